This design comes from an exercise in tuning for a short achievable clock period and few clock cycles on the open sky130 flow, not from production work.
RTL that was checked went through simulation tests only; none was proved equivalent to the original.
Runs are listed by start time; runs that overlapped did not see each other's results, and the first one shown may already differ from the original design.
The series may have gaps, and a smaller design here may also do less where the tests do not look.
Function not checked in runs 2 to 5, 10 to 19, 21, 22, 25 to 30 and 32 to 35: the RTL went through the layout flow alone.
Power figures rest on the tool's default switching activity, not on a simulated workload.

### design/flow/constraint.sdc
create_clock -name core_clock -period 13.0 [get_ports {clk}]
set_input_delay 2.6000 -clock core_clock [delete_from_list [all_inputs] [get_ports {clk}]]
set_output_delay 2.6000 -clock core_clock [all_outputs]
set_load 0.01 [all_outputs]
### design/flow/config.mk
export PLATFORM = sky130hd
export DESIGN_NAME = cpu_pipeline
export DESIGN_NICKNAME = cpu_pipeline
export VERILOG_FILES = /design/flow/design.v
export SDC_FILE = /design/flow/constraint.sdc
export NUM_CORES = 8
export LEC_CHECK = 0
export CAP_MARGIN = 20
export CORE_MARGIN = 2
export CORE_UTILIZATION = 40
export PLACE_DENSITY = 0.6
export SETUP_SLACK_MARGIN = 0.3
export SLEW_MARGIN = 20
### design/flow/design.v
module ALU(A,B,ALUfun,S,sign);
    input [31:0] A,B;
    input [5:0]  ALUfun;
    input        sign;
    output [31:0] S;
    wire  [31:0] addout,compareout,logicout,shifterout;
    wire         Z,V,N;
    adder addmodule(.A(A),.B(B),.S(addout),.addorsub(ALUfun[0]),. Z(Z),.V(V),.N(N),.sign(sign));
    cmp comparemodule(.V(V),.Z(Z),.N(N),.ALUfun(ALUfun[2:0]),.S(compareout));
    logicer logicmodule(.A(A),.B(B),.ALUfun(ALUfun[3:0]),.Z(logicout));
    shifter shiftmodule(.A(A),.B(B),.Z(shifterout),.ALUfun(ALUfun[1:0]));
    mux_4 m(.A(addout),.B(logicout),.C(shifterout),.D(compareout),.s(ALUfun[5:4]),.Z(S));
endmodule
module mux_4(A,B,C,D,s,Z);
	input      [31:0] A,B,C,D;
	input      [1:0]  s;
	output reg [31:0] Z;
	always@(*)
	case(s)
		2'b00:Z = A;
		2'b01:Z = B;
		2'b10:Z = C;
		default:Z = D;
	endcase
endmodule
module adder(A,B,S,addorsub,Z,V,N,sign);
	input      [31:0] A,B;
	input             sign,addorsub;
	output reg        Z,V,N;
	output reg [31:0] S;
	reg               C;	 
	always @(*)
	begin
	case(addorsub)
		1'b0:
		begin
			{C, S} = {1'b0, A} + {1'b0, B};
			Z = (S == 0);
			V = (A[31] == B[31]) && (S[31] != A[31]);
			N = sign ? (S[31] ^ V) : 1'b0;
		end
		default:
		begin
			{C, S} = {1'b0, A} + {1'b0, ~B} + 33'd1;
			Z = (S == 0);
			V = (A[31] != B[31]) && (S[31] != A[31]);
			N = sign ? (S[31] ^ V) : ~C;	 
		end
	endcase
	end
endmodule
module cmp(Z,V,N,ALUfun,S);
	input             Z,V,N;
	input      [2:0]  ALUfun;
	output reg [31:0] S;
	always @(*)
	case(ALUfun)
		3'b001:
			if(Z == 0)
				S = 1;
			else
				S = 0;
		3'b000:
			if(Z == 0)
				S = 0;
			else
				S = 1;
		3'b010:
			if(N == 1)
				S = 1;
			else
				S = 0;
		3'b011:
			if(Z == 1)
				S = 1;
			else
				S = 0;
		3'b101:
		   if(N == 1)  
		      S = 1;
		   else
		      S = 0;
		3'b111:
		   if(N == 1)  
		      S = 0;
		   else
		      S = 1;
		default:
		      S = 0;
	endcase
endmodule
module logicer(A,B,ALUfun,Z);
	input [31:0]A,B;
	input [3:0]	ALUfun;
	output reg [31:0] Z;
	always@(*)
	case(ALUfun)
		4'b1000:
			Z = A&B;
		4'b1110:
			Z = A|B;
		4'b0110:
			Z = A^B;
		4'b0001:
			Z = ~(A|B);
		4'b1010:
			Z = A;
		default:
			Z = 0;
	endcase
endmodule
module shifter(A,B,Z,ALUfun);
	input      [31:0] A,B;
	input      [1:0]  ALUfun;
	output reg [31:0] Z;
	always@(*)
	begin
	case(ALUfun)
		2'b00:
			Z <= (B << A[4:0]);
		2'b01:
			Z <= (B >> A[4:0]);
		2'b11:
			Z <= ({{32{B[31]}}, B} >> A[4:0]);
		default:
			Z <= 0;
	endcase
	end
endmodule
module ALUControl(ALUOp, Funct, ALUCtl, Sign);
	input      [4:0] ALUOp;
	input      [5:0] Funct;
	output reg [5:0] ALUCtl;
	output Sign;
	parameter aluAND = 6'b011_000;
	parameter aluOR  = 6'b011_110;
	parameter aluADD = 6'b000_000;
	parameter aluSUB = 6'b000_001;
	parameter aluNOR = 6'b010_001;
	parameter aluXOR = 6'b010_110;
	parameter aluSLL = 6'b100_000;
	parameter aluSRL = 6'b100_001;
	parameter aluSRA = 6'b100_011;
	parameter aluA   = 6'b011_010; 
	parameter aluEQ  = 6'b110_011;
	parameter aluNEQ = 6'b110_001;
	parameter aluLT  = 6'b110_101;
	parameter aluLEZ = 6'b111_101;
	parameter aluGEZ = 6'b111_001;
	parameter aluGTZ = 6'b111_111;
	assign Sign = (ALUOp[3:0] == 3'b0010)? ~Funct[0]: ~ALUOp[4];
	reg [5:0] aluFunct;
	always @(*)
		case (Funct)
			6'b00_0000: aluFunct <= aluSLL;
			6'b00_0010: aluFunct <= aluSRL;
			6'b00_0011: aluFunct <= aluSRA;
			6'b10_0000: aluFunct <= aluADD;
			6'b10_0001: aluFunct <= aluADD;
			6'b10_0010: aluFunct <= aluSUB;
			6'b10_0011: aluFunct <= aluSUB;
			6'b10_0100: aluFunct <= aluAND;
			6'b10_0101: aluFunct <= aluOR;
			6'b10_0110: aluFunct <= aluXOR;
			6'b10_0111: aluFunct <= aluNOR;
			6'b10_1010: aluFunct <= aluLT;	 
			6'b10_1011: aluFunct <= aluLT;	 
			default: aluFunct <= aluADD;
		endcase
	always @(*)
		case (ALUOp[3:0])
			4'b0000: ALUCtl <= aluADD;
			4'b0001: ALUCtl <= aluEQ; 
			4'b0100: ALUCtl <= aluAND;
			4'b0101: ALUCtl <= aluLT;
			4'b0010: ALUCtl <= aluFunct;
			4'b0011: ALUCtl <= aluNEQ; 
			4'b0110: ALUCtl <= aluLEZ; 
			4'b0111: ALUCtl <= aluGTZ; 
			4'b1000: ALUCtl <= aluGEZ; 
			default: ALUCtl <= aluADD;
		endcase
endmodule
module Control(Instruction,
	            PCSrc, Branch, RegWrite, RegDst, 
	            MemRead, MemWrite, MemtoReg, 
	            ALUSrc1, ALUSrc2, ExtOp, LuOp, ALUOp);
   input      [31:0] Instruction;
	output reg [2:0]  PCSrc;
	output reg        Branch;
	output reg        RegWrite;
	output reg [1:0]  RegDst;
	output reg        MemRead;
	output reg        MemWrite;
	output reg [1:0]  MemtoReg;
	output reg        ALUSrc1;
	output reg        ALUSrc2;
	output reg        ExtOp;
	output reg        LuOp;
	output     [4:0]  ALUOp;
	always @(*)
	begin
       case (Instruction[31:26]) 
	        6'h23: PCSrc <= 3'b000;
		     6'h2b: PCSrc <= 3'b000;
		     6'h0f: PCSrc <= 3'b000;
		     6'h08: PCSrc <= 3'b000;
		     6'h09: PCSrc <= 3'b000;
		     6'h0c: PCSrc <= 3'b000;
		     6'h0a: PCSrc <= 3'b000;
		     6'h0b: PCSrc <= 3'b000;
		     6'h04: PCSrc <= 3'b011; 
		     6'h02: PCSrc <= 3'b001; 
		     6'h03: PCSrc <= 3'b001; 
		     6'h06: PCSrc <= 3'b011; 
		     6'h07: PCSrc <= 3'b011; 
		     6'h01: begin
			             if(Instruction[20:16] == 00001) 
							     PCSrc <= 3'b011; 
							 else 
							     PCSrc <= 3'b000;
						end
			  6'h05: PCSrc <= 3'b011; 
		     6'h0: case (Instruction[5:0]) 
		               6'h20: PCSrc <= 3'b000;
					      6'h21: PCSrc <= 3'b000;
					      6'h22: PCSrc <= 3'b000;
					      6'h23: PCSrc <= 3'b000;
					      6'h24: PCSrc <= 3'b000;
					      6'h25: PCSrc <= 3'b000;
					      6'h26: PCSrc <= 3'b000;
					      6'h27: PCSrc <= 3'b000;
					      6'h00: PCSrc <= 3'b000;
					      6'h02: PCSrc <= 3'b000;
					      6'h03: PCSrc <= 3'b000;
					      6'h2a: PCSrc <= 3'b000;
					      6'h2b: PCSrc <= 3'b000;
					      6'h08: PCSrc <= 3'b010; 
					      6'h09: PCSrc <= 3'b010; 
					      default: begin 
							             PCSrc <= 3'b000;
										end
				     endcase 
		     default: begin 
			               PCSrc <= 3'b000;
						  end
	    endcase
		case (Instruction[31:26])
			6'b000_100: Branch <= 1;   
			6'b000_101: Branch <= 1;   
			6'b000_110: Branch <= 1;   
			6'b000_111: Branch <= 1;   
			6'b000_001: Branch <= 1;   
			default: Branch <= 0;
		endcase
		case (Instruction[31:26])
			6'b101_011: RegWrite <= 0;   
			6'b000_100: RegWrite <= 0;   
			6'b000_101: RegWrite <= 0;   
			6'b000_110: RegWrite <= 0;   
			6'b000_111: RegWrite <= 0;   
			6'b000_001: RegWrite <= 0;   
			6'b000_010: RegWrite <= 0;   
			6'b000_000: begin 
			                 if (Instruction[5:0]==6'b001_000) RegWrite <= 0;   
			                 else RegWrite <= 1;
							end
			default: RegWrite <= 1;
		endcase
		case (Instruction[31:26])
			6'b100_011: RegDst <= 0;   
			6'b001_111: RegDst <= 0;   
			6'b001_000: RegDst <= 0;   
			6'b001_001: RegDst <= 0;   
			6'b001_100: RegDst <= 0;   
			6'b001_010: RegDst <= 0;   
			6'b001_011: RegDst <= 0;   
			6'b000_011: RegDst <= 2;   
			default: RegDst <= 1;
		endcase
		case (Instruction[31:26])
			6'b100_011: MemRead <= 1;   
			default: MemRead <= 0;
		endcase
		case (Instruction[31:26])
			6'b101_011: MemWrite <= 1;   
			default: MemWrite <= 0;
		endcase
		case (Instruction[31:26])
			6'b100_011: MemtoReg <= 1;   
			6'b000_011: MemtoReg <= 2;   
			6'b000_000: begin 
			                 if (Instruction[5:0]==6'b001_001) MemtoReg <= 2;   
			                 else MemtoReg <= 0;
							end
			default: MemtoReg <= 0;
		endcase
		case (Instruction[31:26])
			6'b000_000: begin
			                 if (Instruction[5:0]==6'b000_000) ALUSrc1 <= 1;   
								  else if (Instruction[5:0]==6'b000_010) ALUSrc1 <= 1;   
								  else if (Instruction[5:0]==6'b000_011) ALUSrc1 <= 1;   
								  else ALUSrc1 <= 0;
							end
			default: ALUSrc1 <= 0;
		endcase
		case (Instruction[31:26])
			6'b100_011: ALUSrc2 <= 1;   
			6'b101_011: ALUSrc2 <= 1;   
			6'b001_111: ALUSrc2 <= 1;   
			6'b001_000: ALUSrc2 <= 1;   
			6'b001_001: ALUSrc2 <= 1;   
			6'b001_100: ALUSrc2 <= 1;   
			6'b001_010: ALUSrc2 <= 1;   
			6'b001_011: ALUSrc2 <= 1;   
			default: ALUSrc2 <= 0;
		endcase
		case (Instruction[31:26])
			6'b001_100: ExtOp <= 0;   
			default: ExtOp <= 1;
		endcase
		case (Instruction[31:26])
			6'b001_111: LuOp <= 1;   
			default: LuOp <= 0;
		endcase		
	end
	assign ALUOp[3:0] = 
		(Instruction[31:26] == 6'h00)? 4'b0010: 
		(Instruction[31:26] == 6'h04)? 4'b0001:    
		(Instruction[31:26] == 6'h05)? 4'b0011:    
		(Instruction[31:26] == 6'h06)? 4'b0110:    
		(Instruction[31:26] == 6'h07)? 4'b0111:    
		(Instruction[31:26] == 6'h01)? 4'b1000:    
		(Instruction[31:26] == 6'h0c)? 4'b0100:    
		(Instruction[31:26] == 6'h0a || Instruction[31:26] == 6'h0b)? 4'b0101:    
		4'b0000;
	assign ALUOp[4] = Instruction[26];
endmodule
module RegisterFile(reset, clk, RegWrite,
                    Read_register1, Read_register2, 
						  Write_register1,
						  Write_data1,
						  Read_data1, Read_data2);
	input             reset, clk;
	input             RegWrite;
	input      [4:0]  Read_register1, Read_register2, Write_register1;
	input      [31:0] Write_data1;
	output     [31:0] Read_data1, Read_data2;
	reg    [31:0] RF_data[31:1];
	assign Read_data1 = (Read_register1 == 5'b00000)? 32'h00000000: RF_data[Read_register1];
	assign Read_data2 = (Read_register2 == 5'b00000)? 32'h00000000: RF_data[Read_register2];
	integer i;
	always @(negedge reset or negedge clk)
		if (~reset)
			 for (i = 1; i < 32; i = i + 1)
				  RF_data[i] <= 32'h00000000;
		else begin
		    if (RegWrite && (Write_register1 != 5'b00000))
			     RF_data[Write_register1] <= Write_data1;
		end
endmodule
module IF (
    input clk,       
    input rst_n,     
    input PC_IF_ID_Write,           
    input [31:0] branch_target,
    input [31:0] jump_target,   
    input [31:0] jr_target,     
    input [2:0] select_PC_next,  
    input [31:0] instruction,    
    output [31:0] PC_out,        
    output reg [63:0] IF_ID      
);
reg [31:0] PC;
wire [31:0] PC_plus4;
wire flush_IF_ID;                
assign PC_plus4 = {PC[31], PC[30:0] + 31'd4};    
assign PC_out = PC;
assign flush_IF_ID = (|select_PC_next) & PC_IF_ID_Write;
always @(posedge clk or negedge rst_n) begin
    if(~rst_n) begin
        PC <= 32'h8000_0000;
        IF_ID <= 0;
    end else begin
        if(PC_IF_ID_Write) begin    
            case (select_PC_next)
                3'b000  : PC <= PC_plus4;
                3'b100  : PC <= branch_target;   
                3'b010  : PC <= jump_target;     
                3'b001  : PC <= jr_target;       
                default : PC <= 32'hffff_ffff;   
            endcase
            if(flush_IF_ID) IF_ID <= {PC_plus4, 32'd0};
            else IF_ID <= {PC_plus4, instruction};
        end
    end
end
endmodule
module ID (
    input clk,     
    input rst_n,   
    input [31:0] instruction,    
    input [31:0] PC_plus4,       
    input WB_RegWrite,           
    input [4:0] WB_WriteRegister,    
    input [31:0] WB_RegWriteData,    
    input [4:0] EX_WriteRegister,    
    input [31:0] EX_ALUResult,       
    input [4:0] MEM_WriteRegister,   
    input [31:0] MEM_ALUResult,      
    input MEM_RegWrite,              
    input MEM_MemRead,               
    output Z,    
    output J,    
    output JR,   
    output PC_IF_ID_Write,   
    output [31:0] branch_target, 
    output [31:0] jump_target, 
    output [31:0] jr_target,
    output reg [190:0] ID_EX
);
wire [1:0] ID_MemtoReg;    
wire ID_RegWrite; 
wire ID_MemRead; 
wire ID_MemWrite;
wire [5:0] ID_ALUCtl;
wire ID_ALUSign;         
wire ID_ALUSrc1;
wire ID_ALUSrc2;
wire [1:0] ID_RegDst;    
wire [2:0] PCSrc;
wire Branch;
wire ExtOp;          
wire LuOp;
wire [4:0] ALUOp;
wire [4:0] ID_Rd;
wire [4:0] ID_Rs; 
wire [4:0] ID_Rt; 
wire [31:0] ID_RsData;
wire [31:0] ID_RtData;
assign ID_Rd = instruction[15:11];
assign ID_Rs = instruction[25:21];
assign ID_Rt = instruction[20:16];
Control C1(
    .Instruction(instruction), 
    .PCSrc      (PCSrc),
    .Branch     (Branch),
    .RegWrite   (ID_RegWrite),
    .RegDst     (ID_RegDst),
    .MemRead    (ID_MemRead),
    .MemWrite   (ID_MemWrite),
    .MemtoReg   (ID_MemtoReg),
    .ALUSrc1    (ID_ALUSrc1),
    .ALUSrc2    (ID_ALUSrc2),
    .ExtOp      (ExtOp),
    .LuOp       (LuOp),
    .ALUOp      (ALUOp)
);
ALUControl AC1(
    .ALUOp (ALUOp),
    .Funct (instruction[5:0]),
    .ALUCtl(ID_ALUCtl),
    .Sign  (ID_ALUSign)
);
RegisterFile R1(
    .reset          (rst_n),
    .clk            (clk),
    .RegWrite       (WB_RegWrite),
    .Read_register1 (ID_Rs),
    .Read_register2 (ID_Rt),
    .Write_register1(WB_WriteRegister),
    .Write_data1    (WB_RegWriteData),
    .Read_data1     (ID_RsData),
    .Read_data2     (ID_RtData)
);
wire [1:0] forwardRs, forwardRt;
wire [31:0] RsData, RtData;
assign RsData = (forwardRs == 2'b00) ? ID_RsData :
                (forwardRs == 2'b01) ? EX_ALUResult :
                (forwardRs == 2'b10) ? MEM_ALUResult :
                32'hffff_ffff;   
assign RtData = (forwardRt == 2'b00) ? ID_RtData :
                (forwardRt == 2'b01) ? EX_ALUResult :
                (forwardRt == 2'b10) ? MEM_ALUResult :
                32'hffff_ffff;   
ZeroTest Z1(
    .ALUOp (ALUOp),
    .RsData(RsData),
    .RtData(RtData),
    .Z     (Z)
);
wire [31:0] imm32;
wire [31:0] LuOut;   
wire [31:0] shamt32;
assign imm32 = ExtOp ? {{16{instruction[15]}}, instruction[15:0]} :
                       {16'b0, instruction[15:0]};
assign LuOut = LuOp ? {instruction[15:0], 16'b0} : imm32;
assign shamt32 = {27'b0, instruction[10:6]};                       
assign branch_target = PC_plus4 + {imm32[29:0], 2'b00};
assign J = (PCSrc == 3'b001);
assign jump_target = {PC_plus4[31:28], instruction[25:0], 2'b00};
assign JR = (PCSrc == 3'b010);
assign jr_target = RsData;
wire bubble;     
HazardDetector H1(
    .EX_MemRead      (ID_EX[155]),
    .EX_WriteRegister(EX_WriteRegister),
    .MEM_MemRead     (MEM_MemRead),
    .MEM_WriteRegister(MEM_WriteRegister),
    .ID_UseRegs      (Branch | JR),
    .ID_Rs           (ID_Rs),
    .ID_Rt           (ID_Rt),
    .PC_IF_ID_Write  (PC_IF_ID_Write),
    .bubble          (bubble)
);
IDForward IDF1(
    .bubble           (bubble),
    .ALUOp            (ALUOp),
    .ID_Rs            (ID_Rs),
    .ID_Rt            (ID_Rt),
    .EX_RegWrite      (ID_EX[156]),
    .MEM_RegWrite     (MEM_RegWrite),
    .EX_WriteRegister (EX_WriteRegister),
    .MEM_WriteRegister(MEM_WriteRegister),
    .forwardRs        (forwardRs),
    .forwardRt        (forwardRt)
);
always @(posedge clk or negedge rst_n) begin
    if(~rst_n) begin
        ID_EX <= 0;
    end else begin
        ID_EX[31:0] <= ID_RtData;
        ID_EX[63:32] <= ID_RsData;
        ID_EX[68:64] <= ID_Rt;
        ID_EX[73:69] <= ID_Rs;
        ID_EX[78:74] <= ID_Rd;
        ID_EX[110:79] <= LuOut;
        ID_EX[142:111] <= shamt32;
        if(~bubble) begin
            ID_EX[153:143] <= {ID_ALUCtl, ID_ALUSign, ID_ALUSrc1, ID_ALUSrc2, ID_RegDst};    
            ID_EX[155:154] <= {ID_MemRead, ID_MemWrite};     
            ID_EX[158:156] <= {ID_MemtoReg, ID_RegWrite};    
        end else begin
            ID_EX[158:143] <= 0;
        end
        ID_EX[190:159] <= PC_plus4;      
    end
end
endmodule
module ZeroTest (
    input [4:0] ALUOp,
    input [31:0] RsData,
    input [31:0] RtData,
    output reg Z     
);
wire eq;     
wire zero;   
assign eq = (RsData == RtData);
assign zero = (RsData == 32'd0);
always @(*) begin
    case (ALUOp[3:0])
        4'b0001 : Z <= eq;   
        4'b0011 : Z <= ~eq;  
        4'b0110 : Z <= RsData[31] | zero;     
        4'b0111 : Z <= ~RsData[31] & ~zero;   
        4'b1000 : Z <= ~RsData[31] | zero;    
        default : Z <= 0;
    endcase
end
endmodule
module HazardDetector (
    input EX_MemRead,    
    input [4:0] EX_WriteRegister, 
    input MEM_MemRead,   
    input [4:0] MEM_WriteRegister,
    input ID_UseRegs,    
    input [4:0] ID_Rs,
    input [4:0] ID_Rt,
    output PC_IF_ID_Write,
    output bubble    
);
assign bubble = (EX_MemRead == 1
                && (EX_WriteRegister == ID_Rs
                || EX_WriteRegister == ID_Rt))
             || (ID_UseRegs && MEM_MemRead
                && MEM_WriteRegister != 0
                && (MEM_WriteRegister == ID_Rs
                || MEM_WriteRegister == ID_Rt));
assign PC_IF_ID_Write = ~bubble;
endmodule
module IDForward (
    input bubble,    
    input [4:0] ALUOp,
    input [4:0] ID_Rs,
    input [4:0] ID_Rt,
    input EX_RegWrite,
    input MEM_RegWrite,
    input [4:0] EX_WriteRegister,
    input [4:0] MEM_WriteRegister,
    output reg [1:0] forwardRs,      
    output reg [1:0] forwardRt       
);
always @(*) begin
    forwardRs <= 2'b00;
    if (~bubble) begin
        if (EX_RegWrite && EX_WriteRegister != 0 && EX_WriteRegister == ID_Rs) begin
            forwardRs <= 2'b01;
        end else if (MEM_RegWrite && MEM_WriteRegister != 0 && MEM_WriteRegister == ID_Rs) begin
            forwardRs <= 2'b10;
        end else begin
            forwardRs <= 2'b00;
        end
    end
end
always @(*) begin
    forwardRt <= 2'b00;
    if (~bubble && (ALUOp[3:0] == 4'b0001 || ALUOp[3:0] == 4'b0011)) begin   
        if (EX_RegWrite && EX_WriteRegister != 0 && EX_WriteRegister == ID_Rt) begin
            forwardRt <= 2'b01;
        end else if (MEM_RegWrite && MEM_WriteRegister != 0 && MEM_WriteRegister == ID_Rt) begin
            forwardRt <= 2'b10;
        end else begin
            forwardRt <= 2'b00;
        end
    end
end
endmodule
module EX (
    input clk,     
    input rst_n,   
    input [5:0] EX_ALUCtl,   
    input EX_ALUSign,        
    input EX_ALUSrc1,        
    input EX_ALUSrc2,        
    input [1:0] EX_RegDst,   
    input [31:0] EX_Shamt32,     
    input [31:0] EX_LuOut,       
    input [4:0] EX_Rd,       
    input [4:0] EX_Rs,       
    input [4:0] EX_Rt,       
    input [31:0] EX_RsData,  
    input [31:0] EX_RtData,  
    input MEM_RegWrite,
    input [4:0] MEM_WriteRegister,
    input [31:0] MEM_RegWriteData,
    input WB_RegWrite,
    input [4:0] WB_WriteRegister, 
    input [31:0] WB_RegWriteData,
    input EX_MemWrite,           
    input EX_MemRead,            
    input EX_RegWrite,           
    input [1:0] EX_MemtoReg,     
    input [31:0] PC_plus4,       
    output [4:0] EX_WriteRegister,
    output [31:0] EX_ALUResult,      
    output reg [105:0] EX_MEM
);
wire [1:0] forward1, forward2;
Forward F1(
    .MEM_RegWrite     (MEM_RegWrite),
    .MEM_WriteRegister(MEM_WriteRegister),
    .WB_RegWrite      (WB_RegWrite),
    .WB_WriteRegister (WB_WriteRegister),
    .EX_Rs            (EX_Rs),
    .EX_Rt            (EX_Rt),
    .forward1         (forward1),
    .forward2         (forward2)
);
wire [31:0] A, B;    
assign A = (forward1 == 2'b00) ? EX_RsData : 
           (forward1 == 2'b01) ? MEM_RegWriteData :
           (forward1 == 2'b10) ? WB_RegWriteData : 0;
assign B = (forward2 == 2'b00) ? EX_RtData :
           (forward2 == 2'b01) ? MEM_RegWriteData :
           (forward2 == 2'b10) ? WB_RegWriteData : 0;
wire [31:0] operand1, operand2;      
assign operand1 = (EX_ALUSrc1) ? EX_Shamt32 : A;     
assign operand2 = (EX_ALUSrc2) ? EX_LuOut : B;
wire [31:0] EX_MemWriteData;
assign EX_MemWriteData = B;
wire [31:0] ALU_S;
ALU A1(
    .A     (operand1),
    .B     (operand2),
    .sign  (EX_ALUSign),
    .ALUfun(EX_ALUCtl),
    .S     (ALU_S)
);
assign EX_ALUResult = (EX_MemtoReg == 2'b10) ? PC_plus4 : ALU_S;
assign EX_WriteRegister = (EX_RegDst == 2'b00) ? EX_Rt :
                          (EX_RegDst == 2'b01) ? EX_Rd :
                          (EX_RegDst == 2'b10) ? 5'd31 :     
                          5'd26;     
always @(posedge clk or negedge rst_n) begin
    if(~rst_n) begin
        EX_MEM <= 0;
    end else begin
        EX_MEM[31:0] <= EX_MemWriteData;
        EX_MEM[63:32] <= EX_ALUResult;
        EX_MEM[68:64] <= EX_WriteRegister;
        EX_MEM[70:69] <= {EX_MemWrite, EX_MemRead};      
        EX_MEM[73:71] <= {EX_MemtoReg, EX_RegWrite};     
        EX_MEM[105:74] <= PC_plus4;  
    end
end
endmodule
module Forward (
    input MEM_RegWrite,
    input [4:0] MEM_WriteRegister,
    input WB_RegWrite,
    input [4:0] WB_WriteRegister,
    input [4:0] EX_Rs,
    input [4:0] EX_Rt,
    output reg [1:0] forward1,   
    output reg [1:0] forward2    
);
always @(*) begin
    if (MEM_RegWrite && MEM_WriteRegister != 0 && MEM_WriteRegister == EX_Rs) begin
        forward1 <= 2'b01;   
    end else if (WB_RegWrite && WB_WriteRegister != 0 && WB_WriteRegister == EX_Rs) begin
        forward1 <= 2'b10;   
    end else begin
        forward1 <= 2'b00;
    end
end
always @(*) begin
    if (MEM_RegWrite && MEM_WriteRegister != 0 && MEM_WriteRegister == EX_Rt) begin
        forward2 <= 2'b01;   
    end else if (WB_RegWrite && WB_WriteRegister != 0 && WB_WriteRegister == EX_Rt) begin
        forward2 <= 2'b10;   
    end else begin
        forward2 <= 2'b00;
    end
end
endmodule
module MEM (
    input clk,     
    input rst_n,   
    input MEM_MemWrite,          
    input MEM_MemRead,           
    input [31:0] MEM_ALUResult,  
    input [31:0] MEM_WriteData,  
    input [31:0] PC_plus4,       
    input [1:0] MEM_MemtoReg,    
    input MEM_RegWrite,          
    input [4:0] MEM_WriteRegister,   
    input [31:0] MEM_ReadData,   
    output reg [103:0] MEM_WB
);
always @(posedge clk or negedge rst_n) begin
    if(~rst_n) begin
        MEM_WB <= 0;
    end else begin
        MEM_WB[31:0] <= MEM_ALUResult;
        MEM_WB[63:32] <= MEM_ReadData;
        MEM_WB[68:64] <= MEM_WriteRegister;
        MEM_WB[71:69] <= {MEM_MemtoReg, MEM_RegWrite};
        MEM_WB[103:72] <= PC_plus4;
    end
end
endmodule
module cpu_pipeline (
    input clk,           
    input rst_n,         
    output [31:0] imem_addr,     
    input  [31:0] imem_rdata,    
    output [31:0] dmem_addr,     
    output [31:0] dmem_wdata,    
    output        dmem_we,       
    input  [31:0] dmem_rdata     
);
wire [63:0] IF_ID;
wire [190:0] ID_EX;
wire [105:0] EX_MEM;
wire [103:0] MEM_WB;
wire PC_IF_ID_Write;
wire [31:0] branch_target;
wire [31:0] jump_target;
wire [31:0] jr_target;
wire Z, J, JR;   
IF IF1(
    .clk           (clk),
    .rst_n         (rst_n),
    .PC_IF_ID_Write(PC_IF_ID_Write),
    .branch_target (branch_target),
    .jump_target   (jump_target),
    .jr_target     (jr_target),
    .select_PC_next({Z, J, JR}),
    .instruction   (imem_rdata),
    .PC_out        (imem_addr),
    .IF_ID         (IF_ID)
);
wire [4:0] EX_WriteRegister;
wire [31:0] EX_ALUResult;
wire [1:0] WB_MemtoReg;
wire [31:0] WB_RegWriteData;
assign WB_MemtoReg = MEM_WB[71:70];
assign WB_RegWriteData = (WB_MemtoReg == 2'b00) ? MEM_WB[31:0] :     
                         (WB_MemtoReg == 2'b01) ? MEM_WB[63:32] :    
                         (WB_MemtoReg == 2'b10) ? MEM_WB[103:72] :   
                         32'hffffffff;   
ID ID1(
    .clk              (clk),
    .rst_n            (rst_n),
    .instruction      (IF_ID[31:0]),
    .PC_plus4         (IF_ID[63:32]),
    .WB_WriteRegister (MEM_WB[68:64]),
    .WB_RegWrite      (MEM_WB[69]),
    .WB_RegWriteData  (WB_RegWriteData),
    .EX_WriteRegister (EX_WriteRegister),
    .EX_ALUResult     (EX_ALUResult),
    .MEM_RegWrite     (EX_MEM[71]),
    .MEM_MemRead      (EX_MEM[69]),
    .MEM_WriteRegister(EX_MEM[68:64]),
    .MEM_ALUResult    (EX_MEM[63:32]),
    .Z                (Z),
    .J                (J),
    .JR               (JR),
    .PC_IF_ID_Write   (PC_IF_ID_Write),
    .branch_target    (branch_target),
    .jump_target      (jump_target),
    .jr_target        (jr_target),
    .ID_EX            (ID_EX)
);
EX EX1(
    .clk              (clk),
    .rst_n            (rst_n),
    .PC_plus4         (ID_EX[190:159]),
    .EX_MemtoReg      (ID_EX[158:157]),
    .EX_RegWrite      (ID_EX[156]),
    .EX_MemRead       (ID_EX[155]),
    .EX_MemWrite      (ID_EX[154]),
    .EX_ALUCtl        (ID_EX[153:148]),
    .EX_ALUSign       (ID_EX[147]),
    .EX_ALUSrc1       (ID_EX[146]),
    .EX_ALUSrc2       (ID_EX[145]),
    .EX_RegDst        (ID_EX[144:143]),
    .EX_Shamt32       (ID_EX[142:111]),
    .EX_LuOut         (ID_EX[110:79]),
    .EX_Rd            (ID_EX[78:74]),
    .EX_Rs            (ID_EX[73:69]),
    .EX_Rt            (ID_EX[68:64]),
    .EX_RsData        (ID_EX[63:32]),
    .EX_RtData        (ID_EX[31:0]),
    .MEM_RegWrite     (EX_MEM[71]),
    .MEM_WriteRegister(EX_MEM[68:64]),
    .MEM_RegWriteData (EX_MEM[63:32]),
    .WB_RegWrite      (MEM_WB[69]),
    .WB_WriteRegister (MEM_WB[68:64]),
    .WB_RegWriteData  (WB_RegWriteData),
    .EX_WriteRegister (EX_WriteRegister),
    .EX_ALUResult     (EX_ALUResult),
    .EX_MEM           (EX_MEM)
);
MEM MEM1(
    .clk              (clk),
    .rst_n            (rst_n),
    .PC_plus4         (EX_MEM[105:74]),
    .MEM_MemtoReg     (EX_MEM[73:72]),
    .MEM_RegWrite     (EX_MEM[71]),
    .MEM_MemWrite     (EX_MEM[70]),
    .MEM_MemRead      (EX_MEM[69]),
    .MEM_WriteRegister(EX_MEM[68:64]),
    .MEM_ALUResult    (EX_MEM[63:32]),
    .MEM_WriteData    (EX_MEM[31:0]),
    .MEM_ReadData     (dmem_rdata),
    .MEM_WB           (MEM_WB)
);
assign dmem_addr  = EX_MEM[63:32];
assign dmem_wdata = EX_MEM[31:0];
assign dmem_we    = EX_MEM[70];
endmodule
### design/flow/run.sh
#!/bin/bash
# synth_recipe.tcl (not shown) runs the flow's synth.tcl, then flattens the netlist and writes it again
# the make line also repeats each setting of config.mk as NAME=value (left out here)
make -C /OpenROAD-flow-scripts/flow DESIGN_CONFIG=/design/flow/config.mk WORK_HOME=/design/flow/orfs CLKGATE_MAP_FILE= SYNTH_SCRIPT=/design/flow/synth_recipe.tcl finish
==> flow_summary.json, run 1 <==
{
  "track_usage_pct": 46.14,
  "root_buffer": "clkbuf_16",
  "start_util_pct": 40.34,
  "gr-total-overflow": 0,
  "die_x_microns": 456.2,
  "crit_required_ns": 13.75,
  "nets": 9606,
  "r2r-start": "ID1.R1.RF_data[18][16]$_DFFE_NN0P_",
  "r2r_cells": 19,
  "holdCritStartpoint": "EX1.EX_MEM[78]$_DFF_PN0_",
  "yosysSeqAreaShare_pct": 44.67,
  "fillCellCount": 19543,
  "grt_max_degree": 149,
  "worst_pin_slew_ns": 1.354,
  "antenna_found_initial": 34,
  "gp_congestion": 1.111,
  "async_reset_ff_share_pct": 100.0,
  "routed_wl_microns": 495300,
  "drt_pass1_iterations": 17,
  "synth_edf_count": 0,
  "cap_violations": 0,
  "grt_pass1_wl_microns": 675300,
  "critPathMaxStageDelay_ns": 1.00,
  "synth_area_sq_mm": 0.08179,
  "clkSinkCount": 1460,
  "crit_chain": "a22oi_1, nand4_1, nor2_1, a21oi_1, o22a_1, o21ai_0, nor4_1, o2111ai_1, or4b_1, nor4_1, nand4_1, nor3_2, buf_4, mux2i_4, buf_12, nor2_2, nand2_1, buf_4, o21ai_0",
  "syn_avg_cell_area_sq_um": 8.727,
  "cts_buffer_depth": 3,
  "crit_path_max_fanout": 12,
  "startpoint_type": "register",
  "cts_buffers": 162,
  "die_area_sq_mm": 0.2081,
  "worstSetupEndpointType": "register",
  "setup_viol": 0,
  "drt_iter0_markers": 16116,
  "ant_nets": 0,
  "crit_slowest_cell": "a21oi_1",
  "die_h_microns": 456.2,
  "synth_cells": 9372,
  "ys_warn_count": 16,
  "vias": 87046,
  "rsz0062_at_grt": "no",
  "tritoncts": "built",
  "tns_ns": 0,
  "path_clk_slew_ns": 0.07,
  "grt_pass1_vias": 81407,
  "layout_common_cells": "1629 x nand2_1, 1255 x o21ai_0, 992 x dfrtn_1",
  "syn_to_final_growth_pct": 15.41,
  "slew_headroom_pct": 9.333,
  "place_hpwl_microns": 332500,
  "clk_latency_ns": 0.88,
  "synthesis.nets": 9575,
  "htree_levels": 4,
  "coreArea_sq_mm": 0.2027,
  "cp.arrival_ns": 13.00,
  "hold_class": "reg2reg",
  "worst_clock_skew_ns": 0.1296,
  "holdPathStages": 0,
  "drive_gt1_share_pct": 12.50,
  "final_common_cell": "nand2_1",
  "hold_violations": 0,
  "via_per_inst": 7.110,
  "critPathKind": "reg2reg",
  "ys_types": 106,
  "wire_per_inst_microns": 40.46,
  "postCtsHoldBufs": 0,
  "slew_viol_final": 0,
  "status": "complete, no violations",
  "r2r_slack_ns": 0.75,
  "synth-main-ff-cell": "dfrtn_1",
  "io_buffers": 162,
  "pin_count": 163,
  "hold_end": "MEM1.MEM_WB[76]$_DFF_PN0_",
  "r2r-end": "IF1.IF_ID[24]$_DFFE_PN0P_",
  "ys_ff_latch": 1460,
  "drcViolationCount": 0,
  "num_rows": 165
}
-- flip-flops by register name, indices dropped and copies added (netlist names) --
register / flops
MEM1.MEM_WB: 104
EX1.EX_MEM: 105
ID1.R1.RF_data: 992
ID1.ID_EX: 163
IF1.PC: 32
IF1.IF_ID: 64
-- kinds of logic (layout without fill, tap and decap cells) --
group | after synthesis | after routing | synth area share (%)
compound gates | 3382 | 3382 | 26.61
mux | 193 | 193 | 3.258
flops | 1460 | 1460 | 44.67
simple gates | 3035 | 3035 | 16.70
other cells | 0 | 33 | 0
xor+xnor | 137 | 137 | 1.467
fa+ha+maj | 137 | 137 | 2.132
buf+inv | 1028 | 1194 | 5.166
-- layout make-up --
class	count	area, sq um	area share, %
multi-input combinational	6884	41950	44.44
clock inverter	67	873.3	0.9252
tap	2672	3343	3.542
clock buffer	232	4671	4.948
inverter	146	548.0	0.5805
sequential	1460	36540	38.71
timing repair buffer	749	6387	6.766
antenna	33	82.58	0.08748
-- worst max-delay path, delay by kind of cell (launching register included) --
kind / cells / cell delay (ns)
compound gates: 6 / 1.98
mux: 1 / 0.09
simple gates: 9 / 2.54
flops: 1 / 0.45
buf+inv: 3 / 0.62
-- stage by stage --
stage	utilization, %	instance area [sq um]	std cells	setup WS [ns]	hold WS [ns]
after floorplan	-	81790	9372	2.020	0.3312
after global placement	43.71	88610	11901	0.8520	0.3322
after detailed placement	43.72	88640	11903	0.7604	0.3347
after CTS	46.46	94190	12202	0.7084	0.3437
after global routing	46.52	94320	12211	0.3283	0.3497
final	46.56	94400	12243	0.7489	0.3394
-- how the worst max path moves through the flow --
| stage | from | end |
|---|---|---|
| 6_report | ID1.R1.RF_data[18][16]$_DFFE_NN0P_ | IF1.IF_ID[24]$_DFFE_PN0P_ |
| 5_1_grt | EX1.EX_MEM[66]$_DFF_PN0_ | IF1.IF_ID[24]$_DFFE_PN0P_ |
| 4_1_cts | MEM1.MEM_WB[67]$_DFF_PN0_ | IF1.IF_ID[24]$_DFFE_PN0P_ |
| 3_5_place_dp | ID1.R1.RF_data[19][4]$_DFFE_NN0P_ | IF1.IF_ID[24]$_DFFE_PN0P_ |
| 3_3_place_gp | ID1.R1.RF_data[7][9]$_DFFE_NN0P_ | IF1.IF_ID[17]$_DFFE_PN0P_ |
| 2_1_floorplan | EX1.EX_MEM[65]$_DFF_PN0_ | IF1.PC[30]$_DFFE_PN0P_ |
-- layer usage --
| layer | share of wire (%) | wire length, microns | up-vias | GRT usage [%] |
|---|---|---|---|---|
| li1 | - | - | 34456 | - |
| met1 | 38 | 187600 | 42625 | 60.27 |
| met2 | 38 | 189100 | 7733 | 61.12 |
| met3 | 16 | 79380 | 2198 | 21.50 |
| met4 | 7.9 | 38980 | 34 | 28.11 |
| met5 | 0.066 | 326 | - | 0.8037 |
-- synthesized netlist by cell type, drive strengths merged, types with 59 or more instances --
library cell / count / area share, %
and2: 77 / 0.59
nor3: 165 / 1.0
o21ai: 1272 / 7.8
ha: 133 / 2.0
buf: 172 / 1.2
a21oi: 405 / 2.5
mux2i: 90 / 1.1
inv: 142 / 0.65
clkbuf: 710 / 3.3
a22oi: 822 / 7.5
a211oi: 67 / 0.61
or3: 65 / 0.50
nand2: 1653 / 7.6
xnor2: 85 / 0.91
dfrtp: 467 / 14
nor4: 94 / 0.72
nand3: 227 / 1.4
nand4: 152 / 1.2
a21o: 59 / 0.54
nor2: 368 / 1.7
dfrtn: 992 / 30
a31oi: 111 / 0.89
o22ai: 89 / 0.68
-- repair_timing --
| item | 4_1_cts | 5_1_grt |
|---|---|---|
| gates resized for setup | 0 | 3 |
| buffers inserted | 0 | 2 |
| setup endpoints to repair | 0 | 63 |
| hold endpoints to repair | 0 | 0 |
Testbench counts, summed over its fixed seeds: cycles 286,050.
Power of run 1 is not shown: the default activity estimate is doubtful for this run.
==> run 2: changes to the inputs <==
==> design/flow/design.v (replaced) <==
module ALU (
    input  [31:0] A,
    input  [31:0] B,
    input  [4:0]  sh,
    input  op_add, op_sub, op_slt, op_sltu,
    input  op_and, op_or, op_xor, op_nor, op_passb,
    input  op_sll, op_srl, op_sra,
    output [31:0] S
);
wire [31:0] sum  = A + B;
wire [32:0] diff = {1'b0, A} - {1'b0, B};
wire lt_s = (A[31] ^ B[31]) ? A[31] : diff[31];
wire lt_u = diff[32];
wire [31:0] shl = B << sh;
wire [31:0] shr = B >> sh;
wire [31:0] sra = $signed(B) >>> sh;
assign S = ({32{op_add}}   & sum)
         | ({32{op_sub}}   & diff[31:0])
         | ({31'd0, op_slt  & lt_s})
         | ({31'd0, op_sltu & lt_u})
         | ({32{op_and}}   & (A & B))
         | ({32{op_or}}    & (A | B))
         | ({32{op_xor}}   & (A ^ B))
         | ({32{op_nor}}   & ~(A | B))
         | ({32{op_passb}} & B)
         | ({32{op_sll}}   & shl)
         | ({32{op_srl}}   & shr)
         | ({32{op_sra}}   & sra);
endmodule
module ALUControl (
    input  [31:0] ir,
    output op_add, op_sub, op_slt, op_sltu,
    output op_and, op_or, op_xor, op_nor, op_passb,
    output op_sll, op_srl, op_sra
);
wire [5:0] op = ir[31:26];
wire [5:0] fn = ir[5:0];
wire is_r = (op == 6'h00);
assign op_add   = (is_r & (fn == 6'h20 | fn == 6'h21)) | op == 6'h08 | op == 6'h09 |
                  op == 6'h23 | op == 6'h2b;
assign op_sub   = is_r & (fn == 6'h22 | fn == 6'h23);
assign op_slt   = (is_r & fn == 6'h2a) | op == 6'h0a;
assign op_sltu  = (is_r & fn == 6'h2b) | op == 6'h0b;
assign op_and   = (is_r & fn == 6'h24) | op == 6'h0c;
assign op_or    = is_r & fn == 6'h25;
assign op_xor   = is_r & fn == 6'h26;
assign op_nor   = is_r & fn == 6'h27;
assign op_passb = op == 6'h0f | op == 6'h03 | (is_r & fn == 6'h09);
assign op_sll   = is_r & fn == 6'h00;
assign op_srl   = is_r & fn == 6'h02;
assign op_sra   = is_r & fn == 6'h03;
endmodule
module Control (
    input  [31:0] ir,
    output        uses_rs,       
    output        uses_rt,       
    output        b_rt,          
    output        b_sext,        
    output        b_zext,        
    output        b_lui,         
    output        b_pc4,         
    output        writes,        
    output [4:0]  dst,           
    output        is_lw,
    output        is_sw,
    output        is_beq,
    output        is_bne,
    output        is_blez,
    output        is_bgtz,
    output        is_bgez,
    output        is_br,         
    output        is_j,          
    output        is_jr,         
    output        is_jalr,       
    output        is_call,       
    output        is_ctl         
);
wire [5:0] op = ir[31:26];
wire [5:0] fn = ir[5:0];
wire [4:0] rt = ir[20:16];
wire [4:0] rd = ir[15:11];
wire is_r    = (op == 6'h00);
wire r_alu   = is_r & (fn == 6'h20 | fn == 6'h21 | fn == 6'h22 | fn == 6'h23 |
                       fn == 6'h24 | fn == 6'h25 | fn == 6'h26 | fn == 6'h27 |
                       fn == 6'h2a | fn == 6'h2b);
wire r_sh    = is_r & (fn == 6'h00 | fn == 6'h02 | fn == 6'h03);
assign is_jr   = is_r & (fn == 6'h08);
assign is_jalr = is_r & (fn == 6'h09);
wire i_sext  = (op == 6'h08) | (op == 6'h09) | (op == 6'h0a) | (op == 6'h0b);
wire i_andi  = (op == 6'h0c);
wire i_lui   = (op == 6'h0f);
assign is_lw   = (op == 6'h23);
assign is_sw   = (op == 6'h2b);
assign is_beq  = (op == 6'h04);
assign is_bne  = (op == 6'h05);
assign is_blez = (op == 6'h06);
assign is_bgtz = (op == 6'h07);
assign is_bgez = (op == 6'h01);
assign is_br   = is_beq | is_bne | is_blez | is_bgtz | is_bgez;
wire   is_jal  = (op == 6'h03);
assign is_j    = (op == 6'h02) | is_jal;
assign is_call = is_jal | is_jalr;
assign is_ctl  = is_br | is_j | is_jr | is_jalr;
assign uses_rs = r_alu | is_jr | is_jalr | i_sext | i_andi | is_lw | is_sw | is_br;
assign uses_rt = r_alu | r_sh | is_sw | is_beq | is_bne;
assign b_rt   = r_alu | r_sh | is_beq | is_bne;
assign b_sext = i_sext | is_lw | is_sw;
assign b_zext = i_andi;
assign b_lui  = i_lui;
assign b_pc4  = is_call;
assign writes = r_alu | r_sh | is_jalr | i_sext | i_andi | i_lui | is_lw | is_jal;
assign dst    = is_jal ? 5'd31 : (is_r ? rd : rt);
endmodule
module RegisterFile (
    input         clk,
    input         rst_n,
    input         we,
    input  [4:0]  wa,
    input  [31:0] wd,
    input  [4:0]  ra1,
    input  [4:0]  ra2,
    output [31:0] rd1,
    output [31:0] rd2
);
reg [31:0] rf [1:31];
assign rd1 = (ra1 == 5'd0) ? 32'd0 : rf[ra1];
assign rd2 = (ra2 == 5'd0) ? 32'd0 : rf[ra2];
integer i;
always @(posedge clk or negedge rst_n) begin
    if (~rst_n) begin
        for (i = 1; i < 32; i = i + 1)
            rf[i] <= 32'd0;
    end else if (we && wa != 5'd0) begin
        rf[wa] <= wd;
    end
end
endmodule
module IF_BTB #(parameter N = 16, parameter TW = 12) (
    input clk,
    input rst_n,
    input  [TW-1:0] f_tag,
    input  [31:0]   ras,
    output          pt,          
    output [31:0]   ptgt,        
    input           upd,
    input           u_taken,
    input  [TW-1:0] u_tag,
    input  [31:0]   u_tgt,
    input           u_ret
);
reg  [N-1:0] v;
reg  [N-1:0] isret;
reg  [TW-1:0] tag [0:N-1];
reg  [31:0]   tgt [0:N-1];
reg  [1:0]    ctr [0:N-1];
reg  [$clog2(N)-1:0] rr;
wire [N-1:0] hit, hitnz, hitret, um;
wire [31:0]  tsel [0:N];
assign tsel[0] = 32'd0;
genvar i;
generate
for (i = 0; i < N; i = i + 1) begin : g
    assign hit[i]    = v[i] & (tag[i] == f_tag);
    assign hitnz[i]  = hit[i] & (|ctr[i]);
    assign hitret[i] = hit[i] & isret[i];
    assign um[i]     = v[i] & (tag[i] == u_tag);
    assign tsel[i+1] = tsel[i] | ({32{hit[i] & ~isret[i]}} & tgt[i]);
    wire alloc = upd & u_taken & ~(|um) & (rr == i);
    always @(posedge clk) begin
        if (alloc) begin
            tag[i]   <= u_tag;
            tgt[i]   <= u_tgt;
            isret[i] <= u_ret;
            ctr[i]   <= 2'd2;
        end else if (upd & um[i]) begin
            if (u_taken) begin
                tgt[i]   <= u_tgt;
                isret[i] <= u_ret;
                if (ctr[i] != 2'd3) ctr[i] <= ctr[i] + 2'd1;
            end else begin
                if (ctr[i] != 2'd0) ctr[i] <= ctr[i] - 2'd1;
            end
        end
    end
end
endgenerate
assign pt   = |hitnz;
assign ptgt = tsel[N] | ({32{|hitret}} & ras);
always @(posedge clk or negedge rst_n) begin
    if (~rst_n) begin
        v  <= {N{1'b0}};
        rr <= 0;
    end else if (upd & u_taken & ~(|um)) begin
        v[rr] <= 1'b1;
        rr    <= rr + 1'b1;
    end
end
endmodule
module IDForward (
    input  [4:0] r,
    input        e_rw,
    input  [4:0] e_dst,
    input        m_rw,
    input  [4:0] m_dst,
    output       sel_em,
    output       sel_mw
);
wire hit_e = e_rw & (e_dst == r);
assign sel_em = hit_e;
assign sel_mw = ~hit_e & m_rw & (m_dst == r);
endmodule
module BranchCond (
    input  [31:0] A,
    input  [31:0] B,
    input  is_beq, is_bne, is_blez, is_bgtz, is_bgez,
    output taken
);
wire eq   = (A == B);
wire zero = (A == 32'd0);
wire neg  = A[31];
assign taken = (is_beq  & eq)
             | (is_bne  & ~eq)
             | (is_blez & (neg | zero))
             | (is_bgtz & ~neg & ~zero)
             | (is_bgez & ~neg);
endmodule
module MEM (
    input         is_lw,
    input  [31:0] alu_res,
    input  [31:0] rdata,
    output [31:0] res
);
assign res = is_lw ? rdata : alu_res;
endmodule
module cpu_pipeline (
    input clk,           
    input rst_n,         
    output [31:0] imem_addr,     
    input  [31:0] imem_rdata,    
    output [31:0] dmem_addr,     
    output [31:0] dmem_wdata,    
    output        dmem_we,       
    input  [31:0] dmem_rdata     
);
reg  [31:0] pc;
reg         d_valid;
reg  [31:0] d_ir, d_pc, d_pc4, d_pnpc;
reg         d_pt;
reg         e_valid;
reg  [31:0] e_a, e_b, e_sd, e_pc4, e_bt, e_pnpc;
reg  [4:0]  e_sh, e_dst;
reg  [11:0] e_tag;
reg         e_rw, e_lw, e_sw;
reg         e_beq, e_bne, e_blez, e_bgtz, e_bgez, e_br, e_j, e_jr, e_jalr;
reg         e_pt, e_tgt_ok;
reg         e_a_em, e_a_mw, e_b_em, e_b_mw, e_s_em, e_s_mw;
reg         e_add, e_sub, e_slt, e_sltu, e_and, e_or, e_xor, e_nor, e_passb;
reg         e_sll, e_srl, e_sra;
reg  [31:0] m_res, m_sd;
reg         m_we, m_rw, m_lw;
reg  [4:0]  m_dst;
reg  [31:0] w_res;
reg         w_rw;
reg  [4:0]  w_dst;
reg  [31:0] ra;
wire [31:0] f_pc4 = {pc[31], pc[30:0] + 31'd4};
wire        f_pt;
wire [31:0] f_ptgt;
wire [31:0] f_npc = f_pt ? f_ptgt : f_pc4;
wire        d_call;
wire [31:0] ras = (d_valid & d_call) ? d_pc4 : ra;
wire        btb_upd, btb_taken, btb_ret;
wire [31:0] btb_tgt;
IF_BTB #(.N(16), .TW(12)) BTB (
    .clk    (clk),
    .rst_n  (rst_n),
    .f_tag  (pc[13:2]),
    .ras    (ras),
    .pt     (f_pt),
    .ptgt   (f_ptgt),
    .upd    (btb_upd),
    .u_taken(btb_taken),
    .u_tag  (e_tag),
    .u_tgt  (btb_tgt),
    .u_ret  (btb_ret)
);
assign imem_addr = pc;
wire [4:0] d_rs = d_ir[25:21];
wire [4:0] d_rt = d_ir[20:16];
wire [15:0] d_imm = d_ir[15:0];
wire d_uses_rs, d_uses_rt, d_b_rt, d_b_sext, d_b_zext, d_b_lui, d_b_pc4, d_writes;
wire [4:0] d_dst;
wire d_lw, d_sw, d_beq, d_bne, d_blez, d_bgtz, d_bgez, d_br, d_j, d_jr, d_jalr, d_ctl;
Control C1 (
    .ir     (d_ir),
    .uses_rs(d_uses_rs),
    .uses_rt(d_uses_rt),
    .b_rt   (d_b_rt),
    .b_sext (d_b_sext),
    .b_zext (d_b_zext),
    .b_lui  (d_b_lui),
    .b_pc4  (d_b_pc4),
    .writes (d_writes),
    .dst    (d_dst),
    .is_lw  (d_lw),
    .is_sw  (d_sw),
    .is_beq (d_beq),
    .is_bne (d_bne),
    .is_blez(d_blez),
    .is_bgtz(d_bgtz),
    .is_bgez(d_bgez),
    .is_br  (d_br),
    .is_j   (d_j),
    .is_jr  (d_jr),
    .is_jalr(d_jalr),
    .is_call(d_call),
    .is_ctl (d_ctl)
);
wire d_add, d_sub, d_slt, d_sltu, d_and, d_or, d_xor, d_nor, d_passb, d_sll, d_srl, d_sra;
ALUControl AC1 (
    .ir      (d_ir),
    .op_add  (d_add),
    .op_sub  (d_sub),
    .op_slt  (d_slt),
    .op_sltu (d_sltu),
    .op_and  (d_and),
    .op_or   (d_or),
    .op_xor  (d_xor),
    .op_nor  (d_nor),
    .op_passb(d_passb),
    .op_sll  (d_sll),
    .op_srl  (d_srl),
    .op_sra  (d_sra)
);
wire [31:0] rf_rs, rf_rt;
RegisterFile RF (
    .clk  (clk),
    .rst_n(rst_n),
    .we   (w_rw),
    .wa   (w_dst),
    .wd   (w_res),
    .ra1  (d_rs),
    .ra2  (d_rt),
    .rd1  (rf_rs),
    .rd2  (rf_rt)
);
wire [31:0] d_rsv = (w_rw && w_dst == d_rs) ? w_res : rf_rs;
wire [31:0] d_rtv = (w_rw && w_dst == d_rt) ? w_res : rf_rt;
wire d_rw = d_writes & (d_dst != 5'd0);
wire stall = d_valid & e_lw & e_rw &
             ((d_uses_rs & (e_dst == d_rs)) | (d_uses_rt & (e_dst == d_rt)));
wire [31:0] d_jt = {d_pc4[31:28], d_ir[25:0], 2'b00};
wire [31:0] d_bt = d_pc4 + {{14{d_imm[15]}}, d_imm, 2'b00};
wire red_j  = d_j & ~(d_pt & (d_pnpc == d_jt));
wire red_b  = d_br & ~d_pt & d_imm[15];           
wire red_jr = d_jr & ~d_pt;                       
wire red_nc = d_pt & ~d_ctl;                      
wire d_red  = d_valid & (red_j | red_b | red_jr | red_nc);
wire [31:0] d_rtgt = red_j  ? d_jt :
                     red_b  ? d_bt :
                     red_jr ? ra   : d_pc4;
wire a_em, a_mw, b_em, b_mw, s_em, s_mw;
IDForward FA (.r(d_rs), .e_rw(e_rw), .e_dst(e_dst), .m_rw(m_rw), .m_dst(m_dst), .sel_em(a_em), .sel_mw(a_mw));
IDForward FB (.r(d_rt), .e_rw(e_rw), .e_dst(e_dst), .m_rw(m_rw), .m_dst(m_dst), .sel_em(b_em), .sel_mw(b_mw));
assign s_em = b_em;
assign s_mw = b_mw;
wire [31:0] d_bval = d_b_rt   ? d_rtv :
                     d_b_sext ? {{16{d_imm[15]}}, d_imm} :
                     d_b_zext ? {16'd0, d_imm} :
                     d_b_lui  ? {d_imm, 16'd0} :
                                d_pc4;
wire [31:0] A  = ({32{e_a_em}} & m_res) | ({32{e_a_mw}} & w_res) | ({32{~e_a_em & ~e_a_mw}} & e_a);
wire [31:0] B  = ({32{e_b_em}} & m_res) | ({32{e_b_mw}} & w_res) | ({32{~e_b_em & ~e_b_mw}} & e_b);
wire [31:0] SD = ({32{e_s_em}} & m_res) | ({32{e_s_mw}} & w_res) | ({32{~e_s_em & ~e_s_mw}} & e_sd);
wire [31:0] e_res;
ALU A1 (
    .A(A), .B(B), .sh(e_sh),
    .op_add(e_add), .op_sub(e_sub), .op_slt(e_slt), .op_sltu(e_sltu),
    .op_and(e_and), .op_or(e_or), .op_xor(e_xor), .op_nor(e_nor), .op_passb(e_passb),
    .op_sll(e_sll), .op_srl(e_srl), .op_sra(e_sra),
    .S(e_res)
);
wire taken;
BranchCond BC (
    .A(A), .B(B),
    .is_beq(e_beq), .is_bne(e_bne), .is_blez(e_blez), .is_bgtz(e_bgtz), .is_bgez(e_bgez),
    .taken(taken)
);
wire e_jrx = e_jr | e_jalr;
wire e_mis = e_valid & ((e_br & (taken ? ~(e_pt & e_tgt_ok) : e_pt)) |
                        (e_jrx & (A != e_pnpc)));
wire [31:0] e_tgt = e_jrx ? A : (taken ? e_bt : e_pc4);
assign btb_upd   = e_valid & (e_br | e_j | e_jrx);
assign btb_taken = ~e_br | taken;
assign btb_tgt   = e_jrx ? A : e_bt;
assign btb_ret   = e_jr;
wire [31:0] m_out;
MEM MEM1 (.is_lw(m_lw), .alu_res(m_res), .rdata(dmem_rdata), .res(m_out));
assign dmem_addr  = m_res;
assign dmem_wdata = m_sd;
assign dmem_we    = m_we;
wire d_go = d_valid & ~stall & ~e_mis;    
always @(posedge clk or negedge rst_n) begin
    if (~rst_n) begin
        pc      <= 32'h8000_0000;
        d_valid <= 1'b0;
    end else if (e_mis) begin
        pc      <= e_tgt;
        d_valid <= 1'b0;
    end else if (stall) begin
        pc      <= pc;
    end else if (d_red) begin
        pc      <= d_rtgt;
        d_valid <= 1'b0;
    end else begin
        pc      <= f_npc;
        d_valid <= 1'b1;
    end
end
always @(posedge clk) begin
    if (~stall) begin
        d_ir   <= imem_rdata;
        d_pc   <= pc;
        d_pc4  <= f_pc4;
        d_pnpc <= f_npc;
        d_pt   <= f_pt;
    end
end
always @(posedge clk or negedge rst_n) begin
    if (~rst_n) begin
        ra <= 32'd0;
    end else if (d_go & d_call) begin
        ra <= d_pc4;
    end
end
always @(posedge clk or negedge rst_n) begin
    if (~rst_n) begin
        e_valid <= 1'b0;
        e_rw <= 1'b0; e_lw <= 1'b0; e_sw <= 1'b0;
        e_br <= 1'b0; e_j <= 1'b0; e_jr <= 1'b0; e_jalr <= 1'b0;
    end else begin
        e_valid <= d_go;
        e_rw    <= d_go & d_rw;
        e_lw    <= d_go & d_lw;
        e_sw    <= d_go & d_sw;
        e_br    <= d_go & d_br;
        e_j     <= d_go & d_j;
        e_jr    <= d_go & d_jr;
        e_jalr  <= d_go & d_jalr;
    end
end
always @(posedge clk) begin
    e_a    <= d_rsv;
    e_b    <= d_bval;
    e_sd   <= d_rtv;
    e_sh   <= d_ir[10:6];
    e_dst  <= d_dst;
    e_pc4  <= d_pc4;
    e_bt   <= d_br ? d_bt : d_jt;
    e_pnpc <= d_red ? d_rtgt : d_pnpc;
    e_pt   <= d_pt | red_j | red_b | red_jr;
    e_tgt_ok <= red_b | (d_pnpc == d_bt);
    e_tag  <= d_pc[13:2];
    e_beq  <= d_beq; e_bne <= d_bne; e_blez <= d_blez; e_bgtz <= d_bgtz; e_bgez <= d_bgez;
    e_a_em <= a_em;
    e_a_mw <= a_mw;
    e_b_em <= b_em & d_b_rt;
    e_b_mw <= b_mw & d_b_rt;
    e_s_em <= s_em;
    e_s_mw <= s_mw;
    e_add <= d_add; e_sub <= d_sub; e_slt <= d_slt; e_sltu <= d_sltu;
    e_and <= d_and; e_or <= d_or; e_xor <= d_xor; e_nor <= d_nor; e_passb <= d_passb;
    e_sll <= d_sll; e_srl <= d_srl; e_sra <= d_sra;
end
always @(posedge clk or negedge rst_n) begin
    if (~rst_n) begin
        m_we <= 1'b0;
        m_rw <= 1'b0;
    end else begin
        m_we <= e_sw;
        m_rw <= e_rw;
    end
end
always @(posedge clk) begin
    m_res <= e_res;
    m_sd  <= SD;
    m_lw  <= e_lw;
    m_dst <= e_dst;
end
always @(posedge clk or negedge rst_n) begin
    if (~rst_n) begin
        w_rw <= 1'b0;
    end else begin
        w_rw <= m_rw;
    end
end
always @(posedge clk) begin
    w_res <= m_out;
    w_dst <= m_dst;
end
endmodule
--- a/design/flow/config.mk
+++ b/design/flow/config.mk
@@ -5,9 +5,10 @@
 export SDC_FILE = /design/flow/constraint.sdc
 export NUM_CORES = 8
 export LEC_CHECK = 0
+export ABC_CLOCK_PERIOD_IN_PS = 3000
 export CAP_MARGIN = 20
 export CORE_MARGIN = 2
 export CORE_UTILIZATION = 40
 export PLACE_DENSITY = 0.6
-export SETUP_SLACK_MARGIN = 0.3
+export SETUP_SLACK_MARGIN = 5
 export SLEW_MARGIN = 20
==> flow_summary.json, run 2 <==
{
  "wire_per_inst_microns": 38.66,
  "regMostFlops": "RF.rf",
  "async_reset_ff_share_pct": 47.41,
  "crit_required_ns": 13.51,
  "synthTopCellsByArea": "dfrtp_1 24%, edfxtp_1 22%, mux2_2 11%",
  "period_needed_ns": 7.875,
  "antenna_found_initial": 41,
  "p_sw_mw": 8.217,
  "tns_ns": 0,
  "clkSinkCount": 2295,
  "p_int_mw": 14.59,
  "startpoint_type": "register",
  "ys_warn_count": 7,
  "max_freq_mhz": 127.0,
  "crit_chain": "buf_4, nor2_2, buf_4, a21oi_1, inv_1, ha_1, or4_1, nor3_1, nand3_1, nor4_1, mux2_2, a21oi_4, and2_2, buf_4, nor3_4, nand2_1, nor2_4, o21a_2, buf_4",
  "hold_class": "reg2reg",
  "clk_latency_ns": 0.99,
  "cts_buffers": 242,
  "drt_iter0_markers": 16003,
  "cp_num_buf_inv": 5,
  "worst_pin_slew_ns": 1.366,
  "setup_viol": 0,
  "start_util_pct": 40.17,
  "ys_ff_latch": 2295,
  "crit_family": "simple AND/OR/NAND/NOR gates",
  "synth_top_cell_by_area": "dfrtp_1",
  "crit_top_cell": "buf_4",
  "via_per_inst": 6.825,
  "htree_levels": 4,
  "postCtsHoldBufs": 0,
  "drt_pass1_iterations": 10,
  "grt_max_degree": 182,
  "synth.most_common_cell": "mux2_2",
  "swShare_pct": 36.02,
  "netlist.area_leader.share_pct": 24.03,
  "synth-main-ff-cell": "dfrtp_1",
  "worst_clock_skew_ns": 0.1321,
  "num_rows": 195,
  "largest_reg_flops": 992,
  "ant_nets": 0,
  "yosysSeqAreaShare_pct": 52.73,
  "fillCellCount": 25672,
  "cp.arrival_ns": 8.39,
  "largestRegisters": "RF.rf: 992 flops, BTB.tgt: 512 flops, BTB.tag: 192 flops",
  "power_density_mw_per_mm2": 177.6,
  "grt_pass1_vias": 90264,
  "power.share.sequential_pct": 40.6,
  "pin_count": 163,
  "cts_buffer_depth": 4,
  "seq_area_sq_mm": 0.05972,
  "vias": 94251,
  "drcViolationCount": 0,
  "cap_violations": 0,
  "final_common_cell": "mux2_2",
  "critPathKind": "reg2reg",
  "synth_edf_count": 829,
  "slew_headroom_pct": 8.254,
  "ir_drop_mv": 0.1338,
  "routed_wl_microns": 533900,
  "hold_violations": 0,
  "syn_avg_cell_area_sq_um": 11.39,
  "status": "complete, no violations",
  "critPathMaxStageDelay_ns": 0.64,
  "die_x_microns": 535.9,
  "gp_congestion": 1.021,
  "die_area_sq_mm": 0.2872,
  "synth_cells": 9936,
  "crit_slowest_cell": "or4_1",
  "io_buffers": 162,
  "synth_area_sq_mm": 0.1132,
  "p_total_mw": 22.81,
  "place_hpwl_microns": 331200,
  "tritoncts": "built",
  "p_clk_share_pct": 31.9,
  "coreArea_sq_mm": 0.2818,
  "nets": 10038,
  "layout_common_cells": "1124 x mux2_2, 1086 x dfrtp_1, 829 x edfxtp_1",
  "root_buffer": "clkbuf_16",
  "die_h_microns": 535.9,
  "slew_viol_final": 0,
  "syn_to_final_growth_pct": 13.47,
  "rsz0062_at_grt": "yes",
  "drive_gt1_share_pct": 20.96,
  "synthesis.nets": 10141,
  "synthTopCellsByCount": "1124 x mux2_2, 1087 x dfrtp_1, 829 x edfxtp_1",
  "ys_types": 90,
  "combPwrFrac_pct": 27.5,
  "grt_pass1_wl_microns": 731600,
  "track_usage_pct": 36.08,
  "power.leakage_nw": 52.37,
  "fin_util_pct": 45.57,
  "crit_path_max_fanout": 37,
  "path_clk_slew_ns": 0.06,
  "fin_crit_sh_pct": 60.58,
  "worstSetupEndpointType": "register",
  "gr-total-overflow": 0,
  "multi_input_area_sq_mm": 0.05092,
  "post_cts_buffers": 0
}
==> run 2: cells by family (layout without fill, tap and decap cells) <==
group           Yosys count  after routing  synth area share, %
fa+ha+maj               140            140                1.572
simple gates           1997           1997                8.364
flops                  2295           2295                52.73
xor+xnor                568            568                4.395
other cells               0             28                    0
buf+inv                 986           1088                3.326
mux                    1330           1330                13.06
compound gates         2620           2620                16.55
==> run 2: power by group through the flow <==
stage | registers, mW | clock network [mW] | logic (mW)
finish | 9.25 | 7.28 | 6.28
global route | 9.30 | 7.58 | 6.50
CTS | 9.20 | 7.31 | 6.05
detailed placement | 9.34 | 0 | 6.01
global placement | 9.31 | 0 | 5.98
floorplan | 8.99 | 0 | 3.49
==> run 2: per-stage QoR <==
stage | setup WS, ns | cells | hold WS [ns] | cell area (sq um)
CTS | 4.817 | 13778 | 0.3408 | 128200
finish | 5.125 | 13809 | 0.3375 | 128400
floorplan | 6.679 | 9936 | 0.3233 | 113200
detailed placement | 4.205 | 13329 | 0.3268 | 119900
global route | 4.907 | 13792 | 0.3439 | 128400
global placement | 4.437 | 13328 | 0.3237 | 119900
==> run 2: final timing paths <==
check                      slack (ns)  cells past startpoint                  endpoint               from
setup reg to reg                 5.13                     19   BTB.tgt[9][7]$_DFFE_PP_     e_a_mw$_DFF_P_
setup / recovery                 5.13                     19   BTB.tgt[9][7]$_DFFE_PP_     e_a_mw$_DFF_P_
max in group asynchronous        8.87                      3        pc[13]$_DFFE_PN0P_              rst_n
hold reg to reg                  0.34                      0          e_tag[6]$_DFF_P_  d_pc[8]$_DFFE_PN_
min in group asynchronous        1.65                      1  RF.rf[17][0]$_DFFE_PN0P_              rst_n
hold / removal                   0.34                      0          e_tag[6]$_DFF_P_  d_pc[8]$_DFFE_PN_
==> run 2: timing repair <==
action,4_1_cts,5_1_grt
endpoints found under the setup margin,177,436
resized for setup,9,7
pin swaps,0,1
==> run 2: area by class of cell <==
type | instances | area share, %
repair buffers | 499 | 3.313
diodes | 28 | 0.05456
multi-input cells | 6655 | 39.64
flip-flops and latches | 2295 | 46.50
well taps | 3743 | 3.647
clock inverters | 115 | 1.100
clock buffers | 334 | 5.324
inverters | 140 | 0.4131
==> run 2: layer usage <==
metal	routed length, microns	vias up	GRT usage, %	part of all wire [%]
li1	-	37473	-	-
met1	206300	47486	48.35	39
met2	216000	7338	50.52	40
met3	71260	1936	11.63	13
met4	40170	18	21.65	7.5
met5	136	-	0.04997	0.025
==> run 3: changes to the inputs <==
--- a/design/flow/design.v
+++ b/design/flow/design.v
@@ -2,30 +2,49 @@
     input  [31:0] A,
     input  [31:0] B,
     input  [4:0]  sh,
-    input  op_add, op_sub, op_slt, op_sltu,
+    input  arith,                
+    input  sub,                  
+    input  op_slt, op_sltu,
     input  op_and, op_or, op_xor, op_nor, op_passb,
     input  op_sll, op_srl, op_sra,
     output [31:0] S
 );
-wire [31:0] sum  = A + B;
-wire [32:0] diff = {1'b0, A} - {1'b0, B};
-wire lt_s = (A[31] ^ B[31]) ? A[31] : diff[31];
-wire lt_u = diff[32];
+wire [31:0] Bx = B ^ {32{sub}};
+wire [31:0] p0 = A ^ Bx;
+wire [31:0] g0 = A & Bx;
+wire [32*6-1:0] G, P;
+assign G[31:0] = {g0[31:1], g0[0] | (p0[0] & sub)};
+assign P[31:0] = p0;
+genvar i, l;
+generate
+for (l = 0; l < 5; l = l + 1) begin : lv
+    for (i = 0; i < 32; i = i + 1) begin : b
+        if (i < (1 << l)) begin : pass
+            assign G[32*(l+1)+i] = G[32*l+i];
+            assign P[32*(l+1)+i] = P[32*l+i];
+        end else begin : op
+            assign G[32*(l+1)+i] = G[32*l+i] | (P[32*l+i] & G[32*l+i-(1<<l)]);
+            assign P[32*(l+1)+i] = P[32*l+i] & P[32*l+i-(1<<l)];
+        end
+    end
+end
+endgenerate
+wire [31:0] c    = G[32*5 +: 32];            
+wire [31:0] sum  = p0 ^ {c[30:0], sub};
+wire        lt_s = (A[31] ^ B[31]) ? A[31] : sum[31];
+wire        lt_u = ~c[31];
 wire [31:0] shl = B << sh;
 wire [31:0] shr = B >> sh;
 wire [31:0] sra = $signed(B) >>> sh;
-assign S = ({32{op_add}}   & sum)
-         | ({32{op_sub}}   & diff[31:0])
-         | ({31'd0, op_slt  & lt_s})
-         | ({31'd0, op_sltu & lt_u})
-         | ({32{op_and}}   & (A & B))
-         | ({32{op_or}}    & (A | B))
-         | ({32{op_xor}}   & (A ^ B))
-         | ({32{op_nor}}   & ~(A | B))
-         | ({32{op_passb}} & B)
-         | ({32{op_sll}}   & shl)
-         | ({32{op_srl}}   & shr)
-         | ({32{op_sra}}   & sra);
+wire [31:0] other = ({32{op_and}}   & (A & B))
+                  | ({32{op_or}}    & (A | B))
+                  | ({32{op_xor}}   & (A ^ B))
+                  | ({32{op_nor}}   & ~(A | B))
+                  | ({32{op_passb}} & B)
+                  | ({32{op_sll}}   & shl)
+                  | ({32{op_srl}}   & shr)
+                  | ({32{op_sra}}   & sra);
+assign S = ({32{arith}} & sum) | other | {31'd0, (op_slt & lt_s) | (op_sltu & lt_u)};
 endmodule
 module ALUControl (
     input  [31:0] ir,
@@ -122,41 +141,51 @@
     output [31:0] rd1,
     output [31:0] rd2
 );
-reg [31:0] rf [1:31];
-assign rd1 = (ra1 == 5'd0) ? 32'd0 : rf[ra1];
-assign rd2 = (ra2 == 5'd0) ? 32'd0 : rf[ra2];
-integer i;
+reg [31:0] rf [0:31];
+reg [31:0] written;
+wire [31:0] q [0:31];
+genvar i;
+generate
+for (i = 0; i < 32; i = i + 1) begin : g
+    assign q[i] = rf[i] & {32{written[i]}};
+end
+endgenerate
+assign rd1 = q[ra1];
+assign rd2 = q[ra2];
 always @(posedge clk or negedge rst_n) begin
     if (~rst_n) begin
-        for (i = 1; i < 32; i = i + 1)
-            rf[i] <= 32'd0;
+        written <= 32'd0;
     end else if (we && wa != 5'd0) begin
-        rf[wa] <= wd;
+        written[wa] <= 1'b1;
     end
 end
+always @(posedge clk) begin
+    if (we && wa != 5'd0)
+        rf[wa] <= wd;
+end
 endmodule
 module IF_BTB #(parameter N = 16, parameter TW = 12) (
     input clk,
     input rst_n,
     input  [TW-1:0] f_tag,
-    input  [31:0]   ras,
     output          pt,          
-    output [31:0]   ptgt,        
+    output          pret,        
+    output [TW-1:0] ptgt,        
     input           upd,
     input           u_taken,
     input  [TW-1:0] u_tag,
-    input  [31:0]   u_tgt,
+    input  [TW-1:0] u_tgt,
     input           u_ret
 );
-reg  [N-1:0] v;
-reg  [N-1:0] isret;
+reg  [N-1:0]  v;
+reg  [N-1:0]  isret;
 reg  [TW-1:0] tag [0:N-1];
-reg  [31:0]   tgt [0:N-1];
+reg  [TW-1:0] tgt [0:N-1];
 reg  [1:0]    ctr [0:N-1];
 reg  [$clog2(N)-1:0] rr;
 wire [N-1:0] hit, hitnz, hitret, um;
-wire [31:0]  tsel [0:N];
-assign tsel[0] = 32'd0;
+wire [TW-1:0] tsel [0:N];
+assign tsel[0] = {TW{1'b0}};
 genvar i;
 generate
 for (i = 0; i < N; i = i + 1) begin : g
@@ -164,7 +193,7 @@
     assign hitnz[i]  = hit[i] & (|ctr[i]);
     assign hitret[i] = hit[i] & isret[i];
     assign um[i]     = v[i] & (tag[i] == u_tag);
-    assign tsel[i+1] = tsel[i] | ({32{hit[i] & ~isret[i]}} & tgt[i]);
+    assign tsel[i+1] = tsel[i] | ({TW{hit[i]}} & tgt[i]);
     wire alloc = upd & u_taken & ~(|um) & (rr == i);
     always @(posedge clk) begin
         if (alloc) begin
@@ -185,7 +214,8 @@
 end
 endgenerate
 assign pt   = |hitnz;
-assign ptgt = tsel[N] | ({32{|hitret}} & ras);
+assign pret = |hitret;
+assign ptgt = tsel[N];
 always @(posedge clk or negedge rst_n) begin
     if (~rst_n) begin
         v  <= {N{1'b0}};
@@ -210,14 +240,29 @@
 assign sel_mw = ~hit_e & m_rw & (m_dst == r);
 endmodule
 module BranchCond (
-    input  [31:0] A,
-    input  [31:0] B,
+    input  [31:0] m,             
+    input  [31:0] w,             
+    input  [31:0] ra,            
+    input  [31:0] rb,            
+    input  [31:0] pnpc,          
+    input  a_m, a_w, a_r,        
+    input  [8:0] ab,             
     input  is_beq, is_bne, is_blez, is_bgtz, is_bgez,
-    output taken
+    output taken,
+    output jr_ne                 
 );
-wire eq   = (A == B);
-wire zero = (A == 32'd0);
-wire neg  = A[31];
+wire eq_mw = (m == w);
+wire eq_mr = (m == rb);
+wire eq_wr = (w == rb);
+wire eq_rm = (ra == m);
+wire eq_rw = (ra == w);
+wire eq_rr = (ra == rb);
+wire eq = ab[0] | (ab[1] & eq_mw) | (ab[2] & eq_mr) |
+          (ab[3] & eq_mw) | ab[4] | (ab[5] & eq_wr) |
+          (ab[6] & eq_rm) | (ab[7] & eq_rw) | (ab[8] & eq_rr);
+wire zero = (a_m & (m == 32'd0)) | (a_w & (w == 32'd0)) | (a_r & (ra == 32'd0));
+wire neg  = (a_m & m[31]) | (a_w & w[31]) | (a_r & ra[31]);
+assign jr_ne = (a_m & (m != pnpc)) | (a_w & (w != pnpc)) | (a_r & (ra != pnpc));
 assign taken = (is_beq  & eq)
              | (is_bne  & ~eq)
              | (is_blez & (neg | zero))
@@ -244,16 +289,17 @@
 );
 reg  [31:0] pc;
 reg         d_valid;
-reg  [31:0] d_ir, d_pc, d_pc4, d_pnpc;
+reg  [31:0] d_ir, d_pc4, d_pnpc;
+reg  [11:0] d_tag;
 reg         d_pt;
-reg         e_valid;
 reg  [31:0] e_a, e_b, e_sd, e_pc4, e_bt, e_pnpc;
 reg  [4:0]  e_sh, e_dst;
 reg  [11:0] e_tag;
-reg         e_rw, e_lw, e_sw;
-reg         e_beq, e_bne, e_blez, e_bgtz, e_bgez, e_br, e_j, e_jr, e_jalr;
-reg         e_pt, e_tgt_ok;
-reg         e_a_em, e_a_mw, e_b_em, e_b_mw, e_s_em, e_s_mw;
+reg         e_rw, e_lw, e_sw, e_br, e_j, e_jr, e_jalr;
+reg         e_beq, e_bne, e_blez, e_bgtz, e_bgez;
+reg         e_pt, e_ptok;
+reg         e_a_m, e_a_w, e_a_r, e_b_m, e_b_w, e_b_r, e_s_m, e_s_w, e_s_r;
+reg  [8:0]  e_ab;
 reg         e_add, e_sub, e_slt, e_sltu, e_and, e_or, e_xor, e_nor, e_passb;
 reg         e_sll, e_srl, e_sra;
 reg  [31:0] m_res, m_sd;
@@ -263,30 +309,31 @@
 reg         w_rw;
 reg  [4:0]  w_dst;
 reg  [31:0] ra;
+reg         u_upd, u_taken, u_ret;
+reg  [11:0] u_tag, u_tgt;
 wire [31:0] f_pc4 = {pc[31], pc[30:0] + 31'd4};
-wire        f_pt;
-wire [31:0] f_ptgt;
-wire [31:0] f_npc = f_pt ? f_ptgt : f_pc4;
-wire        d_call;
-wire [31:0] ras = (d_valid & d_call) ? d_pc4 : ra;
-wire        btb_upd, btb_taken, btb_ret;
-wire [31:0] btb_tgt;
+wire        f_pt, f_pret;
+wire [11:0] f_ptgt;
 IF_BTB #(.N(16), .TW(12)) BTB (
     .clk    (clk),
     .rst_n  (rst_n),
     .f_tag  (pc[13:2]),
-    .ras    (ras),
     .pt     (f_pt),
+    .pret   (f_pret),
     .ptgt   (f_ptgt),
-    .upd    (btb_upd),
-    .u_taken(btb_taken),
-    .u_tag  (e_tag),
-    .u_tgt  (btb_tgt),
-    .u_ret  (btb_ret)
+    .upd    (u_upd),
+    .u_taken(u_taken),
+    .u_tag  (u_tag),
+    .u_tgt  (u_tgt),
+    .u_ret  (u_ret)
 );
+wire        d_call;
+wire [31:0] ras   = (d_valid & d_call) ? d_pc4 : ra;
+wire [31:0] f_npc = ~f_pt  ? f_pc4 :
+                    f_pret ? ras   : {pc[31:14], f_ptgt, 2'b00};
 assign imem_addr = pc;
-wire [4:0] d_rs = d_ir[25:21];
-wire [4:0] d_rt = d_ir[20:16];
+wire [4:0]  d_rs  = d_ir[25:21];
+wire [4:0]  d_rt  = d_ir[20:16];
 wire [15:0] d_imm = d_ir[15:0];
 wire d_uses_rs, d_uses_rt, d_b_rt, d_b_sext, d_b_zext, d_b_lui, d_b_pc4, d_writes;
 wire [4:0] d_dst;
@@ -347,7 +394,7 @@
 wire [31:0] d_rsv = (w_rw && w_dst == d_rs) ? w_res : rf_rs;
 wire [31:0] d_rtv = (w_rw && w_dst == d_rt) ? w_res : rf_rt;
 wire d_rw = d_writes & (d_dst != 5'd0);
-wire stall = d_valid & e_lw & e_rw &
+wire stall = d_valid & e_lw &
              ((d_uses_rs & (e_dst == d_rs)) | (d_uses_rt & (e_dst == d_rt)));
 wire [31:0] d_jt = {d_pc4[31:28], d_ir[25:0], 2'b00};
 wire [31:0] d_bt = d_pc4 + {{14{d_imm[15]}}, d_imm, 2'b00};
@@ -359,68 +406,61 @@
 wire [31:0] d_rtgt = red_j  ? d_jt :
                      red_b  ? d_bt :
                      red_jr ? ra   : d_pc4;
-wire a_em, a_mw, b_em, b_mw, s_em, s_mw;
+wire a_em, a_mw, b_em, b_mw;
 IDForward FA (.r(d_rs), .e_rw(e_rw), .e_dst(e_dst), .m_rw(m_rw), .m_dst(m_dst), .sel_em(a_em), .sel_mw(a_mw));
 IDForward FB (.r(d_rt), .e_rw(e_rw), .e_dst(e_dst), .m_rw(m_rw), .m_dst(m_dst), .sel_em(b_em), .sel_mw(b_mw));
-assign s_em = b_em;
-assign s_mw = b_mw;
+wire a_rg = ~a_em & ~a_mw;
+wire b_rg = ~b_em & ~b_mw;
 wire [31:0] d_bval = d_b_rt   ? d_rtv :
                      d_b_sext ? {{16{d_imm[15]}}, d_imm} :
                      d_b_zext ? {16'd0, d_imm} :
                      d_b_lui  ? {d_imm, 16'd0} :
                                 d_pc4;
-wire [31:0] A  = ({32{e_a_em}} & m_res) | ({32{e_a_mw}} & w_res) | ({32{~e_a_em & ~e_a_mw}} & e_a);
-wire [31:0] B  = ({32{e_b_em}} & m_res) | ({32{e_b_mw}} & w_res) | ({32{~e_b_em & ~e_b_mw}} & e_b);
-wire [31:0] SD = ({32{e_s_em}} & m_res) | ({32{e_s_mw}} & w_res) | ({32{~e_s_em & ~e_s_mw}} & e_sd);
+wire [31:0] A  = ({32{e_a_m}} & m_res) | ({32{e_a_w}} & w_res) | ({32{e_a_r}} & e_a);
+wire [31:0] B  = ({32{e_b_m}} & m_res) | ({32{e_b_w}} & w_res) | ({32{e_b_r}} & e_b);
+wire [31:0] SD = ({32{e_s_m}} & m_res) | ({32{e_s_w}} & w_res) | ({32{e_s_r}} & e_sd);
 wire [31:0] e_res;
 ALU A1 (
     .A(A), .B(B), .sh(e_sh),
-    .op_add(e_add), .op_sub(e_sub), .op_slt(e_slt), .op_sltu(e_sltu),
+    .arith(e_add), .sub(e_sub), .op_slt(e_slt), .op_sltu(e_sltu),
     .op_and(e_and), .op_or(e_or), .op_xor(e_xor), .op_nor(e_nor), .op_passb(e_passb),
     .op_sll(e_sll), .op_srl(e_srl), .op_sra(e_sra),
     .S(e_res)
 );
-wire taken;
+wire taken, jr_ne;
 BranchCond BC (
-    .A(A), .B(B),
+    .m(m_res), .w(w_res), .ra(e_a), .rb(e_b), .pnpc(e_pnpc),
+    .a_m(e_a_m), .a_w(e_a_w), .a_r(e_a_r), .ab(e_ab),
     .is_beq(e_beq), .is_bne(e_bne), .is_blez(e_blez), .is_bgtz(e_bgtz), .is_bgez(e_bgez),
-    .taken(taken)
+    .taken(taken), .jr_ne(jr_ne)
 );
-wire e_jrx = e_jr | e_jalr;
-wire e_mis = e_valid & ((e_br & (taken ? ~(e_pt & e_tgt_ok) : e_pt)) |
-                        (e_jrx & (A != e_pnpc)));
-wire [31:0] e_tgt = e_jrx ? A : (taken ? e_bt : e_pc4);
-assign btb_upd   = e_valid & (e_br | e_j | e_jrx);
-assign btb_taken = ~e_br | taken;
-assign btb_tgt   = e_jrx ? A : e_bt;
-assign btb_ret   = e_jr;
+wire e_jrx   = e_jr | e_jalr;
+wire mis_t   = e_br & taken & ~e_ptok;    
+wire mis_nt  = e_br & ~taken & e_pt;      
+wire mis_jr  = e_jrx & jr_ne;             
+wire e_mis   = mis_t | mis_nt | mis_jr;
 wire [31:0] m_out;
 MEM MEM1 (.is_lw(m_lw), .alu_res(m_res), .rdata(dmem_rdata), .res(m_out));
 assign dmem_addr  = m_res;
 assign dmem_wdata = m_sd;
 assign dmem_we    = m_we;
 wire d_go = d_valid & ~stall & ~e_mis;    
+wire [31:0] pc_fd = stall ? pc : d_red ? d_rtgt : f_npc;
+wire [31:0] pc_next = ({32{mis_jr}} & A) | ({32{mis_t}} & e_bt) | ({32{mis_nt}} & e_pc4) |
+                      ({32{~e_mis}} & pc_fd);
 always @(posedge clk or negedge rst_n) begin
     if (~rst_n) begin
         pc      <= 32'h8000_0000;
         d_valid <= 1'b0;
-    end else if (e_mis) begin
-        pc      <= e_tgt;
-        d_valid <= 1'b0;
-    end else if (stall) begin
-        pc      <= pc;
-    end else if (d_red) begin
-        pc      <= d_rtgt;
-        d_valid <= 1'b0;
     end else begin
-        pc      <= f_npc;
-        d_valid <= 1'b1;
+        pc      <= pc_next;
+        d_valid <= ~e_mis & (stall | ~d_red);
     end
 end
 always @(posedge clk) begin
     if (~stall) begin
         d_ir   <= imem_rdata;
-        d_pc   <= pc;
+        d_tag  <= pc[13:2];
         d_pc4  <= f_pc4;
         d_pnpc <= f_npc;
         d_pt   <= f_pt;
@@ -429,19 +469,17 @@
 always @(posedge clk or negedge rst_n) begin
     if (~rst_n) begin
         ra <= 32'd0;
-    end else if (d_go & d_call) begin
+    end else if (d_valid & d_call) begin
         ra <= d_pc4;
     end
 end
 always @(posedge clk or negedge rst_n) begin
     if (~rst_n) begin
-        e_valid <= 1'b0;
         e_rw <= 1'b0; e_lw <= 1'b0; e_sw <= 1'b0;
         e_br <= 1'b0; e_j <= 1'b0; e_jr <= 1'b0; e_jalr <= 1'b0;
     end else begin
-        e_valid <= d_go;
         e_rw    <= d_go & d_rw;
-        e_lw    <= d_go & d_lw;
+        e_lw    <= d_go & d_lw & d_rw;
         e_sw    <= d_go & d_sw;
         e_br    <= d_go & d_br;
         e_j     <= d_go & d_j;
@@ -458,22 +496,41 @@
     e_pc4  <= d_pc4;
     e_bt   <= d_br ? d_bt : d_jt;
     e_pnpc <= d_red ? d_rtgt : d_pnpc;
-    e_pt   <= d_pt | red_j | red_b | red_jr;
-    e_tgt_ok <= red_b | (d_pnpc == d_bt);
-    e_tag  <= d_pc[13:2];
+    e_pt   <= d_pt | red_b;
+    e_ptok <= red_b | (d_pt & (d_pnpc == d_bt));
+    e_tag  <= d_tag;
     e_beq  <= d_beq; e_bne <= d_bne; e_blez <= d_blez; e_bgtz <= d_bgtz; e_bgez <= d_bgez;
-    e_a_em <= a_em;
-    e_a_mw <= a_mw;
-    e_b_em <= b_em & d_b_rt;
-    e_b_mw <= b_mw & d_b_rt;
-    e_s_em <= s_em;
-    e_s_mw <= s_mw;
-    e_add <= d_add; e_sub <= d_sub; e_slt <= d_slt; e_sltu <= d_sltu;
+    e_a_m  <= a_em;
+    e_a_w  <= a_mw;
+    e_a_r  <= a_rg;
+    e_b_m  <= b_em & d_b_rt;
+    e_b_w  <= b_mw & d_b_rt;
+    e_b_r  <= b_rg | ~d_b_rt;
+    e_s_m  <= b_em;
+    e_s_w  <= b_mw;
+    e_s_r  <= b_rg;
+    e_ab   <= {a_rg & b_rg, a_rg & b_mw, a_rg & b_em,
+               a_mw & b_rg, a_mw & b_mw, a_mw & b_em,
+               a_em & b_rg, a_em & b_mw, a_em & b_em};
+    e_add <= d_add | d_sub; e_sub <= d_sub | d_slt | d_sltu; e_slt <= d_slt; e_sltu <= d_sltu;
     e_and <= d_and; e_or <= d_or; e_xor <= d_xor; e_nor <= d_nor; e_passb <= d_passb;
     e_sll <= d_sll; e_srl <= d_srl; e_sra <= d_sra;
 end
 always @(posedge clk or negedge rst_n) begin
     if (~rst_n) begin
+        u_upd <= 1'b0;
+    end else begin
+        u_upd <= e_br | e_j | e_jrx;
+    end
+end
+always @(posedge clk) begin
+    u_taken <= ~e_br | taken;
+    u_tgt   <= e_jrx ? A[13:2] : e_bt[13:2];
+    u_ret   <= e_jr;
+    u_tag   <= e_tag;
+end
+always @(posedge clk or negedge rst_n) begin
+    if (~rst_n) begin
         m_we <= 1'b0;
         m_rw <= 1'b0;
     end else begin
==> design/flow/flow/run.sh (new file) <==
#!/bin/bash
set -euo pipefail
MARGIN=${MARGIN:-9}
sed -e "s/SETUP_SLACK_MARGIN=[-0-9.]*/SETUP_SLACK_MARGIN=$MARGIN/" standard.sh > standard_margin.sh
grep -q "SETUP_SLACK_MARGIN=$MARGIN" standard_margin.sh
bash standard_margin.sh finish > flow_make.log 2>&1
==> design/flow/standard.sh (new file) <==
#!/bin/bash
# synth_recipe.tcl (not shown) runs the flow's synth.tcl, then flattens the netlist and writes it again
# the make line also repeats each setting of config.mk as NAME=value (left out here)
make -C /OpenROAD-flow-scripts/flow DESIGN_CONFIG=/design/flow/config.mk WORK_HOME=/design/flow/orfs CLKGATE_MAP_FILE= SYNTH_SCRIPT=/design/flow/synth_recipe.tcl "${@:-finish}"
--- a/design/flow/config.mk
+++ b/design/flow/config.mk
@@ -5,7 +5,7 @@
 export SDC_FILE = /design/flow/constraint.sdc
 export NUM_CORES = 8
 export LEC_CHECK = 0
-export ABC_CLOCK_PERIOD_IN_PS = 3000
+export ABC_CLOCK_PERIOD_IN_PS = 3500
 export CAP_MARGIN = 20
 export CORE_MARGIN = 2
 export CORE_UTILIZATION = 40
removed: design/flow/run.sh
==> flow_summary.json, run 3 <==
{
  "drive_gt1_share_pct": 16.26,
  "fillCellCount": 23993,
  "postCtsHoldBufs": 0,
  "top_layer_used": "met5",
  "grt_pass1_vias": 93385,
  "cp_num_buf_inv": 2,
  "fin_crit_sh_pct": 33.57,
  "syn_to_final_growth_pct": 17.78,
  "nets": 10532,
  "place_hpwl_microns": 339700,
  "layout_common_cells": "2100 x nand3_1, 1533 x edfxtp_1, 577 x nand4_1",
  "cts_buffers": 228,
  "grt_pass1_wl_microns": 773000,
  "routed_wl_microns": 577000,
  "crit_chain": "buf_12, buf_6",
  "cap_violations": 0,
  "routed-wl-met3_microns": 96980,
  "drt_iter0_markers": 22311,
  "num_rows": 188,
  "vias": 101761,
  "grt_max_degree": 75,
  "critPathKind": "reg2out",
  "yosysSeqAreaShare_pct": 54.42,
  "synthesis.nets": 10363,
  "cts_buffer_depth": 4,
  "synth.most_common_cell": "nand3_1",
  "async_reset_ff_share_pct": 6.163,
  "hold_violations": 0,
  "drcViolationCount": 0,
  "pin_count": 163,
  "ant_nets": 0,
  "synthTopCellsByCount": "2102 x nand3_1, 1533 x edfxtp_1, 741 x clkbuf_1",
  "ys_types": 95,
  "wire_per_inst_microns": 40.99,
  "via_per_inst": 7.230,
  "largest_reg_flops": 1024,
  "final_common_cell": "nand3_1",
  "r2r-start": "d_ir[21]$_DFFE_PN_",
  "synthTopCellsByArea": "edfxtp_1 44%, nand3_1 9.9%, dfxtp_1 7.9%",
  "drt_pass1_iterations": 13,
  "crit_family": "flip-flops",
  "ir_drop_mv": 0.3716,
  "slew_viol_final": 0,
  "syn_avg_cell_area_sq_um": 10.41,
  "hold_slack_ns": 0.3262,
  "setup_viol": 0,
  "period_needed_ns": 4.364,
  "status": "complete, no violations",
  "slew_headroom_pct": 15.94,
  "power_density_mw_per_mm2": 186.9,
  "hold_class": "reg2reg",
  "power.leakage_nw": 44.82,
  "ys_ff_latch": 2077,
  "htree_levels": 4,
  "worstSetupEndpointType": "primary output",
  "ys_warn_count": 6,
  "crit_path_max_fanout": 3,
  "met2WireLength_microns": 224700,
  "coreArea_sq_mm": 0.2627,
  "die_h_microns": 518.2,
  "die_area_sq_mm": 0.2686,
  "holdCritStartpoint": "e_tag[1]$_DFF_P_",
  "tritoncts": "built",
  "antenna_found_initial": 51,
  "largestRegisters": "RF.rf: 1024 flops, BTB.tag: 192 flops, BTB.tgt: 192 flops",
  "tns_ns": 0,
  "cp.arrival_ns": 1.76,
  "path_clk_slew_ns": 0.07,
  "startpoint_type": "register",
  "regMostFlops": "RF.rf",
  "worst_pin_slew_ns": 1.261,
  "synth_cells": 10159,
  "crit_required_ns": 10.40,
  "critPathMaxStageDelay_ns": 0.53,
  "critPathLaunch": "pc[11]$_DFF_PN0_",
  "worst_clock_skew_ns": 0.06671,
  "start_util_pct": 40.26,
  "synth-main-ff-cell": "edfxtp_1",
  "die_x_microns": 518.2,
  "gp_congestion": 1.018,
  "gr-total-overflow": 0,
  "netlist.area_leader.share_pct": 43.52,
  "synth_top_cell_by_area": "edfxtp_1",
  "synth_area_sq_mm": 0.1058,
  "clkSinkCount": 2077,
  "track_usage_pct": 41.01,
  "clk_latency_ns": 0.96,
  "root_buffer": "clkbuf_16",
  "io_buffers": 162,
  "rsz0062_at_grt": "yes",
  "max_freq_mhz": 229.1,
  "wl_met1_microns": 200100,
  "synth_edf_count": 1533,
  "crit_slowest_cell": "dfrtp_4"
}
==> run 3: kinds of logic after synthesis <==
kind of cell / count (synthesis) / share of synthesized area, %
adder cells (fa/ha/maj): 138 / 1.646
flip-flops: 2077 / 54.42
buffers and inverters: 1051 / 3.861
multiplexers: 212 / 2.173
AO/OA/AOI/OAI: 1437 / 9.400
AND/OR/NAND/NOR: 4365 / 21.17
XOR/XNOR: 879 / 7.325
==> run 3: cell type report <==
class	count	area, sq um	area share [%]
sequential	2077	57850	46.43
timing repair buffer	806	7641	6.133
antenna	33	82.58	0.06628
multi-input combinational	7034	45970	36.89
clock buffer	271	6176	4.957
timing repair inverter	1	8.758	0.007030
tap	3515	4398	3.530
clock inverter	157	1779	1.428
inverter	180	691.9	0.5553
==> run 3: path summary, 6_finish.rpt <==
| kind | cells after the start | slack (ns) | endpoint |
|---|---|---|---|
| max reg2reg | 9 | 8.70 | e_a[16]$_DFF_P_ |
| min in group asynchronous | 1 | 1.79 | ra[23]$_DFF_PN0_ |
| max in group asynchronous | 2 | 9.65 | RF.written[31]$_DFFE_PN0P_ |
| min reg2reg | 0 | 0.33 | u_tag[1]$_DFF_P_ |
| min | 0 | 0.33 | u_tag[1]$_DFF_P_ |
| max | 2 | 8.64 | imem_addr[11] |
==> run 3: routing by layer <==
metal  up-vias  GRT usage, %
li1      38892             -
met1     48970         50.56
met2     10454         55.83
met3      3369         19.40
met4        76         28.26
met5         -         3.912
==> run 3: power by group <==
| group | switching, mW | total, mW | internal (mW) |
|---|---|---|---|
| clock network | 3.00 | 7.02 | 4.02 |
| logic | 4.82 | 7.30 | 2.48 |
| registers | 1.06 | 8.97 | 7.90 |
| total | 8.89 | 23.3 | 14.4 |
==> run 3: what timing repair did <==
| item | CTS | global route |
|---|---|---|
| resized for setup | 813 | 180 |
| setup endpoints to repair | 618 | 851 |
| setup buffers | 188 | 42 |
| pin swaps | 40 | 27 |
| gates cloned | 13 | 2 |
==> run 3: per-stage QoR <==
step | cells | area (sq um) | utilization [%] | worst slack [ns] | power (mW)
6_report | 14074 | 124600 | 47.42 | 8.636 | 23.29
5_1_grt | 14050 | 124500 | 47.40 | 8.621 | 23.65
4_1_cts | 13993 | 123300 | 46.93 | 8.610 | 22.67
3_3_place_gp | 13360 | 112400 | 42.77 | 7.299 | 15.11
3_5_place_dp | 13364 | 112400 | 42.78 | 7.534 | 15.15
2_1_floorplan | 10159 | 105800 | - | 9.009 | 12.29
==> run 4: changes to the inputs <==
==> design/flow/run.sh (new file) <==
#!/bin/bash
# synth_recipe.tcl (not shown) runs the flow's synth.tcl, then flattens the netlist and writes it again
# the make line also repeats each setting of config.mk as NAME=value (left out here)
make -C /OpenROAD-flow-scripts/flow DESIGN_CONFIG=/design/flow/config.mk WORK_HOME=/design/flow/orfs CLKGATE_MAP_FILE= SYNTH_SCRIPT=/design/flow/synth_recipe.tcl finish
removed: design/flow/flow/run.sh
removed: design/flow/standard.sh
==> flow_summary.json, run 4 <==
{
  "status": "complete, no violations",
  "crit_slowest_cell": "dfxtp_1",
  "swShare_pct": 37.79,
  "drcViolationCount": 0,
  "netlist.area_leader.share_pct": 43.52,
  "antenna_found_initial": 56,
  "largestRegisters": "RF.rf: 1024 flops, BTB.tag: 192 flops, BTB.tgt: 192 flops",
  "synth_edf_count": 1533,
  "vias": 101228,
  "die_area_sq_mm": 0.2686,
  "place_hpwl_microns": 330800,
  "crit_required_ns": 10.40,
  "htree_levels": 4,
  "cts_buffer_depth": 4,
  "synth-main-ff-cell": "edfxtp_1",
  "start_util_pct": 40.26,
  "power_density_mw_per_mm2": 183.2,
  "yosysSeqAreaShare_pct": 54.42,
  "seq_area_sq_mm": 0.05766,
  "combPwrFrac_pct": 28.6,
  "period_needed_ns": 5.323,
  "coreArea_sq_mm": 0.2627,
  "synth.most_common_cell": "nand3_1",
  "cap_violations": 0,
  "clkSinkCount": 2077,
  "cp.arrival_ns": 2.72,
  "tns_ns": 0,
  "grt_pass1_vias": 92378,
  "gp_congestion": 1.028,
  "grt_max_degree": 81,
  "fin_crit_sh_pct": 40.95,
  "synthTopCellsByCount": "2102 x nand3_1, 1533 x edfxtp_1, 741 x clkbuf_1",
  "p_int_mw": 13.64,
  "critPathKind": "reg2out",
  "drive_gt1_share_pct": 10.59,
  "drt_iter0_markers": 23785,
  "ir_drop_mv": 0.2592,
  "crit_path_max_fanout": 10,
  "synthesis.nets": 10363,
  "final_common_cell": "nand3_1",
  "ant_nets": 0,
  "power.share.sequential_pct": 41.6,
  "r2r-start": "w_res[0]$_DFF_P_",
  "grt_pass1_wl_microns": 747400,
  "clk_latency_ns": 0.99,
  "cts_resized": 0,
  "multi_input_area_sq_mm": 0.04503,
  "holdCritStartpoint": "e_tag[10]$_DFF_P_",
  "cp_num_buf_inv": 1,
  "wire_per_inst_microns": 40.15,
  "pin_count": 163,
  "regMostFlops": "RF.rf",
  "dp.cells": 13344,
  "via_per_inst": 7.330,
  "p_clk_share_pct": 29.8,
  "path_clk_slew_ns": 0.07,
  "postCtsHoldBufs": 0,
  "critPathMaxStageDelay_ns": 1.11,
  "synth_area_sq_mm": 0.1058,
  "slew_headroom_pct": 12.82,
  "ys_ff_latch": 2077,
  "async_reset_ff_share_pct": 6.163,
  "critPathLaunch": "m_res[9]$_DFF_P_",
  "drt_pass1_iterations": 17,
  "stdcell_count": 13811,
  "die_x_microns": 518.2,
  "worstSetupEndpointType": "primary output",
  "track_usage_pct": 39.40,
  "ys_warn_count": 6,
  "routed_wl_microns": 554500,
  "hold_slack_ns": 0.3259,
  "setup_viol": 0,
  "slew_viol_final": 0,
  "synth_top_cell_by_area": "edfxtp_1",
  "synth_cells": 10159,
  "fillCellCount": 24340,
  "rsz0062_at_grt": "no",
  "worst_clock_skew_ns": 0.1582,
  "root_buffer": "clkbuf_16",
  "p_sw_mw": 8.288,
  "synthTopCellsByArea": "edfxtp_1 44%, nand3_1 9.9%, dfxtp_1 7.9%",
  "worst_pin_slew_ns": 1.308,
  "gr-total-overflow": 0,
  "nets": 10265,
  "power.leakage_nw": 42.34,
  "largest_reg_flops": 1024,
  "die_h_microns": 518.2,
  "post_cts_buffers": 0,
  "io_buffers": 162,
  "fin_util_pct": 45.57,
  "hold_violations": 0,
  "cts_buffers": 226,
  "tritoncts": "built",
  "crit_chain": "clkdlybuf4s50_1",
  "max_freq_mhz": 187.9,
  "layout_common_cells": "2101 x nand3_1, 1533 x edfxtp_1, 577 x nand4_1",
  "p_total_mw": 21.93,
  "crit_family": "flip-flops",
  "num_rows": 188,
  "syn_avg_cell_area_sq_um": 10.41,
  "hold_class": "reg2reg",
  "syn_to_final_growth_pct": 13.18,
  "ys_types": 95,
  "startpoint_type": "register"
}
run 4: cell types whose count changed in the layout (fill, tap and decap cells not counted), sizes merged, moves of 4 or more:
cell           change
bufbuf            -10
clkdlybuf4s50     +97
bufinv            -14
clkbuf            +26
clkinv            -17
inv                -4
buf              -345
clkinvlp          -10
diode             +17
run 4: worst register-to-register path, cell delays in order, from the launching register on:
cell	delay, ns
dfxtp_2	0.63
a222oi_1	1.02
mux2_2	0.35
fa_1	0.21
nand2b_1	0.15
a21boi_0	0.13
nor4b_1	0.48
o21ai_0	0.31
a311oi_1	0.64
o31ai_1	0.15
buf_4	0.19
o21a_1	0.20
nor2_1	0.16
mux2i_1	0.21
nand4_1	0.10
run 4: routing by layer:
metal / vias to the layer above / track usage [%] / share of wire [%] / routed length [microns]
met3: 3550 / 19.56 / 17 / 96570
met2: 10985 / 53.05 / 38 / 211500
met5: - / 5.228 / 0.34 / 1876
met1: 48275 / 48.16 / 34 / 189700
li1: 38356 / - / - / -
met4: 62 / 27.65 / 9.9 / 54790
run 4: metrics by stage:
step                area [sq um]  setup WS (ns)
floorplan                 105800          7.512
global placement          112200          7.413
detailed placement        112200          7.624
CTS                       119600          7.585
global route              119700          7.559
finish                    119700          7.677
run 4: power groups by stage:
stage | Sequential [mW] | Clock (mW) | Combinational, mW
6_report | 9.12 | 6.54 | 6.27
5_1_grt | 9.10 | 6.76 | 6.46
4_1_cts | 8.99 | 6.51 | 5.94
3_5_place_dp | 9.12 | 0 | 5.91
3_3_place_gp | 9.11 | 0 | 5.84
2_1_floorplan | 8.51 | 0 | 3.78
run 4: layout make-up:
| cell class | count | area share (%) |
|---|---|---|
| diodes | 50 | 0.1045 |
| inverters | 180 | 0.5643 |
| repair buffers | 545 | 3.770 |
| clock buffers | 300 | 5.218 |
| flip-flops and latches | 2077 | 48.16 |
| clock inverters | 113 | 0.8914 |
| well taps | 3515 | 3.673 |
| multi-input cells | 7031 | 37.61 |
run 4: worst paths after layout:
| check | to | slack [ns] | depth (start not counted) |
|---|---|---|---|
| max in group asynchronous | RF.written[0]$_DFFE_PN0P_ | 9.65 | 2 |
| min in group asynchronous | pc[21]$_DFF_PN0_ | 1.84 | 1 |
| min reg2reg | u_tag[10]$_DFF_P_ | 0.33 | 0 |
| min | u_tag[10]$_DFF_P_ | 0.33 | 0 |
| max | dmem_addr[9] | 7.68 | 1 |
| max reg2reg | m_res[30]$_DFF_P_ | 7.90 | 14 |
run 4: cell families after synthesis:
| group | Yosys count | share of synthesized area [%] |
|---|---|---|
| and+or+nand+nor | 4365 | 21.17 |
| DFF | 2077 | 54.42 |
| AOI/OAI and AO/OA | 1437 | 9.400 |
| buffers and inverters | 1051 | 3.861 |
| xor gates and xnor gates | 879 | 7.325 |
| muxes | 212 | 2.173 |
| adders and majority gates | 138 | 1.646 |
==> run 5: changes to the inputs <==
--- a/design/flow/design.v
+++ b/design/flow/design.v
@@ -136,65 +136,79 @@
     input         we,
     input  [4:0]  wa,
     input  [31:0] wd,
-    input  [4:0]  ra1,
-    input  [4:0]  ra2,
+    input  [31:0] ra1,           
+    input  [31:0] ra2,           
     output [31:0] rd1,
     output [31:0] rd2
 );
-reg [31:0] rf [0:31];
-reg [31:0] written;
-wire [31:0] q [0:31];
+reg  [31:0] rf [1:31];
+reg  [31:1] written;
+wire [31:0] q1 [0:31];
+wire [31:0] q2 [0:31];
+assign q1[0] = 32'd0;
+assign q2[0] = 32'd0;
 genvar i;
 generate
-for (i = 0; i < 32; i = i + 1) begin : g
-    assign q[i] = rf[i] & {32{written[i]}};
-end
-endgenerate
-assign rd1 = q[ra1];
-assign rd2 = q[ra2];
-always @(posedge clk or negedge rst_n) begin
-    if (~rst_n) begin
-        written <= 32'd0;
-    end else if (we && wa != 5'd0) begin
-        written[wa] <= 1'b1;
+for (i = 1; i < 32; i = i + 1) begin : g
+    assign q1[i] = q1[i-1] | (rf[i] & {32{written[i] & ra1[i]}});
+    assign q2[i] = q2[i-1] | (rf[i] & {32{written[i] & ra2[i]}});
+    always @(posedge clk) begin
+        if (we && wa == i)
+            rf[i] <= wd;
+    end
+    always @(posedge clk or negedge rst_n) begin
+        if (~rst_n)
+            written[i] <= 1'b0;
+        else if (we && wa == i)
+            written[i] <= 1'b1;
     end
 end
-always @(posedge clk) begin
-    if (we && wa != 5'd0)
-        rf[wa] <= wd;
-end
+endgenerate
+assign rd1 = q1[31];
+assign rd2 = q2[31];
 endmodule
 module IF_BTB #(parameter N = 16, parameter TW = 12) (
     input clk,
     input rst_n,
     input  [TW-1:0] f_tag,
+    output [N-1:0]  hit,         
     output          pt,          
+    output          plx,         
     output          pret,        
     output [TW-1:0] ptgt,        
     input           upd,
     input           u_taken,
     input  [TW-1:0] u_tag,
     input  [TW-1:0] u_tgt,
-    input           u_ret
+    input           u_ret,
+    input           l_upd,       
+    input  [N-1:0]  l_hit,       
+    input           l_taken
 );
 reg  [N-1:0]  v;
 reg  [N-1:0]  isret;
-reg  [TW-1:0] tag [0:N-1];
-reg  [TW-1:0] tgt [0:N-1];
-reg  [1:0]    ctr [0:N-1];
+reg  [N-1:0]  tv;                
+reg  [TW-1:0] tag  [0:N-1];
+reg  [TW-1:0] tgt  [0:N-1];
+reg  [1:0]    ctr  [0:N-1];
+reg  [3:0]    cnt  [0:N-1];      
+reg  [3:0]    trip [0:N-1];
 reg  [$clog2(N)-1:0] rr;
-wire [N-1:0] hit, hitnz, hitret, um;
+wire [N-1:0] hitnz, hitlx, hitret, um;
 wire [TW-1:0] tsel [0:N];
 assign tsel[0] = {TW{1'b0}};
+wire alloc_any = upd & u_taken & ~(|um);
 genvar i;
 generate
 for (i = 0; i < N; i = i + 1) begin : g
+    wire lx = tv[i] & (cnt[i] == trip[i]);
     assign hit[i]    = v[i] & (tag[i] == f_tag);
-    assign hitnz[i]  = hit[i] & (|ctr[i]);
+    assign hitnz[i]  = hit[i] & (|ctr[i]) & ~lx;
+    assign hitlx[i]  = hit[i] & (|ctr[i]) & lx;
     assign hitret[i] = hit[i] & isret[i];
     assign um[i]     = v[i] & (tag[i] == u_tag);
     assign tsel[i+1] = tsel[i] | ({TW{hit[i]}} & tgt[i]);
-    wire alloc = upd & u_taken & ~(|um) & (rr == i);
+    wire alloc = alloc_any & (rr == i);
     always @(posedge clk) begin
         if (alloc) begin
             tag[i]   <= u_tag;
@@ -211,16 +225,38 @@
             end
         end
     end
+    always @(posedge clk) begin
+        if (alloc) begin
+            cnt[i] <= 4'd1;
+        end else if (l_upd & l_hit[i]) begin
+            if (l_taken) begin
+                if (cnt[i] != 4'd15) cnt[i] <= cnt[i] + 4'd1;
+            end else begin
+                trip[i] <= cnt[i];
+                cnt[i]  <= 4'd0;
+            end
+        end
+    end
+    always @(posedge clk or negedge rst_n) begin
+        if (~rst_n) begin
+            tv[i] <= 1'b0;
+        end else if (alloc) begin
+            tv[i] <= 1'b0;
+        end else if (l_upd & l_hit[i] & ~l_taken) begin
+            tv[i] <= 1'b1;
+        end
+    end
 end
 endgenerate
 assign pt   = |hitnz;
+assign plx  = |hitlx;
 assign pret = |hitret;
 assign ptgt = tsel[N];
 always @(posedge clk or negedge rst_n) begin
     if (~rst_n) begin
         v  <= {N{1'b0}};
         rr <= 0;
-    end else if (upd & u_taken & ~(|um)) begin
+    end else if (alloc_any) begin
         v[rr] <= 1'b1;
         rr    <= rr + 1'b1;
     end
@@ -291,10 +327,13 @@
 reg         d_valid;
 reg  [31:0] d_ir, d_pc4, d_pnpc;
 reg  [11:0] d_tag;
-reg         d_pt;
+reg  [15:0] d_hit;
+reg  [31:0] d_rs_oh, d_rt_oh;    
+reg         d_pt, d_lx;
 reg  [31:0] e_a, e_b, e_sd, e_pc4, e_bt, e_pnpc;
 reg  [4:0]  e_sh, e_dst;
 reg  [11:0] e_tag;
+reg  [15:0] e_hit;
 reg         e_rw, e_lw, e_sw, e_br, e_j, e_jr, e_jalr;
 reg         e_beq, e_bne, e_blez, e_bgtz, e_bgez;
 reg         e_pt, e_ptok;
@@ -308,30 +347,41 @@
 reg  [31:0] w_res;
 reg         w_rw;
 reg  [4:0]  w_dst;
+reg  [31:0] pcn, ma;
 reg  [31:0] ra;
 reg         u_upd, u_taken, u_ret;
 reg  [11:0] u_tag, u_tgt;
-wire [31:0] f_pc4 = {pc[31], pc[30:0] + 31'd4};
-wire        f_pt, f_pret;
+wire        taken, jr_ne;
+wire [31:0] pcx = {pcn[31], ~pcn[30:0]};
+wire [31:0] f_pc4 = {pcx[31], pcx[30:0] + 31'd4};
+wire        f_pt, f_plx, f_pret;
+wire [15:0] f_hit;
 wire [11:0] f_ptgt;
 IF_BTB #(.N(16), .TW(12)) BTB (
     .clk    (clk),
     .rst_n  (rst_n),
-    .f_tag  (pc[13:2]),
+    .f_tag  (pcx[13:2]),
+    .hit    (f_hit),
     .pt     (f_pt),
+    .plx    (f_plx),
     .pret   (f_pret),
     .ptgt   (f_ptgt),
     .upd    (u_upd),
     .u_taken(u_taken),
     .u_tag  (u_tag),
     .u_tgt  (u_tgt),
-    .u_ret  (u_ret)
+    .u_ret  (u_ret),
+    .l_upd  (e_br),
+    .l_hit  (e_hit),
+    .l_taken(taken)
 );
 wire        d_call;
 wire [31:0] ras   = (d_valid & d_call) ? d_pc4 : ra;
 wire [31:0] f_npc = ~f_pt  ? f_pc4 :
-                    f_pret ? ras   : {pc[31:14], f_ptgt, 2'b00};
-assign imem_addr = pc;
+                    f_pret ? ras   : {pcx[31:14], f_ptgt, 2'b00};
+assign imem_addr = {~pc[31], pc[30:0]};
+wire [31:0] f_rs_oh = 32'd1 << imem_rdata[25:21];
+wire [31:0] f_rt_oh = 32'd1 << imem_rdata[20:16];
 wire [4:0]  d_rs  = d_ir[25:21];
 wire [4:0]  d_rt  = d_ir[20:16];
 wire [15:0] d_imm = d_ir[15:0];
@@ -386,8 +436,8 @@
     .we   (w_rw),
     .wa   (w_dst),
     .wd   (w_res),
-    .ra1  (d_rs),
-    .ra2  (d_rt),
+    .ra1  (d_rs_oh),
+    .ra2  (d_rt_oh),
     .rd1  (rf_rs),
     .rd2  (rf_rt)
 );
@@ -399,7 +449,7 @@
 wire [31:0] d_jt = {d_pc4[31:28], d_ir[25:0], 2'b00};
 wire [31:0] d_bt = d_pc4 + {{14{d_imm[15]}}, d_imm, 2'b00};
 wire red_j  = d_j & ~(d_pt & (d_pnpc == d_jt));
-wire red_b  = d_br & ~d_pt & d_imm[15];           
+wire red_b  = d_br & ~d_pt & ~d_lx & d_imm[15];   
 wire red_jr = d_jr & ~d_pt;                       
 wire red_nc = d_pt & ~d_ctl;                      
 wire d_red  = d_valid & (red_j | red_b | red_jr | red_nc);
@@ -427,7 +477,6 @@
     .op_sll(e_sll), .op_srl(e_srl), .op_sra(e_sra),
     .S(e_res)
 );
-wire taken, jr_ne;
 BranchCond BC (
     .m(m_res), .w(w_res), .ra(e_a), .rb(e_b), .pnpc(e_pnpc),
     .a_m(e_a_m), .a_w(e_a_w), .a_r(e_a_r), .ab(e_ab),
@@ -441,29 +490,35 @@
 wire e_mis   = mis_t | mis_nt | mis_jr;
 wire [31:0] m_out;
 MEM MEM1 (.is_lw(m_lw), .alu_res(m_res), .rdata(dmem_rdata), .res(m_out));
-assign dmem_addr  = m_res;
+assign dmem_addr  = ma;
 assign dmem_wdata = m_sd;
 assign dmem_we    = m_we;
 wire d_go = d_valid & ~stall & ~e_mis;    
-wire [31:0] pc_fd = stall ? pc : d_red ? d_rtgt : f_npc;
+wire [31:0] pc_fd = stall ? pcx : d_red ? d_rtgt : f_npc;
 wire [31:0] pc_next = ({32{mis_jr}} & A) | ({32{mis_t}} & e_bt) | ({32{mis_nt}} & e_pc4) |
                       ({32{~e_mis}} & pc_fd);
 always @(posedge clk or negedge rst_n) begin
     if (~rst_n) begin
-        pc      <= 32'h8000_0000;
+        pc      <= 32'h0000_0000;
+        pcn     <= 32'hffff_ffff;
         d_valid <= 1'b0;
     end else begin
-        pc      <= pc_next;
+        pc      <= {~pc_next[31], pc_next[30:0]};
+        pcn     <= {pc_next[31], ~pc_next[30:0]};
         d_valid <= ~e_mis & (stall | ~d_red);
     end
 end
 always @(posedge clk) begin
     if (~stall) begin
         d_ir   <= imem_rdata;
-        d_tag  <= pc[13:2];
+        d_rs_oh <= f_rs_oh;
+        d_rt_oh <= f_rt_oh;
+        d_tag  <= pcx[13:2];
         d_pc4  <= f_pc4;
         d_pnpc <= f_npc;
         d_pt   <= f_pt;
+        d_lx   <= f_plx;
+        d_hit  <= f_hit;
     end
 end
 always @(posedge clk or negedge rst_n) begin
@@ -499,6 +554,7 @@
     e_pt   <= d_pt | red_b;
     e_ptok <= red_b | (d_pt & (d_pnpc == d_bt));
     e_tag  <= d_tag;
+    e_hit  <= d_hit;
     e_beq  <= d_beq; e_bne <= d_bne; e_blez <= d_blez; e_bgtz <= d_bgtz; e_bgez <= d_bgez;
     e_a_m  <= a_em;
     e_a_w  <= a_mw;
@@ -538,6 +594,13 @@
         m_rw <= e_rw;
     end
 end
+always @(posedge clk or negedge rst_n) begin
+    if (~rst_n) begin
+        ma <= 32'd0;
+    end else begin
+        ma <= e_res;
+    end
+end
 always @(posedge clk) begin
     m_res <= e_res;
     m_sd  <= SD;
==> design/flow/flow/run.sh (new file) <==
#!/bin/bash
set -euo pipefail
MARGIN=${MARGIN:-9}
sed -e "s/SETUP_SLACK_MARGIN=[-0-9.]*/SETUP_SLACK_MARGIN=$MARGIN/" standard.sh > standard_margin.sh
grep -q "SETUP_SLACK_MARGIN=$MARGIN" standard_margin.sh
bash standard_margin.sh finish > flow_make.log 2>&1
==> design/flow/standard.sh (new file) <==
#!/bin/bash
# synth_recipe.tcl (not shown) runs the flow's synth.tcl, then flattens the netlist and writes it again
# the make line also repeats each setting of config.mk as NAME=value (left out here)
make -C /OpenROAD-flow-scripts/flow DESIGN_CONFIG=/design/flow/config.mk WORK_HOME=/design/flow/orfs CLKGATE_MAP_FILE= SYNTH_SCRIPT=/design/flow/synth_recipe.tcl "${@:-finish}"
--- a/design/flow/config.mk
+++ b/design/flow/config.mk
@@ -5,7 +5,6 @@
 export SDC_FILE = /design/flow/constraint.sdc
 export NUM_CORES = 8
 export LEC_CHECK = 0
-export ABC_CLOCK_PERIOD_IN_PS = 3500
 export CAP_MARGIN = 20
 export CORE_MARGIN = 2
 export CORE_UTILIZATION = 40
removed: design/flow/run.sh
==> flow_summary.json, run 5 <==
{
  "die_area_sq_mm": 0.2805,
  "async_reset_ff_share_pct": 8.820,
  "worst_clock_skew_ns": 0.1028,
  "final_common_cell": "edfxtp_1",
  "clk_latency_ns": 0.94,
  "fin_crit_sh_pct": 33.53,
  "die_h_microns": 529.6,
  "power.leakage_nw": 48.02,
  "num_rows": 192,
  "io_buffers": 162,
  "synthesis.nets": 9541,
  "slew_viol_final": 0,
  "swShare_pct": 35.04,
  "fin_area_sq_mm": 0.1319,
  "critPathMaxStageDelay_ns": 0.57,
  "tritoncts": "built",
  "drt_pass1_iterations": 11,
  "drive_gt1_share_pct": 18.98,
  "via_per_inst": 6.933,
  "fillCellCount": 24024,
  "cap_violations": 0,
  "p_clk_share_pct": 31.1,
  "p_total_mw": 24.72,
  "power_density_mw_per_mm2": 187.3,
  "path_clk_slew_ns": 0.06,
  "start_util_pct": 40.28,
  "tns_ns": 0,
  "synth.most_common_cell": "edfxtp_1",
  "p_sw_mw": 8.660,
  "syn_avg_cell_area_sq_um": 11.85,
  "multi_input_area_sq_mm": 0.04507,
  "crit_chain": "xor2_1, nor4_1, nand4_1, nor3_1, or3_1, or4_4, nand2_8, buf_12, buf_12, mux2i_4, buf_12, buf_12, a21o_4, buf_6, a311oi_4, a211o_1",
  "grt_max_degree": 141,
  "synth_edf_count": 1644,
  "pin_count": 163,
  "gr-total-overflow": 0,
  "hold_violations": 0,
  "crit_slowest_cell": "nor4_1",
  "grt_pass1_vias": 87236,
  "synthTopCellsByArea": "edfxtp_1 45%, dfxtp_1 9.0%, xnor2_1 4.5%",
  "routed_wl_microns": 535900,
  "ir_drop_mv": 0.1490,
  "largestRegisters": "RF.rf: 992 flops, BTB.tag: 192 flops, BTB.tgt: 192 flops",
  "track_usage_pct": 36.63,
  "ys_types": 94,
  "htree_levels": 5,
  "root_buffer": "clkbuf_16",
  "startpoint_type": "register",
  "synth_cells": 9326,
  "die_x_microns": 529.6,
  "grt_pass1_wl_microns": 716600,
  "synth-main-ff-cell": "edfxtp_1",
  "fin_util_pct": 48.09,
  "r2r_slack_ns": 8.64,
  "placed_cell_area_sq_mm": 0.1162,
  "setup_viol": 0,
  "cp_num_buf_inv": 5,
  "crit_family": "simple AND/OR/NAND/NOR gates",
  "cp.arrival_ns": 5.17,
  "hold_class": "reg2reg",
  "cts_buffers": 262,
  "largest_reg_flops": 992,
  "combPwrFrac_pct": 28.0,
  "layout_common_cells": "1644 x edfxtp_1, 520 x xnor2_1, 506 x a22oi_1",
  "slew_headroom_pct": 11.60,
  "hold_slack_ns": 0.3232,
  "power.share.sequential_pct": 40.9,
  "synth_area_sq_mm": 0.1105,
  "clkSinkCount": 2347,
  "drcViolationCount": 0,
  "max_freq_mhz": 229.4,
  "yosysSeqAreaShare_pct": 58.38,
  "seq_area_sq_mm": 0.06476,
  "regMostFlops": "RF.rf",
  "postCtsHoldBufs": 0,
  "crit_path_max_fanout": 6,
  "period_needed_ns": 4.359,
  "ys_ff_latch": 2347,
  "worstSetupEndpointType": "register",
  "crit_required_ns": 13.81,
  "ant_nets": 0,
  "place_hpwl_microns": 315800,
  "syn_to_final_growth_pct": 19.39,
  "drt_iter0_markers": 18456,
  "cts_buffer_depth": 4,
  "p_int_mw": 16.06,
  "status": "complete, no violations",
  "synth_top_cell_by_area": "edfxtp_1",
  "netlist.area_leader.share_pct": 44.67,
  "rsz0062_at_grt": "yes",
  "worst_pin_slew_ns": 1.320,
  "antenna_found_initial": 38,
  "wire_per_inst_microns": 39.73,
  "critPathKind": "reg2reg",
  "nets": 9784,
  "synthTopCellsByCount": "1644 x edfxtp_1, 567 x xnor2_1, 546 x clkbuf_1",
  "vias": 93506,
  "coreArea_sq_mm": 0.2743,
  "gp_congestion": 1.013,
  "crit_top_cell": "buf_12",
  "ys_warn_count": 9
}
## run 5: cell count changes after synthesis, sizes merged, moves of 195 or more
cell	change
a221oi	+233
a22o	+196
a22oi	+473
clkbuf	-195
nand3	-1847
nand4	-357
## run 5: worst paths after layout
check                                 start                         end  cells after the start
max                         e_a[11]$_DFF_P_           pcn[31]$_DFF_PN1_                     16
min                        e_tag[9]$_DFF_P_            u_tag[9]$_DFF_P_                      0
max reg2reg                 e_a[11]$_DFF_P_           pcn[31]$_DFF_PN1_                     16
min reg2reg                e_tag[9]$_DFF_P_            u_tag[9]$_DFF_P_                      0
max in group asynchronous             rst_n  RF.written[25]$_DFFE_PN0P_                      3
min in group asynchronous             rst_n            ma[20]$_DFF_PN0_                      1
## run 5: logic make-up (layout without fill, tap and decap cells)
group,after synthesis,count (layout),share of synthesized area [%]
AO/OA/AOI/OAI,2386,2389,16.08
XOR/XNOR,940,940,7.450
adder cells (fa/ha/maj),149,149,1.701
buffers and inverters,969,1421,3.572
flip-flops,2347,2347,58.38
multiplexers,218,218,2.155
other,0,19,0
AND/OR/NAND/NOR,2317,2318,10.67
## run 5: power groups by stage
stage          sequential (mW)  clock (mW)  combinational (mW)
4_1_cts                   10.0        7.69                6.30
5_1_grt                   10.1        7.98                7.17
3_3_place_gp              10.4           0                5.34
6_report                  10.1        7.69                6.91
2_1_floorplan             9.53           0                3.72
3_5_place_dp              10.4           0                5.37
## run 5: metal layers
layer,share of wire [%],vias up,track usage [%]
li1,-,36310,-
met3,15,2356,13.77
met1,36,46119,46.88
met2,40,8695,51.41
met4,8.6,26,24.29
met5,0.051,-,0.06838
## run 5: cell type report
cell class / instances / share of cell area [%]
clock buffer: 337 / 5.504
antenna: 19 / 0.03604
tap: 3686 / 3.495
sequential: 2347 / 49.08
multi-input combinational: 6014 / 34.16
timing repair buffer: 710 / 5.927
inverter: 234 / 0.6837
clock inverter: 140 / 1.110
## run 5: through the flow
| stage | instances | worst slack (ns) |
|---|---|---|
| floorplan | 9326 | 8.821 |
| global placement | 12680 | 7.508 |
| detailed placement | 12680 | 7.386 |
| CTS | 13379 | 8.833 |
| global route | 13473 | 8.696 |
| finish | 13487 | 8.641 |
## run 5: timing repair
action	4_1_cts	5_1_grt
pin swaps	66	102
resized for setup	919	293
setup buffers	188	82
setup endpoints to repair	909	475
cloned	34	5
==> run 6: changes to the inputs <==
--- a/design/flow/design.v
+++ b/design/flow/design.v
@@ -29,13 +29,10 @@
     end
 end
 endgenerate
-wire [31:0] c    = G[32*5 +: 32];            
-wire [31:0] sum  = p0 ^ {c[30:0], sub};
-wire        lt_s = (A[31] ^ B[31]) ? A[31] : sum[31];
-wire        lt_u = ~c[31];
+wire [31:0] c = G[32*5 +: 32];               
 wire [31:0] shl = B << sh;
 wire [31:0] shr = B >> sh;
-wire [31:0] sra = $signed(B) >>> sh;
+wire [31:0] sra = shr | ({32{B[31]}} & ~(32'hffff_ffff >> sh));
 wire [31:0] other = ({32{op_and}}   & (A & B))
                   | ({32{op_or}}    & (A | B))
                   | ({32{op_xor}}   & (A ^ B))
@@ -44,7 +41,13 @@
                   | ({32{op_sll}}   & shl)
                   | ({32{op_srl}}   & shr)
                   | ({32{op_sra}}   & sra);
-assign S = ({32{arith}} & sum) | other | {31'd0, (op_slt & lt_s) | (op_sltu & lt_u)};
+wire [31:1] s0 = ({31{arith}} &  p0[31:1]) | other[31:1];    
+wire [31:1] s1 = ({31{arith}} & ~p0[31:1]) | other[31:1];    
+assign S[31:1] = (s0 & ~c[30:0]) | (s1 & c[30:0]);
+wire base0 = (arith & (p0[0] ^ sub)) | other[0];
+wire t0 = base0 | (op_slt & (p0[31] | A[31]))  | (op_sltu & ~g0[31]);               
+wire t1 = base0 | (op_slt & ~p0[31] & A[31])   | (op_sltu & ~g0[31] & ~p0[31]);    
+assign S[0] = c[30] ? t1 : t0;
 endmodule
 module ALUControl (
     input  [31:0] ir,
@@ -174,38 +177,39 @@
     output [N-1:0]  hit,         
     output          pt,          
     output          plx,         
-    output          pret,        
     output [TW-1:0] ptgt,        
     input           upd,
     input           u_taken,
     input  [TW-1:0] u_tag,
     input  [TW-1:0] u_tgt,
-    input           u_ret,
     input           l_upd,       
     input  [N-1:0]  l_hit,       
     input           l_taken
 );
 reg  [N-1:0]  v;
-reg  [N-1:0]  isret;
 reg  [N-1:0]  tv;                
 reg  [TW-1:0] tag  [0:N-1];
 reg  [TW-1:0] tgt  [0:N-1];
 reg  [1:0]    ctr  [0:N-1];
 reg  [3:0]    cnt  [0:N-1];      
 reg  [3:0]    trip [0:N-1];
-reg  [$clog2(N)-1:0] rr;
-wire [N-1:0] hitnz, hitlx, hitret, um;
+reg  [3:0]    rr;              
+wire [N-1:0] hitnz, hitlx, um;
 wire [TW-1:0] tsel [0:N];
 assign tsel[0] = {TW{1'b0}};
 wire alloc_any = upd & u_taken & ~(|um);
 genvar i;
 generate
 for (i = 0; i < N; i = i + 1) begin : g
-    wire lx = tv[i] & (cnt[i] == trip[i]);
+    wire [3:0] cnt1 = (cnt[i] == 4'd15) ? 4'd15 : cnt[i] + 4'd1;
+    wire lx_now = tv[i] & (cnt[i] == trip[i]);
+    wire lx_t   = tv[i] & (cnt1 == trip[i]);      
+    wire lx_nt  = (cnt[i] == 4'd0);               
+    wire pend   = l_upd & l_hit[i];
+    wire lx     = pend ? (l_taken ? lx_t : lx_nt) : lx_now;
     assign hit[i]    = v[i] & (tag[i] == f_tag);
     assign hitnz[i]  = hit[i] & (|ctr[i]) & ~lx;
     assign hitlx[i]  = hit[i] & (|ctr[i]) & lx;
-    assign hitret[i] = hit[i] & isret[i];
     assign um[i]     = v[i] & (tag[i] == u_tag);
     assign tsel[i+1] = tsel[i] | ({TW{hit[i]}} & tgt[i]);
     wire alloc = alloc_any & (rr == i);
@@ -213,12 +217,10 @@
         if (alloc) begin
             tag[i]   <= u_tag;
             tgt[i]   <= u_tgt;
-            isret[i] <= u_ret;
             ctr[i]   <= 2'd2;
         end else if (upd & um[i]) begin
             if (u_taken) begin
                 tgt[i]   <= u_tgt;
-                isret[i] <= u_ret;
                 if (ctr[i] != 2'd3) ctr[i] <= ctr[i] + 2'd1;
             end else begin
                 if (ctr[i] != 2'd0) ctr[i] <= ctr[i] - 2'd1;
@@ -230,7 +232,7 @@
             cnt[i] <= 4'd1;
         end else if (l_upd & l_hit[i]) begin
             if (l_taken) begin
-                if (cnt[i] != 4'd15) cnt[i] <= cnt[i] + 4'd1;
+                cnt[i] <= cnt1;
             end else begin
                 trip[i] <= cnt[i];
                 cnt[i]  <= 4'd0;
@@ -250,7 +252,6 @@
 endgenerate
 assign pt   = |hitnz;
 assign plx  = |hitlx;
-assign pret = |hitret;
 assign ptgt = tsel[N];
 always @(posedge clk or negedge rst_n) begin
     if (~rst_n) begin
@@ -334,7 +335,8 @@
 reg  [4:0]  e_sh, e_dst;
 reg  [11:0] e_tag;
 reg  [15:0] e_hit;
-reg         e_rw, e_lw, e_sw, e_br, e_j, e_jr, e_jalr;
+reg         e_rw, e_lw, e_sw, e_br, e_jr, e_jalr;
+reg         e_kill;              
 reg         e_beq, e_bne, e_blez, e_bgtz, e_bgez;
 reg         e_pt, e_ptok;
 reg         e_a_m, e_a_w, e_a_r, e_b_m, e_b_w, e_b_r, e_s_m, e_s_w, e_s_r;
@@ -349,12 +351,20 @@
 reg  [4:0]  w_dst;
 reg  [31:0] pcn, ma;
 reg  [31:0] ra;
-reg         u_upd, u_taken, u_ret;
+reg         u_upd, u_taken;
+reg         l_upd, l_taken;
+reg  [15:0] l_hit;
 reg  [11:0] u_tag, u_tgt;
 wire        taken, jr_ne;
+wire        e_rwv   = e_rw   & ~e_kill;
+wire        e_lwv   = e_lw   & ~e_kill;
+wire        e_swv   = e_sw   & ~e_kill;
+wire        e_brv   = e_br   & ~e_kill;
+wire        e_jrxv  = (e_jr | e_jalr) & ~e_kill;
+wire        e_jalrv = e_jalr & ~e_kill;
 wire [31:0] pcx = {pcn[31], ~pcn[30:0]};
 wire [31:0] f_pc4 = {pcx[31], pcx[30:0] + 31'd4};
-wire        f_pt, f_plx, f_pret;
+wire        f_pt, f_plx;
 wire [15:0] f_hit;
 wire [11:0] f_ptgt;
 IF_BTB #(.N(16), .TW(12)) BTB (
@@ -364,21 +374,24 @@
     .hit    (f_hit),
     .pt     (f_pt),
     .plx    (f_plx),
-    .pret   (f_pret),
     .ptgt   (f_ptgt),
     .upd    (u_upd),
     .u_taken(u_taken),
     .u_tag  (u_tag),
     .u_tgt  (u_tgt),
-    .u_ret  (u_ret),
-    .l_upd  (e_br),
-    .l_hit  (e_hit),
-    .l_taken(taken)
+    .l_upd  (l_upd),
+    .l_hit  (l_hit),
+    .l_taken(l_taken)
 );
 wire        d_call;
 wire [31:0] ras   = (d_valid & d_call) ? d_pc4 : ra;
-wire [31:0] f_npc = ~f_pt  ? f_pc4 :
-                    f_pret ? ras   : {pcx[31:14], f_ptgt, 2'b00};
+wire        f_j   = (imem_rdata[31:27] == 5'b00001);
+wire        f_jr  = (imem_rdata[31:26] == 6'h00) & (imem_rdata[5:0] == 6'h08);
+wire [31:0] f_jt  = {f_pc4[31:28], imem_rdata[25:0], 2'b00};
+wire [31:0] f_npc = f_j  ? f_jt :
+                    f_jr ? ras  :
+                    f_pt ? {pcx[31:14], f_ptgt, 2'b00} : f_pc4;
+wire        f_ptk = f_j | f_jr | f_pt;
 assign imem_addr = {~pc[31], pc[30:0]};
 wire [31:0] f_rs_oh = 32'd1 << imem_rdata[25:21];
 wire [31:0] f_rt_oh = 32'd1 << imem_rdata[20:16];
@@ -444,21 +457,16 @@
 wire [31:0] d_rsv = (w_rw && w_dst == d_rs) ? w_res : rf_rs;
 wire [31:0] d_rtv = (w_rw && w_dst == d_rt) ? w_res : rf_rt;
 wire d_rw = d_writes & (d_dst != 5'd0);
-wire stall = d_valid & e_lw &
+wire stall = d_valid & e_lwv &
              ((d_uses_rs & (e_dst == d_rs)) | (d_uses_rt & (e_dst == d_rt)));
-wire [31:0] d_jt = {d_pc4[31:28], d_ir[25:0], 2'b00};
 wire [31:0] d_bt = d_pc4 + {{14{d_imm[15]}}, d_imm, 2'b00};
-wire red_j  = d_j & ~(d_pt & (d_pnpc == d_jt));
 wire red_b  = d_br & ~d_pt & ~d_lx & d_imm[15];   
-wire red_jr = d_jr & ~d_pt;                       
 wire red_nc = d_pt & ~d_ctl;                      
-wire d_red  = d_valid & (red_j | red_b | red_jr | red_nc);
-wire [31:0] d_rtgt = red_j  ? d_jt :
-                     red_b  ? d_bt :
-                     red_jr ? ra   : d_pc4;
+wire d_red  = d_valid & (red_b | red_nc);
+wire [31:0] d_rtgt = red_b ? d_bt : d_pc4;
 wire a_em, a_mw, b_em, b_mw;
-IDForward FA (.r(d_rs), .e_rw(e_rw), .e_dst(e_dst), .m_rw(m_rw), .m_dst(m_dst), .sel_em(a_em), .sel_mw(a_mw));
-IDForward FB (.r(d_rt), .e_rw(e_rw), .e_dst(e_dst), .m_rw(m_rw), .m_dst(m_dst), .sel_em(b_em), .sel_mw(b_mw));
+IDForward FA (.r(d_rs), .e_rw(e_rwv), .e_dst(e_dst), .m_rw(m_rw), .m_dst(m_dst), .sel_em(a_em), .sel_mw(a_mw));
+IDForward FB (.r(d_rt), .e_rw(e_rwv), .e_dst(e_dst), .m_rw(m_rw), .m_dst(m_dst), .sel_em(b_em), .sel_mw(b_mw));
 wire a_rg = ~a_em & ~a_mw;
 wire b_rg = ~b_em & ~b_mw;
 wire [31:0] d_bval = d_b_rt   ? d_rtv :
@@ -483,20 +491,20 @@
     .is_beq(e_beq), .is_bne(e_bne), .is_blez(e_blez), .is_bgtz(e_bgtz), .is_bgez(e_bgez),
     .taken(taken), .jr_ne(jr_ne)
 );
-wire e_jrx   = e_jr | e_jalr;
-wire mis_t   = e_br & taken & ~e_ptok;    
-wire mis_nt  = e_br & ~taken & e_pt;      
-wire mis_jr  = e_jrx & jr_ne;             
-wire e_mis   = mis_t | mis_nt | mis_jr;
+wire mis_br  = e_brv & (taken ? ~e_ptok : e_pt);   
+wire mis_jr  = e_jrxv & jr_ne;                      
+wire e_mis   = mis_br | mis_jr;
 wire [31:0] m_out;
 MEM MEM1 (.is_lw(m_lw), .alu_res(m_res), .rdata(dmem_rdata), .res(m_out));
 assign dmem_addr  = ma;
 assign dmem_wdata = m_sd;
 assign dmem_we    = m_we;
-wire d_go = d_valid & ~stall & ~e_mis;    
+wire d_go = d_valid & ~stall;             
 wire [31:0] pc_fd = stall ? pcx : d_red ? d_rtgt : f_npc;
-wire [31:0] pc_next = ({32{mis_jr}} & A) | ({32{mis_t}} & e_bt) | ({32{mis_nt}} & e_pc4) |
-                      ({32{~e_mis}} & pc_fd);
+wire [31:0] pc_xt   = e_ptok ? pc_fd : e_bt;
+wire [31:0] pc_xn   = e_pt   ? e_pc4 : pc_fd;
+wire [31:0] pc_br   = taken  ? pc_xt : pc_xn;
+wire [31:0] pc_next = e_brv  ? pc_br : (mis_jr ? A : pc_fd);
 always @(posedge clk or negedge rst_n) begin
     if (~rst_n) begin
         pc      <= 32'h0000_0000;
@@ -516,7 +524,7 @@
         d_tag  <= pcx[13:2];
         d_pc4  <= f_pc4;
         d_pnpc <= f_npc;
-        d_pt   <= f_pt;
+        d_pt   <= f_ptk;
         d_lx   <= f_plx;
         d_hit  <= f_hit;
     end
@@ -531,15 +539,16 @@
 always @(posedge clk or negedge rst_n) begin
     if (~rst_n) begin
         e_rw <= 1'b0; e_lw <= 1'b0; e_sw <= 1'b0;
-        e_br <= 1'b0; e_j <= 1'b0; e_jr <= 1'b0; e_jalr <= 1'b0;
+        e_br <= 1'b0; e_jr <= 1'b0; e_jalr <= 1'b0;
+        e_kill <= 1'b0;
     end else begin
         e_rw    <= d_go & d_rw;
         e_lw    <= d_go & d_lw & d_rw;
         e_sw    <= d_go & d_sw;
         e_br    <= d_go & d_br;
-        e_j     <= d_go & d_j;
         e_jr    <= d_go & d_jr;
         e_jalr  <= d_go & d_jalr;
+        e_kill  <= e_mis;
     end
 end
 always @(posedge clk) begin
@@ -549,7 +558,7 @@
     e_sh   <= d_ir[10:6];
     e_dst  <= d_dst;
     e_pc4  <= d_pc4;
-    e_bt   <= d_br ? d_bt : d_jt;
+    e_bt   <= d_bt;
     e_pnpc <= d_red ? d_rtgt : d_pnpc;
     e_pt   <= d_pt | red_b;
     e_ptok <= red_b | (d_pt & (d_pnpc == d_bt));
@@ -575,14 +584,17 @@
 always @(posedge clk or negedge rst_n) begin
     if (~rst_n) begin
         u_upd <= 1'b0;
+        l_upd <= 1'b0;
     end else begin
-        u_upd <= e_br | e_j | e_jrx;
+        u_upd <= e_brv | e_jalrv;
+        l_upd <= e_brv;
     end
 end
 always @(posedge clk) begin
     u_taken <= ~e_br | taken;
-    u_tgt   <= e_jrx ? A[13:2] : e_bt[13:2];
-    u_ret   <= e_jr;
+    l_taken <= taken;
+    l_hit   <= e_hit;
+    u_tgt   <= e_jalr ? A[13:2] : e_bt[13:2];
     u_tag   <= e_tag;
 end
 always @(posedge clk or negedge rst_n) begin
@@ -590,8 +602,8 @@
         m_we <= 1'b0;
         m_rw <= 1'b0;
     end else begin
-        m_we <= e_sw;
-        m_rw <= e_rw;
+        m_we <= e_swv;
+        m_rw <= e_rwv;
     end
 end
 always @(posedge clk or negedge rst_n) begin
@@ -604,7 +616,7 @@
 always @(posedge clk) begin
     m_res <= e_res;
     m_sd  <= SD;
-    m_lw  <= e_lw;
+    m_lw  <= e_lwv;
     m_dst <= e_dst;
 end
 always @(posedge clk or negedge rst_n) begin
==> flow_summary.json, run 6 <==
{
  "synth_area_sq_mm": 0.1127,
  "routed_wl_microns": 536600,
  "worst_clock_skew_ns": 0.09609,
  "root_buffer": "clkbuf_16",
  "coreArea_sq_mm": 0.2799,
  "num_rows": 194,
  "crit_family": "flip-flops",
  "synthesis.nets": 9982,
  "power.leakage_nw": 48.35,
  "setup_slack_ns": 8.834,
  "clk_latency_ns": 0.95,
  "tns_ns": 0,
  "slew_viol_final": 0,
  "holdCritStartpoint": "e_tag[2]$_DFF_P_",
  "clkSinkCount": 2346,
  "largestRegisters": "RF.rf: 992 flops, BTB.tag: 192 flops, BTB.tgt: 192 flops",
  "synth_edf_count": 1628,
  "cp.arrival_ns": 1.57,
  "grt_pass1_vias": 90081,
  "crit_chain": "buf_6",
  "setup_viol": 0,
  "netlist.area_leader.share_pct": 43.39,
  "dp.cells": 13148,
  "track_usage_pct": 35.90,
  "status": "complete, no violations",
  "fillCellCount": 25039,
  "place_hpwl_microns": 332100,
  "startpoint_type": "register",
  "placed_cell_area_sq_mm": 0.1189,
  "syn_to_final_growth_pct": 16.64,
  "crit_slowest_cell": "dfrtp_2",
  "grt_max_degree": 106,
  "seq_area_sq_mm": 0.06459,
  "ys_ff_latch": 2346,
  "synthTopCellsByCount": "1628 x edfxtp_1, 569 x clkbuf_1, 556 x nand2_1",
  "hold_slack_ns": 0.3060,
  "drt_pass1_iterations": 14,
  "io_buffers": 162,
  "cp_num_buf_inv": 1,
  "stdcell_count": 13869,
  "path_clk_slew_ns": 0.06,
  "largest_reg_flops": 992,
  "fin_crit_sh_pct": 32.04,
  "worstSetupEndpointType": "primary output",
  "start_util_pct": 40.25,
  "nets": 10120,
  "ant_nets": 0,
  "ys_warn_count": 9,
  "fin_area_sq_mm": 0.1314,
  "cts_buffer_depth": 4,
  "htree_levels": 5,
  "via_per_inst": 6.888,
  "preCtsSetupSlack_ns": 7.060,
  "critPathKind": "reg2out",
  "die_h_microns": 534.7,
  "ir_drop_mv": 0.1287,
  "synth-main-ff-cell": "edfxtp_1",
  "fin_util_pct": 46.95,
  "pin_count": 163,
  "critPathLaunch": "pc[13]$_DFF_PN0_",
  "power_density_mw_per_mm2": 180.0,
  "vias": 95524,
  "ys_types": 105,
  "p_total_mw": 23.66,
  "drive_gt1_share_pct": 17.33,
  "r2r-start": "e_a[8]$_DFF_P_",
  "regMostFlops": "RF.rf",
  "syn_avg_cell_area_sq_um": 11.55,
  "final_common_cell": "edfxtp_1",
  "critPathMaxStageDelay_ns": 0.50,
  "die_x_microns": 534.7,
  "wire_per_inst_microns": 38.69,
  "crit_path_max_fanout": 1,
  "crit_required_ns": 10.40,
  "worst_pin_slew_ns": 1.267,
  "gr-total-overflow": 0,
  "rsz0062_at_grt": "yes",
  "drt_iter0_markers": 16298,
  "hold_violations": 0,
  "cap_violations": 0,
  "synth_top_cell_by_area": "edfxtp_1",
  "slew_headroom_pct": 15.12,
  "grt_pass1_wl_microns": 724600,
  "antenna_found_initial": 48,
  "hold_class": "reg2reg",
  "async_reset_ff_share_pct": 8.866,
  "yosysSeqAreaShare_pct": 57.11,
  "multi_input_area_sq_mm": 0.04665,
  "synth_cells": 9751,
  "synthTopCellsByArea": "edfxtp_1 43%, dfxtp_1 9.1%, xor2_1 4.1%",
  "synth.most_common_cell": "edfxtp_1",
  "tritoncts": "built",
  "gp_congestion": 1.037,
  "cts_buffers": 268,
  "die_area_sq_mm": 0.2859,
  "max_freq_mhz": 240.1,
  "r2r_slack_ns": 8.85,
  "layout_common_cells": "1628 x edfxtp_1, 527 x xor2_1, 522 x nand2_1",
  "drcViolationCount": 0,
  "period_needed_ns": 4.166
}
## run 6: cell count changes in the layout (fill, tap and decap cells not counted), sizes merged, moves of 30 or more
cell,before,now
xor2,373,532
nand3,256,288
buf,615,562
a21oi,292,357
a31oi,123,153
nand2,498,558
or4,47,8
nand2b,57,87
xnor2,567,408
a211oi,78,39
o21ai,223,284
## run 6: power breakdown
group,total (mW),internal (mW),switching [mW]
sequential,10.0,8.96,1.05
combinational,6.09,2.22,3.87
clock,7.56,4.31,3.25
total,23.7,15.5,8.17
## run 6: worst paths after layout
kind	to	depth (start not counted)
max in group asynchronous	l_upd$_DFF_PN0_	2
worst min-delay path	u_tag[2]$_DFF_P_	0
worst max-delay path	imem_addr[13]	1
min in group asynchronous	ma[27]$_DFF_PN0_	1
worst max register to register	pc[24]$_DFF_PN0_	12
worst min register to register	u_tag[2]$_DFF_P_	0
## run 6: cell families after synthesis
logic type	share of synthesized area (%)
XOR/XNOR	7.368
flip-flops	57.11
adder cells (fa/ha/maj)	1.839
multiplexers	2.291
AND/OR/NAND/NOR	10.97
AO/OA/AOI/OAI	16.75
buffers and inverters	3.667
## run 6: repair_timing
action / in CTS / in global routing
hold buffers: 0 / 0
gates cloned: 5 / 8
buffers inserted: 103 / 79
pin swaps: 56 / 46
resized for setup: 798 / 267
setup endpoints to repair: 640 / 440
## run 6: routing by layer
layer / track usage [%] / vias up / part of all wire [%]
met3: 11.60 / 2895 / 13
li1: - / 37651 / -
met4: 31.22 / 24 / 11
met2: 53.96 / 8554 / 43
met1: 41.22 / 46400 / 33
met5: 0.06662 / - / 0.028
## run 6: cell type report
cell class / count / area share, %
repair buffers: 640 / 4.477
clock buffers: 343 / 5.545
inverters: 249 / 0.7198
well taps: 3724 / 3.546
clock inverters: 141 / 0.9788
diodes: 42 / 0.07998
multi-input cells: 6384 / 35.50
flip-flops and latches: 2346 / 49.15
Testbench counts for the RTL of run 6, summed over its fixed seeds: cycles 254,461.
==> run 7: changes to the inputs <==
--- a/design/flow/config.mk
+++ b/design/flow/config.mk
@@ -5,9 +5,9 @@
 export SDC_FILE = /design/flow/constraint.sdc
 export NUM_CORES = 8
 export LEC_CHECK = 0
-export CAP_MARGIN = 20
+export CAP_MARGIN = 40
 export CORE_MARGIN = 2
 export CORE_UTILIZATION = 40
 export PLACE_DENSITY = 0.6
 export SETUP_SLACK_MARGIN = 5
-export SLEW_MARGIN = 20
+export SLEW_MARGIN = 40
==> flow_summary.json, run 7 <==
{
  "synth_cells": 9751,
  "synth_top_cell_by_area": "edfxtp_1",
  "drt_pass1_iterations": 10,
  "hold_violations": 0,
  "worstSetupEndpointType": "primary output",
  "fin_util_pct": 47.29,
  "grt_max_degree": 106,
  "final_common_cell": "edfxtp_1",
  "die_h_microns": 534.7,
  "ir_drop_mv": 0.1176,
  "nets": 10145,
  "ant_nets": 0,
  "synthesis.nets": 9982,
  "hold_slack_ns": 0.3172,
  "cap_violations": 0,
  "synth_area_sq_mm": 0.1127,
  "async_reset_ff_share_pct": 8.866,
  "io_buffers": 162,
  "period_needed_ns": 4.180,
  "gr-total-overflow": 0,
  "fillCellCount": 24973,
  "hold_class": "reg2reg",
  "worst_pin_slew_ns": 1.042,
  "power.leakage_nw": 48.74,
  "drive_gt1_share_pct": 17.75,
  "synth.most_common_cell": "edfxtp_1",
  "slew_viol_final": 0,
  "htree_levels": 5,
  "track_usage_pct": 36.14,
  "num_rows": 194,
  "grt_pass1_vias": 90556,
  "clkSinkCount": 2346,
  "wire_per_inst_microns": 38.78,
  "cp.arrival_ns": 1.58,
  "tns_ns": 0,
  "multi_input_area_sq_mm": 0.04681,
  "seq_area_sq_mm": 0.06459,
  "via_per_inst": 6.840,
  "cp_num_buf_inv": 1,
  "layout_common_cells": "1628 x edfxtp_1, 528 x xor2_1, 527 x nand2_1",
  "drcViolationCount": 0,
  "worst_clock_skew_ns": 0.09592,
  "max_freq_mhz": 239.2,
  "syn_to_final_growth_pct": 17.47,
  "vias": 94935,
  "crit_required_ns": 10.40,
  "cts_buffer_depth": 4,
  "netlist.area_leader.share_pct": 43.39,
  "drt_iter0_markers": 16822,
  "start_util_pct": 40.25,
  "stdcell_count": 13879,
  "status": "complete, no violations",
  "coreArea_sq_mm": 0.2799,
  "crit_family": "flip-flops",
  "ys_warn_count": 9,
  "pin_count": 163,
  "die_x_microns": 534.7,
  "critPathMaxStageDelay_ns": 0.50,
  "antenna_found_initial": 52,
  "crit_path_max_fanout": 1,
  "grt_pass1_wl_microns": 728600,
  "setup_viol": 0,
  "rsz0062_at_grt": "yes",
  "path_clk_slew_ns": 0.06,
  "startpoint_type": "register",
  "largestRegisters": "RF.rf: 992 flops, BTB.tag: 192 flops, BTB.tgt: 192 flops",
  "fin_crit_sh_pct": 32.15,
  "place_hpwl_microns": 332700,
  "clk_latency_ns": 0.96,
  "synth-main-ff-cell": "edfxtp_1",
  "tritoncts": "built",
  "routed_wl_microns": 538300,
  "crit_chain": "buf_6",
  "gp_congestion": 1.037,
  "synthTopCellsByCount": "1628 x edfxtp_1, 569 x clkbuf_1, 556 x nand2_1",
  "crit_slowest_cell": "dfrtp_2",
  "root_buffer": "clkbuf_16",
  "synth_edf_count": 1628,
  "power_density_mw_per_mm2": 181.0,
  "dp.cells": 13160,
  "syn_avg_cell_area_sq_um": 11.55,
  "die_area_sq_mm": 0.2859,
  "synthTopCellsByArea": "edfxtp_1 43%, dfxtp_1 9.1%, xor2_1 4.1%",
  "slew_headroom_pct": 30.52,
  "cts_buffers": 264,
  "critPathKind": "reg2out",
  "ys_ff_latch": 2346,
  "regMostFlops": "RF.rf",
  "yosysSeqAreaShare_pct": 57.11,
  "largest_reg_flops": 992,
  "ys_types": 105
}
## run 7: logic make-up (layout without fill, tap and decap cells)
logic type | count (synthesis) | after routing | synth area share (%)
buf+inv | 1023 | 1396 | 3.667
simple gates | 2469 | 2471 | 10.97
compound gates | 2563 | 2564 | 16.75
other cells | 0 | 28 | 0
xor+xnor | 943 | 943 | 7.368
flops | 2346 | 2346 | 57.11
fa+ha+maj | 165 | 165 | 1.839
mux | 242 | 242 | 2.291
## run 7: worst paths after layout
check	from	to	slack, ns	cells past startpoint
max	pc[13]$_DFF_PN0_	imem_addr[13]	8.82	1
min	e_hit[8]$_DFF_P_	l_hit[8]$_DFF_P_	0.32	0
max reg2reg	w_res[3]$_DFF_P_	ma[31]$_DFF_PN0_	8.95	17
min reg2reg	e_hit[8]$_DFF_P_	l_hit[8]$_DFF_P_	0.32	0
max in group asynchronous	rst_n	l_upd$_DFF_PN0_	9.97	2
min in group asynchronous	rst_n	ma[19]$_DFF_PN0_	1.63	1
## run 7: cell type report
type	instances	share of cell area, %
diodes	28	0.05294
clock buffers	363	5.636
clock inverters	116	1.125
inverters	249	0.7147
multi-input cells	6385	35.37
flip-flops and latches	2346	48.80
well taps	3724	3.521
repair buffers	668	4.779
## run 7: metal layers
layer	vias to the layer above	GRT usage, %	part of all wire, %
li1	37666	-	-
met5	-	0.2665	0.061
met4	40	31.11	11
met3	2739	11.68	13
met1	46137	41.73	33
met2	8353	54.20	43
## run 7: metrics by stage
stage | power [mW] | area, sq um | setup WS, ns
5_1_grt | 24.51 | 132300 | 8.819
4_1_cts | 23.41 | 130100 | 8.813
6_report | 23.95 | 132300 | 8.820
3_3_place_gp | 15.35 | 118900 | 7.106
2_1_floorplan | 13.00 | 113100 | 7.790
3_5_place_dp | 15.40 | 119300 | 7.092
## run 7: timing repair
action / in CTS / in global routing
resized for setup: 762 / 292
pin swaps: 54 / 68
buffers inserted: 105 / 90
hold endpoints to repair: 0 / 0
setup endpoints to repair: 560 / 383
hold buffers: 0 / 0
gates cloned: 7 / 6
## run 7: power breakdown
group	switching (mW)	internal (mW)
combinational	3.87	2.21
sequential	1.07	8.96
clock	3.26	4.59
total	8.20	15.8
==> run 8: changes to the inputs <==
--- a/design/flow/design.v
+++ b/design/flow/design.v
@@ -49,6 +49,35 @@
 wire t1 = base0 | (op_slt & ~p0[31] & A[31])   | (op_sltu & ~g0[31] & ~p0[31]);    
 assign S[0] = c[30] ? t1 : t0;
 endmodule
+module KSAdd #(parameter W = 30) (
+    input  [W-1:0] a,
+    input  [W-1:0] b,
+    input          cin,
+    output [W-1:0] s
+);
+wire [W-1:0] p0 = a ^ b;
+wire [W-1:0] g0 = a & b;
+localparam L = (W <= 1) ? 1 : (W <= 2) ? 1 : (W <= 4) ? 2 : (W <= 8) ? 3 : (W <= 16) ? 4 : (W <= 32) ? 5 : 6;
+wire [W*(L+1)-1:0] G, P;
+assign G[W-1:0] = {g0[W-1:1], g0[0] | (p0[0] & cin)};
+assign P[W-1:0] = p0;
+genvar i, l;
+generate
+for (l = 0; l < L; l = l + 1) begin : lv
+    for (i = 0; i < W; i = i + 1) begin : b
+        if (i < (1 << l)) begin : pass
+            assign G[W*(l+1)+i] = G[W*l+i];
+            assign P[W*(l+1)+i] = P[W*l+i];
+        end else begin : op
+            assign G[W*(l+1)+i] = G[W*l+i] | (P[W*l+i] & G[W*l+i-(1<<l)]);
+            assign P[W*(l+1)+i] = P[W*l+i] & P[W*l+i-(1<<l)];
+        end
+    end
+end
+endgenerate
+wire [W-1:0] c = G[W*L +: W];                
+assign s = p0 ^ {c[W-2:0], cin};
+endmodule
 module ALUControl (
     input  [31:0] ir,
     output op_add, op_sub, op_slt, op_sltu,
@@ -267,39 +296,28 @@
     input  [4:0] r,
     input        e_rw,
     input  [4:0] e_dst,
-    input        m_rw,
-    input  [4:0] m_dst,
-    output       sel_em,
-    output       sel_mw
-);
-wire hit_e = e_rw & (e_dst == r);
-assign sel_em = hit_e;
-assign sel_mw = ~hit_e & m_rw & (m_dst == r);
+    output       sel_em
+);
+assign sel_em = e_rw & (e_dst == r);
 endmodule
 module BranchCond (
     input  [31:0] m,             
-    input  [31:0] w,             
     input  [31:0] ra,            
     input  [31:0] rb,            
     input  [31:0] pnpc,          
-    input  a_m, a_w, a_r,        
-    input  [8:0] ab,             
+    input  a_m,                  
+    input  b_m,                  
     input  is_beq, is_bne, is_blez, is_bgtz, is_bgez,
     output taken,
     output jr_ne                 
 );
-wire eq_mw = (m == w);
 wire eq_mr = (m == rb);
-wire eq_wr = (w == rb);
 wire eq_rm = (ra == m);
-wire eq_rw = (ra == w);
 wire eq_rr = (ra == rb);
-wire eq = ab[0] | (ab[1] & eq_mw) | (ab[2] & eq_mr) |
-          (ab[3] & eq_mw) | ab[4] | (ab[5] & eq_wr) |
-          (ab[6] & eq_rm) | (ab[7] & eq_rw) | (ab[8] & eq_rr);
-wire zero = (a_m & (m == 32'd0)) | (a_w & (w == 32'd0)) | (a_r & (ra == 32'd0));
-wire neg  = (a_m & m[31]) | (a_w & w[31]) | (a_r & ra[31]);
-assign jr_ne = (a_m & (m != pnpc)) | (a_w & (w != pnpc)) | (a_r & (ra != pnpc));
+wire eq = a_m ? (b_m | eq_mr) : (b_m ? eq_rm : eq_rr);
+wire zero = a_m ? (m == 32'd0) : (ra == 32'd0);
+wire neg  = a_m ? m[31] : ra[31];
+assign jr_ne = a_m ? (m != pnpc) : (ra != pnpc);
 assign taken = (is_beq  & eq)
              | (is_bne  & ~eq)
              | (is_blez & (neg | zero))
@@ -339,8 +357,7 @@
 reg         e_kill;              
 reg         e_beq, e_bne, e_blez, e_bgtz, e_bgez;
 reg         e_pt, e_ptok;
-reg         e_a_m, e_a_w, e_a_r, e_b_m, e_b_w, e_b_r, e_s_m, e_s_w, e_s_r;
-reg  [8:0]  e_ab;
+reg         e_a_m, e_a_r, e_b_m, e_b_r, e_s_m, e_s_r;
 reg         e_add, e_sub, e_slt, e_sltu, e_and, e_or, e_xor, e_nor, e_passb;
 reg         e_sll, e_srl, e_sra;
 reg  [31:0] m_res, m_sd;
@@ -349,7 +366,7 @@
 reg  [31:0] w_res;
 reg         w_rw;
 reg  [4:0]  w_dst;
-reg  [31:0] pcn, ma;
+reg  [31:0] pci, ma;
 reg  [31:0] ra;
 reg         u_upd, u_taken;
 reg         l_upd, l_taken;
@@ -362,7 +379,7 @@
 wire        e_brv   = e_br   & ~e_kill;
 wire        e_jrxv  = (e_jr | e_jalr) & ~e_kill;
 wire        e_jalrv = e_jalr & ~e_kill;
-wire [31:0] pcx = {pcn[31], ~pcn[30:0]};
+wire [31:0] pcx = pci;
 wire [31:0] f_pc4 = {pcx[31], pcx[30:0] + 31'd4};
 wire        f_pt, f_plx;
 wire [15:0] f_hit;
@@ -454,29 +471,39 @@
     .rd1  (rf_rs),
     .rd2  (rf_rt)
 );
-wire [31:0] d_rsv = (w_rw && w_dst == d_rs) ? w_res : rf_rs;
-wire [31:0] d_rtv = (w_rw && w_dst == d_rt) ? w_res : rf_rt;
+wire [31:0] m_out;
+wire d_rs_m = m_rw && m_dst == d_rs;
+wire d_rt_m = m_rw && m_dst == d_rt;
+wire d_rs_w = w_rw && w_dst == d_rs;
+wire d_rt_w = w_rw && w_dst == d_rt;
+wire [31:0] d_rsv = d_rs_m ? m_out : d_rs_w ? w_res : rf_rs;
+wire [31:0] d_rtv = d_rt_m ? m_out : d_rt_w ? w_res : rf_rt;
 wire d_rw = d_writes & (d_dst != 5'd0);
 wire stall = d_valid & e_lwv &
              ((d_uses_rs & (e_dst == d_rs)) | (d_uses_rt & (e_dst == d_rt)));
-wire [31:0] d_bt = d_pc4 + {{14{d_imm[15]}}, d_imm, 2'b00};
+wire [31:2] d_bts;
+KSAdd #(.W(30)) BTA (
+    .a  (d_pc4[31:2]),
+    .b  ({{14{d_imm[15]}}, d_imm}),
+    .cin(1'b0),
+    .s  (d_bts)
+);
+wire [31:0] d_bt = {d_bts, d_pc4[1:0]};
 wire red_b  = d_br & ~d_pt & ~d_lx & d_imm[15];   
 wire red_nc = d_pt & ~d_ctl;                      
 wire d_red  = d_valid & (red_b | red_nc);
 wire [31:0] d_rtgt = red_b ? d_bt : d_pc4;
-wire a_em, a_mw, b_em, b_mw;
-IDForward FA (.r(d_rs), .e_rw(e_rwv), .e_dst(e_dst), .m_rw(m_rw), .m_dst(m_dst), .sel_em(a_em), .sel_mw(a_mw));
-IDForward FB (.r(d_rt), .e_rw(e_rwv), .e_dst(e_dst), .m_rw(m_rw), .m_dst(m_dst), .sel_em(b_em), .sel_mw(b_mw));
-wire a_rg = ~a_em & ~a_mw;
-wire b_rg = ~b_em & ~b_mw;
+wire a_em, b_em;
+IDForward FA (.r(d_rs), .e_rw(e_rwv), .e_dst(e_dst), .sel_em(a_em));
+IDForward FB (.r(d_rt), .e_rw(e_rwv), .e_dst(e_dst), .sel_em(b_em));
 wire [31:0] d_bval = d_b_rt   ? d_rtv :
                      d_b_sext ? {{16{d_imm[15]}}, d_imm} :
                      d_b_zext ? {16'd0, d_imm} :
                      d_b_lui  ? {d_imm, 16'd0} :
                                 d_pc4;
-wire [31:0] A  = ({32{e_a_m}} & m_res) | ({32{e_a_w}} & w_res) | ({32{e_a_r}} & e_a);
-wire [31:0] B  = ({32{e_b_m}} & m_res) | ({32{e_b_w}} & w_res) | ({32{e_b_r}} & e_b);
-wire [31:0] SD = ({32{e_s_m}} & m_res) | ({32{e_s_w}} & w_res) | ({32{e_s_r}} & e_sd);
+wire [31:0] A  = ({32{e_a_m}} & m_res) | ({32{e_a_r}} & e_a);
+wire [31:0] B  = ({32{e_b_m}} & m_res) | ({32{e_b_r}} & e_b);
+wire [31:0] SD = ({32{e_s_m}} & m_res) | ({32{e_s_r}} & e_sd);
 wire [31:0] e_res;
 ALU A1 (
     .A(A), .B(B), .sh(e_sh),
@@ -486,15 +513,14 @@
     .S(e_res)
 );
 BranchCond BC (
-    .m(m_res), .w(w_res), .ra(e_a), .rb(e_b), .pnpc(e_pnpc),
-    .a_m(e_a_m), .a_w(e_a_w), .a_r(e_a_r), .ab(e_ab),
+    .m(m_res), .ra(e_a), .rb(e_b), .pnpc(e_pnpc),
+    .a_m(e_a_m), .b_m(e_b_m),
     .is_beq(e_beq), .is_bne(e_bne), .is_blez(e_blez), .is_bgtz(e_bgtz), .is_bgez(e_bgez),
     .taken(taken), .jr_ne(jr_ne)
 );
 wire mis_br  = e_brv & (taken ? ~e_ptok : e_pt);   
 wire mis_jr  = e_jrxv & jr_ne;                      
 wire e_mis   = mis_br | mis_jr;
-wire [31:0] m_out;
 MEM MEM1 (.is_lw(m_lw), .alu_res(m_res), .rdata(dmem_rdata), .res(m_out));
 assign dmem_addr  = ma;
 assign dmem_wdata = m_sd;
@@ -505,14 +531,16 @@
 wire [31:0] pc_xn   = e_pt   ? e_pc4 : pc_fd;
 wire [31:0] pc_br   = taken  ? pc_xt : pc_xn;
 wire [31:0] pc_next = e_brv  ? pc_br : (mis_jr ? A : pc_fd);
+wire [31:0] pc_next_i = ({32{e_brv &  taken}} & pc_xt) | ({32{e_brv & ~taken}} & pc_xn) |
+                        ({32{~e_brv &  mis_jr}} & A)   | ({32{~e_brv & ~mis_jr}} & pc_fd);
 always @(posedge clk or negedge rst_n) begin
     if (~rst_n) begin
         pc      <= 32'h0000_0000;
-        pcn     <= 32'hffff_ffff;
+        pci     <= 32'h8000_0000;
         d_valid <= 1'b0;
     end else begin
         pc      <= {~pc_next[31], pc_next[30:0]};
-        pcn     <= {pc_next[31], ~pc_next[30:0]};
+        pci     <= pc_next_i;
         d_valid <= ~e_mis & (stall | ~d_red);
     end
 end
@@ -566,17 +594,11 @@
     e_hit  <= d_hit;
     e_beq  <= d_beq; e_bne <= d_bne; e_blez <= d_blez; e_bgtz <= d_bgtz; e_bgez <= d_bgez;
     e_a_m  <= a_em;
-    e_a_w  <= a_mw;
-    e_a_r  <= a_rg;
+    e_a_r  <= ~a_em;
     e_b_m  <= b_em & d_b_rt;
-    e_b_w  <= b_mw & d_b_rt;
-    e_b_r  <= b_rg | ~d_b_rt;
+    e_b_r  <= ~(b_em & d_b_rt);
     e_s_m  <= b_em;
-    e_s_w  <= b_mw;
-    e_s_r  <= b_rg;
-    e_ab   <= {a_rg & b_rg, a_rg & b_mw, a_rg & b_em,
-               a_mw & b_rg, a_mw & b_mw, a_mw & b_em,
-               a_em & b_rg, a_em & b_mw, a_em & b_em};
+    e_s_r  <= ~b_em;
     e_add <= d_add | d_sub; e_sub <= d_sub | d_slt | d_sltu; e_slt <= d_slt; e_sltu <= d_sltu;
     e_and <= d_and; e_or <= d_or; e_xor <= d_xor; e_nor <= d_nor; e_passb <= d_passb;
     e_sll <= d_sll; e_srl <= d_srl; e_sra <= d_sra;
==> flow_summary.json, run 8 <==
{
  "status": "complete, no violations",
  "cp.arrival_ns": 1.59,
  "max_freq_mhz": 238.7,
  "power_density_mw_per_mm2": 179.5,
  "grt_pass1_wl_microns": 666800,
  "io_buffers": 162,
  "postCtsHoldBufs": 0,
  "die_area_sq_mm": 0.2776,
  "grt_max_degree": 69,
  "drt_pass1_iterations": 11,
  "hold_violations": 0,
  "via_per_inst": 6.892,
  "htree_levels": 4,
  "largest_reg_flops": 992,
  "period_needed_ns": 4.189,
  "synth_top_cell_by_area": "edfxtp_1",
  "synth_edf_count": 1628,
  "critPathKind": "reg2out",
  "yosys.area_share.adder_pct": 1.895,
  "path_clk_slew_ns": 0.06,
  "cts_buffers": 239,
  "final_common_cell": "edfxtp_1",
  "async_reset_ff_share_pct": 8.912,
  "worst_clock_skew_ns": 0.1028,
  "synth-main-ff-cell": "edfxtp_1",
  "hold_class": "reg2reg",
  "synth_area_sq_mm": 0.1093,
  "synthTopCellsByArea": "edfxtp_1 45%, dfxtp_1 9.1%, dfrtp_1 4.7%",
  "drive_gt1_share_pct": 14.22,
  "ys_warn_count": 9,
  "setup_viol": 0,
  "worstSetupEndpointType": "primary output",
  "tns_ns": 0,
  "startpoint_type": "register",
  "antenna_found_initial": 43,
  "syn_avg_cell_area_sq_um": 11.94,
  "nets": 9402,
  "cap_violations": 0,
  "drt_iter0_markers": 15711,
  "fillCellCount": 24192,
  "slew_headroom_pct": 28.09,
  "rsz0062_at_grt": "yes",
  "power.leakage_nw": 44.72,
  "synthesis.nets": 9387,
  "coreArea_sq_mm": 0.2712,
  "yosysSeqAreaShare_pct": 58.59,
  "gp_congestion": 0.9739,
  "cp_num_buf_inv": 1,
  "cts_buffer_depth": 4,
  "synth.most_common_cell": "edfxtp_1",
  "clk_latency_ns": 0.95,
  "synth_cells": 9156,
  "stdcell_count": 12966,
  "ys_ff_latch": 2334,
  "synth_compound_area_share_pct": 16.61,
  "critPathMaxStageDelay_ns": 0.52,
  "gr-total-overflow": 0,
  "synthXorXnorAreaFrac_pct": 6.196,
  "synthTopCellsByCount": "1628 x edfxtp_1, 628 x a22oi_1, 574 x xnor2_1",
  "tritoncts": "built",
  "start_util_pct": 40.31,
  "synth_simple_gate_area_share_pct": 10.41,
  "crit_chain": "buf_6",
  "ir_drop_mv": 0.1145,
  "die_h_microns": 526.8,
  "track_usage_pct": 33.86,
  "pin_count": 163,
  "worst_pin_slew_ns": 1.079,
  "muxShareOfSynthArea_pct": 2.831,
  "slew_viol_final": 0,
  "crit_path_max_fanout": 2,
  "crit_slowest_cell": "dfrtp_2",
  "ant_nets": 0,
  "vias": 89365,
  "drcViolationCount": 0,
  "ys_types": 105,
  "largestRegisters": "RF.rf: 992 flops, BTB.tag: 192 flops, BTB.tgt: 192 flops",
  "wire_per_inst_microns": 37.72,
  "crit_family": "flip-flops",
  "dp.cells": 12407,
  "num_rows": 191,
  "routed_wl_microns": 489100,
  "place_hpwl_microns": 297600,
  "netlist.area_leader.share_pct": 44.71,
  "synth_top_family_by_area": "compound AO/OA/AOI/OAI gates",
  "layout_common_cells": "1628 x edfxtp_1, 624 x a22oi_1, 570 x xnor2_1",
  "root_buffer": "clkbuf_16",
  "grt_pass1_vias": 83858,
  "syn_to_final_growth_pct": 14.45,
  "crit_required_ns": 10.40,
  "fin_crit_sh_pct": 32.22,
  "clkSinkCount": 2334,
  "die_x_microns": 526.8,
  "regMostFlops": "RF.rf"
}
## run 8: where the power goes
group / switching, mW / internal [mW] / total (mW)
sequential: 1.07 / 8.93 / 10.0
combinational: 3.29 / 2.06 / 5.35
clock: 3.04 / 4.06 / 7.11
## run 8: layout make-up
class                           count  area [sq um]  share of cell area, %
Antenna cell                       23         57.56                0.04599
Clock buffer                      343          6994                  5.589
Clock inverter                    100         998.5                 0.7978
Inverter                          211         822.0                 0.6569
Multi-Input combinational cell   5896         42830                  34.23
Sequential cell                  2334         64230                  51.33
Tap cell                         3570          4467                  3.569
Timing Repair Buffer              487          4722                  3.773
Timing Repair inverter              2         17.52                0.01400
## run 8: routing by layer
metal	up-vias	routed length (microns)	track usage (%)	part of all wire (%)
met5	-	300	0.4156	0.061
met4	22	39250	21.07	8.0
met3	2179	70160	11.93	14
met2	7781	202800	49.22	41
met1	44033	176600	42.92	36
li1	35350	-	-	-
## run 8: metrics by stage
| stage | instance area (sq um) | hold slack, ns | setup slack (ns) | power [mW] | util (%) |
|---|---|---|---|---|---|
| 2_1_floorplan | 109400 | 0.3096 | 8.811 | 12.92 | - |
| 3_3_place_gp | 114700 | 0.3101 | 7.063 | 14.97 | 42.30 |
| 3_5_place_dp | 115200 | 0.3118 | 7.047 | 15.03 | 42.48 |
| 4_1_cts | 124100 | 0.3282 | 8.809 | 22.16 | 45.75 |
| 5_1_grt | 125100 | 0.3314 | 8.818 | 23.06 | 46.12 |
| 6_report | 125100 | 0.3272 | 8.811 | 22.46 | 46.14 |
## run 8: final timing paths
| path | slack, ns | depth (start not counted) | startpoint | endpoint |
|---|---|---|---|---|
| max reg2reg | 8.92 | 10 | RF.written[25]$_DFFE_PN0P_ | e_b[16]$_DFF_P_ |
| min | 0.33 | 0 | e_tag[4]$_DFF_P_ | u_tag[4]$_DFF_P_ |
| max in group asynchronous | 10.16 | 2 | rst_n | RF.written[9]$_DFFE_PN0P_ |
| max | 8.81 | 1 | ma[21]$_DFF_PN0_ | dmem_addr[21] |
| min reg2reg | 0.33 | 0 | e_tag[4]$_DFF_P_ | u_tag[4]$_DFF_P_ |
| min in group asynchronous | 1.63 | 1 | rst_n | BTB.v[1]$_DFFE_PN0P_ |
## run 8: logic make-up after synthesis
group	Yosys count
buffers and inverters	928
and+or+nand+nor	2229
xor gates and xnor gates	764
muxes	292
AOI/OAI and AO/OA	2444
adders and majority gates	165
DFF	2334
## run 8: timing repair
action / 4_1_cts / 5_1_grt
gates resized for setup: 609 / 133
endpoints found under the setup margin: 767 / 394
cloned: 8 / 3
setup buffers: 33 / 34
pin swaps: 12 / 22
endpoints found under the hold margin: 0 / 0
Testbench counts for the RTL of run 8, summed over its fixed seeds: cycles 254,461.
==> run 9: changes to the inputs <==
==> design/flow/flow/run.sh (replaced) <==
#!/bin/bash
# Layout flow: the standard flow (standard.sh: ORFS with the standard
# synthesis), with two changes to how the layout is made; the constraints
# (constraint.sdc) are unchanged:
#  - timing repair aims at a larger setup slack margin, so that it works
#    towards the period the design can reach rather than the design's 13 ns;
#  - after global placement, flow/outbuf.tcl moves each output port's buffer
#    next to the register that feeds it (detailed placement legalizes it).
# Each tool's log is in orfs/logs/; make's own output is in flow_make.log.
set -euo pipefail
MARGIN=${MARGIN:-9}
sed -e "s|SETUP_SLACK_MARGIN=[-0-9.]*|SETUP_SLACK_MARGIN=$MARGIN POST_GLOBAL_PLACE_TCL=$PWD/flow/outbuf.tcl|" standard.sh > standard_margin.sh
grep -q "SETUP_SLACK_MARGIN=$MARGIN" standard_margin.sh
bash standard_margin.sh finish > flow_make.log 2>&1
==> design/flow/flow/outbuf.tcl (new file) <==
# Move the buffer of each output port, and any inverter or buffer between
# it and the register that feeds it, next to that register, so that the
# buffer, not the register, drives the wire to the pin. Detailed placement
# legalizes the moved cells afterwards.
proc outbuf_driver {inst} {
  foreach it [$inst getITerms] {
    if {[$it isInputSignal] && [$it getNet] != "NULL"} {
      foreach jt [[$it getNet] getITerms] {
        if {[$jt isOutputSignal]} { return [$jt getInst] }
      }
    }
  }
  return ""
}
proc outbuf_is_single {inst} {
  set n 0
  foreach it [$inst getITerms] {
    if {[$it isInputSignal] && [$it getNet] != "NULL"} { incr n }
  }
  set m [[$inst getMaster] getName]
  return [expr {$n == 1 && [regexp {__(inv|buf|clkbuf|clkinv)_} $m]}]
}
set block [ord::get_db_block]
set moved 0
foreach bterm [$block getBTerms] {
  if {[$bterm getIoType] != "OUTPUT"} { continue }
  set net [$bterm getNet]
  if {$net == "NULL"} { continue }
  set buf ""
  foreach it [$net getITerms] {
    if {[$it isOutputSignal]} { set buf [$it getInst] }
  }
  if {$buf == ""} { continue }
  set chain [list $buf]
  set src [outbuf_driver $buf]
  while {$src != "" && [outbuf_is_single $src] && [llength $chain] < 4} {
    lappend chain $src
    set src [outbuf_driver $src]
  }
  if {$src == ""} { continue }
  set loc [$src getLocation]
  foreach c $chain {
    $c setLocation [lindex $loc 0] [lindex $loc 1]
    incr moved
  }
}
puts "outbuf: moved $moved cells next to the registers that drive the outputs"
==> flow_summary.json, run 9 <==
{
  "status": "complete, no violations",
  "preCtsSetupSlack_ns": 7.066,
  "synthTopCellsByCount": "1628 x edfxtp_1, 628 x a22oi_1, 574 x xnor2_1",
  "grt_max_degree": 69,
  "power.share.sequential_pct": 43.7,
  "cts_buffers": 246,
  "syn_avg_cell_area_sq_um": 11.94,
  "top_layer_used": "met5",
  "critPathKind": "reg2reg",
  "routed_wl_microns": 490700,
  "drt_pass1_iterations": 10,
  "power_density_mw_per_mm2": 181.3,
  "ant_nets": 0,
  "drt_iter0_markers": 15626,
  "fin_crit_sh_pct": 31.51,
  "swShare_pct": 33.00,
  "clkSinkCount": 2334,
  "synth-main-ff-cell": "edfxtp_1",
  "regMostFlops": "RF.rf",
  "pin_count": 163,
  "p_clk_share_pct": 32.4,
  "cap_violations": 0,
  "cp.arrival_ns": 4.87,
  "synth_edf_count": 1628,
  "power.leakage_nw": 44.94,
  "ir_drop_mv": 0.1236,
  "layout_common_cells": "1628 x edfxtp_1, 625 x a22oi_1, 570 x xnor2_1",
  "synthesis.nets": 9387,
  "p_int_mw": 15.25,
  "p_sw_mw": 7.507,
  "ys_types": 105,
  "wire_per_inst_microns": 37.83,
  "drcViolationCount": 0,
  "rsz0062_at_grt": "yes",
  "cts_buffer_depth": 4,
  "yosysSeqAreaShare_pct": 58.59,
  "num_rows": 191,
  "max_freq_mhz": 244.1,
  "via_per_inst": 6.907,
  "period_needed_ns": 4.097,
  "start_util_pct": 40.31,
  "crit_required_ns": 13.77,
  "postCtsHoldBufs": 0,
  "final_common_cell": "edfxtp_1",
  "largestRegisters": "RF.rf: 992 flops, BTB.tag: 192 flops, BTB.tgt: 192 flops",
  "hold_violations": 0,
  "clk_latency_ns": 1.00,
  "grt_pass1_vias": 84143,
  "startpoint_type": "register",
  "hold_class": "reg2reg",
  "wl_met1_microns": 176400,
  "slew_viol_final": 0,
  "antenna_found_initial": 44,
  "io_buffers": 162,
  "path_clk_slew_ns": 0.07,
  "die_area_sq_mm": 0.2776,
  "combPwrFrac_pct": 23.9,
  "slew_headroom_pct": 29.06,
  "synth_area_sq_mm": 0.1093,
  "ys_ff_latch": 2334,
  "grt_pass1_wl_microns": 667900,
  "root_buffer": "clkbuf_16",
  "crit_path_max_fanout": 17,
  "place_hpwl_microns": 297800,
  "synth_cells": 9156,
  "gr-total-overflow": 0,
  "synthTopCellsByArea": "edfxtp_1 45%, dfxtp_1 9.1%, dfrtp_1 4.7%",
  "synth_top_cell_by_area": "edfxtp_1",
  "track_usage_pct": 33.92,
  "largest_reg_flops": 992,
  "coreArea_sq_mm": 0.2712,
  "htree_levels": 4,
  "r2r_cells": 10,
  "async_reset_ff_share_pct": 8.912,
  "syn_to_final_growth_pct": 14.80,
  "nets": 9400,
  "worstSetupEndpointType": "register",
  "die_h_microns": 526.8,
  "met2WireLength_microns": 204600,
  "die_x_microns": 526.8,
  "tns_ns": 0,
  "worst_clock_skew_ns": 0.1294,
  "setup_viol": 0,
  "drive_gt1_share_pct": 14.08,
  "routed-wl-met3_microns": 70480,
  "worst_pin_slew_ns": 1.059,
  "holdPathStages": 0,
  "setup_slack_ns": 8.903,
  "synth.most_common_cell": "edfxtp_1",
  "netlist.area_leader.share_pct": 44.71,
  "vias": 89607,
  "tritoncts": "built",
  "ys_warn_count": 9
}
## run 9: cell families (layout without fill, tap and decap cells)
family / Yosys count / in the layout / share of synthesized area, %
AO/OA/AOI/OAI: 2444 / 2444 / 16.61
XOR/XNOR: 764 / 764 / 6.196
adder cells (fa/ha/maj): 165 / 165 / 1.895
buffers and inverters: 928 / 1150 / 3.467
flip-flops: 2334 / 2334 / 58.59
multiplexers: 292 / 292 / 2.831
other: 0 / 24 / 0
AND/OR/NAND/NOR: 2229 / 2230 / 10.41
## run 9: worst paths after layout
kind | start | to | slack [ns]
max reg2reg | RF.written[25]$_DFFE_PN0P_ | e_b[16]$_DFF_P_ | 8.90
min reg2reg | e_tag[4]$_DFF_P_ | u_tag[4]$_DFF_P_ | 0.33
min in group asynchronous | rst_n | BTB.v[1]$_DFFE_PN0P_ | 1.63
max in group asynchronous | rst_n | w_rw$_DFF_PN0_ | 10.23
min | e_tag[4]$_DFF_P_ | u_tag[4]$_DFF_P_ | 0.33
max | RF.written[25]$_DFFE_PN0P_ | e_b[16]$_DFF_P_ | 8.90
## run 9: repair_timing
action | 4_1_cts | 5_1_grt
pin swaps | 12 | 20
gates cloned | 7 | 2
buffers inserted | 33 | 28
resized for setup | 657 | 148
endpoints found under the setup margin | 749 | 428
## run 9: area by class of cell
cell class                 count  area, sq um
timing repair inverter         2        17.52
fill                       24060       145700
clock inverter               131         1359
clock buffer                 327         6970
sequential                  2334        64200
antenna                       24        60.06
multi-input combinational   5895        42830
timing repair buffer         479         4797
inverter                     211        822.0
tap                         3570         4467
## run 9: critical path: stages, from the launching register on
cell and delay [ns]:
dfrtp_1 0.39, and2_2 0.50, buf_4 0.43, a22o_1 0.28
a221oi_1 0.27, nand4_1 0.14, nor3_1 0.29, nand4_1 0.13
o211ai_1 0.51, o21ai_0 0.56, o22a_1 0.35
## run 9: power groups by stage
| stage | Clock, mW | Combinational (mW) | Sequential [mW] |
|---|---|---|---|
| 6_report | 7.37 | 5.44 | 9.94 |
| 3_3_place_gp | 0 | 4.85 | 10.1 |
| 3_5_place_dp | 0 | 4.96 | 10.1 |
| 2_1_floorplan | 0 | 3.42 | 9.49 |
| 4_1_cts | 7.37 | 5.17 | 9.92 |
| 5_1_grt | 7.65 | 5.70 | 10.0 |
## run 9: layer usage
metal	vias to the layer above	track usage (%)
li1	35393	-
met1	44140	42.77
met2	7829	49.34
met3	2221	12.06
met4	24	21.44
met5	-	0.3290
## run 9: metrics by stage
step	hold WS (ns)	power (mW)	util, %	instance area [sq um]	instances
floorplan	0.3096	12.92	-	109400	9156
CTS	0.3237	22.46	45.88	124400	12905
global route	0.3263	23.35	46.26	125500	12958
finish	0.3254	22.75	46.28	125500	12973
global placement	0.3101	14.97	42.30	114700	12389
detailed placement	0.3118	15.04	42.48	115200	12407
==> run 10: changes to the inputs <==
--- a/design/flow/design.v
+++ b/design/flow/design.v
@@ -174,7 +174,6 @@
     output [31:0] rd2
 );
 reg  [31:0] rf [1:31];
-reg  [31:1] written;
 wire [31:0] q1 [0:31];
 wire [31:0] q2 [0:31];
 assign q1[0] = 32'd0;
@@ -182,17 +181,13 @@
 genvar i;
 generate
 for (i = 1; i < 32; i = i + 1) begin : g
-    assign q1[i] = q1[i-1] | (rf[i] & {32{written[i] & ra1[i]}});
-    assign q2[i] = q2[i-1] | (rf[i] & {32{written[i] & ra2[i]}});
-    always @(posedge clk) begin
-        if (we && wa == i)
-            rf[i] <= wd;
-    end
+    assign q1[i] = q1[i-1] | (rf[i] & {32{ra1[i]}});
+    assign q2[i] = q2[i-1] | (rf[i] & {32{ra2[i]}});
     always @(posedge clk or negedge rst_n) begin
         if (~rst_n)
-            written[i] <= 1'b0;
+            rf[i] <= 32'd0;
         else if (we && wa == i)
-            written[i] <= 1'b1;
+            rf[i] <= wd;
     end
 end
 endgenerate
--- a/design/flow/config.mk
+++ b/design/flow/config.mk
@@ -8,6 +8,8 @@
 export CAP_MARGIN = 40
 export CORE_MARGIN = 2
 export CORE_UTILIZATION = 40
+export CTS_CLUSTER_DIAMETER = 100
+export CTS_CLUSTER_SIZE = 20
 export PLACE_DENSITY = 0.6
 export SETUP_SLACK_MARGIN = 5
 export SLEW_MARGIN = 40
==> flow_summary.json, run 10 <==
{
  "status": "complete, no violations",
  "placed_cell_area_sq_mm": 0.1198,
  "met1_usage_pct": 42.85,
  "syn_to_final_growth_pct": 11.75,
  "fin_crit_sh_pct": 31.58,
  "grt_util_met3_pct": 12.83,
  "netlist.area_leader.share_pct": 25.68,
  "r2r_cells": 16,
  "vias": 95578,
  "final_common_cell": "dfrtp_1",
  "p_total_mw": 19.46,
  "setup_viol": 0,
  "coreArea_sq_mm": 0.2828,
  "cp.arrival_ns": 4.85,
  "die_h_microns": 537.5,
  "largestRegisters": "RF.rf: 992 flops, BTB.tag: 192 flops, BTB.tgt: 192 flops",
  "synth_area_sq_mm": 0.1138,
  "critPathKind": "reg2reg",
  "synthesis.nets": 10287,
  "slew_headroom_pct": 30.09,
  "max_freq_mhz": 243.6,
  "seq_area_sq_mm": 0.05848,
  "r2r_slack_ns": 8.89,
  "worstSetupEndpointType": "register",
  "htree_levels": 4,
  "root_buffer": "clkbuf_16",
  "holdCritStartpoint": "e_tag[9]$_DFF_P_",
  "path_clk_slew_ns": 0.09,
  "drcViolationCount": 0,
  "layout_common_cells": "1167 x dfrtp_1, 1044 x mux2_2, 636 x edfxtp_1",
  "ys_ff_latch": 2303,
  "slew_viol_final": 0,
  "fillCellCount": 25769,
  "synthTopCellsByCount": "1168 x dfrtp_1, 1045 x mux2_2, 636 x edfxtp_1",
  "crit_required_ns": 13.75,
  "hold_class": "reg2reg",
  "rsz0062_at_grt": "yes",
  "hold_violations": 0,
  "die_x_microns": 537.5,
  "regMostFlops": "RF.rf",
  "synth_top_cell_by_area": "dfrtp_1",
  "crit_path_max_fanout": 7,
  "grt_pass1_vias": 90450,
  "hold_slack_ns": 0.3262,
  "drt_pass1_iterations": 15,
  "pin_count": 163,
  "async_reset_ff_share_pct": 50.76,
  "io_buffers": 162,
  "grt_max_degree": 164,
  "postCtsHoldBufs": 0,
  "r2r-start": "e_b_m$_DFF_P_",
  "hold_end": "u_tag[9]$_DFF_P_",
  "synth_edf_count": 636,
  "nets": 10222,
  "preCtsSetupSlack_ns": 7.590,
  "cap_violations": 0,
  "multi_input_area_sq_mm": 0.05298,
  "fin_area_sq_mm": 0.1272,
  "die_area_sq_mm": 0.2889,
  "drt_iter0_markers": 15799,
  "tritoncts": "built",
  "worst_clock_skew_ns": 0.08723,
  "clk_latency_ns": 0.89,
  "cts_buffer_depth": 4,
  "largest_reg_flops": 992,
  "track_usage_pct": 34.70,
  "gr-total-overflow": 0,
  "place_hpwl_microns": 321400,
  "power_density_mw_per_mm2": 153.0,
  "start_util_pct": 40.25,
  "grt_pass1_wl_microns": 712500,
  "drive_gt1_share_pct": 21.84,
  "ant_nets": 0,
  "tns_ns": 0,
  "ys_warn_count": 9,
  "cts_buffers": 146,
  "grt_use_met2_pct": 49.49,
  "num_rows": 195,
  "r2r-end": "pci[27]$_DFF_PN0_",
  "setup_slack_ns": 8.895,
  "busiest_layer": "met2",
  "ys_types": 110,
  "synth_cells": 10056,
  "ir_drop_mv": 0.1398,
  "synth.most_common_cell": "dfrtp_1",
  "power.leakage_nw": 52.31,
  "clkSinkCount": 2303,
  "routed_wl_microns": 522700,
  "synthTopCellsByArea": "dfrtp_1 26%, edfxtp_1 17%, mux2_2 10%",
  "antenna_found_initial": 43,
  "synth-main-ff-cell": "dfrtp_1",
  "period_needed_ns": 4.105,
  "syn_avg_cell_area_sq_um": 11.32,
  "wire_per_inst_microns": 37.69,
  "via_per_inst": 6.891,
  "worst_pin_slew_ns": 1.038,
  "holdPathStages": 0,
  "yosysSeqAreaShare_pct": 51.24,
  "startpoint_type": "register"
}
-- run 10: changes by cell type after synthesis, moves of 64 or more --
| cell | change |
|---|---|
| dfrtp_1 | +961 |
| clkbuf_1 | +64 |
| a221oi_1 | +95 |
| a22oi_1 | -184 |
| and2_1 | -79 |
| mux2_2 | +986 |
| edfxtp_1 | -992 |
| a22o_1 | +88 |
-- run 10: routing by layer --
layer  up-vias  share of wire, %
li1      37732                 -
met1     47598                36
met2      7815                41
met3      2380                14
met4        53               9.4
met5         -              0.10
-- run 10: layout make-up --
class                      instances  area share, %
clock buffer                     235          3.201
multi-input combinational       6721          41.64
timing repair buffer             615          4.662
tap                             3743          3.682
clock inverter                    17         0.1672
antenna                           31        0.06098
inverter                         204         0.6098
sequential                      2303          45.97
-- run 10: repair_timing --
action / in CTS / in global routing
cloned: 7 / 14
pin swaps: 32 / 62
setup endpoints to repair: 555 / 377
setup buffers: 61 / 81
endpoints found under the hold margin: 0 / 0
gates resized for setup: 703 / 207
-- run 10: power by group --
part	internal [mW]	switching, mW	total, mW	leakage (nW)
Clock	2.21	2.63	4.84	2.05
Sequential	8.34	1.02	9.36	26.4
Combinational	1.92	3.33	5.25	23.8
Total	12.5	6.99	19.5	52.3
-- run 10: cells by family (layout without fill, tap and decap cells) --
| family | Yosys count | count (layout) | synth area share (%) |
|---|---|---|---|
| compound gates | 2424 | 2425 | 15.75 |
| xor+xnor | 767 | 767 | 5.901 |
| fa+ha+maj | 165 | 165 | 1.820 |
| buf+inv | 1042 | 1071 | 3.735 |
| flops | 2303 | 2303 | 51.24 |
| mux | 1281 | 1281 | 12.50 |
| other cells | 0 | 31 | 0 |
| simple gates | 2074 | 2083 | 9.054 |
-- run 10: worst max-delay path, stage by stage, from the launching register on --
cell and delay [ns]:
dfxtp_4 0.46, clkbuf_16 0.20, buf_12 0.12, buf_6 0.09
mux2i_2 0.21, xor2_1 0.19, nand4_1 0.22, nor4_2 0.24
a32oi_2 0.23, mux2i_1 0.26, nand2_2 0.09, and3b_2 0.28
buf_12 0.14, clkbuf_16 0.16, a222oi_1 0.59, o21ai_1 0.22
a31o_2 0.26
-- run 10: how the worst max path moves through the flow --
stage,slack (ns),end,depth (start not counted),from
floorplan,8.91,BTB.tgt[11][0]$_DFFE_PP_,13,u_tag[3]$_DFF_P_
CTS,8.95,pci[25]$_DFF_PN0_,8,imem_rdata[1]
finish,8.89,pci[27]$_DFF_PN0_,16,e_b_m$_DFF_P_
global placement,7.60,pci[18]$_DFF_PN0_,9,imem_rdata[31]
detailed placement,7.59,pc[18]$_DFF_PN0_,9,imem_rdata[31]
global route,8.81,ma[30]$_DFF_PN0_,18,e_b_m$_DFF_P_
-- run 10: per-stage QoR --
| stage | std cells | utilization [%] |
|---|---|---|
| 4_1_cts | 13732 | 44.27 |
| 5_1_grt | 13840 | 44.96 |
| 3_5_place_dp | 13412 | 42.35 |
| 3_3_place_gp | 13401 | 42.21 |
| 6_report | 13869 | 44.99 |
| 2_1_floorplan | 10056 | - |
==> run 11: changes to the inputs <==
--- a/design/flow/flow/run.sh
+++ b/design/flow/flow/run.sh
@@ -8,7 +8,7 @@
 #    next to the register that feeds it (detailed placement legalizes it).
 # Each tool's log is in orfs/logs/; make's own output is in flow_make.log.
 set -euo pipefail
-MARGIN=${MARGIN:-9}
+MARGIN=${MARGIN:-9.3}
 sed -e "s|SETUP_SLACK_MARGIN=[-0-9.]*|SETUP_SLACK_MARGIN=$MARGIN POST_GLOBAL_PLACE_TCL=$PWD/flow/outbuf.tcl|" standard.sh > standard_margin.sh
 grep -q "SETUP_SLACK_MARGIN=$MARGIN" standard_margin.sh
 bash standard_margin.sh finish > flow_make.log 2>&1
==> flow_summary.json, run 11 <==
{
  "synth-main-ff-cell": "dfrtp_1",
  "track_usage_pct": 35.49,
  "critPathKind": "reg2reg",
  "status": "complete, no violations",
  "routed_wl_microns": 531100,
  "largestRegisters": "RF.rf: 992 flops, BTB.tag: 192 flops, BTB.tgt: 192 flops",
  "path_clk_slew_ns": 0.09,
  "clkSinkCount": 2303,
  "max_freq_mhz": 240.1,
  "netlist.area_leader.share_pct": 25.68,
  "vias": 96139,
  "coreArea_sq_mm": 0.2828,
  "drive_gt1_share_pct": 24.69,
  "postCtsHoldBufs": 0,
  "ys_warn_count": 9,
  "nets": 10356,
  "wire_per_inst_microns": 37.96,
  "synthTopCellsByArea": "dfrtp_1 26%, edfxtp_1 17%, mux2_2 10%",
  "grt_max_degree": 149,
  "cap_violations": 0,
  "via_per_inst": 6.872,
  "yosysSeqAreaShare_pct": 51.24,
  "final_common_cell": "dfrtp_1",
  "grt_pass1_wl_microns": 727100,
  "syn_to_final_growth_pct": 14.45,
  "hold_violations": 0,
  "tritoncts": "built",
  "ir_drop_mv": 0.1434,
  "period_needed_ns": 4.164,
  "cts_buffer_depth": 4,
  "synth_cells": 10056,
  "ys_ff_latch": 2303,
  "power.leakage_nw": 53.46,
  "gr-total-overflow": 0,
  "clk_latency_ns": 0.90,
  "num_rows": 195,
  "antenna_found_initial": 31,
  "slew_headroom_pct": 34.56,
  "drcViolationCount": 0,
  "fin_util_pct": 46.07,
  "place_hpwl_microns": 322600,
  "worst_clock_skew_ns": 0.09568,
  "r2r_slack_ns": 8.84,
  "layout_common_cells": "1165 x dfrtp_1, 1044 x mux2_2, 636 x edfxtp_1",
  "dp.cells": 13421,
  "root_buffer": "clkbuf_16",
  "hold_class": "reg2reg",
  "largest_reg_flops": 992,
  "crit_path_max_fanout": 8,
  "startpoint_type": "register",
  "cts_buffers": 142,
  "ys_types": 110,
  "ant_nets": 0,
  "tns_ns": 0,
  "pin_count": 163,
  "drt_pass1_iterations": 13,
  "crit_required_ns": 13.75,
  "synthesis.nets": 10287,
  "worst_pin_slew_ns": 0.9779,
  "htree_levels": 4,
  "fillCellCount": 25697,
  "syn_avg_cell_area_sq_um": 11.32,
  "worstSetupEndpointType": "register",
  "synth_edf_count": 636,
  "grt_pass1_vias": 92039,
  "async_reset_ff_share_pct": 50.76,
  "regMostFlops": "RF.rf",
  "synth_area_sq_mm": 0.1138,
  "rsz0062_at_grt": "yes",
  "die_h_microns": 537.5,
  "drt_iter0_markers": 15371,
  "synth_top_cell_by_area": "dfrtp_1",
  "die_x_microns": 537.5,
  "synth.most_common_cell": "dfrtp_1",
  "fin_crit_sh_pct": 32.03,
  "power_density_mw_per_mm2": 153.3,
  "die_area_sq_mm": 0.2889,
  "cp.arrival_ns": 4.92,
  "slew_viol_final": 0,
  "synthTopCellsByCount": "1168 x dfrtp_1, 1045 x mux2_2, 636 x edfxtp_1",
  "stdcell_count": 13989,
  "io_buffers": 162,
  "start_util_pct": 40.25,
  "setup_viol": 0
}
run 11: cell types whose count changed in the layout (fill, tap and decap cells not counted), sizes merged, moves of 4 or more:
cell / delta
buf: +136
diode: -11
bufbuf: +10
dlygate4sd2: -7
clkbuf: -4
dlymetal6s2s: -4
inv: -4
run 11: through the flow:
| stage | total power [mW] | hold WS [ns] | setup slack, ns | cell area (sq um) |
|---|---|---|---|---|
| floorplan | 12.10 | 0.3096 | 8.934 | 114200 |
| global placement | 14.19 | 0.3105 | 7.318 | 119600 |
| detailed placement | 14.23 | 0.3120 | 7.347 | 120100 |
| CTS | 19.44 | 0.3077 | 8.906 | 128000 |
| global route | 20.51 | 0.3263 | 8.856 | 130200 |
| finish | 19.97 | 0.2864 | 8.836 | 130300 |
run 11: cells by family after synthesis:
logic type      synth area share [%]
xor+xnor                       5.901
flops                          51.24
buf+inv                        3.735
compound gates                 15.75
simple gates                   9.054
mux                            12.50
fa+ha+maj                      1.820
run 11: final cells by class:
cell class              count  area [sq um]  area share, %
flip-flops and latches   2303         58530          44.93
multi-input cells        6722         54000          41.45
repair buffers            752          7984          6.129
well taps                3743          4683          3.595
clock buffers             229          4028          3.092
inverters                 204         782.0         0.6003
clock inverters            16         217.7         0.1671
diodes                     20         50.05        0.03842
run 11: metal layers:
metal	up-vias	GRT usage [%]	share of wire, %
met3	2164	11.94	13
met2	7526	50.55	41
li1	38012	-	-
met5	-	0.2632	0.071
met1	48410	45.21	37
met4	27	24.63	9.0
run 11: critical path, cell delays in order (launching register included):
cell	delay, ns
dfxtp_1	0.79
mux2i_1	0.19
xor2_1	0.19
nand4_1	0.22
nor4_2	0.33
a32oi_2	0.20
mux2i_1	0.27
nand2_2	0.14
and3b_4	0.23
buf_12	0.13
buf_12	0.13
a222oi_1	0.82
a21boi_2	0.30
o21ai_1	0.10
run 11: power breakdown:
part,total [mW],internal [mW],leakage [nW],switching (mW)
Sequential,9.36,8.34,26.5,1.02
Clock,4.84,2.18,2.03,2.66
Combinational,5.77,2.23,25.0,3.54
run 11: timing repair:
| item | in CTS | in global routing |
|---|---|---|
| gates resized for setup | 925 | 301 |
| gates cloned | 29 | 5 |
| endpoints found under the setup margin | 1248 | 990 |
| setup buffers | 175 | 86 |
| pin swaps | 95 | 130 |
run 11: final timing paths:
check | from | to | cells after the start
setup / recovery | m_res[27]$_DFF_P_ | pc[29]$_DFF_PN0_ | 13
hold / removal | d_hit[5]$_DFFE_PN_ | e_hit[5]$_DFF_P_ | 0
setup reg to reg | m_res[27]$_DFF_P_ | pc[29]$_DFF_PN0_ | 13
hold reg to reg | d_hit[5]$_DFFE_PN_ | e_hit[5]$_DFF_P_ | 0
max in group asynchronous | rst_n | RF.rf[4][23]$_DFFE_PN0P_ | 4
min in group asynchronous | rst_n | ra[4]$_DFF_PN0_ | 1
==> run 12: changes to the inputs <==
--- a/design/flow/flow/run.sh
+++ b/design/flow/flow/run.sh
@@ -8,7 +8,7 @@
 #    next to the register that feeds it (detailed placement legalizes it).
 # Each tool's log is in orfs/logs/; make's own output is in flow_make.log.
 set -euo pipefail
-MARGIN=${MARGIN:-9.3}
+MARGIN=${MARGIN:-9}
 sed -e "s|SETUP_SLACK_MARGIN=[-0-9.]*|SETUP_SLACK_MARGIN=$MARGIN POST_GLOBAL_PLACE_TCL=$PWD/flow/outbuf.tcl|" standard.sh > standard_margin.sh
 grep -q "SETUP_SLACK_MARGIN=$MARGIN" standard_margin.sh
 bash standard_margin.sh finish > flow_make.log 2>&1
--- a/design/flow/config.mk
+++ b/design/flow/config.mk
@@ -7,9 +7,9 @@
 export LEC_CHECK = 0
 export CAP_MARGIN = 40
 export CORE_MARGIN = 2
-export CORE_UTILIZATION = 40
+export CORE_UTILIZATION = 50
 export CTS_CLUSTER_DIAMETER = 100
 export CTS_CLUSTER_SIZE = 20
-export PLACE_DENSITY = 0.6
+export PLACE_DENSITY = 0.68
 export SETUP_SLACK_MARGIN = 5
 export SLEW_MARGIN = 40
==> flow_summary.json, run 12 <==
{
  "synthesis.nets": 10287,
  "largest_reg_flops": 992,
  "synthTopCellsByArea": "dfrtp_1 26%, edfxtp_1 17%, mux2_2 10%",
  "status": "complete, no violations",
  "grt_max_degree": 157,
  "drcViolationCount": 0,
  "startpoint_type": "register",
  "worst_pin_slew_ns": 1.063,
  "nets": 10187,
  "syn_avg_cell_area_sq_um": 11.32,
  "power.leakage_nw": 52.04,
  "die_h_microns": 481.1,
  "yosysSeqAreaShare_pct": 51.24,
  "final_common_cell": "dfrtp_1",
  "ant_nets": 0,
  "netlist.area_leader.share_pct": 25.68,
  "fin_util_pct": 55.38,
  "setup_viol": 0,
  "hold_violations": 0,
  "io_buffers": 162,
  "critPathLaunch": "e_a_r$_DFF_P_",
  "cap_violations": 0,
  "clkSinkCount": 2303,
  "max_freq_mhz": 237.4,
  "syn_to_final_growth_pct": 10.36,
  "r2r-start": "e_a_r$_DFF_P_",
  "crit_path_max_fanout": 32,
  "htree_levels": 4,
  "start_util_pct": 50.18,
  "layout_common_cells": "1167 x dfrtp_1, 1044 x mux2_2, 636 x edfxtp_1",
  "cts_buffers": 136,
  "async_reset_ff_share_pct": 50.76,
  "vias": 96128,
  "path_clk_slew_ns": 0.08,
  "worst_clock_skew_ns": 0.04331,
  "p_int_mw": 12.43,
  "routed_wl_microns": 496300,
  "synth_area_sq_mm": 0.1138,
  "crit_required_ns": 13.70,
  "tns_ns": 0,
  "die_area_sq_mm": 0.2315,
  "synth_edf_count": 636,
  "ir_drop_mv": 0.1393,
  "period_needed_ns": 4.212,
  "fin_crit_sh_pct": 32.40,
  "num_rows": 175,
  "synth_cells": 10056,
  "hold_slack_ns": 0.3201,
  "critPathKind": "reg2reg",
  "pin_count": 163,
  "drt_iter0_markers": 17174,
  "swShare_pct": 35.88,
  "cp.arrival_ns": 4.91,
  "r2r_cells": 15,
  "synthTopCellsByCount": "1168 x dfrtp_1, 1045 x mux2_2, 636 x edfxtp_1",
  "die_x_microns": 481.1,
  "worstSetupEndpointType": "register",
  "ys_types": 110,
  "combPwrFrac_pct": 27.6,
  "synth.most_common_cell": "dfrtp_1",
  "ys_ff_latch": 2303,
  "antenna_found_initial": 36,
  "fillCellCount": 19192,
  "grt_pass1_wl_microns": 685200,
  "hold_class": "reg2reg",
  "grt_pass1_vias": 89725,
  "slew_headroom_pct": 29.15,
  "drive_gt1_share_pct": 21.34,
  "power_density_mw_per_mm2": 154.3,
  "largestRegisters": "RF.rf: 992 flops, BTB.tag: 192 flops, BTB.tgt: 192 flops",
  "rsz0062_at_grt": "yes",
  "p_sw_mw": 6.952,
  "power.share.sequential_pct": 48.2,
  "synth-main-ff-cell": "dfrtp_1",
  "drt_pass1_iterations": 13,
  "track_usage_pct": 41.52,
  "root_buffer": "clkbuf_16",
  "tritoncts": "built",
  "coreArea_sq_mm": 0.2268,
  "ys_warn_count": 9,
  "r2r-end": "ma[30]$_DFF_PN0_",
  "endpoint": "ma[30]$_DFF_PN0_",
  "place_hpwl_microns": 307700,
  "cts_buffer_depth": 3,
  "regMostFlops": "RF.rf",
  "gr-total-overflow": 0,
  "r2r_slack_ns": 8.79,
  "synth_top_cell_by_area": "dfrtp_1",
  "slew_viol_final": 0,
  "p_clk_share_pct": 24.2,
  "via_per_inst": 7.337,
  "wire_per_inst_microns": 37.88,
  "clk_latency_ns": 0.87
}
run 12: cell types whose count changed in the layout (fill, tap and decap cells not counted), sizes merged, moves of 7 or more:
cell          before  now
buf              673  523
bufbuf            12    0
dlymetal6s2s       1   10
diode             20   27
run 12: worst max-delay path, stage by stage (launching register included):
cell	delay [ns]
dfxtp_1	0.33
buf_4	0.37
a22o_1	0.54
ha_1	0.36
and3_1	0.21
o211ai_1	0.17
a21oi_4	0.08
o41ai_4	0.44
o21ai_2	0.10
a32o_2	0.29
nand4_1	0.17
a311oi_4	0.20
buf_4	0.22
nor2_2	0.10
nor2_2	0.05
a221o_1	0.42
run 12: logic make-up (layout without fill, tap and decap cells):
| group | count (synthesis) | count (layout) | share of synthesized area, % |
|---|---|---|---|
| simple gates | 2074 | 2080 | 9.054 |
| buf+inv | 1042 | 1045 | 3.735 |
| compound gates | 2424 | 2425 | 15.75 |
| fa+ha+maj | 165 | 165 | 1.820 |
| flops | 2303 | 2303 | 51.24 |
| xor+xnor | 767 | 767 | 5.901 |
| other cells | 0 | 27 | 0 |
| mux | 1281 | 1281 | 12.50 |
run 12: metrics by stage:
step	power, mW	area (sq um)	instances	worst slack [ns]
global route	19.83	125600	13081	8.718
global placement	14.11	118400	12661	7.112
floorplan	12.08	114000	10056	8.914
CTS	18.88	124100	12997	8.952
detailed placement	14.18	118800	12679	7.672
finish	19.38	125600	13102	8.788
run 12: what timing repair did:
item	4_1_cts	5_1_grt
hold buffers	0	0
pin swaps	41	67
buffers inserted	63	59
gates cloned	7	7
setup endpoints to repair	606	408
resized for setup	687	163
run 12: area by class of cell:
| cell class | count | area, sq um | share of cell area [%] |
|---|---|---|---|
| inverter | 204 | 780.7 | 0.6215 |
| clock inverter | 16 | 203.9 | 0.1623 |
| sequential | 2303 | 58440 | 46.52 |
| tap | 3009 | 3765 | 2.997 |
| multi-input combinational | 6718 | 52780 | 42.01 |
| antenna | 27 | 67.56 | 0.05378 |
| clock buffer | 232 | 3921 | 3.121 |
| timing repair buffer | 593 | 5670 | 4.514 |
run 12: power by group through the flow:
stage,combinational [mW],sequential [mW],clock [mW]
floorplan,3.20,8.88,0
global placement,4.60,9.50,0
detailed placement,4.75,9.42,0
CTS,4.96,9.27,4.65
global route,5.54,9.38,4.91
finish,5.35,9.35,4.68
run 12: worst min path at each step:
stage                       end  slack, ns  depth (start not counted)             start
2_1_floorplan  l_hit[0]$_DFF_P_       0.31                          0  e_hit[0]$_DFF_P_
3_3_place_gp   u_tag[4]$_DFF_P_       0.31                          0  e_tag[4]$_DFF_P_
3_5_place_dp   u_tag[4]$_DFF_P_       0.31                          0  e_tag[4]$_DFF_P_
4_1_cts        l_hit[6]$_DFF_P_       0.33                          0  e_hit[6]$_DFF_P_
5_1_grt        u_tag[4]$_DFF_P_       0.33                          0  e_tag[4]$_DFF_P_
6_report       u_tag[9]$_DFF_P_       0.32                          0  e_tag[9]$_DFF_P_
run 12: per-layer routing:
layer	vias up	wire (microns)	track usage, %
met5	-	482	0.3728
met4	44	49310	31.32
met3	2536	75090	16.71
met2	8592	199000	57.71
met1	47321	172500	51.50
li1	37635	-	-
==> run 13: changes to the inputs <==
--- a/design/flow/design.v
+++ b/design/flow/design.v
@@ -344,6 +344,8 @@
 reg  [15:0] d_hit;
 reg  [31:0] d_rs_oh, d_rt_oh;    
 reg         d_pt, d_lx;
+reg         d_stall;             
+reg         d_redb, d_rednc;     
 reg  [31:0] e_a, e_b, e_sd, e_pc4, e_bt, e_pnpc;
 reg  [4:0]  e_sh, e_dst;
 reg  [11:0] e_tag;
@@ -353,6 +355,7 @@
 reg         e_beq, e_bne, e_blez, e_bgtz, e_bgez;
 reg         e_pt, e_ptok;
 reg         e_a_m, e_a_r, e_b_m, e_b_r, e_s_m, e_s_r;
+reg         e_ac_m, e_bc_m;      
 reg         e_add, e_sub, e_slt, e_sltu, e_and, e_or, e_xor, e_nor, e_passb;
 reg         e_sll, e_srl, e_sra;
 reg  [31:0] m_res, m_sd;
@@ -405,6 +408,17 @@
                     f_pt ? {pcx[31:14], f_ptgt, 2'b00} : f_pc4;
 wire        f_ptk = f_j | f_jr | f_pt;
 assign imem_addr = {~pc[31], pc[30:0]};
+wire f_uses_rs, f_uses_rt, f_br, f_ctl;
+Control C0 (
+    .ir     (imem_rdata),
+    .uses_rs(f_uses_rs),
+    .uses_rt(f_uses_rt),
+    .b_rt   (), .b_sext (), .b_zext (), .b_lui  (), .b_pc4  (), .writes (), .dst    (),
+    .is_lw  (), .is_sw  (), .is_beq (), .is_bne (), .is_blez(), .is_bgtz(), .is_bgez(),
+    .is_br  (f_br),
+    .is_j   (), .is_jr  (), .is_jalr(), .is_call(),
+    .is_ctl (f_ctl)
+);
 wire [31:0] f_rs_oh = 32'd1 << imem_rdata[25:21];
 wire [31:0] f_rt_oh = 32'd1 << imem_rdata[20:16];
 wire [4:0]  d_rs  = d_ir[25:21];
@@ -474,8 +488,7 @@
 wire [31:0] d_rsv = d_rs_m ? m_out : d_rs_w ? w_res : rf_rs;
 wire [31:0] d_rtv = d_rt_m ? m_out : d_rt_w ? w_res : rf_rt;
 wire d_rw = d_writes & (d_dst != 5'd0);
-wire stall = d_valid & e_lwv &
-             ((d_uses_rs & (e_dst == d_rs)) | (d_uses_rt & (e_dst == d_rt)));
+wire stall = d_valid & d_stall;
 wire [31:2] d_bts;
 KSAdd #(.W(30)) BTA (
     .a  (d_pc4[31:2]),
@@ -484,9 +497,9 @@
     .s  (d_bts)
 );
 wire [31:0] d_bt = {d_bts, d_pc4[1:0]};
-wire red_b  = d_br & ~d_pt & ~d_lx & d_imm[15];   
-wire red_nc = d_pt & ~d_ctl;                      
-wire d_red  = d_valid & (red_b | red_nc);
+wire [31:0] d_off = {{14{d_imm[15]}}, d_imm, 2'b00};
+wire red_b  = d_redb;                             
+wire d_red  = d_valid & (d_redb | d_rednc);       
 wire [31:0] d_rtgt = red_b ? d_bt : d_pc4;
 wire a_em, b_em;
 IDForward FA (.r(d_rs), .e_rw(e_rwv), .e_dst(e_dst), .sel_em(a_em));
@@ -509,7 +522,7 @@
 );
 BranchCond BC (
     .m(m_res), .ra(e_a), .rb(e_b), .pnpc(e_pnpc),
-    .a_m(e_a_m), .b_m(e_b_m),
+    .a_m(e_ac_m), .b_m(e_bc_m),
     .is_beq(e_beq), .is_bne(e_bne), .is_blez(e_blez), .is_bgtz(e_bgtz), .is_bgez(e_bgez),
     .taken(taken), .jr_ne(jr_ne)
 );
@@ -539,8 +552,19 @@
         d_valid <= ~e_mis & (stall | ~d_red);
     end
 end
+always @(posedge clk or negedge rst_n) begin
+    if (~rst_n) begin
+        d_stall <= 1'b0;
+    end else begin
+        d_stall <= d_go & d_lw & d_rw &
+                   ((f_uses_rs & (imem_rdata[25:21] == d_dst)) |
+                    (f_uses_rt & (imem_rdata[20:16] == d_dst)));
+    end
+end
 always @(posedge clk) begin
     if (~stall) begin
+        d_redb  <= f_br & ~f_ptk & ~f_plx & imem_rdata[15];
+        d_rednc <= f_ptk & ~f_ctl;
         d_ir   <= imem_rdata;
         d_rs_oh <= f_rs_oh;
         d_rt_oh <= f_rt_oh;
@@ -584,11 +608,14 @@
     e_bt   <= d_bt;
     e_pnpc <= d_red ? d_rtgt : d_pnpc;
     e_pt   <= d_pt | red_b;
-    e_ptok <= red_b | (d_pt & (d_pnpc == d_bt));
+    e_ptok <= red_b | (d_pt & ((d_pc4 ^ d_off ^ d_pnpc) ==
+                               {((d_pc4[30:0] & d_off[30:0]) | ((d_pc4[30:0] | d_off[30:0]) & ~d_pnpc[30:0])), 1'b0}));
     e_tag  <= d_tag;
     e_hit  <= d_hit;
     e_beq  <= d_beq; e_bne <= d_bne; e_blez <= d_blez; e_bgtz <= d_bgtz; e_bgez <= d_bgez;
     e_a_m  <= a_em;
+    e_ac_m <= a_em & (d_br | d_jr | d_jalr);
+    e_bc_m <= b_em & d_br;
     e_a_r  <= ~a_em;
     e_b_m  <= b_em & d_b_rt;
     e_b_r  <= ~(b_em & d_b_rt);
--- a/design/flow/config.mk
+++ b/design/flow/config.mk
@@ -7,9 +7,9 @@
 export LEC_CHECK = 0
 export CAP_MARGIN = 40
 export CORE_MARGIN = 2
-export CORE_UTILIZATION = 50
+export CORE_UTILIZATION = 40
 export CTS_CLUSTER_DIAMETER = 100
 export CTS_CLUSTER_SIZE = 20
-export PLACE_DENSITY = 0.68
+export PLACE_DENSITY = 0.6
 export SETUP_SLACK_MARGIN = 5
 export SLEW_MARGIN = 40
==> flow_summary.json, run 13 <==
{
  "status": "complete, no violations",
  "synth_top_cell_by_area": "dfrtp_1",
  "gr-total-overflow": 0,
  "ys_ff_latch": 2307,
  "power_density_mw_per_mm2": 149.7,
  "coreArea_sq_mm": 0.2903,
  "synth-main-ff-cell": "dfrtp_1",
  "rsz0062_at_grt": "yes",
  "setup_viol": 0,
  "worst_clock_skew_ns": 0.1158,
  "ys_types": 101,
  "vias": 98030,
  "power.leakage_nw": 53.89,
  "synth_cells": 10450,
  "netlist.area_leader.share_pct": 25.10,
  "ys_warn_count": 9,
  "drive_gt1_share_pct": 20.66,
  "grt_pass1_vias": 93475,
  "ant_nets": 0,
  "crit_path_max_fanout": 5,
  "root_buffer": "clkbuf_16",
  "yosysSeqAreaShare_pct": 50.12,
  "clkSinkCount": 2307,
  "slew_viol_final": 0,
  "track_usage_pct": 34.43,
  "hold_violations": 0,
  "critPathKind": "in2reg",
  "clk_latency_ns": 0.90,
  "syn_avg_cell_area_sq_um": 11.15,
  "synthTopCellsByArea": "dfrtp_1 25%, edfxtp_1 16%, mux2_2 9.8%",
  "die_h_microns": 543.8,
  "crit_slowest_cell": "or3_4",
  "wire_per_inst_microns": 36.59,
  "pin_count": 163,
  "tns_ns": 0,
  "preCtsSetupSlack_ns": 6.683,
  "postCtsHoldBufs": 0,
  "cap_violations": 0,
  "die_area_sq_mm": 0.2957,
  "die_x_microns": 543.8,
  "start_util_pct": 40.14,
  "hold_class": "reg2reg",
  "path_clk_slew_ns": 0.08,
  "via_per_inst": 6.805,
  "slew_headroom_pct": 27.83,
  "cts_buffers": 142,
  "largest_reg_flops": 992,
  "cp.arrival_ns": 5.08,
  "setup_slack_ns": 8.690,
  "num_rows": 198,
  "ir_drop_mv": 0.1115,
  "regMostFlops": "RF.rf",
  "combPwrFrac_pct": 27.4,
  "worst_pin_slew_ns": 1.076,
  "worstSetupEndpointType": "register",
  "drt_iter0_markers": 14988,
  "cts_buffer_depth": 4,
  "p_total_mw": 19.43,
  "synthTopCellsByCount": "1169 x dfrtp_1, 1014 x mux2_2, 637 x edfxtp_1",
  "crit_chain": "buf_8, or3_4, or3_4, nor4_4, nor2b_4, buf_12, nor2_4, clkbuf_16, nand2_4, a31o_4, nand2_4, o31a_1, a221o_1",
  "fillCellCount": 26861,
  "synthesis.nets": 10741,
  "drt_pass1_iterations": 19,
  "swShare_pct": 35.94,
  "nets": 10656,
  "place_hpwl_microns": 327000,
  "largestRegisters": "RF.rf: 992 flops, BTB.tag: 192 flops, BTB.tgt: 192 flops",
  "p_int_mw": 12.44,
  "fin_crit_sh_pct": 33.16,
  "tritoncts": "built",
  "p_sw_mw": 6.982,
  "critPathMaxStageDelay_ns": 0.42,
  "grt_max_degree": 155,
  "synth_area_sq_mm": 0.1166,
  "synth.most_common_cell": "dfrtp_1",
  "async_reset_ff_share_pct": 50.72,
  "routed_wl_microns": 527100,
  "final_common_cell": "dfrtp_1",
  "syn_to_final_growth_pct": 11.37,
  "grt_pass1_wl_microns": 728000,
  "io_buffers": 162,
  "period_needed_ns": 4.310,
  "power.share.sequential_pct": 47.5,
  "layout_common_cells": "1167 x dfrtp_1, 1011 x mux2_2, 637 x edfxtp_1",
  "p_clk_share_pct": 25.1,
  "max_freq_mhz": 232.0,
  "synth_edf_count": 637,
  "startpoint_type": "input port",
  "drcViolationCount": 0,
  "htree_levels": 4,
  "hold_slack_ns": 0.3031,
  "crit_required_ns": 13.77,
  "antenna_found_initial": 32
}
==> run 13: cell count changes after synthesis, moves of 35 or more <==
cell / change
inv_1: +87
nand2_1: +71
nor2_1: +43
nand3_1: -42
o211ai_1: +36
xor2_1: -36
xnor2_1: +35
==> run 13: power by group through the flow <==
stage	logic, mW	registers (mW)	clock network, mW
final	5.32	9.22	4.88
after global routing	5.58	9.27	5.14
after CTS	5.04	9.19	4.89
after detailed placement	4.77	9.37	0
after global placement	4.65	9.41	0
after floorplan	3.21	8.82	0
==> run 13: worst paths after layout <==
kind	slack, ns	cells after the start	start	end
min in group asynchronous	1.60	1	rst_n	RF.rf[9][15]$_DFFE_PN0P_
min	0.30	0	e_tag[8]$_DFF_P_	u_tag[8]$_DFF_P_
max in group asynchronous	9.28	5	rst_n	BTB.v[5]$_DFFE_PN0P_
max reg2reg	8.85	7	d_ir[18]$_DFFE_PN_	e_b[0]$_DFF_P_
min reg2reg	0.30	0	e_tag[8]$_DFF_P_	u_tag[8]$_DFF_P_
max	8.69	13	imem_rdata[27]	pc[27]$_DFF_PN0_
==> run 13: layout make-up <==
cell class	count	area (sq um)	area share, %
clock inverter	22	329.1	0.2535
antenna	30	75.07	0.05784
multi-input combinational	7011	55140	42.48
sequential	2307	58550	45.11
timing repair buffer	610	5751	4.430
inverter	293	1116	0.8598
clock buffer	232	3965	3.055
tap	3900	4880	3.759
==> run 13: routing by layer <==
layer  routed length, microns  GRT usage (%)  share of wire [%]
met1                   196700          43.95                 37
met2                   218600          49.84                 41
met3                    70060          11.88                 13
met4                    41350          21.17                7.8
met5                      381         0.5844              0.072
==> run 13: kinds of logic (layout without fill, tap and decap cells) <==
logic type	count (synthesis)	in the layout	synth area share (%)
flops	2307	2307	50.12
simple gates	2237	2241	9.599
xor+xnor	766	766	5.756
compound gates	2537	2537	16.18
mux	1242	1242	11.86
fa+ha+maj	225	225	2.609
other cells	0	30	0
buf+inv	1136	1157	3.872
==> run 13: metrics by stage <==
stage / area (sq um) / instances / util, %
2_1_floorplan: 116700 / 10450 / -
3_3_place_gp: 122500 / 13967 / 42.18
3_5_place_dp: 122900 / 13980 / 42.33
4_1_cts: 128600 / 14320 / 44.31
5_1_grt: 129700 / 14379 / 44.68
6_report: 129800 / 14405 / 44.71
==> run 13: worst max-delay path: cells and delay by family <==
| family | cells | cell delay, ns |
|---|---|---|
| and+or+nand+nor | 7 | 1.36 |
| AOI/OAI and AO/OA | 3 | 0.68 |
| buffers and inverters | 3 | 0.42 |
==> run 13: repair_timing <==
action                     4_1_cts  5_1_grt
pin swaps                       54       55
cloned                           7        3
hold endpoints to repair         0        0
setup buffers                   79       46
gates resized for setup        732      151
setup endpoints to repair      843      596
==> run 14: changes to the inputs <==
--- a/design/flow/config.mk
+++ b/design/flow/config.mk
@@ -7,9 +7,9 @@
 export LEC_CHECK = 0
 export CAP_MARGIN = 40
 export CORE_MARGIN = 2
-export CORE_UTILIZATION = 40
+export CORE_UTILIZATION = 33
 export CTS_CLUSTER_DIAMETER = 100
 export CTS_CLUSTER_SIZE = 20
-export PLACE_DENSITY = 0.6
+export PLACE_DENSITY = 0.55
 export SETUP_SLACK_MARGIN = 5
 export SLEW_MARGIN = 40
==> flow_summary.json, run 14 <==
{
  "path_clk_slew_ns": 0.10,
  "vias": 97551,
  "largest_reg_flops": 992,
  "slew_viol_final": 0,
  "critPathKind": "in2reg",
  "tns_ns": 0,
  "synthTopCellsByCount": "1169 x dfrtp_1, 1014 x mux2_2, 637 x edfxtp_1",
  "ant_nets": 0,
  "largestRegisters": "RF.rf: 992 flops, BTB.tag: 192 flops, BTB.tgt: 192 flops",
  "ys_types": 101,
  "combPwrFrac_pct": 27.2,
  "holdPathStages": 0,
  "clk_latency_ns": 0.95,
  "yosysSeqAreaShare_pct": 50.12,
  "clkSinkCount": 2307,
  "drcViolationCount": 0,
  "die_h_microns": 598.3,
  "final_common_cell": "dfrtp_1",
  "wire_per_inst_microns": 35.49,
  "tritoncts": "built",
  "swShare_pct": 35.86,
  "cap_violations": 0,
  "p_total_mw": 19.41,
  "place_hpwl_microns": 340200,
  "hold_violations": 0,
  "drt_pass1_iterations": 14,
  "worst_clock_skew_ns": 0.1336,
  "period_needed_ns": 4.258,
  "drt_iter0_markers": 15129,
  "synth.most_common_cell": "dfrtp_1",
  "start_util_pct": 33.10,
  "power.leakage_nw": 53.79,
  "crit_required_ns": 13.81,
  "fin_crit_sh_pct": 32.76,
  "p_sw_mw": 6.961,
  "gr-total-overflow": 0,
  "r2r_cells": 12,
  "coreArea_sq_mm": 0.3521,
  "synth_area_sq_mm": 0.1166,
  "power.share.sequential_pct": 47.0,
  "root_buffer": "clkbuf_16",
  "via_per_inst": 6.413,
  "cts_buffers": 144,
  "ir_drop_mv": 0.1542,
  "synth_top_cell_by_area": "dfrtp_1",
  "rsz0062_at_grt": "yes",
  "p_clk_share_pct": 25.8,
  "async_reset_ff_share_pct": 50.72,
  "die_area_sq_mm": 0.3580,
  "ys_warn_count": 9,
  "cts_buffer_depth": 4,
  "grt_max_degree": 164,
  "grt_pass1_wl_microns": 742200,
  "syn_to_final_growth_pct": 12.27,
  "cp.arrival_ns": 5.07,
  "layout_common_cells": "1167 x dfrtp_1, 1010 x mux2_2, 637 x edfxtp_1",
  "drive_gt1_share_pct": 20.51,
  "slew_headroom_pct": 29.76,
  "grt_pass1_vias": 93561,
  "startpoint_type": "input port",
  "synthTopCellsByArea": "dfrtp_1 25%, edfxtp_1 16%, mux2_2 9.8%",
  "synth_cells": 10450,
  "postCtsHoldBufs": 0,
  "routed_wl_microns": 539800,
  "status": "complete, no violations",
  "nets": 10618,
  "synth-main-ff-cell": "dfrtp_1",
  "syn_avg_cell_area_sq_um": 11.15,
  "worstSetupEndpointType": "register",
  "power_density_mw_per_mm2": 148.4,
  "worst_pin_slew_ns": 1.049,
  "hold_class": "reg2reg",
  "pin_count": 163,
  "netlist.area_leader.share_pct": 25.10,
  "ys_ff_latch": 2307,
  "track_usage_pct": 29.01,
  "regMostFlops": "RF.rf",
  "io_buffers": 162,
  "antenna_found_initial": 50,
  "p_int_mw": 12.45,
  "crit_path_max_fanout": 6,
  "setup_slack_ns": 8.742,
  "die_x_microns": 598.3,
  "htree_levels": 4,
  "max_freq_mhz": 234.8,
  "synthesis.nets": 10741,
  "num_rows": 218,
  "preCtsSetupSlack_ns": 6.664,
  "synth_edf_count": 637,
  "setup_viol": 0
}
## run 14: through the flow
| stage | cell area [sq um] | hold WS, ns | cells | utilization, % |
|---|---|---|---|---|
| 2_1_floorplan | 116700 | 0.3096 | 10450 | - |
| 3_3_place_gp | 123400 | 0.3096 | 14777 | 35.04 |
| 3_5_place_dp | 124000 | 0.3120 | 14799 | 35.20 |
| 4_1_cts | 129700 | 0.3151 | 15126 | 36.83 |
| 5_1_grt | 130800 | 0.3270 | 15184 | 37.14 |
| 6_report | 130800 | 0.3217 | 15211 | 37.16 |
## run 14: critical path, cell delays in order
cell and delay (ns):
buf_8 0.09, or3_4 0.38, or3_4 0.41, nor4_4 0.17, nor2b_4 0.23, buf_12 0.13
nor2_4 0.05, buf_12 0.17, nand2_4 0.06, a31o_4 0.11, nand2_4 0.05, o31a_1 0.29
a221o_1 0.32
## run 14: what timing repair did
action	in CTS	in global routing
setup buffers	61	34
resized for setup	781	140
pin swaps	50	67
cloned	5	4
setup endpoints to repair	441	450
hold endpoints to repair	0	0
## run 14: layout make-up
class | count | area (sq um)
diodes | 39 | 97.59
fillers | 34285 | 221300
inverters | 293 | 1126
multi-input cells | 7009 | 55200
clock buffers | 238 | 4098
clock inverters | 23 | 340.3
well taps | 4730 | 5918
flip-flops and latches | 2307 | 58550
repair buffers | 572 | 5527
## run 14: kinds of logic after synthesis
logic type / after synthesis / synth area share [%]
AND/OR/NAND/NOR: 2237 / 9.599
AO/OA/AOI/OAI: 2537 / 16.18
XOR/XNOR: 766 / 5.756
multiplexers: 1242 / 11.86
buffers and inverters: 1136 / 3.872
flip-flops: 2307 / 50.12
adder cells (fa/ha/maj): 225 / 2.609
## run 14: path summary, 6_finish.rpt
| kind | start | end | slack, ns |
|---|---|---|---|
| hold reg to reg | d_hit[4]$_DFFE_PN_ | e_hit[4]$_DFF_P_ | 0.32 |
| max in group asynchronous | rst_n | ra[6]$_DFF_PN0_ | 9.23 |
| setup / recovery | imem_rdata[26] | pci[27]$_DFF_PN0_ | 8.74 |
| hold / removal | d_hit[4]$_DFFE_PN_ | e_hit[4]$_DFF_P_ | 0.32 |
| setup reg to reg | e_bc_m$_DFF_P_ | pc[25]$_DFF_PN0_ | 8.85 |
| min in group asynchronous | rst_n | RF.rf[20][0]$_DFFE_PN0P_ | 1.49 |
## run 14: power groups by stage
stage | Sequential [mW] | Combinational [mW] | Clock [mW]
final | 9.12 | 5.29 | 5.00
after global routing | 9.18 | 5.55 | 5.29
after CTS | 9.09 | 5.08 | 5.04
after detailed placement | 9.22 | 4.93 | 0
after global placement | 9.31 | 4.77 | 0
after floorplan | 8.82 | 3.21 | 0
## run 14: per-layer routing
layer  vias up  track usage [%]  share of wire, %
li1      38950                -                 -
met1     49223            37.18                38
met2      7306            42.26                42
met3      2048            9.336                12
met4        24            17.86               7.5
met5         -           0.1738             0.042
==> run 15: changes to the inputs <==
--- a/design/flow/design.v
+++ b/design/flow/design.v
@@ -403,9 +403,13 @@
 wire        f_j   = (imem_rdata[31:27] == 5'b00001);
 wire        f_jr  = (imem_rdata[31:26] == 6'h00) & (imem_rdata[5:0] == 6'h08);
 wire [31:0] f_jt  = {f_pc4[31:28], imem_rdata[25:0], 2'b00};
-wire [31:0] f_npc = f_j  ? f_jt :
-                    f_jr ? ras  :
-                    f_pt ? {pcx[31:14], f_ptgt, 2'b00} : f_pc4;
+wire        f_sel_j  = f_j;
+wire        f_sel_jr = ~f_j & f_jr;
+wire        f_sel_bt = ~f_j & ~f_jr & f_pt;
+wire        f_sel_p4 = ~f_j & ~f_jr & ~f_pt;
+wire [31:0] f_btgt   = {pcx[31:14], f_ptgt, 2'b00};
+wire [31:0] f_npc = ({32{f_sel_j}}  & f_jt)   | ({32{f_sel_jr}} & ras) |
+                    ({32{f_sel_bt}} & f_btgt) | ({32{f_sel_p4}} & f_pc4);
 wire        f_ptk = f_j | f_jr | f_pt;
 assign imem_addr = {~pc[31], pc[30:0]};
 wire f_uses_rs, f_uses_rt, f_br, f_ctl;
@@ -528,19 +532,26 @@
 );
 wire mis_br  = e_brv & (taken ? ~e_ptok : e_pt);   
 wire mis_jr  = e_jrxv & jr_ne;                      
-wire e_mis   = mis_br | mis_jr;
+wire e_mis   = mis_br | mis_jr;    
 MEM MEM1 (.is_lw(m_lw), .alu_res(m_res), .rdata(dmem_rdata), .res(m_out));
 assign dmem_addr  = ma;
 assign dmem_wdata = m_sd;
 assign dmem_we    = m_we;
 wire d_go = d_valid & ~stall;             
-wire [31:0] pc_fd = stall ? pcx : d_red ? d_rtgt : f_npc;
-wire [31:0] pc_xt   = e_ptok ? pc_fd : e_bt;
-wire [31:0] pc_xn   = e_pt   ? e_pc4 : pc_fd;
-wire [31:0] pc_br   = taken  ? pc_xt : pc_xn;
-wire [31:0] pc_next = e_brv  ? pc_br : (mis_jr ? A : pc_fd);
-wire [31:0] pc_next_i = ({32{e_brv &  taken}} & pc_xt) | ({32{e_brv & ~taken}} & pc_xn) |
-                        ({32{~e_brv &  mis_jr}} & A)   | ({32{~e_brv & ~mis_jr}} & pc_fd);
+wire        e_sel_a  = mis_jr;
+wire        e_sel_bt = e_brv & taken & ~e_ptok;
+wire        e_sel_p4 = e_brv & ~taken & e_pt;
+wire        e_keep   = ~(e_sel_a | e_sel_bt | e_sel_p4);
+wire        d_sel_f  = ~stall & ~d_red;
+wire [31:0] pc_next = ({32{e_sel_a}}  & A) | ({32{e_sel_bt}} & e_bt) | ({32{e_sel_p4}} & e_pc4) |
+                      ({32{e_keep & stall}}             & pcx)    |
+                      ({32{e_keep & ~stall & d_red}}    & d_rtgt) |
+                      ({32{e_keep & d_sel_f & f_sel_j}}  & f_jt)   |
+                      ({32{e_keep & d_sel_f & f_sel_jr}} & ras)    |
+                      ({32{e_keep & d_sel_f & f_sel_bt}} & f_btgt) |
+                      ({32{e_keep & d_sel_f & f_sel_p4}} & f_pc4);
+wire [31:0] pc_next_i = ({32{e_sel_a}}  & A) | ({32{e_sel_bt}} & e_bt) | ({32{e_sel_p4}} & e_pc4) |
+                        ({32{e_keep}} & (d_red ? d_rtgt : f_npc));
 always @(posedge clk or negedge rst_n) begin
     if (~rst_n) begin
         pc      <= 32'h0000_0000;
@@ -548,7 +559,8 @@
         d_valid <= 1'b0;
     end else begin
         pc      <= {~pc_next[31], pc_next[30:0]};
-        pci     <= pc_next_i;
+        if (~stall)
+            pci <= pc_next_i;
         d_valid <= ~e_mis & (stall | ~d_red);
     end
 end
--- a/design/flow/config.mk
+++ b/design/flow/config.mk
@@ -7,9 +7,9 @@
 export LEC_CHECK = 0
 export CAP_MARGIN = 40
 export CORE_MARGIN = 2
-export CORE_UTILIZATION = 33
+export CORE_UTILIZATION = 40
 export CTS_CLUSTER_DIAMETER = 100
 export CTS_CLUSTER_SIZE = 20
-export PLACE_DENSITY = 0.55
+export PLACE_DENSITY = 0.6
 export SETUP_SLACK_MARGIN = 5
 export SLEW_MARGIN = 40
==> flow_summary.json, run 15 <==
{
  "status": "complete, no violations",
  "die_area_sq_mm": 0.2938,
  "drt_pass1_iterations": 11,
  "grt_pass1_wl_microns": 718200,
  "slew_headroom_pct": 29.03,
  "swShare_pct": 35.70,
  "ys_warn_count": 9,
  "synthTopCellsByCount": "1169 x dfrtp_1, 1021 x mux2_2, 637 x edfxtp_1",
  "p_sw_mw": 6.891,
  "drive_gt1_share_pct": 20.36,
  "synth_area_sq_mm": 0.1158,
  "tns_ns": 0,
  "hold_slack_ns": 0.3097,
  "place_hpwl_microns": 324100,
  "regMostFlops": "RF.rf",
  "drt_iter0_markers": 15287,
  "setup_viol": 0,
  "power.share.sequential_pct": 47.6,
  "clkSinkCount": 2307,
  "ys_types": 102,
  "root_buffer": "clkbuf_16",
  "worst_pin_slew_ns": 1.053,
  "power.leakage_nw": 52.97,
  "hold_violations": 0,
  "synth_cells": 10274,
  "synth_top_cell_by_area": "dfrtp_1",
  "period_needed_ns": 4.104,
  "synthesis.nets": 10565,
  "start_util_pct": 40.21,
  "io_buffers": 162,
  "hold_class": "reg2reg",
  "fin_util_pct": 44.54,
  "max_freq_mhz": 243.7,
  "grt_max_degree": 133,
  "wire_per_inst_microns": 36.90,
  "final_common_cell": "dfrtp_1",
  "synth-main-ff-cell": "dfrtp_1",
  "die_h_microns": 542.0,
  "startpoint_type": "register",
  "ys_ff_latch": 2307,
  "netlist.area_leader.share_pct": 25.27,
  "p_clk_share_pct": 24.8,
  "tritoncts": "built",
  "p_int_mw": 12.41,
  "gr-total-overflow": 0,
  "path_clk_slew_ns": 0.09,
  "rsz0062_at_grt": "yes",
  "ant_nets": 0,
  "yosysSeqAreaShare_pct": 50.46,
  "die_x_microns": 542.0,
  "grt_pass1_vias": 92047,
  "fin_crit_sh_pct": 31.57,
  "antenna_found_initial": 40,
  "ir_drop_mv": 0.1194,
  "largest_reg_flops": 992,
  "synthTopCellsByArea": "dfrtp_1 25%, edfxtp_1 17%, mux2_2 9.9%",
  "num_rows": 197,
  "setup_slack_ns": 8.896,
  "pin_count": 163,
  "largestRegisters": "RF.rf: 992 flops, BTB.tag: 192 flops, BTB.tgt: 192 flops",
  "synth.most_common_cell": "dfrtp_1",
  "track_usage_pct": 34.13,
  "via_per_inst": 6.865,
  "synth_edf_count": 637,
  "postCtsHoldBufs": 0,
  "cap_violations": 0,
  "critPathKind": "reg2reg",
  "coreArea_sq_mm": 0.2879,
  "syn_avg_cell_area_sq_um": 11.27,
  "drcViolationCount": 0,
  "nets": 10467,
  "vias": 96765,
  "cp.arrival_ns": 4.65,
  "clk_latency_ns": 0.93,
  "slew_viol_final": 0,
  "crit_required_ns": 13.54,
  "fillCellCount": 26594,
  "power_density_mw_per_mm2": 150.5,
  "worst_clock_skew_ns": 0.1308,
  "cts_buffers": 141,
  "routed_wl_microns": 520100,
  "worstSetupEndpointType": "register",
  "combPwrFrac_pct": 27.6,
  "syn_to_final_growth_pct": 10.76,
  "preCtsSetupSlack_ns": 6.635,
  "crit_path_max_fanout": 37,
  "cts_buffer_depth": 4,
  "layout_common_cells": "1166 x dfrtp_1, 1021 x mux2_2, 637 x edfxtp_1",
  "htree_levels": 4,
  "async_reset_ff_share_pct": 50.72
}
-- run 15: kinds of logic after synthesis --
kind of cell / share of synthesized area (%)
AO/OA/AOI/OAI: 16.50
XOR/XNOR: 5.818
adder cells (fa/ha/maj): 2.626
buffers and inverters: 3.899
flip-flops: 50.46
multiplexers: 11.83
AND/OR/NAND/NOR: 8.866
-- run 15: cell type report --
| cell class | count | area, sq um | share of cell area (%) |
|---|---|---|---|
| well taps | 3781 | 4731 | 3.689 |
| flip-flops and latches | 2307 | 58540 | 45.65 |
| diodes | 33 | 82.58 | 0.06440 |
| repair buffers | 586 | 5455 | 4.254 |
| clock inverters | 19 | 246.5 | 0.1922 |
| multi-input cells | 6852 | 54140 | 42.22 |
| inverters | 288 | 1112 | 0.8675 |
| clock buffers | 229 | 3923 | 3.059 |
-- run 15: repair_timing --
action / in CTS / in global routing
resized for setup: 637 / 154
gates cloned: 7 / 7
hold endpoints to repair: 0 / 0
setup buffers: 58 / 42
pin swaps: 22 / 43
setup endpoints to repair: 838 / 641
-- run 15: worst max-delay path: stages, from the launching register on --
cell,delay (ns)
edfxtp_1,0.47
xor2_1,0.17
nor4_1,0.51
nand3_4,0.68
buf_4,0.57
o211ai_1,0.82
o21ai_0,0.54
-- run 15: layer usage --
layer  vias to the layer above  part of all wire (%)  global-route usage, %
met5                         -                 0.058                 0.2959
met4                        30                   8.5                  23.22
met3                      2084                    13                  11.87
met2                      7470                    41                  48.59
met1                     48714                    37                  43.36
li1                      38467                     -                      -
-- run 15: metrics by stage --
step / area, sq um / cells / total power, mW
after global routing: 128200 / 14064 / 19.89
after floorplan: 115900 / 10274 / 12.18
after CTS: 127000 / 14005 / 19.01
after global placement: 121400 / 13681 / 14.13
final: 128200 / 14095 / 19.30
after detailed placement: 121800 / 13692 / 14.22
-- run 15: final timing paths --
check / from / to / slack [ns] / cells past startpoint
max in group asynchronous: rst_n / RF.rf[17][9]$_DFFE_PN0P_ / 9.24 / 4
min in group asynchronous: rst_n / BTB.tv[12]$_DFFE_PN0P_ / 1.62 / 1
setup / recovery: d_ir[23]$_DFFE_PN_ / e_a[14]$_DFF_P_ / 8.90 / 6
setup reg to reg: d_ir[23]$_DFFE_PN_ / e_a[14]$_DFF_P_ / 8.90 / 6
hold reg to reg: e_hit[14]$_DFF_P_ / l_hit[14]$_DFF_P_ / 0.31 / 0
hold / removal: e_hit[14]$_DFF_P_ / l_hit[14]$_DFF_P_ / 0.31 / 0
-- run 15: power groups by stage --
stage          clock (mW)  sequential [mW]  combinational [mW]
6_report             4.78             9.19                5.33
5_1_grt              5.04             9.24                5.60
4_1_cts              4.79             9.14                5.07
3_5_place_dp            0             9.32                4.90
3_3_place_gp            0             9.35                4.78
2_1_floorplan           0             8.86                3.32
==> run 16: changes to the inputs <==
--- a/design/flow/design.v
+++ b/design/flow/design.v
@@ -344,8 +344,6 @@
 reg  [15:0] d_hit;
 reg  [31:0] d_rs_oh, d_rt_oh;    
 reg         d_pt, d_lx;
-reg         d_stall;             
-reg         d_redb, d_rednc;     
 reg  [31:0] e_a, e_b, e_sd, e_pc4, e_bt, e_pnpc;
 reg  [4:0]  e_sh, e_dst;
 reg  [11:0] e_tag;
@@ -412,17 +410,6 @@
                     ({32{f_sel_bt}} & f_btgt) | ({32{f_sel_p4}} & f_pc4);
 wire        f_ptk = f_j | f_jr | f_pt;
 assign imem_addr = {~pc[31], pc[30:0]};
-wire f_uses_rs, f_uses_rt, f_br, f_ctl;
-Control C0 (
-    .ir     (imem_rdata),
-    .uses_rs(f_uses_rs),
-    .uses_rt(f_uses_rt),
-    .b_rt   (), .b_sext (), .b_zext (), .b_lui  (), .b_pc4  (), .writes (), .dst    (),
-    .is_lw  (), .is_sw  (), .is_beq (), .is_bne (), .is_blez(), .is_bgtz(), .is_bgez(),
-    .is_br  (f_br),
-    .is_j   (), .is_jr  (), .is_jalr(), .is_call(),
-    .is_ctl (f_ctl)
-);
 wire [31:0] f_rs_oh = 32'd1 << imem_rdata[25:21];
 wire [31:0] f_rt_oh = 32'd1 << imem_rdata[20:16];
 wire [4:0]  d_rs  = d_ir[25:21];
@@ -492,7 +479,8 @@
 wire [31:0] d_rsv = d_rs_m ? m_out : d_rs_w ? w_res : rf_rs;
 wire [31:0] d_rtv = d_rt_m ? m_out : d_rt_w ? w_res : rf_rt;
 wire d_rw = d_writes & (d_dst != 5'd0);
-wire stall = d_valid & d_stall;
+wire stall = d_valid & e_lwv &
+             ((d_uses_rs & (e_dst == d_rs)) | (d_uses_rt & (e_dst == d_rt)));
 wire [31:2] d_bts;
 KSAdd #(.W(30)) BTA (
     .a  (d_pc4[31:2]),
@@ -502,8 +490,9 @@
 );
 wire [31:0] d_bt = {d_bts, d_pc4[1:0]};
 wire [31:0] d_off = {{14{d_imm[15]}}, d_imm, 2'b00};
-wire red_b  = d_redb;                             
-wire d_red  = d_valid & (d_redb | d_rednc);       
+wire red_b  = d_br & ~d_pt & ~d_lx & d_imm[15];   
+wire red_nc = d_pt & ~d_ctl;                      
+wire d_red  = d_valid & (red_b | red_nc);
 wire [31:0] d_rtgt = red_b ? d_bt : d_pc4;
 wire a_em, b_em;
 IDForward FA (.r(d_rs), .e_rw(e_rwv), .e_dst(e_dst), .sel_em(a_em));
@@ -564,19 +553,8 @@
         d_valid <= ~e_mis & (stall | ~d_red);
     end
 end
-always @(posedge clk or negedge rst_n) begin
-    if (~rst_n) begin
-        d_stall <= 1'b0;
-    end else begin
-        d_stall <= d_go & d_lw & d_rw &
-                   ((f_uses_rs & (imem_rdata[25:21] == d_dst)) |
-                    (f_uses_rt & (imem_rdata[20:16] == d_dst)));
-    end
-end
 always @(posedge clk) begin
     if (~stall) begin
-        d_redb  <= f_br & ~f_ptk & ~f_plx & imem_rdata[15];
-        d_rednc <= f_ptk & ~f_ctl;
         d_ir   <= imem_rdata;
         d_rs_oh <= f_rs_oh;
         d_rt_oh <= f_rt_oh;
==> flow_summary.json, run 16 <==
{
  "place_hpwl_microns": 332900,
  "die_h_microns": 542.4,
  "drive_gt1_share_pct": 20.65,
  "num_rows": 197,
  "ir_drop_mv": 0.1063,
  "worst_clock_skew_ns": 0.1124,
  "largestRegisters": "RF.rf: 992 flops, BTB.tag: 192 flops, BTB.tgt: 192 flops",
  "synth-main-ff-cell": "dfrtp_1",
  "crit_slowest_cell": "edfxtp_1",
  "synthTopCellsByArea": "dfrtp_1 25%, edfxtp_1 16%, mux2_2 10%",
  "cts_buffers": 141,
  "async_reset_ff_share_pct": 50.72,
  "cts_buffer_depth": 4,
  "synth_cells": 10352,
  "root_buffer": "clkbuf_16",
  "drt_iter0_markers": 15982,
  "holdCritStartpoint": "e_tag[7]$_DFF_P_",
  "drcViolationCount": 0,
  "crit_path_max_fanout": 7,
  "drt_pass1_iterations": 10,
  "clkSinkCount": 2305,
  "fin_crit_sh_pct": 32.44,
  "cp_num_cells": 11,
  "netlist.area_leader.share_pct": 25.21,
  "hold_violations": 0,
  "grt_pass1_vias": 92422,
  "rsz0062_at_grt": "yes",
  "routed_wl_microns": 528300,
  "antenna_found_initial": 29,
  "synth_edf_count": 636,
  "holdPathStages": 0,
  "track_usage_pct": 34.60,
  "status": "complete, no violations",
  "ys_ff_latch": 2305,
  "htree_levels": 4,
  "r2r_cells": 11,
  "power_density_mw_per_mm2": 150.3,
  "hold_class": "reg2reg",
  "cap_violations": 0,
  "ys_warn_count": 9,
  "synthesis.nets": 10643,
  "syn_avg_cell_area_sq_um": 11.20,
  "synth_top_cell_by_area": "dfrtp_1",
  "nets": 10571,
  "ant_nets": 0,
  "wire_per_inst_microns": 37.24,
  "largest_reg_flops": 992,
  "setup_viol": 0,
  "path_clk_slew_ns": 0.09,
  "crit_family": "simple AND/OR/NAND/NOR gates",
  "r2r_slack_ns": 8.78,
  "clk_latency_ns": 0.92,
  "synthTopCellsByCount": "1168 x dfrtp_1, 1027 x mux2_2, 636 x edfxtp_1",
  "startpoint_type": "register",
  "max_freq_mhz": 237.1,
  "grt_pass1_wl_microns": 726900,
  "vias": 96729,
  "pin_count": 163,
  "gr-total-overflow": 0,
  "power.leakage_nw": 53.03,
  "io_buffers": 162,
  "hold_end": "u_tag[7]$_DFF_P_",
  "coreArea_sq_mm": 0.2881,
  "ys_types": 112,
  "grt_max_degree": 152,
  "r2r-end": "pc[27]$_DFF_PN0_",
  "worst_pin_slew_ns": 1.036,
  "critPathKind": "reg2reg",
  "layout_common_cells": "1166 x dfrtp_1, 1023 x mux2_2, 636 x edfxtp_1",
  "tns_ns": 0,
  "slew_headroom_pct": 30.18,
  "synth.most_common_cell": "dfrtp_1",
  "dp.cells": 13763,
  "period_needed_ns": 4.218,
  "yosysSeqAreaShare_pct": 50.33,
  "die_area_sq_mm": 0.2942,
  "cp_num_buf_inv": 1,
  "die_x_microns": 542.4,
  "worstSetupEndpointType": "register",
  "stdcell_count": 14185,
  "regMostFlops": "RF.rf",
  "slew_viol_final": 0,
  "synth_area_sq_mm": 0.1160,
  "via_per_inst": 6.819,
  "cp.arrival_ns": 4.96,
  "start_util_pct": 40.24,
  "final_common_cell": "dfrtp_1",
  "syn_to_final_growth_pct": 11.00,
  "crit_chain": "inv_1, ha_1, nand2_1, or3_1, o2bb2ai_2, a21boi_1, o21ai_0, xnor2_1, o211ai_1, and3_1, or3b_1",
  "crit_required_ns": 13.74,
  "critPathMaxStageDelay_ns": 0.69,
  "r2r-start": "d_ir[13]$_DFFE_PN_",
  "tritoncts": "built"
}
run 16: power breakdown:
group | leakage [nW] | internal, mW | switching (mW) | total (mW)
clock network | 1.99 | 2.12 | 2.70 | 4.82
logic | 24.6 | 1.91 | 3.38 | 5.29
registers | 26.5 | 8.30 | 0.923 | 9.22
total | 53.0 | 12.3 | 7.00 | 19.3
run 16: worst max path at each step:
| stage | start | end |
|---|---|---|
| finish | d_ir[13]$_DFFE_PN_ | pc[27]$_DFF_PN0_ |
| global route | d_ir[13]$_DFFE_PN_ | pc[27]$_DFF_PN0_ |
| CTS | d_ir[14]$_DFFE_PN_ | pc[27]$_DFF_PN0_ |
| detailed placement | imem_rdata[31] | pc[11]$_DFF_PN0_ |
| global placement | imem_rdata[31] | pc[11]$_DFF_PN0_ |
| floorplan | d_ir[26]$_DFFE_PN_ | d_hit[0]$_DFFE_PN_ |
run 16: stage by stage:
step / power [mW] / util [%] / setup slack (ns) / area [sq um] / hold WS [ns]
2_1_floorplan: 12.08 / - / 8.253 / 116400 / 0.3096
3_3_place_gp: 14.17 / 42.23 / 7.387 / 121700 / 0.3101
6_report: 19.34 / 44.67 / 8.782 / 128700 / 0.3048
5_1_grt: 19.91 / 44.66 / 8.797 / 128700 / 0.3086
4_1_cts: 19.04 / 44.15 / 8.824 / 127200 / 0.3101
3_5_place_dp: 14.21 / 42.42 / 7.315 / 122200 / 0.3121
run 16: worst reg2reg max path, cell delays in order (launching register included):
cell       delay [ns]
edfxtp_1         0.69
inv_1            0.29
ha_1             0.52
nand2_1          0.25
or3_1            0.41
o2bb2ai_2        0.42
a21boi_1         0.21
o21ai_0          0.23
xnor2_1          0.17
o211ai_1         0.25
and3_1           0.28
or3b_1           0.36
run 16: routing by layer:
layer	wire [microns]	track usage (%)	vias to the layer above
met5	178	0.2301	-
met4	43090	22.82	22
met3	69880	11.25	2023
met2	215300	49.01	7600
met1	199800	44.95	48473
li1	-	-	38611
run 16: timing repair:
action	CTS	global route
resized for setup	628	120
gates cloned	4	5
hold endpoints to repair	0	0
pin swaps	17	24
endpoints found under the setup margin	507	385
hold buffers	0	0
buffers inserted	57	82
run 16: logic make-up (layout without fill, tap and decap cells):
logic type                 count (synthesis)  count (layout)  synth area share [%]
xor gates and xnor gates                 754             754                 5.695
buffers and inverters                   1119            1156                 3.960
other                                      0              12                     0
adders and majority gates                225             225                 2.622
muxes                                   1251            1252                 11.98
DFF                                     2305            2305                 50.33
AOI/OAI and AO/OA                       2519            2519                 16.10
and+or+nand+nor                         2179            2181                 9.309
run 16: final cells by class:
cell class / count / area (sq um)
fillers: 26626 / 159400
flip-flops and latches: 2305 / 58520
multi-input cells: 6931 / 54290
repair buffers: 621 / 5846
well taps: 3781 / 4731
clock buffers: 234 / 3930
inverters: 280 / 1117
clock inverters: 21 / 246.5
diodes: 12 / 30.03
==> run 17: changes to the inputs <==
==> design/flow/design.v: back to that of run 15 <==
--- a/design/flow/config.mk
+++ b/design/flow/config.mk
@@ -10,6 +10,6 @@
 export CORE_UTILIZATION = 40
 export CTS_CLUSTER_DIAMETER = 100
 export CTS_CLUSTER_SIZE = 20
-export PLACE_DENSITY = 0.6
+export PLACE_DENSITY = 0.7
 export SETUP_SLACK_MARGIN = 5
 export SLEW_MARGIN = 40
==> flow_summary.json, run 17 <==
{
  "wire_per_inst_microns": 35.82,
  "ys_warn_count": 9,
  "gr-total-overflow": 0,
  "tritoncts": "built",
  "power.share.sequential_pct": 47.8,
  "grt_max_degree": 165,
  "postCtsHoldBufs": 0,
  "track_usage_pct": 33.00,
  "async_reset_ff_share_pct": 50.72,
  "netlist.area_leader.share_pct": 25.27,
  "final_common_cell": "dfrtp_1",
  "combPwrFrac_pct": 27.4,
  "io_buffers": 162,
  "r2r-end": "pc[4]$_DFF_PN0_",
  "fin_crit_sh_pct": 31.69,
  "power.leakage_nw": 52.89,
  "crit_chain": "buf_8, nor4_4, nor4b_4, nand3_2, nor3_4, buf_12, nor2_4, buf_12, a31oi_4, nor3_4, buf_12, buf_16, a211o_1",
  "clk_latency_ns": 0.88,
  "die_area_sq_mm": 0.2938,
  "worst_pin_slew_ns": 1.097,
  "cts_buffers": 145,
  "startpoint_type": "input port",
  "slew_headroom_pct": 26.89,
  "nets": 10451,
  "p_total_mw": 19.32,
  "ir_drop_mv": 0.1198,
  "cts_buffer_depth": 4,
  "clkSinkCount": 2307,
  "largest_reg_flops": 992,
  "synthesis.nets": 10565,
  "num_rows": 197,
  "ys_ff_latch": 2307,
  "pin_count": 163,
  "setup_slack_ns": 8.881,
  "swShare_pct": 35.53,
  "fillCellCount": 26242,
  "cp.arrival_ns": 4.85,
  "synth.most_common_cell": "dfrtp_1",
  "worst_clock_skew_ns": 0.1220,
  "via_per_inst": 6.933,
  "holdCritStartpoint": "e_tag[9]$_DFF_P_",
  "ant_nets": 0,
  "r2r_slack_ns": 8.97,
  "syn_to_final_growth_pct": 10.79,
  "critPathMaxStageDelay_ns": 0.30,
  "period_needed_ns": 4.119,
  "tns_ns": 0,
  "start_util_pct": 40.21,
  "setup_viol": 0,
  "coreArea_sq_mm": 0.2879,
  "die_h_microns": 542.0,
  "ys_types": 102,
  "antenna_found_initial": 40,
  "status": "complete, no violations",
  "slew_viol_final": 0,
  "crit_slowest_cell": "nor4b_4",
  "synthTopCellsByArea": "dfrtp_1 25%, edfxtp_1 17%, mux2_2 9.9%",
  "power_density_mw_per_mm2": 150.6,
  "layout_common_cells": "1167 x dfrtp_1, 1021 x mux2_2, 637 x edfxtp_1",
  "hold_class": "reg2reg",
  "yosysSeqAreaShare_pct": 50.46,
  "holdPathStages": 0,
  "synth-main-ff-cell": "dfrtp_1",
  "synth_edf_count": 637,
  "drcViolationCount": 0,
  "r2r-start": "pci[13]$_DFFE_PN0N_",
  "worstSetupEndpointType": "register",
  "preCtsSetupSlack_ns": 6.577,
  "synthTopCellsByCount": "1169 x dfrtp_1, 1021 x mux2_2, 637 x edfxtp_1",
  "p_sw_mw": 6.863,
  "r2r_cells": 12,
  "root_buffer": "clkbuf_16",
  "synth_top_cell_by_area": "dfrtp_1",
  "grt_pass1_wl_microns": 701800,
  "drt_iter0_markers": 16280,
  "crit_top_cell": "buf_12",
  "crit_path_max_fanout": 5,
  "largestRegisters": "RF.rf: 992 flops, BTB.tag: 192 flops, BTB.tgt: 192 flops",
  "path_clk_slew_ns": 0.09,
  "p_clk_share_pct": 24.8,
  "drive_gt1_share_pct": 20.24,
  "placed_cell_area_sq_mm": 0.1217,
  "synth_cells": 10274,
  "rsz0062_at_grt": "yes",
  "grt_pass1_vias": 93677,
  "critPathKind": "in2reg",
  "regMostFlops": "RF.rf",
  "routed_wl_microns": 503900,
  "max_freq_mhz": 242.8,
  "vias": 97534,
  "fin_area_sq_mm": 0.1283,
  "crit_required_ns": 13.73,
  "hold_violations": 0,
  "hold_slack_ns": 0.3186,
  "place_hpwl_microns": 312800,
  "drt_pass1_iterations": 15,
  "htree_levels": 4,
  "hold_end": "u_tag[9]$_DFF_P_",
  "syn_avg_cell_area_sq_um": 11.27,
  "cap_violations": 0,
  "p_int_mw": 12.46,
  "die_x_microns": 542.0,
  "synth_area_sq_mm": 0.1158
}
## run 17: cell types whose count changed in the layout (fill, tap and decap cells not counted), sizes merged, moves of 24 or more
cell    previous run  this run
a211oi            22        47
a221o             22        46
a22oi            481       450
and2              48        23
buf              549       499
nand2            570       477
nand2b            55        80
nand4            303       267
nor2             482       448
o211ai           127       100
xnor2            575       607
## run 17: metrics by stage
stage | utilization, % | std cells
2_1_floorplan | - | 10274
3_3_place_gp | 42.10 | 13654
3_5_place_dp | 42.26 | 13674
4_1_cts | 44.08 | 13975
5_1_grt | 44.53 | 14046
6_report | 44.55 | 14068
## run 17: logic make-up (layout without fill, tap and decap cells)
group / count (synthesis) / in the layout / share of synthesized area, %
DFF: 2307 / 2307 / 50.46
xor gates and xnor gates: 769 / 769 / 5.818
other: 0 / 26 / 0
AOI/OAI and AO/OA: 2566 / 2566 / 16.50
and+or+nand+nor: 2056 / 2059 / 8.866
adders and majority gates: 225 / 225 / 2.626
muxes: 1232 / 1232 / 11.83
buffers and inverters: 1119 / 1103 / 3.899
## run 17: power groups by stage
stage                     combinational (mW)  sequential [mW]  clock [mW]
final                                   5.29             9.23        4.80
after global placement                  4.66             9.41           0
after detailed placement                4.79             9.39           0
after floorplan                         3.32             8.86           0
after CTS                               4.93             9.23        4.78
after global routing                    5.56             9.29        5.05
## run 17: cell type report
cell class / instances / area, sq um / share of cell area, %
timing repair inverter: 1 / 5.005 / 0.003902
sequential: 2307 / 58540 / 45.64
inverter: 288 / 1137 / 0.8867
clock buffer: 231 / 4048 / 3.156
antenna: 26 / 65.06 / 0.05072
timing repair buffer: 566 / 5400 / 4.210
clock inverter: 17 / 190.2 / 0.1483
tap: 3781 / 4731 / 3.688
multi-input combinational: 6851 / 54150 / 42.21
## run 17: worst max-delay path by stage
stage | from | end | depth (start not counted)
CTS | imem_rdata[28] | pc[30]$_DFF_PN0_ | 13
detailed placement | imem_rdata[31] | pc[30]$_DFF_PN0_ | 13
finish | imem_rdata[28] | pc[20]$_DFF_PN0_ | 13
floorplan | imem_rdata[31] | pci[22]$_DFFE_PN0N_ | 9
global placement | imem_rdata[27] | d_redb$_DFFE_PN_ | 8
global route | imem_rdata[28] | pc[20]$_DFF_PN0_ | 13
## run 17: worst max-delay path: cells and delay by family
kind | cells | cell delay (ns)
buffers and inverters | 5 | 0.71
AND/OR/NAND/NOR | 6 | 1.08
AO/OA/AOI/OAI | 2 | 0.47
## run 17: repair_timing
item,in CTS,in global routing
pin swaps,53,34
endpoints found under the setup margin,504,384
gates cloned,8,3
setup buffers,45,58
resized for setup,640,128
## run 17: layer usage
| metal | vias to the layer above | part of all wire (%) | global-route usage, % |
|---|---|---|---|
| li1 | 38406 | - | - |
| met2 | 8276 | 41 | 46.68 |
| met1 | 48278 | 35 | 40.87 |
| met5 | - | 0.054 | 0.3781 |
| met4 | 38 | 9.7 | 24.80 |
| met3 | 2536 | 14 | 12.10 |
==> run 18: changes to the inputs <==
--- a/design/flow/flow/run.sh
+++ b/design/flow/flow/run.sh
@@ -8,7 +8,7 @@
 #    next to the register that feeds it (detailed placement legalizes it).
 # Each tool's log is in orfs/logs/; make's own output is in flow_make.log.
 set -euo pipefail
-MARGIN=${MARGIN:-9}
+MARGIN=${MARGIN:-8.8}
 sed -e "s|SETUP_SLACK_MARGIN=[-0-9.]*|SETUP_SLACK_MARGIN=$MARGIN POST_GLOBAL_PLACE_TCL=$PWD/flow/outbuf.tcl|" standard.sh > standard_margin.sh
 grep -q "SETUP_SLACK_MARGIN=$MARGIN" standard_margin.sh
 bash standard_margin.sh finish > flow_make.log 2>&1
--- a/design/flow/config.mk
+++ b/design/flow/config.mk
@@ -10,6 +10,6 @@
 export CORE_UTILIZATION = 40
 export CTS_CLUSTER_DIAMETER = 100
 export CTS_CLUSTER_SIZE = 20
-export PLACE_DENSITY = 0.7
+export PLACE_DENSITY = 0.6
 export SETUP_SLACK_MARGIN = 5
 export SLEW_MARGIN = 40
==> flow_summary.json, run 18 <==
{
  "fillCellCount": 26553,
  "power.leakage_nw": 52.76,
  "drt_pass1_iterations": 8,
  "cp.arrival_ns": 4.97,
  "startpoint_type": "register",
  "synth_top_cell_by_area": "dfrtp_1",
  "drive_gt1_share_pct": 18.51,
  "via_per_inst": 6.820,
  "nets": 10401,
  "r2r-start": "m_res[24]$_DFF_P_",
  "r2r_cells": 13,
  "grt_max_degree": 119,
  "netlist.area_leader.share_pct": 25.27,
  "ys_warn_count": 9,
  "root_buffer": "clkbuf_16",
  "synth_cells": 10274,
  "io_buffers": 162,
  "setup_viol": 0,
  "worst_clock_skew_ns": 0.1333,
  "wire_per_inst_microns": 36.81,
  "synth_area_sq_mm": 0.1158,
  "critPathKind": "reg2reg",
  "crit_required_ns": 13.76,
  "drcViolationCount": 0,
  "place_hpwl_microns": 325800,
  "grt_pass1_wl_microns": 713300,
  "start_util_pct": 40.21,
  "p_sw_mw": 6.865,
  "ir_drop_mv": 0.1383,
  "pin_count": 163,
  "rsz0062_at_grt": "yes",
  "combPwrFrac_pct": 27.0,
  "tritoncts": "built",
  "coreArea_sq_mm": 0.2879,
  "synth-main-ff-cell": "dfrtp_1",
  "critPathMaxStageDelay_ns": 0.73,
  "antenna_found_initial": 30,
  "largest_reg_flops": 992,
  "async_reset_ff_share_pct": 50.72,
  "fin_crit_sh_pct": 32.38,
  "endpoint": "pc[4]$_DFF_PN0_",
  "die_x_microns": 542.0,
  "routed_wl_microns": 516500,
  "placed_cell_area_sq_mm": 0.1219,
  "die_h_microns": 542.0,
  "slew_viol_final": 0,
  "hold_class": "reg2reg",
  "period_needed_ns": 4.209,
  "largestRegisters": "RF.rf: 992 flops, BTB.tag: 192 flops, BTB.tgt: 192 flops",
  "hold_violations": 0,
  "p_clk_share_pct": 25.1,
  "ys_types": 102,
  "cap_violations": 0,
  "crit_slowest_cell": "dfxtp_1",
  "tns_ns": 0,
  "cts_buffer_depth": 4,
  "synth.most_common_cell": "dfrtp_1",
  "worst_pin_slew_ns": 1.039,
  "layout_common_cells": "1166 x dfrtp_1, 1021 x mux2_2, 637 x edfxtp_1",
  "syn_avg_cell_area_sq_um": 11.27,
  "crit_path_max_fanout": 34,
  "clkSinkCount": 2307,
  "r2r_slack_ns": 8.79,
  "worstSetupEndpointType": "register",
  "die_area_sq_mm": 0.2938,
  "synth_edf_count": 637,
  "grt_pass1_vias": 91574,
  "holdCritStartpoint": "e_tag[2]$_DFF_P_",
  "max_freq_mhz": 237.6,
  "power_density_mw_per_mm2": 150.7,
  "gr-total-overflow": 0,
  "clk_latency_ns": 0.92,
  "critPathLaunch": "m_res[24]$_DFF_P_",
  "ant_nets": 0,
  "r2r-end": "pc[4]$_DFF_PN0_",
  "num_rows": 197,
  "synthesis.nets": 10565,
  "p_int_mw": 12.34,
  "fin_area_sq_mm": 0.1275,
  "final_common_cell": "dfrtp_1",
  "crit_chain": "mux2i_1, xnor2_1, nor4_1, nand4_1, or3_1, a21boi_4, o21a_1, clkbuf_8, nor2_4, inv_2, nor2_4, buf_12, a221o_1",
  "syn_to_final_growth_pct": 10.09,
  "track_usage_pct": 33.91,
  "slew_headroom_pct": 30.70,
  "synthTopCellsByCount": "1169 x dfrtp_1, 1021 x mux2_2, 637 x edfxtp_1",
  "crit_top_cell": "nor2_4",
  "drt_iter0_markers": 14094,
  "ys_ff_latch": 2307,
  "status": "complete, no violations",
  "htree_levels": 4,
  "vias": 95710,
  "yosysSeqAreaShare_pct": 50.46,
  "swShare_pct": 35.74,
  "p_total_mw": 19.21,
  "regMostFlops": "RF.rf",
  "synthTopCellsByArea": "dfrtp_1 25%, edfxtp_1 17%, mux2_2 9.9%",
  "path_clk_slew_ns": 0.09,
  "power.share.sequential_pct": 47.8,
  "cts_buffers": 141
}
[run 18: changes by cell type in the layout (fill, tap and decap cells not counted), moves of 13 or more]
cell	change
buf_2	-53
clkinvlp_4	-13
dlygate4sd2_1	+84
buf_4	-41
buf_6	-26
[run 18: through the flow]
step                hold WS (ns)  util (%)  setup slack [ns]  cells
CTS                       0.3278     43.98             8.784  13974
finish                    0.3255     44.27             8.791  14034
detailed placement        0.3135     42.35             6.345  13695
global placement          0.3108     42.15             6.548  13675
global route              0.3321     44.24             8.753  14003
floorplan                 0.3096         -             8.353  10274
[run 18: worst max-delay path, delay by kind of cell, from the launching register on]
family,cells,cell delay (ns)
xor gates and xnor gates,1,0.16
buffers and inverters,3,0.81
AOI/OAI and AO/OA,3,0.85
and+or+nand+nor,5,1.35
muxes,1,0.19
DFF,1,0.73
[run 18: power groups by stage]
stage	registers [mW]	clock network, mW	logic (mW)
after floorplan	8.86	0	3.32
after global placement	9.33	0	4.85
after detailed placement	9.29	0	4.99
after CTS	9.14	4.84	5.00
after global routing	9.23	5.10	5.48
final	9.19	4.83	5.19
[run 18: kinds of logic (layout without fill, tap and decap cells)]
| group | count (synthesis) | in the layout | synth area share (%) |
|---|---|---|---|
| compound gates | 2566 | 2566 | 16.50 |
| flops | 2307 | 2307 | 50.46 |
| simple gates | 2056 | 2057 | 8.866 |
| mux | 1232 | 1232 | 11.83 |
| buf+inv | 1119 | 1063 | 3.899 |
| xor+xnor | 769 | 769 | 5.818 |
| fa+ha+maj | 225 | 225 | 2.626 |
| other cells | 0 | 34 | 0 |
[run 18: worst min-delay path by stage]
stage                             to  slack, ns  depth (start not counted)
finish              u_tag[2]$_DFF_P_       0.33                          0
global route        u_tag[2]$_DFF_P_       0.33                          0
CTS                 u_tag[2]$_DFF_P_       0.33                          0
detailed placement  u_tag[8]$_DFF_P_       0.31                          0
global placement    u_tag[5]$_DFF_P_       0.31                          0
floorplan           l_hit[0]$_DFF_P_       0.31                          0
[run 18: final cells by class]
cell class              instances  area (sq um)  area share, %
diodes                         34         85.08        0.06676
clock buffers                 234          3976          3.120
clock inverters                18         259.0         0.2032
inverters                     288          1095         0.8590
multi-input cells            6849         53810          42.22
flip-flops and latches       2307         58530          45.92
well taps                    3781          4731          3.712
repair buffers                523          4966          3.896
[run 18: routing by layer]
layer	vias to the layer above	part of all wire, %	global-route usage (%)
met5	-	0.049	0.1480
met4	24	8.2	23.00
met3	1967	13	12.06
met2	7218	41	48.40
met1	48169	37	42.85
li1	38332	-	-
[run 18: what timing repair did]
item,in CTS,in global routing
gates resized for setup,227,117
gates cloned,3,2
setup endpoints to repair,318,203
pin swaps,11,22
setup buffers,24,14
hold buffers,0,0
==> run 19: changes to the inputs <==
--- a/design/flow/design.v
+++ b/design/flow/design.v
@@ -340,6 +340,7 @@
 reg  [31:0] pc;
 reg         d_valid;
 reg  [31:0] d_ir, d_pc4, d_pnpc;
+reg  [31:18] d_hi_p1, d_hi_m1;   
 reg  [11:0] d_tag;
 reg  [15:0] d_hit;
 reg  [31:0] d_rs_oh, d_rt_oh;    
@@ -493,14 +494,17 @@
 wire [31:0] d_rtv = d_rt_m ? m_out : d_rt_w ? w_res : rf_rt;
 wire d_rw = d_writes & (d_dst != 5'd0);
 wire stall = d_valid & d_stall;
-wire [31:2] d_bts;
-KSAdd #(.W(30)) BTA (
-    .a  (d_pc4[31:2]),
-    .b  ({{14{d_imm[15]}}, d_imm}),
+wire [17:2] d_btl;
+wire        d_btc;
+KSAdd #(.W(17)) BTA (
+    .a  ({1'b0, d_pc4[17:2]}),
+    .b  ({1'b0, d_imm}),
     .cin(1'b0),
-    .s  (d_bts)
+    .s  ({d_btc, d_btl})
 );
-wire [31:0] d_bt = {d_bts, d_pc4[1:0]};
+wire [31:18] d_bth = d_imm[15] ? (d_btc ? d_pc4[31:18] : d_hi_m1) :
+                                 (d_btc ? d_hi_p1 : d_pc4[31:18]);
+wire [31:0] d_bt = {d_bth, d_btl, d_pc4[1:0]};
 wire [31:0] d_off = {{14{d_imm[15]}}, d_imm, 2'b00};
 wire red_b  = d_redb;                             
 wire d_red  = d_valid & (d_redb | d_rednc);       
@@ -582,6 +586,8 @@
         d_rt_oh <= f_rt_oh;
         d_tag  <= pcx[13:2];
         d_pc4  <= f_pc4;
+        d_hi_p1 <= f_pc4[31:18] + 14'd1;
+        d_hi_m1 <= f_pc4[31:18] - 14'd1;
         d_pnpc <= f_npc;
         d_pt   <= f_ptk;
         d_lx   <= f_plx;
@@ -618,7 +624,7 @@
     e_dst  <= d_dst;
     e_pc4  <= d_pc4;
     e_bt   <= d_bt;
-    e_pnpc <= d_red ? d_rtgt : d_pnpc;
+    e_pnpc <= d_pnpc;       
     e_pt   <= d_pt | red_b;
     e_ptok <= red_b | (d_pt & ((d_pc4 ^ d_off ^ d_pnpc) ==
                                {((d_pc4[30:0] & d_off[30:0]) | ((d_pc4[30:0] | d_off[30:0]) & ~d_pnpc[30:0])), 1'b0}));
--- a/design/flow/flow/run.sh
+++ b/design/flow/flow/run.sh
@@ -8,7 +8,7 @@
 #    next to the register that feeds it (detailed placement legalizes it).
 # Each tool's log is in orfs/logs/; make's own output is in flow_make.log.
 set -euo pipefail
-MARGIN=${MARGIN:-8.8}
+MARGIN=${MARGIN:-9}
 sed -e "s|SETUP_SLACK_MARGIN=[-0-9.]*|SETUP_SLACK_MARGIN=$MARGIN POST_GLOBAL_PLACE_TCL=$PWD/flow/outbuf.tcl|" standard.sh > standard_margin.sh
 grep -q "SETUP_SLACK_MARGIN=$MARGIN" standard_margin.sh
 bash standard_margin.sh finish > flow_make.log 2>&1
==> flow_summary.json, run 19 <==
{
  "final_common_cell": "dfrtp_1",
  "ys_warn_count": 9,
  "syn_avg_cell_area_sq_um": 11.33,
  "critPathKind": "in2reg",
  "swShare_pct": 34.84,
  "hold_class": "reg2reg",
  "root_buffer": "clkbuf_16",
  "power_density_mw_per_mm2": 147.2,
  "synth_edf_count": 664,
  "path_clk_slew_ns": 0.09,
  "synth_cells": 10279,
  "ys_ff_latch": 2334,
  "cap_violations": 0,
  "synth.most_common_cell": "dfrtp_1",
  "netlist.area_leader.share_pct": 25.12,
  "htree_levels": 4,
  "syn_to_final_growth_pct": 11.73,
  "slew_headroom_pct": 27.41,
  "ir_drop_mv": 0.1017,
  "synthTopCellsByCount": "1169 x dfrtp_1, 1053 x mux2_2, 664 x edfxtp_1",
  "io_buffers": 162,
  "tns_ns": 0,
  "p_total_mw": 19.15,
  "nets": 10471,
  "clk_latency_ns": 0.91,
  "worstSetupEndpointType": "register",
  "via_per_inst": 6.761,
  "gr-total-overflow": 0,
  "combPwrFrac_pct": 26.4,
  "wire_per_inst_microns": 36.49,
  "regMostFlops": "RF.rf",
  "grt_pass1_vias": 92512,
  "routed-wl-met3_microns": 71690,
  "setup_viol": 0,
  "hold_violations": 0,
  "ys_types": 94,
  "async_reset_ff_share_pct": 50.13,
  "synth_area_sq_mm": 0.1164,
  "vias": 96118,
  "drt_pass1_iterations": 10,
  "worst_clock_skew_ns": 0.1087,
  "crit_chain": "buf_12, nor4_4, nor4b_4, nand4_1, buf_4, nor2_4, buf_12, nor2_4, buf_6, nand4_1, mux2i_1, or3_1, a22o_1, a211o_1",
  "grt_max_degree": 157,
  "synthTopCellsByArea": "dfrtp_1 25%, edfxtp_1 17%, mux2_2 10%",
  "crit_slowest_cell": "or3_1",
  "max_freq_mhz": 234.3,
  "grt_pass1_wl_microns": 717500,
  "layout_common_cells": "1164 x dfrtp_1, 1053 x mux2_2, 664 x edfxtp_1",
  "crit_path_max_fanout": 5,
  "p_sw_mw": 6.671,
  "power.share.sequential_pct": 48.3,
  "crit_required_ns": 13.74,
  "p_int_mw": 12.47,
  "die_h_microns": 543.5,
  "preCtsSetupSlack_ns": 6.800,
  "slew_viol_final": 0,
  "place_hpwl_microns": 322200,
  "p_clk_share_pct": 25.2,
  "pin_count": 163,
  "fin_crit_sh_pct": 32.83,
  "die_area_sq_mm": 0.2954,
  "track_usage_pct": 33.97,
  "rsz0062_at_grt": "yes",
  "largestRegisters": "RF.rf: 992 flops, BTB.tag: 192 flops, BTB.tgt: 192 flops",
  "drt_iter0_markers": 14601,
  "tritoncts": "built",
  "placed_cell_area_sq_mm": 0.1226,
  "routed_wl_microns": 518800,
  "top_layer_used": "met5",
  "die_x_microns": 543.5,
  "period_needed_ns": 4.268,
  "largest_reg_flops": 992,
  "yosysSeqAreaShare_pct": 50.86,
  "cp.arrival_ns": 5.01,
  "worst_pin_slew_ns": 1.089,
  "synthesis.nets": 10547,
  "startpoint_type": "input port",
  "coreArea_sq_mm": 0.2903,
  "setup_slack_ns": 8.732,
  "cts_buffers": 147,
  "antenna_found_initial": 37,
  "num_rows": 198,
  "power.leakage_nw": 53.58,
  "drive_gt1_share_pct": 21.55,
  "cts_buffer_depth": 4,
  "critPathMaxStageDelay_ns": 0.34,
  "ant_nets": 0,
  "clkSinkCount": 2334,
  "synth-main-ff-cell": "dfrtp_1",
  "drcViolationCount": 0,
  "wl_met1_microns": 195300,
  "status": "complete, no violations",
  "synth_top_cell_by_area": "dfrtp_1",
  "fin_area_sq_mm": 0.1301,
  "met2WireLength_microns": 210900,
  "start_util_pct": 40.10
}
run 19: critical path: cells and delay by family:
family | cells | cell delay (ns)
mux | 1 | 0.09
buf+inv | 4 | 0.56
compound gates | 2 | 0.41
simple gates | 7 | 1.32
run 19: metal layers:
| layer | up-vias | global-route usage [%] |
|---|---|---|
| met3 | 1998 | 12.47 |
| met5 | - | 0.08117 |
| met2 | 7327 | 47.94 |
| met1 | 48339 | 43.97 |
| met4 | 26 | 20.94 |
| li1 | 38428 | - |
run 19: metrics by stage:
step,hold WS [ns],util [%],std cells
6_report,0.3278,44.81,14217
5_1_grt,0.3351,44.79,14194
4_1_cts,0.3293,44.27,14117
3_5_place_dp,0.3120,42.22,13800
3_3_place_gp,0.3101,42.04,13786
2_1_floorplan,0.3096,-,10279
run 19: logic make-up (layout without fill, tap and decap cells):
logic type / Yosys count / count (layout) / synth area share (%)
AND/OR/NAND/NOR: 2073 / 2074 / 8.936
adder cells (fa/ha/maj): 203 / 203 / 2.373
other: 0 / 27 / 0
buffers and inverters: 1129 / 1139 / 3.904
multiplexers: 1272 / 1272 / 12.13
XOR/XNOR: 771 / 771 / 5.799
flip-flops: 2334 / 2334 / 50.87
AO/OA/AOI/OAI: 2497 / 2497 / 16.00
run 19: layout make-up:
cell class                 count  area, sq um
clock inverter                12        157.7
clock buffer                 224         4031
sequential                  2334        59360
inverter                     287         1126
tap                         3900         4880
fill                       26753       160200
antenna                       27        67.56
timing repair buffer         616         6092
multi-input combinational   6817        54390
run 19: worst paths after layout:
path                                    start                        end  slack (ns)  depth (start not counted)
min reg2reg                  e_tag[1]$_DFF_P_           u_tag[1]$_DFF_P_        0.33                          0
max in group asynchronous               rst_n            l_upd$_DFF_PN0_        9.30                          5
max                            imem_rdata[29]        pci[15]$_DFFE_PN0N_        8.73                         14
min                          e_tag[1]$_DFF_P_           u_tag[1]$_DFF_P_        0.33                          0
min in group asynchronous               rst_n  RF.rf[18][16]$_DFFE_PN0P_        1.60                          1
max reg2reg                pci[4]$_DFFE_PN0N_      d_hi_m1[31]$_DFFE_PN_        8.84                         12
run 19: power groups by stage:
stage               sequential (mW)  combinational (mW)  clock [mW]
detailed placement             9.36                4.55           0
finish                         9.26                5.06        4.83
global route                   9.31                5.33        5.12
global placement               9.40                4.42           0
CTS                            9.21                4.77        4.85
floorplan                      8.91                3.03           0
run 19: what timing repair did:
action                     CTS  global route
resized for setup          726           205
buffers inserted            73            60
setup endpoints to repair  578           422
hold buffers                 0             0
cloned                       8             5
pin swaps                   56            75
==> run 20: changes to the inputs <==
--- a/design/flow/design.v
+++ b/design/flow/design.v
@@ -340,7 +340,6 @@
 reg  [31:0] pc;
 reg         d_valid;
 reg  [31:0] d_ir, d_pc4, d_pnpc;
-reg  [31:18] d_hi_p1, d_hi_m1;   
 reg  [11:0] d_tag;
 reg  [15:0] d_hit;
 reg  [31:0] d_rs_oh, d_rt_oh;    
@@ -402,7 +401,7 @@
 wire        d_call;
 wire [31:0] ras   = (d_valid & d_call) ? d_pc4 : ra;
 wire        f_j   = (imem_rdata[31:27] == 5'b00001);
-wire        f_jr  = (imem_rdata[31:26] == 6'h00) & (imem_rdata[5:0] == 6'h08);
+wire        f_jr  = (imem_rdata[31:26] == 6'h00) & ~imem_rdata[5] & imem_rdata[3] & ~imem_rdata[0];
 wire [31:0] f_jt  = {f_pc4[31:28], imem_rdata[25:0], 2'b00};
 wire        f_sel_j  = f_j;
 wire        f_sel_jr = ~f_j & f_jr;
@@ -502,6 +501,8 @@
     .cin(1'b0),
     .s  ({d_btc, d_btl})
 );
+wire [31:18] d_hi_p1 = d_pc4[31:18] + 14'd1;
+wire [31:18] d_hi_m1 = d_pc4[31:18] - 14'd1;
 wire [31:18] d_bth = d_imm[15] ? (d_btc ? d_pc4[31:18] : d_hi_m1) :
                                  (d_btc ? d_hi_p1 : d_pc4[31:18]);
 wire [31:0] d_bt = {d_bth, d_btl, d_pc4[1:0]};
@@ -586,8 +587,6 @@
         d_rt_oh <= f_rt_oh;
         d_tag  <= pcx[13:2];
         d_pc4  <= f_pc4;
-        d_hi_p1 <= f_pc4[31:18] + 14'd1;
-        d_hi_m1 <= f_pc4[31:18] - 14'd1;
         d_pnpc <= f_npc;
         d_pt   <= f_ptk;
         d_lx   <= f_plx;
==> flow_summary.json, run 20 <==
{
  "hold_violations": 0,
  "tritoncts": "built",
  "power_density_mw_per_mm2": 142.5,
  "crit_slowest_cell": "dfrtp_1",
  "path_clk_slew_ns": 0.10,
  "syn_to_final_growth_pct": 10.10,
  "wire_per_inst_microns": 36.70,
  "coreArea_sq_mm": 0.2881,
  "ant_nets": 0,
  "startpoint_type": "register",
  "place_hpwl_microns": 321100,
  "drt_iter0_markers": 14338,
  "cts_buffers": 139,
  "max_freq_mhz": 247.9,
  "die_h_microns": 542.1,
  "die_area_sq_mm": 0.2939,
  "worst_clock_skew_ns": 0.1015,
  "synth_cells": 10301,
  "grt_pass1_wl_microns": 713000,
  "layout_common_cells": "1167 x dfrtp_1, 1027 x mux2_2, 637 x edfxtp_1",
  "yosysSeqAreaShare_pct": 50.44,
  "synthTopCellsByCount": "1169 x dfrtp_1, 1032 x mux2_2, 637 x edfxtp_1",
  "cap_violations": 0,
  "root_buffer": "clkbuf_16",
  "via_per_inst": 6.838,
  "setup_slack_ns": 8.967,
  "grt_max_degree": 162,
  "final_common_cell": "dfrtp_1",
  "preCtsSetupSlack_ns": 6.630,
  "synth.most_common_cell": "dfrtp_1",
  "wl_met1_microns": 193900,
  "start_util_pct": 40.19,
  "async_reset_ff_share_pct": 50.72,
  "vias": 96005,
  "period_needed_ns": 4.033,
  "drive_gt1_share_pct": 20.15,
  "crit_chain": "buf_6",
  "worstSetupEndpointType": "primary output",
  "routed_wl_microns": 515300,
  "routed-wl-met3_microns": 67510,
  "grt_pass1_vias": 91713,
  "gr-total-overflow": 0,
  "setup_viol": 0,
  "critPathLaunch": "pc[12]$_DFF_PN0_",
  "synth-main-ff-cell": "dfrtp_1",
  "hold_slack_ns": 0.2834,
  "p_total_mw": 18.18,
  "critPathMaxStageDelay_ns": 0.40,
  "regMostFlops": "RF.rf",
  "slew_viol_final": 0,
  "pin_count": 163,
  "status": "complete, no violations",
  "fin_crit_sh_pct": 31.02,
  "cp.arrival_ns": 1.43,
  "met2WireLength_microns": 212700,
  "postCtsHoldBufs": 0,
  "cp_num_buf_inv": 1,
  "tns_ns": 0,
  "die_x_microns": 542.1,
  "holdCritStartpoint": "e_tag[11]$_DFF_P_",
  "ys_ff_latch": 2307,
  "r2r-start": "e_sh[1]$_DFF_P_",
  "syn_avg_cell_area_sq_um": 11.24,
  "power.leakage_nw": 52.37,
  "worst_pin_slew_ns": 1.060,
  "netlist.area_leader.share_pct": 25.26,
  "drt_pass1_iterations": 7,
  "cts_buffer_depth": 4,
  "critPathKind": "reg2out",
  "num_rows": 197,
  "rsz0062_at_grt": "yes",
  "synthTopCellsByArea": "dfrtp_1 25%, edfxtp_1 17%, mux2_2 10%",
  "synth_top_cell_by_area": "dfrtp_1",
  "synth_area_sq_mm": 0.1158,
  "htree_levels": 4,
  "drcViolationCount": 0,
  "slew_headroom_pct": 29.32,
  "fin_area_sq_mm": 0.1275,
  "hold_class": "reg2reg",
  "ir_drop_mv": 0.1123,
  "crit_family": "flip-flops",
  "nets": 10405,
  "clkSinkCount": 2307,
  "antenna_found_initial": 36,
  "crit_path_max_fanout": 1,
  "largest_reg_flops": 992,
  "ys_types": 103,
  "io_buffers": 162,
  "synth_edf_count": 637,
  "track_usage_pct": 33.83,
  "synthesis.nets": 10568,
  "clk_latency_ns": 0.93,
  "crit_required_ns": 10.40,
  "ys_warn_count": 9,
  "top_layer_used": "met5",
  "placed_cell_area_sq_mm": 0.1219,
  "largestRegisters": "RF.rf: 992 flops, BTB.tag: 192 flops, BTB.tgt: 192 flops"
}
==> run 20: cell count changes after synthesis, moves of 26 or more <==
cell | before | now
mux2i_1 | 212 | 241
a22o_1 | 385 | 350
nor2_1 | 420 | 460
and3_1 | 69 | 43
o21ai_0 | 299 | 328
a22oi_1 | 440 | 544
a21oi_1 | 290 | 264
nand2_1 | 505 | 473
nand4_1 | 273 | 315
a221oi_1 | 338 | 273
edfxtp_1 | 664 | 637
nand3_1 | 227 | 266
and2_1 | 53 | 24
==> run 20: what timing repair did <==
action,CTS,global route
gates cloned,3,1
buffers inserted,39,36
resized for setup,585,130
setup endpoints to repair,456,185
pin swaps,16,17
==> run 20: report_power, final <==
group          total, mW  internal [mW]  switching, mW  leakage, nW
Clock               4.68           2.07           2.61         1.92
Combinational       4.46           1.62           2.84         23.9
Sequential          9.04           8.22          0.817         26.5
==> run 20: worst paths after layout <==
| kind | slack (ns) | depth (start not counted) | to |
|---|---|---|---|
| max | 8.97 | 1 | imem_addr[12] |
| min | 0.28 | 0 | u_tag[11]$_DFF_P_ |
| max reg2reg | 8.99 | 7 | ma[25]$_DFF_PN0_ |
| min reg2reg | 0.28 | 0 | u_tag[11]$_DFF_P_ |
| max in group asynchronous | 9.26 | 5 | RF.rf[13][0]$_DFFE_PN0P_ |
| min in group asynchronous | 1.57 | 1 | RF.rf[9][23]$_DFFE_PN0P_ |
==> run 20: area by class of cell <==
type / count / area [sq um]
Antenna cell: 23 / 57.56
Clock buffer: 222 / 3852
Clock inverter: 16 / 172.7
Fill cell: 26668 / 160600
Inverter: 273 / 1047
Multi-Input combinational cell: 6878 / 54250
Sequential cell: 2307 / 58530
Tap cell: 3781 / 4731
Timing Repair Buffer: 539 / 4871
==> run 20: stage by stage <==
stage	cells	util (%)
floorplan	10301	-
global placement	13680	42.16
detailed placement	13691	42.31
CTS	13971	43.89
global route	14019	44.23
finish	14039	44.25
==> run 20: cell families (layout without fill, tap and decap cells) <==
logic type / count (synthesis) / after routing / share of synthesized area, %
other: 0 / 23 / 0
and+or+nand+nor: 2139 / 2143 / 9.346
buffers and inverters: 1120 / 1050 / 3.909
xor gates and xnor gates: 769 / 769 / 5.816
DFF: 2307 / 2307 / 50.44
AOI/OAI and AO/OA: 2479 / 2479 / 15.82
adders and majority gates: 201 / 201 / 2.366
muxes: 1286 / 1286 / 12.31
==> run 20: metal layers <==
| layer | global-route usage (%) | vias to the layer above |
|---|---|---|
| li1 | - | 38326 |
| met1 | 43.58 | 48262 |
| met2 | 48.48 | 7472 |
| met3 | 11.05 | 1923 |
| met4 | 21.98 | 22 |
| met5 | 0.1151 | - |
Testbench counts for the RTL of run 20, summed over its fixed seeds: cycles 254,461.
==> run 21: changes to the inputs <==
--- a/design/flow/design.v
+++ b/design/flow/design.v
@@ -1,7 +1,8 @@
 module ALU (
     input  [31:0] A,
     input  [31:0] B,
-    input  [4:0]  sh,
+    input  [3:0]  shh,           
+    input  [7:0]  shl,           
     input  arith,                
     input  sub,                  
     input  op_slt, op_sltu,
@@ -30,17 +31,33 @@
 end
 endgenerate
 wire [31:0] c = G[32*5 +: 32];               
-wire [31:0] shl = B << sh;
-wire [31:0] shr = B >> sh;
-wire [31:0] sra = shr | ({32{B[31]}} & ~(32'hffff_ffff >> sh));
+wire        fill = op_sra & B[31];
+wire [31:0] fillw = {32{fill}};
+wire [38:0] r1 = ({39{shh[0]}} & {fillw[6:0], B})
+               | ({39{shh[1]}} & {fillw[14:0], B[31:8]})
+               | ({39{shh[2]}} & {fillw[22:0], B[31:16]})
+               | ({39{shh[3]}} & {fillw[30:0], B[31:24]});
+wire [31:0] l1 = ({32{shh[0]}} & B)
+               | ({32{shh[1]}} & {B[23:0], 8'd0})
+               | ({32{shh[2]}} & {B[15:0], 16'd0})
+               | ({32{shh[3]}} & {B[7:0], 24'd0});
+reg  [31:0] shr_r, shl_r;
+integer j;
+always @(*) begin
+    shr_r = 32'd0;
+    shl_r = 32'd0;
+    for (j = 0; j < 8; j = j + 1) begin
+        shr_r = shr_r | ({32{shl[j]}} & r1[j +: 32]);
+        shl_r = shl_r | ({32{shl[j]}} & (l1 << j));
+    end
+end
 wire [31:0] other = ({32{op_and}}   & (A & B))
                   | ({32{op_or}}    & (A | B))
                   | ({32{op_xor}}   & (A ^ B))
                   | ({32{op_nor}}   & ~(A | B))
                   | ({32{op_passb}} & B)
-                  | ({32{op_sll}}   & shl)
-                  | ({32{op_srl}}   & shr)
-                  | ({32{op_sra}}   & sra);
+                  | ({32{op_sll}}   & shl_r)
+                  | ({32{op_srl | op_sra}} & shr_r);
 wire [31:1] s0 = ({31{arith}} &  p0[31:1]) | other[31:1];    
 wire [31:1] s1 = ({31{arith}} & ~p0[31:1]) | other[31:1];    
 assign S[31:1] = (s0 & ~c[30:0]) | (s1 & c[30:0]);
@@ -347,7 +364,9 @@
 reg         d_stall;             
 reg         d_redb, d_rednc;     
 reg  [31:0] e_a, e_b, e_sd, e_pc4, e_bt, e_pnpc;
-reg  [4:0]  e_sh, e_dst;
+reg  [4:0]  e_dst;
+reg  [3:0]  e_shh;               
+reg  [7:0]  e_shl;               
 reg  [11:0] e_tag;
 reg  [15:0] e_hit;
 reg         e_rw, e_lw, e_sw, e_br, e_jr, e_jalr;
@@ -523,7 +542,7 @@
 wire [31:0] SD = ({32{e_s_m}} & m_res) | ({32{e_s_r}} & e_sd);
 wire [31:0] e_res;
 ALU A1 (
-    .A(A), .B(B), .sh(e_sh),
+    .A(A), .B(B), .shh(e_shh), .shl(e_shl),
     .arith(e_add), .sub(e_sub), .op_slt(e_slt), .op_sltu(e_sltu),
     .op_and(e_and), .op_or(e_or), .op_xor(e_xor), .op_nor(e_nor), .op_passb(e_passb),
     .op_sll(e_sll), .op_srl(e_srl), .op_sra(e_sra),
@@ -619,7 +638,8 @@
     e_a    <= d_rsv;
     e_b    <= d_bval;
     e_sd   <= d_rtv;
-    e_sh   <= d_ir[10:6];
+    e_shh  <= 4'd1 << d_ir[10:9];
+    e_shl  <= 8'd1 << d_ir[8:6];
     e_dst  <= d_dst;
     e_pc4  <= d_pc4;
     e_bt   <= d_bt;
==> flow_summary.json, run 21 <==
{
  "synthTopCellsByCount": "1169 x dfrtp_1, 1022 x mux2_2, 667 x clkbuf_1",
  "holdCritStartpoint": "e_hit[9]$_DFF_P_",
  "antenna_found_initial": 41,
  "crit_path_max_fanout": 34,
  "via_per_inst": 6.912,
  "crit_required_ns": 13.81,
  "swShare_pct": 33.10,
  "die_x_microns": 542.3,
  "synth_area_sq_mm": 0.1159,
  "ys_ff_latch": 2314,
  "setup_slack_ns": 8.932,
  "coreArea_sq_mm": 0.2881,
  "synth.most_common_cell": "dfrtp_1",
  "tns_ns": 0,
  "cp_num_buf_inv": 3,
  "grt_max_degree": 102,
  "largestRegisters": "RF.rf: 992 flops, BTB.tag: 192 flops, BTB.tgt: 192 flops",
  "crit_slowest_cell": "dfxtp_1",
  "fin_crit_sh_pct": 31.29,
  "critPathMaxStageDelay_ns": 0.74,
  "grt_pass1_wl_microns": 706600,
  "p_total_mw": 17.63,
  "r2r-start": "m_res[29]$_DFF_P_",
  "startpoint_type": "register",
  "slew_headroom_pct": 30.76,
  "synth_compound_area_share_pct": 16.79,
  "vias": 96764,
  "track_usage_pct": 33.54,
  "fin_area_sq_mm": 0.1278,
  "cap_violations": 0,
  "wire_per_inst_microns": 36.69,
  "p_sw_mw": 5.837,
  "syn_to_final_growth_pct": 10.27,
  "num_rows": 197,
  "synth-main-ff-cell": "dfrtp_1",
  "rsz0062_at_grt": "yes",
  "yosysSeqAreaShare_pct": 50.52,
  "combPwrFrac_pct": 21.8,
  "hold_violations": 0,
  "worstSetupEndpointType": "register",
  "critPathLaunch": "m_res[29]$_DFF_P_",
  "power.leakage_nw": 52.63,
  "hold_class": "reg2reg",
  "power.share.sequential_pct": 50.8,
  "ant_nets": 0,
  "synth_top_family_by_area": "compound AO/OA/AOI/OAI gates",
  "status": "complete, no violations",
  "final_common_cell": "dfrtp_1",
  "routed_wl_microns": 513700,
  "p_clk_share_pct": 27.4,
  "cp.arrival_ns": 4.87,
  "place_hpwl_microns": 312800,
  "clk_latency_ns": 0.90,
  "cts_buffers": 145,
  "die_area_sq_mm": 0.2941,
  "synth_top_cell_by_area": "dfrtp_1",
  "cts_buffer_depth": 4,
  "die_h_microns": 542.3,
  "synthXorXnorAreaFrac_pct": 5.841,
  "muxShareOfSynthArea_pct": 11.44,
  "placed_cell_area_sq_mm": 0.1218,
  "root_buffer": "clkbuf_16",
  "clkSinkCount": 2314,
  "worst_clock_skew_ns": 0.1076,
  "slew_viol_final": 0,
  "netlist.area_leader.share_pct": 25.24,
  "ys_types": 92,
  "max_freq_mhz": 245.8,
  "ir_drop_mv": 0.1168,
  "critPathKind": "reg2reg",
  "power_density_mw_per_mm2": 138.0,
  "synth_simple_gate_area_share_pct": 8.950,
  "p_int_mw": 11.80,
  "path_clk_slew_ns": 0.09,
  "async_reset_ff_share_pct": 50.56,
  "grt_pass1_vias": 91291,
  "crit_family": "simple AND/OR/NAND/NOR gates",
  "htree_levels": 4,
  "crit_top_cell": "buf_4",
  "pin_count": 163,
  "syn_avg_cell_area_sq_um": 11.26,
  "crit_chain": "mux2i_1, xnor2_1, nor4_1, nand2_1, nor3_1, a211oi_4, buf_4, a211oi_2, buf_4, nand2_4, buf_4, o21ai_1, o22a_1",
  "synth_edf_count": 637,
  "synthesis.nets": 10560,
  "synthTopCellsByArea": "dfrtp_1 25%, edfxtp_1 17%, mux2_2 9.9%",
  "regMostFlops": "RF.rf",
  "setup_viol": 0,
  "drt_iter0_markers": 15370,
  "worst_pin_slew_ns": 1.028,
  "io_buffers": 162,
  "ys_warn_count": 10,
  "drcViolationCount": 0,
  "layout_common_cells": "1167 x dfrtp_1, 1022 x mux2_2, 637 x edfxtp_1",
  "yosys.area_share.adder_pct": 2.373,
  "period_needed_ns": 4.068,
  "gr-total-overflow": 0,
  "synth_cells": 10293,
  "preCtsSetupSlack_ns": 6.883,
  "start_util_pct": 40.23,
  "drt_pass1_iterations": 16,
  "drive_gt1_share_pct": 19.82,
  "largest_reg_flops": 992,
  "fin_util_pct": 44.36,
  "tritoncts": "built",
  "nets": 10366
}
run 21: changes by cell type after synthesis, sizes merged, moves of 35 or more:
cell / before / now
o21ai: 333 / 226
a22o: 350 / 433
a221oi: 274 / 343
mux2i: 241 / 172
xor2: 145 / 207
nor2: 460 / 399
xnor2: 624 / 566
clkbuf: 621 / 667
a222oi: 78 / 113
nand2: 473 / 508
run 21: what timing repair did:
action / CTS / global route
setup endpoints to repair: 649 / 274
pin swaps: 28 / 20
hold buffers: 0 / 0
setup buffers: 42 / 33
cloned: 5 / 2
resized for setup: 629 / 120
run 21: cells by family (layout without fill, tap and decap cells):
logic type | after synthesis | after routing
compound gates | 2556 | 2556
xor+xnor | 773 | 773
fa+ha+maj | 202 | 202
buf+inv | 1175 | 1078
flops | 2314 | 2314
mux | 1196 | 1196
other cells | 0 | 22
simple gates | 2077 | 2078
run 21: power by group through the flow:
stage / Sequential [mW] / Clock, mW / Combinational (mW)
floorplan: 8.67 / 0 / 2.48
global placement: 9.08 / 0 / 3.51
detailed placement: 9.05 / 0 / 3.63
CTS: 8.91 / 4.83 / 3.70
global route: 8.99 / 5.11 / 4.05
finish: 8.95 / 4.83 / 3.85
run 21: layer usage:
metal | routed length, microns | global-route usage, %
met1 | 192500 | 43.28
met2 | 210900 | 47.70
met3 | 70600 | 11.84
met4 | 39280 | 20.81
met5 | 360 | 0.4274
run 21: layout make-up:
type                    count  area, sq um
clock buffers             232         4060
inverters                 290         1119
multi-input cells        6805        53910
clock inverters            13        150.1
repair buffers            542         5086
well taps                3781         4731
repair inverters            1        5.005
fillers                 26410       160300
diodes                     22        55.05
flip-flops and latches   2314        58700
run 21: stage by stage:
step / std cells / hold slack (ns)
6_report: 14000 / 0.2983
5_1_grt: 13980 / 0.2968
4_1_cts: 13933 / 0.2888
3_5_place_dp: 13641 / 0.3121
3_3_place_gp: 13618 / 0.3109
2_1_floorplan: 10293 / 0.3096
run 21: final timing paths:
| kind | end | slack, ns | depth (start not counted) |
|---|---|---|---|
| max | pci[14]$_DFFE_PN0N_ | 8.93 | 13 |
| min | l_hit[9]$_DFF_P_ | 0.30 | 0 |
| max reg2reg | pci[14]$_DFFE_PN0N_ | 8.93 | 13 |
| min reg2reg | l_hit[9]$_DFF_P_ | 0.30 | 0 |
| max in group asynchronous | ma[13]$_DFF_PN0_ | 9.21 | 5 |
| min in group asynchronous | pc[12]$_DFF_PN0_ | 1.56 | 1 |
==> run 22: changes to the inputs <==
--- a/design/flow/design.v
+++ b/design/flow/design.v
@@ -1,8 +1,7 @@
 module ALU (
     input  [31:0] A,
     input  [31:0] B,
-    input  [3:0]  shh,           
-    input  [7:0]  shl,           
+    input  [4:0]  sh,
     input  arith,                
     input  sub,                  
     input  op_slt, op_sltu,
@@ -31,33 +30,17 @@
 end
 endgenerate
 wire [31:0] c = G[32*5 +: 32];               
-wire        fill = op_sra & B[31];
-wire [31:0] fillw = {32{fill}};
-wire [38:0] r1 = ({39{shh[0]}} & {fillw[6:0], B})
-               | ({39{shh[1]}} & {fillw[14:0], B[31:8]})
-               | ({39{shh[2]}} & {fillw[22:0], B[31:16]})
-               | ({39{shh[3]}} & {fillw[30:0], B[31:24]});
-wire [31:0] l1 = ({32{shh[0]}} & B)
-               | ({32{shh[1]}} & {B[23:0], 8'd0})
-               | ({32{shh[2]}} & {B[15:0], 16'd0})
-               | ({32{shh[3]}} & {B[7:0], 24'd0});
-reg  [31:0] shr_r, shl_r;
-integer j;
-always @(*) begin
-    shr_r = 32'd0;
-    shl_r = 32'd0;
-    for (j = 0; j < 8; j = j + 1) begin
-        shr_r = shr_r | ({32{shl[j]}} & r1[j +: 32]);
-        shl_r = shl_r | ({32{shl[j]}} & (l1 << j));
-    end
-end
+wire [31:0] shl = B << sh;
+wire [31:0] shr = B >> sh;
+wire [31:0] sra = shr | ({32{B[31]}} & ~(32'hffff_ffff >> sh));
 wire [31:0] other = ({32{op_and}}   & (A & B))
                   | ({32{op_or}}    & (A | B))
                   | ({32{op_xor}}   & (A ^ B))
                   | ({32{op_nor}}   & ~(A | B))
                   | ({32{op_passb}} & B)
-                  | ({32{op_sll}}   & shl_r)
-                  | ({32{op_srl | op_sra}} & shr_r);
+                  | ({32{op_sll}}   & shl)
+                  | ({32{op_srl}}   & shr)
+                  | ({32{op_sra}}   & sra);
 wire [31:1] s0 = ({31{arith}} &  p0[31:1]) | other[31:1];    
 wire [31:1] s1 = ({31{arith}} & ~p0[31:1]) | other[31:1];    
 assign S[31:1] = (s0 & ~c[30:0]) | (s1 & c[30:0]);
@@ -364,9 +347,7 @@
 reg         d_stall;             
 reg         d_redb, d_rednc;     
 reg  [31:0] e_a, e_b, e_sd, e_pc4, e_bt, e_pnpc;
-reg  [4:0]  e_dst;
-reg  [3:0]  e_shh;               
-reg  [7:0]  e_shl;               
+reg  [4:0]  e_sh, e_dst;
 reg  [11:0] e_tag;
 reg  [15:0] e_hit;
 reg         e_rw, e_lw, e_sw, e_br, e_jr, e_jalr;
@@ -378,6 +359,7 @@
 reg         e_add, e_sub, e_slt, e_sltu, e_and, e_or, e_xor, e_nor, e_passb;
 reg         e_sll, e_srl, e_sra;
 reg  [31:0] m_res, m_sd;
+reg  [31:0] m_cmpn;              
 reg         m_we, m_rw, m_lw;
 reg  [4:0]  m_dst;
 reg  [31:0] w_res;
@@ -542,40 +524,32 @@
 wire [31:0] SD = ({32{e_s_m}} & m_res) | ({32{e_s_r}} & e_sd);
 wire [31:0] e_res;
 ALU A1 (
-    .A(A), .B(B), .shh(e_shh), .shl(e_shl),
+    .A(A), .B(B), .sh(e_sh),
     .arith(e_add), .sub(e_sub), .op_slt(e_slt), .op_sltu(e_sltu),
     .op_and(e_and), .op_or(e_or), .op_xor(e_xor), .op_nor(e_nor), .op_passb(e_passb),
     .op_sll(e_sll), .op_srl(e_srl), .op_sra(e_sra),
     .S(e_res)
 );
 BranchCond BC (
-    .m(m_res), .ra(e_a), .rb(e_b), .pnpc(e_pnpc),
+    .m(~m_cmpn), .ra(e_a), .rb(e_b), .pnpc(e_pnpc),
     .a_m(e_ac_m), .b_m(e_bc_m),
     .is_beq(e_beq), .is_bne(e_bne), .is_blez(e_blez), .is_bgtz(e_bgtz), .is_bgez(e_bgez),
     .taken(taken), .jr_ne(jr_ne)
 );
 wire mis_br  = e_brv & (taken ? ~e_ptok : e_pt);   
 wire mis_jr  = e_jrxv & jr_ne;                      
-wire e_mis   = mis_br | mis_jr;    
+wire e_mis   = mis_br | mis_jr;
 MEM MEM1 (.is_lw(m_lw), .alu_res(m_res), .rdata(dmem_rdata), .res(m_out));
 assign dmem_addr  = ma;
 assign dmem_wdata = m_sd;
 assign dmem_we    = m_we;
 wire d_go = d_valid & ~stall;             
-wire        e_sel_a  = mis_jr;
-wire        e_sel_bt = e_brv & taken & ~e_ptok;
-wire        e_sel_p4 = e_brv & ~taken & e_pt;
-wire        e_keep   = ~(e_sel_a | e_sel_bt | e_sel_p4);
-wire        d_sel_f  = ~stall & ~d_red;
-wire [31:0] pc_next = ({32{e_sel_a}}  & A) | ({32{e_sel_bt}} & e_bt) | ({32{e_sel_p4}} & e_pc4) |
-                      ({32{e_keep & stall}}             & pcx)    |
-                      ({32{e_keep & ~stall & d_red}}    & d_rtgt) |
-                      ({32{e_keep & d_sel_f & f_sel_j}}  & f_jt)   |
-                      ({32{e_keep & d_sel_f & f_sel_jr}} & ras)    |
-                      ({32{e_keep & d_sel_f & f_sel_bt}} & f_btgt) |
-                      ({32{e_keep & d_sel_f & f_sel_p4}} & f_pc4);
-wire [31:0] pc_next_i = ({32{e_sel_a}}  & A) | ({32{e_sel_bt}} & e_bt) | ({32{e_sel_p4}} & e_pc4) |
-                        ({32{e_keep}} & (d_red ? d_rtgt : f_npc));
+wire [31:0] e_tgt   = e_jrxv ? A : (taken ? e_bt : e_pc4);
+wire [31:0] pc_rest = ({32{stall}}           & pcx)    |
+                      ({32{~stall & d_red}}  & d_rtgt) |
+                      ({32{~stall & ~d_red}} & f_npc);
+wire [31:0] pc_next = e_mis ? e_tgt : pc_rest;
+wire [31:0] pc_next_i = ({32{e_mis}} & e_tgt) | ({32{~e_mis}} & (d_red ? d_rtgt : f_npc));
 always @(posedge clk or negedge rst_n) begin
     if (~rst_n) begin
         pc      <= 32'h0000_0000;
@@ -638,8 +612,7 @@
     e_a    <= d_rsv;
     e_b    <= d_bval;
     e_sd   <= d_rtv;
-    e_shh  <= 4'd1 << d_ir[10:9];
-    e_shl  <= 8'd1 << d_ir[8:6];
+    e_sh   <= d_ir[10:6];
     e_dst  <= d_dst;
     e_pc4  <= d_pc4;
     e_bt   <= d_bt;
@@ -695,7 +668,8 @@
     end
 end
 always @(posedge clk) begin
-    m_res <= e_res;
+    m_res  <= e_res;
+    m_cmpn <= ~e_res;
     m_sd  <= SD;
     m_lw  <= e_lwv;
     m_dst <= e_dst;
==> flow_summary.json, run 22 <==
{
  "synth_edf_count": 637,
  "drive_gt1_share_pct": 20.50,
  "drt_iter0_markers": 15523,
  "power.leakage_nw": 53.45,
  "synth-main-ff-cell": "dfrtp_1",
  "routed_wl_microns": 527000,
  "syn_to_final_growth_pct": 10.85,
  "synthesis.nets": 10768,
  "p_clk_share_pct": 24.5,
  "worstSetupEndpointType": "register",
  "wire_per_inst_microns": 36.57,
  "start_util_pct": 40.24,
  "clk_latency_ns": 0.91,
  "path_clk_slew_ns": 0.08,
  "p_int_mw": 12.64,
  "period_needed_ns": 4.374,
  "ys_warn_count": 9,
  "gr-total-overflow": 0,
  "preCtsSetupSlack_ns": 6.785,
  "synth_area_sq_mm": 0.1171,
  "die_x_microns": 545.2,
  "clkSinkCount": 2339,
  "fin_area_sq_mm": 0.1298,
  "ys_types": 105,
  "setup_slack_ns": 8.626,
  "largestRegisters": "RF.rf: 992 flops, BTB.tag: 192 flops, BTB.tgt: 192 flops",
  "startpoint_type": "input port",
  "largest_reg_flops": 992,
  "power.share.sequential_pct": 47.4,
  "hold_class": "reg2reg",
  "die_area_sq_mm": 0.2972,
  "root_buffer": "clkbuf_16",
  "synthTopCellsByCount": "1169 x dfrtp_1, 1061 x mux2_2, 637 x edfxtp_1",
  "worst_pin_slew_ns": 1.033,
  "hold_violations": 0,
  "via_per_inst": 6.812,
  "p_total_mw": 19.66,
  "pin_count": 163,
  "combPwrFrac_pct": 28.1,
  "crit_path_max_fanout": 6,
  "regMostFlops": "RF.rf",
  "power_density_mw_per_mm2": 151.4,
  "drcViolationCount": 0,
  "grt_max_degree": 151,
  "tritoncts": "built",
  "synth_top_cell_by_area": "dfrtp_1",
  "nets": 10659,
  "antenna_found_initial": 28,
  "worst_clock_skew_ns": 0.1157,
  "cp.arrival_ns": 5.13,
  "hold_slack_ns": 0.3165,
  "grt_pass1_vias": 93487,
  "synthTopCellsByArea": "dfrtp_1 25%, edfxtp_1 16%, mux2_2 10%",
  "ir_drop_mv": 0.1086,
  "critPathKind": "in2reg",
  "cts_buffer_depth": 4,
  "placed_cell_area_sq_mm": 0.1232,
  "async_reset_ff_share_pct": 50.02,
  "synth.most_common_cell": "dfrtp_1",
  "cts_buffers": 145,
  "grt_pass1_wl_microns": 729300,
  "slew_headroom_pct": 31.13,
  "ant_nets": 0,
  "layout_common_cells": "1167 x dfrtp_1, 1058 x mux2_2, 637 x edfxtp_1",
  "coreArea_sq_mm": 0.2911,
  "tns_ns": 0,
  "setup_viol": 0,
  "track_usage_pct": 34.03,
  "max_freq_mhz": 228.6,
  "rsz0062_at_grt": "yes",
  "drt_pass1_iterations": 9,
  "status": "complete, no violations",
  "num_rows": 198,
  "crit_required_ns": 13.76,
  "final_common_cell": "dfrtp_1",
  "synth_cells": 10501,
  "netlist.area_leader.share_pct": 24.97,
  "swShare_pct": 35.70,
  "fin_crit_sh_pct": 33.64,
  "p_sw_mw": 7.017,
  "die_h_microns": 545.2,
  "io_buffers": 162,
  "place_hpwl_microns": 329400,
  "ys_ff_latch": 2339,
  "slew_viol_final": 0,
  "htree_levels": 4,
  "cap_violations": 0,
  "yosysSeqAreaShare_pct": 50.42,
  "vias": 98163,
  "syn_avg_cell_area_sq_um": 11.15,
  "postCtsHoldBufs": 0
}
## run 22: changes by cell type after synthesis, moves of 41 or more
| cell | change |
|---|---|
| a21oi_1 | +96 |
| a222oi_1 | -46 |
| a22o_1 | -50 |
| a22oi_1 | -126 |
| clkbuf_1 | -67 |
| nand2_1 | +75 |
| nand3_1 | -63 |
| nand4_1 | -41 |
| nor2_1 | +59 |
| o21ai_0 | +115 |
| xnor2_1 | +59 |
| xor2_1 | -87 |
## run 22: area by class of cell
| cell class | count | area [sq um] |
|---|---|---|
| fillers | 26819 | 161200 |
| flip-flops and latches | 2339 | 59160 |
| multi-input cells | 7024 | 54880 |
| repair buffers | 584 | 5568 |
| well taps | 3900 | 4880 |
| clock buffers | 227 | 4021 |
| inverters | 298 | 1146 |
| clock inverters | 9 | 125.1 |
| diodes | 29 | 72.57 |
## run 22: logic make-up (layout without fill, tap and decap cells)
group                      count (synthesis)  in the layout  share of synthesized area (%)
muxes                                   1223           1223                          11.64
DFF                                     2339           2339                          50.42
adders and majority gates                201            201                          2.339
xor gates and xnor gates                 745            745                          5.570
buffers and inverters                   1140           1118                          3.983
other                                      0             29                              0
AOI/OAI and AO/OA                       2615           2615                          16.51
and+or+nand+nor                         2238           2240                          9.538
## run 22: power groups by stage
stage | sequential, mW | clock [mW] | combinational (mW)
after floorplan | 8.96 | 0 | 3.35
final | 9.32 | 4.82 | 5.52
after CTS | 9.27 | 4.83 | 5.22
after detailed placement | 9.42 | 0 | 5.05
after global routing | 9.37 | 5.10 | 5.78
after global placement | 9.47 | 0 | 4.92
## run 22: path summary, 6_finish.rpt
kind                                            end  cells past startpoint  slack (ns)                from
max                             pci[12]$_DFFE_PN0N_                     11        8.63      imem_rdata[30]
min                                u_tag[8]$_DFF_P_                      0        0.32    e_tag[8]$_DFF_P_
max reg2reg                      pci[3]$_DFFE_PN0N_                     12        8.77  pci[3]$_DFFE_PN0N_
min reg2reg                        u_tag[8]$_DFF_P_                      0        0.32    e_tag[8]$_DFF_P_
max in group asynchronous     BTB.tv[4]$_DFFE_PN0P_                      5        9.22               rst_n
min in group asynchronous  RF.rf[20][2]$_DFFE_PN0P_                      1        1.56               rst_n
## run 22: repair_timing
action	CTS	global route
gates resized for setup	692	162
endpoints found under the setup margin	459	673
pin swaps	51	70
hold endpoints to repair	0	0
setup buffers	68	35
cloned	7	3
## run 22: metal layers
metal	GRT usage, %	wire length, microns	vias to the layer above
li1	-	-	39122
met1	44.27	197900	49208
met2	48.45	216400	7872
met3	11.58	71810	1947
met4	20.96	40740	14
met5	0	129	-
## run 22: stage by stage
stage / util [%] / instances
after CTS: 44.19 / 14335
after detailed placement: 42.34 / 14024
after global routing: 44.58 / 14383
final: 44.61 / 14410
after global placement: 42.18 / 14010
after floorplan: - / 10501
## run 22: worst max-delay path: stages
cell     delay (ns)
buf_8          0.10
or3_4          0.39
or4_4          0.53
or4_4          0.50
nand2_8        0.11
buf_8          0.13
buf_12         0.13
buf_6          0.10
o211a_4        0.17
a21oi_2        0.05
a221o_1        0.33
==> run 23: changes to the inputs <==
--- a/design/flow/design.v
+++ b/design/flow/design.v
@@ -1,7 +1,8 @@
 module ALU (
     input  [31:0] A,
     input  [31:0] B,
-    input  [4:0]  sh,
+    input  [3:0]  shh,           
+    input  [7:0]  shl,           
     input  arith,                
     input  sub,                  
     input  op_slt, op_sltu,
@@ -30,17 +31,33 @@
 end
 endgenerate
 wire [31:0] c = G[32*5 +: 32];               
-wire [31:0] shl = B << sh;
-wire [31:0] shr = B >> sh;
-wire [31:0] sra = shr | ({32{B[31]}} & ~(32'hffff_ffff >> sh));
+wire        fill = op_sra & B[31];
+wire [31:0] fillw = {32{fill}};
+wire [38:0] r1 = ({39{shh[0]}} & {fillw[6:0], B})
+               | ({39{shh[1]}} & {fillw[14:0], B[31:8]})
+               | ({39{shh[2]}} & {fillw[22:0], B[31:16]})
+               | ({39{shh[3]}} & {fillw[30:0], B[31:24]});
+wire [31:0] l1 = ({32{shh[0]}} & B)
+               | ({32{shh[1]}} & {B[23:0], 8'd0})
+               | ({32{shh[2]}} & {B[15:0], 16'd0})
+               | ({32{shh[3]}} & {B[7:0], 24'd0});
+reg  [31:0] shr_r, shl_r;
+integer j;
+always @(*) begin
+    shr_r = 32'd0;
+    shl_r = 32'd0;
+    for (j = 0; j < 8; j = j + 1) begin
+        shr_r = shr_r | ({32{shl[j]}} & r1[j +: 32]);
+        shl_r = shl_r | ({32{shl[j]}} & (l1 << j));
+    end
+end
 wire [31:0] other = ({32{op_and}}   & (A & B))
                   | ({32{op_or}}    & (A | B))
                   | ({32{op_xor}}   & (A ^ B))
                   | ({32{op_nor}}   & ~(A | B))
                   | ({32{op_passb}} & B)
-                  | ({32{op_sll}}   & shl)
-                  | ({32{op_srl}}   & shr)
-                  | ({32{op_sra}}   & sra);
+                  | ({32{op_sll}}   & shl_r)
+                  | ({32{op_srl | op_sra}} & shr_r);
 wire [31:1] s0 = ({31{arith}} &  p0[31:1]) | other[31:1];    
 wire [31:1] s1 = ({31{arith}} & ~p0[31:1]) | other[31:1];    
 assign S[31:1] = (s0 & ~c[30:0]) | (s1 & c[30:0]);
@@ -347,7 +364,9 @@
 reg         d_stall;             
 reg         d_redb, d_rednc;     
 reg  [31:0] e_a, e_b, e_sd, e_pc4, e_bt, e_pnpc;
-reg  [4:0]  e_sh, e_dst;
+reg  [4:0]  e_dst;
+reg  [3:0]  e_shh;               
+reg  [7:0]  e_shl;               
 reg  [11:0] e_tag;
 reg  [15:0] e_hit;
 reg         e_rw, e_lw, e_sw, e_br, e_jr, e_jalr;
@@ -524,7 +543,7 @@
 wire [31:0] SD = ({32{e_s_m}} & m_res) | ({32{e_s_r}} & e_sd);
 wire [31:0] e_res;
 ALU A1 (
-    .A(A), .B(B), .sh(e_sh),
+    .A(A), .B(B), .shh(e_shh), .shl(e_shl),
     .arith(e_add), .sub(e_sub), .op_slt(e_slt), .op_sltu(e_sltu),
     .op_and(e_and), .op_or(e_or), .op_xor(e_xor), .op_nor(e_nor), .op_passb(e_passb),
     .op_sll(e_sll), .op_srl(e_srl), .op_sra(e_sra),
@@ -612,7 +631,8 @@
     e_a    <= d_rsv;
     e_b    <= d_bval;
     e_sd   <= d_rtv;
-    e_sh   <= d_ir[10:6];
+    e_shh  <= 4'd1 << d_ir[10:9];
+    e_shl  <= 8'd1 << d_ir[8:6];
     e_dst  <= d_dst;
     e_pc4  <= d_pc4;
     e_bt   <= d_bt;
==> flow_summary.json, run 23 <==
{
  "status": "complete, no violations",
  "slew_headroom_pct": 26.19,
  "critPathMaxStageDelay_ns": 0.40,
  "dp.cells": 14021,
  "ys_warn_count": 10,
  "worst_clock_skew_ns": 0.08569,
  "die_area_sq_mm": 0.2973,
  "startpoint_type": "register",
  "tns_ns": 0,
  "seq_area_sq_mm": 0.05929,
  "grt_pass1_vias": 94231,
  "drcViolationCount": 0,
  "hold_class": "reg2reg",
  "final_common_cell": "dfrtp_1",
  "crit_slowest_cell": "dfrtp_1",
  "pin_count": 163,
  "p_total_mw": 19.42,
  "antenna_found_initial": 31,
  "io_buffers": 162,
  "ant_nets": 0,
  "track_usage_pct": 33.43,
  "drive_gt1_share_pct": 19.26,
  "fin_util_pct": 44.36,
  "start_util_pct": 40.25,
  "rsz0062_at_grt": "yes",
  "regMostFlops": "RF.rf",
  "grt_max_degree": 130,
  "setup_viol": 0,
  "synth_area_sq_mm": 0.1172,
  "ys_types": 97,
  "cts_buffer_depth": 4,
  "path_clk_slew_ns": 0.10,
  "syn_to_final_growth_pct": 10.19,
  "power_density_mw_per_mm2": 150.4,
  "layout_common_cells": "1166 x dfrtp_1, 1022 x mux2_2, 637 x edfxtp_1",
  "crit_family": "flip-flops",
  "synthesis.nets": 10783,
  "coreArea_sq_mm": 0.2911,
  "crit_chain": "inv_2, buf_6",
  "synthTopCellsByArea": "dfrtp_1 25%, edfxtp_1 16%, mux2_2 9.8%",
  "worst_pin_slew_ns": 1.107,
  "via_per_inst": 6.857,
  "period_needed_ns": 4.049,
  "cp.arrival_ns": 1.45,
  "crit_path_max_fanout": 1,
  "die_h_microns": 545.2,
  "postCtsHoldBufs": 0,
  "max_freq_mhz": 247.0,
  "htree_levels": 4,
  "worstSetupEndpointType": "primary output",
  "yosysSeqAreaShare_pct": 50.52,
  "crit_required_ns": 10.40,
  "stdcell_count": 14359,
  "tritoncts": "built",
  "num_rows": 198,
  "hold_violations": 0,
  "ys_ff_latch": 2346,
  "die_x_microns": 545.2,
  "synth_cells": 10516,
  "largest_reg_flops": 992,
  "slew_viol_final": 0,
  "hold_slack_ns": 0.2598,
  "clkSinkCount": 2346,
  "top_layer_used": "met5",
  "routed_wl_microns": 518600,
  "netlist.area_leader.share_pct": 24.97,
  "r2r_slack_ns": 8.98,
  "wire_per_inst_microns": 36.12,
  "critPathKind": "reg2out",
  "vias": 98462,
  "cp_num_buf_inv": 2,
  "place_hpwl_microns": 322500,
  "power.leakage_nw": 53.45,
  "drt_iter0_markers": 16365,
  "largestRegisters": "RF.rf: 992 flops, BTB.tag: 192 flops, BTB.tgt: 192 flops",
  "synthTopCellsByCount": "1169 x dfrtp_1, 1023 x mux2_2, 677 x clkbuf_1",
  "nets": 10613,
  "cts_buffers": 144,
  "drt_pass1_iterations": 13,
  "synth_edf_count": 637,
  "met2WireLength_microns": 210000,
  "synth-main-ff-cell": "dfrtp_1",
  "grt_pass1_wl_microns": 720300,
  "fin_crit_sh_pct": 31.15,
  "ir_drop_mv": 0.1128,
  "fillCellCount": 26794,
  "gr-total-overflow": 0,
  "cap_violations": 0,
  "synth_top_cell_by_area": "dfrtp_1",
  "wl_met1_microns": 192600,
  "synth.most_common_cell": "dfrtp_1",
  "routed-wl-met3_microns": 75150,
  "root_buffer": "clkbuf_16",
  "syn_avg_cell_area_sq_um": 11.14,
  "async_reset_ff_share_pct": 49.87,
  "clk_latency_ns": 0.87,
  "multi_input_area_sq_mm": 0.05435
}
-- run 23: cell count changes in the layout (fill, tap and decap cells not counted), sizes merged, moves of 29 or more --
cell	before	now
a21oi	328	251
a222oi	67	101
a22oi	450	643
a31oi	110	149
and3	88	57
mux2	1061	1023
mux2i	157	115
nand3	229	301
nor2	459	383
nor3	158	187
o21ai	355	294
xnor2	625	590
xor2	120	165
-- run 23: logic make-up after synthesis --
kind of cell    share of synthesized area, %
compound gates                         17.06
mux                                    10.81
simple gates                           9.501
xor+xnor                               5.643
fa+ha+maj                              2.339
flops                                  50.52
buf+inv                                4.119
-- run 23: worst paths after layout --
| check | from | endpoint | cells after the start |
|---|---|---|---|
| worst max-delay path | pc[31]$_DFF_PN0_ | imem_addr[31] | 2 |
| worst min-delay path | d_tag[3]$_DFFE_PN_ | e_tag[3]$_DFF_P_ | 0 |
| worst max register to register | w_dst[2]$_DFF_P_ | e_a[18]$_DFF_P_ | 6 |
| worst min register to register | d_tag[3]$_DFFE_PN_ | e_tag[3]$_DFF_P_ | 0 |
| max in group asynchronous | rst_n | l_upd$_DFF_PN0_ | 4 |
| min in group asynchronous | rst_n | RF.rf[11][15]$_DFFE_PN0P_ | 1 |
-- run 23: metal layers --
metal,GRT usage (%),up-vias
li1,-,39227
met1,43.16,49123
met2,47.18,7988
met3,12.47,2101
met4,20.50,23
met5,0.2724,-
-- run 23: per-stage QoR --
step | cell area, sq um | setup WS, ns
global route | 129000 | 8.938
finish | 129100 | 8.951
floorplan | 117400 | 8.646
CTS | 128200 | 8.937
global placement | 123000 | 7.258
detailed placement | 123500 | 7.192
-- run 23: area by class of cell --
class                           count  area share [%]
Antenna cell                       27         0.05233
Clock buffer                      228           3.148
Clock inverter                      4         0.04942
Inverter                          322          0.9739
Multi-Input combinational cell   6974           42.09
Sequential cell                  2346           45.92
Tap cell                         3900           3.779
Timing Repair Buffer              557           3.973
Timing Repair inverter              1        0.006783
-- run 23: repair_timing --
item,4_1_cts,5_1_grt
gates resized for setup,615,97
buffers inserted,30,32
gates cloned,5,3
pin swaps,17,30
setup endpoints to repair,648,368
-- run 23: power breakdown --
group	total, mW	leakage (nW)	switching [mW]	internal [mW]
Combinational	5.25	24.6	3.37	1.88
Sequential	9.39	26.9	0.947	8.44
Clock	4.78	1.99	2.60	2.18
Total	19.4	53.5	6.91	12.5
Testbench counts for the RTL of run 23, summed over its fixed seeds: cycles 254,461.
==> run 24: changes to the inputs <==
--- a/design/flow/flow/run.sh
+++ b/design/flow/flow/run.sh
@@ -8,7 +8,7 @@
 #    next to the register that feeds it (detailed placement legalizes it).
 # Each tool's log is in orfs/logs/; make's own output is in flow_make.log.
 set -euo pipefail
-MARGIN=${MARGIN:-9}
+MARGIN=${MARGIN:-9.2}
 sed -e "s|SETUP_SLACK_MARGIN=[-0-9.]*|SETUP_SLACK_MARGIN=$MARGIN POST_GLOBAL_PLACE_TCL=$PWD/flow/outbuf.tcl|" standard.sh > standard_margin.sh
 grep -q "SETUP_SLACK_MARGIN=$MARGIN" standard_margin.sh
 bash standard_margin.sh finish > flow_make.log 2>&1
==> flow_summary.json, run 24 <==
{
  "layout_common_cells": "1168 x dfrtp_1, 1021 x mux2_2, 637 x edfxtp_1",
  "htree_levels": 4,
  "crit_required_ns": 13.79,
  "endpoint": "pci[24]$_DFFE_PN0N_",
  "fin_area_sq_mm": 0.1311,
  "rsz0062_at_grt": "yes",
  "p_clk_share_pct": 24.3,
  "power.share.sequential_pct": 48.2,
  "tritoncts": "built",
  "placed_cell_area_sq_mm": 0.1236,
  "power_density_mw_per_mm2": 150.1,
  "wire_per_inst_microns": 36.18,
  "r2r-start": "e_bc_m$_DFF_P_",
  "die_area_sq_mm": 0.2973,
  "slew_viol_final": 0,
  "final_common_cell": "dfrtp_1",
  "critPathMaxStageDelay_ns": 0.40,
  "syn_to_final_growth_pct": 11.87,
  "routed_wl_microns": 522600,
  "syn_avg_cell_area_sq_um": 11.14,
  "holdPathStages": 0,
  "critPathKind": "in2reg",
  "synth-main-ff-cell": "dfrtp_1",
  "synth_top_cell_by_area": "dfrtp_1",
  "ys_types": 97,
  "p_int_mw": 12.58,
  "ys_warn_count": 10,
  "tns_ns": 0,
  "synth_area_sq_mm": 0.1172,
  "critPathLaunch": "imem_rdata[29]",
  "power.leakage_nw": 54.28,
  "swShare_pct": 36.07,
  "ir_drop_mv": 0.1156,
  "postCtsHoldBufs": 0,
  "async_reset_ff_share_pct": 49.87,
  "die_x_microns": 545.2,
  "r2r_slack_ns": 8.99,
  "grt_pass1_wl_microns": 723400,
  "drcViolationCount": 0,
  "crit_slowest_cell": "nor4_4",
  "drt_pass1_iterations": 15,
  "track_usage_pct": 33.58,
  "start_util_pct": 40.25,
  "synth_edf_count": 637,
  "worst_clock_skew_ns": 0.1178,
  "ant_nets": 0,
  "synthesis.nets": 10783,
  "grt_pass1_vias": 94689,
  "stdcell_count": 14445,
  "drt_iter0_markers": 16781,
  "path_clk_slew_ns": 0.09,
  "crit_chain": "buf_12, nor4_4, nand2_2, nor2_4, buf_12, nor2_4, clkbuf_16, buf_4, buf_12, a32o_1, a21oi_2, and2_1, a2bb2oi_1, a221o_1",
  "cp_num_buf_inv": 5,
  "fin_crit_sh_pct": 31.44,
  "synth_cells": 10516,
  "grt_max_degree": 146,
  "io_buffers": 162,
  "crit_path_max_fanout": 6,
  "worstSetupEndpointType": "register",
  "pin_count": 163,
  "coreArea_sq_mm": 0.2911,
  "vias": 99217,
  "place_hpwl_microns": 322300,
  "crit_family": "simple AND/OR/NAND/NOR gates",
  "cts_buffers": 145,
  "root_buffer": "clkbuf_16",
  "r2r-end": "pci[24]$_DFFE_PN0N_",
  "setup_viol": 0,
  "netlist.area_leader.share_pct": 24.97,
  "fillCellCount": 26698,
  "combPwrFrac_pct": 27.5,
  "synth.most_common_cell": "dfrtp_1",
  "yosysSeqAreaShare_pct": 50.52,
  "cts_buffer_depth": 4,
  "synthTopCellsByCount": "1169 x dfrtp_1, 1023 x mux2_2, 677 x clkbuf_1",
  "synthTopCellsByArea": "dfrtp_1 25%, edfxtp_1 16%, mux2_2 9.8%",
  "antenna_found_initial": 42,
  "largestRegisters": "RF.rf: 992 flops, BTB.tag: 192 flops, BTB.tgt: 192 flops",
  "max_freq_mhz": 244.7,
  "nets": 10703,
  "period_needed_ns": 4.087,
  "num_rows": 198,
  "via_per_inst": 6.869,
  "startpoint_type": "input port",
  "largest_reg_flops": 992,
  "clkSinkCount": 2346,
  "slew_headroom_pct": 30.41,
  "hold_class": "reg2reg",
  "worst_pin_slew_ns": 1.044,
  "hold_violations": 0,
  "p_sw_mw": 7.096,
  "status": "complete, no violations",
  "regMostFlops": "RF.rf",
  "ys_ff_latch": 2346,
  "cp_num_cells": 14,
  "clk_latency_ns": 0.90,
  "cap_violations": 0,
  "die_h_microns": 545.2,
  "dp.cells": 14027,
  "gr-total-overflow": 0,
  "crit_top_cell": "buf_12",
  "drive_gt1_share_pct": 21.09,
  "cp.arrival_ns": 4.88,
  "r2r_cells": 15
}
==> run 24: changes by cell type in the layout (fill, tap and decap cells not counted), sizes merged, moves of 2 or more <==
cell,delta
buf,+75
clkbuf,+13
diode,-4
clkdlybuf4s50,-2
dlygate4sd2,-4
inv,+5
clkinv,+2
bufbuf,+3
==> run 24: per-stage QoR <==
stage          total power, mW  hold WS, ns  setup slack [ns]  util, %
2_1_floorplan            12.27       0.3096             8.646        -
3_3_place_gp             14.26       0.3109             7.347    42.28
3_5_place_dp             14.36       0.3118             7.218    42.47
4_1_cts                  19.23       0.2507             8.929    44.39
5_1_grt                  20.20       0.2642             8.793    45.02
6_report                 19.67       0.2405             8.913    45.03
==> run 24: cells by family (layout without fill, tap and decap cells) <==
logic type	Yosys count	in the layout	share of synthesized area, %
buffers and inverters	1198	1203	4.119
muxes	1138	1138	10.81
xor gates and xnor gates	755	755	5.643
DFF	2346	2346	50.52
and+or+nand+nor	2217	2218	9.501
AOI/OAI and AO/OA	2661	2661	17.06
adders and majority gates	201	201	2.339
other	0	23	0
==> run 24: worst min path at each step <==
stage,from,endpoint,slack (ns)
finish,e_tag[3]$_DFF_P_,u_tag[3]$_DFF_P_,0.24
global route,e_tag[3]$_DFF_P_,u_tag[3]$_DFF_P_,0.26
CTS,e_tag[3]$_DFF_P_,u_tag[3]$_DFF_P_,0.25
detailed placement,e_tag[0]$_DFF_P_,u_tag[0]$_DFF_P_,0.31
global placement,e_tag[7]$_DFF_P_,u_tag[7]$_DFF_P_,0.31
floorplan,e_hit[0]$_DFF_P_,l_hit[0]$_DFF_P_,0.31
==> run 24: cell type report <==
class,instances,area (sq um),area share [%]
Antenna cell,23,57.56,0.04391
Clock buffer,224,3978,3.034
Clock inverter,9,113.9,0.08686
Inverter,322,1252,0.9554
Multi-Input combinational cell,6973,54990,41.95
Sequential cell,2346,59340,45.27
Tap cell,3900,4880,3.723
Timing Repair Buffer,646,6456,4.925
Timing Repair inverter,2,17.52,0.01336
==> run 24: repair_timing <==
item / 4_1_cts / 5_1_grt
pin swaps: 37 / 88
cloned: 9 / 5
resized for setup: 748 / 229
buffers inserted: 61 / 82
endpoints found under the setup margin: 829 / 545
==> run 24: routing by layer <==
metal  track usage (%)  vias to the layer above  share of wire (%)
li1                  -                    39442                  -
met1             43.51                    49587                 37
met2             47.43                     8086                 41
met3             12.07                     2076                 14
met4             20.76                       26                7.7
met5            0.4808                        -              0.076
==> run 24: power by group through the flow <==
stage | logic (mW) | clock network, mW | registers [mW]
detailed placement | 4.77 | 0 | 9.60
finish | 5.41 | 4.78 | 9.48
CTS | 5.03 | 4.77 | 9.43
floorplan | 3.29 | 0 | 8.98
global placement | 4.61 | 0 | 9.65
global route | 5.64 | 5.03 | 9.52
==> run 25: changes to the inputs <==
--- a/design/flow/design.v
+++ b/design/flow/design.v
@@ -419,20 +419,17 @@
     .l_taken(l_taken)
 );
 wire        d_call;
-wire [31:0] ras   = (d_valid & d_call) ? d_pc4 : ra;
+reg         d_callr;
+wire [31:0] ras   = (d_valid & d_callr) ? d_pc4 : ra;
 wire        f_j   = (imem_rdata[31:27] == 5'b00001);
 wire        f_jr  = (imem_rdata[31:26] == 6'h00) & ~imem_rdata[5] & imem_rdata[3] & ~imem_rdata[0];
 wire [31:0] f_jt  = {f_pc4[31:28], imem_rdata[25:0], 2'b00};
-wire        f_sel_j  = f_j;
-wire        f_sel_jr = ~f_j & f_jr;
-wire        f_sel_bt = ~f_j & ~f_jr & f_pt;
-wire        f_sel_p4 = ~f_j & ~f_jr & ~f_pt;
 wire [31:0] f_btgt   = {pcx[31:14], f_ptgt, 2'b00};
-wire [31:0] f_npc = ({32{f_sel_j}}  & f_jt)   | ({32{f_sel_jr}} & ras) |
-                    ({32{f_sel_bt}} & f_btgt) | ({32{f_sel_p4}} & f_pc4);
+wire [31:0] f_bpc  = f_pt ? f_btgt : f_pc4;    
+wire [31:0] f_npc  = f_j ? f_jt : (f_jr ? ras : f_bpc);
 wire        f_ptk = f_j | f_jr | f_pt;
 assign imem_addr = {~pc[31], pc[30:0]};
-wire f_uses_rs, f_uses_rt, f_br, f_ctl;
+wire f_uses_rs, f_uses_rt, f_br, f_ctl, f_call;
 Control C0 (
     .ir     (imem_rdata),
     .uses_rs(f_uses_rs),
@@ -440,7 +437,7 @@
     .b_rt   (), .b_sext (), .b_zext (), .b_lui  (), .b_pc4  (), .writes (), .dst    (),
     .is_lw  (), .is_sw  (), .is_beq (), .is_bne (), .is_blez(), .is_bgtz(), .is_bgez(),
     .is_br  (f_br),
-    .is_j   (), .is_jr  (), .is_jalr(), .is_call(),
+    .is_j   (), .is_jr  (), .is_jalr(), .is_call(f_call),
     .is_ctl (f_ctl)
 );
 wire [31:0] f_rs_oh = 32'd1 << imem_rdata[25:21];
@@ -594,6 +591,7 @@
     if (~stall) begin
         d_redb  <= f_br & ~f_ptk & ~f_plx & imem_rdata[15];
         d_rednc <= f_ptk & ~f_ctl;
+        d_callr <= f_call;
         d_ir   <= imem_rdata;
         d_rs_oh <= f_rs_oh;
         d_rt_oh <= f_rt_oh;
--- a/design/flow/flow/run.sh
+++ b/design/flow/flow/run.sh
@@ -8,7 +8,7 @@
 #    next to the register that feeds it (detailed placement legalizes it).
 # Each tool's log is in orfs/logs/; make's own output is in flow_make.log.
 set -euo pipefail
-MARGIN=${MARGIN:-9.2}
+MARGIN=${MARGIN:-9}
 sed -e "s|SETUP_SLACK_MARGIN=[-0-9.]*|SETUP_SLACK_MARGIN=$MARGIN POST_GLOBAL_PLACE_TCL=$PWD/flow/outbuf.tcl|" standard.sh > standard_margin.sh
 grep -q "SETUP_SLACK_MARGIN=$MARGIN" standard_margin.sh
 bash standard_margin.sh finish > flow_make.log 2>&1
==> flow_summary.json, run 25 <==
{
  "synth_top_family_by_area": "compound AO/OA/AOI/OAI gates",
  "num_rows": 199,
  "drcViolationCount": 0,
  "layout_common_cells": "1167 x dfrtp_1, 1031 x mux2_2, 667 x nand2_1",
  "synth_top_cell_by_area": "dfrtp_1",
  "power_density_mw_per_mm2": 149.8,
  "final_common_cell": "dfrtp_1",
  "max_freq_mhz": 238.5,
  "die_h_microns": 546.0,
  "clk_latency_ns": 0.89,
  "wire_per_inst_microns": 36.62,
  "setup_viol": 0,
  "start_util_pct": 40.10,
  "fillCellCount": 27148,
  "cts_buffer_depth": 4,
  "largest_reg_flops": 992,
  "worst_pin_slew_ns": 0.9986,
  "status": "complete, no violations",
  "synth_compound_area_share_pct": 16.74,
  "yosysSeqAreaShare_pct": 50.40,
  "pin_count": 163,
  "critPathMaxStageDelay_ns": 0.66,
  "die_x_microns": 546.0,
  "hold_violations": 0,
  "muxShareOfSynthArea_pct": 11.06,
  "postCtsHoldBufs": 0,
  "vias": 99937,
  "synth_area_sq_mm": 0.1175,
  "drive_gt1_share_pct": 19.45,
  "synthXorXnorAreaFrac_pct": 5.635,
  "ys_ff_latch": 2347,
  "synthTopCellsByCount": "1169 x dfrtp_1, 1031 x mux2_2, 731 x clkbuf_1",
  "synth_cells": 10683,
  "track_usage_pct": 34.16,
  "slew_viol_final": 0,
  "power.leakage_nw": 53.49,
  "largestRegisters": "RF.rf: 992 flops, BTB.tag: 192 flops, BTB.tgt: 192 flops",
  "die_area_sq_mm": 0.2981,
  "tns_ns": 0,
  "ys_warn_count": 10,
  "ys_types": 83,
  "worst_clock_skew_ns": 0.09439,
  "clkSinkCount": 2347,
  "htree_levels": 4,
  "cp.arrival_ns": 4.90,
  "regMostFlops": "RF.rf",
  "drt_iter0_markers": 16703,
  "place_hpwl_microns": 329600,
  "path_clk_slew_ns": 0.09,
  "syn_to_final_growth_pct": 10.77,
  "via_per_inst": 6.866,
  "nets": 10777,
  "yosys.area_share.adder_pct": 2.340,
  "critPathKind": "reg2reg",
  "async_reset_ff_share_pct": 49.85,
  "crit_family": "simple AND/OR/NAND/NOR gates",
  "cp_num_buf_inv": 1,
  "grt_max_degree": 166,
  "crit_chain": "xor2_1, nor4_4, nand3_4, buf_4, o211ai_1, o21ai_0, nor2_1, a31oi_1",
  "hold_class": "reg2reg",
  "coreArea_sq_mm": 0.2931,
  "gr-total-overflow": 0,
  "cap_violations": 0,
  "synth.most_common_cell": "dfrtp_1",
  "fin_crit_sh_pct": 32.25,
  "ir_drop_mv": 0.1366,
  "worstSetupEndpointType": "register",
  "synthesis.nets": 10950,
  "netlist.area_leader.share_pct": 24.89,
  "crit_path_max_fanout": 34,
  "crit_slowest_cell": "o211ai_1",
  "io_buffers": 162,
  "syn_avg_cell_area_sq_um": 11.00,
  "period_needed_ns": 4.193,
  "grt_pass1_vias": 94690,
  "tritoncts": "built",
  "dp.cells": 14183,
  "grt_pass1_wl_microns": 734000,
  "synthTopCellsByArea": "dfrtp_1 25%, edfxtp_1 16%, mux2_2 9.9%",
  "antenna_found_initial": 45,
  "drt_pass1_iterations": 13,
  "routed_wl_microns": 533100,
  "stdcell_count": 14556,
  "rsz0062_at_grt": "yes",
  "synth_edf_count": 638,
  "root_buffer": "clkbuf_16",
  "slew_headroom_pct": 33.42,
  "startpoint_type": "register",
  "ant_nets": 0,
  "crit_required_ns": 13.71,
  "cts_buffers": 144,
  "synth_simple_gate_area_share_pct": 9.846,
  "synth-main-ff-cell": "dfrtp_1"
}
==> run 25: kinds of logic after synthesis <==
family                   after synthesis
AND/OR/NAND/NOR                     2375
buffers and inverters               1202
AO/OA/AOI/OAI                       2631
multiplexers                        1170
adder cells (fa/ha/maj)              202
flip-flops                          2347
XOR/XNOR                             756
==> run 25: area by class of cell <==
class                      instances  area [sq um]  share of cell area [%]
tap                             3919          4903                   3.767
antenna                           29         72.57                 0.05575
clock buffer                     223          3974                   3.053
timing repair inverter             1         5.005                0.003845
multi-input combinational       7136         55000                   42.25
clock inverter                    21         225.2                  0.1730
sequential                      2347         59330                   45.58
inverter                         307          1200                  0.9218
timing repair buffer             573          5458                   4.193
==> run 25: metal layers <==
metal  wire, microns  up-vias  track usage (%)
li1                -    39768                -
met1          200100    50322            44.34
met2          221400     7889            49.21
met3           71520     1929            11.09
met4           39670       29            20.80
met5             430        -           0.5769
==> run 25: path summary, 6_finish.rpt <==
| check | startpoint | endpoint | slack (ns) | cells past startpoint |
|---|---|---|---|---|
| setup / recovery | w_dst[2]$_DFF_P_ | e_b[14]$_DFF_P_ | 8.81 | 8 |
| hold / removal | e_tag[10]$_DFF_P_ | u_tag[10]$_DFF_P_ | 0.31 | 0 |
| setup reg to reg | w_dst[2]$_DFF_P_ | e_b[14]$_DFF_P_ | 8.81 | 8 |
| hold reg to reg | e_tag[10]$_DFF_P_ | u_tag[10]$_DFF_P_ | 0.31 | 0 |
| max in group asynchronous | rst_n | BTB.rr[2]$_DFFE_PN0P_ | 9.21 | 6 |
| min in group asynchronous | rst_n | RF.rf[12][5]$_DFFE_PN0P_ | 1.58 | 1 |
==> run 25: timing repair <==
item                       in CTS  in global routing
setup endpoints to repair     420                407
hold endpoints to repair        0                  0
gates cloned                    7                 11
resized for setup             653                122
buffers inserted               35                 39
pin swaps                      12                 34
==> run 25: power breakdown <==
| part | switching [mW] | total [mW] | internal, mW |
|---|---|---|---|
| Clock | 2.74 | 4.89 | 2.15 |
| Sequential | 0.958 | 9.40 | 8.44 |
| Combinational | 3.29 | 5.22 | 1.92 |
| Total | 6.99 | 19.5 | 12.5 |
==> run 25: through the flow <==
stage | hold slack [ns] | worst slack [ns] | power [mW] | instance area (sq um) | util (%)
after global placement | 0.3095 | 6.460 | 14.21 | 123600 | 42.16
after CTS | 0.3260 | 8.909 | 19.19 | 128900 | 44.00
final | 0.3149 | 8.807 | 19.50 | 130200 | 44.42
after detailed placement | 0.3118 | 7.078 | 14.30 | 123900 | 42.28
after floorplan | 0.3096 | 8.523 | 12.25 | 118000 | -
after global routing | 0.3292 | 8.920 | 20.09 | 130100 | 44.40
==> run 26: changes to the inputs <==
--- a/design/flow/design.v
+++ b/design/flow/design.v
@@ -420,6 +420,7 @@
 );
 wire        d_call;
 reg         d_callr;
+reg         d_rs_m, d_rs_w, d_rt_m, d_rt_w;
 wire [31:0] ras   = (d_valid & d_callr) ? d_pc4 : ra;
 wire        f_j   = (imem_rdata[31:27] == 5'b00001);
 wire        f_jr  = (imem_rdata[31:26] == 6'h00) & ~imem_rdata[5] & imem_rdata[3] & ~imem_rdata[0];
@@ -502,10 +503,6 @@
     .rd2  (rf_rt)
 );
 wire [31:0] m_out;
-wire d_rs_m = m_rw && m_dst == d_rs;
-wire d_rt_m = m_rw && m_dst == d_rt;
-wire d_rs_w = w_rw && w_dst == d_rs;
-wire d_rt_w = w_rw && w_dst == d_rt;
 wire [31:0] d_rsv = d_rs_m ? m_out : d_rs_w ? w_res : rf_rs;
 wire [31:0] d_rtv = d_rt_m ? m_out : d_rt_w ? w_res : rf_rt;
 wire d_rw = d_writes & (d_dst != 5'd0);
@@ -578,6 +575,14 @@
         d_valid <= ~e_mis & (stall | ~d_red);
     end
 end
+wire [4:0] n_rs = stall ? d_rs : imem_rdata[25:21];
+wire [4:0] n_rt = stall ? d_rt : imem_rdata[20:16];
+always @(posedge clk) begin
+    d_rs_m <= e_rwv & (e_dst == n_rs);
+    d_rt_m <= e_rwv & (e_dst == n_rt);
+    d_rs_w <= m_rw  & (m_dst == n_rs);
+    d_rt_w <= m_rw  & (m_dst == n_rt);
+end
 always @(posedge clk or negedge rst_n) begin
     if (~rst_n) begin
         d_stall <= 1'b0;
==> flow_summary.json, run 26 <==
{
  "status": "complete, no violations",
  "io_buffers": 162,
  "stdcell_count": 14513,
  "setup_viol": 0,
  "synthesis.nets": 10879,
  "seq_area_sq_mm": 0.05943,
  "root_buffer": "clkbuf_16",
  "ys_warn_count": 10,
  "cts_buffers": 143,
  "cp_num_buf_inv": 1,
  "drt_iter0_markers": 15196,
  "syn_to_final_growth_pct": 11.17,
  "num_rows": 199,
  "synth-main-ff-cell": "dfrtp_1",
  "yosysSeqAreaShare_pct": 50.31,
  "synth_top_cell_by_area": "dfrtp_1",
  "synthTopCellsByCount": "1169 x dfrtp_1, 1069 x mux2_2, 662 x clkbuf_1",
  "vias": 98977,
  "nets": 10729,
  "drive_gt1_share_pct": 20.56,
  "track_usage_pct": 34.17,
  "tns_ns": 0,
  "power_density_mw_per_mm2": 152.5,
  "startpoint_type": "input port",
  "worst_pin_slew_ns": 1.041,
  "dp.cells": 14131,
  "grt_pass1_wl_microns": 736100,
  "cts_buffer_depth": 4,
  "period_needed_ns": 4.082,
  "routed_wl_microns": 532200,
  "largestRegisters": "RF.rf: 992 flops, BTB.tag: 192 flops, BTB.tgt: 192 flops",
  "ys_ff_latch": 2351,
  "die_h_microns": 546.9,
  "crit_top_cell": "mux2_2",
  "tritoncts": "built",
  "layout_common_cells": "1167 x dfrtp_1, 1068 x mux2_2, 638 x edfxtp_1, 638 x nand2_1, 595 x xnor2_1",
  "ir_drop_mv": 0.1566,
  "regMostFlops": "RF.rf",
  "crit_path_max_fanout": 3,
  "multi_input_area_sq_mm": 0.05541,
  "max_freq_mhz": 245.0,
  "async_reset_ff_share_pct": 49.77,
  "via_per_inst": 6.820,
  "slew_viol_final": 0,
  "place_hpwl_microns": 326600,
  "largest_reg_flops": 992,
  "syn_avg_cell_area_sq_um": 11.11,
  "htree_levels": 4,
  "path_clk_slew_ns": 0.09,
  "power.leakage_nw": 53.68,
  "critPathKind": "in2reg",
  "drcViolationCount": 0,
  "synth_cells": 10612,
  "grt_max_degree": 155,
  "cap_violations": 0,
  "critPathMaxStageDelay_ns": 0.79,
  "worstSetupEndpointType": "register",
  "fin_util_pct": 44.64,
  "slew_headroom_pct": 30.40,
  "synth.most_common_cell": "dfrtp_1",
  "synth_edf_count": 638,
  "postCtsHoldBufs": 0,
  "synthTopCellsByArea": "dfrtp_1 25%, edfxtp_1 16%, mux2_2 10%",
  "hold_class": "reg2reg",
  "synth_area_sq_mm": 0.1179,
  "crit_family": "multiplexers",
  "fillCellCount": 26944,
  "drt_pass1_iterations": 15,
  "antenna_found_initial": 49,
  "coreArea_sq_mm": 0.2936,
  "wire_per_inst_microns": 36.67,
  "grt_pass1_vias": 94212,
  "die_x_microns": 546.9,
  "ys_types": 108,
  "hold_slack_ns": 0.2713,
  "final_common_cell": "dfrtp_1",
  "fin_crit_sh_pct": 31.40,
  "rsz0062_at_grt": "yes",
  "crit_required_ns": 13.79,
  "clk_latency_ns": 0.92,
  "ant_nets": 0,
  "netlist.area_leader.share_pct": 24.81,
  "cp.arrival_ns": 4.87,
  "worst_clock_skew_ns": 0.1265,
  "pin_count": 163,
  "clkSinkCount": 2351,
  "hold_violations": 0,
  "crit_slowest_cell": "clkdlybuf4s50_1",
  "gr-total-overflow": 0,
  "start_util_pct": 40.16,
  "crit_chain": "clkdlybuf4s50_1, mux2_2, nand2_1, o21ai_0, mux2_2",
  "die_area_sq_mm": 0.2991
}
run 26: cell types whose count changed in the layout (fill, tap and decap cells not counted), sizes merged, moves of 62 or more:
cell,before,now
o21ai,272,362
o211ai,128,41
nor3,183,116
a221oi,343,405
a222oi,98,36
o32ai,8,70
run 26: area by class of cell:
| cell class | count | area share, % |
|---|---|---|
| Timing Repair Buffer | 592 | 4.491 |
| Antenna cell | 21 | 0.04010 |
| Sequential cell | 2351 | 45.35 |
| Clock inverter | 23 | 0.2349 |
| Clock buffer | 233 | 3.028 |
| Multi-Input combinational cell | 7087 | 42.28 |
| Tap cell | 3919 | 3.742 |
| Inverter | 287 | 0.8411 |
run 26: per-layer routing:
metal  share of wire (%)  global-route usage, %  vias to the layer above  wire [microns]
met2                  41                  48.58                     7796          217200
li1                    -                      -                    39491               -
met5               0.099                 0.5223                        -             528
met1                  37                  43.46                    49444          196900
met4                 8.5                  22.80                       51           45440
met3                  14                  12.20                     2195           72170
run 26: cells by family (layout without fill, tap and decap cells):
group                    after synthesis  count (layout)  synth area share [%]
adder cells (fa/ha/maj)              201             201                 2.324
AO/OA/AOI/OAI                       2688            2689                 16.91
other                                  0              21                     0
AND/OR/NAND/NOR                     2229            2233                 9.361
XOR/XNOR                             773             773                 5.749
multiplexers                        1191            1191                 11.25
flip-flops                          2351            2351                 50.31
buffers and inverters               1179            1135                 4.105
run 26: metrics by stage:
stage                     instance area [sq um]  setup WS, ns  power, mW
after CTS                                129700         8.901      19.62
after floorplan                          118100         8.633      12.49
final                                    131100         8.918      19.98
after global routing                     131000         8.887      20.61
after global placement                   123500         7.350      14.47
after detailed placement                 124100         7.379      14.59
run 26: path summary, 6_finish.rpt:
check	startpoint	to	slack, ns	cells after the start
setup / recovery	dmem_rdata[3]	e_b[3]$_DFF_P_	8.92	5
hold / removal	e_tag[7]$_DFF_P_	u_tag[7]$_DFF_P_	0.27	0
setup reg to reg	e_b_m$_DFF_P_	ma[10]$_DFF_PN0_	8.92	9
hold reg to reg	e_tag[7]$_DFF_P_	u_tag[7]$_DFF_P_	0.27	0
max in group asynchronous	rst_n	RF.rf[19][4]$_DFFE_PN0P_	9.34	4
min in group asynchronous	rst_n	RF.rf[14][15]$_DFFE_PN0P_	1.58	1
run 26: report_power, final:
part	total (mW)	internal (mW)	switching, mW
combinational	5.60	2.10	3.50
sequential	9.47	8.49	0.981
clock	4.91	2.18	2.73
total	20.0	12.8	7.21
run 26: repair_timing:
| action | 4_1_cts | 5_1_grt |
|---|---|---|
| hold endpoints to repair | 0 | 0 |
| pin swaps | 25 | 33 |
| endpoints found under the setup margin | 468 | 345 |
| gates cloned | 11 | 7 |
| setup buffers | 41 | 41 |
| gates resized for setup | 677 | 156 |
==> run 27: changes to the inputs <==
--- a/design/flow/design.v
+++ b/design/flow/design.v
@@ -419,18 +419,21 @@
     .l_taken(l_taken)
 );
 wire        d_call;
-reg         d_callr;
 reg         d_rs_m, d_rs_w, d_rt_m, d_rt_w;
-wire [31:0] ras   = (d_valid & d_callr) ? d_pc4 : ra;
+wire [31:0] ras   = (d_valid & d_call) ? d_pc4 : ra;
 wire        f_j   = (imem_rdata[31:27] == 5'b00001);
 wire        f_jr  = (imem_rdata[31:26] == 6'h00) & ~imem_rdata[5] & imem_rdata[3] & ~imem_rdata[0];
 wire [31:0] f_jt  = {f_pc4[31:28], imem_rdata[25:0], 2'b00};
+wire        f_sel_j  = f_j;
+wire        f_sel_jr = ~f_j & f_jr;
+wire        f_sel_bt = ~f_j & ~f_jr & f_pt;
+wire        f_sel_p4 = ~f_j & ~f_jr & ~f_pt;
 wire [31:0] f_btgt   = {pcx[31:14], f_ptgt, 2'b00};
-wire [31:0] f_bpc  = f_pt ? f_btgt : f_pc4;    
-wire [31:0] f_npc  = f_j ? f_jt : (f_jr ? ras : f_bpc);
+wire [31:0] f_npc = ({32{f_sel_j}}  & f_jt)   | ({32{f_sel_jr}} & ras) |
+                    ({32{f_sel_bt}} & f_btgt) | ({32{f_sel_p4}} & f_pc4);
 wire        f_ptk = f_j | f_jr | f_pt;
 assign imem_addr = {~pc[31], pc[30:0]};
-wire f_uses_rs, f_uses_rt, f_br, f_ctl, f_call;
+wire f_uses_rs, f_uses_rt, f_br, f_ctl;
 Control C0 (
     .ir     (imem_rdata),
     .uses_rs(f_uses_rs),
@@ -438,7 +441,7 @@
     .b_rt   (), .b_sext (), .b_zext (), .b_lui  (), .b_pc4  (), .writes (), .dst    (),
     .is_lw  (), .is_sw  (), .is_beq (), .is_bne (), .is_blez(), .is_bgtz(), .is_bgez(),
     .is_br  (f_br),
-    .is_j   (), .is_jr  (), .is_jalr(), .is_call(f_call),
+    .is_j   (), .is_jr  (), .is_jalr(), .is_call(),
     .is_ctl (f_ctl)
 );
 wire [31:0] f_rs_oh = 32'd1 << imem_rdata[25:21];
@@ -596,7 +599,6 @@
     if (~stall) begin
         d_redb  <= f_br & ~f_ptk & ~f_plx & imem_rdata[15];
         d_rednc <= f_ptk & ~f_ctl;
-        d_callr <= f_call;
         d_ir   <= imem_rdata;
         d_rs_oh <= f_rs_oh;
         d_rt_oh <= f_rt_oh;
==> flow_summary.json, run 27 <==
{
  "power.share.sequential_pct": 47.6,
  "final_common_cell": "dfrtp_1",
  "largest_reg_flops": 992,
  "p_int_mw": 12.77,
  "swShare_pct": 36.24,
  "crit_chain": "inv_1, buf_6",
  "syn_to_final_growth_pct": 10.98,
  "synth_simple_gate_area_share_pct": 8.924,
  "start_util_pct": 40.23,
  "hold_class": "reg2reg",
  "num_rows": 198,
  "syn_avg_cell_area_sq_um": 11.26,
  "postCtsHoldBufs": 0,
  "clkSinkCount": 2350,
  "layout_common_cells": "1168 x dfrtp_1, 1081 x mux2_2, 637 x edfxtp_1",
  "critPathMaxStageDelay_ns": 0.39,
  "synth_top_cell_by_area": "dfrtp_1",
  "ys_ff_latch": 2350,
  "die_area_sq_mm": 0.2971,
  "ys_types": 107,
  "fin_area_sq_mm": 0.1300,
  "hold_violations": 0,
  "grt_pass1_wl_microns": 712900,
  "largestRegisters": "RF.rf: 992 flops, BTB.tag: 192 flops, BTB.tgt: 192 flops",
  "nets": 10563,
  "crit_required_ns": 10.40,
  "tritoncts": "built",
  "ant_nets": 0,
  "fin_crit_sh_pct": 31.27,
  "drt_pass1_iterations": 14,
  "cts_buffers": 142,
  "cts_buffer_depth": 4,
  "preCtsSetupSlack_ns": 7.097,
  "ys_warn_count": 10,
  "regMostFlops": "RF.rf",
  "tns_ns": 0,
  "met1_usage_pct": 43.36,
  "pin_count": 163,
  "antenna_found_initial": 40,
  "hold_slack_ns": 0.3256,
  "crit_path_max_fanout": 1,
  "synth-main-ff-cell": "dfrtp_1",
  "slew_viol_final": 0,
  "crit_slowest_cell": "dfrtp_1",
  "power.leakage_nw": 53.13,
  "grt_max_degree": 160,
  "combPwrFrac_pct": 28.4,
  "grt_pass1_vias": 92029,
  "root_buffer": "clkbuf_16",
  "muxShareOfSynthArea_pct": 11.26,
  "synth_edf_count": 637,
  "drt_iter0_markers": 16395,
  "cap_violations": 0,
  "routed_wl_microns": 518400,
  "track_usage_pct": 33.62,
  "dp.cells": 13914,
  "vias": 97332,
  "synthXorXnorAreaFrac_pct": 5.759,
  "startpoint_type": "register",
  "slew_headroom_pct": 28.68,
  "coreArea_sq_mm": 0.2911,
  "wire_per_inst_microns": 36.20,
  "cp.arrival_ns": 1.46,
  "stdcell_count": 14323,
  "status": "complete, no violations",
  "gr-total-overflow": 0,
  "synth_area_sq_mm": 0.1171,
  "via_per_inst": 6.796,
  "p_sw_mw": 7.257,
  "die_x_microns": 545.1,
  "io_buffers": 162,
  "synth_compound_area_share_pct": 17.04,
  "power_density_mw_per_mm2": 154.1,
  "path_clk_slew_ns": 0.09,
  "drive_gt1_share_pct": 20.93,
  "synthTopCellsByArea": "dfrtp_1 25%, edfxtp_1 16%, mux2_2 10%",
  "grt_use_met2_pct": 47.09,
  "htree_levels": 4,
  "p_total_mw": 20.02,
  "drcViolationCount": 0,
  "yosys.area_share.adder_pct": 2.340,
  "synth_cells": 10404,
  "max_freq_mhz": 246.0,
  "worst_pin_slew_ns": 1.070,
  "grt_util_met3_pct": 11.70,
  "period_needed_ns": 4.065,
  "worstSetupEndpointType": "primary output",
  "synthTopCellsByCount": "1169 x dfrtp_1, 1084 x mux2_2, 665 x clkbuf_1",
  "setup_slack_ns": 8.935,
  "synth.most_common_cell": "dfrtp_1",
  "synthesis.nets": 10671,
  "clk_latency_ns": 0.90,
  "setup_viol": 0,
  "crit_family": "flip-flops",
  "place_hpwl_microns": 321300,
  "yosysSeqAreaShare_pct": 50.62,
  "placed_cell_area_sq_mm": 0.1234,
  "critPathKind": "reg2out",
  "p_clk_share_pct": 24.0,
  "cp_num_buf_inv": 2,
  "ir_drop_mv": 0.2446,
  "worst_clock_skew_ns": 0.1148,
  "die_h_microns": 545.1,
  "fin_util_pct": 44.65,
  "busiest_layer": "met2",
  "synth_top_family_by_area": "compound AO/OA/AOI/OAI gates",
  "async_reset_ff_share_pct": 49.79,
  "rsz0062_at_grt": "yes",
  "netlist.area_leader.share_pct": 24.98
}
## run 27: changes by cell type in the layout (fill, tap and decap cells not counted), sizes merged, moves of 16 or more
cell   previous run  this run
a21oi           359       305
a22oi           538       565
buf             519       551
mux2           1069      1085
mux2i           122        97
nand2           660       592
nand4           299       276
nor2            435       358
nor3            116       134
o21a             24        53
o21ai           362       289
xnor2           609       632
xor2            164       138
## run 27: final cells by class
type,count,area (sq um)
tap,3900,4880
inverter,287,1122
antenna,27,67.56
clock inverter,17,187.7
sequential,2350,59390
fill,26813,161100
timing repair buffer,629,5921
multi-input combinational,6886,54460
clock buffer,227,3934
## run 27: path summary, 6_finish.rpt
path	startpoint	to	slack (ns)	cells after the start
worst max-delay path	pc[31]$_DFF_PN0_	imem_addr[31]	8.94	2
worst min-delay path	d_hit[7]$_DFFE_PN_	e_hit[7]$_DFF_P_	0.33	0
min in group asynchronous	rst_n	BTB.tv[9]$_DFFE_PN0P_	1.57	1
worst max register to register	e_b_m$_DFF_P_	ma[7]$_DFF_PN0_	8.96	11
max in group asynchronous	rst_n	ma[14]$_DFF_PN0_	9.25	5
worst min register to register	d_hit[7]$_DFFE_PN_	e_hit[7]$_DFF_P_	0.33	0
## run 27: what timing repair did
action	CTS	global route
resized for setup	639	164
pin swaps	27	48
setup buffers	54	68
cloned	7	7
setup endpoints to repair	674	648
## run 27: worst reg2reg max path: cells and delay by family (launching register included)
family / cells / cell delay [ns]
simple gates: 4 / 1.53
compound gates: 5 / 1.52
flops: 1 / 0.36
buf+inv: 2 / 0.35
## run 27: kinds of logic (layout without fill, tap and decap cells)
| group | after synthesis | after routing |
|---|---|---|
| muxes | 1182 | 1182 |
| and+or+nand+nor | 2075 | 2077 |
| AOI/OAI and AO/OA | 2656 | 2656 |
| buffers and inverters | 1170 | 1160 |
| other | 0 | 27 |
| DFF | 2350 | 2350 |
| adders and majority gates | 201 | 201 |
| xor gates and xnor gates | 770 | 770 |
## run 27: layer usage
metal	part of all wire, %	wire (microns)	up-vias
met5	0.18	926	-
met2	40	209400	7538
li1	-	-	38909
met3	13	67740	1967
met4	8.5	43820	36
met1	38	196500	48882
## run 27: power groups by stage
| stage | registers, mW | clock network (mW) | logic (mW) |
|---|---|---|---|
| after floorplan | 9.07 | 0 | 3.45 |
| after global placement | 9.68 | 0 | 5.00 |
| after detailed placement | 9.62 | 0 | 5.14 |
| after CTS | 9.47 | 4.82 | 5.28 |
| after global routing | 9.58 | 5.07 | 5.97 |
| final | 9.53 | 4.80 | 5.70 |
==> run 28: changes to the inputs <==
--- a/design/flow/design.v
+++ b/design/flow/design.v
@@ -225,7 +225,11 @@
     input  [TW-1:0] u_tgt,
     input           l_upd,       
     input  [N-1:0]  l_hit,       
-    input           l_taken
+    input           l_taken,
+    input           l_az,        
+    input  [7:0]    l_a,         
+    input           l_small,     
+    input           l_beq, l_bne, l_blez, l_bgtz, l_bgez
 );
 reg  [N-1:0]  v;
 reg  [N-1:0]  tv;                
@@ -235,6 +239,12 @@
 reg  [3:0]    cnt  [0:N-1];      
 reg  [3:0]    trip [0:N-1];
 reg  [3:0]    rr;              
+reg  [N-1:0]  sv;                
+reg  [N-1:0]  stv;               
+reg  [7:0]    lst  [0:N-1];      
+reg  [N-1:0]  vpv;               
+reg  [N-1:0]  vp1, vp2;          
+reg  [7:0]    lasta [0:N-1];     
 wire [N-1:0] hitnz, hitlx, um;
 wire [TW-1:0] tsel [0:N];
 assign tsel[0] = {TW{1'b0}};
@@ -248,9 +258,10 @@
     wire lx_nt  = (cnt[i] == 4'd0);               
     wire pend   = l_upd & l_hit[i];
     wire lx     = pend ? (l_taken ? lx_t : lx_nt) : lx_now;
+    wire vp     = pend ? vp2[i] : vp1[i];
     assign hit[i]    = v[i] & (tag[i] == f_tag);
-    assign hitnz[i]  = hit[i] & (|ctr[i]) & ~lx;
-    assign hitlx[i]  = hit[i] & (|ctr[i]) & lx;
+    assign hitnz[i]  = hit[i] & (vpv[i] ? vp : ((|ctr[i]) & ~lx));
+    assign hitlx[i]  = hit[i] & (vpv[i] ? ~vp : ((|ctr[i]) & lx));
     assign um[i]     = v[i] & (tag[i] == u_tag);
     assign tsel[i+1] = tsel[i] | ({TW{hit[i]}} & tgt[i]);
     wire alloc = alloc_any & (rr == i);
@@ -280,6 +291,40 @@
             end
         end
     end
+    wire [7:0] st = l_a - lasta[i];
+    wire [7:0] n1 = l_a + st;
+    wire [7:0] n2 = n1 + st;
+    wire c1 = (l_beq & (n1 == 8'd0)) | (l_bne & (n1 != 8'd0)) |
+              (l_blez & (n1[7] | (n1 == 8'd0))) | (l_bgtz & ~n1[7] & (n1 != 8'd0)) |
+              (l_bgez & ~n1[7]);
+    wire c2 = (l_beq & (n2 == 8'd0)) | (l_bne & (n2 != 8'd0)) |
+              (l_blez & (n2[7] | (n2 == 8'd0))) | (l_bgtz & ~n2[7] & (n2 != 8'd0)) |
+              (l_bgez & ~n2[7]);
+    always @(posedge clk) begin
+        if ((alloc | (l_upd & l_hit[i])) & l_az) begin
+            lasta[i] <= l_a;
+        end
+        if (l_upd & l_hit[i] & l_az) begin
+            lst[i] <= st;
+            vp1[i] <= c1;
+            vp2[i] <= c2;
+        end
+    end
+    always @(posedge clk or negedge rst_n) begin
+        if (~rst_n) begin
+            sv[i]  <= 1'b0;
+            stv[i] <= 1'b0;
+            vpv[i] <= 1'b0;
+        end else if (alloc) begin
+            sv[i]  <= l_upd & l_az;
+            stv[i] <= 1'b0;
+            vpv[i] <= 1'b0;
+        end else if (l_upd & l_hit[i]) begin
+            sv[i]  <= l_az;
+            stv[i] <= l_az & sv[i];
+            vpv[i] <= l_az & l_small & sv[i] & stv[i] & (st == lst[i]) & l_taken;
+        end
+    end
     always @(posedge clk or negedge rst_n) begin
         if (~rst_n) begin
             tv[i] <= 1'b0;
@@ -372,6 +417,7 @@
 reg         e_rw, e_lw, e_sw, e_br, e_jr, e_jalr;
 reg         e_kill;              
 reg         e_beq, e_bne, e_blez, e_bgtz, e_bgez;
+reg         e_rt0;               
 reg         e_pt, e_ptok;
 reg         e_a_m, e_a_r, e_b_m, e_b_r, e_s_m, e_s_r;
 reg         e_ac_m, e_bc_m;      
@@ -388,6 +434,9 @@
 reg  [31:0] ra;
 reg         u_upd, u_taken;
 reg         l_upd, l_taken;
+reg         l_az, l_beq, l_bne, l_blez, l_bgtz, l_bgez;
+reg  [7:0]  l_a;
+reg         l_small;
 reg  [15:0] l_hit;
 reg  [11:0] u_tag, u_tgt;
 wire        taken, jr_ne;
@@ -416,10 +465,13 @@
     .u_tgt  (u_tgt),
     .l_upd  (l_upd),
     .l_hit  (l_hit),
-    .l_taken(l_taken)
+    .l_taken(l_taken),
+    .l_az   (l_az),
+    .l_a    (l_a),
+    .l_small(l_small),
+    .l_beq  (l_beq), .l_bne(l_bne), .l_blez(l_blez), .l_bgtz(l_bgtz), .l_bgez(l_bgez)
 );
 wire        d_call;
-reg         d_rs_m, d_rs_w, d_rt_m, d_rt_w;
 wire [31:0] ras   = (d_valid & d_call) ? d_pc4 : ra;
 wire        f_j   = (imem_rdata[31:27] == 5'b00001);
 wire        f_jr  = (imem_rdata[31:26] == 6'h00) & ~imem_rdata[5] & imem_rdata[3] & ~imem_rdata[0];
@@ -506,6 +558,10 @@
     .rd2  (rf_rt)
 );
 wire [31:0] m_out;
+wire d_rs_m = m_rw && m_dst == d_rs;
+wire d_rt_m = m_rw && m_dst == d_rt;
+wire d_rs_w = w_rw && w_dst == d_rs;
+wire d_rt_w = w_rw && w_dst == d_rt;
 wire [31:0] d_rsv = d_rs_m ? m_out : d_rs_w ? w_res : rf_rs;
 wire [31:0] d_rtv = d_rt_m ? m_out : d_rt_w ? w_res : rf_rt;
 wire d_rw = d_writes & (d_dst != 5'd0);
@@ -578,14 +634,6 @@
         d_valid <= ~e_mis & (stall | ~d_red);
     end
 end
-wire [4:0] n_rs = stall ? d_rs : imem_rdata[25:21];
-wire [4:0] n_rt = stall ? d_rt : imem_rdata[20:16];
-always @(posedge clk) begin
-    d_rs_m <= e_rwv & (e_dst == n_rs);
-    d_rt_m <= e_rwv & (e_dst == n_rt);
-    d_rs_w <= m_rw  & (m_dst == n_rs);
-    d_rt_w <= m_rw  & (m_dst == n_rt);
-end
 always @(posedge clk or negedge rst_n) begin
     if (~rst_n) begin
         d_stall <= 1'b0;
@@ -647,6 +695,7 @@
                                {((d_pc4[30:0] & d_off[30:0]) | ((d_pc4[30:0] | d_off[30:0]) & ~d_pnpc[30:0])), 1'b0}));
     e_tag  <= d_tag;
     e_hit  <= d_hit;
+    e_rt0  <= (d_rt == 5'd0);
     e_beq  <= d_beq; e_bne <= d_bne; e_blez <= d_blez; e_bgtz <= d_bgtz; e_bgez <= d_bgez;
     e_a_m  <= a_em;
     e_ac_m <= a_em & (d_br | d_jr | d_jalr);
@@ -672,6 +721,10 @@
 always @(posedge clk) begin
     u_taken <= ~e_br | taken;
     l_taken <= taken;
+    l_a     <= A[7:0];
+    l_small <= (A[31:7] == 25'd0) | (A[31:7] == {25{1'b1}});
+    l_az    <= e_blez | e_bgtz | e_bgez | ((e_beq | e_bne) & e_rt0);
+    l_beq   <= e_beq; l_bne <= e_bne; l_blez <= e_blez; l_bgtz <= e_bgtz; l_bgez <= e_bgez;
     l_hit   <= e_hit;
     u_tgt   <= e_jalr ? A[13:2] : e_bt[13:2];
     u_tag   <= e_tag;
==> flow_summary.json, run 28 <==
{
  "grt_max_degree": 136,
  "layout_common_cells": "1207 x dfrtp_1, 1037 x mux2_2, 925 x edfxtp_1",
  "die_area_sq_mm": 0.3695,
  "period_needed_ns": 4.340,
  "drt_pass1_iterations": 12,
  "power.leakage_nw": 69.22,
  "cts_buffers": 161,
  "final_common_cell": "dfrtp_1",
  "ys_warn_count": 12,
  "tritoncts": "built",
  "synthTopCellsByArea": "dfrtp_1 21%, edfxtp_1 19%, mux2_2 8.0%",
  "die_x_microns": 607.9,
  "grt_pass1_wl_microns": 860400,
  "clkSinkCount": 2698,
  "via_per_inst": 6.565,
  "synth_edf_count": 925,
  "crit_family": "adder cells",
  "vias": 121361,
  "r2r-end": "BTB.vp2[12]$_DFFE_PP_",
  "drive_gt1_share_pct": 22.95,
  "synth_top_cell_by_area": "dfrtp_1",
  "critPathLaunch": "l_a[0]$_DFF_P_",
  "cap_violations": 0,
  "clk_latency_ns": 0.97,
  "crit_slowest_cell": "fa_2",
  "largestRegisters": "RF.rf: 992 flops, BTB.tag: 192 flops, BTB.tgt: 192 flops",
  "holdPathStages": 0,
  "track_usage_pct": 32.06,
  "ys_types": 112,
  "r2r-start": "l_a[0]$_DFF_P_",
  "ys_ff_latch": 2698,
  "rsz0062_at_grt": "yes",
  "placed_cell_area_sq_mm": 0.1535,
  "synthTopCellsByCount": "1217 x dfrtp_1, 1041 x mux2_2, 925 x edfxtp_1",
  "regMostFlops": "RF.rf",
  "wire_per_inst_microns": 33.65,
  "worstSetupEndpointType": "register",
  "synth-main-ff-cell": "dfrtp_1",
  "setup_slack_ns": 8.660,
  "num_rows": 221,
  "cp_num_cells": 20,
  "path_clk_slew_ns": 0.09,
  "synth_cells": 13371,
  "synthesis.nets": 14006,
  "root_buffer": "clkbuf_16",
  "die_h_microns": 607.9,
  "hold_class": "reg2reg",
  "slew_viol_final": 0,
  "crit_required_ns": 13.65,
  "critPathKind": "reg2reg",
  "postCtsHoldBufs": 0,
  "startpoint_type": "register",
  "antenna_found_initial": 47,
  "syn_to_final_growth_pct": 14.48,
  "crit_chain": "buf_12, clkinv_16, buf_6, ha_4, inv_4, fa_2, inv_2, fa_2, inv_2, ha_4, a21o_1, a21oi_2, buf_4, buf_4, buf_4, xnor2_1, nand3_1, nor4_2, o21bai_1, a221o_1",
  "drt_iter0_markers": 17681,
  "gr-total-overflow": 0,
  "pin_count": 163,
  "place_hpwl_microns": 376900,
  "ant_nets": 0,
  "netlist.area_leader.share_pct": 20.88,
  "critPathMaxStageDelay_ns": 0.63,
  "async_reset_ff_share_pct": 45.14,
  "drcViolationCount": 0,
  "crit_path_max_fanout": 8,
  "worst_clock_skew_ns": 0.1046,
  "max_freq_mhz": 230.4,
  "crit_top_cell": "buf_4",
  "syn_avg_cell_area_sq_um": 10.91,
  "status": "complete, no violations",
  "r2r_cells": 20,
  "setup_viol": 0,
  "cts_buffer_depth": 4,
  "start_util_pct": 40.21,
  "routed_wl_microns": 622100,
  "synth.most_common_cell": "dfrtp_1",
  "largest_reg_flops": 992,
  "hold_slack_ns": 0.3264,
  "fin_crit_sh_pct": 33.38,
  "ir_drop_mv": 0.1374,
  "htree_levels": 4,
  "synth_area_sq_mm": 0.1459,
  "io_buffers": 162,
  "hold_violations": 0,
  "preCtsSetupSlack_ns": 6.984,
  "endpoint": "BTB.vp2[12]$_DFFE_PP_",
  "yosysSeqAreaShare_pct": 47.55,
  "grt_pass1_vias": 113855,
  "power_density_mw_per_mm2": 135.3,
  "tns_ns": 0,
  "worst_pin_slew_ns": 1.048,
  "cp.arrival_ns": 4.99,
  "nets": 14166,
  "cp_num_buf_inv": 9,
  "slew_headroom_pct": 30.15,
  "fin_area_sq_mm": 0.1670,
  "r2r_slack_ns": 8.66,
  "coreArea_sq_mm": 0.3628
}
run 28: worst reg2reg max path: cells and delay by family, from the launching register on:
kind | cells | cell delay (ns)
AOI/OAI and AO/OA | 4 | 0.65
xor gates and xnor gates | 1 | 0.12
adders and majority gates | 4 | 1.59
buffers and inverters | 9 | 0.94
DFF | 1 | 0.35
and+or+nand+nor | 2 | 0.44
run 28: area by class of cell:
cell class / instances / area [sq um]
fillers: 33371 / 195800
inverters: 621 / 2454
flip-flops and latches: 2698 / 69550
well taps: 4794 / 5998
multi-input cells: 9096 / 74990
clock buffers: 273 / 4629
repair buffers: 951 / 9080
clock inverters: 18 / 172.7
repair inverters: 2 / 38.79
diodes: 32 / 80.08
run 28: power breakdown:
group	internal [mW]	switching, mW
clock	2.47	3.13
sequential	9.69	1.07
combinational	2.36	3.87
total	14.5	8.07
run 28: through the flow:
stage                     std cells  power [mW]  util [%]
after CTS                     18302       22.11     44.96
after global routing          18457       23.26     46.01
after global placement        17698       16.34     42.16
after floorplan               13371       14.12         -
after detailed placement      17714       16.38     42.31
final                         18485       22.59     46.03
run 28: worst min-delay path by stage:
stage / startpoint / end / slack [ns]
5_1_grt: e_tag[1]$_DFF_P_ / u_tag[1]$_DFF_P_ / 0.33
4_1_cts: e_tag[3]$_DFF_P_ / u_tag[3]$_DFF_P_ / 0.33
3_5_place_dp: e_tag[0]$_DFF_P_ / u_tag[0]$_DFF_P_ / 0.31
2_1_floorplan: e_hit[0]$_DFF_P_ / l_hit[0]$_DFF_P_ / 0.31
6_report: e_tag[3]$_DFF_P_ / u_tag[3]$_DFF_P_ / 0.33
3_3_place_gp: e_tag[5]$_DFF_P_ / u_tag[5]$_DFF_P_ / 0.31
run 28: kinds of logic (layout without fill, tap and decap cells):
family / Yosys count / in the layout / synth area share [%]
buffers and inverters: 1581 / 1865 / 4.314
AO/OA/AOI/OAI: 3270 / 3270 / 16.36
other: 0 / 32 / 0
multiplexers: 1193 / 1193 / 9.079
AND/OR/NAND/NOR: 2854 / 2858 / 10.06
flip-flops: 2698 / 2698 / 47.55
adder cells (fa/ha/maj): 569 / 569 / 5.282
XOR/XNOR: 1206 / 1206 / 7.354
run 28: what timing repair did:
| item | 4_1_cts | 5_1_grt |
|---|---|---|
| endpoints found under the hold margin | 0 | 0 |
| gates resized for setup | 1099 | 447 |
| buffers inserted | 284 | 136 |
| gates cloned | 13 | 10 |
| endpoints found under the setup margin | 738 | 312 |
| pin swaps | 308 | 301 |
run 28: layer usage:
metal | routed length [microns] | global-route usage, % | vias to the layer above
li1 | - | - | 50156
met1 | 233900 | 41.17 | 60744
met5 | 192 | 0.05166 | -
met3 | 76760 | 9.536 | 2187
met4 | 49530 | 20.07 | 28
met2 | 261600 | 47.23 | 8246
==> run 29: changes to the inputs <==
--- a/design/flow/design.v
+++ b/design/flow/design.v
@@ -249,6 +249,28 @@
 wire [TW-1:0] tsel [0:N];
 assign tsel[0] = {TW{1'b0}};
 wire alloc_any = upd & u_taken & ~(|um);
+reg  [7:0] l_last, l_lst;
+reg        l_sv, l_stv;
+integer k;
+always @(*) begin
+    l_last = 8'd0; l_lst = 8'd0; l_sv = 1'b0; l_stv = 1'b0;
+    for (k = 0; k < N; k = k + 1) begin
+        l_last = l_last | ({8{l_hit[k]}} & lasta[k]);
+        l_lst  = l_lst  | ({8{l_hit[k]}} & lst[k]);
+        l_sv   = l_sv   | (l_hit[k] & sv[k]);
+        l_stv  = l_stv  | (l_hit[k] & stv[k]);
+    end
+end
+wire [7:0] l_st = l_a - l_last;
+wire [7:0] l_n1 = l_a + l_st;
+wire [7:0] l_n2 = l_n1 + l_st;
+wire l_c1 = (l_beq & (l_n1 == 8'd0)) | (l_bne & (l_n1 != 8'd0)) |
+            (l_blez & (l_n1[7] | (l_n1 == 8'd0))) | (l_bgtz & ~l_n1[7] & (l_n1 != 8'd0)) |
+            (l_bgez & ~l_n1[7]);
+wire l_c2 = (l_beq & (l_n2 == 8'd0)) | (l_bne & (l_n2 != 8'd0)) |
+            (l_blez & (l_n2[7] | (l_n2 == 8'd0))) | (l_bgtz & ~l_n2[7] & (l_n2 != 8'd0)) |
+            (l_bgez & ~l_n2[7]);
+wire l_vpv = l_az & l_small & l_sv & l_stv & (l_st == l_lst) & l_taken;
 genvar i;
 generate
 for (i = 0; i < N; i = i + 1) begin : g
@@ -291,23 +313,14 @@
             end
         end
     end
-    wire [7:0] st = l_a - lasta[i];
-    wire [7:0] n1 = l_a + st;
-    wire [7:0] n2 = n1 + st;
-    wire c1 = (l_beq & (n1 == 8'd0)) | (l_bne & (n1 != 8'd0)) |
-              (l_blez & (n1[7] | (n1 == 8'd0))) | (l_bgtz & ~n1[7] & (n1 != 8'd0)) |
-              (l_bgez & ~n1[7]);
-    wire c2 = (l_beq & (n2 == 8'd0)) | (l_bne & (n2 != 8'd0)) |
-              (l_blez & (n2[7] | (n2 == 8'd0))) | (l_bgtz & ~n2[7] & (n2 != 8'd0)) |
-              (l_bgez & ~n2[7]);
     always @(posedge clk) begin
         if ((alloc | (l_upd & l_hit[i])) & l_az) begin
             lasta[i] <= l_a;
         end
         if (l_upd & l_hit[i] & l_az) begin
-            lst[i] <= st;
-            vp1[i] <= c1;
-            vp2[i] <= c2;
+            lst[i] <= l_st;
+            vp1[i] <= l_c1;
+            vp2[i] <= l_c2;
         end
     end
     always @(posedge clk or negedge rst_n) begin
@@ -321,8 +334,8 @@
             vpv[i] <= 1'b0;
         end else if (l_upd & l_hit[i]) begin
             sv[i]  <= l_az;
-            stv[i] <= l_az & sv[i];
-            vpv[i] <= l_az & l_small & sv[i] & stv[i] & (st == lst[i]) & l_taken;
+            stv[i] <= l_az & l_sv;
+            vpv[i] <= l_vpv;
         end
     end
     always @(posedge clk or negedge rst_n) begin
==> flow_summary.json, run 29 <==
{
  "worstSetupEndpointType": "register",
  "grt_pass1_wl_microns": 829700,
  "max_freq_mhz": 189.9,
  "die_h_microns": 580.1,
  "fillCellCount": 30063,
  "async_reset_ff_share_pct": 45.14,
  "die_area_sq_mm": 0.3365,
  "drive_gt1_share_pct": 21.23,
  "p_total_mw": 22.34,
  "regMostFlops": "RF.rf",
  "setup_slack_ns": 7.735,
  "synth-main-ff-cell": "dfrtp_1",
  "period_needed_ns": 5.265,
  "nets": 11985,
  "root_buffer": "clkbuf_16",
  "syn_avg_cell_area_sq_um": 11.30,
  "multi_input_area_sq_mm": 0.06107,
  "power.leakage_nw": 60.63,
  "preCtsSetupSlack_ns": 7.040,
  "drt_pass1_iterations": 13,
  "yosysSeqAreaShare_pct": 52.25,
  "ys_types": 115,
  "antenna_found_initial": 44,
  "synthTopCellsByCount": "1217 x dfrtp_1, 1028 x mux2_2, 925 x edfxtp_1",
  "routed_wl_microns": 603600,
  "drcViolationCount": 0,
  "layout_common_cells": "1213 x dfrtp_1, 1028 x mux2_2, 925 x edfxtp_1",
  "htree_levels": 4,
  "vias": 111495,
  "cp.arrival_ns": 5.91,
  "die_x_microns": 580.1,
  "crit_top_cell": "ha_4",
  "hold_class": "reg2reg",
  "seq_area_sq_mm": 0.06953,
  "crit_slowest_cell": "or4_4",
  "crit_required_ns": 13.64,
  "ys_warn_count": 12,
  "tns_ns": 0,
  "crit_path_max_fanout": 3,
  "pin_count": 163,
  "place_hpwl_microns": 375900,
  "final_common_cell": "dfrtp_1",
  "synth_cells": 11746,
  "slew_viol_final": 0,
  "wire_per_inst_microns": 37.22,
  "ir_drop_mv": 0.1352,
  "hold_violations": 0,
  "coreArea_sq_mm": 0.3303,
  "synth.most_common_cell": "dfrtp_1",
  "status": "complete, no violations",
  "clk_latency_ns": 0.94,
  "gr-total-overflow": 0,
  "grt_max_degree": 132,
  "synthesis.nets": 12036,
  "track_usage_pct": 34.22,
  "clkSinkCount": 2698,
  "crit_chain": "buf_12, buf_8, a22oi_2, nand2_1, or4_4, inv_2, ha_4, nor2b_4, o21ai_2, a21boi_2, o21a_1, or3_4, and2_4, ha_4, xnor2_2, ha_1, a21oi_2, xor2_1, nand4_1, buf_4, o21ai_4, o221ai_4, buf_6",
  "startpoint_type": "register",
  "worst_pin_slew_ns": 1.115,
  "fin_crit_sh_pct": 40.50,
  "rsz0062_at_grt": "yes",
  "critPathMaxStageDelay_ns": 0.55,
  "slew_headroom_pct": 24.86,
  "cts_buffer_depth": 4,
  "worst_clock_skew_ns": 0.09900,
  "setup_viol": 0,
  "synth_edf_count": 925,
  "start_util_pct": 40.20,
  "syn_to_final_growth_pct": 12.83,
  "synthTopCellsByArea": "dfrtp_1 23%, edfxtp_1 21%, mux2_2 8.7%",
  "synth_area_sq_mm": 0.1328,
  "num_rows": 211,
  "power_density_mw_per_mm2": 149.1,
  "tritoncts": "built",
  "path_clk_slew_ns": 0.09,
  "cap_violations": 0,
  "ys_ff_latch": 2698,
  "via_per_inst": 6.875,
  "largestRegisters": "RF.rf: 992 flops, BTB.tag: 192 flops, BTB.tgt: 192 flops",
  "grt_pass1_vias": 105834,
  "critPathKind": "reg2reg",
  "cts_buffers": 161,
  "io_buffers": 162,
  "netlist.area_leader.share_pct": 22.94,
  "largest_reg_flops": 992,
  "synth_top_cell_by_area": "dfrtp_1",
  "drt_iter0_markers": 18082,
  "ant_nets": 0
}
## run 29: cell type report
type | instances | area share (%)
Timing Repair inverter | 4 | 0.01420
Multi-Input combinational cell | 7760 | 40.77
Inverter | 324 | 0.8586
Clock buffer | 273 | 3.055
Sequential cell | 2698 | 46.41
Clock inverter | 16 | 0.1545
Timing Repair Buffer | 746 | 5.038
Tap cell | 4366 | 3.647
Antenna cell | 30 | 0.05012
## run 29: metrics by stage
step                instance area, sq um  instances  hold slack, ns  util (%)
floorplan                         133700      11746          0.3096         -
global placement                  139200      15628          0.3105     42.15
detailed placement                140000      15650          0.3120     42.38
CTS                               147400      16070          0.3277     44.63
global route                      149700      16193          0.3324     45.34
finish                            149800      16217          0.3234     45.36
## run 29: final timing paths
path | from | endpoint | slack, ns | depth (start not counted)
max | l_hit[15]$_DFF_P_ | BTB.vp2[9]$_DFFE_PP_ | 7.73 | 23
min | e_tag[10]$_DFF_P_ | u_tag[10]$_DFF_P_ | 0.32 | 0
max reg2reg | l_hit[15]$_DFF_P_ | BTB.vp2[9]$_DFFE_PP_ | 7.73 | 23
min reg2reg | e_tag[10]$_DFF_P_ | u_tag[10]$_DFF_P_ | 0.32 | 0
max in group asynchronous | rst_n | BTB.tv[13]$_DFFE_PN0P_ | 9.30 | 4
min in group asynchronous | rst_n | pci[6]$_DFFE_PN0N_ | 1.57 | 1
## run 29: what timing repair did
action | in CTS | in global routing
hold buffers | 0 | 0
buffers inserted | 113 | 96
pin swaps | 81 | 92
resized for setup | 873 | 228
hold endpoints to repair | 0 | 0
gates cloned | 18 | 12
endpoints found under the setup margin | 695 | 594
## run 29: worst max-delay path: cells and delay by family, from the launching register on
kind	cells	cell delay [ns]
xor+xnor	2	0.34
fa+ha+maj	3	0.78
buf+inv	5	0.74
flops	1	0.36
compound gates	7	1.24
simple gates	6	1.54
## run 29: cells by family (layout without fill, tap and decap cells)
kind of cell	Yosys count	after routing	share of synthesized area, %
AOI/OAI and AO/OA	2868	2871	16.33
muxes	1168	1168	9.775
adders and majority gates	224	224	2.298
xor gates and xnor gates	782	782	5.175
and+or+nand+nor	2712	2715	10.14
DFF	2698	2698	52.25
other	0	30	0
buffers and inverters	1294	1363	4.025
## run 29: per-layer routing
layer,global-route usage [%],vias up,part of all wire (%)
li1,-,44217,-
met1,44.35,56006,37
met2,49.30,8921,42
met3,10.58,2325,13
met4,22.03,26,8.1
met5,0.3969,-,0.036
## run 29: power by group
group | internal [mW] | leakage, nW | total [mW] | switching, mW
Clock | 2.50 | 2.30 | 5.56 | 3.06
Sequential | 9.71 | 30.1 | 10.7 | 1.00
Combinational | 2.22 | 28.2 | 6.06 | 3.84
Total | 14.4 | 60.6 | 22.3 | 7.91
==> run 30: changes to the inputs <==
--- a/design/flow/design.v
+++ b/design/flow/design.v
@@ -211,7 +211,7 @@
 assign rd1 = q1[31];
 assign rd2 = q2[31];
 endmodule
-module IF_BTB #(parameter N = 16, parameter TW = 12) (
+module IF_BTB #(parameter N = 16, parameter TW = 12, parameter W8 = 6) (
     input clk,
     input rst_n,
     input  [TW-1:0] f_tag,
@@ -227,8 +227,9 @@
     input  [N-1:0]  l_hit,       
     input           l_taken,
     input           l_az,        
-    input  [7:0]    l_a,         
+    input  [W8-1:0] l_a,         
     input           l_small,     
+    input  [N-1:0]  e_hit,       
     input           l_beq, l_bne, l_blez, l_bgtz, l_bgez
 );
 reg  [N-1:0]  v;
@@ -241,35 +242,43 @@
 reg  [3:0]    rr;              
 reg  [N-1:0]  sv;                
 reg  [N-1:0]  stv;               
-reg  [7:0]    lst  [0:N-1];      
+reg  [W8-1:0] lst  [0:N-1];      
 reg  [N-1:0]  vpv;               
 reg  [N-1:0]  vp1, vp2;          
-reg  [7:0]    lasta [0:N-1];     
+reg  [W8-1:0] lasta [0:N-1];     
+integer k;
 wire [N-1:0] hitnz, hitlx, um;
 wire [TW-1:0] tsel [0:N];
 assign tsel[0] = {TW{1'b0}};
 wire alloc_any = upd & u_taken & ~(|um);
-reg  [7:0] l_last, l_lst;
-reg        l_sv, l_stv;
-integer k;
+reg  [W8-1:0] r_last, r_lst;
+reg           r_sv, r_stv;
 always @(*) begin
-    l_last = 8'd0; l_lst = 8'd0; l_sv = 1'b0; l_stv = 1'b0;
+    r_last = {W8{1'b0}}; r_lst = {W8{1'b0}}; r_sv = 1'b0; r_stv = 1'b0;
     for (k = 0; k < N; k = k + 1) begin
-        l_last = l_last | ({8{l_hit[k]}} & lasta[k]);
-        l_lst  = l_lst  | ({8{l_hit[k]}} & lst[k]);
-        l_sv   = l_sv   | (l_hit[k] & sv[k]);
-        l_stv  = l_stv  | (l_hit[k] & stv[k]);
+        r_last = r_last | ({W8{e_hit[k]}} & lasta[k]);
+        r_lst  = r_lst  | ({W8{e_hit[k]}} & lst[k]);
+        r_sv   = r_sv   | (e_hit[k] & sv[k]);
+        r_stv  = r_stv  | (e_hit[k] & stv[k]);
     end
 end
-wire [7:0] l_st = l_a - l_last;
-wire [7:0] l_n1 = l_a + l_st;
-wire [7:0] l_n2 = l_n1 + l_st;
-wire l_c1 = (l_beq & (l_n1 == 8'd0)) | (l_bne & (l_n1 != 8'd0)) |
-            (l_blez & (l_n1[7] | (l_n1 == 8'd0))) | (l_bgtz & ~l_n1[7] & (l_n1 != 8'd0)) |
-            (l_bgez & ~l_n1[7]);
-wire l_c2 = (l_beq & (l_n2 == 8'd0)) | (l_bne & (l_n2 != 8'd0)) |
-            (l_blez & (l_n2[7] | (l_n2 == 8'd0))) | (l_bgtz & ~l_n2[7] & (l_n2 != 8'd0)) |
-            (l_bgez & ~l_n2[7]);
+reg  [W8-1:0] l_last, l_lst;
+reg           l_sv, l_stv;
+always @(posedge clk) begin
+    l_last <= r_last;
+    l_lst  <= r_lst;
+    l_sv   <= r_sv;
+    l_stv  <= r_stv;
+end
+wire [W8-1:0] l_st = l_a - l_last;
+wire [W8-1:0] l_n1 = {l_a[W8-2:0], 1'b0} - l_last;                            
+wire [W8-1:0] l_n2 = ({l_a[W8-2:0], 1'b0} + l_a) - {l_last[W8-2:0], 1'b0};   
+wire l_z1 = (l_n1 == {W8{1'b0}});
+wire l_z2 = (l_n2 == {W8{1'b0}});
+wire l_c1 = (l_beq & l_z1) | (l_bne & ~l_z1) | (l_blez & (l_n1[W8-1] | l_z1)) |
+            (l_bgtz & ~l_n1[W8-1] & ~l_z1) | (l_bgez & ~l_n1[W8-1]);
+wire l_c2 = (l_beq & l_z2) | (l_bne & ~l_z2) | (l_blez & (l_n2[W8-1] | l_z2)) |
+            (l_bgtz & ~l_n2[W8-1] & ~l_z2) | (l_bgez & ~l_n2[W8-1]);
 wire l_vpv = l_az & l_small & l_sv & l_stv & (l_st == l_lst) & l_taken;
 genvar i;
 generate
@@ -448,7 +457,7 @@
 reg         u_upd, u_taken;
 reg         l_upd, l_taken;
 reg         l_az, l_beq, l_bne, l_blez, l_bgtz, l_bgez;
-reg  [7:0]  l_a;
+reg  [5:0]  l_a;
 reg         l_small;
 reg  [15:0] l_hit;
 reg  [11:0] u_tag, u_tgt;
@@ -482,6 +491,7 @@
     .l_az   (l_az),
     .l_a    (l_a),
     .l_small(l_small),
+    .e_hit  (e_hit),
     .l_beq  (l_beq), .l_bne(l_bne), .l_blez(l_blez), .l_bgtz(l_bgtz), .l_bgez(l_bgez)
 );
 wire        d_call;
@@ -734,8 +744,8 @@
 always @(posedge clk) begin
     u_taken <= ~e_br | taken;
     l_taken <= taken;
-    l_a     <= A[7:0];
-    l_small <= (A[31:7] == 25'd0) | (A[31:7] == {25{1'b1}});
+    l_a     <= A[5:0];
+    l_small <= (A[31:5] == 27'd0) | (A[31:5] == {27{1'b1}});
     l_az    <= e_blez | e_bgtz | e_bgez | ((e_beq | e_bne) & e_rt0);
     l_beq   <= e_beq; l_bne <= e_bne; l_blez <= e_blez; l_bgtz <= e_bgtz; l_bgez <= e_bgez;
     l_hit   <= e_hit;
==> flow_summary.json, run 30 <==
{
  "drcViolationCount": 0,
  "setup_viol": 0,
  "vias": 108065,
  "power.leakage_nw": 58.92,
  "pin_count": 163,
  "antenna_found_initial": 48,
  "r2r-end": "pc[16]$_DFF_PN0_",
  "root_buffer": "clkbuf_16",
  "slew_viol_final": 0,
  "crit_chain": "buf_12, clkbuf_16, buf_4, xnor2_1, nand4_1, buf_4, nor4_1, a2111oi_4, o2111ai_2, a2111oi_4, buf_6, buf_4, and2_4, buf_4, nand3_1, o21ai_1, a2111oi_2, a221oi_2",
  "cts_buffers": 158,
  "fin_util_pct": 45.22,
  "routed_wl_microns": 587700,
  "start_util_pct": 40.22,
  "synthTopCellsByCount": "1217 x dfrtp_1, 1015 x mux2_2, 861 x edfxtp_1",
  "setup_slack_ns": 8.876,
  "async_reset_ff_share_pct": 46.03,
  "ys_warn_count": 12,
  "crit_required_ns": 13.78,
  "worst_clock_skew_ns": 0.1132,
  "cts_buffer_depth": 4,
  "power_density_mw_per_mm2": 151.2,
  "crit_top_cell": "buf_4",
  "netlist.area_leader.share_pct": 23.56,
  "critPathMaxStageDelay_ns": 0.71,
  "ys_types": 97,
  "yosysSeqAreaShare_pct": 52.36,
  "clkSinkCount": 2646,
  "synth_top_cell_by_area": "dfrtp_1",
  "drt_pass1_iterations": 14,
  "drt_iter0_markers": 17867,
  "ir_drop_mv": 0.1236,
  "r2r-start": "pci[4]$_DFFE_PN0N_",
  "coreArea_sq_mm": 0.3214,
  "grt_max_degree": 138,
  "die_x_microns": 572.5,
  "hold_class": "reg2reg",
  "syn_avg_cell_area_sq_um": 11.29,
  "cap_violations": 0,
  "die_area_sq_mm": 0.3277,
  "largest_reg_flops": 992,
  "critPathKind": "reg2reg",
  "largestRegisters": "RF.rf: 992 flops, BTB.tag: 192 flops, BTB.tgt: 192 flops",
  "synth.most_common_cell": "dfrtp_1",
  "track_usage_pct": 34.36,
  "wire_per_inst_microns": 37.03,
  "critPathLaunch": "pci[4]$_DFFE_PN0N_",
  "ys_ff_latch": 2646,
  "drive_gt1_share_pct": 20.50,
  "slew_headroom_pct": 28.82,
  "synth_area_sq_mm": 0.1293,
  "die_h_microns": 572.5,
  "tritoncts": "built",
  "fin_crit_sh_pct": 31.72,
  "r2r_slack_ns": 8.88,
  "status": "complete, no violations",
  "via_per_inst": 6.809,
  "preCtsSetupSlack_ns": 6.222,
  "io_buffers": 162,
  "synth-main-ff-cell": "dfrtp_1",
  "regMostFlops": "RF.rf",
  "period_needed_ns": 4.124,
  "path_clk_slew_ns": 0.09,
  "nets": 11703,
  "startpoint_type": "register",
  "final_common_cell": "dfrtp_1",
  "crit_path_max_fanout": 6,
  "clk_latency_ns": 0.94,
  "num_rows": 208,
  "gr-total-overflow": 0,
  "crit_slowest_cell": "nor4_1",
  "synthTopCellsByArea": "dfrtp_1 24%, edfxtp_1 20%, mux2_2 8.8%",
  "syn_to_final_growth_pct": 12.44,
  "place_hpwl_microns": 366200,
  "postCtsHoldBufs": 0,
  "grt_pass1_wl_microns": 801700,
  "layout_common_cells": "1206 x dfrtp_1, 1014 x mux2_2, 861 x edfxtp_1",
  "r2r_cells": 18,
  "grt_pass1_vias": 102390,
  "cp.arrival_ns": 4.91,
  "synth_edf_count": 861,
  "htree_levels": 4,
  "rsz0062_at_grt": "yes",
  "hold_violations": 0,
  "tns_ns": 0,
  "synth_cells": 11454,
  "synthesis.nets": 11740,
  "worst_pin_slew_ns": 1.057,
  "worstSetupEndpointType": "register",
  "endpoint": "pc[16]$_DFF_PN0_",
  "ant_nets": 0,
  "max_freq_mhz": 242.5,
  "hold_slack_ns": 0.3221
}
[run 30: cell types whose count changed in the layout (fill, tap and decap cells not counted), sizes merged, moves of 24 or more]
cell and change:
a221oi +25, a22o +33, a22oi -95, and2 -29, edfxtp -64, nand2 -24, nand3 -40, nor2 -25
[run 30: worst min-delay path by stage]
stage / from / end / slack, ns / cells past startpoint
after floorplan: e_tag[0]$_DFF_P_ / u_tag[0]$_DFF_P_ / 0.31 / 0
after global placement: e_tag[10]$_DFF_P_ / u_tag[10]$_DFF_P_ / 0.31 / 0
after detailed placement: e_tag[0]$_DFF_P_ / u_tag[0]$_DFF_P_ / 0.31 / 0
after CTS: e_tag[5]$_DFF_P_ / u_tag[5]$_DFF_P_ / 0.32 / 0
after global routing: e_tag[5]$_DFF_P_ / u_tag[5]$_DFF_P_ / 0.33 / 0
final: e_tag[5]$_DFF_P_ / u_tag[5]$_DFF_P_ / 0.32 / 0
[run 30: through the flow]
step                power [mW]  std cells  area (sq um)
finish                   21.98      15870        145400
global route             22.58      15851        145300
CTS                      21.34      15671        142400
detailed placement       15.74      15315        135900
global placement         15.66      15305        135500
floorplan                13.46      11454        129300
[run 30: area by class of cell]
cell class	count	area (sq um)
Inverter	324	1236
Sequential cell	2646	67860
Tap cell	4305	5386
Fill cell	29381	176100
Multi-Input combinational cell	7538	58550
Clock inverter	14	180.2
Timing Repair Buffer	749	7561
Antenna cell	27	67.56
Clock buffer	267	4511
[run 30: metal layers]
layer | part of all wire, % | up-vias | global-route usage (%)
li1 | - | 43117 | -
met1 | 37 | 54307 | 44.25
met2 | 41 | 8541 | 49.02
met3 | 13 | 2072 | 11.09
met4 | 8.3 | 28 | 23.14
met5 | 0.049 | - | 0.4115
[run 30: where the power goes]
group / internal, mW / switching, mW
clock: 2.44 / 3.02
combinational: 2.26 / 3.82
sequential: 9.51 / 0.932
total: 14.2 / 7.77
[run 30: cells by family (layout without fill, tap and decap cells)]
group / Yosys count / after routing / share of synthesized area (%)
fa+ha+maj: 220 / 220 / 2.338
other cells: 0 / 27 / 0
buf+inv: 1272 / 1354 / 3.915
mux: 1147 / 1147 / 9.864
compound gates: 2799 / 2799 / 16.28
xor+xnor: 801 / 801 / 5.427
simple gates: 2569 / 2571 / 9.820
flops: 2646 / 2646 / 52.36
[run 30: critical path: cells and delay by family, from the launching register on]
family	cells	cell delay, ns
flip-flops	1	0.45
XOR/XNOR	1	0.22
AND/OR/NAND/NOR	4	1.26
AO/OA/AOI/OAI	6	0.86
buffers and inverters	7	1.17
[run 30: what timing repair did]
item,4_1_cts,5_1_grt
endpoints found under the setup margin,1023,428
gates resized for setup,792,233
setup buffers,62,153
pin swaps,29,79
cloned,13,15
==> run 31: changes to the inputs <==
==> design/flow/design.v: back to that of run 23 <==
--- a/design/flow/config.mk
+++ b/design/flow/config.mk
@@ -10,6 +10,7 @@
 export CORE_UTILIZATION = 40
 export CTS_CLUSTER_DIAMETER = 100
 export CTS_CLUSTER_SIZE = 20
+export GPL_ROUTABILITY_DRIVEN = 0
 export PLACE_DENSITY = 0.6
 export SETUP_SLACK_MARGIN = 5
 export SLEW_MARGIN = 40
==> flow_summary.json, run 31 <==
{
  "status": "complete, no violations",
  "cts_buffer_depth": 4,
  "cp_num_cells": 1,
  "track_usage_pct": 32.93,
  "worst_clock_skew_ns": 0.08213,
  "grt_pass1_vias": 93814,
  "crit_path_max_fanout": 1,
  "htree_levels": 4,
  "placed_cell_area_sq_mm": 0.1234,
  "holdCritStartpoint": "e_hit[3]$_DFF_P_",
  "root_buffer": "clkbuf_16",
  "vias": 98869,
  "postCtsHoldBufs": 0,
  "gr-total-overflow": 0,
  "slew_headroom_pct": 27.88,
  "setup_slack_ns": 8.971,
  "synth_area_sq_mm": 0.1172,
  "wire_per_inst_microns": 35.69,
  "cp_num_buf_inv": 1,
  "clk_latency_ns": 0.88,
  "slew_viol_final": 0,
  "r2r-start": "d_ir[3]$_DFFE_PN_",
  "cts_buffers": 145,
  "nets": 10619,
  "ir_drop_mv": 0.1251,
  "critPathMaxStageDelay_ns": 0.41,
  "synth-main-ff-cell": "dfrtp_1",
  "worstSetupEndpointType": "primary output",
  "routed_wl_microns": 512400,
  "endpoint": "imem_addr[8]",
  "largestRegisters": "RF.rf: 992 flops, BTB.tag: 192 flops, BTB.tgt: 192 flops",
  "crit_family": "flip-flops",
  "crit_slowest_cell": "dfrtp_1",
  "clkSinkCount": 2346,
  "synth_cells": 10516,
  "crit_required_ns": 10.40,
  "synthesis.nets": 10783,
  "fin_util_pct": 44.33,
  "cp.arrival_ns": 1.43,
  "syn_avg_cell_area_sq_um": 11.14,
  "yosysSeqAreaShare_pct": 50.52,
  "num_rows": 198,
  "coreArea_sq_mm": 0.2911,
  "tritoncts": "built",
  "cap_violations": 0,
  "synth.most_common_cell": "dfrtp_1",
  "final_common_cell": "dfrtp_1",
  "path_clk_slew_ns": 0.09,
  "ys_warn_count": 10,
  "syn_to_final_growth_pct": 10.13,
  "r2r_cells": 13,
  "r2r-end": "pci[30]$_DFFE_PN0N_",
  "pin_count": 163,
  "antenna_found_initial": 34,
  "seq_area_sq_mm": 0.05928,
  "startpoint_type": "register",
  "preCtsSetupSlack_ns": 7.059,
  "crit_chain": "buf_6",
  "via_per_inst": 6.886,
  "worst_pin_slew_ns": 1.082,
  "io_buffers": 162,
  "ys_ff_latch": 2346,
  "drt_iter0_markers": 17319,
  "synthTopCellsByArea": "dfrtp_1 25%, edfxtp_1 16%, mux2_2 9.8%",
  "multi_input_area_sq_mm": 0.05429,
  "start_util_pct": 40.25,
  "fin_crit_sh_pct": 30.99,
  "hold_class": "reg2reg",
  "grt_pass1_wl_microns": 711300,
  "power.leakage_nw": 53.47,
  "setup_viol": 0,
  "drcViolationCount": 0,
  "synthTopCellsByCount": "1169 x dfrtp_1, 1023 x mux2_2, 677 x clkbuf_1",
  "die_area_sq_mm": 0.2973,
  "hold_slack_ns": 0.3267,
  "r2r_slack_ns": 9.01,
  "power_density_mw_per_mm2": 150.2,
  "place_hpwl_microns": 315600,
  "stdcell_count": 14358,
  "critPathLaunch": "pc[8]$_DFF_PN0_",
  "regMostFlops": "RF.rf",
  "fillCellCount": 26755,
  "p_total_mw": 19.38,
  "netlist.area_leader.share_pct": 24.97,
  "hold_violations": 0,
  "critPathKind": "reg2out",
  "async_reset_ff_share_pct": 49.87,
  "tns_ns": 0,
  "fin_area_sq_mm": 0.1290,
  "rsz0062_at_grt": "yes",
  "die_x_microns": 545.2,
  "synth_top_cell_by_area": "dfrtp_1",
  "grt_max_degree": 134,
  "period_needed_ns": 4.029,
  "ys_types": 97,
  "max_freq_mhz": 248.2,
  "drive_gt1_share_pct": 19.20,
  "largest_reg_flops": 992,
  "die_h_microns": 545.2,
  "ant_nets": 0,
  "layout_common_cells": "1167 x dfrtp_1, 1022 x mux2_2, 637 x edfxtp_1",
  "dp.cells": 14006,
  "synth_edf_count": 637,
  "drt_pass1_iterations": 14
}
## run 31: cell types whose count changed after synthesis, moves of 29 or more
cell and change:
a21oi_1 -44, a221oi_1 -83, a22o_1 -96, a22oi_1 +64, a31oi_1 +30, buf_2 +29, clkbuf_1 -87, dfrtp_1 -48
edfxtp_1 -224, nand2_1 -126, nor2_1 -99, nor4_1 -45, o21ai_0 -34
## run 31: report_power, final
part	internal, mW	switching, mW	total [mW]
logic	1.89	3.38	5.27
clock network	2.13	2.61	4.74
registers	8.44	0.927	9.37
total	12.5	6.92	19.4
## run 31: cell families after synthesis
logic type	synth area share, %
compound gates	17.06
flops	50.52
simple gates	9.501
buf+inv	4.119
mux	10.81
xor+xnor	5.643
fa+ha+maj	2.339
## run 31: cell type report
type,instances,area share [%]
Sequential cell,2346,45.94
Multi-Input combinational cell,6973,42.07
Timing Repair Buffer,563,4.041
Tap cell,3900,3.781
Clock buffer,220,3.072
Inverter,322,0.9715
Clock inverter,9,0.06787
Antenna cell,24,0.04654
Timing Repair inverter,1,0.006787
## run 31: metal layers
layer	track usage (%)	vias up	routed length, microns
met5	0.5128	-	411
met4	20.22	32	39790
met3	13.58	2186	78710
met2	46.02	8347	206300
met1	42.02	49099	187200
li1	-	39205	-
## run 31: how the worst min path moves through the flow
stage,end,slack (ns),cells after the start
after floorplan,l_hit[0]$_DFF_P_,0.31,0
after global placement,u_tag[4]$_DFF_P_,0.31,0
after detailed placement,u_tag[9]$_DFF_P_,0.31,0
after CTS,u_tag[9]$_DFF_P_,0.33,0
after global routing,u_tag[8]$_DFF_P_,0.33,0
final,l_hit[3]$_DFF_P_,0.33,0
## run 31: timing repair
item                       CTS  global route
setup endpoints to repair  506           291
pin swaps                   15            33
buffers inserted            36            38
gates cloned                 5             1
resized for setup          616            93
Testbench counts for the RTL of run 31, summed over its fixed seeds: cycles 254,461.
==> run 32: changes to the inputs <==
--- a/design/flow/design.v
+++ b/design/flow/design.v
@@ -419,7 +419,8 @@
     .l_taken(l_taken)
 );
 wire        d_call;
-wire [31:0] ras   = (d_valid & d_call) ? d_pc4 : ra;
+reg         d_callr;
+wire [31:0] ras   = (d_valid & d_callr) ? d_pc4 : ra;
 wire        f_j   = (imem_rdata[31:27] == 5'b00001);
 wire        f_jr  = (imem_rdata[31:26] == 6'h00) & ~imem_rdata[5] & imem_rdata[3] & ~imem_rdata[0];
 wire [31:0] f_jt  = {f_pc4[31:28], imem_rdata[25:0], 2'b00};
@@ -432,7 +433,7 @@
                     ({32{f_sel_bt}} & f_btgt) | ({32{f_sel_p4}} & f_pc4);
 wire        f_ptk = f_j | f_jr | f_pt;
 assign imem_addr = {~pc[31], pc[30:0]};
-wire f_uses_rs, f_uses_rt, f_br, f_ctl;
+wire f_uses_rs, f_uses_rt, f_br, f_ctl, f_call;
 Control C0 (
     .ir     (imem_rdata),
     .uses_rs(f_uses_rs),
@@ -440,7 +441,7 @@
     .b_rt   (), .b_sext (), .b_zext (), .b_lui  (), .b_pc4  (), .writes (), .dst    (),
     .is_lw  (), .is_sw  (), .is_beq (), .is_bne (), .is_blez(), .is_bgtz(), .is_bgez(),
     .is_br  (f_br),
-    .is_j   (), .is_jr  (), .is_jalr(), .is_call(),
+    .is_j   (), .is_jr  (), .is_jalr(), .is_call(f_call),
     .is_ctl (f_ctl)
 );
 wire [31:0] f_rs_oh = 32'd1 << imem_rdata[25:21];
@@ -594,6 +595,7 @@
     if (~stall) begin
         d_redb  <= f_br & ~f_ptk & ~f_plx & imem_rdata[15];
         d_rednc <= f_ptk & ~f_ctl;
+        d_callr <= f_call;
         d_ir   <= imem_rdata;
         d_rs_oh <= f_rs_oh;
         d_rt_oh <= f_rt_oh;
--- a/design/flow/config.mk
+++ b/design/flow/config.mk
@@ -10,7 +10,6 @@
 export CORE_UTILIZATION = 40
 export CTS_CLUSTER_DIAMETER = 100
 export CTS_CLUSTER_SIZE = 20
-export GPL_ROUTABILITY_DRIVEN = 0
 export PLACE_DENSITY = 0.6
 export SETUP_SLACK_MARGIN = 5
 export SLEW_MARGIN = 40
==> flow_summary.json, run 32 <==
{
  "startpoint_type": "register",
  "hold_violations": 0,
  "hold_class": "reg2reg",
  "wire_per_inst_microns": 35.88,
  "synth_cells": 10554,
  "gr-total-overflow": 0,
  "die_x_microns": 544.9,
  "setup_viol": 0,
  "power.share.sequential_pct": 48.3,
  "io_buffers": 162,
  "track_usage_pct": 33.57,
  "ys_types": 89,
  "hold_slack_ns": 0.3175,
  "cap_violations": 0,
  "worstSetupEndpointType": "register",
  "status": "complete, no violations",
  "largest_reg_flops": 992,
  "synth_top_family_by_area": "compound AO/OA/AOI/OAI gates",
  "p_int_mw": 12.67,
  "ys_warn_count": 10,
  "clk_latency_ns": 0.90,
  "power.leakage_nw": 53.27,
  "slew_viol_final": 0,
  "synthTopCellsByArea": "dfrtp_1 25%, edfxtp_1 16%, mux2_2 9.8%",
  "syn_avg_cell_area_sq_um": 11.09,
  "layout_common_cells": "1166 x dfrtp_1, 1017 x mux2_2, 638 x edfxtp_1",
  "synthesis.nets": 10821,
  "start_util_pct": 40.20,
  "async_reset_ff_share_pct": 49.85,
  "ant_nets": 0,
  "stdcell_count": 14393,
  "cp.arrival_ns": 4.86,
  "num_rows": 198,
  "synth_edf_count": 638,
  "setup_slack_ns": 8.854,
  "slew_headroom_pct": 26.55,
  "routed_wl_microns": 516400,
  "die_h_microns": 544.9,
  "dp.cells": 14000,
  "netlist.area_leader.share_pct": 25.00,
  "synthTopCellsByCount": "1169 x dfrtp_1, 1017 x mux2_2, 657 x clkbuf_1",
  "tritoncts": "built",
  "fillCellCount": 26688,
  "rsz0062_at_grt": "yes",
  "drt_iter0_markers": 16590,
  "coreArea_sq_mm": 0.2911,
  "place_hpwl_microns": 313300,
  "largestRegisters": "RF.rf: 992 flops, BTB.tag: 192 flops, BTB.tgt: 192 flops",
  "synth_area_sq_mm": 0.1170,
  "pin_count": 163,
  "muxShareOfSynthArea_pct": 11.02,
  "path_clk_slew_ns": 0.09,
  "multi_input_area_sq_mm": 0.05490,
  "fin_crit_sh_pct": 31.89,
  "synth_compound_area_share_pct": 16.69,
  "via_per_inst": 6.843,
  "grt_pass1_vias": 93461,
  "antenna_found_initial": 43,
  "drt_pass1_iterations": 11,
  "cts_buffers": 147,
  "yosysSeqAreaShare_pct": 50.62,
  "p_clk_share_pct": 25.2,
  "max_freq_mhz": 241.2,
  "fin_area_sq_mm": 0.1302,
  "synth-main-ff-cell": "dfrtp_1",
  "tns_ns": 0,
  "worst_pin_slew_ns": 1.102,
  "synth.most_common_cell": "dfrtp_1",
  "p_sw_mw": 6.967,
  "crit_slowest_cell": "a2111o_1",
  "ys_ff_latch": 2347,
  "clkSinkCount": 2347,
  "cts_buffer_depth": 4,
  "regMostFlops": "RF.rf",
  "crit_path_max_fanout": 6,
  "critPathKind": "reg2reg",
  "crit_required_ns": 13.71,
  "final_common_cell": "dfrtp_1",
  "yosys.area_share.adder_pct": 2.342,
  "power_density_mw_per_mm2": 150.9,
  "synth_simple_gate_area_share_pct": 9.404,
  "nets": 10633,
  "synthXorXnorAreaFrac_pct": 5.839,
  "worst_clock_skew_ns": 0.07817,
  "htree_levels": 4,
  "root_buffer": "clkbuf_16",
  "placed_cell_area_sq_mm": 0.1229,
  "drcViolationCount": 0,
  "combPwrFrac_pct": 26.5,
  "seq_area_sq_mm": 0.05939,
  "crit_chain": "buf_12, a22o_4, xor2_2, ha_1, and2_4, or3_1, o31a_1, o211ai_1, buf_4, a31oi_4, a2111oi_4, buf_4, nor2_4, o21ai_4, o21ai_2, xor2_2, a2111o_1",
  "preCtsSetupSlack_ns": 7.242,
  "synth_top_cell_by_area": "dfrtp_1",
  "syn_to_final_growth_pct": 11.24,
  "swShare_pct": 35.47,
  "vias": 98490,
  "ir_drop_mv": 0.1089,
  "drive_gt1_share_pct": 20.00,
  "grt_max_degree": 146,
  "period_needed_ns": 4.146,
  "critPathMaxStageDelay_ns": 0.50,
  "grt_pass1_wl_microns": 714200,
  "die_area_sq_mm": 0.2969
}
run 32: changes by cell type in the layout (fill, tap and decap cells not counted), sizes merged, moves of 22 or more:
cell	before	now
a22oi	643	552
a21oi	251	319
a22o	382	425
buf	491	467
mux2i	115	143
and2	49	27
xor2	165	200
nor4	98	72
nor2	382	469
a221oi	324	349
run 32: routing by layer:
layer  GRT usage [%]  routed length, microns  up-vias  part of all wire, %
met3           11.98                   72490     2028                   14
met4           22.20                   42210       20                  8.2
met2           47.22                  210800     7958                   41
li1                -                       -    39206                    -
met5          0.3084                     172        -                0.033
met1           43.18                  190700    49278                   37
run 32: logic make-up after synthesis:
group,Yosys count
AO/OA/AOI/OAI,2616
XOR/XNOR,780
adder cells (fa/ha/maj),201
buffers and inverters,1196
flip-flops,2347
multiplexers,1160
AND/OR/NAND/NOR,2254
run 32: worst paths after layout:
path | from | endpoint | slack, ns | depth (start not counted)
min reg2reg | e_tag[6]$_DFF_P_ | u_tag[6]$_DFF_P_ | 0.32 | 0
min | e_tag[6]$_DFF_P_ | u_tag[6]$_DFF_P_ | 0.32 | 0
max in group asynchronous | rst_n | l_upd$_DFF_PN0_ | 9.30 | 5
min in group asynchronous | rst_n | RF.rf[19][25]$_DFFE_PN0P_ | 1.62 | 1
max reg2reg | e_b_m$_DFF_P_ | ma[30]$_DFF_PN0_ | 8.85 | 17
max | e_b_m$_DFF_P_ | ma[30]$_DFF_PN0_ | 8.85 | 17
run 32: area by class of cell:
cell class / instances / share of cell area [%]
diodes: 23 / 0.04422
clock buffers: 239 / 3.165
clock inverters: 14 / 0.1759
inverters: 317 / 0.9363
multi-input cells: 7012 / 42.18
flip-flops and latches: 2347 / 45.63
well taps: 3900 / 3.749
repair buffers: 541 / 4.117
run 32: per-stage QoR:
stage                     power (mW)  util (%)
after floorplan                12.24         -
final                          19.64     44.71
after CTS                      19.30     44.27
after global placement         14.15     42.04
after global routing           20.21     44.70
after detailed placement       14.26     42.23
run 32: power by group through the flow:
stage / combinational, mW / clock (mW) / sequential [mW]
CTS: 4.91 / 4.95 / 9.44
global route: 5.46 / 5.22 / 9.53
finish: 5.21 / 4.95 / 9.49
global placement: 4.50 / 0 / 9.65
floorplan: 3.24 / 0 / 9.01
detailed placement: 4.66 / 0 / 9.59
run 32: repair_timing:
action | CTS | global route
pin swaps | 46 | 47
gates cloned | 8 | 3
setup buffers | 61 | 33
hold buffers | 0 | 0
setup endpoints to repair | 537 | 414
resized for setup | 729 | 165
run 32: critical path, delay by kind of cell, from the launching register on:
kind	cells	cell delay, ns
buffers and inverters	3	0.49
XOR/XNOR	2	0.32
AO/OA/AOI/OAI	8	2.00
adder cells (fa/ha/maj)	1	0.33
flip-flops	1	0.36
AND/OR/NAND/NOR	3	0.52
==> run 33: changes to the inputs <==
--- a/design/flow/design.v
+++ b/design/flow/design.v
@@ -381,9 +381,6 @@
 reg  [31:0] m_cmpn;              
 reg         m_we, m_rw, m_lw;
 reg  [4:0]  m_dst;
-reg  [31:0] w_res;
-reg         w_rw;
-reg  [4:0]  w_dst;
 reg  [31:0] pci, ma;
 reg  [31:0] ra;
 reg         u_upd, u_taken;
@@ -419,8 +416,7 @@
     .l_taken(l_taken)
 );
 wire        d_call;
-reg         d_callr;
-wire [31:0] ras   = (d_valid & d_callr) ? d_pc4 : ra;
+wire [31:0] ras   = (d_valid & d_call) ? d_pc4 : ra;
 wire        f_j   = (imem_rdata[31:27] == 5'b00001);
 wire        f_jr  = (imem_rdata[31:26] == 6'h00) & ~imem_rdata[5] & imem_rdata[3] & ~imem_rdata[0];
 wire [31:0] f_jt  = {f_pc4[31:28], imem_rdata[25:0], 2'b00};
@@ -433,7 +429,7 @@
                     ({32{f_sel_bt}} & f_btgt) | ({32{f_sel_p4}} & f_pc4);
 wire        f_ptk = f_j | f_jr | f_pt;
 assign imem_addr = {~pc[31], pc[30:0]};
-wire f_uses_rs, f_uses_rt, f_br, f_ctl, f_call;
+wire f_uses_rs, f_uses_rt, f_br, f_ctl;
 Control C0 (
     .ir     (imem_rdata),
     .uses_rs(f_uses_rs),
@@ -441,7 +437,7 @@
     .b_rt   (), .b_sext (), .b_zext (), .b_lui  (), .b_pc4  (), .writes (), .dst    (),
     .is_lw  (), .is_sw  (), .is_beq (), .is_bne (), .is_blez(), .is_bgtz(), .is_bgez(),
     .is_br  (f_br),
-    .is_j   (), .is_jr  (), .is_jalr(), .is_call(f_call),
+    .is_j   (), .is_jr  (), .is_jalr(), .is_call(),
     .is_ctl (f_ctl)
 );
 wire [31:0] f_rs_oh = 32'd1 << imem_rdata[25:21];
@@ -497,9 +493,9 @@
 RegisterFile RF (
     .clk  (clk),
     .rst_n(rst_n),
-    .we   (w_rw),
-    .wa   (w_dst),
-    .wd   (w_res),
+    .we   (m_rw),
+    .wa   (m_dst),
+    .wd   (m_out),
     .ra1  (d_rs_oh),
     .ra2  (d_rt_oh),
     .rd1  (rf_rs),
@@ -508,10 +504,8 @@
 wire [31:0] m_out;
 wire d_rs_m = m_rw && m_dst == d_rs;
 wire d_rt_m = m_rw && m_dst == d_rt;
-wire d_rs_w = w_rw && w_dst == d_rs;
-wire d_rt_w = w_rw && w_dst == d_rt;
-wire [31:0] d_rsv = d_rs_m ? m_out : d_rs_w ? w_res : rf_rs;
-wire [31:0] d_rtv = d_rt_m ? m_out : d_rt_w ? w_res : rf_rt;
+wire [31:0] d_rsv = d_rs_m ? m_out : rf_rs;
+wire [31:0] d_rtv = d_rt_m ? m_out : rf_rt;
 wire d_rw = d_writes & (d_dst != 5'd0);
 wire stall = d_valid & d_stall;
 wire [17:2] d_btl;
@@ -595,7 +589,6 @@
     if (~stall) begin
         d_redb  <= f_br & ~f_ptk & ~f_plx & imem_rdata[15];
         d_rednc <= f_ptk & ~f_ctl;
-        d_callr <= f_call;
         d_ir   <= imem_rdata;
         d_rs_oh <= f_rs_oh;
         d_rt_oh <= f_rt_oh;
@@ -696,15 +689,4 @@
     m_lw  <= e_lwv;
     m_dst <= e_dst;
 end
-always @(posedge clk or negedge rst_n) begin
-    if (~rst_n) begin
-        w_rw <= 1'b0;
-    end else begin
-        w_rw <= m_rw;
-    end
-end
-always @(posedge clk) begin
-    w_res <= m_out;
-    w_dst <= m_dst;
-end
 endmodule
==> flow_summary.json, run 33 <==
{
  "status": "complete, no violations",
  "syn_to_final_growth_pct": 11.33,
  "ys_ff_latch": 2308,
  "rsz0062_at_grt": "yes",
  "crit_slowest_cell": "dfrtp_1",
  "worst_clock_skew_ns": 0.08457,
  "die_area_sq_mm": 0.2855,
  "layout_common_cells": "1167 x dfrtp_1, 953 x nor2_1, 891 x nand2_1",
  "preCtsSetupSlack_ns": 7.279,
  "crit_chain": "inv_1, buf_6",
  "num_rows": 194,
  "cap_violations": 0,
  "cp.arrival_ns": 1.42,
  "crit_family": "flip-flops",
  "die_h_microns": 534.3,
  "setup_viol": 0,
  "ant_nets": 0,
  "gr-total-overflow": 0,
  "grt_pass1_wl_microns": 704200,
  "synthTopCellsByCount": "1168 x dfrtp_1, 980 x nor2_1, 908 x nand2_1",
  "hold_class": "reg2reg",
  "power.leakage_nw": 47.93,
  "die_x_microns": 534.3,
  "netlist.area_leader.share_pct": 25.98,
  "crit_path_max_fanout": 1,
  "synth.most_common_cell": "dfrtp_1",
  "root_buffer": "clkbuf_16",
  "cp_num_buf_inv": 2,
  "start_util_pct": 40.23,
  "stdcell_count": 14807,
  "ys_types": 94,
  "largestRegisters": "RF.rf: 992 flops, BTB.tag: 192 flops, BTB.tgt: 192 flops",
  "synthesis.nets": 11429,
  "hold_violations": 0,
  "via_per_inst": 6.684,
  "cts_buffers": 145,
  "period_needed_ns": 4.015,
  "synthTopCellsByArea": "dfrtp_1 26%, edfxtp_1 17%, dfxtp_1 8.9%",
  "worstSetupEndpointType": "primary output",
  "regMostFlops": "RF.rf",
  "critPathMaxStageDelay_ns": 0.38,
  "drive_gt1_share_pct": 9.934,
  "coreArea_sq_mm": 0.2796,
  "largest_reg_flops": 992,
  "place_hpwl_microns": 313300,
  "cts_buffer_depth": 4,
  "worst_pin_slew_ns": 0.9994,
  "path_clk_slew_ns": 0.09,
  "tns_ns": 0,
  "drcViolationCount": 0,
  "fillCellCount": 26232,
  "htree_levels": 4,
  "postCtsHoldBufs": 0,
  "synth_cells": 11162,
  "wire_per_inst_microns": 34.35,
  "ys_warn_count": 10,
  "io_buffers": 162,
  "synth_area_sq_mm": 0.1125,
  "pin_count": 163,
  "track_usage_pct": 34.13,
  "critPathKind": "reg2out",
  "final_common_cell": "dfrtp_1",
  "tritoncts": "built",
  "drt_iter0_markers": 16625,
  "dp.cells": 14457,
  "ir_drop_mv": 0.1232,
  "max_freq_mhz": 249.0,
  "antenna_found_initial": 47,
  "yosysSeqAreaShare_pct": 51.95,
  "startpoint_type": "register",
  "slew_headroom_pct": 32.86,
  "syn_avg_cell_area_sq_um": 10.08,
  "grt_max_degree": 130,
  "synth_edf_count": 637,
  "async_reset_ff_share_pct": 50.65,
  "routed_wl_microns": 508700,
  "grt_pass1_vias": 92522,
  "crit_required_ns": 10.40,
  "clk_latency_ns": 0.88,
  "slew_viol_final": 0,
  "clkSinkCount": 2308,
  "setup_slack_ns": 8.985,
  "vias": 98977,
  "fin_crit_sh_pct": 30.89,
  "synth_top_cell_by_area": "dfrtp_1",
  "synth-main-ff-cell": "dfrtp_1",
  "drt_pass1_iterations": 19,
  "nets": 11250,
  "power_density_mw_per_mm2": 172.6
}
run 33: cell count changes in the layout (fill, tap and decap cells not counted), moves of 24 or more:
| cell | change |
|---|---|
| clkbuf_1 | -25 |
| inv_1 | -35 |
| o211ai_1 | -73 |
| buf_4 | +65 |
| o21ai_0 | +322 |
| nand3_1 | -24 |
| nand2_1 | +298 |
| nor2_1 | +517 |
| and3_1 | +24 |
| dfxtp_2 | -45 |
| a21oi_1 | +540 |
| mux2i_1 | +54 |
| mux2_2 | -971 |
run 33: path summary, 6_finish.rpt:
kind	startpoint	end	slack, ns	cells after the start
worst max register to register	d_pc4[8]$_DFFE_PN_	pci[29]$_DFFE_PN0N_	8.99	14
min in group asynchronous	rst_n	RF.rf[8][18]$_DFFE_PN0P_	1.61	1
worst min register to register	e_tag[11]$_DFF_P_	u_tag[11]$_DFF_P_	0.32	0
max in group asynchronous	rst_n	l_upd$_DFF_PN0_	9.32	4
worst max-delay path	pc[31]$_DFF_PN0_	imem_addr[31]	8.98	2
worst min-delay path	e_tag[11]$_DFF_P_	u_tag[11]$_DFF_P_	0.32	0
run 33: per-layer routing:
layer | global-route usage, % | vias up | wire length [microns]
met3 | 11.61 | 2044 | 70600
met1 | 44.24 | 48271 | 188800
li1 | - | 40642 | -
met4 | 22.11 | 38 | 41580
met5 | 0.4997 | - | 400
met2 | 48.36 | 7982 | 207300
run 33: kinds of logic after synthesis:
family	after synthesis	share of synthesized area (%)
mux	273	2.493
compound gates	3386	20.56
xor+xnor	767	5.972
simple gates	3009	12.27
flops	2308	51.95
buf+inv	1218	4.318
fa+ha+maj	201	2.436
run 33: repair_timing:
action                     in CTS  in global routing
buffers inserted               50                 38
gates cloned                    2                  7
setup endpoints to repair     547                315
gates resized for setup       579                145
pin swaps                      23                 28
run 33: final cells by class:
type	count	area [sq um]	area share [%]
Inverter	272	1045	0.8342
Multi-Input combinational cell	7639	50930	40.67
Sequential cell	2308	58490	46.71
Clock inverter	14	165.2	0.1319
Antenna cell	20	50.05	0.03996
Tap cell	3724	4659	3.721
Clock buffer	213	4000	3.194
Timing Repair Buffer	617	5887	4.701
run 33: metrics by stage:
stage	utilization (%)	hold slack (ns)	power, mW	area [sq um]
finish	44.79	0.3166	21.61	125200
global route	44.77	0.3284	22.34	125200
CTS	44.36	0.3231	21.17	124000
detailed placement	42.62	0.3120	16.39	119200
global placement	42.29	0.3119	16.20	118300
floorplan	-	0.3096	13.70	112600
run 33: report_power, final:
group          switching, mW  internal, mW
Combinational           4.12          2.43
Sequential              1.41          8.86
Clock                   2.61          2.18
==> run 34: changes to the inputs <==
--- a/design/flow/flow/run.sh
+++ b/design/flow/flow/run.sh
@@ -8,7 +8,7 @@
 #    next to the register that feeds it (detailed placement legalizes it).
 # Each tool's log is in orfs/logs/; make's own output is in flow_make.log.
 set -euo pipefail
-MARGIN=${MARGIN:-9}
+MARGIN=${MARGIN:-9.1}
 sed -e "s|SETUP_SLACK_MARGIN=[-0-9.]*|SETUP_SLACK_MARGIN=$MARGIN POST_GLOBAL_PLACE_TCL=$PWD/flow/outbuf.tcl|" standard.sh > standard_margin.sh
 grep -q "SETUP_SLACK_MARGIN=$MARGIN" standard_margin.sh
 bash standard_margin.sh finish > flow_make.log 2>&1
==> flow_summary.json, run 34 <==
{
  "htree_levels": 4,
  "worst_clock_skew_ns": 0.09268,
  "muxShareOfSynthArea_pct": 2.493,
  "synthesis.nets": 11429,
  "crit_path_max_fanout": 7,
  "holdPathStages": 0,
  "regMostFlops": "RF.rf",
  "pin_count": 163,
  "start_util_pct": 40.23,
  "setup_viol": 0,
  "postCtsHoldBufs": 0,
  "die_x_microns": 534.3,
  "status": "complete, no violations",
  "cap_violations": 0,
  "place_hpwl_microns": 311700,
  "cts_buffer_depth": 4,
  "io_buffers": 162,
  "async_reset_ff_share_pct": 50.65,
  "tritoncts": "built",
  "clk_latency_ns": 0.89,
  "power_density_mw_per_mm2": 172.2,
  "drive_gt1_share_pct": 11.07,
  "stdcell_count": 14855,
  "power.leakage_nw": 48.46,
  "drcViolationCount": 0,
  "setup_slack_ns": 8.972,
  "synth_area_sq_mm": 0.1125,
  "max_freq_mhz": 248.3,
  "routed_wl_microns": 510100,
  "synth_top_family_by_area": "compound AO/OA/AOI/OAI gates",
  "synth_top_cell_by_area": "dfrtp_1",
  "worst_pin_slew_ns": 1.031,
  "p_total_mw": 21.81,
  "root_buffer": "clkbuf_16",
  "cts_buffers": 143,
  "r2r_slack_ns": 8.97,
  "fillCellCount": 26023,
  "syn_to_final_growth_pct": 12.63,
  "holdCritStartpoint": "e_hit[5]$_DFF_P_",
  "cp.arrival_ns": 4.78,
  "ys_warn_count": 10,
  "die_h_microns": 534.3,
  "ant_nets": 0,
  "startpoint_type": "register",
  "ir_drop_mv": 0.1259,
  "worstSetupEndpointType": "register",
  "fin_area_sq_mm": 0.1267,
  "r2r-end": "pci[27]$_DFFE_PN0N_",
  "syn_avg_cell_area_sq_um": 10.08,
  "r2r-start": "d_pc4[4]$_DFFE_PN_",
  "antenna_found_initial": 30,
  "crit_chain": "buf_4, ha_1, o31a_1, o211a_1, a221o_2, a211o_4, nand3b_1, mux2i_2, nand2_1, xor2_2, mux2i_1, a221o_1",
  "drt_iter0_markers": 16573,
  "grt_pass1_vias": 93595,
  "largest_reg_flops": 992,
  "coreArea_sq_mm": 0.2796,
  "period_needed_ns": 4.028,
  "dp.cells": 14447,
  "track_usage_pct": 34.31,
  "drt_pass1_iterations": 11,
  "slew_viol_final": 0,
  "synth_cells": 11162,
  "preCtsSetupSlack_ns": 7.089,
  "critPathKind": "reg2reg",
  "layout_common_cells": "1166 x dfrtp_1, 952 x nor2_1, 883 x nand2_1",
  "placed_cell_area_sq_mm": 0.1193,
  "ys_ff_latch": 2308,
  "grt_pass1_wl_microns": 709100,
  "crit_slowest_cell": "edfxtp_1",
  "synthXorXnorAreaFrac_pct": 5.972,
  "vias": 99158,
  "die_area_sq_mm": 0.2855,
  "yosysSeqAreaShare_pct": 51.95,
  "gr-total-overflow": 0,
  "slew_headroom_pct": 30.74,
  "num_rows": 194,
  "fin_crit_sh_pct": 30.98,
  "crit_required_ns": 13.75,
  "synth-main-ff-cell": "dfrtp_1",
  "wire_per_inst_microns": 34.34,
  "grt_max_degree": 158,
  "hold_end": "l_hit[5]$_DFF_P_",
  "synthTopCellsByCount": "1168 x dfrtp_1, 980 x nor2_1, 908 x nand2_1",
  "path_clk_slew_ns": 0.09,
  "largestRegisters": "RF.rf: 992 flops, BTB.tag: 192 flops, BTB.tgt: 192 flops",
  "synth.most_common_cell": "dfrtp_1",
  "tns_ns": 0,
  "via_per_inst": 6.675,
  "netlist.area_leader.share_pct": 25.98,
  "synth_edf_count": 637,
  "clkSinkCount": 2308,
  "ys_types": 94,
  "hold_violations": 0,
  "synthTopCellsByArea": "dfrtp_1 26%, edfxtp_1 17%, dfxtp_1 8.9%",
  "hold_class": "reg2reg",
  "synth_simple_gate_area_share_pct": 12.27,
  "rsz0062_at_grt": "yes",
  "final_common_cell": "dfrtp_1",
  "yosys.area_share.adder_pct": 2.436,
  "critPathMaxStageDelay_ns": 0.58,
  "nets": 11301,
  "synth_compound_area_share_pct": 20.56,
  "r2r_cells": 12
}
==> run 34: cell types whose count changed in the layout (fill, tap and decap cells not counted), sizes merged <==
| cell | before | now |
|---|---|---|
| buf | 544 | 597 |
| bufbuf | 1 | 5 |
| bufinv | 1 | 0 |
| clkbuf | 224 | 225 |
| clkdlybuf4s15 | 1 | 0 |
| clkinvlp | 2 | 4 |
| diode | 20 | 18 |
| dlygate4sd2 | 3 | 2 |
| dlymetal6s2s | 2 | 0 |
| inv | 276 | 271 |
==> run 34: report_power, final <==
part,total [mW],switching (mW),internal (mW)
combinational,6.81,4.20,2.61
sequential,10.3,1.44,8.86
clock,4.71,2.58,2.13
==> run 34: logic make-up (layout without fill, tap and decap cells) <==
group,after synthesis,after routing
buffers and inverters,1218,1166
AO/OA/AOI/OAI,3386,3388
multiplexers,273,273
adder cells (fa/ha/maj),201,201
flip-flops,2308,2308
XOR/XNOR,767,767
other,0,18
AND/OR/NAND/NOR,3009,3010
==> run 34: worst max-delay path by stage <==
stage                       start                  end  slack [ns]  cells after the start
2_1_floorplan      imem_rdata[31]  pci[18]$_DFFE_PN0N_        8.63                     11
3_3_place_gp       imem_rdata[31]  pci[18]$_DFFE_PN0N_        7.03                     13
3_5_place_dp       imem_rdata[31]  pci[18]$_DFFE_PN0N_        7.09                     13
4_1_cts          pc[21]$_DFF_PN0_        imem_addr[21]        8.96                      1
5_1_grt        d_pc4[2]$_DFFE_PN_  pci[27]$_DFFE_PN0N_        8.91                     14
6_report       d_pc4[4]$_DFFE_PN_  pci[27]$_DFFE_PN0N_        8.97                     12
==> run 34: metrics by stage <==
stage / util (%) / hold WS, ns
global route: 45.29 / 0.3307
CTS: 44.67 / 0.3262
global placement: 42.24 / 0.3108
detailed placement: 42.66 / 0.3120
finish: 45.31 / 0.3192
floorplan: - / 0.3096
==> run 34: layout make-up <==
class / count / area, sq um / area share (%)
Clock inverter: 10 / 93.84 / 0.07407
Multi-Input combinational cell: 7639 / 51300 / 40.49
Inverter: 272 / 1052 / 0.8306
Antenna cell: 18 / 45.04 / 0.03555
Tap cell: 3724 / 4659 / 3.678
Sequential cell: 2308 / 58540 / 46.20
Clock buffer: 214 / 3964 / 3.129
Timing Repair Buffer: 670 / 7044 / 5.560
==> run 34: timing repair <==
action / 4_1_cts / 5_1_grt
pin swaps: 40 / 42
gates resized for setup: 712 / 201
buffers inserted: 74 / 71
cloned: 7 / 9
setup endpoints to repair: 809 / 526
==> run 34: critical path, delay by kind of cell (launching register included) <==
family,cells,cell delay [ns]
AOI/OAI and AO/OA,5,1.77
DFF,1,0.58
and+or+nand+nor,2,0.43
muxes,2,0.39
buffers and inverters,1,0.26
xor gates and xnor gates,1,0.26
adders and majority gates,1,0.23
==> run 34: routing by layer <==
metal | GRT usage (%) | wire [microns] | vias to the layer above
met1 | 44.29 | 189400 | 48722
met5 | 0.1166 | 157 | -
met4 | 22.00 | 41410 | 18
met3 | 11.57 | 70190 | 2009
li1 | - | - | 40731
met2 | 49.06 | 208900 | 7678
==> run 35: changes to the inputs <==
--- a/design/flow/flow/run.sh
+++ b/design/flow/flow/run.sh
@@ -8,7 +8,7 @@
 #    next to the register that feeds it (detailed placement legalizes it).
 # Each tool's log is in orfs/logs/; make's own output is in flow_make.log.
 set -euo pipefail
-MARGIN=${MARGIN:-9.1}
+MARGIN=${MARGIN:-9}
 sed -e "s|SETUP_SLACK_MARGIN=[-0-9.]*|SETUP_SLACK_MARGIN=$MARGIN POST_GLOBAL_PLACE_TCL=$PWD/flow/outbuf.tcl|" standard.sh > standard_margin.sh
 grep -q "SETUP_SLACK_MARGIN=$MARGIN" standard_margin.sh
 bash standard_margin.sh finish > flow_make.log 2>&1
--- a/design/flow/config.mk
+++ b/design/flow/config.mk
@@ -7,9 +7,9 @@
 export LEC_CHECK = 0
 export CAP_MARGIN = 40
 export CORE_MARGIN = 2
-export CORE_UTILIZATION = 40
+export CORE_UTILIZATION = 45
 export CTS_CLUSTER_DIAMETER = 100
 export CTS_CLUSTER_SIZE = 20
-export PLACE_DENSITY = 0.6
+export PLACE_DENSITY = 0.62
 export SETUP_SLACK_MARGIN = 5
 export SLEW_MARGIN = 40
==> flow_summary.json, run 35 <==
{
  "max_freq_mhz": 243.7,
  "htree_levels": 4,
  "final_common_cell": "dfrtp_1",
  "largestRegisters": "RF.rf: 992 flops, BTB.tag: 192 flops, BTB.tgt: 192 flops",
  "preCtsSetupSlack_ns": 6.874,
  "slew_viol_final": 0,
  "cts_buffers": 135,
  "synth_cells": 11162,
  "startpoint_type": "register",
  "track_usage_pct": 37.54,
  "vias": 99178,
  "hold_class": "reg2reg",
  "crit_top_cell": "mux2i_1",
  "stdcell_count": 14418,
  "syn_avg_cell_area_sq_um": 10.08,
  "clk_latency_ns": 0.86,
  "worstSetupEndpointType": "register",
  "crit_chain": "ha_2, inv_2, fa_2, nor2b_1, o31a_1, o211a_1, a221o_2, a211o_4, buf_4, mux2i_1, nor2_2, nand2_1, xnor2_1, a222oi_1, mux2i_1",
  "synth_area_sq_mm": 0.1125,
  "synth_edf_count": 637,
  "hold_violations": 0,
  "layout_common_cells": "1166 x dfrtp_1, 955 x nor2_1, 886 x nand2_1",
  "drt_iter0_markers": 16540,
  "hold_end": "u_tag[5]$_DFF_P_",
  "grt_pass1_vias": 92049,
  "synthTopCellsByCount": "1168 x dfrtp_1, 980 x nor2_1, 908 x nand2_1",
  "antenna_found_initial": 30,
  "place_hpwl_microns": 310100,
  "cp_num_buf_inv": 2,
  "drt_pass1_iterations": 17,
  "setup_viol": 0,
  "holdCritStartpoint": "e_tag[5]$_DFF_P_",
  "clkSinkCount": 2308,
  "io_buffers": 162,
  "status": "complete, no violations",
  "start_util_pct": 45.24,
  "coreArea_sq_mm": 0.2487,
  "gr-total-overflow": 0,
  "r2r_cells": 15,
  "crit_path_max_fanout": 7,
  "cts_buffer_depth": 3,
  "grt_max_degree": 147,
  "regMostFlops": "RF.rf",
  "worst_clock_skew_ns": 0.04358,
  "root_buffer": "clkbuf_16",
  "crit_required_ns": 13.68,
  "postCtsHoldBufs": 0,
  "power.leakage_nw": 47.88,
  "tritoncts": "built",
  "period_needed_ns": 4.103,
  "worst_pin_slew_ns": 1.072,
  "critPathMaxStageDelay_ns": 0.56,
  "setup_slack_ns": 8.897,
  "cp.arrival_ns": 4.78,
  "rsz0062_at_grt": "yes",
  "pin_count": 163,
  "r2r_slack_ns": 8.90,
  "yosysSeqAreaShare_pct": 51.95,
  "critPathKind": "reg2reg",
  "r2r-start": "d_pc4[2]$_DFFE_PN_",
  "fin_area_sq_mm": 0.1248,
  "power_density_mw_per_mm2": 171.9,
  "die_area_sq_mm": 0.2540,
  "die_x_microns": 504.0,
  "ys_warn_count": 10,
  "synthesis.nets": 11429,
  "synthTopCellsByArea": "dfrtp_1 26%, edfxtp_1 17%, dfxtp_1 8.9%",
  "tns_ns": 0,
  "die_h_microns": 504.0,
  "drive_gt1_share_pct": 10.27,
  "dp.cells": 14064,
  "syn_to_final_growth_pct": 10.91,
  "fillCellCount": 22501,
  "ys_ff_latch": 2308,
  "synth-main-ff-cell": "dfrtp_1",
  "synth.most_common_cell": "dfrtp_1",
  "slew_headroom_pct": 28.54,
  "fin_crit_sh_pct": 31.56,
  "grt_pass1_wl_microns": 691500,
  "wire_per_inst_microns": 34.49,
  "netlist.area_leader.share_pct": 25.98,
  "holdPathStages": 0,
  "nets": 11250,
  "routed_wl_microns": 497300,
  "placed_cell_area_sq_mm": 0.1187,
  "path_clk_slew_ns": 0.08,
  "largest_reg_flops": 992,
  "crit_slowest_cell": "edfxtp_1",
  "drcViolationCount": 0,
  "ys_types": 94,
  "r2r-end": "pc[30]$_DFF_PN0_",
  "synth_top_cell_by_area": "dfrtp_1",
  "cap_violations": 0,
  "async_reset_ff_share_pct": 50.65,
  "ant_nets": 0,
  "num_rows": 183,
  "ir_drop_mv": 0.1509,
  "crit_family": "compound AO/OA/AOI/OAI gates",
  "via_per_inst": 6.879
}
## run 35: cell counts after synthesis
No cell type changed its count.
## run 35: how the worst max path moves through the flow
| stage | end | slack, ns | cells after the start | start |
|---|---|---|---|---|
| final | pc[30]$_DFF_PN0_ | 8.90 | 15 | d_pc4[2]$_DFFE_PN_ |
| after global placement | pci[18]$_DFFE_PN0N_ | 6.94 | 13 | imem_rdata[31] |
| after floorplan | pci[16]$_DFFE_PN0N_ | 8.59 | 9 | imem_rdata[31] |
| after CTS | pci[18]$_DFFE_PN0N_ | 8.94 | 13 | imem_rdata[0] |
| after global routing | pci[27]$_DFFE_PN0N_ | 8.91 | 15 | d_pc4[2]$_DFFE_PN_ |
| after detailed placement | pci[18]$_DFFE_PN0N_ | 6.87 | 13 | imem_rdata[31] |
## run 35: final cells by class
| type | count | area, sq um | area share, % |
|---|---|---|---|
| clock inverters | 19 | 274.0 | 0.2196 |
| inverters | 272 | 1049 | 0.8405 |
| flip-flops and latches | 2308 | 58500 | 46.89 |
| multi-input cells | 7638 | 51060 | 40.93 |
| clock buffers | 191 | 3620 | 2.901 |
| diodes | 32 | 80.08 | 0.06419 |
| repair buffers | 628 | 6005 | 4.813 |
| well taps | 3330 | 4167 | 3.340 |
## run 35: worst reg2reg max path: stages (launching register included)
cell      delay (ns)
edfxtp_1        0.56
ha_2            0.28
inv_2           0.05
fa_2            0.21
nor2b_1         0.06
o31a_1          0.30
o211a_1         0.26
a221o_2         0.36
a211o_4         0.42
buf_4           0.18
mux2i_1         0.16
nor2_2          0.19
nand2_1         0.10
xnor2_1         0.26
a222oi_1        0.37
mux2i_1         0.14
## run 35: cells by family (layout without fill, tap and decap cells)
family	after synthesis	in the layout	share of synthesized area, %
AO/OA/AOI/OAI	3386	3387	20.56
XOR/XNOR	767	767	5.972
adder cells (fa/ha/maj)	201	201	2.436
buffers and inverters	1218	1110	4.318
flip-flops	2308	2308	51.95
multiplexers	273	273	2.493
other	0	32	0
AND/OR/NAND/NOR	3009	3010	12.27
## run 35: through the flow
stage          total power [mW]  utilization (%)  hold slack (ns)
2_1_floorplan             13.70                -           0.3096
3_3_place_gp              16.21            47.31           0.3102
3_5_place_dp              16.41            47.75           0.3120
4_1_cts                   20.96            49.58           0.3281
5_1_grt                   22.16            50.14           0.3320
6_report                  21.45            50.17           0.3277
## run 35: power by group
group / total, mW / internal (mW) / switching, mW
registers: 10.3 / 8.86 / 1.44
logic: 6.59 / 2.44 / 4.15
clock network: 4.56 / 1.98 / 2.58
total: 21.4 / 13.3 / 8.17
## run 35: what timing repair did
action                     4_1_cts  5_1_grt
pin swaps                       29       33
gates resized for setup        582      178
setup buffers                   42       57
cloned                           5        3
setup endpoints to repair      599      472
## run 35: routing by layer
metal  track usage (%)  wire (microns)  vias to the layer above
li1                  -               -                    40626
met1             49.05          184000                    48593
met2             52.41          201100                     7937
met3             14.06           72400                     2006
met4             23.09           39580                       16
met5            0.2065             163                        -

-- port drivers added, routing unchanged --
No port has a modelled driver above. Below, the same layouts with a new extraction and two added sets of constraints. Step 1 (the two cells are an assumption about what drives the block):
set clk [get_ports {clk}]
set_driving_cell -lib_cell sky130_fd_sc_hd__clkbuf_16 $clk
set_driving_cell -lib_cell sky130_fd_sc_hd__buf_2 [delete_from_list [all_inputs] $clk]
Step 2 adds t to the input delays and takes it off the output delays; t is the mean of the earliest and latest rising clock arrival at the registers after step 1. Input paths then give back, and output paths get back, about the clock's delay inside the block. a / b / c = no drivers / after step 1 / after step 2; a / b = the first two.
run | t (ns) | setup WS [ns] | worst register clock-pin slew, ns | worst slew at a driven data input, ns
run 2 | 1.026 | 5.125 / 5.125 / 5.125 | 0.07 / 0.07 | 0.06
run 3 | 1.030 | 8.636 / 8.534 / 8.678 | 0.08 / 0.08 | 0.08
run 4 | 0.986 | 7.677 / 7.581 / 7.904 | 0.08 / 0.08 | 0.05
run 5 | 1.009 | 8.641 / 8.641 / 8.281 | 0.07 / 0.07 | 0.19
run 6 | 1.010 | 8.834 / 8.727 / 8.079 | 0.07 / 0.07 | 0.38
run 7 | 1.016 | 8.820 / 8.717 / 8.076 | 0.07 / 0.07 | 0.40
run 8 | 1.007 | 8.811 / 8.710 / 8.037 | 0.07 / 0.07 | 0.18
run 9 | 1.025 | 8.903 / 8.817 / 8.067 | 0.07 / 0.07 | 0.19
run 10 | 0.940 | 8.895 / 8.889 / 8.150 | 0.10 / 0.10 | 0.08
run 11 | 0.943 | 8.836 / 8.836 / 8.354 | 0.11 / 0.11 | 0.11
run 12 | 0.929 | 8.788 / 8.788 / 7.975 | 0.10 / 0.10 | 0.34
run 13 | 0.950 | 8.690 / 8.743 / 7.792 | 0.10 / 0.10 | 0.06
run 14 | 0.970 | 8.742 / 8.791 / 7.833 | 0.10 / 0.10 | 0.30
run 15 | 0.957 | 8.896 / 8.863 / 8.052 | 0.10 / 0.10 | 0.20
run 16 | 0.942 | 8.782 / 8.782 / 8.141 | 0.10 / 0.10 | 0.08
run 17 | 0.926 | 8.881 / 8.884 / 8.013 | 0.10 / 0.10 | 0.31
run 18 | 0.949 | 8.791 / 8.735 / 7.941 | 0.10 / 0.10 | 0.16
run 19 | 0.944 | 8.732 / 8.784 / 7.840 | 0.10 / 0.10 | 0.16
run 20 | 0.961 | 8.967 / 8.865 / 8.120 | 0.10 / 0.10 | 0.22
run 21 | 0.942 | 8.932 / 8.870 / 8.181 | 0.10 / 0.10 | 0.21
run 22 | 0.945 | 8.626 / 8.682 / 7.737 | 0.10 / 0.10 | 0.14
run 23 | 0.931 | 8.951 / 8.857 / 8.104 | 0.10 / 0.10 | 0.20
run 24 | 0.940 | 8.913 / 8.822 / 8.022 | 0.10 / 0.10 | 0.22
run 25 | 0.958 | 8.807 / 8.807 / 8.125 | 0.10 / 0.10 | 0.29
run 26 | 0.975 | 8.918 / 8.811 / 8.018 | 0.10 / 0.10 | 0.22
run 27 | 0.938 | 8.935 / 8.836 / 8.173 | 0.10 / 0.10 | 0.23
run 28 | 1.014 | 8.660 / 8.660 / 8.005 | 0.10 / 0.10 | 0.24
run 29 | 0.994 | 7.735 / 7.735 / 7.735 | 0.10 / 0.10 | 0.26
run 30 | 0.979 | 8.876 / 8.815 / 7.969 | 0.10 / 0.10 | 0.27
run 31 | 0.942 | 8.971 / 8.872 / 8.128 | 0.11 / 0.11 | 0.17
run 32 | 0.949 | 8.854 / 8.854 / 8.125 | 0.10 / 0.10 | 0.22
run 33 | 0.936 | 8.985 / 8.891 / 8.083 | 0.10 / 0.10 | 0.21
run 34 | 0.924 | 8.972 / 8.888 / 8.234 | 0.10 / 0.10 | 0.18
run 35 | 0.933 | 8.897 / 8.891 / 8.067 | 0.09 / 0.09 | 0.06
After both steps every run listed still meets setup and hold. The setup slack of run 14, which loses most, moves by +0.049 ns with the drivers and by -0.909 ns with both steps. The worst setup slack also covers recovery checks on asynchronous resets.
